Source: an optimization exercise on an open RTL-to-GDS flow (aim: small area, a short achievable clock period and few clock cycles per item). Production flows keep margins and buffers that such runs may drop. In this exercise RTL edits were held to simulation tests only and were not proved equivalent to the original. Runs are listed by start time; runs that overlapped did not see each other's results, and the first one shown may already differ from the original design. Some runs may be left out. An edit can pass the tests and still lose a function that they never use.

==> flow/design.v <==
`timescale 1ns / 1ps
module decoder_3nrm_mld_final_v3 (
    input wire clk,
    input wire rst_n,          
    input wire start,           
    input wire [63:0] residues_in, 
    output reg [15:0] data_out,   
    output reg valid,
    output reg uncorrectable      
);
    wire [6:0] r [0:8];
    assign r[0] = {1'b0, residues_in[63:58]}; 
    assign r[1] = {1'b0, residues_in[57:52]}; 
    assign r[2] =        residues_in[51:45];  
    assign r[3] = {2'b0, residues_in[44:40]}; 
    assign r[4] = {2'b0, residues_in[39:35]}; 
    assign r[5] = {2'b0, residues_in[34:30]}; 
    assign r[6] = {2'b0, residues_in[29:25]}; 
    assign r[7] = {2'b0, residues_in[24:20]}; 
    assign r[8] = {3'b0, residues_in[19:16]}; 
    function automatic [6:0] MODS(input [3:0] idx);
        case (idx)
            4'd0: MODS = 7'd64; 4'd1: MODS = 7'd63; 4'd2: MODS = 7'd65;
            4'd3: MODS = 7'd31; 4'd4: MODS = 7'd29; 4'd5: MODS = 7'd23;
            4'd6: MODS = 7'd19; 4'd7: MODS = 7'd17;
            default: MODS = 7'd11;
        endcase
    endfunction
    typedef enum logic [3:0] {
        ST_IDLE,      
        ST_LOAD,      
        ST_MRC,       
        ST_DIST_INIT, 
        ST_DIST_MOD,   
        ST_DIST_LATCH, 
        ST_DIST_CMP,
        ST_UPDATE,    
        ST_NEXT,      
        ST_DONE       
    } state_t;
    state_t state, next_state;
    reg [6:0] combo_idx;       
    reg [3:0] i_idx, j_idx, k_idx;  
    reg [4:0] dist_idx;        
    reg [17:0] current_x_reg; 
    reg [6:0]  current_mod_res;  
    reg [3:0]  current_dist_acc; 
    reg [3:0]  min_dist_reg;   
    reg [17:0] best_val_reg;  
    wire [17:0] mrc_result;
    wire [6:0]  mod_result_wire;
    integer count, x, y, z;
    always @(*) begin
        x = 0; y = 1; z = 2;
        count = 0;
        i_idx = 0; j_idx = 1; k_idx = 2;  
        for(x=0; x<7; x=x+1) begin
            for(y=x+1; y<8; y=y+1) begin
                for(z=y+1; z<9; z=z+1) begin
                    if (count == combo_idx) begin
                        i_idx = x; 
                        j_idx = y; 
                        k_idx = z;
                    end
                    count = count + 1;
                end
            end
        end
    end
    wire [6:0] m1 = MODS(i_idx);
    wire [6:0] m2 = MODS(j_idx);
    wire [6:0] m3 = MODS(k_idx);
    wire [6:0] r1 = r[i_idx];
    wire [6:0] r2 = r[j_idx];
    wire [6:0] r3 = r[k_idx];
    mrc_unit_optimized u_mrc_single (
        .r1(r1), .m1(m1),
        .r2(r2), .m2(m2),
        .r3(r3), .m3(m3),
        .x_out(mrc_result)
    );
    mod_unit u_mod_calc (
        .x({14'd0, current_x_reg}), 
        .mod_sel(dist_idx),
        .mod_out(mod_result_wire)
    );
    wire [3:0] diff_step = (current_mod_res != r[dist_idx]) ? 4'd1 : 4'd0;
    wire [3:0] next_dist_acc = current_dist_acc + diff_step;
    always @(posedge clk or negedge rst_n) begin
        if (!rst_n) begin
            state <= ST_IDLE;
        end else begin
            state <= next_state;
        end
    end
    always @(*) begin
        next_state = state;
        case (state)
            ST_IDLE: begin
                if (start) next_state = ST_LOAD;
            end
            ST_LOAD: begin
                next_state = ST_MRC;
            end
            ST_MRC: begin
                next_state = ST_DIST_INIT;
            end
            ST_DIST_INIT: begin
                next_state = ST_DIST_MOD;
            end
            ST_DIST_MOD: begin
                next_state = ST_DIST_LATCH;
            end
            ST_DIST_LATCH: begin
                next_state = ST_DIST_CMP;
            end
            ST_DIST_CMP: begin
                if (dist_idx == 4'd8) begin
                    next_state = ST_UPDATE;
                end else begin
                    next_state = ST_DIST_MOD; 
                end
            end
            ST_UPDATE: begin
                next_state = ST_NEXT;
            end
            ST_NEXT: begin
                if (combo_idx == 7'd83) begin
                    next_state = ST_DONE;
                end else begin
                    next_state = ST_LOAD;
                end
            end
            ST_DONE: begin
                next_state = ST_IDLE;
            end
            default: next_state = ST_IDLE;
        endcase
    end
    always @(posedge clk or negedge rst_n) begin
        if (!rst_n) begin
            combo_idx       <= 0;
            dist_idx        <= 0;
            current_x_reg   <= 0;
            current_mod_res <= 0;
            current_dist_acc<= 0;
            min_dist_reg    <= 4'd10;
            best_val_reg    <= 0;
            valid           <= 0;
            uncorrectable   <= 0;
            data_out        <= 0;
        end else begin
            valid         <= 0;
            uncorrectable <= 0;
            case (state)
                ST_IDLE: begin
                    if (start) begin
                        combo_idx    <= 0;
                        min_dist_reg <= 4'd10; 
                        best_val_reg <= 0;
                    end
                end
                ST_MRC: begin
                    current_x_reg <= mrc_result;
                end
                ST_DIST_INIT: begin
                    dist_idx        <= 0;
                    current_dist_acc<= 0;
                    current_mod_res <= 0;
                end
                ST_DIST_MOD: begin
                end
                ST_DIST_LATCH: begin
                    current_mod_res <= mod_result_wire;
                end
                ST_DIST_CMP: begin
                    if (current_mod_res != r[dist_idx]) begin
                        current_dist_acc <= current_dist_acc + 1;
                    end 
                    if (dist_idx != 4'd8) begin
                        dist_idx <= dist_idx + 1;
                    end
                end
                ST_UPDATE: begin
                    if (current_dist_acc < min_dist_reg) begin
                        min_dist_reg <= current_dist_acc;
                        best_val_reg <= current_x_reg;
                    end
                end
                ST_NEXT: begin
                    if (combo_idx == 7'd83) begin
                    end else begin
                        combo_idx <= combo_idx + 1;
                    end
                end
                ST_DONE: begin
                    if (min_dist_reg <= 3 && best_val_reg < 18'd65536) begin
                        data_out <= best_val_reg[15:0];
                        valid <= 1;
                    end else begin
                        uncorrectable <= 1;
                        valid <= 1;
                        data_out <= 0;
                    end
                end
                default: begin
                end
            endcase
        end
    end
endmodule
    module mrc_unit_optimized (
        input wire [6:0] r1, m1,
        input wire [6:0] r2, m2,
        input wire [6:0] r3, m3,
        output wire [17:0] x_out
    );
        wire [6:0] a1 = r1;
        wire [6:0] a2, a3;
        wire [6:0] inv_12 = get_mod_inv(m1, m2);
        wire [6:0] a1_m2 = small_mod(a1, m2);
        wire [7:0] diff2 = (r2 >= a1_m2) ? (r2 - a1_m2) : (r2 + m2 - a1_m2);
        wire [13:0] prod2 = diff2 * inv_12;
        assign a2 = fast_mod_safe(prod2, m2);
        wire [6:0] inv_13 = get_mod_inv(m1, m3);
        wire [6:0] inv_23 = get_mod_inv(m2, m3);
        wire [6:0] a1_m3 = small_mod(a1, m3);
        wire [6:0] a2_m3 = small_mod(a2, m3);
        wire [8:0] diff3_raw = (r3 >= a1_m3) ? (r3 - a1_m3) : (r3 + m3 - a1_m3);
        wire [14:0] term1 = diff3_raw * inv_13;
        wire [6:0] term1_mod = fast_mod_safe(term1, m3);
        wire [8:0] diff3_final = (term1_mod >= a2_m3) ? (term1_mod - a2_m3) : (term1_mod + m3 - a2_m3);
        wire [14:0] term2 = diff3_final * inv_23;
        assign a3 = fast_mod_safe(term2, m3);
        assign x_out = a1 + (a2 * m1) + (a3 * m1 * m2);
        function automatic [6:0] small_mod(input [6:0] val, input [6:0] m);
            reg [9:0] t;
            begin
                t = {3'd0, val};
                if (t >= {1'b0, m, 2'b00}) t = t - {1'b0, m, 2'b00};
                if (t >= {2'b0, m, 1'b0}) t = t - {2'b0, m, 1'b0};
                if (t >= {3'd0, m}) t = t - {3'd0, m};
                small_mod = t[6:0];
            end
        endfunction
        function automatic [6:0] fast_mod_safe(input [15:0] val, input [6:0] m);
            reg [15:0] t;
            begin
                t = val;
                if (t >= (m * 16'd512)) t = t - (m * 16'd512);
                if (t >= (m * 16'd256)) t = t - (m * 16'd256);
                if (t >= (m * 16'd128)) t = t - (m * 16'd128);
                if (t >= (m * 16'd64))  t = t - (m * 16'd64);
                if (t >= (m * 16'd32))  t = t - (m * 16'd32);
                if (t >= (m * 16'd16))  t = t - (m * 16'd16);
                if (t >= (m * 16'd8))   t = t - (m * 16'd8);
                if (t >= (m * 16'd4))   t = t - (m * 16'd4);
                if (t >= (m * 16'd2))   t = t - (m * 16'd2);
                if (t >= m)             t = t - m;
                if (t >= m) t = t - m;
                fast_mod_safe = t[6:0];
            end
        endfunction
        function automatic [6:0] get_mod_inv(input [6:0] mx, input [6:0] my);
            begin
                case ({mx, my})
                    {7'd64, 7'd63}: get_mod_inv = 7'd1;   {7'd64, 7'd65}: get_mod_inv = 7'd64;
                    {7'd64, 7'd31}: get_mod_inv = 7'd16;  {7'd64, 7'd29}: get_mod_inv = 7'd5;
                    {7'd64, 7'd23}: get_mod_inv = 7'd9;   {7'd64, 7'd19}: get_mod_inv = 7'd11;
                    {7'd64, 7'd17}: get_mod_inv = 7'd4;   {7'd64, 7'd11}: get_mod_inv = 7'd5;
                    {7'd63, 7'd64}: get_mod_inv = 7'd63;  {7'd63, 7'd65}: get_mod_inv = 7'd32;
                    {7'd63, 7'd31}: get_mod_inv = 7'd1;   {7'd63, 7'd29}: get_mod_inv = 7'd6;
                    {7'd63, 7'd23}: get_mod_inv = 7'd19;  {7'd63, 7'd19}: get_mod_inv = 7'd16;
                    {7'd63, 7'd17}: get_mod_inv = 7'd10;  {7'd63, 7'd11}: get_mod_inv = 7'd7;
                    {7'd65, 7'd64}: get_mod_inv = 7'd1;   {7'd65, 7'd63}: get_mod_inv = 7'd32;
                    {7'd65, 7'd31}: get_mod_inv = 7'd21;  {7'd65, 7'd29}: get_mod_inv = 7'd25;
                    {7'd65, 7'd23}: get_mod_inv = 7'd17;  {7'd65, 7'd19}: get_mod_inv = 7'd12;
                    {7'd65, 7'd17}: get_mod_inv = 7'd11;  {7'd65, 7'd11}: get_mod_inv = 7'd10;
                    {7'd31, 7'd64}: get_mod_inv = 7'd39;  {7'd31, 7'd63}: get_mod_inv = 7'd47;
                    {7'd31, 7'd65}: get_mod_inv = 7'd44;  {7'd31, 7'd29}: get_mod_inv = 7'd15;
                    {7'd31, 7'd23}: get_mod_inv = 7'd3;   {7'd31, 7'd19}: get_mod_inv = 7'd8;
                    {7'd31, 7'd17}: get_mod_inv = 7'd11;  {7'd31, 7'd11}: get_mod_inv = 7'd5;
                    {7'd29, 7'd64}: get_mod_inv = 7'd55;  {7'd29, 7'd63}: get_mod_inv = 7'd58;
                    {7'd29, 7'd65}: get_mod_inv = 7'd56;  {7'd29, 7'd31}: get_mod_inv = 7'd15;
                    {7'd29, 7'd23}: get_mod_inv = 7'd4;   {7'd29, 7'd19}: get_mod_inv = 7'd2;
                    {7'd29, 7'd17}: get_mod_inv = 7'd10;  {7'd29, 7'd11}: get_mod_inv = 7'd8;
                    {7'd23, 7'd64}: get_mod_inv = 7'd47;  {7'd23, 7'd63}: get_mod_inv = 7'd44;
                    {7'd23, 7'd65}: get_mod_inv = 7'd47;  {7'd23, 7'd31}: get_mod_inv = 7'd27;
                    {7'd23, 7'd29}: get_mod_inv = 7'd24;  {7'd23, 7'd19}: get_mod_inv = 7'd5;
                    {7'd23, 7'd17}: get_mod_inv = 7'd3;   {7'd23, 7'd11}: get_mod_inv = 7'd1;
                    {7'd19, 7'd64}: get_mod_inv = 7'd51;  {7'd19, 7'd63}: get_mod_inv = 7'd10;
                    {7'd19, 7'd65}: get_mod_inv = 7'd51;  {7'd19, 7'd31}: get_mod_inv = 7'd18;
                    {7'd19, 7'd29}: get_mod_inv = 7'd26;  {7'd19, 7'd23}: get_mod_inv = 7'd17;
                    {7'd19, 7'd17}: get_mod_inv = 7'd9;   {7'd19, 7'd11}: get_mod_inv = 7'd7;
                    {7'd17, 7'd64}: get_mod_inv = 7'd49;  {7'd17, 7'd63}: get_mod_inv = 7'd26;
                    {7'd17, 7'd65}: get_mod_inv = 7'd38;  {7'd17, 7'd31}: get_mod_inv = 7'd11;
                    {7'd17, 7'd29}: get_mod_inv = 7'd12;  {7'd17, 7'd23}: get_mod_inv = 7'd19;
                    {7'd17, 7'd19}: get_mod_inv = 7'd9;   {7'd17, 7'd11}: get_mod_inv = 7'd2;
                    {7'd11, 7'd64}: get_mod_inv = 7'd35;  {7'd11, 7'd63}: get_mod_inv = 7'd23;
                    {7'd11, 7'd65}: get_mod_inv = 7'd6;   {7'd11, 7'd31}: get_mod_inv = 7'd17;
                    {7'd11, 7'd29}: get_mod_inv = 7'd8;   {7'd11, 7'd23}: get_mod_inv = 7'd21;
                    {7'd11, 7'd19}: get_mod_inv = 7'd7;   {7'd11, 7'd17}: get_mod_inv = 7'd14;
                    default: get_mod_inv = 7'd1;
                endcase
            end
        endfunction
    endmodule
    module mod_unit (
        input  logic [31:0] x,
        input  logic [3:0]  mod_sel,    
        output logic [6:0]  mod_out
    );
        function automatic [6:0] mod64(input logic [31:0] x);
            begin mod64 = x[5:0]; end
        endfunction
        function automatic [6:0] mod63(input logic [31:0] x);
            logic [11:0] sum1;
            logic [6:0]  sum2;
            begin
                sum1 = x[5:0]+x[11:6]+x[17:12]+x[23:18]+x[29:24]+{4'b0,x[31:30]};
                sum2 = sum1[5:0] + sum1[11:6];
                if (sum2 >= 63) mod63 = sum2 - 63;
                else            mod63 = sum2;
            end
        endfunction
        function automatic [6:0] mod65(input logic [31:0] x);
            logic signed [12:0] sum1;
            logic [8:0] t;
            begin
                sum1 =  x[5:0] - x[11:6] + x[17:12]
                      - x[23:18] + x[29:24] - {4'b0,x[31:30]};
                t = sum1 + 13'sd130;            
                if (t >= 9'd260) t = t - 9'd260;
                if (t >= 9'd130) t = t - 9'd130;
                if (t >= 9'd65)  t = t - 9'd65;
                mod65 = t[6:0];
            end
        endfunction
        function automatic [5:0] mod31(input logic [31:0] x);
            logic [11:0] sum1;
            logic [5:0]  sum2;
            begin
                sum1 = x[4:0]+x[9:5]+x[14:10]+x[19:15]+
                       x[24:20]+x[29:25]+{3'b0,x[31:30]};
                sum2 = sum1[4:0] + sum1[9:5];
                if (sum2 >= 31) mod31 = sum2 - 31;
                else            mod31 = sum2;
            end
        endfunction
        function automatic [5:0] mod29(input logic [31:0] x);
            logic [11:0] temp;
            begin
                temp = x[4:0] + 3*x[9:5] + 9*x[14:10] +
                       27*x[19:15] + 23*x[24:20] +
                       11*x[29:25] + 4*x[31:30];
                if (temp >= 12'd1856) temp = temp - 12'd1856;
                if (temp >= 12'd928) temp = temp - 12'd928;
                if (temp >= 12'd464) temp = temp - 12'd464;
                if (temp >= 12'd232) temp = temp - 12'd232;
                if (temp >= 12'd116) temp = temp - 12'd116;
                if (temp >= 12'd58) temp = temp - 12'd58;
                if (temp >= 12'd29) temp = temp - 12'd29;
                mod29 = temp[5:0];
            end
        endfunction
        function automatic [5:0] mod23(input logic [31:0] x);
            logic [11:0] temp;
            begin
                temp = x[4:0] + 9*x[9:5] + 12*x[14:10] +
                       16*x[19:15] + 6*x[24:20] +
                       8*x[29:25] + 3*x[31:30];
                if (temp >= 12'd1472) temp = temp - 12'd1472;
                if (temp >= 12'd736) temp = temp - 12'd736;
                if (temp >= 12'd368) temp = temp - 12'd368;
                if (temp >= 12'd184) temp = temp - 12'd184;
                if (temp >= 12'd92) temp = temp - 12'd92;
                if (temp >= 12'd46) temp = temp - 12'd46;
                if (temp >= 12'd23) temp = temp - 12'd23;
                mod23 = temp[5:0];
            end
        endfunction
        function automatic [5:0] mod19(input logic [31:0] x);
            logic [11:0] temp;
            begin
                temp = x[4:0] + 13*x[9:5] + 17*x[14:10] +
                       12*x[19:15] + 4*x[24:20] +
                       14*x[29:25] + 11*x[31:30];
                if (temp >= 12'd1216) temp = temp - 12'd1216;
                if (temp >= 12'd608) temp = temp - 12'd608;
                if (temp >= 12'd304) temp = temp - 12'd304;
                if (temp >= 12'd152) temp = temp - 12'd152;
                if (temp >= 12'd76) temp = temp - 12'd76;
                if (temp >= 12'd38) temp = temp - 12'd38;
                if (temp >= 12'd19) temp = temp - 12'd19;
                mod19 = temp[5:0];
            end
        endfunction
        function automatic [4:0] mod17(input logic [31:0] x);
            logic signed [8:0] temp;
            logic [7:0] t;
            begin
                temp = x[3:0] - x[7:4] + x[11:8] -
                       x[15:12] + x[19:16] -
                       x[23:20] + x[27:24] -
                       x[31:28];
                t = temp + 9'sd68;              
                if (t >= 8'd68) t = t - 8'd68;
                if (t >= 8'd34) t = t - 8'd34;
                if (t >= 8'd17) t = t - 8'd17;
                mod17 = t[4:0];
            end
        endfunction
        function automatic [3:0] mod11(input logic [31:0] x);
            logic signed [7:0] temp;
            logic [8:0] t;
            begin
                temp = x[4:0]-x[9:5]+x[14:10]-x[19:15]
                      +x[24:20]-x[29:25]+x[31:30];
                t = {temp[7], temp} + 9'sd110;   
                if (t >= 9'd176) t = t - 9'd176;
                if (t >= 9'd88)  t = t - 9'd88;
                if (t >= 9'd44)  t = t - 9'd44;
                if (t >= 9'd22)  t = t - 9'd22;
                if (t >= 9'd11)  t = t - 9'd11;
                mod11 = t[3:0];
            end
        endfunction
        always_comb begin
            case (mod_sel)
                4'd0: mod_out = {1'b0, mod64(x)};        
                4'd1: mod_out = mod63(x);
                4'd2: mod_out = mod65(x);
                4'd3: mod_out = {1'b0, mod31(x)};        
                4'd4: mod_out = {1'b0, mod29(x)};
                4'd5: mod_out = {1'b0, mod23(x)};
                4'd6: mod_out = {1'b0, mod19(x)};
                4'd7: mod_out = {2'b0, mod17(x)};        
                4'd8: mod_out = {3'b0, mod11(x)};        
                default: mod_out = 7'd0;
            endcase
        end
    endmodule
==> flow/run.sh <==
#!/bin/bash
# synth_recipe.tcl (not shown) runs the flow's synth.tcl, then flattens the netlist and writes it again
# the make line also repeats each setting of config.mk as NAME=value (left out here)
make -C /OpenROAD-flow-scripts/flow DESIGN_CONFIG=/design/flow/config.mk WORK_HOME=/design/flow/orfs CLKGATE_MAP_FILE= SYNTH_SCRIPT=/design/flow/synth_recipe.tcl finish
==> flow/config.mk <==
export PLATFORM = sky130hd
export DESIGN_NAME = decoder_3nrm_mld_final_v3
export DESIGN_NICKNAME = decoder_3nrm_mld_final_v3
export VERILOG_FILES = /design/flow/design.v
export SDC_FILE = /design/flow/constraint.sdc
export NUM_CORES = 4
export LEC_CHECK = 0
export CAP_MARGIN = 20
export CORE_MARGIN = 2
export CORE_UTILIZATION = 40
export SLEW_MARGIN = 20
==> flow/constraint.sdc <==
create_clock -name core_clock -period 110.0 [get_ports {clk}]
set_input_delay 22.0000 -clock core_clock [delete_from_list [all_inputs] [get_ports {clk}]]
set_output_delay 22.0000 -clock core_clock [all_outputs]
set_load 0.01 [all_outputs]
==> reports/qor.txt, run 1 <==
Status -> timing/DRC/antenna clean
1st-pass router iterations -> 6
Die Ht -> 378 microns
Initial antenna violation count -> 1
Worst Path Arrival -> 104.89 ns
Worst Hold Depth -> 2
Syn. warnings -> 4
Req. time, crit path -> 110.19 ns
Worst Tran Pin Value -> 1.13 ns
Fin. max-slew vios -> 0
Final Hold Vio Count -> 0
Count leader, synth -> ha_1
Die width -> 378 microns
H-Tree Depth -> 3
Number of global-route vias before repair -> 53.3k
Dpl ws -> 0.950 ns
Root buffer cell -> clkbuf_16
Starting Density -> 0.402
CP max FO -> 10
Placed insts -> 9512
FP Rows -> 137
Top_reg_cell synth -> dfrtp_1
Final min period -> 104.70 ns
GR Util All Layers -> 0.241
DRT antenna net count -> 0
Fraction of registers with async set or reset after synthesis -> 1.00
CP dominant cell by count -> a21o_1
DP HPWL -> 143 mm
Area fraction of the dominant cell type after synthesis -> 0.170
N_diodes -> 0
CP Launch Type -> primary input
Seq cells post-synth -> 85
CORE AREA -> 139000 sq um
Ports -> 85
Synthesized cell area -> 55900 sq um
Distinct cell type count after synthesis -> 141
Largest net degree at the start of global routing -> 72
Layout cells sized above 1 -> 0.105
Clock Sinks -> 85
Residual DRC -> 0
Clock buffer depth -> 2
Via-to-Cell Ratio -> 5.83
Setup ws final -> 5.30 ns
WL per Instance -> 18.6 microns
CTS tree -> done
Crit path max-delay cell type -> or4_4
Post-layout net count -> 8837
Post-synthesis average cell area -> 7.53 sq um
Post-Syn Instances -> 7422
First-pass GRT wire length -> 285 mm
Seq/Total Area, Yosys -> 0.0381
Clock Latency Late Sink -> 0.35 ns
FMAX -> 9.55 MHz
Vias -> 55.7k
Detailed Route WL -> 177 mm
Area leader, netlist -> ha_1
Hold Path Class -> reg -> reg
Slew margin rel. -> 0.226
Slowest cell delay on critical path -> 0.60 ns
Total die area -> 143000 sq um
CP Capture Type -> flip-flop
Final Wtd Congestion -> 0.941
Layout Cells excl Fill -> 9551
GRT Residual Overflow -> 0
WS Path Type -> in -> reg
Top post-synthesis cells by area -> ha_1 (17%), fa_1 (12%), xnor2_1 (5.9%)
Layout area overhead -> 10.8%
Skew final -> 0.0178 ns
# setup viols final -> 0
Starting DRT DRC Count -> 4552
Reg2reg path depth -> 448
IO Port Bufs -> 68
Final worst-path cycle share -> 0.952
Synth cell count leaders -> ha_1 (759), inv_1 (693), nand2_1 (635)
Worst-path clk slew -> 0.08 ns
Max_cap viols -> 0
Clock buffer count from CTS -> 9
Post-synth EDFFs -> 0
## repair_timing
| action | CTS | global route |
|---|---|---|
| hold buffers | 0 | 0 |
| setup buffers | 0 | 21 |
| setup endpoints to repair | 0 | 18 |
| gates resized for setup | 0 | 196 |
| hold endpoints to repair | 0 | 0 |
## through the flow
step	area, sq um	setup TNS (ns)	util	hold WS, ns
floorplan	56000	0	-	0.440
global placement	60700	0	0.436	0.457
detailed placement	60700	0	0.437	0.457
CTS	61000	0	0.439	0.474
global route	61900	-0.726	0.445	0.500
finish	61900	0	0.445	0.471
## worst max-delay path: cells and delay by family
kind | cells | cell delay, ns
AO/OA/AOI/OAI | 187 | 30.64
adder cells (fa/ha/maj) | 55 | 20.62
AND/OR/NAND/NOR | 121 | 18.16
multiplexers | 21 | 6.49
buffers and inverters | 53 | 6.05
XOR/XNOR | 5 | 0.78
## worst paths after layout
path	from	slack (ns)	endpoint
worst max-delay path	residues_in[47]	5.30	current_x_reg[17]
worst min-delay path	best_val_reg[6]	0.47	best_val_reg[6]
worst max register to register	combo_idx[0]	23.07	current_x_reg[17]
worst min register to register	best_val_reg[6]	0.47	best_val_reg[6]
max in group asynchronous	rst_n	87.35	current_x_reg[10]
min in group asynchronous	rst_n	21.60	data_out[7]
## cell type report
| class | instances | area [sq um] |
|---|---|---|
| clock buffers | 9 | 225 |
| clock inverters | 7 | 75.1 |
| fillers | 14000 | 77100 |
| inverters | 707 | 2650 |
| multi-input cells | 6435 | 51000 |
| flip-flops and latches | 85 | 2130 |
| well taps | 1876 | 2350 |
| repair buffers | 432 | 3480 |
## cells by family (layout without fill, tap and decap cells)
group | after synthesis | in the layout | synth area share
xor gates and xnor gates | 578 | 578 | 0.0906
other | 2 | 23 | 0.000134
adders and majority gates | 1101 | 1101 | 0.292
muxes | 242 | 242 | 0.0462
DFF | 85 | 85 | 0.0381
buffers and inverters | 924 | 1155 | 0.0646
AOI/OAI and AO/OA | 2052 | 2053 | 0.251
and+or+nand+nor | 2438 | 2438 | 0.217
## cells in the final DEF, fill, tap and decap left out, types with 91 or more instances in the layout
| cell type | count |
|---|---|
| nor2_1 | 615 |
| fa_1 | 340 |
| a21oi_1 | 453 |
| inv_1 | 691 |
| nor2b_1 | 153 |
| mux2_2 | 109 |
| buf_4 | 359 |
| o21bai_1 | 112 |
| mux2i_1 | 109 |
| xnor2_1 | 366 |
| nand2_1 | 633 |
| nand3_1 | 165 |
| and2_1 | 91 |
| xor2_1 | 203 |
| a21o_1 | 239 |
| ha_1 | 754 |
| o21ai_0 | 354 |
| nand2b_1 | 164 |
| nor3_1 | 142 |
## per-layer routing
metal,part of all wire,track usage,vias to the layer above
met1,0.48,0.352,26800
met4,0.014,0.0363,2
li1,-,-,27000
met2,0.45,0.394,1737
met5,0.000068,0,-
met3,0.059,0.0161,183
Testbench counts, summed over its fixed seeds: cycles 1,291,200, items 480.
Power of run 1 is not shown: default switching activity piles up to over one toggle a cycle in this logic, so the estimate is an artifact.
==> inputs of run 2 (changes only) <==
==> flow/design.v (replaced) <==
module decoder_3nrm_mld_final_v3 (input wire clk, input wire rst_n, input wire start, input wire [63:0] residues_in,
  output reg [15:0] data_out, output reg valid, output reg uncorrectable);
  reg [5:0] r0;
  reg [5:0] r1;
  reg [6:0] r2;
  reg [4:0] r3;
  reg [4:0] r4;
  reg [4:0] r5;
  reg [4:0] r6;
  reg [4:0] r7;
  reg [3:0] r8;
  always @(posedge clk) begin
    r0 <= residues_in[63:58];
    r1 <= residues_in[57:52];
    r2 <= residues_in[51:45];
    r3 <= residues_in[44:40];
    r4 <= residues_in[39:35];
    r5 <= residues_in[34:30];
    r6 <= residues_in[29:25];
    r7 <= residues_in[24:20];
    r8 <= residues_in[19:16];
  end
  reg busy; reg [4:0] f; reg bf; reg [4:0] bl; reg bbig;
  reg [3:0] pid; reg [1:0] usel; reg [6:0] Q; reg [4:0] lex; reg [4:0] exitpos;
  always @* begin case(f)
    5'd0: begin pid=0; usel=2; Q=44; lex=4; exitpos=10; end
    5'd1: begin pid=1; usel=1; Q=50; lex=2; exitpos=9; end
    5'd2: begin pid=2; usel=2; Q=22; lex=10; exitpos=13; end
    5'd3: begin pid=3; usel=2; Q=33; lex=0; exitpos=9; end
    5'd4: begin pid=4; usel=2; Q=59; lex=16; exitpos=16; end
    5'd5: begin pid=4; usel=0; Q=43; lex=7; exitpos=11; end
    5'd6: begin pid=0; usel=1; Q=61; lex=1; exitpos=9; end
    5'd7: begin pid=1; usel=2; Q=56; lex=5; exitpos=10; end
    5'd8: begin pid=4; usel=1; Q=26; lex=13; exitpos=14; end
    5'd9: begin pid=5; usel=2; Q=28; lex=11; exitpos=13; end
    5'd10: begin pid=6; usel=1; Q=11; lex=3; exitpos=10; end
    5'd11: begin pid=6; usel=2; Q=48; lex=6; exitpos=11; end
    5'd12: begin pid=7; usel=0; Q=57; lex=8; exitpos=12; end
    5'd13: begin pid=8; usel=0; Q=19; lex=9; exitpos=13; end
    5'd14: begin pid=9; usel=2; Q=24; lex=12; exitpos=14; end
    5'd15: begin pid=7; usel=1; Q=41; lex=14; exitpos=15; end
    5'd16: begin pid=8; usel=1; Q=46; lex=15; exitpos=16; end
    5'd17: begin pid=7; usel=2; Q=32; lex=17; exitpos=17; end
    5'd18: begin pid=8; usel=2; Q=23; lex=18; exitpos=18; end
    5'd19: begin pid=8; usel=3; Q=2; lex=19; exitpos=19; end
    default: begin pid=0; usel=0; Q=1; lex=0; exitpos=0; end
  endcase end
  wire [6:0] y0 = ((({3'd0,r3} + 10'd93) - ({3'd0,r0} % 10'd31)) * 14'd16) % 14'd31;
  wire [12:0] x2_0 = r0 + 13'd64 * y0;
  wire [12:0] P_0 = 13'd1984;
  wire [6:0] y1 = ((({3'd0,r4} + 10'd87) - ({3'd0,r0} % 10'd29)) * 14'd5) % 14'd29;
  wire [12:0] x2_1 = r0 + 13'd64 * y1;
  wire [12:0] P_1 = 13'd1856;
  wire [6:0] y2 = ((({3'd0,r3} + 10'd93) - ({3'd0,r1} % 10'd31)) * 14'd1) % 14'd31;
  wire [12:0] x2_2 = r1 + 13'd63 * y2;
  wire [12:0] P_2 = 13'd1953;
  wire [6:0] y3 = ((({3'd0,r1} + 10'd189) - ({3'd0,r0} % 10'd63)) * 14'd1) % 14'd63;
  wire [12:0] x2_3 = r0 + 13'd64 * y3;
  wire [12:0] P_3 = 13'd4032;
  wire [6:0] y4 = ((({3'd0,r4} + 10'd87) - ({3'd0,r3} % 10'd29)) * 14'd15) % 14'd29;
  wire [12:0] x2_4 = r3 + 13'd31 * y4;
  wire [12:0] P_4 = 13'd899;
  wire [6:0] y5 = ((({3'd0,r4} + 10'd87) - ({3'd0,r1} % 10'd29)) * 14'd6) % 14'd29;
  wire [12:0] x2_5 = r1 + 13'd63 * y5;
  wire [12:0] P_5 = 13'd1827;
  wire [6:0] y6 = ((({3'd0,r5} + 10'd69) - ({3'd0,r0} % 10'd23)) * 14'd9) % 14'd23;
  wire [12:0] x2_6 = r0 + 13'd64 * y6;
  wire [12:0] P_6 = 13'd1472;
  wire [6:0] y7 = ((({3'd0,r5} + 10'd69) - ({3'd0,r3} % 10'd23)) * 14'd3) % 14'd23;
  wire [12:0] x2_7 = r3 + 13'd31 * y7;
  wire [12:0] P_7 = 13'd713;
  wire [6:0] y8 = ((({3'd0,r5} + 10'd69) - ({3'd0,r4} % 10'd23)) * 14'd4) % 14'd23;
  wire [12:0] x2_8 = r4 + 13'd29 * y8;
  wire [12:0] P_8 = 13'd667;
  wire [6:0] y9 = ((({3'd0,r5} + 10'd69) - ({3'd0,r1} % 10'd23)) * 14'd19) % 14'd23;
  wire [12:0] x2_9 = r1 + 13'd63 * y9;
  wire [12:0] P_9 = 13'd1449;
  reg [12:0] X2; reg [12:0] P;
  always @* begin case(pid)
    4'd0: begin X2 = x2_0; P = P_0; end
    4'd1: begin X2 = x2_1; P = P_1; end
    4'd2: begin X2 = x2_2; P = P_2; end
    4'd3: begin X2 = x2_3; P = P_3; end
    4'd4: begin X2 = x2_4; P = P_4; end
    4'd5: begin X2 = x2_5; P = P_5; end
    4'd6: begin X2 = x2_6; P = P_6; end
    4'd7: begin X2 = x2_7; P = P_7; end
    4'd8: begin X2 = x2_8; P = P_8; end
    4'd9: begin X2 = x2_9; P = P_9; end
    default: begin X2 = 0; P = 0; end endcase end
  reg [6:0] ru; reg [7:0] mu;
  always @* case(usel) 2'd0: begin ru=r0; mu=64; end 2'd1: begin ru=r1; mu=63; end 2'd2: begin ru=r2; mu=65; end default: begin ru=r3; mu=31; end endcase
  reg [6:0] x2m;
  always @* case(usel) 2'd0: x2m = X2 % 64; 2'd1: x2m = X2 % 63; 2'd2: x2m = X2 % 65; default: x2m = X2 % 31; endcase
  reg [6:0] tdm;
  always @* case(usel) 2'd0: tdm = (r0 + 8'd64 - x2m) % 64; 2'd1: tdm = (r1 + 8'd63 - x2m) % 63; 2'd2: tdm = (r2 + 8'd65 - x2m) % 65; default: tdm = (r3 + 8'd31 - x2m) % 31; endcase
  wire [13:0] tq = tdm * Q;
  reg [6:0] a3;
  always @* case(usel) 2'd0: a3 = tq % 64; 2'd1: a3 = tq % 63; 2'd2: a3 = tq % 65; default: a3 = tq % 31; endcase
  wire [17:0] X = X2 + P * a3;
  wire [8:0] mt;
  assign mt[0] = (X % 18'd64) == r0;
  assign mt[1] = (X % 18'd63) == r1;
  assign mt[2] = (X % 18'd65) == r2;
  assign mt[3] = (X % 18'd31) == r3;
  assign mt[4] = (X % 18'd29) == r4;
  assign mt[5] = (X % 18'd23) == r5;
  assign mt[6] = (X % 18'd19) == r6;
  assign mt[7] = (X % 18'd17) == r7;
  assign mt[8] = (X % 18'd11) == r8;
  wire [3:0] nm = mt[0]+mt[1]+mt[2]+mt[3]+mt[4]+mt[5]+mt[6]+mt[7]+mt[8];
  wire dle2 = nm >= 4'd7; wire d3 = nm == 4'd6;
  wire big = X[17] | X[16];
  wire upd = d3 && (!bf || lex < bl);
  wire nbf = bf | upd; wire [4:0] nbl = upd ? lex : bl;
  reg [4:0] nexit;
  always @* begin case(nbl)
    5'd0: nexit = 9;
    5'd1: nexit = 9;
    5'd2: nexit = 9;
    5'd3: nexit = 10;
    5'd4: nexit = 10;
    5'd5: nexit = 10;
    5'd6: nexit = 11;
    5'd7: nexit = 11;
    5'd8: nexit = 12;
    5'd9: nexit = 13;
    5'd10: nexit = 13;
    5'd11: nexit = 13;
    5'd12: nexit = 14;
    5'd13: nexit = 14;
    5'd14: nexit = 15;
    5'd15: nexit = 16;
    5'd16: nexit = 16;
    5'd17: nexit = 17;
    5'd18: nexit = 18;
    5'd19: nexit = 19;
    default: nexit = 0; endcase end
  wire fin = dle2 || (nbf && f >= nexit) || (f == 5'd19);
  always @(posedge clk or negedge rst_n) begin
    if (!rst_n) begin busy <= 0; valid <= 0; end
    else begin
      valid <= busy & fin;
      if (busy) busy <= !fin; else busy <= start;
    end
  end
  always @(posedge clk) begin
    if (!busy) begin f <= 0; bf <= 0; end
    else begin f <= f + 1; bf <= nbf; bl <= nbl; 
      if (dle2 | upd) begin data_out <= X[15:0]; bbig <= big; end
      if (dle2) uncorrectable <= big; else if (fin) uncorrectable <= upd ? big : (bf ? bbig : 1'b1);
    end
  end
endmodule
--- a/flow/config.mk
+++ b/flow/config.mk
@@ -7,2 +7,3 @@
 export LEC_CHECK = 0
+export ABC_CLOCK_PERIOD_IN_PS = 20000
 export CAP_MARGIN = 20
==> reports/qor.txt, run 2 <==
Post-layout net count -> 13.4k (was 8837)
CTS tree -> done (unchanged)
Post-route cell area -> 96500 sq um (was 61900 sq um)
CP Launch Type -> flip-flop (was primary input)
Critical path depth -> 575 (was 442)
WS Path Type -> reg -> reg (was in -> reg)
Vias -> 87.6k (was 55.7k)
Setup ws final -> 4.64 ns (was 5.30 ns)
Xor and xnor fraction of the mapped netlist area -> 0.107 (was 0.0906)
Status -> timing/DRC/antenna clean (unchanged)
Hold Crit Start -> bbig (was best_val_reg[6])
CP dominant cell by count -> a21oi_2 (was a21o_1)
Multiplexer share of the synthesized area -> 0.0421 (was 0.0462)
Die width -> 438 microns (was 378 microns)
Die Ht -> 438 microns (was 378 microns)
Ports -> 85 (unchanged)
DP HPWL -> 211 mm (was 143 mm)
R2R setup slack -> 4.64 ns (was 23.07 ns)
Req. time, crit path -> 110.21 ns (was 110.19 ns)
Max reg flops -> 16
Worst r2r dst -> uncorrectable (was current_x_reg[17])
Max_cap viols -> 0 (unchanged)
CP Launch Point -> r1[2] (was residues_in[47])
Final min period -> 105.36 ns (was 104.70 ns)
CP max FO -> 8 (was 10)
First-pass GRT wire length -> 419 mm (was 285 mm)
Met2 usage -> 0.458 (was 0.394)
GR Util All Layers -> 0.257 (was 0.241)
Final setup TNS -> 0 ns (unchanged)
Synth cell count leaders -> nor2_1 (1013), nand2_1 (885), inv_1 (805) (was ha_1 (759), inv_1 (693), nand2_1 (635))
Worst-path clk slew -> 0.13 ns (was 0.08 ns)
CP Capture Type -> flip-flop (unchanged)
Seq cells post-synth -> 96 (was 85)
Crit path max-delay cell type -> fa_1 (was or4_4)
Starting DRT DRC Count -> 6340 (was 4552)
Via-to-Cell Ratio -> 5.90 (was 5.83)
Worst Hold Depth -> 2 (unchanged)
Placed instance area -> 90500 sq um (was 60700 sq um)
Worst Path Arrival -> 105.57 ns (was 104.89 ns)
GRT Residual Overflow -> 0 (unchanged)
Final Wtd Congestion -> 0.974 (was 0.941)
GR Util met3 -> 0.0232 (was 0.0161)
Initial antenna violation count -> 4 (was 1)
Reg with most FFs -> data_out
Hold Path Class -> reg -> reg (unchanged)
Detailed Route WL -> 264 mm (was 177 mm)
Commonest non-fill, non-tap cell in the layout -> buf_4 (was ha_1)
Post-synthesis compound-gate area fraction -> 0.331 (was 0.251)
H-Tree Depth -> 3 (unchanged)
Slowest cell delay on critical path -> 0.62 ns (was 0.60 ns)
WL per Instance -> 17.8 microns (was 18.6 microns)
Post-Synth Simple-Gate Area -> 0.242 (was 0.217)
Most frequent cells in the layout -> buf_4 (1867), nor2_1 (968), nand2_1 (860) (was ha_1 (754), inv_1 (691), nand2_1 (633))
Layout area overhead -> 28.4% (was 10.8%)
Syn. warnings -> 1 (was 4)
Seq/Total Area, Yosys -> 0.0288 (was 0.0381)
# setup viols final -> 0 (unchanged)
Clock Sinks -> 96 (was 85)
Total die area -> 191000 sq um (was 143000 sq um)
Clock buffer count from CTS -> 9 (unchanged)
CP top delay family -> compound AO/OA/AOI/OAI gates (unchanged)
Post-synth EDFFs -> 23 (was 0)
GR peak layer -> met2 (unchanged)
Starting Density -> 0.402 (about the same)
CORE AREA -> 187000 sq um (was 139000 sq um)
DRT antenna net count -> 0 (unchanged)
Area fraction of the dominant cell type after synthesis -> 0.118 (was 0.170)
End point of the critical path -> uncorrectable (was current_x_reg[17])
Skew final -> 0.0383 ns (was 0.0178 ns)
Clock Latency Late Sink -> 0.47 ns (was 0.35 ns)
Synthesized cell area -> 75200 sq um (was 55900 sq um)
FMAX -> 9.49 MHz (was 9.55 MHz)
Top_reg_cell synth -> dfxtp_1 (was dfrtp_1)
Residual DRC -> 0 (unchanged)
Synth Area in Adders -> 0.188 (was 0.292)
Grt met1 use -> 0.319 (was 0.352)
Final Hold Vio Count -> 0 (unchanged)
Fin. max-slew vios -> 0 (unchanged)
Top post-synthesis cells by area -> ha_1 (12%), xnor2_1 (7.2%), fa_1 (6.2%) (was ha_1 (17%), fa_1 (12%), xnor2_1 (5.9%))
WHS Endpoint -> uncorrectable (was best_val_reg[6])
IO Port Bufs -> 68 (unchanged)
Largest net degree at the start of global routing -> 55 (was 72)
Area leader, netlist -> ha_1 (unchanged)
1st-pass router iterations -> 6 (unchanged)
Layout cells sized above 1 -> 0.250 (was 0.105)
Placed insts -> 14.6k (was 9512)
Layout Cells excl Fill -> 14.9k (was 9551)
RR Startpoint -> r1[2] (was combo_idx[0])
Number of global-route vias before repair -> 83.9k (was 53.3k)
Main combinational cell family by area after synthesis -> compound AO/OA/AOI/OAI gates (was adder cells)
Worst Tran Pin Value -> 1.14 ns (was 1.13 ns)
Clock buffer depth -> 2 (unchanged)
Count leader, synth -> nor2_1 (was ha_1)
Post-Syn Instances -> 10.7k (was 7422)
FP Rows -> 159 (was 137)
Fraction of registers with async set or reset after synthesis -> 0.0208 (was 1.00)
Worst path bufs/invs -> 84 (was 53)
Slew margin rel. -> 0.234 (was 0.226)
Distinct cell type count after synthesis -> 167 (was 141)
Final worst-path cycle share -> 0.958 (was 0.952)
Root buffer cell -> clkbuf_16 (unchanged)
Dpl ws -> -2.76 ns (was 0.950 ns)
Post-synthesis average cell area -> 7.02 sq um (was 7.53 sq um)
Reg2reg path depth -> 575 (was 448)
[run 2: worst min path at each step]
| stage | from | endpoint | slack (ns) | cells past startpoint |
|---|---|---|---|---|
| 3_3_place_gp | bf | bf | 0.55 | 2 |
| 2_1_floorplan | bf | bf | 0.50 | 2 |
[run 2: through the flow]
step	utilization	hold slack [ns]
6_report	0.516	0.601
5_1_grt	0.515	0.668
4_1_cts	0.489	0.593
3_5_place_dp	0.483	0.566
3_3_place_gp	0.483	0.554
2_1_floorplan	-	0.496
[run 2: timing repair]
item                                    in CTS  in global routing
gates resized for setup                    125                781
gates cloned                                 0                  3
hold buffers                                 0                  0
setup buffers                               28                171
endpoints found under the setup margin      27                 27
pin swaps                                   26                348
[run 2: logic make-up (layout without fill, tap and decap cells)]
kind of cell,Yosys count,after routing
other,2,25
flip-flops,96,96
AND/OR/NAND/NOR,3690,3691
adder cells (fa/ha/maj),1000,1000
AO/OA/AOI/OAI,3549,3549
buffers and inverters,1178,2804
multiplexers,293,293
XOR/XNOR,901,902
[run 2: routing by layer]
metal / up-vias / routed length (microns) / part of all wire
li1: 42800 / - / -
met1: 41800 / 113000 / 0.43
met2: 2509 / 128000 / 0.49
met3: 527 / 12300 / 0.047
met4: 6 / 10600 / 0.040
met5: - / 46 / 0.00017
[run 2: final cells by class]
type | instances | area (sq um)
diodes | 3 | 7.51
clock buffers | 9 | 225
clock inverters | 7 | 100
fillers | 18000 | 90700
inverters | 829 | 3130
multi-input cells | 9457 | 72700
flip-flops and latches | 96 | 2180
well taps | 2495 | 3120
repair buffers | 1959 | 15000
Testbench counts for the RTL of run 2, summed over its fixed seeds: cycles 2,979, items 480.
Power of run 2 is not shown: the default activity estimate is doubtful for this run.
## Run 3: large edit since run 2, in outline
flow/design.v: 154 -> 2734 lines; modules unchanged: 0
  decoder_3nrm_mld_final_v3: edited, 154 -> 2390 lines, shown in part
  c64: new, 1 line
  c63: new, 8 lines
  c31: new, 10 lines
  c65: new, 52 lines
  c17: new, 52 lines
  c11: new, 52 lines
  c19: new, 55 lines
  c23: new, 57 lines
  c29: new, 52 lines
  chk_all: new, 5 lines
==> module decoder_3nrm_mld_final_v3, changes in run 3, first 56 of 2531 lines <==
@@ -1,152 +1,2388 @@
-module decoder_3nrm_mld_final_v3 (input wire clk, input wire rst_n, input wire start, input wire [63:0] residues_in,
-  output reg [15:0] data_out, output reg valid, output reg uncorrectable);
-  reg [5:0] r0;
-  reg [5:0] r1;
-  reg [6:0] r2;
-  reg [4:0] r3;
-  reg [4:0] r4;
-  reg [4:0] r5;
-  reg [4:0] r6;
-  reg [4:0] r7;
-  reg [3:0] r8;
+module decoder_3nrm_mld_final_v3 (
+    input wire clk,
+    input wire rst_n,
+    input wire start,
+    input wire [63:0] residues_in,
+    output reg [15:0] data_out,
+    output reg valid,
+    output reg uncorrectable
+);
+function automatic [24:0] rca(input [23:0] a, input [23:0] b, input ci);
+  integer i; reg c;
+  begin
+    c = ci;
+    for (i = 0; i < 24; i = i + 1) begin
+      rca[i] = a[i] ^ b[i] ^ c;
+      c = (a[i] & b[i]) | (a[i] & c) | (b[i] & c);
+    end
+    rca[24] = c;
+  end
+endfunction
+function automatic [23:0] csa3(input [23:0] a, input [23:0] b, input [23:0] c);
+  reg [24:0] t;
+  begin
+    t = rca(a ^ b ^ c, {((a & b) | (a & c) | (b & c)), 1'b0}, 1'b0);
+    csa3 = t[23:0];
+  end
+endfunction
+function automatic [23:0] csa4(input [23:0] a, input [23:0] b, input [23:0] c, input [23:0] d);
+  reg [23:0] s, k;
+  begin
+    s = a ^ b ^ c; k = {((a & b) | (a & c) | (b & c)), 1'b0};
+    csa4 = csa3(s, k, d);
+  end
+endfunction
+function automatic [23:0] csa5(input [23:0] a, input [23:0] b, input [23:0] c, input [23:0] d, input [23:0] e);
+  reg [23:0] s, k;
+  begin
+    s = a ^ b ^ c; k = {((a & b) | (a & c) | (b & c)), 1'b0};
+    csa5 = csa4(s, k, d, e);
+  end
+endfunction
+function automatic [23:0] csa6(input [23:0] a, input [23:0] b, input [23:0] c, input [23:0] d, input [23:0] e, input [23:0] f);
+  reg [23:0] s1, k1, s2, k2;
+  begin
==> module c64 as of run 3 <==
module c64(input [17:0] X, input [5:0] r, output e); assign e = X[5:0] == r; endmodule
==> module c63 as of run 3 <==
module c63(input [17:0] X, input [5:0] r, output e);
  wire [5:0] x0 = X[5:0], x1 = X[11:6], x2 = X[17:12], rr = ~r;
  wire [5:0] s1 = x0 ^ x1 ^ x2, k1 = (x0 & x1) | (x0 & x2) | (x1 & x2);
  wire [5:0] c1 = {k1[4:0], k1[5]};
  wire [5:0] s2 = s1 ^ c1 ^ rr, k2 = (s1 & c1) | (s1 & rr) | (c1 & rr);
  wire [5:0] c2 = {k2[4:0], k2[5]};
  assign e = (&(s2 ^ c2)) | ~(|(s2 | c2)) | (&(s2 & c2));
endmodule
==> module c31 as of run 3 <==
module c31(input [17:0] X, input [4:0] r, output e);
  wire [4:0] x0 = X[4:0], x1 = X[9:5], x2 = X[14:10], x3 = {2'b0, X[17:15]}, rr = ~r;
  wire [4:0] s1 = x0 ^ x1 ^ x2, k1 = (x0 & x1) | (x0 & x2) | (x1 & x2);
  wire [4:0] c1 = {k1[3:0], k1[4]};
  wire [4:0] s2 = x3 ^ rr ^ s1, k2 = (x3 & rr) | (x3 & s1) | (rr & s1);
  wire [4:0] c2 = {k2[3:0], k2[4]};
  wire [4:0] s3 = c1 ^ c2 ^ s2, k3 = (c1 & c2) | (c1 & s2) | (c2 & s2);
  wire [4:0] c3 = {k3[3:0], k3[4]};
  assign e = (&(s3 ^ c3)) | ~(|(s3 | c3)) | (&(s3 & c3));
endmodule
==> module c65 as of run 3 <==
module c65(input [17:0] X, input [6:0] r, output e);
  function automatic [24:0] rca(input [23:0] a, input [23:0] b, input ci);
  integer i; reg c;
  begin
    c = ci;
    for (i = 0; i < 24; i = i + 1) begin
      rca[i] = a[i] ^ b[i] ^ c;
      c = (a[i] & b[i]) | (a[i] & c) | (b[i] & c);
    end
    rca[24] = c;
  end
endfunction
function automatic [23:0] csa3(input [23:0] a, input [23:0] b, input [23:0] c);
  reg [24:0] t;
  begin
    t = rca(a ^ b ^ c, {((a & b) | (a & c) | (b & c)), 1'b0}, 1'b0);
    csa3 = t[23:0];
  end
endfunction
function automatic [23:0] csa4(input [23:0] a, input [23:0] b, input [23:0] c, input [23:0] d);
  reg [23:0] s, k;
  begin
    s = a ^ b ^ c; k = {((a & b) | (a & c) | (b & c)), 1'b0};
    csa4 = csa3(s, k, d);
  end
endfunction
function automatic [23:0] csa5(input [23:0] a, input [23:0] b, input [23:0] c, input [23:0] d, input [23:0] e);
  reg [23:0] s, k;
  begin
    s = a ^ b ^ c; k = {((a & b) | (a & c) | (b & c)), 1'b0};
    csa5 = csa4(s, k, d, e);
  end
endfunction
function automatic [23:0] csa6(input [23:0] a, input [23:0] b, input [23:0] c, input [23:0] d, input [23:0] e, input [23:0] f);
  reg [23:0] s1, k1, s2, k2;
  begin
    s1 = a ^ b ^ c; k1 = {((a & b) | (a & c) | (b & c)), 1'b0};
    s2 = d ^ e ^ f; k2 = {((d & e) | (d & f) | (e & f)), 1'b0};
    csa6 = csa4(s1, k1, s2, k2);
  end
endfunction
function automatic [23:0] csa7(input [23:0] a, input [23:0] b, input [23:0] c, input [23:0] d, input [23:0] e, input [23:0] f, input [23:0] g);
  reg [23:0] s1, k1, s2, k2;
  begin
    s1 = a ^ b ^ c; k1 = {((a & b) | (a & c) | (b & c)), 1'b0};
    s2 = d ^ e ^ f; k2 = {((d & e) | (d & f) | (e & f)), 1'b0};
    csa7 = csa5(s1, k1, s2, k2, g);
  end
endfunction
  wire [8:0] S = csa4({3'd0,X[5:0]}, {3'd0,X[17:12]}, {3'd0,~X[11:6]}, {2'd0,~r});
  assign e = (S == 9'd125) | (S == 9'd190) | (S == 9'd255);
endmodule
==> module c17 as of run 3 <==
module c17(input [17:0] X, input [4:0] r, output e);
  function automatic [24:0] rca(input [23:0] a, input [23:0] b, input ci);
  integer i; reg c;
  begin
    c = ci;
    for (i = 0; i < 24; i = i + 1) begin
      rca[i] = a[i] ^ b[i] ^ c;
      c = (a[i] & b[i]) | (a[i] & c) | (b[i] & c);
    end
    rca[24] = c;
  end
endfunction
function automatic [23:0] csa3(input [23:0] a, input [23:0] b, input [23:0] c);
  reg [24:0] t;
  begin
    t = rca(a ^ b ^ c, {((a & b) | (a & c) | (b & c)), 1'b0}, 1'b0);
    csa3 = t[23:0];
  end
endfunction
function automatic [23:0] csa4(input [23:0] a, input [23:0] b, input [23:0] c, input [23:0] d);
  reg [23:0] s, k;
  begin
    s = a ^ b ^ c; k = {((a & b) | (a & c) | (b & c)), 1'b0};
    csa4 = csa3(s, k, d);
  end
endfunction
function automatic [23:0] csa5(input [23:0] a, input [23:0] b, input [23:0] c, input [23:0] d, input [23:0] e);
  reg [23:0] s, k;
  begin
    s = a ^ b ^ c; k = {((a & b) | (a & c) | (b & c)), 1'b0};
    csa5 = csa4(s, k, d, e);
  end
endfunction
function automatic [23:0] csa6(input [23:0] a, input [23:0] b, input [23:0] c, input [23:0] d, input [23:0] e, input [23:0] f);
  reg [23:0] s1, k1, s2, k2;
  begin
    s1 = a ^ b ^ c; k1 = {((a & b) | (a & c) | (b & c)), 1'b0};
    s2 = d ^ e ^ f; k2 = {((d & e) | (d & f) | (e & f)), 1'b0};
    csa6 = csa4(s1, k1, s2, k2);
  end
endfunction
function automatic [23:0] csa7(input [23:0] a, input [23:0] b, input [23:0] c, input [23:0] d, input [23:0] e, input [23:0] f, input [23:0] g);
  reg [23:0] s1, k1, s2, k2;
  begin
    s1 = a ^ b ^ c; k1 = {((a & b) | (a & c) | (b & c)), 1'b0};
    s2 = d ^ e ^ f; k2 = {((d & e) | (d & f) | (e & f)), 1'b0};
    csa7 = csa5(s1, k1, s2, k2, g);
  end
endfunction
  wire [6:0] S = csa6({3'd0,X[3:0]}, {3'd0,~X[7:4]}, {3'd0,X[11:8]}, {3'd0,~X[15:12]}, {5'd0,X[17:16]}, {2'd0,~r});
  assign e = (S == 7'd10) | (S == 7'd27) | (S == 7'd44) | (S == 7'd61) | (S == 7'd78);
endmodule
==> module c11 as of run 3 <==
module c11(input [17:0] X, input [3:0] r, output e);
  function automatic [24:0] rca(input [23:0] a, input [23:0] b, input ci);
  integer i; reg c;
  begin
    c = ci;
    for (i = 0; i < 24; i = i + 1) begin
      rca[i] = a[i] ^ b[i] ^ c;
      c = (a[i] & b[i]) | (a[i] & c) | (b[i] & c);
    end
    rca[24] = c;
  end
endfunction
function automatic [23:0] csa3(input [23:0] a, input [23:0] b, input [23:0] c);
  reg [24:0] t;
  begin
    t = rca(a ^ b ^ c, {((a & b) | (a & c) | (b & c)), 1'b0}, 1'b0);
    csa3 = t[23:0];
  end
endfunction
function automatic [23:0] csa4(input [23:0] a, input [23:0] b, input [23:0] c, input [23:0] d);
  reg [23:0] s, k;
  begin
    s = a ^ b ^ c; k = {((a & b) | (a & c) | (b & c)), 1'b0};
    csa4 = csa3(s, k, d);
  end
endfunction
function automatic [23:0] csa5(input [23:0] a, input [23:0] b, input [23:0] c, input [23:0] d, input [23:0] e);
  reg [23:0] s, k;
  begin
    s = a ^ b ^ c; k = {((a & b) | (a & c) | (b & c)), 1'b0};
    csa5 = csa4(s, k, d, e);
  end
endfunction
function automatic [23:0] csa6(input [23:0] a, input [23:0] b, input [23:0] c, input [23:0] d, input [23:0] e, input [23:0] f);
  reg [23:0] s1, k1, s2, k2;
  begin
    s1 = a ^ b ^ c; k1 = {((a & b) | (a & c) | (b & c)), 1'b0};
    s2 = d ^ e ^ f; k2 = {((d & e) | (d & f) | (e & f)), 1'b0};
    csa6 = csa4(s1, k1, s2, k2);
  end
endfunction
function automatic [23:0] csa7(input [23:0] a, input [23:0] b, input [23:0] c, input [23:0] d, input [23:0] e, input [23:0] f, input [23:0] g);
  reg [23:0] s1, k1, s2, k2;
  begin
    s1 = a ^ b ^ c; k1 = {((a & b) | (a & c) | (b & c)), 1'b0};
    s2 = d ^ e ^ f; k2 = {((d & e) | (d & f) | (e & f)), 1'b0};
    csa7 = csa5(s1, k1, s2, k2, g);
  end
endfunction
  wire [6:0] S = csa5({2'd0,X[4:0]}, {2'd0,~X[9:5]}, {2'd0,X[14:10]}, {4'd0,~X[17:15]}, {3'd0,~r});
  assign e = (S==7'd9)|(S==7'd20)|(S==7'd31)|(S==7'd42)|(S==7'd53)|(S==7'd64)|(S==7'd75)|(S==7'd86)|(S==7'd97)|(S==7'd108);
endmodule
==> module c19 as of run 3 <==
module c19(input [17:0] X, input [4:0] r, output e);
  function automatic [24:0] rca(input [23:0] a, input [23:0] b, input ci);
  integer i; reg c;
  begin
    c = ci;
    for (i = 0; i < 24; i = i + 1) begin
      rca[i] = a[i] ^ b[i] ^ c;
      c = (a[i] & b[i]) | (a[i] & c) | (b[i] & c);
    end
    rca[24] = c;
  end
endfunction
function automatic [23:0] csa3(input [23:0] a, input [23:0] b, input [23:0] c);
  reg [24:0] t;
  begin
    t = rca(a ^ b ^ c, {((a & b) | (a & c) | (b & c)), 1'b0}, 1'b0);
    csa3 = t[23:0];
  end
endfunction
function automatic [23:0] csa4(input [23:0] a, input [23:0] b, input [23:0] c, input [23:0] d);
  reg [23:0] s, k;
  begin
    s = a ^ b ^ c; k = {((a & b) | (a & c) | (b & c)), 1'b0};
    csa4 = csa3(s, k, d);
  end
endfunction
function automatic [23:0] csa5(input [23:0] a, input [23:0] b, input [23:0] c, input [23:0] d, input [23:0] e);
  reg [23:0] s, k;
  begin
    s = a ^ b ^ c; k = {((a & b) | (a & c) | (b & c)), 1'b0};
    csa5 = csa4(s, k, d, e);
  end
endfunction
function automatic [23:0] csa6(input [23:0] a, input [23:0] b, input [23:0] c, input [23:0] d, input [23:0] e, input [23:0] f);
  reg [23:0] s1, k1, s2, k2;
  begin
    s1 = a ^ b ^ c; k1 = {((a & b) | (a & c) | (b & c)), 1'b0};
    s2 = d ^ e ^ f; k2 = {((d & e) | (d & f) | (e & f)), 1'b0};
    csa6 = csa4(s1, k1, s2, k2);
  end
endfunction
function automatic [23:0] csa7(input [23:0] a, input [23:0] b, input [23:0] c, input [23:0] d, input [23:0] e, input [23:0] f, input [23:0] g);
  reg [23:0] s1, k1, s2, k2;
  begin
    s1 = a ^ b ^ c; k1 = {((a & b) | (a & c) | (b & c)), 1'b0};
    s2 = d ^ e ^ f; k2 = {((d & e) | (d & f) | (e & f)), 1'b0};
    csa7 = csa5(s1, k1, s2, k2, g);
  end
endfunction
  wire [24:0] s1w = rca({15'd0, X[8:0]}, {15'd0, ~X[17:9]}, 1'b0);
  wire [9:0] S1 = s1w[9:0];
  wire [5:0] l = S1[5:0]; wire [3:0] h = S1[9:6];
  wire [7:0] S = csa4({2'd0,l}, {1'd0,h,3'd0}, {4'd0,~h}, {3'd0,~r});
  assign e = (S==8'd6)|(S==8'd25)|(S==8'd44)|(S==8'd63)|(S==8'd82)|(S==8'd101)|(S==8'd120)|(S==8'd139)|(S==8'd158)|(S==8'd177)|(S==8'd196)|(S==8'd215);
endmodule
==> module c23 as of run 3 <==
module c23(input [17:0] X, input [4:0] r, output e);
  function automatic [24:0] rca(input [23:0] a, input [23:0] b, input ci);
  integer i; reg c;
  begin
    c = ci;
    for (i = 0; i < 24; i = i + 1) begin
      rca[i] = a[i] ^ b[i] ^ c;
      c = (a[i] & b[i]) | (a[i] & c) | (b[i] & c);
    end
    rca[24] = c;
  end
endfunction
function automatic [23:0] csa3(input [23:0] a, input [23:0] b, input [23:0] c);
  reg [24:0] t;
  begin
    t = rca(a ^ b ^ c, {((a & b) | (a & c) | (b & c)), 1'b0}, 1'b0);
    csa3 = t[23:0];
  end
endfunction
function automatic [23:0] csa4(input [23:0] a, input [23:0] b, input [23:0] c, input [23:0] d);
  reg [23:0] s, k;
  begin
    s = a ^ b ^ c; k = {((a & b) | (a & c) | (b & c)), 1'b0};
    csa4 = csa3(s, k, d);
  end
endfunction
function automatic [23:0] csa5(input [23:0] a, input [23:0] b, input [23:0] c, input [23:0] d, input [23:0] e);
  reg [23:0] s, k;
  begin
    s = a ^ b ^ c; k = {((a & b) | (a & c) | (b & c)), 1'b0};
    csa5 = csa4(s, k, d, e);
  end
endfunction
function automatic [23:0] csa6(input [23:0] a, input [23:0] b, input [23:0] c, input [23:0] d, input [23:0] e, input [23:0] f);
  reg [23:0] s1, k1, s2, k2;
  begin
    s1 = a ^ b ^ c; k1 = {((a & b) | (a & c) | (b & c)), 1'b0};
    s2 = d ^ e ^ f; k2 = {((d & e) | (d & f) | (e & f)), 1'b0};
    csa6 = csa4(s1, k1, s2, k2);
  end
endfunction
function automatic [23:0] csa7(input [23:0] a, input [23:0] b, input [23:0] c, input [23:0] d, input [23:0] e, input [23:0] f, input [23:0] g);
  reg [23:0] s1, k1, s2, k2;
  begin
    s1 = a ^ b ^ c; k1 = {((a & b) | (a & c) | (b & c)), 1'b0};
    s2 = d ^ e ^ f; k2 = {((d & e) | (d & f) | (e & f)), 1'b0};
    csa7 = csa5(s1, k1, s2, k2, g);
  end
endfunction
  wire [24:0] s1w = rca({13'd0, X[10:0]}, {17'd0, X[17:11]}, 1'b0);
  wire [11:0] S1 = s1w[11:0];
  wire [5:0] l = S1[5:0]; wire [5:0] h = S1[11:6];
  wire [8:0] S2 = csa3({3'd0,l}, {1'd0,~h,2'd0}, {3'd0,~h}) ;
  wire [5:0] l2 = S2[5:0]; wire [2:0] h2 = S2[8:6];
  wire [7:0] S = csa4({2'd0,l2}, {3'd0,~h2,2'd0}, {5'd0,~h2}, {3'd0,~r});
  assign e = (S==8'd13)|(S==8'd36)|(S==8'd59)|(S==8'd82)|(S==8'd105)|(S==8'd128);
endmodule
==> module c29 as of run 3 <==
module c29(input [17:0] X, input [4:0] r, output e);
  function automatic [24:0] rca(input [23:0] a, input [23:0] b, input ci);
  integer i; reg c;
  begin
    c = ci;
    for (i = 0; i < 24; i = i + 1) begin
      rca[i] = a[i] ^ b[i] ^ c;
      c = (a[i] & b[i]) | (a[i] & c) | (b[i] & c);
    end
    rca[24] = c;
  end
endfunction
function automatic [23:0] csa3(input [23:0] a, input [23:0] b, input [23:0] c);
  reg [24:0] t;
  begin
    t = rca(a ^ b ^ c, {((a & b) | (a & c) | (b & c)), 1'b0}, 1'b0);
    csa3 = t[23:0];
  end
endfunction
function automatic [23:0] csa4(input [23:0] a, input [23:0] b, input [23:0] c, input [23:0] d);
  reg [23:0] s, k;
  begin
    s = a ^ b ^ c; k = {((a & b) | (a & c) | (b & c)), 1'b0};
    csa4 = csa3(s, k, d);
  end
endfunction
function automatic [23:0] csa5(input [23:0] a, input [23:0] b, input [23:0] c, input [23:0] d, input [23:0] e);
  reg [23:0] s, k;
  begin
    s = a ^ b ^ c; k = {((a & b) | (a & c) | (b & c)), 1'b0};
    csa5 = csa4(s, k, d, e);
  end
endfunction
function automatic [23:0] csa6(input [23:0] a, input [23:0] b, input [23:0] c, input [23:0] d, input [23:0] e, input [23:0] f);
  reg [23:0] s1, k1, s2, k2;
  begin
    s1 = a ^ b ^ c; k1 = {((a & b) | (a & c) | (b & c)), 1'b0};
    s2 = d ^ e ^ f; k2 = {((d & e) | (d & f) | (e & f)), 1'b0};
    csa6 = csa4(s1, k1, s2, k2);
  end
endfunction
function automatic [23:0] csa7(input [23:0] a, input [23:0] b, input [23:0] c, input [23:0] d, input [23:0] e, input [23:0] f, input [23:0] g);
  reg [23:0] s1, k1, s2, k2;
  begin
    s1 = a ^ b ^ c; k1 = {((a & b) | (a & c) | (b & c)), 1'b0};
    s2 = d ^ e ^ f; k2 = {((d & e) | (d & f) | (e & f)), 1'b0};
    csa7 = csa5(s1, k1, s2, k2, g);
  end
endfunction
  wire [8:0] S = csa7({4'd0,X[4:0]}, {4'd0,X[9:5]}, {3'd0,X[9:5],1'b0}, {5'd0,X[13:10]}, {2'd0,X[13:10],3'd0}, {5'd0,~X[17:14]}, {4'd0,~r});
  assign e = (S==9'd17)|(S==9'd46)|(S==9'd75)|(S==9'd104)|(S==9'd133)|(S==9'd162)|(S==9'd191)|(S==9'd220)|(S==9'd249)|(S==9'd278);
endmodule
==> module chk_all as of run 3 <==
module chk_all(input [17:0] X, input [5:0] r0, input [5:0] r1, input [6:0] r2, input [4:0] r3, input [4:0] r4,
  input [4:0] r5, input [4:0] r6, input [4:0] r7, input [3:0] r8, output [8:0] mt);
  c64 u0(X,r0,mt[0]); c63 u1(X,r1,mt[1]); c65 u2(X,r2,mt[2]); c31 u3(X,r3,mt[3]); c29 u4(X,r4,mt[4]);
  c23 u5(X,r5,mt[5]); c19 u6(X,r6,mt[6]); c17 u7(X,r7,mt[7]); c11 u8(X,r8,mt[8]);
endmodule
--- a/flow/config.mk
+++ b/flow/config.mk
@@ -12 +12,2 @@
 export SLEW_MARGIN = 20
+export SYNTH_MEMORY_MAX_BITS = 65536
==> reports/qor.txt, run 3 <==
Total die area -> 62800 sq um (was 191000 sq um)
Largest net degree at the start of global routing -> 92 (was 55)
FP Rows -> 90 (was 159)
Final Hold Vio Count -> 0 (unchanged)
Synth Area in Adders -> 0.288 (was 0.188)
Worst path bufs/invs -> 1 (was 84)
DP HPWL -> 58.5 mm (was 211 mm)
Slew margin rel. -> 0.338 (was 0.234)
Post-CTS Resized -> 0 (was 125)
Number of global-route vias before repair -> 22.1k (was 83.9k)
FMAX -> 42.9 MHz (was 9.49 MHz)
Count leader, synth -> inv_1 (was nor2_1)
Seq cells post-synth -> 108 (was 96)
Hold Path Class -> reg -> reg (unchanged)
Reg with most FFs -> xr (was data_out)
CP top delay family -> buffers and inverters (was compound AO/OA/AOI/OAI gates)
Post-synthesis average cell area -> 7.51 sq um (was 7.02 sq um)
Slowest cell delay on critical path -> 0.54 ns (was 0.62 ns)
Residual DRC -> 0 (unchanged)
Starting Density -> 0.404 (was 0.402)
WS Path Type -> reg -> out (was reg -> reg)
Distinct cell type count after synthesis -> 98 (was 167)
Synth cell count leaders -> inv_1 (356), nand2_1 (318), a21oi_1 (269) (was nor2_1 (1013), nand2_1 (885), inv_1 (805))
Area leader, netlist -> fa_1 (was ha_1)
H-Tree Depth -> 3 (unchanged)
Post-Syn Instances -> 3240 (was 10.7k)
IO Port Bufs -> 68 (unchanged)
# hold bufs at CTS -> 0 (unchanged)
Critical path cell sequence -> clkdlybuf4s50_1
CTS tree -> done (unchanged)
Vias -> 23.9k (was 87.6k)
RSZ-0062 raised after global routing -> no
Status -> timing/DRC/antenna clean (unchanged)
Skew final -> 0.0159 ns (was 0.0383 ns)
1st-pass router iterations -> 6 (unchanged)
Layout cells sized above 1 -> 0.0498 (was 0.250)
Post-CTS setup buffers -> 0 (was 28)
CP Launch Type -> flip-flop (unchanged)
Syn. warnings -> 7 (was 1)
Main combinational cell family by area after synthesis -> adder cells (was compound AO/OA/AOI/OAI gates)
Synthesized cell area -> 24300 sq um (was 75200 sq um)
Final setup TNS -> 0 ns (unchanged)
Ports -> 85 (unchanged)
N_diodes -> 0 (was 3)
Clock Latency Late Sink -> 0.39 ns (was 0.47 ns)
Max reg flops -> 18 (was 16)
Req. time, crit path -> 88.00 ns (was 110.21 ns)
Post-Synth Simple-Gate Area -> 0.181 (was 0.242)
Max_cap viols -> 0 (unchanged)
Via-to-Cell Ratio -> 6.13 (was 5.90)
Clock Sinks -> 108 (was 96)
Top_reg_cell synth -> dfxtp_1 (unchanged)
GRT Residual Overflow -> 0 (unchanged)
Final worst-path cycle share -> 0.212 (was 0.958)
Commonest non-fill, non-tap cell in the layout -> inv_1 (was buf_4)
Fraction of registers with async set or reset after synthesis -> 0.0185 (was 0.0208)
CP max FO -> 1 (was 8)
Top post-synthesis cells by area -> fa_1 (17%), ha_1 (12%), dfxtp_1 (6.8%) (was ha_1 (12%), xnor2_1 (7.2%), fa_1 (6.2%))
Post-layout net count -> 3612 (was 13.4k)
Layout area overhead -> 4.75% (was 28.4%)
Clock buffer count from CTS -> 9 (unchanged)
Multiplexer share of the synthesized area -> 0.0486 (was 0.0421)
Xor and xnor fraction of the mapped netlist area -> 0.0144 (was 0.107)
Worst-path clk slew -> 0.09 ns (was 0.13 ns)
CP Capture Type -> output pin (was flip-flop)
Clock buffer depth -> 2 (unchanged)
Final min period -> 23.30 ns (was 105.36 ns)
Die Ht -> 251 microns (was 438 microns)
Initial antenna violation count -> 0 (was 4)
GR Util All Layers -> 0.251 (was 0.257)
Die width -> 251 microns (was 438 microns)
CORE AREA -> 60200 sq um (was 187000 sq um)
First-pass GRT wire length -> 127 mm (was 419 mm)
Crit path max-delay cell type -> clkdlybuf4s50_1 (was fa_1)
Detailed Route WL -> 80.6 mm (was 264 mm)
Fin. max-slew vios -> 0 (unchanged)
Area fraction of the dominant cell type after synthesis -> 0.167 (was 0.118)
Post-synth EDFFs -> 23 (unchanged)
Most frequent cells in the layout -> inv_1 (356), nand2_1 (318), a21oi_1 (269) (was buf_4 (1867), nor2_1 (968), nand2_1 (860))
Root buffer cell -> clkbuf_16 (unchanged)
DRT antenna net count -> 0 (unchanged)
WL per Instance -> 20.7 microns (was 17.8 microns)
# setup viols final -> 0 (unchanged)
Worst Path Arrival -> 1.30 ns (was 105.57 ns)
Post-synthesis compound-gate area fraction -> 0.265 (was 0.331)
Starting DRT DRC Count -> 3065 (was 6340)
Number of fill cells -> 6179 (was 18.0k)
Worst Tran Pin Value -> 0.994 ns (was 1.14 ns)
Final Wtd Congestion -> 0.966 (was 0.974)
Seq/Total Area, Yosys -> 0.0987 (was 0.0288)
==> run 3: cell count changes in the layout (fill, tap and decap cells not counted), sizes merged, moves of 255 or more <==
cell	before	now
nor2	1022	248
xnor2	626	22
a21oi	813	271
o21ai	685	271
inv	817	365
nand2	887	320
ha	708	234
buf	1890	44
nor3	363	86
xor2	273	18
==> run 3: per-layer routing <==
metal  vias up  share of wire  track usage
met4         0          0.035       0.0878
li1      11200              -            -
met3       196          0.081       0.0296
met2      1157           0.44        0.387
met5         -              0            0
met1     11400           0.44        0.361
==> run 3: logic make-up (layout without fill, tap and decap cells) <==
group | count (synthesis) | count (layout)
and+or+nand+nor | 942 | 942
adders and majority gates | 439 | 439
buffers and inverters | 623 | 496
DFF | 108 | 108
xor gates and xnor gates | 40 | 40
muxes | 82 | 82
AOI/OAI and AO/OA | 1006 | 1006
==> run 3: cell type report <==
type	instances	area [sq um]	area share
timing repair buffer	112	1010	0.0397
sequential	108	2410	0.0944
multi-input combinational	2509	19400	0.762
inverter	368	1380	0.0542
clock buffer	10	229	0.00898
clock inverter	6	56.3	0.00221
tap	782	978	0.0384
==> run 3: final timing paths <==
check	startpoint	endpoint	slack (ns)	cells past startpoint
setup / recovery	data_out[12]	data_out[12]	86.70	1
hold / removal	xr[14]	data_out[14]	0.51	0
setup reg to reg	uc[1]	xr[17]	89.01	73
hold reg to reg	xr[14]	data_out[14]	0.51	0
max in group asynchronous	rst_n	busy	88.10	1
min in group asynchronous	rst_n	valid	21.78	1
==> run 3: stage by stage <==
step	instance area, sq um	worst slack, ns	hold slack, ns	utilization	instances
finish	25500	86.70	0.512	0.423	3895
global route	25500	86.64	0.532	0.423	3895
CTS	25500	86.66	0.534	0.423	3895
detailed placement	25200	87.09	0.508	0.418	3879
global placement	25200	87.09	0.515	0.418	3879
floorplan	24300	87.61	0.408	-	3240
Testbench counts for the RTL of run 3, summed over its fixed seeds: cycles 3,459, items 480.
Power of run 3 is not shown: default switching activity piles up to over one toggle a cycle in this logic, so the estimate is an artifact.
==> inputs of run 4 (changes only) <==
--- a/flow/design.v
+++ b/flow/design.v
@@ -76,8 +76,8 @@
     case (g)
-      5'd0: begin uc=2'd0; pc=2'd1; qc=2'd1; end
-      5'd1: begin uc=2'd0; pc=2'd0; qc=2'd2; end
+      5'd0: begin uc=2'd0; pc=2'd0; qc=2'd0; end
+      5'd1: begin uc=2'd0; pc=2'd2; qc=2'd2; end
       5'd2: begin uc=2'd1; pc=2'd1; qc=2'd1; end
-      5'd3: begin uc=2'd0; pc=2'd0; qc=2'd0; end
-      5'd4: begin uc=2'd2; pc=2'd2; qc=2'd2; end
-      5'd5: begin uc=2'd0; pc=2'd2; qc=2'd2; end
+      5'd3: begin uc=2'd0; pc=2'd0; qc=2'd2; end
+      5'd4: begin uc=2'd0; pc=2'd1; qc=2'd1; end
+      5'd5: begin uc=2'd2; pc=2'd2; qc=2'd2; end
       5'd6: begin uc=2'd0; pc=2'd0; qc=2'd1; end
@@ -2298,3 +2298,11 @@
   wire [17:0] xn = xwide[17:0];
-  wire [17:0] X = xr;
+  wire [6:0] e1 = {1'b0, r1} - {1'b0, r0};
+  wire [5:0] b2 = e1[6] ? e1[5:0] - 6'd1 : e1[5:0];
+  wire [8:0] z0 = {2'b0, r0, 1'b0} + 9'd130 - {3'b0, r1} - {2'b0, r2} + {7'd0, e1[6], 1'b0};   
+  wire [8:0] z1 = (z0 >= 9'd195) ? z0 - 9'd195 : (z0 >= 9'd130) ? z0 - 9'd130 : (z0 >= 9'd65) ? z0 - 9'd65 : z0;
+  wire [5:0] zk = z1[6:1];
+  wire [6:0] b3 = z1[0] ? 7'd32 - {1'b0, zk} : (zk == 6'd0) ? 7'd0 : 7'd65 - {1'b0, zk};
+  wire [11:0] y012 = {b3[5:0], 6'd0} + {6'd0, b2} - {5'd0, b3};
+  wire [17:0] x012 = {y012, r0};
+  wire [17:0] X = (g == 5'd1) ? x012 : xr;
   wire [8:0] mt;
@@ -2315,8 +2323,8 @@
     case (g)
-      5'd1: lex=5'd4;
-      5'd2: lex=5'd2;
+      5'd1: lex=5'd0;
+      5'd2: lex=5'd7;
       5'd3: lex=5'd10;
-      5'd4: lex=5'd0;
-      5'd5: lex=5'd16;
-      5'd6: lex=5'd7;
+      5'd4: lex=5'd2;
+      5'd5: lex=5'd4;
+      5'd6: lex=5'd16;
       5'd7: lex=5'd1;
@@ -2338,3 +2346,3 @@
   end
-  wire run = busy & (g != 5'd0);
+  wire run = busy;
   wire upd = deq3 && (!bf || !ge({19'd0, lex}, {19'd0, bl}));
@@ -2380,3 +2388,3 @@
     xr <= xn;
-    if (!busy | fin) g <= 5'd0; else g <= ginc[4:0];
+    if (!busy | fin) g <= 5'd1; else g <= ginc[4:0];
     if (!run) begin
--- a/flow/config.mk
+++ b/flow/config.mk
@@ -7,2 +7,3 @@
 export LEC_CHECK = 0
+export ABC_AREA = 1
 export ABC_CLOCK_PERIOD_IN_PS = 20000
==> reports/qor.txt, run 4 <==
Status -> timing/DRC/antenna clean (unchanged)
Vias -> 25.5k (was 23.9k)
Reg with most FFs -> xr (unchanged)
Critical path cell sequence -> clkdlybuf4s50_1 (unchanged)
Fraction of registers with async set or reset after synthesis -> 0.0185 (unchanged)
CP top delay family -> buffers and inverters (unchanged)
Top post-synthesis cells by area -> fa_1 (17%), ha_1 (14%), inv_1 (10%) (was fa_1 (17%), ha_1 (12%), dfxtp_1 (6.8%))
Worst Path Arrival -> 1.29 ns (was 1.30 ns)
Worst Hold Depth -> 1 (was 0)
Post-synth EDFFs -> 23 (unchanged)
WS Path Type -> reg -> out (unchanged)
Req. time, crit path -> 88.00 ns (about the same)
Residual DRC -> 0 (unchanged)
FP Rows -> 90 (unchanged)
Detailed Route WL -> 85.1 mm (was 80.6 mm)
Final Wtd Congestion -> 1.02 (was 0.966)
Syn. warnings -> 7 (unchanged)
Clock Sinks -> 108 (unchanged)
Hold Path Class -> reg -> reg (unchanged)
Largest net degree at the start of global routing -> 59 (was 92)
Commonest non-fill, non-tap cell in the layout -> inv_1 (unchanged)
Post-Syn Instances -> 3620 (was 3240)
Final worst-path cycle share -> 0.212 (about the same)
Distinct cell type count after synthesis -> 73 (was 98)
Area leader, netlist -> fa_1 (unchanged)
DP HPWL -> 65.9 mm (was 58.5 mm)
IO Port Bufs -> 68 (unchanged)
Clock Latency Late Sink -> 0.40 ns (was 0.39 ns)
Max reg flops -> 18 (unchanged)
Fin. max-slew vios -> 0 (unchanged)
Max_cap viols -> 0 (unchanged)
RSZ-0062 raised after global routing -> no (unchanged)
Post-CTS Resized -> 0 (unchanged)
Number of fill cells -> 6439 (was 6179)
Layout cells sized above 1 -> 0.0441 (was 0.0498)
Die width -> 250 microns (was 251 microns)
Seq/Total Area, Yosys -> 0.0990 (was 0.0987)
CORE AREA -> 60100 sq um (was 60200 sq um)
Slowest cell delay on critical path -> 0.56 ns (was 0.54 ns)
Initial antenna violation count -> 0 (unchanged)
Die Ht -> 250 microns (was 251 microns)
Total die area -> 62700 sq um (was 62800 sq um)
Root buffer cell -> clkbuf_16 (unchanged)
Number of global-route vias before repair -> 24.2k (was 22.1k)
Starting DRT DRC Count -> 2841 (was 3065)
Clock buffer count from CTS -> 9 (unchanged)
Skew final -> 0.0231 ns (was 0.0159 ns)
Final min period -> 23.29 ns (was 23.30 ns)
Worst-path clk slew -> 0.08 ns (was 0.09 ns)
FMAX -> 42.9 MHz (about the same)
Crit path max-delay cell type -> clkdlybuf4s50_1 (unchanged)
Post-CTS setup buffers -> 0 (unchanged)
CP max FO -> 1 (unchanged)
CP Launch Type -> flip-flop (unchanged)
Slew margin rel. -> 0.311 (was 0.338)
Synth cell count leaders -> inv_1 (654), nand2_1 (633), nor2_1 (366) (was inv_1 (356), nand2_1 (318), a21oi_1 (269))
Count leader, synth -> inv_1 (unchanged)
Final Hold Vio Count -> 0 (unchanged)
1st-pass router iterations -> 9 (was 6)
Ports -> 85 (unchanged)
Seq cells post-synth -> 108 (unchanged)
Clock buffer depth -> 2 (unchanged)
Top_reg_cell synth -> dfxtp_1 (unchanged)
GR Util All Layers -> 0.270 (was 0.251)
Post-synthesis average cell area -> 6.71 sq um (was 7.51 sq um)
Worst r2r dst -> xr[17] (unchanged)
WHS Endpoint -> g[0] (was data_out[14])
CTS tree -> done (unchanged)
# setup viols final -> 0 (unchanged)
DRT antenna net count -> 0 (unchanged)
Worst Tran Pin Value -> 1.03 ns (was 0.994 ns)
Via-to-Cell Ratio -> 5.79 (was 6.13)
CP Capture Type -> output pin (unchanged)
RR Startpoint -> uc[0] (was uc[1])
Post-layout net count -> 4165 (was 3612)
Final setup TNS -> 0 ns (unchanged)
Area fraction of the dominant cell type after synthesis -> 0.175 (was 0.167)
R2R setup slack -> 88.83 ns (was 89.01 ns)
WL per Instance -> 19.3 microns (was 20.7 microns)
Synthesized cell area -> 24300 sq um (about the same)
# hold bufs at CTS -> 0 (unchanged)
Starting Density -> 0.404 (about the same)
Most frequent cells in the layout -> inv_1 (654), nand2_1 (633), nor2_1 (366) (was inv_1 (356), nand2_1 (318), a21oi_1 (269))
First-pass GRT wire length -> 135 mm (was 127 mm)
N_diodes -> 0 (unchanged)
Reg2reg path depth -> 76 (was 73)
Worst path bufs/invs -> 1 (unchanged)
H-Tree Depth -> 3 (unchanged)
Hold Crit Start -> g[0] (was xr[14])
GRT Residual Overflow -> 0 (unchanged)
Layout area overhead -> 7.56% (was 4.75%)
[run 4: cell types whose count changed after synthesis, sizes merged, moves of 48 or more]
| cell | change |
|---|---|
| nand2b | -57 |
| a211oi | -48 |
| nor2 | +132 |
| nand3 | +120 |
| a21oi | -59 |
| inv | +307 |
| buf | -85 |
| nand2 | +343 |
| o21ai | +63 |
| nor3 | -56 |
[run 4: cell families (layout without fill, tap and decap cells)]
family,after synthesis,after routing,share of synthesized area
adders and majority gates,477,477,0.311
and+or+nand+nor,1325,1325,0.233
DFF,108,108,0.0990
xor gates and xnor gates,40,40,0.0155
AOI/OAI and AO/OA,859,859,0.214
buffers and inverters,811,817,0.127
[run 4: worst max path at each step]
stage                             from           end  slack [ns]  cells past startpoint
after floorplan            data_out[0]   data_out[0]       87.61                      0
after global placement     data_out[9]   data_out[9]       87.14                      1
after detailed placement  data_out[12]  data_out[12]       87.14                      1
after CTS                  data_out[9]   data_out[9]       86.69                      1
after global routing       data_out[9]   data_out[9]       86.66                      1
final                      data_out[9]   data_out[9]       86.71                      1
[run 4: per-layer routing]
layer / track usage / up-vias / wire length [microns]
met5: 0 / - / 0
li1: - / 11900 / -
met2: 0.431 / 1404 / 37900
met3: 0.0299 / 267 / 6830
met1: 0.371 / 11900 / 36600
met4: 0.111 / 0 / 3760
[run 4: area by class of cell]
type                       instances  area (sq um)  share of cell area
multi-input combinational       2701         18800               0.720
inverter                         681          2560              0.0982
sequential                       108          2400              0.0920
timing repair buffer             120          1070              0.0410
tap                              782           978              0.0375
clock buffer                       9           225             0.00863
clock inverter                     7          67.6             0.00259
[run 4: stage by stage]
stage	hold slack [ns]	cell area [sq um]	setup slack, ns	utilization	std cells
floorplan	0.422	24300	87.61	-	3620
global placement	0.457	25800	87.14	0.429	4392
detailed placement	0.464	25800	87.14	0.429	4392
CTS	0.485	26100	86.69	0.434	4408
global route	0.515	26100	86.66	0.434	4408
finish	0.481	26100	86.71	0.434	4408
Testbench counts for the RTL of run 4, summed over its fixed seeds: cycles 2,975, items 480.
Power of run 4 is left out for the same reason.
==> inputs of run 5 (changes only) <==
==> flow/design.v (replaced) <==
module decoder_3nrm_mld_final_v3 (
    input wire clk,
    input wire rst_n,
    input wire start,
    input wire [63:0] residues_in,
    output reg [15:0] data_out,
    output reg valid,
    output reg uncorrectable
);
function automatic [24:0] rca(input [23:0] a, input [23:0] b, input ci);
  integer i; reg c;
  begin
    c = ci;
    for (i = 0; i < 24; i = i + 1) begin
      rca[i] = a[i] ^ b[i] ^ c;
      c = (a[i] & b[i]) | (a[i] & c) | (b[i] & c);
    end
    rca[24] = c;
  end
endfunction
function automatic [23:0] csa3(input [23:0] a, input [23:0] b, input [23:0] c);
  reg [24:0] t;
  begin
    t = rca(a ^ b ^ c, {((a & b) | (a & c) | (b & c)), 1'b0}, 1'b0);
    csa3 = t[23:0];
  end
endfunction
function automatic [23:0] csa4(input [23:0] a, input [23:0] b, input [23:0] c, input [23:0] d);
  reg [23:0] s, k;
  begin
    s = a ^ b ^ c; k = {((a & b) | (a & c) | (b & c)), 1'b0};
    csa4 = csa3(s, k, d);
  end
endfunction
function automatic [23:0] csa5(input [23:0] a, input [23:0] b, input [23:0] c, input [23:0] d, input [23:0] e);
  reg [23:0] s, k;
  begin
    s = a ^ b ^ c; k = {((a & b) | (a & c) | (b & c)), 1'b0};
    csa5 = csa4(s, k, d, e);
  end
endfunction
function automatic [23:0] csa6(input [23:0] a, input [23:0] b, input [23:0] c, input [23:0] d, input [23:0] e, input [23:0] f);
  reg [23:0] s1, k1, s2, k2;
  begin
    s1 = a ^ b ^ c; k1 = {((a & b) | (a & c) | (b & c)), 1'b0};
    s2 = d ^ e ^ f; k2 = {((d & e) | (d & f) | (e & f)), 1'b0};
    csa6 = csa4(s1, k1, s2, k2);
  end
endfunction
function automatic [23:0] csa7(input [23:0] a, input [23:0] b, input [23:0] c, input [23:0] d, input [23:0] e, input [23:0] f, input [23:0] g);
  reg [23:0] s1, k1, s2, k2;
  begin
    s1 = a ^ b ^ c; k1 = {((a & b) | (a & c) | (b & c)), 1'b0};
    s2 = d ^ e ^ f; k2 = {((d & e) | (d & f) | (e & f)), 1'b0};
    csa7 = csa5(s1, k1, s2, k2, g);
  end
endfunction
  function automatic ge(input [23:0] a, input [23:0] b);    
    reg [24:0] t;
    begin t = rca(a, ~b, 1'b1); ge = t[24]; end
  endfunction
  function automatic [6:0] modmul(input [7:0] x, input [6:0] c, input [1:0] ms);
    reg [23:0] p0,p1,p2,p3,p4,p5,p6, pr, s; reg [24:0] t;
    begin
      p0 = c[0] ? {16'd0, x} : 24'd0;
      p1 = c[1] ? {15'd0, x, 1'd0} : 24'd0;
      p2 = c[2] ? {14'd0, x, 2'd0} : 24'd0;
      p3 = c[3] ? {13'd0, x, 3'd0} : 24'd0;
      p4 = c[4] ? {12'd0, x, 4'd0} : 24'd0;
      p5 = c[5] ? {11'd0, x, 5'd0} : 24'd0;
      p6 = c[6] ? {10'd0, x, 6'd0} : 24'd0;
      pr = csa7(p0, p1, p2, p3, p4, p5, p6);      
      case (ms)
        2'd0: modmul = {1'b0, pr[5:0]};
        2'd1: begin  
          s = csa3({18'd0, pr[5:0]}, {18'd0, pr[11:6]}, {21'd0, pr[14:12]});
          s = csa3({18'd0, s[5:0]}, {22'd0, s[7:6]}, 24'd0);             
          t = rca(s, ~24'd63, 1'b1); modmul = t[24] ? t[6:0] : s[6:0];
        end
        2'd2: begin  
          s = csa3({18'd0, pr[5:0]}, {18'd0, 6'h3f ^ pr[11:6]}, {21'd0, pr[14:12]});
          s = rca(s, 24'd67, 1'b0);
          t = rca(s, ~24'd130, 1'b1); if (t[24]) s = t[23:0];
          t = rca(s, ~24'd65, 1'b1); modmul = t[24] ? t[6:0] : s[6:0];
        end
        default: begin  
          s = csa3({19'd0, pr[4:0]}, {19'd0, pr[9:5]}, {19'd0, pr[14:10]});    
          s = csa3({19'd0, s[4:0]}, {22'd0, s[6:5]}, 24'd0);                  
          t = rca(s, ~24'd31, 1'b1); modmul = t[24] ? t[6:0] : s[6:0];
        end
      endcase
    end
  endfunction
  reg [5:0] r0, r1; reg [6:0] r2; reg [4:0] r3, r4, r5, r6, r7; reg [3:0] r8;
  always @(posedge clk) begin
    r0 <= residues_in[63:58]; r1 <= residues_in[57:52]; r2 <= residues_in[51:45];
    r3 <= residues_in[44:40]; r4 <= residues_in[39:35]; r5 <= residues_in[34:30];
    r6 <= residues_in[29:25]; r7 <= residues_in[24:20]; r8 <= residues_in[19:16];
  end
  reg busy;
  reg [4:0] g;        
  reg bf;             
  reg [4:0] bl;       
  reg bbig;           
  reg [6:0] wr, br; reg [1:0] mr, ur;    
  reg [1:0] uc;       
  reg [2:0] pt;       
  reg [1:0] xc;       
  always @* begin
    case (g)
      5'd1: begin uc=2'd1; pt=3'd3; xc=2'd0; end
      5'd2: begin uc=2'd0; pt=3'd2; xc=2'd0; end
      5'd3: begin uc=2'd1; pt=3'd0; xc=2'd0; end
      5'd4: begin uc=2'd0; pt=3'd1; xc=2'd0; end
      5'd5: begin uc=2'd1; pt=3'd3; xc=2'd2; end
      5'd6: begin uc=2'd0; pt=3'd0; xc=2'd0; end
      5'd7: begin uc=2'd1; pt=3'd1; xc=2'd0; end
      5'd8: begin uc=2'd1; pt=3'd3; xc=2'd1; end
      5'd9: begin uc=2'd1; pt=3'd2; xc=2'd0; end
      5'd10: begin uc=2'd2; pt=3'd0; xc=2'd0; end
      5'd11: begin uc=2'd2; pt=3'd1; xc=2'd0; end
      5'd12: begin uc=2'd2; pt=3'd3; xc=2'd0; end
      5'd13: begin uc=2'd1; pt=3'd4; xc=2'd0; end
      5'd14: begin uc=2'd2; pt=3'd2; xc=2'd0; end
      5'd15: begin uc=2'd2; pt=3'd3; xc=2'd1; end
      5'd16: begin uc=2'd1; pt=3'd4; xc=2'd1; end
      5'd17: begin uc=2'd2; pt=3'd3; xc=2'd2; end
      5'd18: begin uc=2'd1; pt=3'd4; xc=2'd2; end
      5'd19: begin uc=2'd1; pt=3'd5; xc=2'd0; end
      default: begin uc=2'd0; pt=3'd0; xc=2'd0; end
    endcase
  end
  wire u3 = (uc == 2'd0), u4 = (uc == 2'd1), u5 = (uc == 2'd2);
  wire [4:0] ru = u3 ? r3 : u4 ? r4 : r5;
  wire [24:0] d0w = rca({18'd0, r0}, ~{19'd0, ru}, 1'b1);
  wire [5:0] d0 = d0w[5:0];
  wire [23:0] l0a = {18'd0, d0[0], 5'd0};
  wire [23:0] l0b = u4 ? {18'd0, d0[1:0], 4'd0} : 24'd0;
  wire [23:0] l0c = (u4 | u5) ? {18'd0, d0[3:0], 2'd0} : 24'd0;
  wire [23:0] l0d = u5 ? {18'd0, d0[4:0], 1'd0} : 24'd0;
  wire [23:0] l0e = u3 ? {18'd0, ~d0} : {18'd0, d0};
  wire [23:0] l0s = csa5(l0a, l0b, l0c, l0d, l0e);
  wire [24:0] l0t = rca(l0s, 24'd0, u3);
  wire [5:0] v0 = l0t[5:0];
  wire [24:0] d1w = rca({18'd0, r1}, ~{19'd0, ru}, 1'b1);
  wire [24:0] d1f = rca({18'd0, d1w[5:0]}, 24'd63, 1'b0);
  wire [5:0] d1 = d1w[24] ? d1w[5:0] : d1f[5:0];             
  wire [5:0] d1r0 = d1, d1r1 = {d1[4:0], d1[5]}, d1r3 = {d1[2:0], d1[5:3]}, d1r4 = {d1[1:0], d1[5:2]}, d1r5 = {d1[0], d1[5:1]};
  wire [5:0] l1a = u3 ? ~d1r1 : d1r1;
  wire [5:0] l1b = u4 ? d1r4 : u5 ? d1r0 : 6'd0;
  wire [5:0] l1c = u4 ? d1r5 : u5 ? d1r3 : 6'd0;
  wire [5:0] l1s = l1a ^ l1b ^ l1c;
  wire [5:0] l1k = (l1a & l1b) | (l1a & l1c) | (l1b & l1c);
  wire [24:0] l1t = rca({18'd0, l1s}, {18'd0, l1k[4:0], l1k[5]}, 1'b0);
  wire [24:0] l1u = rca({18'd0, l1t[5:0]}, 24'd0, l1t[6]);
  wire [5:0] v1 = (l1u[5:0] == 6'd63) ? 6'd0 : l1u[5:0];
  wire [24:0] d2w = rca({17'd0, r2}, ~{19'd0, ru}, 1'b1);
  wire [24:0] d2f = rca({17'd0, d2w[6:0]}, 24'd65, 1'b0);
  wire [6:0] d2 = d2w[24] ? d2w[6:0] : d2f[6:0];             
  wire [23:0] l2s = csa4({17'd0, d2}, (u3 | u5) ? {13'd0, d2, 4'd0} : 24'd0, u3 ? {15'd0, d2, 2'd0} : 24'd0, u4 ? {14'd0, d2, 3'd0} : 24'd0);
  wire [23:0] l2f = csa3({18'd0, l2s[5:0]}, {19'd0, ~l2s[10:6]}, 24'd34);    
  wire [24:0] l2g = rca(l2f, ~24'd65, 1'b1);
  wire [6:0] v2 = l2g[24] ? l2g[6:0] : l2f[6:0];
  wire [24:0] d3w = rca({19'd0, r3}, ~{19'd0, ru}, 1'b1);
  wire [24:0] d3f = rca({19'd0, d3w[4:0]}, 24'd31, 1'b0);
  wire [4:0] d3 = d3w[24] ? d3w[4:0] : d3f[4:0];             
  wire [4:0] d3r0 = d3, d3r1 = {d3[3:0], d3[4]}, d3r3 = {d3[1:0], d3[4:2]}, d3r4 = {d3[0], d3[4:1]};
  wire [4:0] l3a = u5 ? d3r4 : ~d3r4;
  wire [4:0] l3b = u5 ? d3r3 : 5'd0;
  wire [4:0] l3c = u5 ? d3r1 : 5'd0;
  wire [4:0] l3d = u5 ? d3r0 : 5'd0;
  wire [4:0] l3s1 = l3a ^ l3b ^ l3c, l3k1 = (l3a & l3b) | (l3a & l3c) | (l3b & l3c);
  wire [4:0] l3c1 = {l3k1[3:0], l3k1[4]};
  wire [4:0] l3s2 = l3s1 ^ l3c1 ^ l3d, l3k2 = (l3s1 & l3c1) | (l3s1 & l3d) | (l3c1 & l3d);
  wire [24:0] l3t = rca({19'd0, l3s2}, {19'd0, l3k2[3:0], l3k2[4]}, 1'b0);
  wire [24:0] l3u = rca({19'd0, l3t[4:0]}, 24'd0, l3t[5]);
  wire [4:0] v3 = (l3u[4:0] == 5'd31) ? 5'd0 : l3u[4:0];
  wire [24:0] d5w = rca({19'd0, r5}, ~{19'd0, r4}, 1'b1);
  wire [24:0] d5f = rca({18'd0, d5w[5:0]}, 24'd23, 1'b0);    
  wire [24:0] d5g = rca({18'd0, d5w[5:0]}, 24'd46, 1'b0);
  wire [4:0] d5 = d5w[24] ? d5w[4:0] : ~d5f[5] ? d5f[4:0] : d5g[4:0];    
  wire [6:0] q5 = {d5, 2'b0};
  wire [24:0] q5a = rca({17'd0, q5}, ~24'd69, 1'b1);
  wire [24:0] q5b = rca({17'd0, q5}, ~24'd46, 1'b1);
  wire [24:0] q5c = rca({17'd0, q5}, ~24'd23, 1'b1);
  wire [4:0] v5 = q5a[24] ? q5a[4:0] : q5b[24] ? q5b[4:0] : q5c[24] ? q5c[4:0] : q5[4:0];
  wire [6:0] vx = (xc == 2'd0) ? {1'b0, v0} : (xc == 2'd1) ? {1'b0, v1} : v2;
  reg [6:0] da, db, dc; reg [7:0] doff; reg [1:0] dms;
  always @* case (pt)
    3'd0: begin da = {1'b0, v1}; db = {1'b0, v0}; dc = 7'd1; doff = 8'd127; dms = 2'd1; end
    3'd1: begin da = {1'b0, v0}; db = v2; dc = 7'd1; doff = 8'd131; dms = 2'd2; end
    3'd2: begin da = v2; db = {1'b0, v1}; dc = 7'd32; doff = 8'd131; dms = 2'd2; end
    3'd3: begin da = {2'b0, v3}; db = vx; dc = (xc == 2'd0) ? 7'd16 : (xc == 2'd1) ? 7'd1 : 7'd21; doff = 8'd94; dms = 2'd3; end
    3'd4: begin da = vx; db = {2'b0, v5}; dc = (xc == 2'd0) ? 7'd39 : (xc == 2'd1) ? 7'd11 : 7'd17;
                doff = (xc == 2'd0) ? 8'd65 : (xc == 2'd1) ? 8'd64 : 8'd66; dms = xc; end
    default: begin da = {2'b0, v3}; db = {2'b0, v5}; dc = 7'd27; doff = 8'd32; dms = 2'd3; end
  endcase
  wire [23:0] dxw = csa3({17'd0, da}, {16'd0, doff}, {16'd0, 1'b1, ~db});
  wire [6:0] wd = modmul(dxw[7:0], dc, dms);
  wire [6:0] base = (pt == 3'd2) ? {1'b0, v1} : (pt == 3'd3) ? vx : (pt[2]) ? {2'b0, v5} : {1'b0, v0};
  wire [1:0] mbs = (pt == 3'd2) ? 2'd1 : (pt == 3'd3) ? xc : (pt[2]) ? 2'd3 : 2'd0;
  wire [6:0] e1 = {1'b0, r1} - {1'b0, r0};
  wire [5:0] b2 = e1[6] ? e1[5:0] - 6'd1 : e1[5:0];
  wire [8:0] z0 = {2'b0, r0, 1'b0} + 9'd130 - {3'b0, r1} - {2'b0, r2} + {7'd0, e1[6], 1'b0};   
  wire [8:0] z1 = (z0 >= 9'd195) ? z0 - 9'd195 : (z0 >= 9'd130) ? z0 - 9'd130 : (z0 >= 9'd65) ? z0 - 9'd65 : z0;
  wire [5:0] zk = z1[6:1];
  wire [6:0] b3 = z1[0] ? 7'd32 - {1'b0, zk} : (zk == 6'd0) ? 7'd0 : 7'd65 - {1'b0, zk};
  wire [11:0] y012 = {b3[5:0], 6'd0} + {6'd0, b2} - {5'd0, b3};
  wire [17:0] x012 = {y012, r0};
  wire [23:0] wm = (mr == 2'd3) ? ~{14'd0, rca({17'd0, wr}, {14'd0, wr, 3'd0}, 1'b0)} : (mr == 2'd1) ? ~{17'd0, wr} : (mr == 2'd2) ? {17'd0, wr} : 24'd0;
  wire [23:0] wsh = (mr == 2'd3) ? {12'd0, wr, 5'd0} : {11'd0, wr, 6'd0};
  wire [23:0] Ws = csa3(wsh, {17'd0, br}, wm);
  wire [24:0] Ww = rca(Ws, 24'd0, mr[0]);
  wire [12:0] W = Ww[12:0];
  wire [4:0] rur = (ur == 2'd0) ? r3 : (ur == 2'd1) ? r4 : r5;
  wire [23:0] kW = (ur == 2'd0) ? {11'd0, W} : (ur == 2'd1) ? csa3({11'd0, W}, {10'd0, W, 1'b0}, 24'd0) : csa3({11'd0, W}, {8'd0, W, 3'b0}, 24'd0);
  wire [23:0] Xs = csa3({6'd0, W, 5'd0}, {19'd0, rur}, ~kW);
  wire [24:0] Xw = rca(Xs, 24'd0, 1'b1);
  wire [17:0] X = (g == 5'd1) ? x012 : Xw[17:0];
  wire [8:0] mt;
  chk_all u_chk (.X(X), .r0(r0), .r1(r1), .r2(r2), .r3(r3), .r4(r4), .r5(r5), .r6(r6), .r7(r7), .r8(r8), .mt(mt));
  wire [2:0] ps1 = mt[2:0] ^ mt[5:3] ^ mt[8:6];
  wire [2:0] pk1 = (mt[2:0] & mt[5:3]) | (mt[2:0] & mt[8:6]) | (mt[5:3] & mt[8:6]);
  wire ones = ps1[0] ^ ps1[1] ^ ps1[2];
  wire onec = (ps1[0] & ps1[1]) | (ps1[0] & ps1[2]) | (ps1[1] & ps1[2]);
  wire twos = pk1[0] ^ pk1[1] ^ pk1[2];
  wire twoc = (pk1[0] & pk1[1]) | (pk1[0] & pk1[2]) | (pk1[1] & pk1[2]);
  wire t2s = onec ^ twos, t2c = onec & twos;
  wire [3:0] nm = {twoc & t2c, (twoc ^ t2c), t2s, ones};
  wire dle2 = nm[3] | (nm[2] & nm[1] & nm[0]);    
  wire deq3 = ~nm[3] & nm[2] & nm[1] & ~nm[0];    
  wire big = X[17] | X[16];
  reg [4:0] lex;
  always @* begin
    case (g)
      5'd1: lex=5'd0;
      5'd2: lex=5'd7;
      5'd3: lex=5'd10;
      5'd4: lex=5'd2;
      5'd5: lex=5'd4;
      5'd6: lex=5'd16;
      5'd7: lex=5'd1;
      5'd8: lex=5'd5;
      5'd9: lex=5'd13;
      5'd10: lex=5'd11;
      5'd11: lex=5'd3;
      5'd12: lex=5'd6;
      5'd13: lex=5'd8;
      5'd14: lex=5'd9;
      5'd15: lex=5'd12;
      5'd16: lex=5'd14;
      5'd17: lex=5'd15;
      5'd18: lex=5'd17;
      5'd19: lex=5'd18;
      5'd20: lex=5'd19;
      default: lex = 5'd0;
    endcase
  end
  wire run = busy;
  wire upd = deq3 && (!bf || !ge({19'd0, lex}, {19'd0, bl}));
  wire nbf = bf | upd;
  wire [4:0] nbl = upd ? lex : bl;
  reg [4:0] nexit;
  always @* begin
    case (nbl)
      5'd0: nexit = 5'd10;
      5'd1: nexit = 5'd10;
      5'd2: nexit = 5'd10;
      5'd3: nexit = 5'd11;
      5'd4: nexit = 5'd11;
      5'd5: nexit = 5'd11;
      5'd6: nexit = 5'd12;
      5'd7: nexit = 5'd12;
      5'd8: nexit = 5'd13;
      5'd9: nexit = 5'd14;
      5'd10: nexit = 5'd14;
      5'd11: nexit = 5'd14;
      5'd12: nexit = 5'd15;
      5'd13: nexit = 5'd15;
      5'd14: nexit = 5'd16;
      5'd15: nexit = 5'd17;
      5'd16: nexit = 5'd17;
      5'd17: nexit = 5'd18;
      5'd18: nexit = 5'd19;
      5'd19: nexit = 5'd20;
      default: nexit = 5'd0;
    endcase
  end
  wire fin = run & (dle2 | (nbf & ge({19'd0, g}, {19'd0, nexit})) | (g == 5'd20));
  always @(posedge clk or negedge rst_n) begin
    if (!rst_n) begin
      busy <= 1'b0; valid <= 1'b0;
    end else begin
      valid <= fin;
      busy <= busy ? !fin : start;
    end
  end
  wire [24:0] ginc = rca({19'd0, g}, 24'd0, 1'b1);
  always @(posedge clk) begin
    wr <= wd; br <= base; mr <= mbs; ur <= uc;
    if (!busy | fin) g <= 5'd1; else g <= ginc[4:0];
    if (!run) begin
      bf <= 1'b0;
    end else begin
      bf <= nbf; bl <= nbl;
      if (dle2 | upd) begin data_out <= X[15:0]; bbig <= big; end
      if (fin) uncorrectable <= (dle2 | upd) ? big : bf ? bbig : 1'b1;
    end
  end
endmodule
module c64(input [17:0] X, input [5:0] r, output e); assign e = X[5:0] == r; endmodule
module c63(input [17:0] X, input [5:0] r, output e);
  wire [5:0] x0 = X[5:0], x1 = X[11:6], x2 = X[17:12], rr = ~r;
  wire [5:0] s1 = x0 ^ x1 ^ x2, k1 = (x0 & x1) | (x0 & x2) | (x1 & x2);
  wire [5:0] c1 = {k1[4:0], k1[5]};
  wire [5:0] s2 = s1 ^ c1 ^ rr, k2 = (s1 & c1) | (s1 & rr) | (c1 & rr);
  wire [5:0] c2 = {k2[4:0], k2[5]};
  assign e = (&(s2 ^ c2)) | ~(|(s2 | c2)) | (&(s2 & c2));
endmodule
module c31(input [17:0] X, input [4:0] r, output e);
  wire [4:0] x0 = X[4:0], x1 = X[9:5], x2 = X[14:10], x3 = {2'b0, X[17:15]}, rr = ~r;
  wire [4:0] s1 = x0 ^ x1 ^ x2, k1 = (x0 & x1) | (x0 & x2) | (x1 & x2);
  wire [4:0] c1 = {k1[3:0], k1[4]};
  wire [4:0] s2 = x3 ^ rr ^ s1, k2 = (x3 & rr) | (x3 & s1) | (rr & s1);
  wire [4:0] c2 = {k2[3:0], k2[4]};
  wire [4:0] s3 = c1 ^ c2 ^ s2, k3 = (c1 & c2) | (c1 & s2) | (c2 & s2);
  wire [4:0] c3 = {k3[3:0], k3[4]};
  assign e = (&(s3 ^ c3)) | ~(|(s3 | c3)) | (&(s3 & c3));
endmodule
module c65(input [17:0] X, input [6:0] r, output e);
  function automatic [24:0] rca(input [23:0] a, input [23:0] b, input ci);
  integer i; reg c;
  begin
    c = ci;
    for (i = 0; i < 24; i = i + 1) begin
      rca[i] = a[i] ^ b[i] ^ c;
      c = (a[i] & b[i]) | (a[i] & c) | (b[i] & c);
    end
    rca[24] = c;
  end
endfunction
function automatic [23:0] csa3(input [23:0] a, input [23:0] b, input [23:0] c);
  reg [24:0] t;
  begin
    t = rca(a ^ b ^ c, {((a & b) | (a & c) | (b & c)), 1'b0}, 1'b0);
    csa3 = t[23:0];
  end
endfunction
function automatic [23:0] csa4(input [23:0] a, input [23:0] b, input [23:0] c, input [23:0] d);
  reg [23:0] s, k;
  begin
    s = a ^ b ^ c; k = {((a & b) | (a & c) | (b & c)), 1'b0};
    csa4 = csa3(s, k, d);
  end
endfunction
function automatic [23:0] csa5(input [23:0] a, input [23:0] b, input [23:0] c, input [23:0] d, input [23:0] e);
  reg [23:0] s, k;
  begin
    s = a ^ b ^ c; k = {((a & b) | (a & c) | (b & c)), 1'b0};
    csa5 = csa4(s, k, d, e);
  end
endfunction
function automatic [23:0] csa6(input [23:0] a, input [23:0] b, input [23:0] c, input [23:0] d, input [23:0] e, input [23:0] f);
  reg [23:0] s1, k1, s2, k2;
  begin
    s1 = a ^ b ^ c; k1 = {((a & b) | (a & c) | (b & c)), 1'b0};
    s2 = d ^ e ^ f; k2 = {((d & e) | (d & f) | (e & f)), 1'b0};
    csa6 = csa4(s1, k1, s2, k2);
  end
endfunction
function automatic [23:0] csa7(input [23:0] a, input [23:0] b, input [23:0] c, input [23:0] d, input [23:0] e, input [23:0] f, input [23:0] g);
  reg [23:0] s1, k1, s2, k2;
  begin
    s1 = a ^ b ^ c; k1 = {((a & b) | (a & c) | (b & c)), 1'b0};
    s2 = d ^ e ^ f; k2 = {((d & e) | (d & f) | (e & f)), 1'b0};
    csa7 = csa5(s1, k1, s2, k2, g);
  end
endfunction
  wire [8:0] S = csa4({3'd0,X[5:0]}, {3'd0,X[17:12]}, {3'd0,~X[11:6]}, {2'd0,~r});
  assign e = (S == 9'd125) | (S == 9'd190) | (S == 9'd255);
endmodule
module c17(input [17:0] X, input [4:0] r, output e);
  function automatic [24:0] rca(input [23:0] a, input [23:0] b, input ci);
  integer i; reg c;
  begin
    c = ci;
    for (i = 0; i < 24; i = i + 1) begin
      rca[i] = a[i] ^ b[i] ^ c;
      c = (a[i] & b[i]) | (a[i] & c) | (b[i] & c);
    end
    rca[24] = c;
  end
endfunction
function automatic [23:0] csa3(input [23:0] a, input [23:0] b, input [23:0] c);
  reg [24:0] t;
  begin
    t = rca(a ^ b ^ c, {((a & b) | (a & c) | (b & c)), 1'b0}, 1'b0);
    csa3 = t[23:0];
  end
endfunction
function automatic [23:0] csa4(input [23:0] a, input [23:0] b, input [23:0] c, input [23:0] d);
  reg [23:0] s, k;
  begin
    s = a ^ b ^ c; k = {((a & b) | (a & c) | (b & c)), 1'b0};
    csa4 = csa3(s, k, d);
  end
endfunction
function automatic [23:0] csa5(input [23:0] a, input [23:0] b, input [23:0] c, input [23:0] d, input [23:0] e);
  reg [23:0] s, k;
  begin
    s = a ^ b ^ c; k = {((a & b) | (a & c) | (b & c)), 1'b0};
    csa5 = csa4(s, k, d, e);
  end
endfunction
function automatic [23:0] csa6(input [23:0] a, input [23:0] b, input [23:0] c, input [23:0] d, input [23:0] e, input [23:0] f);
  reg [23:0] s1, k1, s2, k2;
  begin
    s1 = a ^ b ^ c; k1 = {((a & b) | (a & c) | (b & c)), 1'b0};
    s2 = d ^ e ^ f; k2 = {((d & e) | (d & f) | (e & f)), 1'b0};
    csa6 = csa4(s1, k1, s2, k2);
  end
endfunction
function automatic [23:0] csa7(input [23:0] a, input [23:0] b, input [23:0] c, input [23:0] d, input [23:0] e, input [23:0] f, input [23:0] g);
  reg [23:0] s1, k1, s2, k2;
  begin
    s1 = a ^ b ^ c; k1 = {((a & b) | (a & c) | (b & c)), 1'b0};
    s2 = d ^ e ^ f; k2 = {((d & e) | (d & f) | (e & f)), 1'b0};
    csa7 = csa5(s1, k1, s2, k2, g);
  end
endfunction
  wire [6:0] S = csa6({3'd0,X[3:0]}, {3'd0,~X[7:4]}, {3'd0,X[11:8]}, {3'd0,~X[15:12]}, {5'd0,X[17:16]}, {2'd0,~r});
  assign e = (S == 7'd10) | (S == 7'd27) | (S == 7'd44) | (S == 7'd61) | (S == 7'd78);
endmodule
module c11(input [17:0] X, input [3:0] r, output e);
  function automatic [24:0] rca(input [23:0] a, input [23:0] b, input ci);
  integer i; reg c;
  begin
    c = ci;
    for (i = 0; i < 24; i = i + 1) begin
      rca[i] = a[i] ^ b[i] ^ c;
      c = (a[i] & b[i]) | (a[i] & c) | (b[i] & c);
    end
    rca[24] = c;
  end
endfunction
function automatic [23:0] csa3(input [23:0] a, input [23:0] b, input [23:0] c);
  reg [24:0] t;
  begin
    t = rca(a ^ b ^ c, {((a & b) | (a & c) | (b & c)), 1'b0}, 1'b0);
    csa3 = t[23:0];
  end
endfunction
function automatic [23:0] csa4(input [23:0] a, input [23:0] b, input [23:0] c, input [23:0] d);
  reg [23:0] s, k;
  begin
    s = a ^ b ^ c; k = {((a & b) | (a & c) | (b & c)), 1'b0};
    csa4 = csa3(s, k, d);
  end
endfunction
function automatic [23:0] csa5(input [23:0] a, input [23:0] b, input [23:0] c, input [23:0] d, input [23:0] e);
  reg [23:0] s, k;
  begin
    s = a ^ b ^ c; k = {((a & b) | (a & c) | (b & c)), 1'b0};
    csa5 = csa4(s, k, d, e);
  end
endfunction
function automatic [23:0] csa6(input [23:0] a, input [23:0] b, input [23:0] c, input [23:0] d, input [23:0] e, input [23:0] f);
  reg [23:0] s1, k1, s2, k2;
  begin
    s1 = a ^ b ^ c; k1 = {((a & b) | (a & c) | (b & c)), 1'b0};
    s2 = d ^ e ^ f; k2 = {((d & e) | (d & f) | (e & f)), 1'b0};
    csa6 = csa4(s1, k1, s2, k2);
  end
endfunction
function automatic [23:0] csa7(input [23:0] a, input [23:0] b, input [23:0] c, input [23:0] d, input [23:0] e, input [23:0] f, input [23:0] g);
  reg [23:0] s1, k1, s2, k2;
  begin
    s1 = a ^ b ^ c; k1 = {((a & b) | (a & c) | (b & c)), 1'b0};
    s2 = d ^ e ^ f; k2 = {((d & e) | (d & f) | (e & f)), 1'b0};
    csa7 = csa5(s1, k1, s2, k2, g);
  end
endfunction
  wire [6:0] S = csa5({2'd0,X[4:0]}, {2'd0,~X[9:5]}, {2'd0,X[14:10]}, {4'd0,~X[17:15]}, {3'd0,~r});
  assign e = (S==7'd9)|(S==7'd20)|(S==7'd31)|(S==7'd42)|(S==7'd53)|(S==7'd64)|(S==7'd75)|(S==7'd86)|(S==7'd97)|(S==7'd108);
endmodule
module c19(input [17:0] X, input [4:0] r, output e);
  function automatic [24:0] rca(input [23:0] a, input [23:0] b, input ci);
  integer i; reg c;
  begin
    c = ci;
    for (i = 0; i < 24; i = i + 1) begin
      rca[i] = a[i] ^ b[i] ^ c;
      c = (a[i] & b[i]) | (a[i] & c) | (b[i] & c);
    end
    rca[24] = c;
  end
endfunction
function automatic [23:0] csa3(input [23:0] a, input [23:0] b, input [23:0] c);
  reg [24:0] t;
  begin
    t = rca(a ^ b ^ c, {((a & b) | (a & c) | (b & c)), 1'b0}, 1'b0);
    csa3 = t[23:0];
  end
endfunction
function automatic [23:0] csa4(input [23:0] a, input [23:0] b, input [23:0] c, input [23:0] d);
  reg [23:0] s, k;
  begin
    s = a ^ b ^ c; k = {((a & b) | (a & c) | (b & c)), 1'b0};
    csa4 = csa3(s, k, d);
  end
endfunction
function automatic [23:0] csa5(input [23:0] a, input [23:0] b, input [23:0] c, input [23:0] d, input [23:0] e);
  reg [23:0] s, k;
  begin
    s = a ^ b ^ c; k = {((a & b) | (a & c) | (b & c)), 1'b0};
    csa5 = csa4(s, k, d, e);
  end
endfunction
function automatic [23:0] csa6(input [23:0] a, input [23:0] b, input [23:0] c, input [23:0] d, input [23:0] e, input [23:0] f);
  reg [23:0] s1, k1, s2, k2;
  begin
    s1 = a ^ b ^ c; k1 = {((a & b) | (a & c) | (b & c)), 1'b0};
    s2 = d ^ e ^ f; k2 = {((d & e) | (d & f) | (e & f)), 1'b0};
    csa6 = csa4(s1, k1, s2, k2);
  end
endfunction
function automatic [23:0] csa7(input [23:0] a, input [23:0] b, input [23:0] c, input [23:0] d, input [23:0] e, input [23:0] f, input [23:0] g);
  reg [23:0] s1, k1, s2, k2;
  begin
    s1 = a ^ b ^ c; k1 = {((a & b) | (a & c) | (b & c)), 1'b0};
    s2 = d ^ e ^ f; k2 = {((d & e) | (d & f) | (e & f)), 1'b0};
    csa7 = csa5(s1, k1, s2, k2, g);
  end
endfunction
  wire [24:0] s1w = rca({15'd0, X[8:0]}, {15'd0, ~X[17:9]}, 1'b0);
  wire [9:0] S1 = s1w[9:0];
  wire [5:0] l = S1[5:0]; wire [3:0] h = S1[9:6];
  wire [7:0] S = csa4({2'd0,l}, {1'd0,h,3'd0}, {4'd0,~h}, {3'd0,~r});
  assign e = (S==8'd6)|(S==8'd25)|(S==8'd44)|(S==8'd63)|(S==8'd82)|(S==8'd101)|(S==8'd120)|(S==8'd139)|(S==8'd158)|(S==8'd177)|(S==8'd196)|(S==8'd215);
endmodule
module c23(input [17:0] X, input [4:0] r, output e);
  function automatic [24:0] rca(input [23:0] a, input [23:0] b, input ci);
  integer i; reg c;
  begin
    c = ci;
    for (i = 0; i < 24; i = i + 1) begin
      rca[i] = a[i] ^ b[i] ^ c;
      c = (a[i] & b[i]) | (a[i] & c) | (b[i] & c);
    end
    rca[24] = c;
  end
endfunction
function automatic [23:0] csa3(input [23:0] a, input [23:0] b, input [23:0] c);
  reg [24:0] t;
  begin
    t = rca(a ^ b ^ c, {((a & b) | (a & c) | (b & c)), 1'b0}, 1'b0);
    csa3 = t[23:0];
  end
endfunction
function automatic [23:0] csa4(input [23:0] a, input [23:0] b, input [23:0] c, input [23:0] d);
  reg [23:0] s, k;
  begin
    s = a ^ b ^ c; k = {((a & b) | (a & c) | (b & c)), 1'b0};
    csa4 = csa3(s, k, d);
  end
endfunction
function automatic [23:0] csa5(input [23:0] a, input [23:0] b, input [23:0] c, input [23:0] d, input [23:0] e);
  reg [23:0] s, k;
  begin
    s = a ^ b ^ c; k = {((a & b) | (a & c) | (b & c)), 1'b0};
    csa5 = csa4(s, k, d, e);
  end
endfunction
function automatic [23:0] csa6(input [23:0] a, input [23:0] b, input [23:0] c, input [23:0] d, input [23:0] e, input [23:0] f);
  reg [23:0] s1, k1, s2, k2;
  begin
    s1 = a ^ b ^ c; k1 = {((a & b) | (a & c) | (b & c)), 1'b0};
    s2 = d ^ e ^ f; k2 = {((d & e) | (d & f) | (e & f)), 1'b0};
    csa6 = csa4(s1, k1, s2, k2);
  end
endfunction
function automatic [23:0] csa7(input [23:0] a, input [23:0] b, input [23:0] c, input [23:0] d, input [23:0] e, input [23:0] f, input [23:0] g);
  reg [23:0] s1, k1, s2, k2;
  begin
    s1 = a ^ b ^ c; k1 = {((a & b) | (a & c) | (b & c)), 1'b0};
    s2 = d ^ e ^ f; k2 = {((d & e) | (d & f) | (e & f)), 1'b0};
    csa7 = csa5(s1, k1, s2, k2, g);
  end
endfunction
  wire [24:0] s1w = rca({13'd0, X[10:0]}, {17'd0, X[17:11]}, 1'b0);
  wire [11:0] S1 = s1w[11:0];
  wire [5:0] l = S1[5:0]; wire [5:0] h = S1[11:6];
  wire [8:0] S2 = csa3({3'd0,l}, {1'd0,~h,2'd0}, {3'd0,~h}) ;
  wire [5:0] l2 = S2[5:0]; wire [2:0] h2 = S2[8:6];
  wire [7:0] S = csa4({2'd0,l2}, {3'd0,~h2,2'd0}, {5'd0,~h2}, {3'd0,~r});
  assign e = (S==8'd13)|(S==8'd36)|(S==8'd59)|(S==8'd82)|(S==8'd105)|(S==8'd128);
endmodule
module c29(input [17:0] X, input [4:0] r, output e);
  function automatic [24:0] rca(input [23:0] a, input [23:0] b, input ci);
  integer i; reg c;
  begin
    c = ci;
    for (i = 0; i < 24; i = i + 1) begin
      rca[i] = a[i] ^ b[i] ^ c;
      c = (a[i] & b[i]) | (a[i] & c) | (b[i] & c);
    end
    rca[24] = c;
  end
endfunction
function automatic [23:0] csa3(input [23:0] a, input [23:0] b, input [23:0] c);
  reg [24:0] t;
  begin
    t = rca(a ^ b ^ c, {((a & b) | (a & c) | (b & c)), 1'b0}, 1'b0);
    csa3 = t[23:0];
  end
endfunction
function automatic [23:0] csa4(input [23:0] a, input [23:0] b, input [23:0] c, input [23:0] d);
  reg [23:0] s, k;
  begin
    s = a ^ b ^ c; k = {((a & b) | (a & c) | (b & c)), 1'b0};
    csa4 = csa3(s, k, d);
  end
endfunction
function automatic [23:0] csa5(input [23:0] a, input [23:0] b, input [23:0] c, input [23:0] d, input [23:0] e);
  reg [23:0] s, k;
  begin
    s = a ^ b ^ c; k = {((a & b) | (a & c) | (b & c)), 1'b0};
    csa5 = csa4(s, k, d, e);
  end
endfunction
function automatic [23:0] csa6(input [23:0] a, input [23:0] b, input [23:0] c, input [23:0] d, input [23:0] e, input [23:0] f);
  reg [23:0] s1, k1, s2, k2;
  begin
    s1 = a ^ b ^ c; k1 = {((a & b) | (a & c) | (b & c)), 1'b0};
    s2 = d ^ e ^ f; k2 = {((d & e) | (d & f) | (e & f)), 1'b0};
    csa6 = csa4(s1, k1, s2, k2);
  end
endfunction
function automatic [23:0] csa7(input [23:0] a, input [23:0] b, input [23:0] c, input [23:0] d, input [23:0] e, input [23:0] f, input [23:0] g);
  reg [23:0] s1, k1, s2, k2;
  begin
    s1 = a ^ b ^ c; k1 = {((a & b) | (a & c) | (b & c)), 1'b0};
    s2 = d ^ e ^ f; k2 = {((d & e) | (d & f) | (e & f)), 1'b0};
    csa7 = csa5(s1, k1, s2, k2, g);
  end
endfunction
  wire [8:0] S = csa7({4'd0,X[4:0]}, {4'd0,X[9:5]}, {3'd0,X[9:5],1'b0}, {5'd0,X[13:10]}, {2'd0,X[13:10],3'd0}, {5'd0,~X[17:14]}, {4'd0,~r});
  assign e = (S==9'd17)|(S==9'd46)|(S==9'd75)|(S==9'd104)|(S==9'd133)|(S==9'd162)|(S==9'd191)|(S==9'd220)|(S==9'd249)|(S==9'd278);
endmodule
module chk_all(input [17:0] X, input [5:0] r0, input [5:0] r1, input [6:0] r2, input [4:0] r3, input [4:0] r4,
  input [4:0] r5, input [4:0] r6, input [4:0] r7, input [3:0] r8, output [8:0] mt);
  c64 u0(X,r0,mt[0]); c63 u1(X,r1,mt[1]); c65 u2(X,r2,mt[2]); c31 u3(X,r3,mt[3]); c29 u4(X,r4,mt[4]);
  c23 u5(X,r5,mt[5]); c19 u6(X,r6,mt[6]); c17 u7(X,r7,mt[7]); c11 u8(X,r8,mt[8]);
endmodule
==> reports/qor.txt, run 5 <==
Total die area -> 58100 sq um (was 62700 sq um)
Final setup TNS -> 0 ns (unchanged)
Post-synthesis average cell area -> 8.35 sq um (was 6.71 sq um)
Die Ht -> 241 microns (was 250 microns)
Layout area overhead -> 8.53% (was 7.56%)
Layout Cells excl Fill -> 3515 (was 4408)
IO Port Bufs -> 68 (unchanged)
Seq/Total Area, Yosys -> 0.108 (was 0.0990)
Most frequent cells in the layout -> inv_1 (688), nand2_1 (426), ha_1 (371) (was inv_1 (654), nand2_1 (633), nor2_1 (366))
1st-pass router iterations -> 6 (was 9)
Top post-synthesis cells by area -> fa_1 (30%), ha_1 (21%), inv_1 (11%) (was fa_1 (17%), ha_1 (14%), inv_1 (10%))
CP top delay family -> adder cells (was buffers and inverters)
Clock buffer depth -> 2 (unchanged)
DP HPWL -> 46.9 mm (was 65.9 mm)
Critical path depth -> 93 (was 1)
H-Tree Depth -> 3 (unchanged)
Req. time, crit path -> 110.24 ns (was 88.00 ns)
Worst path bufs/invs -> 19 (was 1)
Reg with most FFs -> data_out (was xr)
Detailed Route WL -> 54.5 mm (was 85.1 mm)
Worst Hold Depth -> 0 (was 1)
Die width -> 241 microns (was 250 microns)
Hold Crit Start -> uc[0] (was g[0])
Starting Density -> 0.406 (was 0.404)
GRT Residual Overflow -> 0 (unchanged)
Worst Tran Pin Value -> 0.891 ns (was 1.03 ns)
Worst Path Arrival -> 27.00 ns (was 1.29 ns)
Crit path max-delay cell type -> fa_1 (was clkdlybuf4s50_1)
Synthesized cell area -> 22500 sq um (was 24300 sq um)
FP Rows -> 86 (was 90)
CP max FO -> 19 (was 1)
Residual DRC -> 0 (unchanged)
Hold Slack -> 0.449 ns (was 0.481 ns)
CP Launch Type -> flip-flop (unchanged)
Worst-path clk slew -> 0.08 ns (about the same)
Layout cells sized above 1 -> 0.0394 (was 0.0441)
Distinct cell type count after synthesis -> 62 (was 73)
Largest net degree at the start of global routing -> 22 (was 59)
CP dominant cell by count -> fa_1
Clock buffer count from CTS -> 9 (unchanged)
Fraction of registers with async set or reset after synthesis -> 0.0183 (was 0.0185)
Syn. warnings -> 7 (unchanged)
Post-CTS Resized -> 0 (unchanged)
CTS tree -> done (unchanged)
Post-CTS setup buffers -> 0 (unchanged)
CP Capture Type -> flip-flop (was output pin)
RSZ-0062 raised after global routing -> no (unchanged)
Fin. max-slew vios -> 0 (unchanged)
Post-Syn Instances -> 2692 (was 3620)
Vias -> 17.3k (was 25.5k)
Post-layout net count -> 3535 (was 4165)
Status -> timing/DRC/antenna clean (unchanged)
Max_cap viols -> 0 (unchanged)
WS Path Type -> reg -> reg (was reg -> out)
Reg2reg path depth -> 93 (was 76)
Initial antenna violation count -> 0 (unchanged)
GR Util All Layers -> 0.198 (was 0.270)
WHS Endpoint -> ur[0] (was g[0])
Max reg flops -> 16 (was 18)
Count leader, synth -> inv_1 (unchanged)
Slew margin rel. -> 0.405 (was 0.311)
Skew final -> 0.00780 ns (was 0.0231 ns)
Placed insts -> 3498 (was 4392)
Starting DRT DRC Count -> 978 (was 2841)
Root buffer cell -> clkbuf_16 (unchanged)
Area leader, netlist -> fa_1 (unchanged)
Ports -> 85 (unchanged)
Number of global-route vias before repair -> 18.1k (was 24.2k)
Commonest non-fill, non-tap cell in the layout -> inv_1 (unchanged)
R2R setup slack -> 83.24 ns (was 88.83 ns)
Final worst-path cycle share -> 0.243 (was 0.212)
Synth cell count leaders -> inv_1 (688), nand2_1 (426), ha_1 (371) (was inv_1 (654), nand2_1 (633), nor2_1 (366))
RR Startpoint -> uc[1] (was uc[0])
Post-synth EDFFs -> 23 (unchanged)
FMAX -> 37.4 MHz (was 42.9 MHz)
Clock Sinks -> 109 (was 108)
Clock Latency Late Sink -> 0.37 ns (was 0.40 ns)
Area fraction of the dominant cell type after synthesis -> 0.299 (was 0.175)
Top_reg_cell synth -> dfxtp_1 (unchanged)
# hold bufs at CTS -> 0 (unchanged)
Seq cells post-synth -> 109 (was 108)
WL per Instance -> 15.5 microns (was 19.3 microns)
Worst r2r dst -> wr[0] (was xr[17])
First-pass GRT wire length -> 91.8 mm (was 135 mm)
Slowest cell delay on critical path -> 0.61 ns (was 0.56 ns)
# setup viols final -> 0 (unchanged)
DRT antenna net count -> 0 (unchanged)
Hold Path Class -> reg -> reg (unchanged)
CORE AREA -> 55300 sq um (was 60100 sq um)
Via-to-Cell Ratio -> 4.93 (was 5.79)
Final Hold Vio Count -> 0 (unchanged)
Final Wtd Congestion -> 0.912 (was 1.02)
Final min period -> 26.76 ns (was 23.29 ns)
==> run 5: logic make-up (layout without fill, tap and decap cells) <==
kind of cell    count (synthesis)  after routing  share of synthesized area
mux                            10             10                    0.00445
compound gates                278            278                     0.0745
other cells                     0              1                          0
buf+inv                       724            798                      0.121
xor+xnor                       84             84                     0.0336
flops                         109            109                      0.108
fa+ha+maj                     707            707                      0.506
simple gates                  780            780                      0.153
==> run 5: worst register-to-register path: cells and delay by family, from the launching register on <==
family,cells,cell delay (ns)
AOI/OAI and AO/OA,8,2.34
xor gates and xnor gates,3,0.82
adders and majority gates,56,19.90
buffers and inverters,19,1.86
DFF,1,0.38
and+or+nand+nor,7,1.35
==> run 5: per-layer routing <==
layer	part of all wire	global-route usage	wire, microns	vias to the layer above
li1	-	-	-	8450
met1	0.46	0.272	25300	8470
met2	0.48	0.342	26300	387
met3	0.042	0.0177	2300	34
met4	0.011	0.0368	617	0
met5	0	0	0	-
==> run 5: stage by stage <==
stage	util	worst slack, ns	instance area [sq um]
after detailed placement	0.436	83.13	24100
after floorplan	-	86.16	22500
after CTS	0.441	83.12	24400
final	0.441	83.24	24400
after global routing	0.441	81.68	24400
after global placement	0.436	83.53	24100
==> run 5: worst max-delay path by stage <==
stage                     startpoint  endpoint  slack [ns]
after detailed placement       uc[0]     wr[0]       83.13
after global routing           uc[0]     wr[0]       81.68
after floorplan                uc[0]     wr[0]       86.16
after CTS                      uc[0]     wr[0]       83.12
after global placement         uc[0]     wr[0]       83.53
final                          uc[1]     wr[0]       83.24
==> run 5: layout make-up <==
class	count	area (sq um)
multi-input combinational	1859	17300
timing repair buffer	85	808
tap	748	936
fill	5514	30900
clock inverter	6	46.3
sequential	109	2420
clock buffer	10	229
inverter	697	2620
antenna	1	2.50
Testbench counts for the RTL of run 5, summed over its fixed seeds: cycles 2,975, items 480.
Power of run 5 is left out for the same reason.
==> inputs of run 6 (changes only) <==
--- a/flow/design.v
+++ b/flow/design.v
@@ -61,3 +61,3 @@
   endfunction
-  function automatic [6:0] modmul(input [7:0] x, input [6:0] c, input [1:0] ms);
+  function automatic [7:0] modmul(input [7:0] x, input [6:0] c, input [1:0] ms);
     reg [23:0] p0,p1,p2,p3,p4,p5,p6, pr, s; reg [24:0] t;
@@ -73,3 +73,3 @@
       case (ms)
-        2'd0: modmul = {1'b0, pr[5:0]};
+        2'd0: modmul = {2'b0, pr[5:0]};
         2'd1: begin  
@@ -77,3 +77,3 @@
           s = csa3({18'd0, s[5:0]}, {22'd0, s[7:6]}, 24'd0);             
-          t = rca(s, ~24'd63, 1'b1); modmul = t[24] ? t[6:0] : s[6:0];
+          modmul = s[7:0];
         end
@@ -83,3 +83,3 @@
           t = rca(s, ~24'd130, 1'b1); if (t[24]) s = t[23:0];
-          t = rca(s, ~24'd65, 1'b1); modmul = t[24] ? t[6:0] : s[6:0];
+          modmul = s[7:0];
         end
@@ -88,3 +88,3 @@
           s = csa3({19'd0, s[4:0]}, {22'd0, s[6:5]}, 24'd0);                  
-          t = rca(s, ~24'd31, 1'b1); modmul = t[24] ? t[6:0] : s[6:0];
+          modmul = s[7:0];
         end
@@ -104,3 +104,3 @@
   reg bbig;           
-  reg [6:0] wr, br; reg [1:0] mr, ur;    
+  reg [7:0] wq; reg [6:0] br; reg [1:0] mr, ur, dmr;    
   reg [1:0] uc;       
@@ -198,13 +198,24 @@
   wire [23:0] dxw = csa3({17'd0, da}, {16'd0, doff}, {16'd0, 1'b1, ~db});
-  wire [6:0] wd = modmul(dxw[7:0], dc, dms);
+  wire [7:0] wd = modmul(dxw[7:0], dc, dms);
   wire [6:0] base = (pt == 3'd2) ? {1'b0, v1} : (pt == 3'd3) ? vx : (pt[2]) ? {2'b0, v5} : {1'b0, v0};
   wire [1:0] mbs = (pt == 3'd2) ? 2'd1 : (pt == 3'd3) ? xc : (pt[2]) ? 2'd3 : 2'd0;
-  wire [6:0] e1 = {1'b0, r1} - {1'b0, r0};
-  wire [5:0] b2 = e1[6] ? e1[5:0] - 6'd1 : e1[5:0];
-  wire [8:0] z0 = {2'b0, r0, 1'b0} + 9'd130 - {3'b0, r1} - {2'b0, r2} + {7'd0, e1[6], 1'b0};   
-  wire [8:0] z1 = (z0 >= 9'd195) ? z0 - 9'd195 : (z0 >= 9'd130) ? z0 - 9'd130 : (z0 >= 9'd65) ? z0 - 9'd65 : z0;
+  wire [24:0] e1w = rca({18'd0, r1}, ~{18'd0, r0}, 1'b1);
+  wire [24:0] e1m = rca({18'd0, e1w[5:0]}, 24'd63, 1'b0);
+  wire [5:0] b2 = e1w[24] ? e1w[5:0] : e1m[5:0];
+  wire [23:0] z0w = csa5({17'd0, r0, 1'b0}, {16'd0, 2'b11, ~r1}, {16'd0, 1'b1, ~r2}, {22'd0, ~e1w[24], 1'b0}, 24'd132);
+  wire [8:0] z0 = z0w[8:0];
+  wire [24:0] z195 = rca({15'd0, z0}, ~24'd195, 1'b1);
+  wire [24:0] z130 = rca({15'd0, z0}, ~24'd130, 1'b1);
+  wire [24:0] z65 = rca({15'd0, z0}, ~24'd65, 1'b1);
+  wire [6:0] z1 = z195[24] ? z195[6:0] : z130[24] ? z130[6:0] : z65[24] ? z65[6:0] : z0[6:0];
   wire [5:0] zk = z1[6:1];
-  wire [6:0] b3 = z1[0] ? 7'd32 - {1'b0, zk} : (zk == 6'd0) ? 7'd0 : 7'd65 - {1'b0, zk};
-  wire [11:0] y012 = {b3[5:0], 6'd0} + {6'd0, b2} - {5'd0, b3};
-  wire [17:0] x012 = {y012, r0};
+  wire [24:0] b3o = rca(24'd32, ~{18'd0, zk}, 1'b1);
+  wire [24:0] b3e = rca(24'd65, ~{18'd0, zk}, 1'b1);
+  wire [6:0] b3 = z1[0] ? b3o[6:0] : (zk == 6'd0) ? 7'd0 : b3e[6:0];
+  wire [23:0] y012 = csa3({12'd0, b3[5:0], 6'd0}, {18'd0, b2}, {12'd0, 5'h1f, ~b3});
+  wire [24:0] y012p = rca(y012, 24'd1, 1'b0);
+  wire [17:0] x012 = {y012p[11:0], r0};
+  wire [6:0] mdig = (dmr == 2'd1) ? 7'd63 : (dmr == 2'd2) ? 7'd65 : (dmr == 2'd3) ? 7'd31 : 7'd127;
+  wire [24:0] wqs = rca({16'd0, wq}, ~{17'd0, mdig}, 1'b1);
+  wire [6:0] wr = (wqs[24] && dmr != 2'd0) ? wqs[6:0] : wq[6:0];
   wire [23:0] wm = (mr == 2'd3) ? ~{14'd0, rca({17'd0, wr}, {14'd0, wr, 3'd0}, 1'b0)} : (mr == 2'd1) ? ~{17'd0, wr} : (mr == 2'd2) ? {17'd0, wr} : 24'd0;
@@ -299,4 +310,4 @@
   always @(posedge clk) begin
-    wr <= wd; br <= base; mr <= mbs; ur <= uc;
-    if (!busy | fin) g <= 5'd1; else g <= ginc[4:0];
+    wq <= wd; dmr <= dms; br <= base; mr <= mbs; ur <= uc;
+    if (!busy) g <= 5'd1; else g <= ginc[4:0];
     if (!run) begin
==> reports/qor.txt, run 6 <==
Clock Sinks -> 112 (was 109)
Fraction of registers with async set or reset after synthesis -> 0.0179 (was 0.0183)
WHS Endpoint -> ur[0] (unchanged)
Detailed Route WL -> 53.5 mm (was 54.5 mm)
Ports -> 85 (unchanged)
First-pass GRT wire length -> 89.9 mm (was 91.8 mm)
Hold Crit Start -> uc[0] (unchanged)
Worst Path Arrival -> 25.74 ns (was 27.00 ns)
Fin. max-slew vios -> 0 (unchanged)
Via-to-Cell Ratio -> 4.95 (was 4.93)
GR Util All Layers -> 0.200 (was 0.198)
Count leader, synth -> inv_1 (unchanged)
Number of fill cells -> 5420 (was 5514)
Final min period -> 25.66 ns (was 26.76 ns)
DP HPWL -> 46.4 mm (was 46.9 mm)
CP max FO -> 13 (was 19)
Top post-synthesis cells by area -> fa_1 (32%), ha_1 (22%), inv_1 (12%) (was fa_1 (30%), ha_1 (21%), inv_1 (11%))
Number of global-route vias before repair -> 17.6k (was 18.1k)
Most frequent cells in the layout -> inv_1 (725), ha_1 (382), fa_1 (356) (was inv_1 (688), nand2_1 (426), ha_1 (371))
Final core utilization -> 0.438 (was 0.441)
Reg2reg path depth -> 100 (was 93)
DRT antenna net count -> 0 (unchanged)
RSZ-0062 raised after global routing -> no (unchanged)
Clock Latency Late Sink -> 0.40 ns (was 0.37 ns)
Hold Path Class -> reg -> reg (unchanged)
# hold bufs at CTS -> 0 (unchanged)
CP Capture Type -> flip-flop (unchanged)
Starting DRT DRC Count -> 988 (was 978)
Max_cap viols -> 0 (unchanged)
Starting Density -> 0.404 (was 0.406)
Die width -> 239 microns (was 241 microns)
Final Wtd Congestion -> 0.910 (was 0.912)
N_diodes -> 0 (was 1)
Crit path max-delay cell type -> o22ai_1 (was fa_1)
Synthesized cell area -> 22200 sq um (was 22500 sq um)
Synth cell count leaders -> inv_1 (725), ha_1 (382), fa_1 (356) (was inv_1 (688), nand2_1 (426), ha_1 (371))
Area fraction of the dominant cell type after synthesis -> 0.322 (was 0.299)
Reg with most FFs -> data_out (unchanged)
Worst-path clk slew -> 0.09 ns (was 0.08 ns)
FP Rows -> 86 (unchanged)
WL per Instance -> 15.9 microns (was 15.5 microns)
Final worst-path cycle share -> 0.233 (was 0.243)
Req. time, crit path -> 110.09 ns (was 110.24 ns)
GRT Residual Overflow -> 0 (unchanged)
Post-CTS Resized -> 0 (unchanged)
CTS tree -> done (unchanged)
WS Path Type -> reg -> reg (unchanged)
Final Hold Vio Count -> 0 (unchanged)
Worst Tran Pin Value -> 1.11 ns (was 0.891 ns)
Post-synth EDFFs -> 23 (unchanged)
Area leader, netlist -> fa_1 (unchanged)
Slew margin rel. -> 0.257 (was 0.405)
Root buffer cell -> clkbuf_16 (unchanged)
1st-pass router iterations -> 7 (was 6)
Die Ht -> 239 microns (was 241 microns)
Largest net degree at the start of global routing -> 34 (was 22)
Syn. warnings -> 7 (unchanged)
Max reg flops -> 16 (unchanged)
Post-layout net count -> 3457 (was 3535)
Final setup TNS -> 0 ns (unchanged)
Commonest non-fill, non-tap cell in the layout -> inv_1 (unchanged)
H-Tree Depth -> 3 (unchanged)
Distinct cell type count after synthesis -> 60 (was 62)
CP dominant cell by count -> fa_1 (unchanged)
Worst Hold Depth -> 0 (unchanged)
Hold Slack -> 0.413 ns (was 0.449 ns)
Top_reg_cell synth -> dfxtp_1 (unchanged)
CORE AREA -> 54900 sq um (was 55300 sq um)
Residual DRC -> 0 (unchanged)
Layout area overhead -> 8.56% (was 8.53%)
Layout cells sized above 1 -> 0.0339 (was 0.0394)
CP Launch Type -> flip-flop (unchanged)
Placed instance area -> 23800 sq um (was 24100 sq um)
Initial antenna violation count -> 0 (unchanged)
R2R setup slack -> 84.34 ns (was 83.24 ns)
Total die area -> 57300 sq um (was 58100 sq um)
Post-synthesis average cell area -> 8.58 sq um (was 8.35 sq um)
Worst r2r dst -> uncorrectable (was wr[0])
Sequential Area -> 2480 sq um (was 2420 sq um)
Clock buffer count from CTS -> 9 (unchanged)
# setup viols final -> 0 (unchanged)
RR Startpoint -> dmr[1] (was uc[1])
Clock buffer depth -> 2 (unchanged)
Post-route cell area -> 24000 sq um (was 24400 sq um)
Status -> timing/DRC/antenna clean (unchanged)
FMAX -> 39.0 MHz (was 37.4 MHz)
Vias -> 16.6k (was 17.3k)
Post-CTS setup buffers -> 0 (unchanged)
Multi-input gate area -> 16800 sq um (was 17300 sq um)
Seq cells post-synth -> 112 (was 109)
Skew final -> 0.0165 ns (was 0.00780 ns)
Seq/Total Area, Yosys -> 0.112 (was 0.108)
IO Port Bufs -> 68 (unchanged)
Slowest cell delay on critical path -> 0.69 ns (was 0.61 ns)
Post-Syn Instances -> 2581 (was 2692)
[run 6: changes by cell type after synthesis, sizes merged, moves of 13 or more]
cell / before / now
xnor2: 40 / 27
or2: 24 / 11
a21oi: 78 / 56
inv: 693 / 732
nand3: 85 / 63
xor2: 44 / 28
nor2: 172 / 187
nand2: 450 / 334
fa: 336 / 356
o21ai: 109 / 124
[run 6: final cells by class]
cell class              instances  share of cell area
multi-input cells            1705               0.699
inverters                     737               0.115
flip-flops and latches        112               0.103
well taps                     704              0.0366
repair buffers                 87              0.0342
clock buffers                  10             0.00994
clock inverters                 6             0.00198
[run 6: how the worst max path moves through the flow]
stage | from | end | slack, ns | cells past startpoint
global route | dmr[0] | uncorrectable | 82.86 | 99
floorplan | dmr[1] | uncorrectable | 87.00 | 101
finish | dmr[1] | uncorrectable | 84.34 | 100
detailed placement | dmr[1] | uncorrectable | 84.35 | 100
global placement | dmr[1] | uncorrectable | 84.81 | 100
CTS | dmr[1] | uncorrectable | 84.29 | 100
[run 6: worst max-delay path: cells and delay by family (launching register included)]
kind | cells | cell delay [ns]
AO/OA/AOI/OAI | 10 | 2.74
adder cells (fa/ha/maj) | 51 | 18.71
buffers and inverters | 20 | 1.74
flip-flops | 1 | 0.32
AND/OR/NAND/NOR | 19 | 1.86
[run 6: per-layer routing]
metal | part of all wire | up-vias | track usage
met5 | 0 | - | 0
met4 | 0.016 | 0 | 0.0487
met3 | 0.041 | 57 | 0.0262
met2 | 0.47 | 354 | 0.328
met1 | 0.47 | 8205 | 0.278
li1 | - | 8023 | -
[run 6: logic make-up (layout without fill, tap and decap cells)]
logic type / Yosys count / after routing / synth area share
flip-flops: 112 / 112 / 0.112
buffers and inverters: 764 / 840 / 0.130
AO/OA/AOI/OAI: 281 / 281 / 0.0770
multiplexers: 5 / 5 / 0.00226
AND/OR/NAND/NOR: 626 / 626 / 0.119
XOR/XNOR: 55 / 55 / 0.0221
adder cells (fa/ha/maj): 738 / 738 / 0.538
[run 6: per-stage QoR]
step | std cells | worst slack (ns)
4_1_cts | 3361 | 84.29
2_1_floorplan | 2581 | 87.00
5_1_grt | 3361 | 82.86
3_3_place_gp | 3345 | 84.81
3_5_place_dp | 3345 | 84.35
6_report | 3361 | 84.34
Testbench counts for the RTL of run 6, summed over its fixed seeds: cycles 2,975, items 480.
Power of run 6 is left out for the same reason.
==> inputs of run 7 (changes only) <==
--- a/flow/design.v
+++ b/flow/design.v
@@ -10,11 +10,3 @@
 function automatic [24:0] rca(input [23:0] a, input [23:0] b, input ci);
-  integer i; reg c;
-  begin
-    c = ci;
-    for (i = 0; i < 24; i = i + 1) begin
-      rca[i] = a[i] ^ b[i] ^ c;
-      c = (a[i] & b[i]) | (a[i] & c) | (b[i] & c);
-    end
-    rca[24] = c;
-  end
+  rca = {1'b0, a} + {1'b0, b} + {24'd0, ci};
 endfunction
@@ -104,2 +96,3 @@
   reg bbig;           
+  reg bfl;            
   reg [7:0] wq; reg [6:0] br; reg [1:0] mr, ur, dmr;    
@@ -110,11 +103,11 @@
     case (g)
-      5'd1: begin uc=2'd1; pt=3'd3; xc=2'd0; end
-      5'd2: begin uc=2'd0; pt=3'd2; xc=2'd0; end
-      5'd3: begin uc=2'd1; pt=3'd0; xc=2'd0; end
-      5'd4: begin uc=2'd0; pt=3'd1; xc=2'd0; end
-      5'd5: begin uc=2'd1; pt=3'd3; xc=2'd2; end
-      5'd6: begin uc=2'd0; pt=3'd0; xc=2'd0; end
-      5'd7: begin uc=2'd1; pt=3'd1; xc=2'd0; end
+      5'd1: begin uc=2'd1; pt=3'd3; xc=2'd2; end
+      5'd2: begin uc=2'd0; pt=3'd0; xc=2'd0; end
+      5'd3: begin uc=2'd0; pt=3'd1; xc=2'd0; end
+      5'd4: begin uc=2'd0; pt=3'd2; xc=2'd0; end
+      5'd5: begin uc=2'd1; pt=3'd0; xc=2'd0; end
+      5'd6: begin uc=2'd1; pt=3'd2; xc=2'd0; end
+      5'd7: begin uc=2'd1; pt=3'd3; xc=2'd0; end
       5'd8: begin uc=2'd1; pt=3'd3; xc=2'd1; end
-      5'd9: begin uc=2'd1; pt=3'd2; xc=2'd0; end
+      5'd9: begin uc=2'd1; pt=3'd1; xc=2'd0; end
       5'd10: begin uc=2'd2; pt=3'd0; xc=2'd0; end
@@ -124,4 +117,4 @@
       5'd14: begin uc=2'd2; pt=3'd2; xc=2'd0; end
-      5'd15: begin uc=2'd2; pt=3'd3; xc=2'd1; end
-      5'd16: begin uc=2'd1; pt=3'd4; xc=2'd1; end
+      5'd15: begin uc=2'd1; pt=3'd4; xc=2'd1; end
+      5'd16: begin uc=2'd2; pt=3'd3; xc=2'd1; end
       5'd17: begin uc=2'd2; pt=3'd3; xc=2'd2; end
@@ -247,11 +240,11 @@
       5'd1: lex=5'd0;
-      5'd2: lex=5'd7;
-      5'd3: lex=5'd10;
-      5'd4: lex=5'd2;
-      5'd5: lex=5'd4;
-      5'd6: lex=5'd16;
-      5'd7: lex=5'd1;
-      5'd8: lex=5'd5;
+      5'd2: lex=5'd16;
+      5'd3: lex=5'd1;
+      5'd4: lex=5'd4;
+      5'd5: lex=5'd10;
+      5'd6: lex=5'd2;
+      5'd7: lex=5'd11;
+      5'd8: lex=5'd7;
       5'd9: lex=5'd13;
-      5'd10: lex=5'd11;
+      5'd10: lex=5'd5;
       5'd11: lex=5'd3;
@@ -261,4 +254,4 @@
       5'd15: lex=5'd12;
-      5'd16: lex=5'd14;
-      5'd17: lex=5'd15;
+      5'd16: lex=5'd15;
+      5'd17: lex=5'd14;
       5'd18: lex=5'd17;
@@ -273,25 +266,80 @@
   wire [4:0] nbl = upd ? lex : bl;
+  reg fl;
+  always @* begin
+    case (mt)
+      9'd63: fl = 1'b1;
+      9'd95: fl = 1'b1;
+      9'd159: fl = 1'b1;
+      9'd287: fl = 1'b1;
+      9'd111: fl = 1'b1;
+      9'd175: fl = 1'b1;
+      9'd303: fl = 1'b1;
+      9'd207: fl = 1'b1;
+      9'd335: fl = 1'b1;
+      9'd399: fl = 1'b1;
+      9'd119: fl = 1'b1;
+      9'd183: fl = 1'b1;
+      9'd311: fl = 1'b1;
+      9'd215: fl = 1'b1;
+      9'd343: fl = 1'b1;
+      9'd407: fl = 1'b1;
+      9'd231: fl = 1'b1;
+      9'd359: fl = 1'b1;
+      9'd423: fl = 1'b1;
+      9'd123: fl = 1'b1;
+      9'd187: fl = 1'b1;
+      9'd219: fl = 1'b1;
+      9'd125: fl = 1'b1;
+      9'd189: fl = 1'b1;
+      9'd221: fl = 1'b1;
+      9'd126: fl = 1'b1;
+      9'd190: fl = 1'b1;
+      9'd222: fl = 1'b1;
+      default: fl = 1'b0;
+    endcase
+  end
+  wire nbfl = upd ? fl : bfl;
   reg [4:0] nexit;
   always @* begin
-    case (nbl)
-      5'd0: nexit = 5'd10;
-      5'd1: nexit = 5'd10;
-      5'd2: nexit = 5'd10;
-      5'd3: nexit = 5'd11;
-      5'd4: nexit = 5'd11;
-      5'd5: nexit = 5'd11;
-      5'd6: nexit = 5'd12;
-      5'd7: nexit = 5'd12;
-      5'd8: nexit = 5'd13;
-      5'd9: nexit = 5'd14;
-      5'd10: nexit = 5'd14;
-      5'd11: nexit = 5'd14;
-      5'd12: nexit = 5'd15;
-      5'd13: nexit = 5'd15;
-      5'd14: nexit = 5'd16;
-      5'd15: nexit = 5'd17;
-      5'd16: nexit = 5'd17;
-      5'd17: nexit = 5'd18;
-      5'd18: nexit = 5'd19;
-      5'd19: nexit = 5'd20;
+    case ({nbfl, nbl})
+      {1'b0,5'd0}: nexit = 5'd10;
+      {1'b0,5'd1}: nexit = 5'd10;
+      {1'b0,5'd2}: nexit = 5'd10;
+      {1'b0,5'd3}: nexit = 5'd11;
+      {1'b0,5'd4}: nexit = 5'd11;
+      {1'b0,5'd5}: nexit = 5'd11;
+      {1'b0,5'd6}: nexit = 5'd12;
+      {1'b0,5'd7}: nexit = 5'd12;
+      {1'b0,5'd8}: nexit = 5'd13;
+      {1'b0,5'd9}: nexit = 5'd14;
+      {1'b0,5'd10}: nexit = 5'd14;
+      {1'b0,5'd11}: nexit = 5'd14;
+      {1'b0,5'd12}: nexit = 5'd15;
+      {1'b0,5'd13}: nexit = 5'd15;
+      {1'b0,5'd14}: nexit = 5'd17;
+      {1'b0,5'd15}: nexit = 5'd17;
+      {1'b0,5'd16}: nexit = 5'd17;
+      {1'b0,5'd17}: nexit = 5'd18;
+      {1'b0,5'd18}: nexit = 5'd19;
+      {1'b0,5'd19}: nexit = 5'd20;
+      {1'b1,5'd0}: nexit = 5'd1;
+      {1'b1,5'd1}: nexit = 5'd3;
+      {1'b1,5'd2}: nexit = 5'd6;
+      {1'b1,5'd3}: nexit = 5'd11;
+      {1'b1,5'd4}: nexit = 5'd11;
+      {1'b1,5'd5}: nexit = 5'd11;
+      {1'b1,5'd6}: nexit = 5'd12;
+      {1'b1,5'd7}: nexit = 5'd12;
+      {1'b1,5'd8}: nexit = 5'd13;
+      {1'b1,5'd9}: nexit = 5'd14;
+      {1'b1,5'd10}: nexit = 5'd14;
+      {1'b1,5'd11}: nexit = 5'd14;
+      {1'b1,5'd12}: nexit = 5'd15;
+      {1'b1,5'd13}: nexit = 5'd15;
+      {1'b1,5'd14}: nexit = 5'd17;
+      {1'b1,5'd15}: nexit = 5'd17;
+      {1'b1,5'd16}: nexit = 5'd17;
+      {1'b1,5'd17}: nexit = 5'd18;
+      {1'b1,5'd18}: nexit = 5'd19;
+      {1'b1,5'd19}: nexit = 5'd20;
       default: nexit = 5'd0;
@@ -315,3 +363,3 @@
     end else begin
-      bf <= nbf; bl <= nbl;
+      bf <= nbf; bl <= nbl; bfl <= nbfl;
       if (dle2 | upd) begin data_out <= X[15:0]; bbig <= big; end
==> reports/qor.txt, run 7 <==
Clock Sinks -> 113 (was 112)
Fin. max-slew vios -> 0 (unchanged)
Vias -> 20.2k (was 16.6k)
Layout area overhead -> 9.21% (was 8.56%)
Skew final -> 0.0166 ns (was 0.0165 ns)
WL per Instance -> 14.5 microns (was 15.9 microns)
Final setup TNS -> 0 ns (unchanged)
# hold bufs at CTS -> 0 (unchanged)
DRT antenna net count -> 0 (unchanged)
Seq/Total Area, Yosys -> 0.103 (was 0.112)
FP Rows -> 90 (was 86)
GR Util All Layers -> 0.198 (was 0.200)
Worst-path clk slew -> 0.06 ns (was 0.09 ns)
Area fraction of the dominant cell type after synthesis -> 0.211 (was 0.322)
Seq cells post-synth -> 113 (was 112)
Post-CTS setup buffers -> 0 (unchanged)
Layout cells sized above 1 -> 0.0398 (was 0.0339)
Top_reg_cell synth -> dfxtp_1 (unchanged)
Worst path bufs/invs -> 1 (was 20)
Layout Cells excl Fill -> 4153 (was 3361)
H-Tree Depth -> 4 (was 3)
Largest net degree at the start of global routing -> 32 (was 34)
Top post-synthesis cells by area -> ha_1 (21%), fa_1 (20%), inv_1 (11%) (was fa_1 (32%), ha_1 (22%), inv_1 (12%))
Post-Syn Instances -> 3284 (was 2581)
CTS tree -> done (unchanged)
First-pass GRT wire length -> 100 mm (was 89.9 mm)
GRT Residual Overflow -> 0 (unchanged)
Fraction of registers with async set or reset after synthesis -> 0.0177 (was 0.0179)
Placed insts -> 4121 (was 3345)
Area leader, netlist -> ha_1 (was fa_1)
Clock Latency Late Sink -> 0.49 ns (was 0.40 ns)
Number of fill cells -> 6251 (was 5420)
Final Wtd Congestion -> 0.917 (was 0.910)
Critical path cell sequence -> clkdlybuf4s50_1
Final Hold Vio Count -> 0 (unchanged)
Synthesized cell area -> 24500 sq um (was 22200 sq um)
Distinct cell type count after synthesis -> 67 (was 60)
FMAX -> 42.8 MHz (was 39.0 MHz)
WS Path Type -> reg -> out (was reg -> reg)
Slew margin rel. -> 0.361 (was 0.257)
Slowest cell delay on critical path -> 0.54 ns (was 0.69 ns)
Residual DRC -> 0 (unchanged)
Req. time, crit path -> 88.00 ns (was 110.09 ns)
Final min period -> 23.35 ns (was 25.66 ns)
Root buffer cell -> clkbuf_16 (unchanged)
Synth cell count leaders -> inv_1 (748), nand2_1 (560), ha_1 (413) (was inv_1 (725), ha_1 (382), fa_1 (356))
N_diodes -> 0 (unchanged)
Reg with most FFs -> data_out (unchanged)
CP top delay family -> buffers and inverters (was adder cells)
Detailed Route WL -> 60.1 mm (was 53.5 mm)
RSZ-0062 raised after global routing -> no (unchanged)
Post-CTS Resized -> 0 (unchanged)
Post-layout net count -> 4081 (was 3457)
Total die area -> 63100 sq um (was 57300 sq um)
Starting Density -> 0.405 (was 0.404)
Initial antenna violation count -> 0 (unchanged)
Starting DRT DRC Count -> 918 (was 988)
# setup viols final -> 0 (unchanged)
Die width -> 251 microns (was 239 microns)
Ports -> 85 (unchanged)
Count leader, synth -> inv_1 (unchanged)
Syn. warnings -> 7 (unchanged)
IO Port Bufs -> 68 (unchanged)
Post-synth EDFFs -> 24 (was 23)
Most frequent cells in the layout -> inv_1 (748), nand2_1 (560), ha_1 (413) (was inv_1 (725), ha_1 (382), fa_1 (356))
Final worst-path cycle share -> 0.212 (was 0.233)
DP HPWL -> 51.1 mm (was 46.4 mm)
Critical path depth -> 1 (was 100)
Max reg flops -> 16 (unchanged)
Die Ht -> 251 microns (was 239 microns)
Reg2reg path depth -> 115 (was 100)
Crit path max-delay cell type -> clkdlybuf4s50_1 (was o22ai_1)
1st-pass router iterations -> 5 (was 7)
Commonest non-fill, non-tap cell in the layout -> inv_1 (unchanged)
Worst Path Arrival -> 1.35 ns (was 25.74 ns)
Post-synthesis average cell area -> 7.45 sq um (was 8.58 sq um)
Clock buffer count from CTS -> 17 (was 9)
Via-to-Cell Ratio -> 4.85 (was 4.95)
Clock buffer depth -> 2 (unchanged)
Status -> timing/DRC/antenna clean (unchanged)
CP Launch Type -> flip-flop (unchanged)
Worst Tran Pin Value -> 0.958 ns (was 1.11 ns)
Hold Path Class -> reg -> reg (unchanged)
Max_cap viols -> 0 (unchanged)
CP Capture Type -> output pin (was flip-flop)
Worst Hold Depth -> 0 (unchanged)
CP max FO -> 1 (was 13)
Number of global-route vias before repair -> 19.9k (was 17.6k)
CORE AREA -> 60400 sq um (was 54900 sq um)
## run 7: cell count changes in the layout (fill, tap and decap cells not counted), moves of 31 or more
cell,delta
xor2_1,+87
fa_1,-113
nand3_1,+56
ha_1,+31
a21oi_1,+107
nor2_1,+102
o21ai_0,+38
nand2_1,+239
## run 7: final timing paths
kind | endpoint | start | slack, ns
worst max-delay path | uncorrectable | uncorrectable | 86.65
worst max register to register | uncorrectable | dmr[1] | 86.96
min in group asynchronous | valid | rst_n | 21.67
worst min-delay path | ur[1] | uc[1] | 0.48
worst min register to register | ur[1] | uc[1] | 0.48
max in group asynchronous | busy | rst_n | 88.21
## run 7: routing by layer
layer / up-vias / global-route usage / share of wire
met5: - / 0 / 0
met4: 0 / 0.0682 / 0.025
met3: 75 / 0.0197 / 0.035
met2: 343 / 0.349 / 0.48
met1: 9272 / 0.253 / 0.46
li1: 10500 / - / -
## run 7: cell families after synthesis
| logic type | count (synthesis) | share of synthesized area |
|---|---|---|
| AND/OR/NAND/NOR | 1085 | 0.190 |
| adder cells (fa/ha/maj) | 656 | 0.410 |
| multiplexers | 4 | 0.00164 |
| flip-flops | 113 | 0.103 |
| AO/OA/AOI/OAI | 462 | 0.111 |
| buffers and inverters | 793 | 0.122 |
| XOR/XNOR | 171 | 0.0623 |
## run 7: stage by stage
stage,cell area [sq um],hold WS [ns],util,setup WS [ns]
detailed placement,26100,0.469,0.433,86.95
finish,26700,0.479,0.442,86.65
floorplan,24500,0.355,-,87.61
CTS,26700,0.478,0.442,86.61
global placement,26100,0.470,0.433,87.01
global route,26700,0.477,0.442,85.09
## run 7: final cells by class
cell class	instances	area, sq um	share of cell area
clock buffers	21	503	0.0188
multi-input cells	2378	19000	0.710
repair buffers	82	786	0.0294
flip-flops and latches	113	2510	0.0941
inverters	766	2890	0.108
well taps	782	978	0.0366
clock inverters	11	88.8	0.00333
## run 7: worst register-to-register path: cells and delay by family (launching register included)
| kind | cells | cell delay (ns) |
|---|---|---|
| compound gates | 18 | 2.67 |
| fa+ha+maj | 34 | 11.68 |
| flops | 1 | 0.36 |
| xor+xnor | 2 | 0.73 |
| simple gates | 38 | 4.79 |
| buf+inv | 23 | 2.45 |
Testbench counts for the RTL of run 7, summed over its fixed seeds: cycles 2,836, items 480.
Power of run 7 is left out for the same reason.
==> run 8: too many edits to list; what changed since run 7 <==
flow/design.v: 713 -> 2798 lines; modules unchanged: 10
  decoder_3nrm_mld_final_v3: edited, 369 -> 2454 lines, shown in part
==> module decoder_3nrm_mld_final_v3, changes in run 8, first 49 of 2411 lines <==
@@ -10,3 +10,11 @@
 function automatic [24:0] rca(input [23:0] a, input [23:0] b, input ci);
-  rca = {1'b0, a} + {1'b0, b} + {24'd0, ci};
+  integer i; reg c;
+  begin
+    c = ci;
+    for (i = 0; i < 24; i = i + 1) begin
+      rca[i] = a[i] ^ b[i] ^ c;
+      c = (a[i] & b[i]) | (a[i] & c) | (b[i] & c);
+    end
+    rca[24] = c;
+  end
 endfunction
@@ -53,34 +61,2 @@
   endfunction
-  function automatic [7:0] modmul(input [7:0] x, input [6:0] c, input [1:0] ms);
-    reg [23:0] p0,p1,p2,p3,p4,p5,p6, pr, s; reg [24:0] t;
-    begin
-      p0 = c[0] ? {16'd0, x} : 24'd0;
-      p1 = c[1] ? {15'd0, x, 1'd0} : 24'd0;
-      p2 = c[2] ? {14'd0, x, 2'd0} : 24'd0;
-      p3 = c[3] ? {13'd0, x, 3'd0} : 24'd0;
-      p4 = c[4] ? {12'd0, x, 4'd0} : 24'd0;
-      p5 = c[5] ? {11'd0, x, 5'd0} : 24'd0;
-      p6 = c[6] ? {10'd0, x, 6'd0} : 24'd0;
-      pr = csa7(p0, p1, p2, p3, p4, p5, p6);      
-      case (ms)
-        2'd0: modmul = {2'b0, pr[5:0]};
-        2'd1: begin  
-          s = csa3({18'd0, pr[5:0]}, {18'd0, pr[11:6]}, {21'd0, pr[14:12]});
-          s = csa3({18'd0, s[5:0]}, {22'd0, s[7:6]}, 24'd0);             
-          modmul = s[7:0];
-        end
-        2'd2: begin  
-          s = csa3({18'd0, pr[5:0]}, {18'd0, 6'h3f ^ pr[11:6]}, {21'd0, pr[14:12]});
-          s = rca(s, 24'd67, 1'b0);
-          t = rca(s, ~24'd130, 1'b1); if (t[24]) s = t[23:0];
-          modmul = s[7:0];
-        end
-        default: begin  
-          s = csa3({19'd0, pr[4:0]}, {19'd0, pr[9:5]}, {19'd0, pr[14:10]});    
-          s = csa3({19'd0, s[4:0]}, {22'd0, s[6:5]}, 24'd0);                  
-          modmul = s[7:0];
-        end
-      endcase
-    end
-  endfunction
   reg [5:0] r0, r1; reg [6:0] r2; reg [4:0] r3, r4, r5, r6, r7; reg [3:0] r8;
@@ -97,128 +73,2237 @@
==> reports/qor.txt, run 8 <==
Starting DRT DRC Count -> 3304 (was 918)
Clock Latency Late Sink -> 0.39 ns (was 0.49 ns)
Post-synthesis compound-gate area fraction -> 0.219 (was 0.111)
Final worst-path cycle share -> 0.212 (about the same)
Detailed Route WL -> 86.5 mm (was 60.1 mm)
Clock buffer count from CTS -> 9 (was 17)
Post-CTS setup buffers -> 0 (unchanged)
Vias -> 25.7k (was 20.2k)
Layout cells sized above 1 -> 0.0378 (was 0.0398)
N_diodes -> 0 (unchanged)
Sequential Area -> 2430 sq um (was 2510 sq um)
Residual DRC -> 0 (unchanged)
Die Ht -> 251 microns (about the same)
Seq/Total Area, Yosys -> 0.0996 (was 0.103)
Count leader, synth -> nand2_1 (was inv_1)
Status -> timing/DRC/antenna clean (unchanged)
H-Tree Depth -> 3 (was 4)
First-pass GRT wire length -> 136 mm (was 100 mm)
CP Capture Type -> output pin (unchanged)
Fin. max-slew vios -> 0 (unchanged)
Number of fill cells -> 6431 (was 6251)
Die width -> 251 microns (about the same)
Final Hold Vio Count -> 0 (unchanged)
FMAX -> 42.9 MHz (was 42.8 MHz)
Setup ws final -> 86.72 ns (was 86.65 ns)
Max_cap viols -> 0 (unchanged)
Starting Density -> 0.405 (about the same)
IO Port Bufs -> 68 (unchanged)
Post-synthesis average cell area -> 6.65 sq um (was 7.45 sq um)
Worst path bufs/invs -> 1 (unchanged)
Root buffer cell -> clkbuf_16 (unchanged)
WL per Instance -> 19.4 microns (was 14.5 microns)
Slew margin rel. -> 0.265 (was 0.361)
Most frequent cells in the layout -> nand2_1 (675), inv_1 (670), nor2_1 (385) (was inv_1 (748), nand2_1 (560), ha_1 (413))
Final min period -> 23.28 ns (was 23.35 ns)
Commonest non-fill, non-tap cell in the layout -> nand2_1 (was inv_1)
Worst Path Arrival -> 1.28 ns (was 1.35 ns)
Worst-path clk slew -> 0.09 ns (was 0.06 ns)
Post-Synth Simple-Gate Area -> 0.229 (was 0.190)
Multi-input gate area -> 18900 sq um (was 19000 sq um)
Area fraction of the dominant cell type after synthesis -> 0.174 (was 0.211)
Total die area -> 63100 sq um (about the same)
Post-CTS Resized -> 0 (unchanged)
# setup viols final -> 0 (unchanged)
Xor and xnor fraction of the mapped netlist area -> 0.0157 (was 0.0623)
Post-Syn Instances -> 3676 (was 3284)
1st-pass router iterations -> 6 (was 5)
Dpl ws -> 87.12 ns (was 86.95 ns)
Via-to-Cell Ratio -> 5.76 (was 4.85)
Clock buffer depth -> 2 (unchanged)
Crit path max-delay cell type -> clkdlybuf4s50_1 (unchanged)
Initial antenna violation count -> 0 (unchanged)
Critical path cell sequence -> clkdlybuf4s50_1 (unchanged)
Area leader, netlist -> fa_1 (was ha_1)
Largest net degree at the start of global routing -> 56 (was 32)
Hold Path Class -> reg -> reg (unchanged)
Main combinational cell family by area after synthesis -> adder cells (unchanged)
Fraction of registers with async set or reset after synthesis -> 0.0183 (was 0.0177)
Top post-synthesis cells by area -> fa_1 (17%), ha_1 (14%), nand2_1 (10%) (was ha_1 (21%), fa_1 (20%), inv_1 (11%))
Seq cells post-synth -> 109 (was 113)
CTS tree -> done (unchanged)
Synth Area in Adders -> 0.309 (was 0.410)
Final Wtd Congestion -> 1.00 (was 0.917)
CP max FO -> 1 (unchanged)
GR Util met3 -> 0.0379 (was 0.0197)
Grt met1 use -> 0.381 (was 0.253)
DRT antenna net count -> 0 (unchanged)
Final setup TNS -> 0 ns (unchanged)
Reg with most FFs -> xr (was data_out)
DP HPWL -> 66.4 mm (was 51.1 mm)
Req. time, crit path -> 88.00 ns (about the same)
Met2 usage -> 0.422 (was 0.349)
FP Rows -> 90 (unchanged)
Worst Tran Pin Value -> 1.07 ns (was 0.958 ns)
# hold bufs at CTS -> 0 (unchanged)
CP Launch Type -> flip-flop (unchanged)
Layout area overhead -> 7.53% (was 9.21%)
Post-layout net count -> 4217 (was 4081)
Multiplexer share of the synthesized area -> 0 (was 0.00164)
WS Path Type -> reg -> out (unchanged)
GR peak layer -> met2 (unchanged)
Top_reg_cell synth -> dfxtp_1 (unchanged)
Synthesized cell area -> 24400 sq um (was 24500 sq um)
GRT Residual Overflow -> 0 (unchanged)
CP top delay family -> buffers and inverters (unchanged)
Hold Slack -> 0.483 ns (was 0.479 ns)
Synth cell count leaders -> nand2_1 (675), inv_1 (670), nor2_1 (386) (was inv_1 (748), nand2_1 (560), ha_1 (413))
Distinct cell type count after synthesis -> 67 (unchanged)
Ports -> 85 (unchanged)
Syn. warnings -> 7 (unchanged)
CORE AREA -> 60400 sq um (unchanged)
GR Util All Layers -> 0.271 (was 0.198)
RSZ-0062 raised after global routing -> no (unchanged)
Max reg flops -> 18 (was 16)
Post-synth EDFFs -> 24 (unchanged)
Number of global-route vias before repair -> 24.2k (was 19.9k)
Slowest cell delay on critical path -> 0.54 ns (about the same)
Skew final -> 0.0202 ns (was 0.0166 ns)
Clock Sinks -> 109 (was 113)
[run 8: kinds of logic (layout without fill, tap and decap cells)]
group,Yosys count,in the layout
AND/OR/NAND/NOR,1347,1347
AO/OA/AOI/OAI,879,879
buffers and inverters,824,826
adder cells (fa/ha/maj),477,477
flip-flops,109,109
XOR/XNOR,40,40
[run 8: worst paths after layout]
path / from / to / slack, ns / cells after the start
min in group asynchronous: rst_n / valid / 21.77 / 1
setup / recovery: data_out[15] / data_out[15] / 86.72 / 1
max in group asynchronous: rst_n / busy / 88.11 / 1
hold / removal: g[0] / g[0] / 0.48 / 1
setup reg to reg: r1[0] / uncorrectable / 89.18 / 103
hold reg to reg: g[0] / g[0] / 0.48 / 1
[run 8: layer usage]
metal	up-vias	routed length, microns
li1	12100	-
met1	11900	37300
met2	1420	37800
met3	285	8020
met4	0	3340
met5	-	0
[run 8: metrics by stage]
step | instance area [sq um] | std cells | util
CTS | 26300 | 4460 | 0.435
global placement | 26000 | 4444 | 0.430
finish | 26300 | 4460 | 0.435
floorplan | 24400 | 3676 | -
global route | 26300 | 4460 | 0.435
detailed placement | 26000 | 4444 | 0.430
[run 8: final cells by class]
class                      instances  area share
sequential                       109      0.0926
multi-input combinational       2743       0.720
clock buffer                       9     0.00857
inverter                         690      0.0987
timing repair buffer             120      0.0408
clock inverter                     7     0.00252
tap                              782      0.0372
Testbench counts for the RTL of run 8, summed over its fixed seeds: cycles 2,836, items 480.
Power of run 8 is left out for the same reason.
==> inputs of run 9 (changes only) <==
==> flow/design.v (replaced) <==
module decoder_3nrm_mld_final_v3 (
    input wire clk,
    input wire rst_n,
    input wire start,
    input wire [63:0] residues_in,
    output reg [15:0] data_out,
    output reg valid,
    output reg uncorrectable
);
function automatic [24:0] rca(input [23:0] a, input [23:0] b, input ci);
  integer i; reg c;
  begin
    c = ci;
    for (i = 0; i < 24; i = i + 1) begin
      rca[i] = a[i] ^ b[i] ^ c;
      c = (a[i] & b[i]) | (a[i] & c) | (b[i] & c);
    end
    rca[24] = c;
  end
endfunction
function automatic [23:0] csa3(input [23:0] a, input [23:0] b, input [23:0] c);
  reg [24:0] t;
  begin
    t = rca(a ^ b ^ c, {((a & b) | (a & c) | (b & c)), 1'b0}, 1'b0);
    csa3 = t[23:0];
  end
endfunction
function automatic [23:0] csa4(input [23:0] a, input [23:0] b, input [23:0] c, input [23:0] d);
  reg [23:0] s, k;
  begin
    s = a ^ b ^ c; k = {((a & b) | (a & c) | (b & c)), 1'b0};
    csa4 = csa3(s, k, d);
  end
endfunction
function automatic [23:0] csa5(input [23:0] a, input [23:0] b, input [23:0] c, input [23:0] d, input [23:0] e);
  reg [23:0] s, k;
  begin
    s = a ^ b ^ c; k = {((a & b) | (a & c) | (b & c)), 1'b0};
    csa5 = csa4(s, k, d, e);
  end
endfunction
function automatic [23:0] csa6(input [23:0] a, input [23:0] b, input [23:0] c, input [23:0] d, input [23:0] e, input [23:0] f);
  reg [23:0] s1, k1, s2, k2;
  begin
    s1 = a ^ b ^ c; k1 = {((a & b) | (a & c) | (b & c)), 1'b0};
    s2 = d ^ e ^ f; k2 = {((d & e) | (d & f) | (e & f)), 1'b0};
    csa6 = csa4(s1, k1, s2, k2);
  end
endfunction
function automatic [23:0] csa7(input [23:0] a, input [23:0] b, input [23:0] c, input [23:0] d, input [23:0] e, input [23:0] f, input [23:0] g);
  reg [23:0] s1, k1, s2, k2;
  begin
    s1 = a ^ b ^ c; k1 = {((a & b) | (a & c) | (b & c)), 1'b0};
    s2 = d ^ e ^ f; k2 = {((d & e) | (d & f) | (e & f)), 1'b0};
    csa7 = csa5(s1, k1, s2, k2, g);
  end
endfunction
  function automatic [24:0] rcf(input [23:0] a, input [23:0] b, input ci);
    rcf = {1'b0, a} + {1'b0, b} + {24'd0, ci};
  endfunction
  function automatic [23:0] csa3f(input [23:0] a, input [23:0] b, input [23:0] c);
    reg [24:0] t;
    begin t = rcf(a ^ b ^ c, {((a & b) | (a & c) | (b & c)), 1'b0}, 1'b0); csa3f = t[23:0]; end
  endfunction
  function automatic [23:0] csa5f(input [23:0] a, input [23:0] b, input [23:0] c, input [23:0] d, input [23:0] e);
    reg [23:0] s1, k1, s2, k2;
    begin
      s1 = a ^ b ^ c; k1 = {((a & b) | (a & c) | (b & c)), 1'b0};
      s2 = s1 ^ k1 ^ d; k2 = {((s1 & k1) | (s1 & d) | (k1 & d)), 1'b0};
      csa5f = csa3f(s2, k2, e);
    end
  endfunction
  function automatic ge(input [23:0] a, input [23:0] b);    
    reg [24:0] t;
    begin t = rca(a, ~b, 1'b1); ge = t[24]; end
  endfunction
  function automatic [7:0] modmul(input [7:0] x, input [6:0] c, input [1:0] ms);
    reg [23:0] p0,p1,p2,p3,p4,p5,p6, pr, s, s1, s2, s3, s4, s5, k1, k2, k3, k4, k5; reg [24:0] t;
    begin
      p0 = c[0] ? {16'd0, x} : 24'd0;
      p1 = c[1] ? {15'd0, x, 1'd0} : 24'd0;
      p2 = c[2] ? {14'd0, x, 2'd0} : 24'd0;
      p3 = c[3] ? {13'd0, x, 3'd0} : 24'd0;
      p4 = c[4] ? {12'd0, x, 4'd0} : 24'd0;
      p5 = c[5] ? {11'd0, x, 5'd0} : 24'd0;
      p6 = c[6] ? {10'd0, x, 6'd0} : 24'd0;
      s1 = p0 ^ p1 ^ p2; k1 = {((p0 & p1) | (p0 & p2) | (p1 & p2)), 1'b0};
      s2 = p3 ^ p4 ^ p5; k2 = {((p3 & p4) | (p3 & p5) | (p4 & p5)), 1'b0};
      s3 = s1 ^ k1 ^ s2; k3 = {((s1 & k1) | (s1 & s2) | (k1 & s2)), 1'b0};
      s4 = k2 ^ p6 ^ s3; k4 = {((k2 & p6) | (k2 & s3) | (p6 & s3)), 1'b0};
      s5 = s4 ^ k4 ^ k3; k5 = {((s4 & k4) | (s4 & k3) | (k4 & k3)), 1'b0};
      t = rcf(s5, k5, 1'b0); pr = t[23:0];      
      case (ms)
        2'd0: modmul = {2'b0, pr[5:0]};
        2'd1: begin  
          s = csa3({18'd0, pr[5:0]}, {18'd0, pr[11:6]}, {21'd0, pr[14:12]});
          s = csa3({18'd0, s[5:0]}, {22'd0, s[7:6]}, 24'd0);             
          modmul = s[7:0];
        end
        2'd2: begin  
          s = csa3({18'd0, pr[5:0]}, {18'd0, 6'h3f ^ pr[11:6]}, {21'd0, pr[14:12]});
          s = rca(s, 24'd67, 1'b0);
          t = rca(s, ~24'd130, 1'b1); if (t[24]) s = t[23:0];
          modmul = s[7:0];
        end
        default: begin  
          s = csa3({19'd0, pr[4:0]}, {19'd0, pr[9:5]}, {19'd0, pr[14:10]});    
          s = csa3({19'd0, s[4:0]}, {22'd0, s[6:5]}, 24'd0);                  
          modmul = s[7:0];
        end
      endcase
    end
  endfunction
  reg [5:0] r0, r1; reg [6:0] r2; reg [4:0] r3, r4, r5, r6, r7; reg [3:0] r8;
  always @(posedge clk) begin
    r0 <= residues_in[63:58]; r1 <= residues_in[57:52]; r2 <= residues_in[51:45];
    r3 <= residues_in[44:40]; r4 <= residues_in[39:35]; r5 <= residues_in[34:30];
    r6 <= residues_in[29:25]; r7 <= residues_in[24:20]; r8 <= residues_in[19:16];
  end
  reg busy;
  reg [4:0] g;        
  reg bf;             
  reg [4:0] bl;       
  reg bbig;           
  reg [4:0] nx_unused;
  reg [7:0] wq; reg [6:0] br; reg [1:0] mr, ur, dmr;    
  reg [1:0] uc;       
  reg [2:0] pt;       
  reg [1:0] xc;       
  always @* begin
    case (g)
      5'd1: begin uc=2'd1; pt=3'd3; xc=2'd2; end
      5'd2: begin uc=2'd0; pt=3'd0; xc=2'd0; end
      5'd3: begin uc=2'd0; pt=3'd1; xc=2'd0; end
      5'd4: begin uc=2'd0; pt=3'd2; xc=2'd0; end
      5'd5: begin uc=2'd1; pt=3'd0; xc=2'd0; end
      5'd6: begin uc=2'd1; pt=3'd2; xc=2'd0; end
      5'd7: begin uc=2'd1; pt=3'd3; xc=2'd0; end
      5'd8: begin uc=2'd1; pt=3'd3; xc=2'd1; end
      5'd9: begin uc=2'd1; pt=3'd1; xc=2'd0; end
      5'd10: begin uc=2'd2; pt=3'd0; xc=2'd0; end
      5'd11: begin uc=2'd2; pt=3'd1; xc=2'd0; end
      5'd12: begin uc=2'd2; pt=3'd3; xc=2'd0; end
      5'd13: begin uc=2'd1; pt=3'd4; xc=2'd0; end
      5'd14: begin uc=2'd2; pt=3'd2; xc=2'd0; end
      5'd15: begin uc=2'd1; pt=3'd4; xc=2'd1; end
      5'd16: begin uc=2'd2; pt=3'd3; xc=2'd1; end
      5'd17: begin uc=2'd2; pt=3'd3; xc=2'd2; end
      5'd18: begin uc=2'd1; pt=3'd4; xc=2'd2; end
      5'd19: begin uc=2'd1; pt=3'd5; xc=2'd0; end
      default: begin uc=2'd0; pt=3'd0; xc=2'd0; end
    endcase
  end
  wire u3 = (uc == 2'd0), u4 = (uc == 2'd1), u5 = (uc == 2'd2);
  wire [4:0] ru = u3 ? r3 : u4 ? r4 : r5;
  wire [24:0] d0w = rcf({18'd0, r0}, ~{19'd0, ru}, 1'b1);
  wire [5:0] d0 = d0w[5:0];
  wire [23:0] l0a = {18'd0, d0[0], 5'd0};
  wire [23:0] l0b = u4 ? {18'd0, d0[1:0], 4'd0} : 24'd0;
  wire [23:0] l0c = (u4 | u5) ? {18'd0, d0[3:0], 2'd0} : 24'd0;
  wire [23:0] l0d = u5 ? {18'd0, d0[4:0], 1'd0} : 24'd0;
  wire [23:0] l0e = u3 ? {18'd0, ~d0} : {18'd0, d0};
  wire [23:0] l0s = csa5(l0a, l0b, l0c, l0d, l0e);
  wire [24:0] l0t = rcf(l0s, 24'd0, u3);
  wire [5:0] v0 = l0t[5:0];
  wire [24:0] d1w = rcf({18'd0, r1}, ~{19'd0, ru}, 1'b1);
  wire [24:0] d1f = rcf({18'd0, d1w[5:0]}, 24'd63, 1'b0);
  wire [5:0] d1 = d1w[24] ? d1w[5:0] : d1f[5:0];             
  wire [5:0] d1r0 = d1, d1r1 = {d1[4:0], d1[5]}, d1r3 = {d1[2:0], d1[5:3]}, d1r4 = {d1[1:0], d1[5:2]}, d1r5 = {d1[0], d1[5:1]};
  wire [5:0] l1a = u3 ? ~d1r1 : d1r1;
  wire [5:0] l1b = u4 ? d1r4 : u5 ? d1r0 : 6'd0;
  wire [5:0] l1c = u4 ? d1r5 : u5 ? d1r3 : 6'd0;
  wire [5:0] l1s = l1a ^ l1b ^ l1c;
  wire [5:0] l1k = (l1a & l1b) | (l1a & l1c) | (l1b & l1c);
  wire [24:0] l1t = rcf({18'd0, l1s}, {18'd0, l1k[4:0], l1k[5]}, 1'b0);
  wire [24:0] l1u = rcf({18'd0, l1t[5:0]}, 24'd0, l1t[6]);
  wire [5:0] v1 = (l1u[5:0] == 6'd63) ? 6'd0 : l1u[5:0];
  wire [24:0] d2w = rcf({17'd0, r2}, ~{19'd0, ru}, 1'b1);
  wire [24:0] d2f = rcf({17'd0, d2w[6:0]}, 24'd65, 1'b0);
  wire [6:0] d2 = d2w[24] ? d2w[6:0] : d2f[6:0];             
  wire [23:0] l2s = csa4({17'd0, d2}, (u3 | u5) ? {13'd0, d2, 4'd0} : 24'd0, u3 ? {15'd0, d2, 2'd0} : 24'd0, u4 ? {14'd0, d2, 3'd0} : 24'd0);
  wire [23:0] l2f = csa3({18'd0, l2s[5:0]}, {19'd0, ~l2s[10:6]}, 24'd34);    
  wire [24:0] l2g = rcf(l2f, ~24'd65, 1'b1);
  wire [6:0] v2 = l2g[24] ? l2g[6:0] : l2f[6:0];
  wire [24:0] d3w = rcf({19'd0, r3}, ~{19'd0, ru}, 1'b1);
  wire [24:0] d3f = rcf({19'd0, d3w[4:0]}, 24'd31, 1'b0);
  wire [4:0] d3 = d3w[24] ? d3w[4:0] : d3f[4:0];             
  wire [4:0] d3r0 = d3, d3r1 = {d3[3:0], d3[4]}, d3r3 = {d3[1:0], d3[4:2]}, d3r4 = {d3[0], d3[4:1]};
  wire [4:0] l3a = u5 ? d3r4 : ~d3r4;
  wire [4:0] l3b = u5 ? d3r3 : 5'd0;
  wire [4:0] l3c = u5 ? d3r1 : 5'd0;
  wire [4:0] l3d = u5 ? d3r0 : 5'd0;
  wire [4:0] l3s1 = l3a ^ l3b ^ l3c, l3k1 = (l3a & l3b) | (l3a & l3c) | (l3b & l3c);
  wire [4:0] l3c1 = {l3k1[3:0], l3k1[4]};
  wire [4:0] l3s2 = l3s1 ^ l3c1 ^ l3d, l3k2 = (l3s1 & l3c1) | (l3s1 & l3d) | (l3c1 & l3d);
  wire [24:0] l3t = rcf({19'd0, l3s2}, {19'd0, l3k2[3:0], l3k2[4]}, 1'b0);
  wire [24:0] l3u = rcf({19'd0, l3t[4:0]}, 24'd0, l3t[5]);
  wire [4:0] v3 = (l3u[4:0] == 5'd31) ? 5'd0 : l3u[4:0];
  wire [24:0] d5w = rcf({19'd0, r5}, ~{19'd0, r4}, 1'b1);
  wire [24:0] d5f = rcf({18'd0, d5w[5:0]}, 24'd23, 1'b0);    
  wire [24:0] d5g = rcf({18'd0, d5w[5:0]}, 24'd46, 1'b0);
  wire [4:0] d5 = d5w[24] ? d5w[4:0] : ~d5f[5] ? d5f[4:0] : d5g[4:0];    
  wire [6:0] q5 = {d5, 2'b0};
  wire [24:0] q5a = rcf({17'd0, q5}, ~24'd69, 1'b1);
  wire [24:0] q5b = rcf({17'd0, q5}, ~24'd46, 1'b1);
  wire [24:0] q5c = rcf({17'd0, q5}, ~24'd23, 1'b1);
  wire [4:0] v5 = q5a[24] ? q5a[4:0] : q5b[24] ? q5b[4:0] : q5c[24] ? q5c[4:0] : q5[4:0];
  wire [6:0] vx = (xc == 2'd0) ? {1'b0, v0} : (xc == 2'd1) ? {1'b0, v1} : v2;
  reg [6:0] da, db, dc; reg [7:0] doff; reg [1:0] dms;
  always @* case (pt)
    3'd0: begin da = {1'b0, v1}; db = {1'b0, v0}; dc = 7'd1; doff = 8'd127; dms = 2'd1; end
    3'd1: begin da = {1'b0, v0}; db = v2; dc = 7'd1; doff = 8'd131; dms = 2'd2; end
    3'd2: begin da = v2; db = {1'b0, v1}; dc = 7'd32; doff = 8'd131; dms = 2'd2; end
    3'd3: begin da = {2'b0, v3}; db = vx; dc = (xc == 2'd0) ? 7'd16 : (xc == 2'd1) ? 7'd1 : 7'd21; doff = 8'd94; dms = 2'd3; end
    3'd4: begin da = vx; db = {2'b0, v5}; dc = (xc == 2'd0) ? 7'd39 : (xc == 2'd1) ? 7'd11 : 7'd17;
                doff = (xc == 2'd0) ? 8'd65 : (xc == 2'd1) ? 8'd64 : 8'd66; dms = xc; end
    default: begin da = {2'b0, v3}; db = {2'b0, v5}; dc = 7'd27; doff = 8'd32; dms = 2'd3; end
  endcase
  wire [23:0] dxa = {17'd0, da} ^ {16'd0, doff} ^ {16'd0, 1'b1, ~db};
  wire [23:0] dxk = {(({17'd0, da} & {16'd0, doff}) | ({17'd0, da} & {16'd0, 1'b1, ~db}) | ({16'd0, doff} & {16'd0, 1'b1, ~db})), 1'b0};
  wire [24:0] dxs = rcf(dxa, dxk, 1'b0);
  wire [23:0] dxw = dxs[23:0];
  wire [7:0] wd = modmul(dxw[7:0], dc, dms);
  wire [6:0] base = (pt == 3'd2) ? {1'b0, v1} : (pt == 3'd3) ? vx : (pt[2]) ? {2'b0, v5} : {1'b0, v0};
  wire [1:0] mbs = (pt == 3'd2) ? 2'd1 : (pt == 3'd3) ? xc : (pt[2]) ? 2'd3 : 2'd0;
  wire [24:0] e1w = rcf({18'd0, r1}, ~{18'd0, r0}, 1'b1);
  wire [24:0] e1m = rcf({18'd0, e1w[5:0]}, 24'd63, 1'b0);
  wire [5:0] b2 = e1w[24] ? e1w[5:0] : e1m[5:0];
  wire [23:0] z0w = csa5f({17'd0, r0, 1'b0}, {16'd0, 2'b11, ~r1}, {16'd0, 1'b1, ~r2}, {22'd0, ~e1w[24], 1'b0}, 24'd132);
  wire [8:0] z0 = z0w[8:0];
  wire [24:0] z195 = rcf({15'd0, z0}, ~24'd195, 1'b1);
  wire [24:0] z130 = rcf({15'd0, z0}, ~24'd130, 1'b1);
  wire [24:0] z65 = rcf({15'd0, z0}, ~24'd65, 1'b1);
  wire [6:0] z1 = z195[24] ? z195[6:0] : z130[24] ? z130[6:0] : z65[24] ? z65[6:0] : z0[6:0];
  wire [5:0] zk = z1[6:1];
  wire [24:0] b3o = rcf(24'd32, ~{18'd0, zk}, 1'b1);
  wire [24:0] b3e = rcf(24'd65, ~{18'd0, zk}, 1'b1);
  wire [6:0] b3 = z1[0] ? b3o[6:0] : (zk == 6'd0) ? 7'd0 : b3e[6:0];
  wire [23:0] y012 = csa3f({12'd0, b3[5:0], 6'd0}, {18'd0, b2}, {12'd0, 5'h1f, ~b3});
  wire [24:0] y012p = rcf(y012, 24'd1, 1'b0);
  wire [17:0] x012 = {y012p[11:0], r0};
  wire [6:0] mdig = (dmr == 2'd1) ? 7'd63 : (dmr == 2'd2) ? 7'd65 : (dmr == 2'd3) ? 7'd31 : 7'd127;
  wire [24:0] wqs = rcf({16'd0, wq}, ~{17'd0, mdig}, 1'b1);
  wire [6:0] wr = (wqs[24] && dmr != 2'd0) ? wqs[6:0] : wq[6:0];
  wire [23:0] wm = (mr == 2'd3) ? ~{14'd0, rca({17'd0, wr}, {14'd0, wr, 3'd0}, 1'b0)} : (mr == 2'd1) ? ~{17'd0, wr} : (mr == 2'd2) ? {17'd0, wr} : 24'd0;
  wire [23:0] wsh = (mr == 2'd3) ? {12'd0, wr, 5'd0} : {11'd0, wr, 6'd0};
  wire [23:0] Ws = csa3(wsh, {17'd0, br}, wm);
  wire [24:0] Ww = rcf(Ws, 24'd0, mr[0]);
  wire [12:0] W = Ww[12:0];
  wire [4:0] rur = (ur == 2'd0) ? r3 : (ur == 2'd1) ? r4 : r5;
  wire [23:0] xo1 = {6'd0, W, 5'd0}, xo2 = {19'd0, rur}, xo3 = ~{11'd0, W};
  wire [23:0] xo4 = (ur == 2'd1) ? ~{10'd0, W, 1'b0} : (ur == 2'd2) ? ~{8'd0, W, 3'b0} : 24'd0;
  wire [23:0] xa1 = xo1 ^ xo2 ^ xo3, xk1 = {((xo1 & xo2) | (xo1 & xo3) | (xo2 & xo3)), 1'b0};
  wire [23:0] xa2 = xa1 ^ xk1 ^ xo4, xk2 = {((xa1 & xk1) | (xa1 & xo4) | (xk1 & xo4)), 1'b0};
  wire [24:0] Xw = rcf(xa2, xk2 | {23'd0, ur != 2'd0}, 1'b1);
  wire [17:0] X = (g == 5'd1) ? x012 : Xw[17:0];
  wire [8:0] mt;
  chk_all u_chk (.X(X), .r0(r0), .r1(r1), .r2(r2), .r3(r3), .r4(r4), .r5(r5), .r6(r6), .r7(r7), .r8(r8), .mt(mt));
  wire [2:0] ps1 = mt[2:0] ^ mt[5:3] ^ mt[8:6];
  wire [2:0] pk1 = (mt[2:0] & mt[5:3]) | (mt[2:0] & mt[8:6]) | (mt[5:3] & mt[8:6]);
  wire ones = ps1[0] ^ ps1[1] ^ ps1[2];
  wire onec = (ps1[0] & ps1[1]) | (ps1[0] & ps1[2]) | (ps1[1] & ps1[2]);
  wire twos = pk1[0] ^ pk1[1] ^ pk1[2];
  wire twoc = (pk1[0] & pk1[1]) | (pk1[0] & pk1[2]) | (pk1[1] & pk1[2]);
  wire t2s = onec ^ twos, t2c = onec & twos;
  wire [3:0] nm = {twoc & t2c, (twoc ^ t2c), t2s, ones};
  wire dle2 = nm[3] | (nm[2] & nm[1] & nm[0]);    
  wire deq3 = ~nm[3] & nm[2] & nm[1] & ~nm[0];    
  wire big = X[17] | X[16];
  reg [4:0] lex;
  always @* begin
    case (g)
      5'd1: lex=5'd0;
      5'd2: lex=5'd16;
      5'd3: lex=5'd1;
      5'd4: lex=5'd4;
      5'd5: lex=5'd10;
      5'd6: lex=5'd2;
      5'd7: lex=5'd11;
      5'd8: lex=5'd7;
      5'd9: lex=5'd13;
      5'd10: lex=5'd5;
      5'd11: lex=5'd3;
      5'd12: lex=5'd6;
      5'd13: lex=5'd8;
      5'd14: lex=5'd9;
      5'd15: lex=5'd12;
      5'd16: lex=5'd15;
      5'd17: lex=5'd14;
      5'd18: lex=5'd17;
      5'd19: lex=5'd18;
      5'd20: lex=5'd19;
      default: lex = 5'd0;
    endcase
  end
  wire run = busy;
  wire ltb = !ge({19'd0, lex}, {19'd0, bl});       
  wire upd = deq3 && (!bf || ltb);
  wire nbf = bf | upd;
  wire [4:0] nbl = upd ? lex : bl;
  reg fl;
  always @* begin
    case (mt)
      9'd63: fl = 1'b1;
      9'd95: fl = 1'b1;
      9'd159: fl = 1'b1;
      9'd287: fl = 1'b1;
      9'd111: fl = 1'b1;
      9'd175: fl = 1'b1;
      9'd303: fl = 1'b1;
      9'd207: fl = 1'b1;
      9'd335: fl = 1'b1;
      9'd399: fl = 1'b1;
      9'd119: fl = 1'b1;
      9'd183: fl = 1'b1;
      9'd311: fl = 1'b1;
      9'd215: fl = 1'b1;
      9'd343: fl = 1'b1;
      9'd407: fl = 1'b1;
      9'd231: fl = 1'b1;
      9'd359: fl = 1'b1;
      9'd423: fl = 1'b1;
      9'd123: fl = 1'b1;
      9'd187: fl = 1'b1;
      9'd219: fl = 1'b1;
      9'd125: fl = 1'b1;
      9'd189: fl = 1'b1;
      9'd221: fl = 1'b1;
      9'd126: fl = 1'b1;
      9'd190: fl = 1'b1;
      9'd222: fl = 1'b1;
      default: fl = 1'b0;
    endcase
  end
  reg ea, eb;      
  always @* begin
    case (g)
      5'd1: begin ea = 1'b0; eb = 1'b1; end
      5'd2: begin ea = 1'b0; eb = 1'b0; end
      5'd3: begin ea = 1'b0; eb = 1'b1; end
      5'd4: begin ea = 1'b0; eb = 1'b0; end
      5'd5: begin ea = 1'b0; eb = 1'b0; end
      5'd6: begin ea = 1'b0; eb = 1'b1; end
      5'd7: begin ea = 1'b0; eb = 1'b0; end
      5'd8: begin ea = 1'b0; eb = 1'b0; end
      5'd9: begin ea = 1'b0; eb = 1'b0; end
      5'd10: begin ea = 1'b0; eb = 1'b0; end
      5'd11: begin ea = 1'b1; eb = 1'b1; end
      5'd12: begin ea = 1'b1; eb = 1'b1; end
      5'd13: begin ea = 1'b1; eb = 1'b1; end
      5'd14: begin ea = 1'b1; eb = 1'b1; end
      5'd15: begin ea = 1'b1; eb = 1'b1; end
      5'd16: begin ea = 1'b0; eb = 1'b0; end
      5'd17: begin ea = 1'b1; eb = 1'b1; end
      5'd18: begin ea = 1'b1; eb = 1'b1; end
      5'd19: begin ea = 1'b1; eb = 1'b1; end
      5'd20: begin ea = 1'b1; eb = 1'b1; end
      default: begin ea = 1'b0; eb = 1'b0; end
    endcase
  end
  reg [4:0] rdy1, ext1;    
  always @* begin
    case (g)
      5'd1: begin rdy1 = 5'd1; ext1 = 5'd10; end
      5'd2: begin rdy1 = 5'd17; ext1 = 5'd17; end
      5'd3: begin rdy1 = 5'd3; ext1 = 5'd10; end
      5'd4: begin rdy1 = 5'd11; ext1 = 5'd11; end
      5'd5: begin rdy1 = 5'd14; ext1 = 5'd14; end
      5'd6: begin rdy1 = 5'd6; ext1 = 5'd10; end
      5'd7: begin rdy1 = 5'd14; ext1 = 5'd14; end
      5'd8: begin rdy1 = 5'd12; ext1 = 5'd12; end
      5'd9: begin rdy1 = 5'd15; ext1 = 5'd15; end
      5'd10: begin rdy1 = 5'd11; ext1 = 5'd11; end
      5'd11: begin rdy1 = 5'd11; ext1 = 5'd11; end
      5'd12: begin rdy1 = 5'd12; ext1 = 5'd12; end
      5'd13: begin rdy1 = 5'd13; ext1 = 5'd13; end
      5'd14: begin rdy1 = 5'd14; ext1 = 5'd14; end
      5'd15: begin rdy1 = 5'd15; ext1 = 5'd15; end
      5'd16: begin rdy1 = 5'd17; ext1 = 5'd17; end
      5'd17: begin rdy1 = 5'd17; ext1 = 5'd17; end
      5'd18: begin rdy1 = 5'd18; ext1 = 5'd18; end
      5'd19: begin rdy1 = 5'd19; ext1 = 5'd19; end
      5'd20: begin rdy1 = 5'd20; ext1 = 5'd20; end
      default: begin rdy1 = 5'd0; ext1 = 5'd0; end
    endcase
  end
  reg [4:0] nx;
  wire eold = bf & ge({19'd0, g}, {19'd0, nx});
  wire fin = run & (dle2 | (upd ? (fl ? eb : ea) : eold) | (g == 5'd20));
  always @(posedge clk or negedge rst_n) begin
    if (!rst_n) begin
      busy <= 1'b0; valid <= 1'b0;
    end else begin
      valid <= fin;
      busy <= busy ? !fin : start;
    end
  end
  wire [24:0] ginc = rca({19'd0, g}, 24'd0, 1'b1);
  always @(posedge clk) begin
    wq <= wd; dmr <= dms; br <= base; mr <= mbs; ur <= uc;
    if (!busy) g <= 5'd1; else g <= ginc[4:0];
    if (!run) begin
      bf <= 1'b0;
    end else begin
      bf <= nbf; bl <= nbl;
      if (upd) nx <= fl ? rdy1 : ext1;
      if (dle2 | upd) begin data_out <= X[15:0]; bbig <= big; end
      if (fin) uncorrectable <= (dle2 | upd) ? big : bf ? bbig : 1'b1;
    end
  end
endmodule
module c64(input [17:0] X, input [5:0] r, output e); assign e = X[5:0] == r; endmodule
module c63(input [17:0] X, input [5:0] r, output e);
  wire [5:0] x0 = X[5:0], x1 = X[11:6], x2 = X[17:12], rr = ~r;
  wire [5:0] s1 = x0 ^ x1 ^ x2, k1 = (x0 & x1) | (x0 & x2) | (x1 & x2);
  wire [5:0] c1 = {k1[4:0], k1[5]};
  wire [5:0] s2 = s1 ^ c1 ^ rr, k2 = (s1 & c1) | (s1 & rr) | (c1 & rr);
  wire [5:0] c2 = {k2[4:0], k2[5]};
  assign e = (&(s2 ^ c2)) | ~(|(s2 | c2)) | (&(s2 & c2));
endmodule
module c31(input [17:0] X, input [4:0] r, output e);
  wire [4:0] x0 = X[4:0], x1 = X[9:5], x2 = X[14:10], x3 = {2'b0, X[17:15]}, rr = ~r;
  wire [4:0] s1 = x0 ^ x1 ^ x2, k1 = (x0 & x1) | (x0 & x2) | (x1 & x2);
  wire [4:0] c1 = {k1[3:0], k1[4]};
  wire [4:0] s2 = x3 ^ rr ^ s1, k2 = (x3 & rr) | (x3 & s1) | (rr & s1);
  wire [4:0] c2 = {k2[3:0], k2[4]};
  wire [4:0] s3 = c1 ^ c2 ^ s2, k3 = (c1 & c2) | (c1 & s2) | (c2 & s2);
  wire [4:0] c3 = {k3[3:0], k3[4]};
  assign e = (&(s3 ^ c3)) | ~(|(s3 | c3)) | (&(s3 & c3));
endmodule
module c65(input [17:0] X, input [6:0] r, output e);
  function automatic [24:0] rca(input [23:0] a, input [23:0] b, input ci);
  integer i; reg c;
  begin
    c = ci;
    for (i = 0; i < 24; i = i + 1) begin
      rca[i] = a[i] ^ b[i] ^ c;
      c = (a[i] & b[i]) | (a[i] & c) | (b[i] & c);
    end
    rca[24] = c;
  end
endfunction
function automatic [23:0] csa3(input [23:0] a, input [23:0] b, input [23:0] c);
  reg [24:0] t;
  begin
    t = rca(a ^ b ^ c, {((a & b) | (a & c) | (b & c)), 1'b0}, 1'b0);
    csa3 = t[23:0];
  end
endfunction
function automatic [23:0] csa4(input [23:0] a, input [23:0] b, input [23:0] c, input [23:0] d);
  reg [23:0] s, k;
  begin
    s = a ^ b ^ c; k = {((a & b) | (a & c) | (b & c)), 1'b0};
    csa4 = csa3(s, k, d);
  end
endfunction
function automatic [23:0] csa5(input [23:0] a, input [23:0] b, input [23:0] c, input [23:0] d, input [23:0] e);
  reg [23:0] s, k;
  begin
    s = a ^ b ^ c; k = {((a & b) | (a & c) | (b & c)), 1'b0};
    csa5 = csa4(s, k, d, e);
  end
endfunction
function automatic [23:0] csa6(input [23:0] a, input [23:0] b, input [23:0] c, input [23:0] d, input [23:0] e, input [23:0] f);
  reg [23:0] s1, k1, s2, k2;
  begin
    s1 = a ^ b ^ c; k1 = {((a & b) | (a & c) | (b & c)), 1'b0};
    s2 = d ^ e ^ f; k2 = {((d & e) | (d & f) | (e & f)), 1'b0};
    csa6 = csa4(s1, k1, s2, k2);
  end
endfunction
function automatic [23:0] csa7(input [23:0] a, input [23:0] b, input [23:0] c, input [23:0] d, input [23:0] e, input [23:0] f, input [23:0] g);
  reg [23:0] s1, k1, s2, k2;
  begin
    s1 = a ^ b ^ c; k1 = {((a & b) | (a & c) | (b & c)), 1'b0};
    s2 = d ^ e ^ f; k2 = {((d & e) | (d & f) | (e & f)), 1'b0};
    csa7 = csa5(s1, k1, s2, k2, g);
  end
endfunction
  wire [8:0] S = csa4({3'd0,X[5:0]}, {3'd0,X[17:12]}, {3'd0,~X[11:6]}, {2'd0,~r});
  assign e = (S == 9'd125) | (S == 9'd190) | (S == 9'd255);
endmodule
module c17(input [17:0] X, input [4:0] r, output e);
  function automatic [24:0] rca(input [23:0] a, input [23:0] b, input ci);
  integer i; reg c;
  begin
    c = ci;
    for (i = 0; i < 24; i = i + 1) begin
      rca[i] = a[i] ^ b[i] ^ c;
      c = (a[i] & b[i]) | (a[i] & c) | (b[i] & c);
    end
    rca[24] = c;
  end
endfunction
function automatic [23:0] csa3(input [23:0] a, input [23:0] b, input [23:0] c);
  reg [24:0] t;
  begin
    t = rca(a ^ b ^ c, {((a & b) | (a & c) | (b & c)), 1'b0}, 1'b0);
    csa3 = t[23:0];
  end
endfunction
function automatic [23:0] csa4(input [23:0] a, input [23:0] b, input [23:0] c, input [23:0] d);
  reg [23:0] s, k;
  begin
    s = a ^ b ^ c; k = {((a & b) | (a & c) | (b & c)), 1'b0};
    csa4 = csa3(s, k, d);
  end
endfunction
function automatic [23:0] csa5(input [23:0] a, input [23:0] b, input [23:0] c, input [23:0] d, input [23:0] e);
  reg [23:0] s, k;
  begin
    s = a ^ b ^ c; k = {((a & b) | (a & c) | (b & c)), 1'b0};
    csa5 = csa4(s, k, d, e);
  end
endfunction
function automatic [23:0] csa6(input [23:0] a, input [23:0] b, input [23:0] c, input [23:0] d, input [23:0] e, input [23:0] f);
  reg [23:0] s1, k1, s2, k2;
  begin
    s1 = a ^ b ^ c; k1 = {((a & b) | (a & c) | (b & c)), 1'b0};
    s2 = d ^ e ^ f; k2 = {((d & e) | (d & f) | (e & f)), 1'b0};
    csa6 = csa4(s1, k1, s2, k2);
  end
endfunction
function automatic [23:0] csa7(input [23:0] a, input [23:0] b, input [23:0] c, input [23:0] d, input [23:0] e, input [23:0] f, input [23:0] g);
  reg [23:0] s1, k1, s2, k2;
  begin
    s1 = a ^ b ^ c; k1 = {((a & b) | (a & c) | (b & c)), 1'b0};
    s2 = d ^ e ^ f; k2 = {((d & e) | (d & f) | (e & f)), 1'b0};
    csa7 = csa5(s1, k1, s2, k2, g);
  end
endfunction
  wire [6:0] S = csa6({3'd0,X[3:0]}, {3'd0,~X[7:4]}, {3'd0,X[11:8]}, {3'd0,~X[15:12]}, {5'd0,X[17:16]}, {2'd0,~r});
  assign e = (S == 7'd10) | (S == 7'd27) | (S == 7'd44) | (S == 7'd61) | (S == 7'd78);
endmodule
module c11(input [17:0] X, input [3:0] r, output e);
  function automatic [24:0] rca(input [23:0] a, input [23:0] b, input ci);
  integer i; reg c;
  begin
    c = ci;
    for (i = 0; i < 24; i = i + 1) begin
      rca[i] = a[i] ^ b[i] ^ c;
      c = (a[i] & b[i]) | (a[i] & c) | (b[i] & c);
    end
    rca[24] = c;
  end
endfunction
function automatic [23:0] csa3(input [23:0] a, input [23:0] b, input [23:0] c);
  reg [24:0] t;
  begin
    t = rca(a ^ b ^ c, {((a & b) | (a & c) | (b & c)), 1'b0}, 1'b0);
    csa3 = t[23:0];
  end
endfunction
function automatic [23:0] csa4(input [23:0] a, input [23:0] b, input [23:0] c, input [23:0] d);
  reg [23:0] s, k;
  begin
    s = a ^ b ^ c; k = {((a & b) | (a & c) | (b & c)), 1'b0};
    csa4 = csa3(s, k, d);
  end
endfunction
function automatic [23:0] csa5(input [23:0] a, input [23:0] b, input [23:0] c, input [23:0] d, input [23:0] e);
  reg [23:0] s, k;
  begin
    s = a ^ b ^ c; k = {((a & b) | (a & c) | (b & c)), 1'b0};
    csa5 = csa4(s, k, d, e);
  end
endfunction
function automatic [23:0] csa6(input [23:0] a, input [23:0] b, input [23:0] c, input [23:0] d, input [23:0] e, input [23:0] f);
  reg [23:0] s1, k1, s2, k2;
  begin
    s1 = a ^ b ^ c; k1 = {((a & b) | (a & c) | (b & c)), 1'b0};
    s2 = d ^ e ^ f; k2 = {((d & e) | (d & f) | (e & f)), 1'b0};
    csa6 = csa4(s1, k1, s2, k2);
  end
endfunction
function automatic [23:0] csa7(input [23:0] a, input [23:0] b, input [23:0] c, input [23:0] d, input [23:0] e, input [23:0] f, input [23:0] g);
  reg [23:0] s1, k1, s2, k2;
  begin
    s1 = a ^ b ^ c; k1 = {((a & b) | (a & c) | (b & c)), 1'b0};
    s2 = d ^ e ^ f; k2 = {((d & e) | (d & f) | (e & f)), 1'b0};
    csa7 = csa5(s1, k1, s2, k2, g);
  end
endfunction
  wire [6:0] S = csa5({2'd0,X[4:0]}, {2'd0,~X[9:5]}, {2'd0,X[14:10]}, {4'd0,~X[17:15]}, {3'd0,~r});
  assign e = (S==7'd9)|(S==7'd20)|(S==7'd31)|(S==7'd42)|(S==7'd53)|(S==7'd64)|(S==7'd75)|(S==7'd86)|(S==7'd97)|(S==7'd108);
endmodule
module c19(input [17:0] X, input [4:0] r, output e);
  function automatic [24:0] rca(input [23:0] a, input [23:0] b, input ci);
  integer i; reg c;
  begin
    c = ci;
    for (i = 0; i < 24; i = i + 1) begin
      rca[i] = a[i] ^ b[i] ^ c;
      c = (a[i] & b[i]) | (a[i] & c) | (b[i] & c);
    end
    rca[24] = c;
  end
endfunction
function automatic [23:0] csa3(input [23:0] a, input [23:0] b, input [23:0] c);
  reg [24:0] t;
  begin
    t = rca(a ^ b ^ c, {((a & b) | (a & c) | (b & c)), 1'b0}, 1'b0);
    csa3 = t[23:0];
  end
endfunction
function automatic [23:0] csa4(input [23:0] a, input [23:0] b, input [23:0] c, input [23:0] d);
  reg [23:0] s, k;
  begin
    s = a ^ b ^ c; k = {((a & b) | (a & c) | (b & c)), 1'b0};
    csa4 = csa3(s, k, d);
  end
endfunction
function automatic [23:0] csa5(input [23:0] a, input [23:0] b, input [23:0] c, input [23:0] d, input [23:0] e);
  reg [23:0] s, k;
  begin
    s = a ^ b ^ c; k = {((a & b) | (a & c) | (b & c)), 1'b0};
    csa5 = csa4(s, k, d, e);
  end
endfunction
function automatic [23:0] csa6(input [23:0] a, input [23:0] b, input [23:0] c, input [23:0] d, input [23:0] e, input [23:0] f);
  reg [23:0] s1, k1, s2, k2;
  begin
    s1 = a ^ b ^ c; k1 = {((a & b) | (a & c) | (b & c)), 1'b0};
    s2 = d ^ e ^ f; k2 = {((d & e) | (d & f) | (e & f)), 1'b0};
    csa6 = csa4(s1, k1, s2, k2);
  end
endfunction
function automatic [23:0] csa7(input [23:0] a, input [23:0] b, input [23:0] c, input [23:0] d, input [23:0] e, input [23:0] f, input [23:0] g);
  reg [23:0] s1, k1, s2, k2;
  begin
    s1 = a ^ b ^ c; k1 = {((a & b) | (a & c) | (b & c)), 1'b0};
    s2 = d ^ e ^ f; k2 = {((d & e) | (d & f) | (e & f)), 1'b0};
    csa7 = csa5(s1, k1, s2, k2, g);
  end
endfunction
  wire [24:0] s1w = rca({15'd0, X[8:0]}, {15'd0, ~X[17:9]}, 1'b0);
  wire [9:0] S1 = s1w[9:0];
  wire [5:0] l = S1[5:0]; wire [3:0] h = S1[9:6];
  wire [7:0] S = csa4({2'd0,l}, {1'd0,h,3'd0}, {4'd0,~h}, {3'd0,~r});
  assign e = (S==8'd6)|(S==8'd25)|(S==8'd44)|(S==8'd63)|(S==8'd82)|(S==8'd101)|(S==8'd120)|(S==8'd139)|(S==8'd158)|(S==8'd177)|(S==8'd196)|(S==8'd215);
endmodule
module c23(input [17:0] X, input [4:0] r, output e);
  function automatic [24:0] rca(input [23:0] a, input [23:0] b, input ci);
  integer i; reg c;
  begin
    c = ci;
    for (i = 0; i < 24; i = i + 1) begin
      rca[i] = a[i] ^ b[i] ^ c;
      c = (a[i] & b[i]) | (a[i] & c) | (b[i] & c);
    end
    rca[24] = c;
  end
endfunction
function automatic [23:0] csa3(input [23:0] a, input [23:0] b, input [23:0] c);
  reg [24:0] t;
  begin
    t = rca(a ^ b ^ c, {((a & b) | (a & c) | (b & c)), 1'b0}, 1'b0);
    csa3 = t[23:0];
  end
endfunction
function automatic [23:0] csa4(input [23:0] a, input [23:0] b, input [23:0] c, input [23:0] d);
  reg [23:0] s, k;
  begin
    s = a ^ b ^ c; k = {((a & b) | (a & c) | (b & c)), 1'b0};
    csa4 = csa3(s, k, d);
  end
endfunction
function automatic [23:0] csa5(input [23:0] a, input [23:0] b, input [23:0] c, input [23:0] d, input [23:0] e);
  reg [23:0] s, k;
  begin
    s = a ^ b ^ c; k = {((a & b) | (a & c) | (b & c)), 1'b0};
    csa5 = csa4(s, k, d, e);
  end
endfunction
function automatic [23:0] csa6(input [23:0] a, input [23:0] b, input [23:0] c, input [23:0] d, input [23:0] e, input [23:0] f);
  reg [23:0] s1, k1, s2, k2;
  begin
    s1 = a ^ b ^ c; k1 = {((a & b) | (a & c) | (b & c)), 1'b0};
    s2 = d ^ e ^ f; k2 = {((d & e) | (d & f) | (e & f)), 1'b0};
    csa6 = csa4(s1, k1, s2, k2);
  end
endfunction
function automatic [23:0] csa7(input [23:0] a, input [23:0] b, input [23:0] c, input [23:0] d, input [23:0] e, input [23:0] f, input [23:0] g);
  reg [23:0] s1, k1, s2, k2;
  begin
    s1 = a ^ b ^ c; k1 = {((a & b) | (a & c) | (b & c)), 1'b0};
    s2 = d ^ e ^ f; k2 = {((d & e) | (d & f) | (e & f)), 1'b0};
    csa7 = csa5(s1, k1, s2, k2, g);
  end
endfunction
  wire [24:0] s1w = rca({13'd0, X[10:0]}, {17'd0, X[17:11]}, 1'b0);
  wire [11:0] S1 = s1w[11:0];
  wire [5:0] l = S1[5:0]; wire [5:0] h = S1[11:6];
  wire [8:0] S2 = csa3({3'd0,l}, {1'd0,~h,2'd0}, {3'd0,~h}) ;
  wire [5:0] l2 = S2[5:0]; wire [2:0] h2 = S2[8:6];
  wire [7:0] S = csa4({2'd0,l2}, {3'd0,~h2,2'd0}, {5'd0,~h2}, {3'd0,~r});
  assign e = (S==8'd13)|(S==8'd36)|(S==8'd59)|(S==8'd82)|(S==8'd105)|(S==8'd128);
endmodule
module c29(input [17:0] X, input [4:0] r, output e);
  function automatic [24:0] rca(input [23:0] a, input [23:0] b, input ci);
  integer i; reg c;
  begin
    c = ci;
    for (i = 0; i < 24; i = i + 1) begin
      rca[i] = a[i] ^ b[i] ^ c;
      c = (a[i] & b[i]) | (a[i] & c) | (b[i] & c);
    end
    rca[24] = c;
  end
endfunction
function automatic [23:0] csa3(input [23:0] a, input [23:0] b, input [23:0] c);
  reg [24:0] t;
  begin
    t = rca(a ^ b ^ c, {((a & b) | (a & c) | (b & c)), 1'b0}, 1'b0);
    csa3 = t[23:0];
  end
endfunction
function automatic [23:0] csa4(input [23:0] a, input [23:0] b, input [23:0] c, input [23:0] d);
  reg [23:0] s, k;
  begin
    s = a ^ b ^ c; k = {((a & b) | (a & c) | (b & c)), 1'b0};
    csa4 = csa3(s, k, d);
  end
endfunction
function automatic [23:0] csa5(input [23:0] a, input [23:0] b, input [23:0] c, input [23:0] d, input [23:0] e);
  reg [23:0] s, k;
  begin
    s = a ^ b ^ c; k = {((a & b) | (a & c) | (b & c)), 1'b0};
    csa5 = csa4(s, k, d, e);
  end
endfunction
function automatic [23:0] csa6(input [23:0] a, input [23:0] b, input [23:0] c, input [23:0] d, input [23:0] e, input [23:0] f);
  reg [23:0] s1, k1, s2, k2;
  begin
    s1 = a ^ b ^ c; k1 = {((a & b) | (a & c) | (b & c)), 1'b0};
    s2 = d ^ e ^ f; k2 = {((d & e) | (d & f) | (e & f)), 1'b0};
    csa6 = csa4(s1, k1, s2, k2);
  end
endfunction
function automatic [23:0] csa7(input [23:0] a, input [23:0] b, input [23:0] c, input [23:0] d, input [23:0] e, input [23:0] f, input [23:0] g);
  reg [23:0] s1, k1, s2, k2;
  begin
    s1 = a ^ b ^ c; k1 = {((a & b) | (a & c) | (b & c)), 1'b0};
    s2 = d ^ e ^ f; k2 = {((d & e) | (d & f) | (e & f)), 1'b0};
    csa7 = csa5(s1, k1, s2, k2, g);
  end
endfunction
  wire [8:0] S = csa7({4'd0,X[4:0]}, {4'd0,X[9:5]}, {3'd0,X[9:5],1'b0}, {5'd0,X[13:10]}, {2'd0,X[13:10],3'd0}, {5'd0,~X[17:14]}, {4'd0,~r});
  assign e = (S==9'd17)|(S==9'd46)|(S==9'd75)|(S==9'd104)|(S==9'd133)|(S==9'd162)|(S==9'd191)|(S==9'd220)|(S==9'd249)|(S==9'd278);
endmodule
module chk_all(input [17:0] X, input [5:0] r0, input [5:0] r1, input [6:0] r2, input [4:0] r3, input [4:0] r4,
  input [4:0] r5, input [4:0] r6, input [4:0] r7, input [3:0] r8, output [8:0] mt);
  c64 u0(X,r0,mt[0]); c63 u1(X,r1,mt[1]); c65 u2(X,r2,mt[2]); c31 u3(X,r3,mt[3]); c29 u4(X,r4,mt[4]);
  c23 u5(X,r5,mt[5]); c19 u6(X,r6,mt[6]); c17 u7(X,r7,mt[7]); c11 u8(X,r8,mt[8]);
endmodule
==> reports/qor.txt, run 9 <==
Number of fill cells -> 5814 (was 6431)
Critical path cell sequence -> clkdlybuf4s50_1 (unchanged)
Clock buffer depth -> 2 (unchanged)
Most frequent cells in the layout -> inv_1 (719), nand2_1 (491), ha_1 (354) (was nand2_1 (675), inv_1 (670), nor2_1 (385))
Largest net degree at the start of global routing -> 27 (was 56)
Post-Syn Instances -> 2990 (was 3676)
Syn. warnings -> 7 (unchanged)
Final setup TNS -> 0 ns (unchanged)
Via-to-Cell Ratio -> 4.84 (was 5.76)
Root buffer cell -> clkbuf_16 (unchanged)
Initial antenna violation count -> 0 (unchanged)
Reg with most FFs -> data_out (was xr)
Final min period -> 23.34 ns (was 23.28 ns)
Clock buffer count from CTS -> 17 (was 9)
RSZ-0062 raised after global routing -> no (unchanged)
Seq cells post-synth -> 128 (was 109)
Starting DRT DRC Count -> 839 (was 3304)
Synthesized cell area -> 23400 sq um (was 24400 sq um)
Slew margin rel. -> 0.362 (was 0.265)
Seq/Total Area, Yosys -> 0.122 (was 0.0996)
Layout cells sized above 1 -> 0.0370 (was 0.0378)
Post-CTS Resized -> 0 (unchanged)
Max_cap viols -> 0 (unchanged)
Starting Density -> 0.405 (about the same)
Ports -> 85 (unchanged)
WS Path Type -> reg -> out (unchanged)
CP top delay family -> buffers and inverters (unchanged)
Post-synth EDFFs -> 28 (was 24)
H-Tree Depth -> 4 (was 3)
Post-route cell area -> 25600 sq um (was 26300 sq um)
1st-pass router iterations -> 5 (was 6)
Post-layout net count -> 3765 (was 4217)
Commonest non-fill, non-tap cell in the layout -> inv_1 (was nand2_1)
Worst-path clk slew -> 0.09 ns (about the same)
Worst path bufs/invs -> 1 (unchanged)
GRT Residual Overflow -> 0 (unchanged)
CP Launch Type -> flip-flop (unchanged)
Layout Cells excl Fill -> 3842 (was 4460)
N_diodes -> 0 (unchanged)
Area leader, netlist -> fa_1 (unchanged)
Dpl ws -> 87.15 ns (was 87.12 ns)
FP Rows -> 88 (was 90)
Number of global-route vias before repair -> 18.7k (was 24.2k)
Worst Tran Pin Value -> 0.956 ns (was 1.07 ns)
Top_reg_cell synth -> dfxtp_1 (unchanged)
CTS tree -> done (unchanged)
Crit path max-delay cell type -> clkdlybuf4s50_1 (unchanged)
Clock Latency Late Sink -> 0.48 ns (was 0.39 ns)
CORE AREA -> 57700 sq um (was 60400 sq um)
Residual DRC -> 0 (unchanged)
Fraction of registers with async set or reset after synthesis -> 0.0156 (was 0.0183)
Total die area -> 60400 sq um (was 63100 sq um)
Skew final -> 0.0289 ns (was 0.0202 ns)
Top post-synthesis cells by area -> fa_1 (24%), ha_1 (19%), inv_1 (12%) (was fa_1 (17%), ha_1 (14%), nand2_1 (10%))
Count leader, synth -> inv_1 (was nand2_1)
Detailed Route WL -> 56.9 mm (was 86.5 mm)
CP max FO -> 1 (unchanged)
Slowest cell delay on critical path -> 0.53 ns (was 0.54 ns)
DP HPWL -> 48.6 mm (was 66.4 mm)
Post-synthesis average cell area -> 7.82 sq um (was 6.65 sq um)
DRT antenna net count -> 0 (unchanged)
FMAX -> 42.8 MHz (was 42.9 MHz)
Post-CTS setup buffers -> 0 (unchanged)
Final Wtd Congestion -> 0.939 (was 1.00)
Max reg flops -> 16 (was 18)
Final worst-path cycle share -> 0.212 (about the same)
Fin. max-slew vios -> 0 (unchanged)
Layout area overhead -> 9.46% (was 7.53%)
Die Ht -> 246 microns (was 251 microns)
Status -> timing/DRC/antenna clean (unchanged)
Req. time, crit path -> 88.00 ns (about the same)
Distinct cell type count after synthesis -> 64 (was 67)
Placed insts -> 3810 (was 4444)
# setup viols final -> 0 (unchanged)
Setup ws final -> 86.66 ns (was 86.72 ns)
IO Port Bufs -> 68 (unchanged)
# hold bufs at CTS -> 0 (unchanged)
Synth cell count leaders -> inv_1 (719), nand2_1 (491), ha_1 (354) (was nand2_1 (675), inv_1 (670), nor2_1 (386))
WL per Instance -> 14.8 microns (was 19.4 microns)
Hold Path Class -> reg -> reg (unchanged)
Die width -> 246 microns (was 251 microns)
Final Hold Vio Count -> 0 (unchanged)
First-pass GRT wire length -> 95.0 mm (was 136 mm)
GR Util All Layers -> 0.198 (was 0.271)
Area fraction of the dominant cell type after synthesis -> 0.240 (was 0.174)
CP Capture Type -> output pin (unchanged)
Worst Path Arrival -> 1.34 ns (was 1.28 ns)
Placed instance area -> 25000 sq um (was 26000 sq um)
Clock Sinks -> 128 (was 109)
Vias -> 18.6k (was 25.7k)
run 9: cell types whose count changed after synthesis, sizes merged, moves of 27 or more:
cell    before  now
o21ai      335  125
nor2       397  212
nand2      695  513
clkbuf     121   21
ha         265  354
a21oi      209  123
xor2        24   97
fa         212  280
nand3      169  119
inv        679  727
o211ai      58   16
xnor2       16   50
o22ai       47   19
nor3        39   12
run 9: final cells by class:
cell class | count | area (sq um) | area share
inverter | 731 | 2750 | 0.107
multi-input combinational | 2104 | 17700 | 0.690
tap | 765 | 957 | 0.0374
timing repair buffer | 82 | 786 | 0.0307
clock inverter | 15 | 160 | 0.00626
clock buffer | 17 | 425 | 0.0166
sequential | 128 | 2850 | 0.111
run 9: cells by family (layout without fill, tap and decap cells):
| logic type | count (synthesis) | after routing | share of synthesized area |
|---|---|---|---|
| compound gates | 373 | 373 | 0.0945 |
| xor+xnor | 147 | 147 | 0.0551 |
| fa+ha+maj | 634 | 634 | 0.429 |
| buf+inv | 758 | 845 | 0.122 |
| flops | 128 | 128 | 0.122 |
| mux | 5 | 5 | 0.00235 |
| simple gates | 945 | 945 | 0.174 |
run 9: worst paths after layout:
check | startpoint | to | slack [ns] | cells past startpoint
setup / recovery | data_out[3] | data_out[3] | 86.66 | 1
hold / removal | uc[1] | ur[1] | 0.41 | 0
setup reg to reg | dmr[1] | bl[1] | 88.04 | 94
hold reg to reg | uc[1] | ur[1] | 0.41 | 0
max in group asynchronous | rst_n | busy | 88.18 | 1
min in group asynchronous | rst_n | valid | 21.70 | 1
run 9: stage by stage:
step | utilization | hold WS [ns]
after CTS | 0.444 | 0.408
after floorplan | - | 0.355
final | 0.444 | 0.409
after global routing | 0.444 | 0.420
after detailed placement | 0.433 | 0.416
after global placement | 0.433 | 0.412
run 9: metal layers:
| layer | part of all wire | vias to the layer above | track usage |
|---|---|---|---|
| li1 | - | 9491 | - |
| met1 | 0.47 | 8689 | 0.259 |
| met5 | 0 | - | 0 |
| met3 | 0.037 | 61 | 0.0246 |
| met4 | 0.023 | 0 | 0.0542 |
| met2 | 0.47 | 359 | 0.342 |
Testbench counts for the RTL of run 9, summed over its fixed seeds: cycles 2,836, items 480.
Power of run 9 is left out for the same reason.
==> inputs of run 10 (changes only) <==
--- a/flow/config.mk
+++ b/flow/config.mk
@@ -11,3 +11,4 @@
 export CORE_MARGIN = 2
-export CORE_UTILIZATION = 40
+export CORE_UTILIZATION = 65
+export PLACE_DENSITY = 0.75
 export SLEW_MARGIN = 20
==> reports/qor.txt, run 10 <==
CP Launch Type -> flip-flop (unchanged)
Synth cell count leaders -> inv_1 (719), nand2_1 (491), ha_1 (354) (unchanged)
Worst-path clk slew -> 0.07 ns (was 0.09 ns)
Final core utilization -> 0.712 (was 0.444)
Placed instance area -> 24600 sq um (was 25000 sq um)
RSZ-0062 raised after global routing -> no (unchanged)
Clock buffer count from CTS -> 17 (unchanged)
Syn. warnings -> 7 (unchanged)
Top post-synthesis cells by area -> fa_1 (24%), ha_1 (19%), inv_1 (12%) (unchanged)
# setup viols final -> 0 (unchanged)
Total die area -> 37500 sq um (was 60400 sq um)
Initial antenna violation count -> 0 (unchanged)
Die width -> 194 microns (was 246 microns)
Worst Path Arrival -> 1.34 ns (about the same)
Post-route cell area -> 25300 sq um (was 25600 sq um)
Largest net degree at the start of global routing -> 27 (unchanged)
Clock buffer depth -> 2 (unchanged)
H-Tree Depth -> 4 (unchanged)
Final worst-path cycle share -> 0.212 (about the same)
IO Port Bufs -> 68 (unchanged)
Root buffer cell -> clkbuf_16 (unchanged)
Post-Syn Instances -> 2990 (unchanged)
Area fraction of the dominant cell type after synthesis -> 0.240 (unchanged)
Post-CTS setup buffers -> 0 (unchanged)
Max_cap viols -> 0 (unchanged)
R2R setup slack -> 88.24 ns (was 88.04 ns)
Fin. max-slew vios -> 0 (unchanged)
Reg with most FFs -> data_out (unchanged)
Number of fill cells -> 2895 (was 5814)
Starting Density -> 0.659 (was 0.405)
Residual DRC -> 0 (unchanged)
GR Util All Layers -> 0.329 (was 0.198)
# hold bufs at CTS -> 0 (unchanged)
DP HPWL -> 50.2 mm (was 48.6 mm)
WL per Instance -> 16.9 microns (was 14.8 microns)
Critical path cell sequence -> clkdlybuf4s50_1 (unchanged)
Distinct cell type count after synthesis -> 64 (unchanged)
Commonest non-fill, non-tap cell in the layout -> inv_1 (unchanged)
Vias -> 19.6k (was 18.6k)
WS Path Type -> reg -> out (unchanged)
CP top delay family -> buffers and inverters (unchanged)
Layout area overhead -> 8.04% (was 9.46%)
Max reg flops -> 16 (unchanged)
Met2 Wirelength -> 29.8 mm (was 27.0 mm)
Crit path max-delay cell type -> clkdlybuf4s50_1 (unchanged)
Routed length on met3 -> 3.04 mm (was 2.09 mm)
Die Ht -> 194 microns (was 246 microns)
Final Hold Vio Count -> 0 (unchanged)
Status -> timing/DRC/antenna clean (unchanged)
Req. time, crit path -> 88.00 ns (about the same)
Ports -> 85 (unchanged)
Number of global-route vias before repair -> 20.5k (was 18.7k)
1st-pass router iterations -> 7 (was 5)
Final setup TNS -> 0 ns (unchanged)
Slew margin rel. -> 0.301 (was 0.362)
Fraction of registers with async set or reset after synthesis -> 0.0156 (unchanged)
CP max FO -> 1 (unchanged)
Layout cells sized above 1 -> 0.0380 (was 0.0370)
Detailed Route WL -> 59.7 mm (was 56.9 mm)
Most frequent cells in the layout -> inv_1 (719), nand2_1 (491), ha_1 (354) (unchanged)
Skew final -> 0.0153 ns (was 0.0289 ns)
Post-layout net count -> 3768 (was 3765)
Via-to-Cell Ratio -> 5.53 (was 4.84)
Final Wtd Congestion -> 0.979 (was 0.939)
DRT antenna net count -> 0 (unchanged)
CTS tree -> done (unchanged)
M1 wire length -> 23.9 mm (was 26.5 mm)
Worst path bufs/invs -> 1 (unchanged)
Seq/Total Area, Yosys -> 0.122 (unchanged)
Critical path depth -> 1 (unchanged)
Post-synth EDFFs -> 28 (unchanged)
FP Rows -> 69 (was 88)
CORE AREA -> 35500 sq um (was 57700 sq um)
Starting DRT DRC Count -> 1200 (was 839)
FMAX -> 42.8 MHz (about the same)
Hold Path Class -> reg -> reg (unchanged)
Count leader, synth -> inv_1 (unchanged)
N_diodes -> 0 (unchanged)
Clock Latency Late Sink -> 0.47 ns (was 0.48 ns)
Worst Tran Pin Value -> 1.04 ns (was 0.956 ns)
Top_reg_cell synth -> dfxtp_1 (unchanged)
Final min period -> 23.34 ns (about the same)
Post-CTS Resized -> 0 (unchanged)
Post-synthesis average cell area -> 7.82 sq um (unchanged)
Synthesized cell area -> 23400 sq um (unchanged)
Reg2reg path depth -> 94 (unchanged)
Worst Hold Depth -> 0 (unchanged)
Slowest cell delay on critical path -> 0.55 ns (was 0.53 ns)
First-pass GRT wire length -> 99.3 mm (was 95.0 mm)
Clock Sinks -> 128 (unchanged)
Seq cells post-synth -> 128 (unchanged)
Top sig layer -> met4 (unchanged)
CP Capture Type -> output pin (unchanged)
GRT Residual Overflow -> 0 (unchanged)
Area leader, netlist -> fa_1 (unchanged)
-- run 10: cell types whose count changed in the layout (fill, tap and decap cells not counted) --
cell	change
clkinvlp_4	-1
inv_6	-1
inv_8	+1
bufinv_16	+1
o21ai_0	+1
o21ai_1	-1
buf_4	+3
-- run 10: metrics by stage --
| stage | setup WS [ns] | hold slack (ns) | cells |
|---|---|---|---|
| after global placement | 87.16 | 0.414 | 3509 |
| after detailed placement | 87.12 | 0.420 | 3509 |
| after floorplan | 87.61 | 0.355 | 2990 |
| after CTS | 86.63 | 0.437 | 3541 |
| after global routing | 86.64 | 0.445 | 3541 |
| final | 86.66 | 0.435 | 3541 |
-- run 10: logic make-up after synthesis --
family / count (synthesis) / share of synthesized area
AND/OR/NAND/NOR: 945 / 0.174
buffers and inverters: 758 / 0.122
adder cells (fa/ha/maj): 634 / 0.429
AO/OA/AOI/OAI: 373 / 0.0945
XOR/XNOR: 147 / 0.0551
flip-flops: 128 / 0.122
multiplexers: 5 / 0.00235
-- run 10: worst paths after layout --
kind / startpoint / endpoint
worst min-delay path: rdy1[4] / nx[4]
worst min register to register: rdy1[4] / nx[4]
worst max register to register: dmr[1] / nx[3]
max in group asynchronous: rst_n / busy
worst max-delay path: data_out[4] / data_out[4]
min in group asynchronous: rst_n / valid
-- run 10: layer usage --
layer	up-vias	GRT usage
li1	9505	-
met1	9329	0.384
met2	568	0.588
met3	190	0.0508
met4	0	0.161
met5	-	0
-- run 10: final cells by class --
| type | instances | area, sq um | share of cell area |
|---|---|---|---|
| multi-input combinational | 2104 | 17700 | 0.699 |
| timing repair buffer | 85 | 808 | 0.0320 |
| inverter | 731 | 2750 | 0.109 |
| clock buffer | 17 | 425 | 0.0168 |
| sequential | 128 | 2850 | 0.113 |
| tap | 461 | 577 | 0.0228 |
| clock inverter | 15 | 185 | 0.00733 |
Power of run 10 is left out for the same reason.
==> inputs of run 11 (changes only) <==
--- a/flow/design.v
+++ b/flow/design.v
@@ -269,28 +269,8 @@
   wire big = X[17] | X[16];
-  reg [4:0] lex;
-  always @* begin
-    case (g)
-      5'd1: lex=5'd0;
-      5'd2: lex=5'd16;
-      5'd3: lex=5'd1;
-      5'd4: lex=5'd4;
-      5'd5: lex=5'd10;
-      5'd6: lex=5'd2;
-      5'd7: lex=5'd11;
-      5'd8: lex=5'd7;
-      5'd9: lex=5'd13;
-      5'd10: lex=5'd5;
-      5'd11: lex=5'd3;
-      5'd12: lex=5'd6;
-      5'd13: lex=5'd8;
-      5'd14: lex=5'd9;
-      5'd15: lex=5'd12;
-      5'd16: lex=5'd15;
-      5'd17: lex=5'd14;
-      5'd18: lex=5'd17;
-      5'd19: lex=5'd18;
-      5'd20: lex=5'd19;
-      default: lex = 5'd0;
-    endcase
-  end
+  wire [4:0] lex;
+  assign lex[0] = (g == 5'd3) | (g == 5'd7) | (g == 5'd8) | (g == 5'd9) | (g == 5'd10) | (g == 5'd11) | (g == 5'd14) | (g == 5'd16) | (g == 5'd18) | (g == 5'd20);
+  assign lex[1] = (g == 5'd5) | (g == 5'd6) | (g == 5'd7) | (g == 5'd8) | (g == 5'd11) | (g == 5'd12) | (g == 5'd16) | (g == 5'd17) | (g == 5'd19) | (g == 5'd20);
+  assign lex[2] = (g == 5'd4) | (g == 5'd8) | (g == 5'd9) | (g == 5'd10) | (g == 5'd12) | (g == 5'd15) | (g == 5'd16) | (g == 5'd17);
+  assign lex[3] = (g == 5'd5) | (g == 5'd7) | (g == 5'd9) | (g == 5'd13) | (g == 5'd14) | (g == 5'd15) | (g == 5'd16) | (g == 5'd17);
+  assign lex[4] = (g == 5'd2) | (g == 5'd18) | (g == 5'd19) | (g == 5'd20);
   wire run = busy;
@@ -334,54 +314,16 @@
   end
-  reg ea, eb;      
-  always @* begin
-    case (g)
-      5'd1: begin ea = 1'b0; eb = 1'b1; end
-      5'd2: begin ea = 1'b0; eb = 1'b0; end
-      5'd3: begin ea = 1'b0; eb = 1'b1; end
-      5'd4: begin ea = 1'b0; eb = 1'b0; end
-      5'd5: begin ea = 1'b0; eb = 1'b0; end
-      5'd6: begin ea = 1'b0; eb = 1'b1; end
-      5'd7: begin ea = 1'b0; eb = 1'b0; end
-      5'd8: begin ea = 1'b0; eb = 1'b0; end
-      5'd9: begin ea = 1'b0; eb = 1'b0; end
-      5'd10: begin ea = 1'b0; eb = 1'b0; end
-      5'd11: begin ea = 1'b1; eb = 1'b1; end
-      5'd12: begin ea = 1'b1; eb = 1'b1; end
-      5'd13: begin ea = 1'b1; eb = 1'b1; end
-      5'd14: begin ea = 1'b1; eb = 1'b1; end
-      5'd15: begin ea = 1'b1; eb = 1'b1; end
-      5'd16: begin ea = 1'b0; eb = 1'b0; end
-      5'd17: begin ea = 1'b1; eb = 1'b1; end
-      5'd18: begin ea = 1'b1; eb = 1'b1; end
-      5'd19: begin ea = 1'b1; eb = 1'b1; end
-      5'd20: begin ea = 1'b1; eb = 1'b1; end
-      default: begin ea = 1'b0; eb = 1'b0; end
-    endcase
-  end
-  reg [4:0] rdy1, ext1;    
-  always @* begin
-    case (g)
-      5'd1: begin rdy1 = 5'd1; ext1 = 5'd10; end
-      5'd2: begin rdy1 = 5'd17; ext1 = 5'd17; end
-      5'd3: begin rdy1 = 5'd3; ext1 = 5'd10; end
-      5'd4: begin rdy1 = 5'd11; ext1 = 5'd11; end
-      5'd5: begin rdy1 = 5'd14; ext1 = 5'd14; end
-      5'd6: begin rdy1 = 5'd6; ext1 = 5'd10; end
-      5'd7: begin rdy1 = 5'd14; ext1 = 5'd14; end
-      5'd8: begin rdy1 = 5'd12; ext1 = 5'd12; end
-      5'd9: begin rdy1 = 5'd15; ext1 = 5'd15; end
-      5'd10: begin rdy1 = 5'd11; ext1 = 5'd11; end
-      5'd11: begin rdy1 = 5'd11; ext1 = 5'd11; end
-      5'd12: begin rdy1 = 5'd12; ext1 = 5'd12; end
-      5'd13: begin rdy1 = 5'd13; ext1 = 5'd13; end
-      5'd14: begin rdy1 = 5'd14; ext1 = 5'd14; end
-      5'd15: begin rdy1 = 5'd15; ext1 = 5'd15; end
-      5'd16: begin rdy1 = 5'd17; ext1 = 5'd17; end
-      5'd17: begin rdy1 = 5'd17; ext1 = 5'd17; end
-      5'd18: begin rdy1 = 5'd18; ext1 = 5'd18; end
-      5'd19: begin rdy1 = 5'd19; ext1 = 5'd19; end
-      5'd20: begin rdy1 = 5'd20; ext1 = 5'd20; end
-      default: begin rdy1 = 5'd0; ext1 = 5'd0; end
-    endcase
-  end
+  wire ea, eb;      
+  assign ea = (g == 5'd11) | (g == 5'd12) | (g == 5'd13) | (g == 5'd14) | (g == 5'd15) | (g == 5'd17) | (g == 5'd18) | (g == 5'd19) | (g == 5'd20);
+  assign eb = (g == 5'd1) | (g == 5'd3) | (g == 5'd6) | (g == 5'd11) | (g == 5'd12) | (g == 5'd13) | (g == 5'd14) | (g == 5'd15) | (g == 5'd17) | (g == 5'd18) | (g == 5'd19) | (g == 5'd20);
+  wire [4:0] rdy1, ext1;    
+  assign rdy1[0] = (g == 5'd1) | (g == 5'd2) | (g == 5'd3) | (g == 5'd4) | (g == 5'd9) | (g == 5'd10) | (g == 5'd11) | (g == 5'd13) | (g == 5'd15) | (g == 5'd16) | (g == 5'd17) | (g == 5'd19);
+  assign rdy1[1] = (g == 5'd3) | (g == 5'd4) | (g == 5'd5) | (g == 5'd6) | (g == 5'd7) | (g == 5'd9) | (g == 5'd10) | (g == 5'd11) | (g == 5'd14) | (g == 5'd15) | (g == 5'd18) | (g == 5'd19);
+  assign rdy1[2] = (g == 5'd5) | (g == 5'd6) | (g == 5'd7) | (g == 5'd8) | (g == 5'd9) | (g == 5'd12) | (g == 5'd13) | (g == 5'd14) | (g == 5'd15) | (g == 5'd20);
+  assign rdy1[3] = (g == 5'd4) | (g == 5'd5) | (g == 5'd7) | (g == 5'd8) | (g == 5'd9) | (g == 5'd10) | (g == 5'd11) | (g == 5'd12) | (g == 5'd13) | (g == 5'd14) | (g == 5'd15);
+  assign rdy1[4] = (g == 5'd2) | (g == 5'd16) | (g == 5'd17) | (g == 5'd18) | (g == 5'd19) | (g == 5'd20);
+  assign ext1[0] = (g == 5'd2) | (g == 5'd4) | (g == 5'd9) | (g == 5'd10) | (g == 5'd11) | (g == 5'd13) | (g == 5'd15) | (g == 5'd16) | (g == 5'd17) | (g == 5'd19);
+  assign ext1[1] = (g == 5'd1) | (g == 5'd3) | (g == 5'd4) | (g == 5'd5) | (g == 5'd6) | (g == 5'd7) | (g == 5'd9) | (g == 5'd10) | (g == 5'd11) | (g == 5'd14) | (g == 5'd15) | (g == 5'd18) | (g == 5'd19);
+  assign ext1[2] = (g == 5'd5) | (g == 5'd7) | (g == 5'd8) | (g == 5'd9) | (g == 5'd12) | (g == 5'd13) | (g == 5'd14) | (g == 5'd15) | (g == 5'd20);
+  assign ext1[3] = (g == 5'd1) | (g == 5'd3) | (g == 5'd4) | (g == 5'd5) | (g == 5'd6) | (g == 5'd7) | (g == 5'd8) | (g == 5'd9) | (g == 5'd10) | (g == 5'd11) | (g == 5'd12) | (g == 5'd13) | (g == 5'd14) | (g == 5'd15);
+  assign ext1[4] = (g == 5'd2) | (g == 5'd16) | (g == 5'd17) | (g == 5'd18) | (g == 5'd19) | (g == 5'd20);
   reg [4:0] nx;
--- a/flow/config.mk
+++ b/flow/config.mk
@@ -11,4 +11,3 @@
 export CORE_MARGIN = 2
-export CORE_UTILIZATION = 65
-export PLACE_DENSITY = 0.75
+export CORE_UTILIZATION = 40
 export SLEW_MARGIN = 20
==> reports/qor.txt, run 11 <==
Status -> timing/DRC/antenna clean (unchanged)
Area fraction of the dominant cell type after synthesis -> 0.242 (was 0.240)
Worst Path Arrival -> 1.31 ns (was 1.34 ns)
Total die area -> 60000 sq um (was 37500 sq um)
FMAX -> 42.9 MHz (was 42.8 MHz)
Die Ht -> 245 microns (was 194 microns)
CORE AREA -> 57500 sq um (was 35500 sq um)
Reg with most FFs -> data_out (unchanged)
Distinct cell type count after synthesis -> 64 (unchanged)
Detailed Route WL -> 56.2 mm (was 59.7 mm)
Max reg flops -> 16 (unchanged)
Clock buffer count from CTS -> 9 (was 17)
Placed insts -> 3839 (was 3509)
Crit path max-delay cell type -> clkdlybuf4s50_1 (unchanged)
WL per Instance -> 14.6 microns (was 16.9 microns)
GRT Residual Overflow -> 0 (unchanged)
Post-CTS Resized -> 0 (unchanged)
DP HPWL -> 48.5 mm (was 50.2 mm)
1st-pass router iterations -> 6 (was 7)
FP Rows -> 88 (was 69)
H-Tree Depth -> 3 (was 4)
Ports -> 85 (unchanged)
GR Util met3 -> 0.0225 (was 0.0508)
Worst-path clk slew -> 0.09 ns (was 0.07 ns)
Root buffer cell -> clkbuf_16 (unchanged)
Met2 usage -> 0.346 (was 0.588)
Syn. warnings -> 7 (unchanged)
Count leader, synth -> inv_1 (unchanged)
Via-to-Cell Ratio -> 4.86 (was 5.53)
Area leader, netlist -> fa_1 (unchanged)
Synth cell count leaders -> inv_1 (728), nand2_1 (477), ha_1 (349) (was inv_1 (719), nand2_1 (491), ha_1 (354))
Initial antenna violation count -> 0 (unchanged)
First-pass GRT wire length -> 94.7 mm (was 99.3 mm)
Worst path bufs/invs -> 1 (unchanged)
Post-Syn Instances -> 3016 (was 2990)
Seq cells post-synth -> 112 (was 128)
Final worst-path cycle share -> 0.212 (about the same)
Final setup TNS -> 0 ns (unchanged)
IO Port Bufs -> 68 (unchanged)
Post-synth EDFFs -> 28 (unchanged)
CP Launch Type -> flip-flop (unchanged)
RSZ-0062 raised after global routing -> no (unchanged)
Commonest non-fill, non-tap cell in the layout -> inv_1 (unchanged)
Post-synthesis average cell area -> 7.69 sq um (was 7.82 sq um)
Hold Slack -> 0.435 ns (about the same)
CP top delay family -> buffers and inverters (unchanged)
CP max FO -> 1 (unchanged)
DRT antenna net count -> 0 (unchanged)
N_diodes -> 0 (unchanged)
Worst Tran Pin Value -> 1.18 ns (was 1.04 ns)
Vias -> 18.8k (was 19.6k)
Layout area overhead -> 8.28% (was 8.04%)
Synthesized cell area -> 23200 sq um (was 23400 sq um)
Seq/Total Area, Yosys -> 0.109 (was 0.122)
Clock Sinks -> 112 (was 128)
Most frequent cells in the layout -> inv_1 (728), nand2_1 (477), ha_1 (349) (was inv_1 (719), nand2_1 (491), ha_1 (354))
Slowest cell delay on critical path -> 0.54 ns (was 0.55 ns)
WS Path Type -> reg -> out (unchanged)
Layout cells sized above 1 -> 0.0366 (was 0.0380)
# hold bufs at CTS -> 0 (unchanged)
Residual DRC -> 0 (unchanged)
Top_reg_cell synth -> dfxtp_1 (unchanged)
Starting DRT DRC Count -> 983 (was 1200)
Max_cap viols -> 0 (unchanged)
Critical path cell sequence -> clkdlybuf4s50_1 (unchanged)
Fin. max-slew vios -> 0 (unchanged)
Fraction of registers with async set or reset after synthesis -> 0.0179 (was 0.0156)
Number of global-route vias before repair -> 19.0k (was 20.5k)
Final Hold Vio Count -> 0 (unchanged)
Req. time, crit path -> 88.00 ns (about the same)
Slew margin rel. -> 0.210 (was 0.301)
Clock Latency Late Sink -> 0.41 ns (was 0.47 ns)
Grt met1 use -> 0.257 (was 0.384)
Layout Cells excl Fill -> 3855 (was 3541)
Starting Density -> 0.404 (was 0.659)
Top post-synthesis cells by area -> fa_1 (24%), ha_1 (19%), inv_1 (12%) (unchanged)
Clock buffer depth -> 2 (unchanged)
Post-layout net count -> 3781 (was 3768)
Die width -> 245 microns (was 194 microns)
# setup viols final -> 0 (unchanged)
CTS tree -> done (unchanged)
GR Util All Layers -> 0.197 (was 0.329)
Final Wtd Congestion -> 0.923 (was 0.979)
Post-CTS setup buffers -> 0 (unchanged)
Final min period -> 23.31 ns (was 23.34 ns)
CP Capture Type -> output pin (unchanged)
Largest net degree at the start of global routing -> 28 (was 27)
GR peak layer -> met2 (unchanged)
Hold Path Class -> reg -> reg (unchanged)
Skew final -> 0.0135 ns (was 0.0153 ns)
-- run 11: cell count changes in the layout (fill, tap and decap cells not counted), moves of 7 or more --
cell       change
xor2_1         +8
or2_2          -8
o21ai_1        +8
dfxtp_1       -16
o21ai_2        +7
inv_1          +9
o21ai_0        +9
nor2_1        +23
clkbuf_16      -7
nand2_1       -14
-- run 11: kinds of logic after synthesis --
family,share of synthesized area
DFF,0.109
xor gates and xnor gates,0.0570
adders and majority gates,0.430
muxes,0.000431
and+or+nand+nor,0.180
buffers and inverters,0.126
AOI/OAI and AO/OA,0.0971
-- run 11: layer usage --
metal | vias up | share of wire | routed length [microns]
met3 | 63 | 0.039 | 2200
met5 | - | 0 | 0
met1 | 8790 | 0.46 | 25900
met2 | 346 | 0.48 | 27100
met4 | 0 | 0.018 | 984
li1 | 9551 | - | -
-- run 11: worst paths after layout --
path / depth (start not counted) / start / end / slack [ns]
setup / recovery: 1 / data_out[11] / data_out[11] / 86.69
hold / removal: 0 / uc[1] / ur[1] / 0.43
setup reg to reg: 88 / dmr[1] / bl[0] / 88.86
hold reg to reg: 0 / uc[1] / ur[1] / 0.43
max in group asynchronous: 1 / rst_n / busy / 88.12
min in group asynchronous: 1 / rst_n / valid / 21.75
-- run 11: metrics by stage --
step                      utilization  worst slack (ns)  cell area (sq um)
after floorplan                     -             87.61              23200
after global placement          0.432             87.12              24800
after detailed placement        0.432             87.12              24800
after CTS                       0.437             86.64              25100
after global routing            0.437             86.64              25100
final                           0.437             86.69              25100
-- run 11: final cells by class --
class	instances	area, sq um
clock inverter	6	55.1
clock buffer	10	250
timing repair buffer	80	771
inverter	745	2810
multi-input combinational	2137	17800
tap	765	957
sequential	112	2530
fill	5977	32300
Testbench counts for the RTL of run 11, summed over its fixed seeds: cycles 2,836, items 480.
Power of run 11 is left out for the same reason.
==> inputs of run 12 (changes only) <==
==> flow/flow/run.sh (new file) <==
#!/bin/bash
# The standard layout, with the port buffers that buffer_ports inserts taken
# from sky130_fd_sc_hd__buf_2 (every input and output port is still buffered).
set -o pipefail
cat standard.sh > flow_standard_sh_copy.log 2>&1
export BUFFER_PORTS_ARGS="-buffer_cell sky130_fd_sc_hd__buf_2"
bash standard.sh > standard.log 2>&1
==> flow/standard.sh (new file) <==
#!/bin/bash
# synth_recipe.tcl (not shown) runs the flow's synth.tcl, then flattens the netlist and writes it again
# the make line also repeats each setting of config.mk as NAME=value (left out here)
make -C /OpenROAD-flow-scripts/flow DESIGN_CONFIG=/design/flow/config.mk WORK_HOME=/design/flow/orfs CLKGATE_MAP_FILE= SYNTH_SCRIPT=/design/flow/synth_recipe.tcl "${@:-finish}"
removed: flow/run.sh
==> reports/qor.txt, run 12 <==
Seq cells post-synth -> 112 (unchanged)
Initial antenna violation count -> 1 (was 0)
CP max FO -> 1 (unchanged)
Crit path max-delay cell type -> edfxtp_1 (was clkdlybuf4s50_1)
GRT Residual Overflow -> 0 (unchanged)
Layout cells sized above 1 -> 0.0586 (was 0.0366)
Syn. warnings -> 7 (unchanged)
Worst Path Arrival -> 0.97 ns (was 1.31 ns)
Largest net degree at the start of global routing -> 28 (unchanged)
1st-pass router iterations -> 8 (was 6)
Die width -> 245 microns (unchanged)
Fin. max-slew vios -> 0 (unchanged)
Area fraction of the dominant cell type after synthesis -> 0.242 (unchanged)
Clock buffer count from CTS -> 9 (unchanged)
Detailed Route WL -> 55.9 mm (was 56.2 mm)
Count leader, synth -> inv_1 (unchanged)
Sequential Area -> 2530 sq um (unchanged)
CORE AREA -> 57500 sq um (unchanged)
Slew margin rel. -> 0.333 (was 0.210)
Post-CTS setup buffers -> 0 (unchanged)
Starting DRT DRC Count -> 1047 (was 983)
Layout area overhead -> 6.76% (was 8.28%)
Fraction of registers with async set or reset after synthesis -> 0.0179 (unchanged)
CP Capture Type -> output pin (unchanged)
IO Port Bufs -> 68 (unchanged)
Total die area -> 60000 sq um (unchanged)
Slowest cell delay on critical path -> 0.39 ns (was 0.54 ns)
Worst path bufs/invs -> 1 (unchanged)
Top post-synthesis cells by area -> fa_1 (24%), ha_1 (19%), inv_1 (12%) (unchanged)
Number of fill cells -> 5953 (was 5977)
Final Wtd Congestion -> 0.911 (was 0.923)
Clock Sinks -> 112 (unchanged)
CP Launch Type -> flip-flop (unchanged)
Post-Syn Instances -> 3016 (unchanged)
RSZ-0062 raised after global routing -> no (unchanged)
Seq/Total Area, Yosys -> 0.109 (unchanged)
WL per Instance -> 14.5 microns (was 14.6 microns)
Worst-path clk slew -> 0.09 ns (about the same)
Req. time, crit path -> 88.00 ns (about the same)
Most frequent cells in the layout -> inv_1 (728), nand2_1 (477), ha_1 (349) (unchanged)
Final Hold Vio Count -> 0 (unchanged)
Clock Latency Late Sink -> 0.42 ns (was 0.41 ns)
Vias -> 18.7k (was 18.8k)
# setup viols final -> 0 (unchanged)
Via-to-Cell Ratio -> 4.84 (was 4.86)
CTS tree -> done (unchanged)
Hold Path Class -> reg -> reg (unchanged)
Max_cap viols -> 0 (unchanged)
Ports -> 85 (unchanged)
Status -> timing/DRC/antenna clean (unchanged)
R2R setup slack -> 89.01 ns (was 88.86 ns)
Area leader, netlist -> fa_1 (unchanged)
Root buffer cell -> clkbuf_16 (unchanged)
Final setup TNS -> 0 ns (unchanged)
Max reg flops -> 16 (unchanged)
Post-layout net count -> 3781 (unchanged)
Synthesized cell area -> 23200 sq um (unchanged)
Skew final -> 0.0182 ns (was 0.0135 ns)
Critical path cell sequence -> buf_2 (was clkdlybuf4s50_1)
H-Tree Depth -> 3 (unchanged)
Top_reg_cell synth -> dfxtp_1 (unchanged)
Number of global-route vias before repair -> 19.0k (about the same)
First-pass GRT wire length -> 94.3 mm (was 94.7 mm)
WS Path Type -> reg -> out (unchanged)
Post-synth EDFFs -> 28 (unchanged)
Clock buffer depth -> 2 (unchanged)
DRT antenna net count -> 0 (unchanged)
Final worst-path cycle share -> 0.209 (was 0.212)
Worst Tran Pin Value -> 0.994 ns (was 1.18 ns)
Reg with most FFs -> data_out (unchanged)
Post-CTS Resized -> 0 (unchanged)
# hold bufs at CTS -> 0 (unchanged)
Distinct cell type count after synthesis -> 64 (unchanged)
Die Ht -> 245 microns (unchanged)
Commonest non-fill, non-tap cell in the layout -> inv_1 (unchanged)
Residual DRC -> 0 (unchanged)
FP Rows -> 88 (unchanged)
Multi-input gate area -> 17800 sq um (unchanged)
Final min period -> 22.97 ns (was 23.31 ns)
Post-synthesis average cell area -> 7.69 sq um (unchanged)
DP HPWL -> 48.4 mm (was 48.5 mm)
Synth cell count leaders -> inv_1 (728), nand2_1 (477), ha_1 (349) (unchanged)
Starting Density -> 0.404 (unchanged)
Hold Slack -> 0.456 ns (was 0.435 ns)
CP top delay family -> flip-flops (was buffers and inverters)
FMAX -> 43.5 MHz (was 42.9 MHz)
GR Util All Layers -> 0.196 (was 0.197)
[run 12: cell families after synthesis]
kind of cell / after synthesis / synth area share
AND/OR/NAND/NOR: 967 / 0.180
flip-flops: 112 / 0.109
multiplexers: 1 / 0.000431
XOR/XNOR: 151 / 0.0570
AO/OA/AOI/OAI: 388 / 0.0971
adder cells (fa/ha/maj): 630 / 0.430
buffers and inverters: 767 / 0.126
[run 12: metrics by stage]
step / std cells / worst slack, ns / instance area [sq um] / utilization
after global placement: 3839 / 87.47 / 24500 / 0.426
after CTS: 3855 / 87.01 / 24800 / 0.431
final: 3856 / 87.03 / 24800 / 0.431
after detailed placement: 3839 / 87.47 / 24500 / 0.426
after global routing: 3855 / 87.00 / 24800 / 0.431
after floorplan: 3016 / 87.61 / 23200 / -
[run 12: final cells by class]
type	count	share of cell area
Tap cell	765	0.0386
Multi-Input combinational cell	2137	0.717
Clock inverter	6	0.00207
Antenna cell	1	0.000101
Clock buffer	10	0.00965
Inverter	745	0.113
Timing Repair Buffer	80	0.0174
Sequential cell	112	0.102
[run 12: path summary, 6_finish.rpt]
kind / startpoint / to / cells after the start
min reg2reg: uc[1] / ur[1] / 0
max reg2reg: dmr[1] / bl[0] / 84
min: uc[1] / ur[1] / 0
max: data_out[1] / data_out[1] / 1
min in group asynchronous: rst_n / valid / 1
max in group asynchronous: rst_n / busy / 1
[run 12: worst register-to-register path: cells and delay by family (launching register included)]
family                   cells  cell delay [ns]
AO/OA/AOI/OAI               10             2.16
XOR/XNOR                     1             0.36
adder cells (fa/ha/maj)     37            13.73
buffers and inverters       17             1.17
flip-flops                   1             0.39
AND/OR/NAND/NOR             19             2.83
[run 12: routing by layer]
layer,part of all wire,GRT usage
met1,0.45,0.252
met2,0.47,0.338
met3,0.054,0.0339
met4,0.024,0.0558
met5,0,0
Power of run 12 is left out for the same reason.
==> inputs of run 13 (changes only) <==
--- a/flow/design.v
+++ b/flow/design.v
@@ -199,10 +199,10 @@
   wire [24:0] d5w = rcf({19'd0, r5}, ~{19'd0, r4}, 1'b1);
-  wire [24:0] d5f = rcf({18'd0, d5w[5:0]}, 24'd23, 1'b0);    
-  wire [24:0] d5g = rcf({18'd0, d5w[5:0]}, 24'd46, 1'b0);
-  wire [4:0] d5 = d5w[24] ? d5w[4:0] : ~d5f[5] ? d5f[4:0] : d5g[4:0];    
+  wire d5n = ~d5w[24];
+  wire d5m = ge({18'd0, d5w[5:0]}, 24'd41);               
+  wire [24:0] d5s = rcf({18'd0, d5w[5:0]}, {18'd0, d5n ? (d5m ? 6'd23 : 6'd46) : 6'd0}, 1'b0);
+  wire [4:0] d5 = d5s[4:0];    
   wire [6:0] q5 = {d5, 2'b0};
-  wire [24:0] q5a = rcf({17'd0, q5}, ~24'd69, 1'b1);
-  wire [24:0] q5b = rcf({17'd0, q5}, ~24'd46, 1'b1);
-  wire [24:0] q5c = rcf({17'd0, q5}, ~24'd23, 1'b1);
-  wire [4:0] v5 = q5a[24] ? q5a[4:0] : q5b[24] ? q5b[4:0] : q5c[24] ? q5c[4:0] : q5[4:0];
+  wire [6:0] q5k = ge({17'd0, q5}, 24'd69) ? 7'd69 : ge({17'd0, q5}, 24'd46) ? 7'd46 : ge({17'd0, q5}, 24'd23) ? 7'd23 : 7'd0;
+  wire [24:0] q5s = rcf({17'd0, q5}, ~{17'd0, q5k}, 1'b1);
+  wire [4:0] v5 = q5s[4:0];
   wire [6:0] vx = (xc == 2'd0) ? {1'b0, v0} : (xc == 2'd1) ? {1'b0, v1} : v2;
@@ -230,10 +230,9 @@
   wire [8:0] z0 = z0w[8:0];
-  wire [24:0] z195 = rcf({15'd0, z0}, ~24'd195, 1'b1);
-  wire [24:0] z130 = rcf({15'd0, z0}, ~24'd130, 1'b1);
-  wire [24:0] z65 = rcf({15'd0, z0}, ~24'd65, 1'b1);
-  wire [6:0] z1 = z195[24] ? z195[6:0] : z130[24] ? z130[6:0] : z65[24] ? z65[6:0] : z0[6:0];
+  wire [8:0] zkk = ge({15'd0, z0}, 24'd195) ? 9'd195 : ge({15'd0, z0}, 24'd130) ? 9'd130 : ge({15'd0, z0}, 24'd65) ? 9'd65 : 9'd0;
+  wire [24:0] z1s = rcf({15'd0, z0}, ~{15'd0, zkk}, 1'b1);
+  wire [6:0] z1 = z1s[6:0];
   wire [5:0] zk = z1[6:1];
-  wire [24:0] b3o = rcf(24'd32, ~{18'd0, zk}, 1'b1);
-  wire [24:0] b3e = rcf(24'd65, ~{18'd0, zk}, 1'b1);
-  wire [6:0] b3 = z1[0] ? b3o[6:0] : (zk == 6'd0) ? 7'd0 : b3e[6:0];
+  wire [6:0] b3c = z1[0] ? 7'd32 : (zk == 6'd0) ? 7'd0 : 7'd65;
+  wire [24:0] b3s = rcf({17'd0, b3c}, ~{18'd0, zk}, 1'b1);
+  wire [6:0] b3 = b3s[6:0];
   wire [23:0] y012 = csa3f({12'd0, b3[5:0], 6'd0}, {18'd0, b2}, {12'd0, 5'h1f, ~b3});
==> reports/qor.txt, run 13 <==
Post-layout net count -> 3728 (was 3781)
Initial antenna violation count -> 1 (unchanged)
Layout area overhead -> 7.02% (was 6.76%)
Reg with most FFs -> data_out (unchanged)
FMAX -> 43.6 MHz (was 43.5 MHz)
CP Capture Type -> output pin (unchanged)
Post-synthesis average cell area -> 7.73 sq um (was 7.69 sq um)
Synth Area in Adders -> 0.438 (was 0.430)
Reg2reg path depth -> 90 (was 84)
Grt met1 use -> 0.248 (was 0.252)
GR peak layer -> met2 (unchanged)
GR Util All Layers -> 0.190 (was 0.196)
Crit path max-delay cell type -> edfxtp_1 (unchanged)
Vias -> 18.2k (was 18.7k)
Distinct cell type count after synthesis -> 67 (was 64)
Synthesized cell area -> 22900 sq um (was 23200 sq um)
N_diodes -> 0 (was 1)
DP HPWL -> 46.3 mm (was 48.4 mm)
Via-to-Cell Ratio -> 4.79 (was 4.84)
Syn. warnings -> 7 (unchanged)
1st-pass router iterations -> 6 (was 8)
Top post-synthesis cells by area -> fa_1 (25%), ha_1 (19%), inv_1 (12%) (was fa_1 (24%), ha_1 (19%), inv_1 (12%))
DRT antenna net count -> 0 (unchanged)
Most frequent cells in the layout -> inv_1 (740), nand2_1 (460), ha_1 (350) (was inv_1 (728), nand2_1 (477), ha_1 (349))
Worst Tran Pin Value -> 0.966 ns (was 0.994 ns)
# hold bufs at CTS -> 0 (unchanged)
Max reg flops -> 16 (unchanged)
Clock buffer count from CTS -> 9 (unchanged)
CORE AREA -> 56500 sq um (was 57500 sq um)
Seq/Total Area, Yosys -> 0.111 (was 0.109)
Starting DRT DRC Count -> 1019 (was 1047)
WL per Instance -> 14.1 microns (was 14.5 microns)
Worst Path Arrival -> 0.93 ns (was 0.97 ns)
Ports -> 85 (unchanged)
Detailed Route WL -> 53.5 mm (was 55.9 mm)
Layout Cells excl Fill -> 3790 (was 3856)
Placed insts -> 3774 (was 3839)
CTS tree -> done (unchanged)
CP max FO -> 1 (unchanged)
Die Ht -> 243 microns (was 245 microns)
Final min period -> 22.93 ns (was 22.97 ns)
Final worst-path cycle share -> 0.208 (was 0.209)
CP Launch Type -> flip-flop (unchanged)
GR Util met3 -> 0.0219 (was 0.0339)
Fraction of registers with async set or reset after synthesis -> 0.0179 (unchanged)
Clock buffer depth -> 2 (unchanged)
Slew margin rel. -> 0.356 (was 0.333)
Largest net degree at the start of global routing -> 28 (unchanged)
Critical path depth -> 1 (unchanged)
Critical path cell sequence -> buf_2 (unchanged)
WS Path Type -> reg -> out (unchanged)
R2R setup slack -> 88.77 ns (was 89.01 ns)
Root buffer cell -> clkbuf_16 (unchanged)
Worst Hold Depth -> 0 (unchanged)
Multiplexer share of the synthesized area -> 0.000930 (was 0.000431)
Synth cell count leaders -> inv_1 (740), nand2_1 (460), ha_1 (350) (was inv_1 (728), nand2_1 (477), ha_1 (349))
Req. time, crit path -> 88.00 ns (about the same)
Number of global-route vias before repair -> 18.3k (was 19.0k)
Layout cells sized above 1 -> 0.0521 (was 0.0586)
Clock Sinks -> 112 (unchanged)
Setup ws final -> 87.07 ns (was 87.03 ns)
Die width -> 243 microns (was 245 microns)
Area leader, netlist -> fa_1 (unchanged)
Area fraction of the dominant cell type after synthesis -> 0.247 (was 0.242)
Dpl ws -> 87.50 ns (was 87.47 ns)
Total die area -> 59100 sq um (was 60000 sq um)
Post-Synth Simple-Gate Area -> 0.174 (was 0.180)
Post-synthesis compound-gate area fraction -> 0.0925 (was 0.0971)
Final setup TNS -> 0 ns (unchanged)
Hold Path Class -> reg -> reg (unchanged)
CP top delay family -> flip-flops (unchanged)
Post-CTS Resized -> 0 (unchanged)
Final Hold Vio Count -> 0 (unchanged)
Fin. max-slew vios -> 0 (unchanged)
Seq cells post-synth -> 112 (unchanged)
Starting Density -> 0.405 (was 0.404)
Max_cap viols -> 0 (unchanged)
Top_reg_cell synth -> dfxtp_1 (unchanged)
GRT Residual Overflow -> 0 (unchanged)
Status -> timing/DRC/antenna clean (unchanged)
RSZ-0062 raised after global routing -> no (unchanged)
Slowest cell delay on critical path -> 0.37 ns (was 0.39 ns)
H-Tree Depth -> 3 (unchanged)
FP Rows -> 87 (was 88)
Post-synth EDFFs -> 28 (unchanged)
Clock Latency Late Sink -> 0.40 ns (was 0.42 ns)
Worst-path clk slew -> 0.09 ns (about the same)
Residual DRC -> 0 (unchanged)
Met2 usage -> 0.332 (was 0.338)
IO Port Bufs -> 68 (unchanged)
Main combinational cell family by area after synthesis -> adder cells (unchanged)
# setup viols final -> 0 (unchanged)
Skew final -> 0.0131 ns (was 0.0182 ns)
First-pass GRT wire length -> 90.4 mm (was 94.3 mm)
Final Wtd Congestion -> 0.930 (was 0.911)
Count leader, synth -> inv_1 (unchanged)
Xor and xnor fraction of the mapped netlist area -> 0.0569 (was 0.0570)
Commonest non-fill, non-tap cell in the layout -> inv_1 (unchanged)
Post-CTS setup buffers -> 0 (unchanged)
Post-Syn Instances -> 2958 (was 3016)
Worst path bufs/invs -> 1 (unchanged)
==> run 13: cell count changes after synthesis, sizes merged, moves of 6 or more <==
cell and delta:
nand2 -26, o21ai -21, nor3 +17, nand3 -14, nand4 -11, a21oi -8, nor2 +6, o21bai +6
or2 -6
==> run 13: path summary, 6_finish.rpt <==
path | startpoint | to
worst max-delay path | data_out[3] | data_out[3]
worst min-delay path | uc[1] | ur[1]
worst max register to register | dmr[0] | uncorrectable
worst min register to register | uc[1] | ur[1]
max in group asynchronous | rst_n | busy
min in group asynchronous | rst_n | valid
==> run 13: cell type report <==
| class | count | area, sq um |
|---|---|---|
| fill | 5799 | 32000 |
| inverter | 749 | 2810 |
| multi-input combinational | 2076 | 17400 |
| sequential | 112 | 2530 |
| clock buffer | 9 | 225 |
| tap | 756 | 946 |
| timing repair buffer | 81 | 438 |
| clock inverter | 7 | 85.1 |
==> run 13: cell families (layout without fill, tap and decap cells) <==
kind of cell / after synthesis / after routing
flops: 112 / 112
mux: 2 / 2
xor+xnor: 147 / 147
fa+ha+maj: 632 / 632
compound gates: 360 / 360
buf+inv: 770 / 846
simple gates: 935 / 935
==> run 13: per-stage QoR <==
step                area, sq um  hold slack [ns]   util
finish                    24500            0.423  0.433
global route              24500            0.444  0.433
global placement          24200            0.432  0.428
detailed placement        24200            0.428  0.428
floorplan                 22900            0.355      -
CTS                       24500            0.449  0.433
==> run 13: routing by layer <==
layer  up-vias  share of wire  routed length (microns)
met5         -              0                        0
met4         0          0.023                     1230
met3        62          0.039                     2070
met2       337           0.48                    25600
met1      8454           0.46                    24600
li1       9313              -                        -
Testbench counts for the RTL of run 13, summed over its fixed seeds: cycles 2,836, items 480.
Power of run 13 is left out for the same reason.
==> inputs of run 14 (changes only) <==
--- a/flow/design.v
+++ b/flow/design.v
@@ -155,3 +155,3 @@
   wire [4:0] ru = u3 ? r3 : u4 ? r4 : r5;
-  wire [24:0] d0w = rcf({18'd0, r0}, ~{19'd0, ru}, 1'b1);
+  wire [24:0] d0w = rca({18'd0, r0}, ~{19'd0, ru}, 1'b1);
   wire [5:0] d0 = d0w[5:0];
@@ -163,6 +163,6 @@
   wire [23:0] l0s = csa5(l0a, l0b, l0c, l0d, l0e);
-  wire [24:0] l0t = rcf(l0s, 24'd0, u3);
+  wire [24:0] l0t = rca(l0s, 24'd0, u3);
   wire [5:0] v0 = l0t[5:0];
-  wire [24:0] d1w = rcf({18'd0, r1}, ~{19'd0, ru}, 1'b1);
-  wire [24:0] d1f = rcf({18'd0, d1w[5:0]}, 24'd63, 1'b0);
+  wire [24:0] d1w = rca({18'd0, r1}, ~{19'd0, ru}, 1'b1);
+  wire [24:0] d1f = rca({18'd0, d1w[5:0]}, 24'd63, 1'b0);
   wire [5:0] d1 = d1w[24] ? d1w[5:0] : d1f[5:0];             
@@ -174,7 +174,7 @@
   wire [5:0] l1k = (l1a & l1b) | (l1a & l1c) | (l1b & l1c);
-  wire [24:0] l1t = rcf({18'd0, l1s}, {18'd0, l1k[4:0], l1k[5]}, 1'b0);
-  wire [24:0] l1u = rcf({18'd0, l1t[5:0]}, 24'd0, l1t[6]);
+  wire [24:0] l1t = rca({18'd0, l1s}, {18'd0, l1k[4:0], l1k[5]}, 1'b0);
+  wire [24:0] l1u = rca({18'd0, l1t[5:0]}, 24'd0, l1t[6]);
   wire [5:0] v1 = (l1u[5:0] == 6'd63) ? 6'd0 : l1u[5:0];
-  wire [24:0] d2w = rcf({17'd0, r2}, ~{19'd0, ru}, 1'b1);
-  wire [24:0] d2f = rcf({17'd0, d2w[6:0]}, 24'd65, 1'b0);
+  wire [24:0] d2w = rca({17'd0, r2}, ~{19'd0, ru}, 1'b1);
+  wire [24:0] d2f = rca({17'd0, d2w[6:0]}, 24'd65, 1'b0);
   wire [6:0] d2 = d2w[24] ? d2w[6:0] : d2f[6:0];             
@@ -182,6 +182,6 @@
   wire [23:0] l2f = csa3({18'd0, l2s[5:0]}, {19'd0, ~l2s[10:6]}, 24'd34);    
-  wire [24:0] l2g = rcf(l2f, ~24'd65, 1'b1);
+  wire [24:0] l2g = rca(l2f, ~24'd65, 1'b1);
   wire [6:0] v2 = l2g[24] ? l2g[6:0] : l2f[6:0];
-  wire [24:0] d3w = rcf({19'd0, r3}, ~{19'd0, ru}, 1'b1);
-  wire [24:0] d3f = rcf({19'd0, d3w[4:0]}, 24'd31, 1'b0);
+  wire [24:0] d3w = rca({19'd0, r3}, ~{19'd0, ru}, 1'b1);
+  wire [24:0] d3f = rca({19'd0, d3w[4:0]}, 24'd31, 1'b0);
   wire [4:0] d3 = d3w[24] ? d3w[4:0] : d3f[4:0];             
@@ -195,9 +195,9 @@
   wire [4:0] l3s2 = l3s1 ^ l3c1 ^ l3d, l3k2 = (l3s1 & l3c1) | (l3s1 & l3d) | (l3c1 & l3d);
-  wire [24:0] l3t = rcf({19'd0, l3s2}, {19'd0, l3k2[3:0], l3k2[4]}, 1'b0);
-  wire [24:0] l3u = rcf({19'd0, l3t[4:0]}, 24'd0, l3t[5]);
+  wire [24:0] l3t = rca({19'd0, l3s2}, {19'd0, l3k2[3:0], l3k2[4]}, 1'b0);
+  wire [24:0] l3u = rca({19'd0, l3t[4:0]}, 24'd0, l3t[5]);
   wire [4:0] v3 = (l3u[4:0] == 5'd31) ? 5'd0 : l3u[4:0];
-  wire [24:0] d5w = rcf({19'd0, r5}, ~{19'd0, r4}, 1'b1);
+  wire [24:0] d5w = rca({19'd0, r5}, ~{19'd0, r4}, 1'b1);
   wire d5n = ~d5w[24];
   wire d5m = ge({18'd0, d5w[5:0]}, 24'd41);               
-  wire [24:0] d5s = rcf({18'd0, d5w[5:0]}, {18'd0, d5n ? (d5m ? 6'd23 : 6'd46) : 6'd0}, 1'b0);
+  wire [24:0] d5s = rca({18'd0, d5w[5:0]}, {18'd0, d5n ? (d5m ? 6'd23 : 6'd46) : 6'd0}, 1'b0);
   wire [4:0] d5 = d5s[4:0];    
@@ -205,3 +205,3 @@
   wire [6:0] q5k = ge({17'd0, q5}, 24'd69) ? 7'd69 : ge({17'd0, q5}, 24'd46) ? 7'd46 : ge({17'd0, q5}, 24'd23) ? 7'd23 : 7'd0;
-  wire [24:0] q5s = rcf({17'd0, q5}, ~{17'd0, q5k}, 1'b1);
+  wire [24:0] q5s = rca({17'd0, q5}, ~{17'd0, q5k}, 1'b1);
   wire [4:0] v5 = q5s[4:0];
==> reports/qor.txt, run 14 <==
Status -> timing/DRC/antenna clean (unchanged)
Synth cell count leaders -> inv_1 (706), nand2_1 (429), ha_1 (341) (was inv_1 (740), nand2_1 (460), ha_1 (350))
Most frequent cells in the layout -> inv_1 (706), nand2_1 (429), ha_1 (341) (was inv_1 (740), nand2_1 (460), ha_1 (350))
Commonest non-fill, non-tap cell in the layout -> inv_1 (unchanged)
CP Launch Point -> data_out[11] (was data_out[3])
Top sig layer -> met4 (unchanged)
Final Wtd Congestion -> 0.930 (about the same)
Worst Tran Pin Value -> 1.02 ns (was 0.966 ns)
Initial antenna violation count -> 0 (was 1)
Count leader, synth -> inv_1 (unchanged)
WS Path Type -> reg -> out (unchanged)
DRT antenna net count -> 0 (unchanged)
Synthesized cell area -> 22400 sq um (was 22900 sq um)
Post-CTS setup buffers -> 0 (unchanged)
Layout area overhead -> 6.98% (was 7.02%)
Distinct cell type count after synthesis -> 65 (was 67)
Root buffer cell -> clkbuf_16 (unchanged)
Number of global-route vias before repair -> 18.2k (was 18.3k)
Top post-synthesis cells by area -> fa_1 (27%), ha_1 (19%), inv_1 (12%) (was fa_1 (25%), ha_1 (19%), inv_1 (12%))
Skew final -> 0.0138 ns (was 0.0131 ns)
Fin. max-slew vios -> 0 (unchanged)
Largest net degree at the start of global routing -> 29 (was 28)
Area fraction of the dominant cell type after synthesis -> 0.272 (was 0.247)
Max_cap viols -> 0 (unchanged)
Seq/Total Area, Yosys -> 0.113 (was 0.111)
Worst Hold Depth -> 0 (unchanged)
Post-Syn Instances -> 2806 (was 2958)
Placed instance area -> 23600 sq um (was 24200 sq um)
# hold bufs at CTS -> 0 (unchanged)
Clock buffer depth -> 2 (unchanged)
# setup viols final -> 0 (unchanged)
Hold Path Class -> reg -> reg (unchanged)
Post-synthesis average cell area -> 7.97 sq um (was 7.73 sq um)
Ports -> 85 (unchanged)
GR Util All Layers -> 0.203 (was 0.190)
Residual DRC -> 0 (unchanged)
1st-pass router iterations -> 5 (was 6)
DP HPWL -> 48.5 mm (was 46.3 mm)
FP Rows -> 86 (was 87)
Die width -> 240 microns (was 243 microns)
CP Launch Type -> flip-flop (unchanged)
CTS tree -> done (unchanged)
H-Tree Depth -> 3 (unchanged)
Hold Slack -> 0.431 ns (was 0.423 ns)
Worst Path Arrival -> 0.98 ns (was 0.93 ns)
Starting DRT DRC Count -> 881 (was 1019)
Slowest cell delay on critical path -> 0.41 ns (was 0.37 ns)
Die Ht -> 240 microns (was 243 microns)
Syn. warnings -> 7 (unchanged)
Seq cells post-synth -> 112 (unchanged)
Worst path bufs/invs -> 1 (unchanged)
Via-to-Cell Ratio -> 4.89 (was 4.79)
Critical path cell sequence -> buf_2 (unchanged)
Met2 Wirelength -> 27.4 mm (was 25.6 mm)
GRT Residual Overflow -> 0 (unchanged)
Final setup TNS -> 0 ns (unchanged)
Fraction of registers with async set or reset after synthesis -> 0.0179 (unchanged)
Detailed Route WL -> 55.7 mm (was 53.5 mm)
N_diodes -> 0 (unchanged)
IO Port Bufs -> 68 (unchanged)
Starting Density -> 0.405 (about the same)
Post-synth EDFFs -> 28 (unchanged)
Vias -> 17.7k (was 18.2k)
Critical path depth -> 1 (unchanged)
Crit path max-delay cell type -> edfxtp_1 (unchanged)
First-pass GRT wire length -> 92.4 mm (was 90.4 mm)
Final Hold Vio Count -> 0 (unchanged)
Clock buffer count from CTS -> 9 (unchanged)
RSZ-0062 raised after global routing -> no (unchanged)
Reg2reg path depth -> 83 (was 90)
Top_reg_cell synth -> dfxtp_1 (unchanged)
Final core utilization -> 0.433 (about the same)
RR Startpoint -> uc[1] (was dmr[0])
Post-route cell area -> 23900 sq um (was 24500 sq um)
Layout cells sized above 1 -> 0.0547 (was 0.0521)
R2R setup slack -> 88.38 ns (was 88.77 ns)
Worst r2r dst -> wq[2] (was uncorrectable)
Final worst-path cycle share -> 0.209 (was 0.208)
Worst-path clk slew -> 0.08 ns (was 0.09 ns)
CORE AREA -> 55200 sq um (was 56500 sq um)
Clock Sinks -> 112 (unchanged)
CP top delay family -> flip-flops (unchanged)
Routed length on met3 -> 1.99 mm (was 2.07 mm)
Post-layout net count -> 3579 (was 3728)
Total die area -> 57800 sq um (was 59100 sq um)
Req. time, crit path -> 88.00 ns (about the same)
Area leader, netlist -> fa_1 (unchanged)
FMAX -> 43.5 MHz (was 43.6 MHz)
CP max FO -> 1 (unchanged)
Slew margin rel. -> 0.314 (was 0.356)
Reg with most FFs -> data_out (unchanged)
Clock Latency Late Sink -> 0.41 ns (was 0.40 ns)
M1 wire length -> 24.9 mm (was 24.6 mm)
Post-CTS Resized -> 0 (unchanged)
Final min period -> 22.98 ns (was 22.93 ns)
End point of the critical path -> data_out[11] (was data_out[3])
Number of fill cells -> 5622 (was 5799)
Max reg flops -> 16 (unchanged)
WL per Instance -> 15.4 microns (was 14.1 microns)
CP Capture Type -> output pin (unchanged)
[run 14: cell types whose count changed after synthesis, moves of 13 or more]
cell     previous run  this run
inv_1             740       706
a21oi_1           120        94
fa_1              282       304
nor3_1             32        19
nor2_1            242       227
xor2_1            100        60
nand2_1           460       429
[run 14: logic make-up after synthesis]
logic type	count (synthesis)	share of synthesized area
buffers and inverters	747	0.126
XOR/XNOR	105	0.0418
AO/OA/AOI/OAI	320	0.0859
flip-flops	112	0.113
multiplexers	3	0.00134
adder cells (fa/ha/maj)	645	0.463
AND/OR/NAND/NOR	874	0.168
[run 14: metal layers]
| layer | vias up | global-route usage |
|---|---|---|
| met5 | - | 0 |
| met4 | 0 | 0.0610 |
| met3 | 63 | 0.0230 |
| met2 | 330 | 0.359 |
| met1 | 8524 | 0.259 |
| li1 | 8798 | - |
[run 14: how the worst min path moves through the flow]
stage          startpoint  slack, ns    end
3_3_place_gp         g[0]       0.43   g[0]
4_1_cts             uc[1]       0.45  ur[1]
5_1_grt             uc[1]       0.45  ur[1]
6_report            uc[0]       0.43  ur[0]
3_5_place_dp         g[0]       0.43   g[0]
2_1_floorplan       uc[1]       0.35  ur[1]
[run 14: metrics by stage]
step	instances	setup slack, ns
floorplan	2806	87.61
global placement	3604	87.46
detailed placement	3604	87.46
CTS	3620	86.99
global route	3620	86.93
finish	3620	87.02
[run 14: final cells by class]
cell class / count / area [sq um] / area share
Timing Repair Buffer: 76 / 400 / 0.0167
Sequential cell: 112 / 2530 / 0.106
Multi-Input combinational cell: 1947 / 17000 / 0.711
Clock inverter: 7 / 114 / 0.00476
Tap cell: 748 / 936 / 0.0391
Clock buffer: 9 / 225 / 0.00942
Inverter: 721 / 2710 / 0.113
Testbench counts for the RTL of run 14, summed over its fixed seeds: cycles 2,836, items 480.
Power of run 14 is left out for the same reason.
==> inputs of run 15 (changes only) <==
--- a/flow/design.v
+++ b/flow/design.v
@@ -91,3 +91,3 @@
       s5 = s4 ^ k4 ^ k3; k5 = {((s4 & k4) | (s4 & k3) | (k4 & k3)), 1'b0};
-      t = rcf(s5, k5, 1'b0); pr = t[23:0];      
+      t = rca(s5, k5, 1'b0); pr = t[23:0];      
       case (ms)
@@ -225,9 +225,9 @@
   wire [1:0] mbs = (pt == 3'd2) ? 2'd1 : (pt == 3'd3) ? xc : (pt[2]) ? 2'd3 : 2'd0;
-  wire [24:0] e1w = rcf({18'd0, r1}, ~{18'd0, r0}, 1'b1);
-  wire [24:0] e1m = rcf({18'd0, e1w[5:0]}, 24'd63, 1'b0);
+  wire [24:0] e1w = rca({18'd0, r1}, ~{18'd0, r0}, 1'b1);
+  wire [24:0] e1m = rca({18'd0, e1w[5:0]}, 24'd63, 1'b0);
   wire [5:0] b2 = e1w[24] ? e1w[5:0] : e1m[5:0];
-  wire [23:0] z0w = csa5f({17'd0, r0, 1'b0}, {16'd0, 2'b11, ~r1}, {16'd0, 1'b1, ~r2}, {22'd0, ~e1w[24], 1'b0}, 24'd132);
+  wire [23:0] z0w = csa5({17'd0, r0, 1'b0}, {16'd0, 2'b11, ~r1}, {16'd0, 1'b1, ~r2}, {22'd0, ~e1w[24], 1'b0}, 24'd132);
   wire [8:0] z0 = z0w[8:0];
   wire [8:0] zkk = ge({15'd0, z0}, 24'd195) ? 9'd195 : ge({15'd0, z0}, 24'd130) ? 9'd130 : ge({15'd0, z0}, 24'd65) ? 9'd65 : 9'd0;
-  wire [24:0] z1s = rcf({15'd0, z0}, ~{15'd0, zkk}, 1'b1);
+  wire [24:0] z1s = rca({15'd0, z0}, ~{15'd0, zkk}, 1'b1);
   wire [6:0] z1 = z1s[6:0];
@@ -235,6 +235,6 @@
   wire [6:0] b3c = z1[0] ? 7'd32 : (zk == 6'd0) ? 7'd0 : 7'd65;
-  wire [24:0] b3s = rcf({17'd0, b3c}, ~{18'd0, zk}, 1'b1);
+  wire [24:0] b3s = rca({17'd0, b3c}, ~{18'd0, zk}, 1'b1);
   wire [6:0] b3 = b3s[6:0];
-  wire [23:0] y012 = csa3f({12'd0, b3[5:0], 6'd0}, {18'd0, b2}, {12'd0, 5'h1f, ~b3});
-  wire [24:0] y012p = rcf(y012, 24'd1, 1'b0);
+  wire [23:0] y012 = csa3({12'd0, b3[5:0], 6'd0}, {18'd0, b2}, {12'd0, 5'h1f, ~b3});
+  wire [24:0] y012p = rca(y012, 24'd1, 1'b0);
   wire [17:0] x012 = {y012p[11:0], r0};
==> reports/qor.txt, run 15 <==
Syn. warnings -> 7 (unchanged)
Worst Hold Depth -> 0 (unchanged)
GRT Residual Overflow -> 0 (unchanged)
Reg with most FFs -> data_out (unchanged)
R2R setup slack -> 86.54 ns (was 88.38 ns)
Slowest cell delay on critical path -> 0.59 ns (was 0.41 ns)
GR Util All Layers -> 0.202 (was 0.203)
Final setup TNS -> 0 ns (unchanged)
WHS Endpoint -> ur[0] (unchanged)
Slew margin rel. -> 0.343 (was 0.314)
CP max FO -> 22 (was 1)
Top post-synthesis cells by area -> fa_1 (30%), ha_1 (19%), inv_1 (13%) (was fa_1 (27%), ha_1 (19%), inv_1 (12%))
CP dominant cell by count -> fa_1
Synth cell count leaders -> inv_1 (736), nand2_1 (395), fa_1 (335) (was inv_1 (706), nand2_1 (429), ha_1 (341))
Largest net degree at the start of global routing -> 38 (was 29)
Final Wtd Congestion -> 0.923 (was 0.930)
CORE AREA -> 54100 sq um (was 55200 sq um)
Die Ht -> 239 microns (was 240 microns)
Crit path max-delay cell type -> fa_1 (was edfxtp_1)
Number of fill cells -> 5407 (was 5622)
Area leader, netlist -> fa_1 (unchanged)
Clock buffer count from CTS -> 9 (unchanged)
Final min period -> 23.46 ns (was 22.98 ns)
Post-route cell area -> 23500 sq um (was 23900 sq um)
RSZ-0062 raised after global routing -> no (unchanged)
Max_cap viols -> 0 (unchanged)
Worst Path Arrival -> 23.73 ns (was 0.98 ns)
Worst Tran Pin Value -> 0.974 ns (was 1.02 ns)
Detailed Route WL -> 54.4 mm (was 55.7 mm)
Worst r2r dst -> wq[2] (unchanged)
# setup viols final -> 0 (unchanged)
Layout cells sized above 1 -> 0.0502 (was 0.0547)
DRT antenna net count -> 0 (unchanged)
Max reg flops -> 16 (unchanged)
First-pass GRT wire length -> 91.2 mm (was 92.4 mm)
Clock Latency Late Sink -> 0.38 ns (was 0.41 ns)
Final Hold Vio Count -> 0 (unchanged)
Fin. max-slew vios -> 0 (unchanged)
Post-synth EDFFs -> 28 (unchanged)
Final worst-path cycle share -> 0.213 (was 0.209)
Area fraction of the dominant cell type after synthesis -> 0.305 (was 0.272)
Commonest non-fill, non-tap cell in the layout -> inv_1 (unchanged)
N_diodes -> 0 (unchanged)
Root buffer cell -> clkbuf_16 (unchanged)
Fraction of registers with async set or reset after synthesis -> 0.0179 (unchanged)
Post-layout net count -> 3495 (was 3579)
Hold Path Class -> reg -> reg (unchanged)
Seq/Total Area, Yosys -> 0.115 (was 0.113)
RR Startpoint -> uc[1] (unchanged)
Synthesized cell area -> 22000 sq um (was 22400 sq um)
Req. time, crit path -> 110.27 ns (was 88.00 ns)
Clock Sinks -> 112 (unchanged)
Vias -> 17.2k (was 17.7k)
Post-CTS Resized -> 0 (unchanged)
Starting DRT DRC Count -> 1075 (was 881)
Count leader, synth -> inv_1 (unchanged)
Number of global-route vias before repair -> 18.2k (about the same)
WL per Instance -> 15.7 microns (was 15.4 microns)
Post-Syn Instances -> 2693 (was 2806)
Status -> timing/DRC/antenna clean (unchanged)
Placed instance area -> 23200 sq um (was 23600 sq um)
Post-synthesis average cell area -> 8.18 sq um (was 7.97 sq um)
Skew final -> 0.0103 ns (was 0.0138 ns)
CP Launch Type -> flip-flop (unchanged)
Layout area overhead -> 6.92% (was 6.98%)
Seq cells post-synth -> 112 (unchanged)
H-Tree Depth -> 3 (unchanged)
Hold Crit Start -> uc[0] (unchanged)
Top_reg_cell synth -> dfxtp_1 (unchanged)
Worst path bufs/invs -> 19 (was 1)
Most frequent cells in the layout -> inv_1 (736), nand2_1 (395), fa_1 (335) (was inv_1 (706), nand2_1 (429), ha_1 (341))
Ports -> 85 (unchanged)
Residual DRC -> 0 (unchanged)
Distinct cell type count after synthesis -> 62 (was 65)
Via-to-Cell Ratio -> 4.97 (was 4.89)
# hold bufs at CTS -> 0 (unchanged)
Clock buffer depth -> 2 (unchanged)
Post-CTS setup buffers -> 0 (unchanged)
Reg2reg path depth -> 85 (was 83)
CP top delay family -> adder cells (was flip-flops)
WS Path Type -> reg -> reg (was reg -> out)
Initial antenna violation count -> 0 (unchanged)
IO Port Bufs -> 68 (unchanged)
FMAX -> 42.6 MHz (was 43.5 MHz)
Starting Density -> 0.407 (was 0.405)
DP HPWL -> 47.6 mm (was 48.5 mm)
FP Rows -> 85 (was 86)
1st-pass router iterations -> 8 (was 5)
CTS tree -> done (unchanged)
Total die area -> 56900 sq um (was 57800 sq um)
CP Capture Type -> flip-flop (was output pin)
Worst-path clk slew -> 0.08 ns (about the same)
CP Launch Point -> uc[1] (was data_out[11])
Die width -> 239 microns (was 240 microns)
run 15: cell types whose count changed in the layout (fill, tap and decap cells not counted), moves of 12 or more:
cell,change
xor2_1,-15
nor2_1,-40
nand2_1,-34
a21oi_1,-22
inv_1,+30
ha_1,-12
fa_1,+31
run 15: worst register-to-register path: cells and delay by family (launching register included):
kind / cells / cell delay [ns]
simple gates: 5 / 0.53
flops: 1 / 0.47
buf+inv: 19 / 1.47
compound gates: 14 / 3.11
fa+ha+maj: 46 / 17.31
xor+xnor: 1 / 0.47
run 15: cells by family after synthesis:
logic type	after synthesis	synth area share
AOI/OAI and AO/OA	297	0.0810
xor gates and xnor gates	80	0.0318
adders and majority gates	664	0.492
buffers and inverters	774	0.133
DFF	112	0.115
muxes	3	0.00136
and+or+nand+nor	763	0.147
run 15: metrics by stage:
| step | std cells | utilization | setup slack (ns) | hold WS, ns |
|---|---|---|---|---|
| 2_1_floorplan | 2693 | - | 87.61 | 0.355 |
| 3_3_place_gp | 3449 | 0.429 | 86.77 | 0.431 |
| 3_5_place_dp | 3449 | 0.429 | 86.63 | 0.443 |
| 4_1_cts | 3465 | 0.435 | 86.57 | 0.461 |
| 5_1_grt | 3465 | 0.435 | 85.13 | 0.487 |
| 6_report | 3465 | 0.435 | 86.54 | 0.460 |
run 15: worst max-delay path by stage:
stage                   to  slack, ns  cells past startpoint
3_3_place_gp         wq[2]      86.77                     83
4_1_cts              wq[2]      86.57                     88
6_report             wq[2]      86.54                     85
3_5_place_dp         wq[2]      86.63                     85
5_1_grt              wq[2]      85.13                     85
2_1_floorplan  data_out[0]      87.61                      0
run 15: routing by layer:
layer | vias up | GRT usage | part of all wire
met2 | 460 | 0.339 | 0.47
met5 | - | 0 | 0
met3 | 58 | 0.0365 | 0.060
met4 | 0 | 0.0504 | 0.019
met1 | 8304 | 0.268 | 0.45
li1 | 8410 | - | -
run 15: cell type report:
type	count	area, sq um	area share
well taps	696	871	0.0370
clock buffers	12	236	0.0100
clock inverters	4	55.1	0.00234
inverters	751	2830	0.120
flip-flops and latches	112	2530	0.108
multi-input cells	1807	16600	0.704
repair buffers	83	453	0.0192
Testbench counts for the RTL of run 15, summed over its fixed seeds: cycles 2,836, items 480.
Power of run 15 is left out for the same reason.
==> inputs of run 16 (changes only) <==
--- a/flow/design.v
+++ b/flow/design.v
@@ -91,3 +91,3 @@
       s5 = s4 ^ k4 ^ k3; k5 = {((s4 & k4) | (s4 & k3) | (k4 & k3)), 1'b0};
-      t = rca(s5, k5, 1'b0); pr = t[23:0];      
+      t = rcf(s5, k5, 1'b0); pr = t[23:0];      
       case (ms)
@@ -225,9 +225,9 @@
   wire [1:0] mbs = (pt == 3'd2) ? 2'd1 : (pt == 3'd3) ? xc : (pt[2]) ? 2'd3 : 2'd0;
-  wire [24:0] e1w = rca({18'd0, r1}, ~{18'd0, r0}, 1'b1);
-  wire [24:0] e1m = rca({18'd0, e1w[5:0]}, 24'd63, 1'b0);
+  wire [24:0] e1w = rcf({18'd0, r1}, ~{18'd0, r0}, 1'b1);
+  wire [24:0] e1m = rcf({18'd0, e1w[5:0]}, 24'd63, 1'b0);
   wire [5:0] b2 = e1w[24] ? e1w[5:0] : e1m[5:0];
-  wire [23:0] z0w = csa5({17'd0, r0, 1'b0}, {16'd0, 2'b11, ~r1}, {16'd0, 1'b1, ~r2}, {22'd0, ~e1w[24], 1'b0}, 24'd132);
+  wire [23:0] z0w = csa5f({17'd0, r0, 1'b0}, {16'd0, 2'b11, ~r1}, {16'd0, 1'b1, ~r2}, {22'd0, ~e1w[24], 1'b0}, 24'd132);
   wire [8:0] z0 = z0w[8:0];
   wire [8:0] zkk = ge({15'd0, z0}, 24'd195) ? 9'd195 : ge({15'd0, z0}, 24'd130) ? 9'd130 : ge({15'd0, z0}, 24'd65) ? 9'd65 : 9'd0;
-  wire [24:0] z1s = rca({15'd0, z0}, ~{15'd0, zkk}, 1'b1);
+  wire [24:0] z1s = rcf({15'd0, z0}, ~{15'd0, zkk}, 1'b1);
   wire [6:0] z1 = z1s[6:0];
@@ -235,6 +235,6 @@
   wire [6:0] b3c = z1[0] ? 7'd32 : (zk == 6'd0) ? 7'd0 : 7'd65;
-  wire [24:0] b3s = rca({17'd0, b3c}, ~{18'd0, zk}, 1'b1);
+  wire [24:0] b3s = rcf({17'd0, b3c}, ~{18'd0, zk}, 1'b1);
   wire [6:0] b3 = b3s[6:0];
-  wire [23:0] y012 = csa3({12'd0, b3[5:0], 6'd0}, {18'd0, b2}, {12'd0, 5'h1f, ~b3});
-  wire [24:0] y012p = rca(y012, 24'd1, 1'b0);
+  wire [23:0] y012 = csa3f({12'd0, b3[5:0], 6'd0}, {18'd0, b2}, {12'd0, 5'h1f, ~b3});
+  wire [24:0] y012p = rcf(y012, 24'd1, 1'b0);
   wire [17:0] x012 = {y012p[11:0], r0};
--- a/flow/config.mk
+++ b/flow/config.mk
@@ -12,2 +12,4 @@
 export CORE_UTILIZATION = 40
+export CTS_CLUSTER_DIAMETER = 500
+export CTS_CLUSTER_SIZE = 100
 export SLEW_MARGIN = 20
==> reports/qor.txt, run 16 <==
Synthesized cell area -> 22400 sq um (was 22000 sq um)
# hold bufs at CTS -> 0 (unchanged)
Final Wtd Congestion -> 0.930 (was 0.923)
CP Capture Type -> output pin (was flip-flop)
Die Ht -> 240 microns (was 239 microns)
Req. time, crit path -> 88.00 ns (was 110.27 ns)
Count leader, synth -> inv_1 (unchanged)
Max_cap viols -> 0 (unchanged)
Final Hold Vio Count -> 0 (unchanged)
Worst-path clk slew -> 0.08 ns (about the same)
Number of global-route vias before repair -> 18.2k (about the same)
Detailed Route WL -> 55.7 mm (was 54.4 mm)
Critical path cell sequence -> buf_2
Reg2reg path depth -> 83 (was 85)
Residual DRC -> 0 (unchanged)
GRT Residual Overflow -> 0 (unchanged)
Slowest cell delay on critical path -> 0.41 ns (was 0.59 ns)
Largest net degree at the start of global routing -> 29 (was 38)
Top_reg_cell synth -> dfxtp_1 (unchanged)
CTS tree -> done (unchanged)
Root buffer cell -> clkbuf_16 (unchanged)
Starting Density -> 0.405 (was 0.407)
Worst Path Arrival -> 0.98 ns (was 23.73 ns)
WS Path Type -> reg -> out (was reg -> reg)
Clock buffer depth -> 2 (unchanged)
Vias -> 17.7k (was 17.2k)
Post-synthesis average cell area -> 7.97 sq um (was 8.18 sq um)
1st-pass router iterations -> 5 (was 8)
RSZ-0062 raised after global routing -> no (unchanged)
N_diodes -> 0 (unchanged)
Hold Crit Start -> uc[0] (unchanged)
Slew margin rel. -> 0.314 (was 0.343)
CP top delay family -> flip-flops (was adder cells)
Most frequent cells in the layout -> inv_1 (706), nand2_1 (429), ha_1 (341) (was inv_1 (736), nand2_1 (395), fa_1 (335))
DP HPWL -> 48.5 mm (was 47.6 mm)
CORE AREA -> 55200 sq um (was 54100 sq um)
CP Launch Type -> flip-flop (unchanged)
Starting DRT DRC Count -> 881 (was 1075)
Final min period -> 22.98 ns (was 23.46 ns)
RR Startpoint -> uc[1] (unchanged)
Clock Latency Late Sink -> 0.41 ns (was 0.38 ns)
WL per Instance -> 15.4 microns (was 15.7 microns)
Placed insts -> 3604 (was 3449)
Initial antenna violation count -> 0 (unchanged)
Critical path depth -> 1 (was 85)
Area fraction of the dominant cell type after synthesis -> 0.272 (was 0.305)
Worst Hold Depth -> 0 (unchanged)
Worst path bufs/invs -> 1 (was 19)
Layout cells sized above 1 -> 0.0547 (was 0.0502)
Post-synth EDFFs -> 28 (unchanged)
Post-layout net count -> 3579 (was 3495)
Ports -> 85 (unchanged)
# setup viols final -> 0 (unchanged)
Final setup TNS -> 0 ns (unchanged)
First-pass GRT wire length -> 92.4 mm (was 91.2 mm)
Clock buffer count from CTS -> 9 (unchanged)
Top post-synthesis cells by area -> fa_1 (27%), ha_1 (19%), inv_1 (12%) (was fa_1 (30%), ha_1 (19%), inv_1 (13%))
Hold Slack -> 0.431 ns (was 0.460 ns)
Post-Syn Instances -> 2806 (was 2693)
DRT antenna net count -> 0 (unchanged)
Hold Path Class -> reg -> reg (unchanged)
H-Tree Depth -> 3 (unchanged)
Post-CTS setup buffers -> 0 (unchanged)
Clock Sinks -> 112 (unchanged)
Crit path max-delay cell type -> edfxtp_1 (was fa_1)
Distinct cell type count after synthesis -> 65 (was 62)
GR Util All Layers -> 0.203 (was 0.202)
FMAX -> 43.5 MHz (was 42.6 MHz)
Area leader, netlist -> fa_1 (unchanged)
Reg with most FFs -> data_out (unchanged)
Commonest non-fill, non-tap cell in the layout -> inv_1 (unchanged)
Number of fill cells -> 5622 (was 5407)
Max reg flops -> 16 (unchanged)
Layout Cells excl Fill -> 3620 (was 3465)
Worst Tran Pin Value -> 1.02 ns (was 0.974 ns)
Via-to-Cell Ratio -> 4.89 (was 4.97)
Fraction of registers with async set or reset after synthesis -> 0.0179 (unchanged)
CP max FO -> 1 (was 22)
IO Port Bufs -> 68 (unchanged)
FP Rows -> 86 (was 85)
Seq/Total Area, Yosys -> 0.113 (was 0.115)
Fin. max-slew vios -> 0 (unchanged)
Status -> timing/DRC/antenna clean (unchanged)
Seq cells post-synth -> 112 (unchanged)
Final worst-path cycle share -> 0.209 (was 0.213)
Die width -> 240 microns (was 239 microns)
Post-CTS Resized -> 0 (unchanged)
Layout area overhead -> 6.98% (was 6.92%)
CP Launch Point -> data_out[11] (was uc[1])
Syn. warnings -> 7 (unchanged)
Total die area -> 57800 sq um (was 56900 sq um)
Skew final -> 0.0138 ns (was 0.0103 ns)
Synth cell count leaders -> inv_1 (706), nand2_1 (429), ha_1 (341) (was inv_1 (736), nand2_1 (395), fa_1 (335))
-- run 16: worst paths after layout --
check                               endpoint  slack (ns)
worst min-delay path                   ur[0]        0.43
worst min register to register         ur[0]        0.43
worst max register to register         wq[2]       88.38
min in group asynchronous              valid       21.36
worst max-delay path            data_out[11]       87.02
max in group asynchronous               busy       88.55
-- run 16: per-layer routing --
layer / part of all wire / GRT usage / vias to the layer above
li1: - / - / 8798
met5: 0 / 0 / -
met2: 0.49 / 0.359 / 330
met3: 0.036 / 0.0230 / 63
met1: 0.45 / 0.259 / 8524
met4: 0.023 / 0.0610 / 0
-- run 16: cell type report --
cell class / instances / area (sq um) / area share
tap: 748 / 936 / 0.0391
multi-input combinational: 1947 / 17000 / 0.711
clock inverter: 7 / 114 / 0.00476
sequential: 112 / 2530 / 0.106
clock buffer: 9 / 225 / 0.00942
inverter: 721 / 2710 / 0.113
timing repair buffer: 76 / 400 / 0.0167
-- run 16: through the flow --
step	area [sq um]	utilization	worst slack, ns
after floorplan	22400	-	87.61
after global placement	23600	0.427	87.46
after detailed placement	23600	0.427	87.46
after CTS	23900	0.433	86.99
after global routing	23900	0.433	86.93
final	23900	0.433	87.02
-- run 16: cell families (layout without fill, tap and decap cells) --
| logic type | after synthesis | in the layout | share of synthesized area |
|---|---|---|---|
| AND/OR/NAND/NOR | 874 | 874 | 0.168 |
| buffers and inverters | 747 | 813 | 0.126 |
| adder cells (fa/ha/maj) | 645 | 645 | 0.463 |
| AO/OA/AOI/OAI | 320 | 320 | 0.0859 |
| flip-flops | 112 | 112 | 0.113 |
| XOR/XNOR | 105 | 105 | 0.0418 |
| multiplexers | 3 | 3 | 0.00134 |
Testbench counts for the RTL of run 16, summed over its fixed seeds: cycles 2,836, items 480.
Power of run 16 is left out for the same reason.

what the ideal ports hide:
Ports are ideal in the flow. The routed layouts listed here were re-timed in OpenROAD.
Step 1 assumes that a clkbuf_16 drives the clock port and a buf_2 every other input.
Step 2 adds t to the input delays and takes it off the output delays; t is the mean of the earliest and latest rising clock arrival at the registers after step 1. Input paths then give back, and output paths get back, about the clock's delay inside the block.
Slacks: ideal ports / drivers / drivers and shift; pairs: ideal ports / drivers.
| run | shift t [ns] | setup WS [ns] | worst setup path after step 2 |
|---|---|---|---|
| run 1 | 0.396 | 5.299 / 5.311 / 4.915 | input to register |
| run 2 | 0.531 | 4.639 / 4.639 / 4.639 | register to register |
| run 3 | 0.436 | 86.704 / 86.649 / 87.085 | register to output |
| run 4 | 0.439 | 86.705 / 86.653 / 87.092 | register to output |
| run 5 | 0.424 | 83.242 / 83.242 / 83.242 | register to register |
| run 6 | 0.448 | 84.343 / 84.343 / 84.343 | register to register |
| run 7 | 0.541 | 86.655 / 86.593 / 86.963 | register to register |
| run 8 | 0.435 | 86.716 / 86.665 / 87.100 | register to output |
| run 9 | 0.524 | 86.657 / 86.600 / 87.124 | register to output |
| run 10 | 0.514 | 86.660 / 86.604 / 87.117 | register to output |
| run 11 | 0.458 | 86.688 / 86.633 / 87.091 | register to output |
| run 12 | 0.466 | 87.034 / 86.977 / 87.442 | register to output |
| run 13 | 0.455 | 87.069 / 87.012 / 87.467 | register to output |
| run 14 | 0.454 | 87.025 / 86.972 / 87.426 | register to output |
| run 15 | 0.436 | 86.539 / 86.539 / 86.539 | register to register |
| run 16 | 0.454 | 87.025 / 86.972 / 87.426 | register to output |
After both steps every run listed still meets setup and hold. For run 1, which loses most, drivers alone change the setup slack by +0.012 ns; drivers and shift together by -0.384 ns.
